What follows belongs to an exercise in optimizing a design on an open flow for small area, a short achievable clock period and few clock cycles; a production flow would make more cautious choices.
At most, simulation tests tie the RTL to the original design; equivalence was not proved.
Order is by start time. A run may have started before the one above it ended, and the first run may already hold edits.
The series may have gaps, and a smaller design here may also do less where the tests do not look.
The RTL of runs 1 to 17, 20 to 28, 35, 37, 41, 42 and 46 was laid out without a check of its function.
Power is estimated from default activity; no workload was simulated.

==> flow/design.v <==
module geofence ( clk,reset,X,Y,valid,is_inside);
input clk;
input reset;
input [9:0] X;
input [9:0] Y;
output reg valid;
output is_inside;
reg [2:0]state, next_state;
parameter IDLE = 3'd0,
	  READ = 3'd1,
      SORTING = 3'd2,
	  CAL = 3'd3,
	  OUT = 3'd4,
      BUFFF = 3'd5;
reg [2:0] sort_cnt;
reg [2:0] cnt;
reg [9:0] tmp_x[0:5];
reg [9:0] tmp_y[0:5];
reg [9:0] target_x;
reg [9:0] target_y;
reg [2:0] sort_idx;
reg signed [10:0] buf1;
reg signed [10:0] buf2;
reg signed [21:0] tmp;
reg done;
wire signed [21:0]mul;
assign mul = buf1 * buf2;
reg [5:0] result;
assign is_inside = &result | &(~result);
always@(posedge clk or posedge reset)begin
    if(reset)
        state <= IDLE;
    else 
        state <= next_state;
end
always@(*)begin
    if(reset)
        next_state = IDLE;
    else begin
        case(state)
            IDLE:
                next_state = READ;
            READ:begin
                if(done == 1) next_state = SORTING;
                else next_state = READ;  
            end
            SORTING:begin
                if(sort_idx == 0) next_state = CAL;
                else next_state = SORTING;
            end
            CAL:begin
                if(sort_idx == 6) next_state = OUT;
                else next_state = CAL;
            end 
            OUT:
                next_state = BUFFF;
            BUFFF:
                next_state = READ; 
            default:    next_state = IDLE;
        endcase
    end 
end
always@(posedge clk or posedge reset)begin
    if(reset)begin
        cnt <= 0;
        done <= 0;
        sort_cnt <= 1;
        sort_idx <= 4;
        valid <= 0;
    end
    else begin
        if(next_state == READ) begin
            valid <= 0;
            case(cnt)
                0:begin
                    target_x <= X;
                    target_y <= Y;
                end
                1:begin
                    tmp_x[0] <= X;
                    tmp_y[0] <= Y;
                end
                2:begin
                    tmp_x[1] <= X;
                    tmp_y[1] <= Y;
                end
                3:begin
                    tmp_x[2] <= X;
                    tmp_y[2] <= Y;
                end
                4:begin
                    tmp_x[3] <= X;
                    tmp_y[3] <= Y;
                end
                5:begin
                    tmp_x[4] <= X;
                    tmp_y[4] <= Y;
                end
                6:begin
                    tmp_x[5] <= X;
                    tmp_y[5] <= Y;
                end
            endcase
            if(cnt < 6)
                cnt <= cnt + 1;
            else begin
                cnt <= 0;
                done <= 1;
            end
        end
        else if(next_state == SORTING)begin
            done <= 0;
            case(cnt)
                0:begin
                    buf1 <= tmp_x[sort_cnt] - tmp_x[0];         
                    cnt <= cnt + 1;
                end
                1:begin      
                    buf2 <= tmp_y[sort_cnt+1] - tmp_y[0];    
                    cnt <= cnt + 1;
                end
                2:begin
                    tmp <= mul;
                    buf2 <= tmp_y[sort_cnt] - tmp_y[0];    
                    cnt <= cnt + 1;
                end
                3:begin
                    buf1 <= tmp_x[sort_cnt+1] - tmp_x[0];
                    cnt <= cnt + 1;
                end
                4:begin
                    if(tmp > mul)begin
                        cnt <= 5;
                    end
                    else begin
                        if(sort_cnt == sort_idx) begin
                            sort_idx <= sort_idx - 1;
                            sort_cnt <= 1;
                        end
                        else 
                            sort_cnt <= sort_cnt + 1;
                        cnt <= 0;
                    end
                end
                5:begin
                    tmp_x[sort_cnt] <= tmp_x[sort_cnt+1];
                    tmp_x[sort_cnt+1] <= tmp_x[sort_cnt];
                    tmp_y[sort_cnt] <= tmp_y[sort_cnt+1];
                    tmp_y[sort_cnt+1] <= tmp_y[sort_cnt];
                    if(sort_cnt == sort_idx) begin
                        sort_idx <= sort_idx - 1;
                        sort_cnt <= 1;
                    end
                    else 
                        sort_cnt <= sort_cnt + 1;
                    cnt <= 0;
                end
            endcase
        end
        else if(next_state == CAL)begin
            case(cnt)
            0:begin
                buf1 <= tmp_x[sort_idx] - target_x;
            end
            1:begin
                if(sort_idx == 5)
                    buf2 <= tmp_y[0] - target_y;
                else
                    buf2 <= tmp_y[sort_idx+1] - target_y;
            end
            2:begin
                tmp <= mul;
                buf2 <= tmp_y[sort_idx] - target_y;
            end
            3:begin
                if(sort_idx == 5)
                    buf1 <= tmp_x[0] - target_x;
                else
                    buf1 <= tmp_x[sort_idx+1] - target_x;
             end
            4:begin
                result[sort_idx] <= (tmp > mul);
                sort_idx <= sort_idx + 1;
            end
            endcase
            if(cnt < 4)begin
                cnt <= cnt + 1;
            end
            else 
                cnt <= 0;
        end
        else if(next_state == OUT)begin
            sort_idx <= 4;
            sort_cnt <= 1;
            cnt <= 0;
            valid <= 1;
        end
    end
end
endmodule
==> flow/config.mk <==
export PLATFORM = sky130hd
export DESIGN_NAME = geofence
export DESIGN_NICKNAME = geofence
export VERILOG_FILES = /design/flow/design.v
export SDC_FILE = /design/flow/constraint.sdc
export NUM_CORES = 4
export LEC_CHECK = 0
export CAP_MARGIN = 20
export CORE_MARGIN = 2
export CORE_UTILIZATION = 40
export SLEW_MARGIN = 20
==> flow/run.sh <==
#!/bin/bash
# synth_recipe.tcl (not shown) runs the flow's synth.tcl, then flattens the netlist and writes it again
# the make line also repeats each setting of config.mk as NAME=value (left out here)
make -C /OpenROAD-flow-scripts/flow DESIGN_CONFIG=/design/flow/config.mk WORK_HOME=/design/flow/orfs CLKGATE_MAP_FILE= SYNTH_SCRIPT=/design/flow/synth_recipe.tcl finish
==> flow/constraint.sdc <==
create_clock -name core_clock -period 8.0 [get_ports {clk}]
set_input_delay 1.6000 -clock core_clock [delete_from_list [all_inputs] [get_ports {clk}]]
set_output_delay 1.6000 -clock core_clock [all_outputs]
set_load 0.01 [all_outputs]
==> results of run 1 <==
-- kinds of logic after synthesis --
logic type	Yosys count	share of synthesized area, %
AOI/OAI and AO/OA	705	22.4
xor gates and xnor gates	58	2.58
adders and majority gates	254	20.7
buffers and inverters	382	7.43
DFF	204	30.8
muxes	45	2.53
and+or+nand+nor	606	13.5
-- how the worst max path moves through the flow --
stage                        start     endpoint  slack [ps]  cells after the start
after floorplan            buf2[2]  sort_idx[0]        1370                     27
after global placement     buf1[7]  sort_idx[0]         850                     27
after detailed placement   buf2[2]  sort_idx[0]         710                     26
after CTS                  buf2[2]  sort_idx[0]         670                     27
after global routing      buf1[10]  sort_idx[0]         210                     26
final                     buf1[10]  sort_idx[0]         670                     27
-- synthesized netlist by cell type, drive strengths merged (10+ instances only) --
master / count / area share, %
and2: 58 / 1.8
xnor2: 38 / 1.7
a221oi: 43 / 1.9
ha: 133 / 8.4
o21ai: 221 / 5.6
a222oi: 36 / 1.8
nand2: 343 / 6.5
xor2: 20 / 0.89
a31oi: 37 / 1.2
clkbuf: 106 / 2.0
nor3: 19 / 0.51
mux2: 39 / 2.2
inv: 242 / 4.6
nor2: 117 / 2.4
a22o: 48 / 2.1
nand4: 10 / 0.32
a22oi: 29 / 1.1
dfrtp: 12 / 1.5
a21o: 16 / 0.61
a21oi: 214 / 5.4
buf: 33 / 0.77
nor2b: 16 / 0.51
edfxtp: 190 / 29
fa: 121 / 12
-- layout make-up --
cell class                      instances  area [um2]  share of cell area, %
Antenna cell                            2        5.00                 0.0232
Clock buffer                           27         654                   3.04
Clock inverter                         21         287                   1.33
Inverter                              243         912                   4.23
Multi-Input combinational cell       1668       12300                   56.9
Sequential cell                       204        6060                   28.1
Tap cell                              664         831                   3.86
Timing Repair Buffer                   65         546                   2.53
-- worst max-delay path: cells and delay by family, from the launching register on --
family          cells  cell delay (ps)
xor+xnor            1              250
compound gates      9             1920
simple gates        5              770
buf+inv             4              220
flops               1              560
fa+ha+maj           7             3150
mux                 1              320
-- state kept, by name (all words and copies together), names as in the netlist --
name,cells
buf1,11
tmp,22
sort_cnt,3
sort_idx,3
buf2,11
done,1
cnt,3
tmp_y,60
state,3
valid,1
target_x,10
target_y,10
result,6
tmp_x,60
-- routing by layer --
metal	GRT usage, %	routed length (um)	share of wire (%)	vias to the layer above
met5	0	0	0	-
met4	12.8	3550	5.5	0
met3	5.26	6440	10	246
met2	39.6	28700	44	990
met1	32.9	26000	40	8264
li1	-	-	-	7864
-- metrics by stage --
step           setup slack (ps)  instances  hold slack [ps]  instance area (um2)
6_report                    670       2894              535                21500
5_1_grt                     207       2893              562                21500
4_1_cts                     671       2892              536                21500
3_5_place_dp                709       2844              528                20600
3_3_place_gp                847       2844              525                20600
2_1_floorplan              1370       2254              480                19700
==> flow_summary.json, run 1 <==
{
  "cpPeakStageDelay_ps": 560,
  "fillers": 4672,
  "cts_hold_buf": 0,
  "place.gp.congestion": 0.912,
  "finalWirelength_um": 64600,
  "setup_viol": 0,
  "synth_ff_type": "edfxtp_1",
  "drtIter0Drc": 2356,
  "clk_path_buf_depth": 3,
  "finalSetupTns_ps": 0,
  "cts_buffers": 26,
  "antenna_found_initial": 2,
  "rsz0062_at_grt": "no",
  "start_util_pct": 40.4,
  "overflow": 0,
  "worst-path-max-fanout": 11,
  "port_buffers": 23,
  "synth_enable_flop_cells": 190,
  "insertion_delay_ps": 580,
  "min_from": "sort_idx[2]",
  "area_growth_pct": 9.38,
  "r2r_end": "sort_idx[0]",
  "grt_use_total_pct": 25.2,
  "layout_commonest_cell": "nand2_1",
  "hold_end": "sort_idx[2]",
  "cts_sinks": 204,
  "synth_area_mm2": 0.0197,
  "hold_viol": 0,
  "fmax_mhz": 136,
  "vias": 17400,
  "postRouteAntennaNets": 0,
  "htreeDepth": 1,
  "dpl.hpwl_um": 43700,
  "ys_warn_count": 3,
  "nNetsFinal": 2484,
  "cts_tree": "yes",
  "die_w_um": 226,
  "rr_startpoint": "buf1[10]",
  "ctsResizeCount": 0,
  "hold_path.class": "flip-flop to flip-flop",
  "dieArea_mm2": 0.0510,
  "ios": 24,
  "crit_path_end_kind": "flip-flop",
  "clk_pin_slew_worst_paths_ps": 60,
  "cp_common_cell": "fa_1",
  "drc_errors": 0,
  "arrival_ps": 7760,
  "avgSynthCellArea_um2": 8.74,
  "viasPerCell": 6.00,
  "grt_max_degree": 98,
  "whs_path_depth": 2,
  "async_reset_ff_share_pct": 6.86,
  "worst_pin_slew_ps": 1120,
  "finClkSkew_ps": 42.0,
  "worstSetupPathType": "flip-flop to flip-flop",
  "maxSlewHeadroom_pct": 25.6,
  "r2r_slack_ps": 670,
  "slowest_stage": "edfxtp_1",
  "outcome": "complete, no violations",
  "drtPass1Iterations": 10,
  "utilization_pct": 44.2,
  "min_period_ps": 7330,
  "seq_area_frac_synth_pct": 30.8,
  "drv_slew": 0,
  "row_count": 81,
  "fin_crit_sh_pct": 91.6,
  "ys_seq_elements": 204,
  "grt_pass1_wl_um": 98900,
  "wire_per_inst_um": 22.3,
  "start_kind": "flip-flop",
  "reg2reg_depth": 27,
  "grt_pass1_vias": 16900,
  "postSynthCellCount": 2254,
  "synth.distinct_cells": 67,
  "cts_setup_buffers": 0,
  "critical_path_required_ps": 8430,
  "layout_common_cells": "nand2_1 (338), inv_1 (241), a21oi_1 (211), o21ai_0 (197), edfxtp_1 (190)",
  "layout-drive-gt1-share_pct": 7.36,
  "syn-num-nets": 2530,
  "core_mm2": 0.0487,
  "die_y_um": 226,
  "root_buffer": "clkbuf_16",
  "maxCapViolCount": 0
}
Power of run 1 is not shown: default switching activity piles up to over one toggle a cycle in this logic, so the estimate is an artifact.
==> inputs of run 2 (changes only) <==
==> flow/design.v (replaced) <==
module geofence ( clk,reset,X,Y,valid,is_inside);
input clk;
input reset;
input [9:0] X;
input [9:0] Y;
output reg valid;
output is_inside;
reg [3:0] cnt;           
reg [9:0] px, py;        
reg vsx, vsy; reg [9:0] vmx, vmy;    
reg rsx, rsy; reg [9:0] rmx, rmy;    
reg lsx, lsy; reg [9:0] lmx, lmy;    
reg full;
assign is_inside = full;
wire [10:0] dx = {1'b0, X} - {1'b0, px};
wire [10:0] dy = {1'b0, Y} - {1'b0, py};
wire [9:0] adx = dx[10] ? (px - X) : dx[9:0];
wire [9:0] ady = dy[10] ? (py - Y) : dy[9:0];
function [1:0] xsign;
    input asx; input [9:0] amx; input asy; input [9:0] amy;
    input bsx; input [9:0] bmx; input bsy; input [9:0] bmy;
    reg sp, sq, zs, zd;
    reg [20:0] d, m1, m2;
    begin
        sp = asx ^ bsy;
        sq = asy ^ bsx;
        m1 = amx;
        m2 = amy;
        d = m1 * bmy - m2 * bmx;
        zd = (d == 21'd0);
        zs = ((amx == 10'd0) | (bmy == 10'd0)) & ((amy == 10'd0) | (bmx == 10'd0));
        if (sp == sq)
            xsign = {sp ? (~d[20] & ~zd) : d[20], zd};
        else
            xsign = {sp, zs};
    end
endfunction
wire [1:0] ca = xsign(rsx, rmx, rsy, rmy, vsx, vmx, vsy, vmy);    
wire [1:0] cb = xsign(lsx, lmx, lsy, lmy, vsx, vmx, vsy, vmy);    
wire a_neg = ca[1] & ~ca[0];
wire a_zero = ca[0];
wire a_pos = ~ca[1] & ~ca[0];
wire b_neg = cb[1] & ~cb[0];
wire b_zero = cb[0];
wire b_pos = ~cb[1] & ~cb[0];
wire opp = (rsx ^ vsx) | (rsy ^ vsy);
wire spill = (a_zero & b_pos) | (a_neg & b_zero) | (a_neg & b_pos) | (a_zero & b_zero & opp);
always @(posedge clk or posedge reset) begin
    if (reset) begin
        cnt <= 4'd0;
        valid <= 1'b0;
    end else begin
        cnt <= (cnt == 4'd8) ? 4'd0 : cnt + 4'd1;
        valid <= (cnt == 4'd7);
    end
end
always @(posedge clk) begin
    if (cnt == 4'd0) begin
        px <= X;
        py <= Y;
    end
    if (cnt >= 4'd1 && cnt <= 4'd6) begin
        vsx <= dx[10]; vmx <= adx;
        vsy <= dy[10]; vmy <= ady;
    end
    if (cnt == 4'd2) begin
        rsx <= vsx; rmx <= vmx; rsy <= vsy; rmy <= vmy;
        lsx <= vsx; lmx <= vmx; lsy <= vsy; lmy <= vmy;
        full <= 1'b0;
    end else if (cnt >= 4'd3 && cnt <= 4'd7) begin
        if (spill) full <= 1'b1;
        if (a_neg & b_neg) begin
            rsx <= vsx; rmx <= vmx; rsy <= vsy; rmy <= vmy;
        end
        if (a_pos & b_pos) begin
            lsx <= vsx; lmx <= vmx; lsy <= vsy; lmy <= vmy;
        end
    end
end
endmodule
==> run 2 against run 1 <==
Effect of this change: critical path depth decreased by 3; clock skew is 29 ps lower; cell area is 1.7% lower; register-to-register slack got worse by 400 ps; critical endpoint is now rmy[5]; highest routed layer unchanged.
==> flow_summary.json, run 2 <==
{
  "min_period_ps": 7730,
  "yosysMostFrequentCell": "inv_1",
  "synth.area.top_cells": "fa_1 (34%), ha_1 (16%), edfxtp_1 (13%)",
  "final_area_mm2": 0.0212,
  "ios": 24,
  "fmax_mhz": 129,
  "maxCapViolCount": 0,
  "hold_path.class": "flip-flop to flip-flop",
  "cts_hold_buf": 0,
  "drtPass1Iterations": 5,
  "dieArea_mm2": 0.0505,
  "drtIter0Drc": 750,
  "place.gp.congestion": 0.892,
  "r2r_end": "rmy[5]",
  "synth_commonest_cells": "inv_1 (458), fa_1 (328), ha_1 (247)",
  "drv_slew": 0,
  "arrival_ps": 7780,
  "setup_viol": 0,
  "critical_path_required_ps": 8050,
  "row_count": 80,
  "wire_per_inst_um": 16.8,
  "cts_tree": "yes",
  "insertion_delay_ps": 350,
  "die_w_um": 225,
  "cts_buffers": 9,
  "crit_chain": "and2_1 -> fa_1 -> fa_1 -> inv_1 -> fa_1 -> fa_1 -> fa_1 -> fa_1 -> inv_1 -> fa_1 -> inv_1 -> ha_1 -> nand3_1 -> a21o_1 -> and4b_1 -> o31ai_2 -> a221oi_2 -> xnor2_2 -> nor4_4 -> buf_4 -> nor3b_2 -> or4_1 -> o21ai_2 -> buf_12",
  "worst_pin_slew_ps": 1090,
  "area_growth_pct": 8.53,
  "hold_viol": 0,
  "viasPerCell": 5.13,
  "avgSynthCellArea_um2": 9.40,
  "finalWirelength_um": 45600,
  "fillers": 4571,
  "synth_ff_type": "edfxtp_1",
  "ys_warn_count": 1,
  "nNetsFinal": 2691,
  "vias": 13900,
  "hold_end": "cnt[0]",
  "cp_common_cell": "fa_1",
  "syn-num-nets": 2672,
  "min_from": "cnt[0]",
  "synth_enable_flop_cells": 86,
  "start_util_pct": 40.7,
  "regArea_mm2": 0.00273,
  "rsz0062_at_grt": "no",
  "layout-drive-gt1-share_pct": 5.76,
  "fin_crit_sh_pct": 96.6,
  "maxSlewHeadroom_pct": 27.5,
  "outcome": "complete, no violations",
  "cpPeakStageDelay_ps": 670,
  "port_buffers": 23,
  "htreeDepth": 3,
  "root_buffer": "clkbuf_16",
  "dpl.hpwl_um": 37400,
  "clk_pin_slew_worst_paths_ps": 70,
  "layout_commonest_cell": "inv_1",
  "crit_start": "rmy[2]",
  "cts_sinks": 92,
  "whs_path_depth": 1,
  "postSynthCellCount": 2075,
  "crit_path_end_kind": "flip-flop",
  "netlist.area_leader.share_pct": 33.7,
  "finClkSkew_ps": 12.7,
  "reg2reg_depth": 24,
  "worst-path-max-fanout": 22,
  "slowest_stage": "edfxtp_1",
  "core_mm2": 0.0479,
  "worstSetupPathType": "flip-flop to flip-flop",
  "seq_area_frac_synth_pct": 14.0,
  "synth_top_area_cell": "fa_1",
  "clk_path_buf_depth": 2,
  "synth_area_mm2": 0.0195,
  "grt_pass1_wl_um": 76700,
  "finalSetupTns_ps": 0,
  "cp_top_family": "adder cells",
  "utilization_pct": 44.2,
  "synth.distinct_cells": 76,
  "grt_max_degree": 24,
  "start_kind": "flip-flop",
  "drc_errors": 0,
  "async_reset_ff_share_pct": 5.43,
  "die_y_um": 225,
  "postRouteAntennaNets": 0,
  "critPathBufInv": 5,
  "postPlaceCellArea_mm2": 0.0208,
  "r2r_slack_ps": 270,
  "layout_common_cells": "inv_1 (458), fa_1 (328), ha_1 (247), nand2_1 (232), and2_1 (212)",
  "antenna_found_initial": 0,
  "grt_use_total_pct": 19.1,
  "overflow": 0,
  "multiInputGateArea_mm2": 0.0147,
  "grt_pass1_vias": 15000,
  "rr_startpoint": "rmy[2]",
  "ys_seq_elements": 92,
  "antennaDiodeCount": 0
}
==> run 2: changes by cell type after synthesis, sizes merged, moves of 104 or more <==
| cell | change |
|---|---|
| and2 | +154 |
| fa | +207 |
| o21ai | -176 |
| a21oi | -157 |
| ha | +114 |
| edfxtp | -104 |
| inv | +216 |
| nand2 | -111 |
==> run 2: layer usage <==
layer | GRT usage [%] | up-vias | share of wire [%]
li1 | - | 6498 | -
met1 | 25.0 | 6999 | 43
met2 | 34.0 | 383 | 50
met3 | 2.10 | 56 | 4.8
met4 | 4.23 | 0 | 2.0
met5 | 0 | - | 0
==> run 2: stage by stage <==
| stage | instances | hold slack, ps | setup WS [ps] |
|---|---|---|---|
| after floorplan | 2075 | 473 | 349 |
| after global placement | 2684 | 501 | 220 |
| after global routing | 2714 | 573 | 6.58 |
| final | 2714 | 539 | 272 |
| after detailed placement | 2684 | 533 | 141 |
| after CTS | 2700 | 551 | 107 |
==> run 2: how the worst max path moves through the flow <==
stage	endpoint	slack, ps	cells past startpoint
6_report	rmy[5]	270	24
5_1_grt	rmy[5]	7	24
4_1_cts	lmy[5]	110	24
3_5_place_dp	lsx	140	24
3_3_place_gp	rmx[7]	220	24
2_1_floorplan	rmx[0]	350	24
==> run 2: timing repair <==
action | 4_1_cts | 5_1_grt
endpoints found under the setup margin | 0 | 44
gates resized for setup | 0 | 2
setup buffers | 0 | 14
==> run 2: logic make-up after synthesis <==
logic type	share of synthesized area [%]
XOR/XNOR	1.97
adder cells (fa/ha/maj)	49.5
multiplexers	1.27
flip-flops	14.0
buffers and inverters	10.7
AND/OR/NAND/NOR	15.3
AO/OA/AOI/OAI	7.27
==> run 2: final cells by class <==
cell class / count / area share [%]
multi-input combinational: 1432 / 69.5
sequential: 92 / 12.9
inverter: 459 / 8.14
timing repair buffer: 100 / 4.53
tap: 615 / 3.63
clock buffer: 9 / 1.06
clock inverter: 7 / 0.272
Power of run 2 is left out for the same reason.
--- run 3: outline of the changes from run 2 ---
flow/design.v: 80 -> 640 lines; modules unchanged: 0
  geofence: edited, 80 -> 64 lines
  xsign: new, 576 lines, shown in part
==> module geofence as of run 3 <==
module geofence ( clk,reset,X,Y,valid,is_inside);
input clk;
input reset;
input [9:0] X;
input [9:0] Y;
output reg valid;
output is_inside;
reg [3:0] cnt;           
reg [9:0] px, py;        
reg vsx, vsy; reg [9:0] vmx, vmy;    
reg rsx, rsy; reg [9:0] rmx, rmy;    
reg lsx, lsy; reg [9:0] lmx, lmy;    
reg full;
assign is_inside = full;
wire [10:0] dx = {1'b0, X} - {1'b0, px};
wire [10:0] dy = {1'b0, Y} - {1'b0, py};
wire [9:0] adx = dx[10] ? (px - X) : dx[9:0];
wire [9:0] ady = dy[10] ? (py - Y) : dy[9:0];
wire ra_sp = rsx ^ vsy;
wire ra_sq = rsy ^ vsx;
wire la_sp = lsx ^ vsy;
wire la_sq = lsy ^ vsx;
wire vzx = (vmx == 10'd0);
wire vzy = (vmy == 10'd0);
wire r_zero = ((rmx == 10'd0) | vzy) & ((rmy == 10'd0) | vzx);
wire l_zero = ((lmx == 10'd0) | vzy) & ((lmy == 10'd0) | vzx);
wire r_lt, l_lt;
xsign u_r (.a(rmx), .b(vmy), .c(rmy), .d(vmx), .e(ra_sp), .neg(r_lt));
xsign u_l (.a(lmx), .b(vmy), .c(lmy), .d(vmx), .e(~la_sp), .neg(l_lt));
wire a_neg = (ra_sp == ra_sq) ? (ra_sp ^ r_lt) : (ra_sp & ~r_zero);
wire b_pos = (la_sp == la_sq) ? (~la_sp ^ l_lt) : (~la_sp & ~l_zero);
wire first = (cnt == 4'd2);      
wire second = (cnt == 4'd3);     
wire later = (cnt >= 4'd4) & (cnt <= 4'd7);
wire load_r = first | (second & a_neg) | (later & a_neg & ~b_pos);
wire load_l = first | (second & ~a_neg) | (later & ~a_neg & b_pos);
always @(posedge clk or posedge reset) begin
    if (reset) begin
        cnt <= 4'd0;
        valid <= 1'b0;
    end else begin
        cnt <= (cnt == 4'd8) ? 4'd0 : cnt + 4'd1;
        valid <= (cnt == 4'd7);
    end
end
always @(posedge clk) begin
    if (cnt == 4'd0) begin
        px <= X;
        py <= Y;
    end
    vsx <= dx[10]; vmx <= adx;
    vsy <= dy[10]; vmy <= ady;
    if (load_r) begin
        rsx <= vsx; rmx <= vmx; rsy <= vsy; rmy <= vmy;
    end
    if (load_l) begin
        lsx <= vsx; lmx <= vmx; lsy <= vsy; lmy <= vmy;
    end
    if (first)
        full <= 1'b0;
    else if (later & a_neg & b_pos)
        full <= 1'b1;
end
endmodule
==> module xsign as of run 3, first 69 of 576 lines <==
module xsign (a, b, c, d, e, neg);
input [9:0] a, b, c, d;
input e;
output neg;
wire t0 = (a[0] & b[0]);
wire t1 = ~(c[0] & d[0]);
wire t2 = ~e;
wire t3 = (a[0] & b[1]);
wire t4 = ~(c[0] & d[1]);
wire t5 = (a[1] & b[0]);
wire t6 = ~(c[1] & d[0]);
wire t7 = (a[0] & b[2]);
wire t8 = ~(c[0] & d[2]);
wire t9 = (a[1] & b[1]);
wire t10 = ~(c[1] & d[1]);
wire t11 = (a[2] & b[0]);
wire t12 = ~(c[2] & d[0]);
wire t13 = (a[0] & b[3]);
wire t14 = ~(c[0] & d[3]);
wire t15 = (a[1] & b[2]);
wire t16 = ~(c[1] & d[2]);
wire t17 = (a[2] & b[1]);
wire t18 = ~(c[2] & d[1]);
wire t19 = (a[3] & b[0]);
wire t20 = ~(c[3] & d[0]);
wire t21 = (a[0] & b[4]);
wire t22 = ~(c[0] & d[4]);
wire t23 = (a[1] & b[3]);
wire t24 = ~(c[1] & d[3]);
wire t25 = (a[2] & b[2]);
wire t26 = ~(c[2] & d[2]);
wire t27 = (a[3] & b[1]);
wire t28 = ~(c[3] & d[1]);
wire t29 = (a[4] & b[0]);
wire t30 = ~(c[4] & d[0]);
wire t31 = (a[0] & b[5]);
wire t32 = ~(c[0] & d[5]);
wire t33 = (a[1] & b[4]);
wire t34 = ~(c[1] & d[4]);
wire t35 = (a[2] & b[3]);
wire t36 = ~(c[2] & d[3]);
wire t37 = (a[3] & b[2]);
wire t38 = ~(c[3] & d[2]);
wire t39 = (a[4] & b[1]);
wire t40 = ~(c[4] & d[1]);
wire t41 = (a[5] & b[0]);
wire t42 = ~(c[5] & d[0]);
wire t43 = (a[0] & b[6]);
wire t44 = ~(c[0] & d[6]);
wire t45 = (a[1] & b[5]);
wire t46 = ~(c[1] & d[5]);
wire t47 = (a[2] & b[4]);
wire t48 = ~(c[2] & d[4]);
wire t49 = (a[3] & b[3]);
wire t50 = ~(c[3] & d[3]);
wire t51 = (a[4] & b[2]);
wire t52 = ~(c[4] & d[2]);
wire t53 = (a[5] & b[1]);
wire t54 = ~(c[5] & d[1]);
wire t55 = (a[6] & b[0]);
wire t56 = ~(c[6] & d[0]);
wire t57 = (a[0] & b[7]);
wire t58 = ~(c[0] & d[7]);
wire t59 = (a[1] & b[6]);
wire t60 = ~(c[1] & d[6]);
wire t61 = (a[2] & b[5]);
wire t62 = ~(c[2] & d[5]);
wire t63 = (a[3] & b[4]);
wire t64 = ~(c[3] & d[4]);
==> run 3 against run 2 <==
Effect of this change: worst hold slack got worse by 46 ps; cell area fell by 19%; critical path depth down 4; register-to-register slack improved by 660 ps; die area shrank 18%.
==> flow_summary.json, run 3 <==
{
  "crit_chain": "nand2_1 -> fa_1 -> inv_1 -> fa_1 -> inv_1 -> fa_1 -> fa_1 -> inv_1 -> fa_1 -> fa_1 -> inv_1 -> ha_1 -> a21oi_1 -> o21ai_0 -> a221o_1 -> a221oi_1 -> mux2i_1 -> or3b_1 -> nand3_1 -> buf_4",
  "insertion_delay_ps": 350,
  "drv_slew": 0,
  "layout_common_cells": "inv_1 (391), fa_1 (330), nand2_1 (235), and2_1 (192), ha_1 (111)",
  "cts_tree": "yes",
  "synth.distinct_cells": 59,
  "drtPass1Iterations": 5,
  "netlist.area_leader.share_pct": 41.3,
  "setup_viol": 0,
  "cpPeakStageDelay_ps": 690,
  "layout-drive-gt1-share_pct": 3.63,
  "cts_buffers": 9,
  "worstSetupPathType": "flip-flop to flip-flop",
  "rsz0062_at_grt": "no",
  "critPathBufInv": 5,
  "synth_area_mm2": 0.0160,
  "worst-path-max-fanout": 22,
  "grt_pass1_vias": 12100,
  "port_buffers": 23,
  "die_w_um": 204,
  "maxCapViolCount": 0,
  "syn-num-nets": 2135,
  "cp_common_cell": "fa_1",
  "drtIter0Drc": 668,
  "ctsResizeCount": 0,
  "synth_ff_type": "edfxtp_1",
  "clk_path_buf_depth": 2,
  "yosysMostFrequentCell": "inv_1",
  "place.gp.congestion": 0.840,
  "placed_cells": 2164,
  "hold_viol": 0,
  "wire_per_inst_um": 17.5,
  "finClkSkew_ps": 9.39,
  "area_growth_pct": 6.69,
  "synth_enable_flop_cells": 64,
  "crit_path_end_kind": "flip-flop",
  "htreeDepth": 3,
  "clk_pin_slew_worst_paths_ps": 70,
  "dpl.hpwl_um": 30200,
  "die_y_um": 204,
  "row_count": 73,
  "dieArea_mm2": 0.0416,
  "synth_commonest_cells": "inv_1 (391), fa_1 (330), nand2_1 (235)",
  "maxSlewHeadroom_pct": 50.7,
  "synth.area.top_cells": "fa_1 (41%), edfxtp_1 (12%), inv_1 (9.2%)",
  "grt_max_degree": 23,
  "async_reset_ff_share_pct": 5.43,
  "fin_cells": 2182,
  "viasPerCell": 5.02,
  "core_mm2": 0.0395,
  "postSynthCellCount": 1672,
  "grt_use_total_pct": 19.7,
  "synth_top_area_cell": "fa_1",
  "slowest_stage": "dfxtp_1",
  "fin_crit_sh_pct": 88.3,
  "cp_top_family": "adder cells",
  "min_period_ps": 7060,
  "finalSetupTns_ps": 0,
  "drc_errors": 0,
  "finalWirelength_um": 38200,
  "ios": 24,
  "antenna_found_initial": 0,
  "overflow": 0,
  "grt_pass1_wl_um": 63500,
  "start_kind": "flip-flop",
  "outcome": "complete, no violations",
  "layout_commonest_cell": "inv_1",
  "nNetsFinal": 2113,
  "seq_area_frac_synth_pct": 15.7,
  "cts_setup_buffers": 0,
  "ys_warn_count": 1,
  "arrival_ps": 7090,
  "start_util_pct": 40.4,
  "cts_hold_buf": 0,
  "cts_sinks": 92,
  "fmax_mhz": 142,
  "vias": 11000,
  "ys_seq_elements": 92,
  "postRouteAntennaNets": 0,
  "hold_path.class": "flip-flop to flip-flop",
  "root_buffer": "clkbuf_16",
  "avgSynthCellArea_um2": 9.56,
  "critical_path_required_ps": 8030,
  "worst_pin_slew_ps": 738
}
run 3: stage by stage:
step | setup slack, ps | util (%) | instance area, um2 | hold WS (ps)
finish | 936 | 43.1 | 17100 | 493
global route | 600 | 43.1 | 17000 | 539
CTS | 926 | 43.1 | 17000 | 497
detailed placement | 953 | 42.4 | 16800 | 482
global placement | 1030 | 42.4 | 16800 | 475
floorplan | 1140 | - | 16000 | 448
run 3: final cells by class:
type	instances	area, um2
antenna	2	5.00
clock buffer	9	225
clock inverter	7	63.8
fill	3849	22500
inverter	391	1470
multi-input combinational	1104	11700
sequential	92	2510
tap	525	657
timing repair buffer	52	448
run 3: logic make-up (layout without fill, tap and decap cells):
kind of cell | after synthesis | in the layout | synth area share (%)
compound gates | 103 | 103 | 4.46
other cells | 0 | 2 | 0
flops | 92 | 92 | 15.7
fa+ha+maj | 441 | 441 | 50.0
xor+xnor | 22 | 22 | 1.21
mux | 14 | 14 | 0.877
buf+inv | 476 | 459 | 11.3
simple gates | 524 | 524 | 16.5
run 3: worst paths after layout:
kind / startpoint / end / slack, ps / cells after the start
min in group asynchronous: reset / cnt[1] / 1480 / 2
max in group asynchronous: reset / cnt[2] / 6300 / 2
worst max-delay path: vmx[9] / lmx[2] / 940 / 20
worst min register to register: cnt[0] / cnt[0] / 490 / 1
worst min-delay path: cnt[0] / cnt[0] / 490 / 1
worst max register to register: vmx[9] / lmx[2] / 940 / 20
run 3: layer usage:
layer | up-vias | GRT usage (%) | share of wire (%)
met3 | 63 | 2.07 | 5.5
met4 | 0 | 5.84 | 2.8
li1 | 4926 | - | -
met5 | - | 0 | 0
met1 | 5602 | 26.7 | 43
met2 | 364 | 33.4 | 49
run 3: worst register-to-register path, stage by stage (launching register included):
cell and delay [ps]:
dfxtp_1 690, nand2_1 150, fa_1 530, inv_1 60, fa_1 540, inv_1 60
fa_1 510, fa_1 580, inv_1 60, fa_1 510, fa_1 550, inv_1 50
ha_1 280, a21oi_1 150, o21ai_0 100, a221o_1 380, a221oi_1 500, mux2i_1 280
or3b_1 400, nand3_1 90, buf_4 290
Power of run 3 is left out for the same reason.
==> inputs of run 4 (changes only) <==
--- a/flow/config.mk
+++ b/flow/config.mk
@@ -7,2 +7,3 @@
 export LEC_CHECK = 0
+export ABC_CLOCK_PERIOD_IN_PS = 4000
 export CAP_MARGIN = 20
@@ -10,2 +11,3 @@
 export CORE_UTILIZATION = 40
+export SETUP_SLACK_MARGIN = 3.0
 export SLEW_MARGIN = 20
==> run 4 against run 3 <==
Effect of this change: routed wire length up 11%; largest cell class unchanged; clock skew is 2.4 ps higher; critical endpoint is now rmx[0]; worst hold slack got worse by 7.0 ps; critical path type unchanged.
==> flow_summary.json, run 4 <==
{
  "ys_warn_count": 1,
  "regArea_mm2": 0.00257,
  "port_buffers": 23,
  "wire_per_inst_um": 18.3,
  "fillers": 3636,
  "clk_path_buf_depth": 2,
  "syn-num-nets": 2135,
  "insertion_delay_ps": 350,
  "netlist.area_leader.share_pct": 41.3,
  "maxSlewHeadroom_pct": 49.0,
  "cp_num_cells": 21,
  "postRouteAntennaNets": 0,
  "die_w_um": 204,
  "drtIter0Drc": 789,
  "grt_pass1_vias": 12800,
  "die_y_um": 204,
  "drtPass1Iterations": 7,
  "async_reset_ff_share_pct": 5.43,
  "worst-path-max-fanout": 6,
  "core_mm2": 0.0395,
  "synth.area.top_cells": "fa_1 (41%), edfxtp_1 (12%), inv_1 (9.2%)",
  "layout_common_cells": "inv_1 (380), fa_1 (316), nand2_1 (230), and2_1 (177), buf_4 (147)",
  "start_util_pct": 40.4,
  "crit_chain": "buf_4 -> and2_4 -> fa_1 -> inv_1 -> fa_1 -> inv_1 -> fa_1 -> fa_1 -> inv_1 -> fa_1 -> fa_1 -> inv_1 -> ha_4 -> a21oi_4 -> o21ai_2 -> a221o_1 -> a211o_1 -> a211o_4 -> nand2b_4 -> o221ai_4 -> buf_6",
  "reg2reg_depth": 21,
  "whs_ps": 486,
  "area_growth_pct": 18.7,
  "avgSynthCellArea_um2": 9.56,
  "critical_path_required_ps": 8060,
  "drv_slew": 0,
  "overflow": 0,
  "whs_path_depth": 1,
  "layout-drive-gt1-share_pct": 17.0,
  "dieArea_mm2": 0.0416,
  "cts_sinks": 92,
  "critPathBufInv": 6,
  "postSynthCellCount": 1672,
  "grt_pass1_wl_um": 68000,
  "yosysMostFrequentCell": "inv_1",
  "dpl.hpwl_um": 29900,
  "htreeDepth": 3,
  "min_period_ps": 6220,
  "placed_cells": 2154,
  "cp_common_cell": "fa_1",
  "cpPeakStageDelay_ps": 550,
  "multiInputGateArea_mm2": 0.0122,
  "nNetsFinal": 2263,
  "synth_ff_type": "edfxtp_1",
  "clk_pin_slew_worst_paths_ps": 70,
  "slowest_stage": "fa_1",
  "grt_use_total_pct": 21.3,
  "synth_top_area_cell": "fa_1",
  "hold_path.class": "flip-flop to flip-flop",
  "synth_enable_flop_cells": 64,
  "maxCapViolCount": 0,
  "ys_seq_elements": 92,
  "seq_area_frac_synth_pct": 15.7,
  "finalSetupTns_ps": 0,
  "synth_area_mm2": 0.0160,
  "fin_crit_sh_pct": 77.8,
  "layout_commonest_cell": "inv_1",
  "start_kind": "flip-flop",
  "cts_hold_buf": 0,
  "viasPerCell": 5.06,
  "synth_commonest_cells": "inv_1 (391), fa_1 (330), nand2_1 (235)",
  "finClkSkew_ps": 11.8,
  "outcome": "complete, no violations",
  "cts_tree": "yes",
  "fin_cells": 2331,
  "place.gp.congestion": 0.864,
  "crit_path_end_kind": "flip-flop",
  "cts_buffers": 9,
  "hold_viol": 0,
  "synth.distinct_cells": 59,
  "worstSetupPathType": "flip-flop to flip-flop",
  "setup_viol": 0,
  "rsz0062_at_grt": "yes",
  "worst_pin_slew_ps": 759,
  "utilization_pct": 48.0,
  "antenna_found_initial": 1,
  "grt_max_degree": 24,
  "drc_errors": 0,
  "arrival_ps": 6290,
  "ios": 24,
  "root_buffer": "clkbuf_16",
  "row_count": 73,
  "cp_top_family": "adder cells",
  "vias": 11800,
  "finalWirelength_um": 42600,
  "fmax_mhz": 161
}
## run 4: cell counts after synthesis
Identical to the previous run, type by type.
## run 4: path summary, 6_finish.rpt
check / start / endpoint / slack, ps
setup / recovery: rmx[5] / rmx[0] / 1780
hold / removal: cnt[0] / cnt[0] / 490
hold reg to reg: cnt[0] / cnt[0] / 490
max in group asynchronous: reset / valid / 6360
min in group asynchronous: reset / cnt[1] / 1460
setup reg to reg: rmx[5] / rmx[0] / 1780
## run 4: area by class of cell
class / instances / area share, %
sequential: 92 / 13.5
antenna: 1 / 0.0132
inverter: 391 / 7.74
multi-input combinational: 1108 / 64.5
timing repair buffer: 198 / 8.96
tap: 525 / 3.46
clock inverter: 6 / 0.581
clock buffer: 10 / 1.21
## run 4: logic make-up after synthesis
kind of cell / Yosys count / share of synthesized area [%]
muxes: 14 / 0.877
adders and majority gates: 441 / 50.0
xor gates and xnor gates: 22 / 1.21
and+or+nand+nor: 524 / 16.5
AOI/OAI and AO/OA: 103 / 4.46
buffers and inverters: 476 / 11.3
DFF: 92 / 15.7
## run 4: per-stage QoR
stage,setup WS (ps),area (um2)
finish,1780,19000
global route,1630,19000
detailed placement,883,16800
CTS,1810,18400
floorplan,1850,16100
global placement,1060,16800
## run 4: repair_timing
item,in CTS,in global routing
resized for setup,89,56
hold endpoints to repair,0,0
pin swaps,48,48
setup endpoints to repair,45,45
setup buffers,122,34
gates cloned,4,0
## run 4: per-layer routing
metal	vias to the layer above	track usage (%)	wire length, um
met5	-	0	0
met4	0	8.39	1850
met3	114	4.15	3370
met2	486	37.5	21400
met1	5972	25.8	16000
li1	5227	-	-
Power of run 4 is left out for the same reason.
==> inputs of run 5 (changes only) <==
==> flow/design.v (replaced) <==
module geofence ( clk,reset,X,Y,valid,is_inside);
input clk;
input reset;
input [9:0] X;
input [9:0] Y;
output valid;
output is_inside;
localparam USCAN = 2'd0, WSCAN = 2'd1, MUL = 2'd2, DONE = 2'd3;
reg [2:0] cnt;           
reg [9:0] px, py;        
reg [19:0] q0, q1, q2, q3, q4, q5;   
reg [15:0] m;            
reg [1:0] st;
reg pass;                
reg [2:0] ucnt, wcnt;    
reg [3:0] bcnt;          
reg signed [10:0] ux, uy, wx, wy;
reg signed [12:0] acc;
reg res;
wire load = (cnt != 3'd0) & (cnt != 3'd7);
wire [9:0] cx = load ? X : q0[19:10];
wire [9:0] cy = load ? Y : q0[9:0];
wire signed [10:0] dx = {1'b0, cx} - {1'b0, px};
wire signed [10:0] dy = {1'b0, cy} - {1'b0, py};
wire signed [12:0] ex = dx;
wire signed [12:0] ey = dy;
wire signed [12:0] s1 = 2 * ey - ex;         
wire signed [12:0] s2 = ey - ex;             
wire signed [12:0] s3 = ey - 2 * ex;         
wire signed [12:0] s5 = -ey - 2 * ex;        
wire signed [12:0] s6 = -ey - ex;            
wire signed [12:0] s7 = -2 * ey - ex;        
wire [8:0] b;
assign b[0] = ~dy[10] & (dy != 11'd0);       
assign b[1] = ~s1[12];
assign b[2] = ~s2[12];
assign b[3] = ~s3[12];
assign b[4] = dx[10] | (dx == 11'd0);        
assign b[5] = ~s5[12];
assign b[6] = ~s6[12];
assign b[7] = ~s7[12];
assign b[8] = ~b[0];
wire [15:0] h;
genvar k;
generate
    for (k = 0; k < 8; k = k + 1) begin : g_sec
        assign h[k] = b[k] & ~b[k+1];
        assign h[k+8] = ~b[k] & b[k+1];
    end
endgenerate
wire [15:0] z = ~m;
wire [31:0] zz = {z, z};
wire [15:0] r7, r8;
generate
    for (k = 0; k < 16; k = k + 1) begin : g_run
        assign r7[k] = &zz[k+6:k];
        assign r8[k] = &zz[k+7:k];
    end
endgenerate
wire out = |r8;
wire amb = ~out & (|r7);
wire lo = |r7[7:0];
wire [15:0] rs = pass ? {r7[15:8], 8'd0} : (lo ? {8'd0, r7[7:0]} : r7);
wire two = lo & (|r7[15:8]);
wire [15:0] gi = {rs[0], rs[15:1]};
wire [15:0] gj = {rs[8:0], rs[15:9]};
wire in_i = |(h & gi);
wire in_j = |(h & gj);
wire last = (bcnt == 4'd10);
wire signed [12:0] ta = wy[0] ? ux : 13'sd0;
wire signed [12:0] tb = wx[0] ? uy : 13'sd0;
wire signed [12:0] sum = last ? (acc - ta + tb) : (acc + ta - tb);
assign valid = (cnt == 3'd7) & (~amb | (st == DONE));
assign is_inside = (st == DONE) ? res : ~out;
always @(posedge clk or posedge reset) begin
    if (reset)
        cnt <= 3'd0;
    else if (cnt != 3'd7)
        cnt <= cnt + 3'd1;
    else if (~amb | (st == DONE))
        cnt <= 3'd0;
end
always @(posedge clk) begin
    if (cnt == 3'd0) begin
        px <= X;
        py <= Y;
    end
    q0 <= q1; q1 <= q2; q2 <= q3; q3 <= q4; q4 <= q5;
    q5 <= {cx, cy};
    if (cnt == 3'd1)
        m <= h;
    else if (load)
        m <= m | h;
end
always @(posedge clk) begin
    if (cnt != 3'd7) begin
        st <= USCAN;
        pass <= 1'b0;
        ucnt <= 3'd0;
    end else begin
        case (st)
        USCAN: begin
            if (ucnt == 3'd6) begin
                if (two & ~pass) begin
                    pass <= 1'b1;
                    ucnt <= 3'd0;
                end else begin
                    res <= 1'b0;
                    st <= DONE;
                end
            end else begin
                ucnt <= ucnt + 3'd1;
                if (in_i) begin
                    ux <= dx;
                    uy <= dy;
                    wcnt <= 3'd0;
                    st <= WSCAN;
                end
            end
        end
        WSCAN: begin
            wcnt <= wcnt + 3'd1;
            if (in_j) begin
                wx <= dx;
                wy <= dy;
                acc <= 13'sd0;
                bcnt <= 4'd0;
                st <= MUL;
            end else if (wcnt == 3'd5)
                st <= USCAN;
        end
        MUL: begin
            bcnt <= bcnt + 4'd1;
            if (bcnt <= 4'd10) begin
                acc <= last ? sum : (sum >>> 1);
                wx <= wx >>> 1;
                wy <= wy >>> 1;
            end else begin
                if (~acc[12]) begin
                    if (two & ~pass) begin
                        pass <= 1'b1;
                        ucnt <= 3'd0;
                        st <= USCAN;
                    end else begin
                        res <= 1'b1;
                        st <= DONE;
                    end
                end else
                    st <= (wcnt == 3'd6) ? USCAN : WSCAN;
            end
        end
        default: ;
        endcase
    end
end
endmodule
--- a/flow/config.mk
+++ b/flow/config.mk
@@ -7,3 +7,2 @@
 export LEC_CHECK = 0
-export ABC_CLOCK_PERIOD_IN_PS = 4000
 export CAP_MARGIN = 20
@@ -11,3 +10,2 @@
 export CORE_UTILIZATION = 40
-export SETUP_SLACK_MARGIN = 3.0
 export SLEW_MARGIN = 20
==> run 5 against run 4 <==
Effect of this change: still clean; clock skew up 13 ps; non-clock buffer count down 161; synthesized area down 21%; synthesized cell count is 27% lower; utilization shrank 2.1 points; critical path depth rose by 3; setup slack worse by 500 ps; die area fell by 21%; critical path type is now input pin to flip-flop.
==> flow_summary.json, run 5 <==
{
  "hold_viol": 0,
  "cts_hold_buf": 0,
  "fin_ws_ps": 1280,
  "finalSetupTns_ps": 0,
  "vias": 8460,
  "finClkSkew_ps": 24.8,
  "drv_slew": 0,
  "outcome": "complete, no violations",
  "whs_path_depth": 0,
  "seq_area_frac_synth_pct": 44.8,
  "fin_crit_sh_pct": 84.0,
  "critical_path_required_ps": 8210,
  "place.gp.congestion": 0.901,
  "grt_max_degree": 43,
  "ios": 24,
  "synth_top_area_cell": "edfxtp_1",
  "finalWirelength_um": 24900,
  "cts_tree": "yes",
  "postSynthCellCount": 1213,
  "min_period_ps": 6720,
  "maxSlewHeadroom_pct": 45.8,
  "placed_cells": 1625,
  "ctsResizeCount": 0,
  "antennaDiodeCount": 0,
  "viasPerCell": 5.08,
  "clk_path_buf_depth": 3,
  "grt_pass1_wl_um": 42000,
  "ys_warn_count": 1,
  "worstSetupPathType": "input pin to flip-flop",
  "start_util_pct": 40.9,
  "insertion_delay_ps": 530,
  "synth_area_mm2": 0.0126,
  "arrival_ps": 6930,
  "fmax_mhz": 149,
  "setup_viol": 0,
  "async_reset_ff_share_pct": 1.30,
  "min_from": "q2[15]",
  "met1_usage_pct": 21.2,
  "htreeDepth": 1,
  "r2r_end": "acc[12]",
  "overflow": 0,
  "yosysMostFrequentCell": "inv_1",
  "post-place-ws_ps": 720,
  "grt_use_total_pct": 15.4,
  "fin_cells": 1665,
  "dieArea_mm2": 0.0328,
  "grtUsageMet3_pct": 1.73,
  "avgSynthCellArea_um2": 10.4,
  "rsz0062_at_grt": "no",
  "layout_commonest_cell": "inv_1",
  "port_buffers": 23,
  "drc_errors": 0,
  "grt-busiest-layer": "met2",
  "postRouteAntennaNets": 0,
  "die_y_um": 181,
  "postPlaceCellArea_mm2": 0.0134,
  "core_mm2": 0.0307,
  "layout-drive-gt1-share_pct": 9.22,
  "cts_setup_buffers": 0,
  "syn-num-nets": 1402,
  "reg2reg_depth": 27,
  "worst_pin_slew_ps": 813,
  "dpl.hpwl_um": 19000,
  "met2_usage_pct": 25.2,
  "grt_pass1_vias": 8456,
  "drtIter0Drc": 458,
  "synth_enable_flop_cells": 101,
  "fillers": 2872,
  "worst-path-max-fanout": 33,
  "maxCapViolCount": 0,
  "r2r_slack_ps": 1290,
  "rr_startpoint": "cnt[0]",
  "area_growth_pct": 12.2,
  "synth.area.top_cells": "edfxtp_1 (24%), dfxtp_1 (20%), ha_1 (14%)",
  "drtPass1Iterations": 5,
  "hold_path.class": "flip-flop to flip-flop",
  "synth.distinct_cells": 85,
  "start_kind": "input pin",
  "final_area_mm2": 0.0141,
  "root_buffer": "clkbuf_16",
  "antenna_found_initial": 0,
  "hold_end": "q1[15]",
  "cts_buffers": 22,
  "crit_path_end_kind": "flip-flop",
  "nNetsFinal": 1442,
  "clk_pin_slew_worst_paths_ps": 70,
  "synth_commonest_cells": "inv_1 (158), ha_1 (141), dfxtp_1 (126)",
  "cts_sinks": 230,
  "layout_common_cells": "inv_1 (158), ha_1 (140), dfxtp_1 (126), nand2_1 (107), edfxtp_1 (101)",
  "wire_per_inst_um": 15.0,
  "netlist.area_leader.share_pct": 24.1,
  "die_w_um": 181,
  "synth_ff_type": "dfxtp_1",
  "row_count": 64,
  "ys_seq_elements": 230
}
==> run 5: final cells by class <==
type	count	area (um2)	share of cell area, %
clock buffers	28	646	4.58
multi-input cells	799	6270	44.4
flip-flops and latches	230	5630	39.9
inverters	163	612	4.34
well taps	396	495	3.51
clock inverters	12	104	0.736
repair buffers	37	348	2.47
==> run 5: per-layer routing <==
| layer | vias up | share of wire, % |
|---|---|---|
| li1 | 4290 | - |
| met1 | 3955 | 48 |
| met2 | 163 | 45 |
| met3 | 52 | 3.6 |
| met4 | 0 | 3.0 |
| met5 | - | 0 |
==> run 5: metrics by stage <==
step	util [%]	hold WS [ps]
5_1_grt	45.9	319
2_1_floorplan	-	310
3_5_place_dp	43.4	312
4_1_cts	45.9	311
6_report	45.9	305
3_3_place_gp	43.4	310
==> run 5: kinds of logic after synthesis <==
group / Yosys count / synth area share, %
buffers and inverters: 184 / 5.51
multiplexers: 32 / 2.86
flip-flops: 230 / 44.8
adder cells (fa/ha/maj): 167 / 18.2
XOR/XNOR: 42 / 3.32
AND/OR/NAND/NOR: 328 / 12.9
AO/OA/AOI/OAI: 230 / 12.4
==> run 5: worst max path at each step <==
stage	slack [ps]	startpoint	to	depth (start not counted)
after floorplan	560	cnt[0]	acc[0]	26
after global placement	870	Y[0]	acc[0]	24
after detailed placement	720	Y[0]	wy[1]	23
after CTS	1170	cnt[0]	wx[9]	27
after global routing	700	cnt[0]	acc[11]	26
final	1280	Y[0]	acc[12]	24
==> run 5: critical path, cell delays in order <==
cell and delay, ps:
clkdlybuf4s50_1 480, mux2i_1 100, ha_1 220, fa_1 400
nand2b_1 180, a21oi_1 280, nor3_4 80, xor2_2 310
inv_2 140, nor3_2 420, nand3_1 180, xnor2_1 170
ha_1 280, o21a_1 110, nor2_1 40, or3_1 340
o22ai_1 260, xnor2_2 150, xnor2_4 290, mux2i_1 160
nand3_1 90, nor2_1 70, nor4_4 310, buf_12 250
Power of run 5 is left out for the same reason.
==> inputs of run 6 (changes only) <==
==> flow/design.v (replaced) <==
module geofence ( clk,reset,X,Y,valid,is_inside);
input clk;
input reset;
input [9:0] X;
input [9:0] Y;
output valid;
output is_inside;
localparam FIRST = 3'd0, USCAN = 3'd1, WSCAN = 3'd2, MULW = 3'd3, DONE = 3'd4;
reg [2:0] cnt;           
reg [9:0] px, py;        
reg [25:0] q0, q1, q2, q3, q4, q5;
reg [15:0] m;            
reg [2:0] st;
reg pass;                
reg [2:0] pcnt;          
reg [2:0] wcnt;          
reg have_u, have_w, more;
reg [3:0] bcnt;          
reg signed [10:0] ux, uy, wx, wy;
reg signed [12:0] acc;
reg res;
wire load = (cnt != 3'd0) & (cnt != 3'd7);
wire signed [10:0] dx = {1'b0, X} - {1'b0, px};
wire signed [10:0] dy = {1'b0, Y} - {1'b0, py};
wire signed [12:0] ex = dx;
wire signed [12:0] ey = dy;
wire [8:0] b;
assign b[0] = dy > 11'sd0;                   
assign b[1] = 2 * ey >= ex;                  
assign b[2] = ey >= ex;                      
assign b[3] = ey >= 2 * ex;                  
assign b[4] = dx <= 11'sd0;                  
assign b[5] = ey + 2 * ex <= 13'sd0;         
assign b[6] = ey + ex <= 13'sd0;             
assign b[7] = 2 * ey + ex <= 13'sd0;         
assign b[8] = ~b[0];
wire [15:0] h;
genvar k;
generate
    for (k = 0; k < 8; k = k + 1) begin : g_sec
        assign h[k] = b[k] & ~b[k+1];
        assign h[k+8] = ~b[k] & b[k+1];
    end
endgenerate
wire [3:0] sec;
assign sec[0] = h[1] | h[3] | h[5] | h[7] | h[9] | h[11] | h[13] | h[15];
assign sec[1] = h[2] | h[3] | h[6] | h[7] | h[10] | h[11] | h[14] | h[15];
assign sec[2] = h[4] | h[5] | h[6] | h[7] | h[12] | h[13] | h[14] | h[15];
assign sec[3] = ~b[0];
wire [15:0] z = ~m;
wire [31:0] zz = {z, z};
wire [15:0] r7, r8;
generate
    for (k = 0; k < 16; k = k + 1) begin : g_run
        assign r7[k] = &zz[k+6:k];
        assign r8[k] = &zz[k+7:k];
    end
endgenerate
wire out = |r8;
wire amb = ~out & (|r7);
wire lo = |r7[7:0];
wire two = lo & (|r7[15:8]);
wire [15:0] rs = pass ? {r7[15:8], 8'd0} : (lo ? {8'd0, r7[7:0]} : r7);
wire [3:0] s;
assign s[0] = rs[1] | rs[3] | rs[5] | rs[7] | rs[9] | rs[11] | rs[13] | rs[15];
assign s[1] = rs[2] | rs[3] | rs[6] | rs[7] | rs[10] | rs[11] | rs[14] | rs[15];
assign s[2] = rs[4] | rs[5] | rs[6] | rs[7] | rs[12] | rs[13] | rs[14] | rs[15];
assign s[3] = |rs[15:8];
wire in_i = (q0[25:22] == s - 4'd1);
wire in_j = (q0[25:22] == s + 4'd7);
wire signed [10:0] qx = q0[21:11];
wire signed [10:0] qy = q0[10:0];
wire last = (bcnt == 4'd10);
wire mdone = (bcnt == 4'd11);
wire signed [12:0] ta = wy[0] ? ux : 13'sd0;
wire signed [12:0] tb = wx[0] ? uy : 13'sd0;
wire signed [12:0] sum = last ? (acc - ta + tb) : (acc + ta - tb);
wire nonneg = ~acc[12];
assign valid = (cnt == 3'd7) & (~amb | (st == DONE));
assign is_inside = (st == DONE) ? res : ~out;
always @(posedge clk or posedge reset) begin
    if (reset)
        cnt <= 3'd0;
    else if (cnt != 3'd7)
        cnt <= cnt + 3'd1;
    else if (~amb | (st == DONE))
        cnt <= 3'd0;
end
always @(posedge clk) begin
    if (cnt == 3'd0) begin
        px <= X;
        py <= Y;
    end
    q0 <= q1; q1 <= q2; q2 <= q3; q3 <= q4; q4 <= q5;
    q5 <= load ? {sec, dx, dy} : q0;
    if (cnt == 3'd1)
        m <= h;
    else if (load)
        m <= m | h;
end
task finish_run;
    input outside;
    begin
        if (outside & two & ~pass) begin
            pass <= 1'b1;
            st <= FIRST;
            pcnt <= 3'd0;
            have_u <= 1'b0;
            have_w <= 1'b0;
            more <= 1'b0;
            bcnt <= 4'd15;
        end else begin
            res <= ~outside;
            st <= DONE;
        end
    end
endtask
always @(posedge clk) begin
    if (cnt != 3'd7) begin
        st <= FIRST;
        pass <= 1'b0;
        pcnt <= 3'd0;
        have_u <= 1'b0;
        have_w <= 1'b0;
        more <= 1'b0;
        bcnt <= 4'd15;
    end else begin
        if (bcnt <= 4'd10) begin
            bcnt <= bcnt + 4'd1;
            acc <= last ? sum : (sum >>> 1);
            wx <= wx >>> 1;
            wy <= wy >>> 1;
        end
        case (st)
        FIRST: begin
            if (pcnt != 3'd6) begin
                pcnt <= pcnt + 3'd1;
                if (in_i) begin
                    if (~have_u) begin
                        ux <= qx;
                        uy <= qy;
                        have_u <= 1'b1;
                    end else
                        more <= 1'b1;
                end
                if (in_j) begin
                    if (~have_w) begin
                        wx <= qx;
                        wy <= qy;
                        have_w <= 1'b1;
                    end else
                        more <= 1'b1;
                end
            end
            if (have_u & have_w & (bcnt == 4'd15)) begin
                bcnt <= 4'd0;
                acc <= 13'sd0;
            end
            if ((pcnt == 3'd6) & mdone) begin
                if (nonneg)
                    finish_run(1'b0);
                else if (~more)
                    finish_run(1'b1);
                else begin
                    st <= USCAN;
                    pcnt <= 3'd0;
                end
            end
        end
        USCAN: begin
            if (pcnt == 3'd6)
                finish_run(1'b1);
            else begin
                pcnt <= pcnt + 3'd1;
                if (in_i) begin
                    ux <= qx;
                    uy <= qy;
                    wcnt <= 3'd0;
                    st <= WSCAN;
                end
            end
        end
        WSCAN: begin
            wcnt <= wcnt + 3'd1;
            if (in_j) begin
                wx <= qx;
                wy <= qy;
                acc <= 13'sd0;
                bcnt <= 4'd0;
                st <= MULW;
            end else if (wcnt == 3'd5)
                st <= USCAN;
        end
        MULW: begin
            if (mdone) begin
                if (nonneg)
                    finish_run(1'b0);
                else
                    st <= (wcnt == 3'd6) ? USCAN : WSCAN;
            end
        end
        default: ;
        endcase
    end
end
endmodule
==> run 6 against run 5 <==
Effect of this change: routed wire length is 19% higher; die area increased by 15%; utilization fell by 0.55 points; sequential share of layout area is 0.37 points lower; first-iteration DRC count grew 23%; synthesized cell count grew 17%; count of clock-buffer cells in the layout rose by 13; register-to-register slack better by 1800 ps; final cell count is 16% higher; critical path type unchanged; largest cell class unchanged.
==> flow_summary.json, run 6 <==
{
  "seq_area_frac_synth_pct": 44.0,
  "ctsResizeCount": 0,
  "crit_path_end_kind": "flip-flop",
  "antenna_found_initial": 0,
  "insertion_delay_ps": 540,
  "cts_setup_buffers": 0,
  "outcome": "complete, no violations",
  "layout_common_cells": "dfxtp_1 (170), inv_1 (146), nand2_1 (134), ha_1 (119), edfxtp_1 (97)",
  "hold_path.class": "flip-flop to flip-flop",
  "worst_pin_slew_ps": 893,
  "start_util_pct": 40.7,
  "critical_path_required_ps": 8250,
  "cts_hold_buf": 0,
  "vias": 10000,
  "fin_crit_sh_pct": 75.5,
  "root_buffer": "clkbuf_16",
  "grtUsageMet3_pct": 1.63,
  "dieArea_mm2": 0.0378,
  "hold_viol": 0,
  "overflow": 0,
  "postSynthCellCount": 1425,
  "dpl.hpwl_um": 21900,
  "synth_area_mm2": 0.0145,
  "finalWirelength_um": 29600,
  "postRouteAntennaNets": 0,
  "maxSlewHeadroom_pct": 39.9,
  "port_buffers": 23,
  "grt-busiest-layer": "met2",
  "worst-path-max-fanout": 7,
  "cts_buffers": 28,
  "synth_enable_flop_cells": 97,
  "synth.distinct_cells": 97,
  "die_y_um": 194,
  "met2_usage_pct": 27.0,
  "avgSynthCellArea_um2": 10.2,
  "synth_ff_type": "dfxtp_1",
  "critPathBufInv": 2,
  "grt_pass1_vias": 10100,
  "drv_slew": 0,
  "maxCapViolCount": 0,
  "antennaDiodeCount": 0,
  "wire_per_inst_um": 15.4,
  "drtIter0Drc": 563,
  "fmax_mhz": 166,
  "core_mm2": 0.0357,
  "arrival_ps": 6290,
  "worstSetupPathType": "input pin to flip-flop",
  "cpPeakStageDelay_ps": 770,
  "synth_top_area_cell": "dfxtp_1",
  "area_growth_pct": 11.3,
  "grt_use_total_pct": 15.8,
  "layout_commonest_cell": "dfxtp_1",
  "htreeDepth": 1,
  "rsz0062_at_grt": "no",
  "setup_viol": 0,
  "met1_usage_pct": 21.1,
  "nNetsFinal": 1617,
  "ios": 24,
  "place.gp.congestion": 0.849,
  "start_kind": "input pin",
  "grt_pass1_wl_um": 50000,
  "grt_max_degree": 47,
  "min_period_ps": 6040,
  "yosysMostFrequentCell": "dfxtp_1",
  "synth_commonest_cells": "dfxtp_1 (170), inv_1 (146), nand2_1 (134)",
  "row_count": 69,
  "crit_chain": "clkdlybuf4s50_1 -> ha_1 -> nor2b_1 -> o2111ai_1 -> a41oi_1 -> or2_2 -> xnor2_1 -> inv_1 -> ha_1 -> or4_1 -> a31o_2 -> a21oi_1 -> xnor2_1 -> o31ai_1 -> o21ai_0",
  "fillers": 3363,
  "ys_seq_elements": 270,
  "async_reset_ff_share_pct": 1.11,
  "viasPerCell": 5.20,
  "die_w_um": 194,
  "drtPass1Iterations": 5,
  "cts_tree": "yes",
  "finalSetupTns_ps": 0,
  "ys_warn_count": 1,
  "netlist.area_leader.share_pct": 23.5,
  "finClkSkew_ps": 22.6,
  "postPlaceCellArea_mm2": 0.0152,
  "slowest_stage": "o31ai_1",
  "syn-num-nets": 1596,
  "cts_sinks": 270,
  "layout-drive-gt1-share_pct": 9.67,
  "clk_path_buf_depth": 3,
  "synth.area.top_cells": "dfxtp_1 (23%), edfxtp_1 (20%), ha_1 (10%)",
  "drc_errors": 0,
  "final_area_mm2": 0.0162,
  "clk_pin_slew_worst_paths_ps": 60,
  "cp_top_family": "compound AO/OA/AOI/OAI gates"
}
-- run 6: path summary, 6_finish.rpt --
check,cells after the start,slack [ps],start,endpoint
worst max register to register,15,3080,px[1],m[4]
worst min register to register,0,310,q2[19],q1[19]
worst max-delay path,15,1960,X[1],m[4]
max in group asynchronous,2,6630,reset,cnt[1]
worst min-delay path,0,310,q2[19],q1[19]
min in group asynchronous,2,1230,reset,cnt[2]
-- run 6: metal layers --
layer	up-vias	part of all wire [%]
met4	0	2.1
met3	42	2.7
met2	128	47
li1	5065	-
met5	-	0
met1	4797	48
-- run 6: worst register-to-register path: cells and delay by family (launching register included) --
family,cells,cell delay (ps)
AO/OA/AOI/OAI,6,1840
XOR/XNOR,2,560
adder cells (fa/ha/maj),2,500
buffers and inverters,2,290
flip-flops,1,410
AND/OR/NAND/NOR,3,1050
-- run 6: through the flow --
stage / hold slack (ps) / instances / worst slack, ps / util (%)
floorplan: 310 / 1425 / 2380 / -
global route: 316 / 1929 / 1560 / 45.3
finish: 308 / 1929 / 1960 / 45.3
detailed placement: 312 / 1877 / 1410 / 42.6
CTS: 309 / 1929 / 1960 / 45.3
global placement: 310 / 1877 / 1540 / 42.6
-- run 6: kinds of logic (layout without fill, tap and decap cells) --
logic type	Yosys count	count (layout)	synth area share [%]
AND/OR/NAND/NOR	389	389	13.3
multiplexers	48	48	4.23
AO/OA/AOI/OAI	316	316	15.0
flip-flops	270	270	44.0
adder cells (fa/ha/maj)	149	149	14.3
buffers and inverters	190	233	5.35
XOR/XNOR	63	63	3.80
-- run 6: final cells by class --
type / count / area (um2) / share of cell area (%)
timing repair buffer: 35 / 320 / 1.98
clock buffer: 41 / 865 / 5.35
inverter: 146 / 548 / 3.39
tap: 461 / 577 / 3.57
multi-input combinational: 965 / 7360 / 45.6
sequential: 270 / 6390 / 39.6
clock inverter: 11 / 90.1 / 0.558
Power of run 6 is not shown: the default activity estimate is doubtful for this run.
==> inputs of run 7 (changes only) <==
--- a/flow/config.mk
+++ b/flow/config.mk
@@ -7,2 +7,3 @@
 export LEC_CHECK = 0
+export ABC_CLOCK_PERIOD_IN_PS = 3000
 export CAP_MARGIN = 20
@@ -10,2 +11,3 @@
 export CORE_UTILIZATION = 40
+export SETUP_SLACK_MARGIN = 2.5
 export SLEW_MARGIN = 20
==> run 7 against run 6 <==
Effect of this change: worst hold slack improved by 9.8 ps; die area is the same; synthesized area stayed put; still clean; non-clock buffer count is 27 higher; highest routed layer unchanged; global-route usage is 0.16 points lower; critical path type unchanged; critical path depth grew 2.
==> flow_summary.json, run 7 <==
{
  "layout-drive-gt1-share_pct": 16.1,
  "syn-num-nets": 1596,
  "root_buffer": "clkbuf_16",
  "viasPerCell": 5.20,
  "arrival_ps": 5800,
  "critical_path_required_ps": 8420,
  "antenna_found_initial": 0,
  "core_mm2": 0.0357,
  "rsz0062_at_grt": "yes",
  "cts_buffers": 27,
  "grt_pass1_vias": 9981,
  "avgSynthCellArea_um2": 10.2,
  "area_growth_pct": 16.2,
  "start_util_pct": 40.7,
  "vias": 10200,
  "maxSlewHeadroom_pct": 32.7,
  "dpl.hpwl_um": 21900,
  "fin_cells": 1953,
  "drtPass1Iterations": 5,
  "grt_max_degree": 48,
  "die_w_um": 194,
  "fmax_mhz": 186,
  "row_count": 69,
  "layout_common_cells": "dfxtp_1 (170), inv_1 (141), nand2_1 (134), ha_1 (103), edfxtp_1 (97)",
  "ys_warn_count": 1,
  "htreeDepth": 1,
  "synth_area_mm2": 0.0145,
  "synth_top_area_cell": "dfxtp_1",
  "drc_errors": 0,
  "drv_slew": 0,
  "grt-busiest-layer": "met2",
  "fin_crit_sh_pct": 67.2,
  "dieArea_mm2": 0.0378,
  "start_kind": "input pin",
  "hold_path.class": "flip-flop to flip-flop",
  "antennaDiodeCount": 0,
  "netlist.area_leader.share_pct": 23.5,
  "overflow": 0,
  "synth_ff_type": "dfxtp_1",
  "met2_usage_pct": 26.8,
  "min_period_ps": 5380,
  "finalSetupTns_ps": 0,
  "synth_enable_flop_cells": 97,
  "drtIter0Drc": 667,
  "seq_area_frac_synth_pct": 44.0,
  "outcome": "complete, no violations",
  "maxCapViolCount": 0,
  "setup_viol": 0,
  "crit_path_end_kind": "flip-flop",
  "worst-path-max-fanout": 4,
  "grt_pass1_wl_um": 49200,
  "worstSetupPathType": "input pin to flip-flop",
  "clk_path_buf_depth": 3,
  "ios": 24,
  "cts_tree": "yes",
  "wire_per_inst_um": 15.5,
  "finClkSkew_ps": 12.4,
  "clk_pin_slew_worst_paths_ps": 60,
  "postSynthCellCount": 1425,
  "finalWirelength_um": 30200,
  "die_y_um": 194,
  "yosysMostFrequentCell": "dfxtp_1",
  "nNetsFinal": 1643,
  "synth.area.top_cells": "dfxtp_1 (23%), edfxtp_1 (20%), ha_1 (10%)",
  "insertion_delay_ps": 540,
  "hold_viol": 0,
  "grtUsageMet3_pct": 1.68,
  "ys_seq_elements": 270,
  "synth.distinct_cells": 97,
  "async_reset_ff_share_pct": 1.11,
  "port_buffers": 23,
  "postRouteAntennaNets": 0,
  "placed_cells": 1874,
  "cts_sinks": 270,
  "layout_commonest_cell": "dfxtp_1",
  "grt_use_total_pct": 15.6,
  "worst_pin_slew_ps": 1010,
  "place.gp.congestion": 0.877,
  "cts_hold_buf": 0,
  "synth_commonest_cells": "dfxtp_1 (170), inv_1 (146), nand2_1 (134)",
  "met1_usage_pct": 20.6
}
==> run 7: final cells by class <==
cell class	instances	area [um2]
clock buffer	40	797
clock inverter	9	70.1
fill	3246	18800
inverter	146	552
multi-input combinational	965	7950
sequential	270	6390
tap	461	577
timing repair buffer	62	529
==> run 7: worst max-delay path: stages <==
cell and delay [ps]:
clkdlybuf4s50_1 430, ha_1 360, nor2b_2 170, o31a_1 310
o311ai_4 330, a21boi_4 280, buf_4 160, buf_4 120
ha_1 300, o21ai_1 200, a211oi_1 140, a2111oi_2 450
or2_2 210, a21oi_2 90, nand3b_1 220, o41ai_1 330
o21ai_1 100
==> run 7: metrics by stage <==
| step | cell area [um2] | setup slack, ps | utilization [%] | hold slack (ps) |
|---|---|---|---|---|
| after global routing | 16900 | 2410 | 47.3 | 324 |
| after floorplan | 14500 | 2520 | - | 310 |
| after global placement | 15200 | 1430 | 42.6 | 310 |
| after detailed placement | 15200 | 1240 | 42.6 | 312 |
| final | 16900 | 2620 | 47.3 | 318 |
| after CTS | 16300 | 2440 | 45.8 | 322 |
==> run 7: metal layers <==
layer  part of all wire, %  wire length (um)  vias up
met1                    47             14200     4818
met4                   2.4               713        0
met3                   3.1               932       47
met2                    47             14300      178
li1                      -                 -     5110
met5                     0                 0        -
==> run 7: logic make-up after synthesis <==
| family | Yosys count | synth area share [%] |
|---|---|---|
| buffers and inverters | 190 | 5.35 |
| adder cells (fa/ha/maj) | 149 | 14.3 |
| XOR/XNOR | 63 | 3.80 |
| flip-flops | 270 | 44.0 |
| AO/OA/AOI/OAI | 316 | 15.0 |
| AND/OR/NAND/NOR | 389 | 13.3 |
| multiplexers | 48 | 4.23 |
==> run 7: worst paths after layout <==
path / slack (ps) / cells after the start / endpoint / startpoint
worst max register to register: 3730 / 18 / q5[24] / py[0]
worst min-delay path: 320 / 0 / q1[19] / q2[19]
max in group asynchronous: 6630 / 2 / cnt[0] / reset
worst max-delay path: 2620 / 17 / q5[24] / Y[2]
worst min register to register: 320 / 0 / q1[19] / q2[19]
min in group asynchronous: 1240 / 2 / cnt[2] / reset
==> run 7: repair_timing <==
action                     4_1_cts  5_1_grt
pin swaps                        8       32
setup buffers                    9       21
gates resized for setup         38       75
setup endpoints to repair       15       12
Power of run 7 is not shown: the default activity estimate is doubtful for this run.
==> inputs of run 8 (changes only) <==
--- a/flow/config.mk
+++ b/flow/config.mk
@@ -11,3 +11,3 @@
 export CORE_UTILIZATION = 40
-export SETUP_SLACK_MARGIN = 2.5
+export SETUP_SLACK_MARGIN = 3.5
 export SLEW_MARGIN = 20
==> run 8 against run 7 <==
Effect of this change: setup slack improved by 480 ps; first-iteration DRC count fell by 7.9%; critical path type unchanged; largest cell class unchanged; synthesized area stayed put; critical endpoint is now q5[22].
==> flow_summary.json, run 8 <==
{
  "maxCapViolCount": 0,
  "fin_cells": 2023,
  "yosysMostFrequentCell": "dfxtp_1",
  "cts_tree": "yes",
  "whs_path_depth": 0,
  "insertion_delay_ps": 540,
  "wire_per_inst_um": 16.1,
  "hold_viol": 0,
  "maxSlewHeadroom_pct": 30.8,
  "postRouteAntennaNets": 0,
  "row_count": 69,
  "worstSetupPathType": "input pin to flip-flop",
  "synth_ff_type": "dfxtp_1",
  "seq_area_frac_synth_pct": 44.0,
  "r2r_end": "q5[22]",
  "hold_path.class": "flip-flop to flip-flop",
  "finalSetupTns_ps": 0,
  "antennaDiodeCount": 0,
  "viasPerCell": 5.24,
  "grt_max_degree": 48,
  "die_y_um": 194,
  "min_period_ps": 4900,
  "synth.distinct_cells": 97,
  "crit_chain": "buf_12 -> inv_12 -> ha_4 -> fa_2 -> nor2b_2 -> o31a_1 -> buf_4 -> a21oi_4 -> buf_12 -> ha_4 -> buf_4 -> nor4_2 -> a2111oi_4 -> xnor2_1 -> nand3_1 -> a2111oi_4 -> o21ai_2 -> a2111oi_2 -> a31oi_1",
  "start_util_pct": 40.7,
  "fillers": 3097,
  "worst_pin_slew_ps": 1040,
  "drc_errors": 0,
  "dpl.hpwl_um": 22300,
  "synth_enable_flop_cells": 97,
  "finalWirelength_um": 32500,
  "htreeDepth": 1,
  "area_growth_pct": 26.4,
  "overflow": 0,
  "ys_warn_count": 1,
  "cts_buffers": 27,
  "cts_sinks": 270,
  "ios": 24,
  "rsz0062_at_grt": "yes",
  "fin_crit_sh_pct": 61.3,
  "outcome": "complete, no violations",
  "arrival_ps": 5280,
  "grt_pass1_vias": 10800,
  "layout_common_cells": "dfxtp_1 (169), inv_1 (130), nand2_1 (130), edfxtp_1 (97), buf_4 (91)",
  "finClkSkew_ps": 17.2,
  "vias": 10600,
  "synth_area_mm2": 0.0145,
  "drtPass1Iterations": 5,
  "reg2reg_depth": 16,
  "layout-drive-gt1-share_pct": 25.9,
  "root_buffer": "clkbuf_16",
  "clk_path_buf_depth": 3,
  "place.gp.congestion": 0.914,
  "postSynthCellCount": 1425,
  "netlist.area_leader.share_pct": 23.5,
  "critical_path_required_ps": 8380,
  "crit_path_end_kind": "flip-flop",
  "slowest_stage": "a2111oi_4",
  "clk_pin_slew_worst_paths_ps": 70,
  "drtIter0Drc": 614,
  "synth.area.top_cells": "dfxtp_1 (23%), edfxtp_1 (20%), ha_1 (10%)",
  "ys_seq_elements": 270,
  "r2r_slack_ps": 3840,
  "antenna_found_initial": 0,
  "start_kind": "input pin",
  "nNetsFinal": 1712,
  "worst-path-max-fanout": 7,
  "dieArea_mm2": 0.0378,
  "synth_commonest_cells": "dfxtp_1 (170), inv_1 (146), nand2_1 (134)",
  "fmax_mhz": 204,
  "layout_commonest_cell": "dfxtp_1",
  "core_mm2": 0.0357,
  "drv_slew": 0,
  "grt_pass1_wl_um": 53200,
  "rr_startpoint": "px[0]",
  "hold_end": "q4[18]",
  "grt_use_total_pct": 16.9,
  "port_buffers": 23,
  "min_from": "q5[18]",
  "placed_cells": 1870,
  "syn-num-nets": 1596,
  "cpPeakStageDelay_ps": 480,
  "avgSynthCellArea_um2": 10.2,
  "die_w_um": 194,
  "synth_top_area_cell": "dfxtp_1",
  "setup_viol": 0,
  "async_reset_ff_share_pct": 1.11
}
## run 8: changes by cell type in the layout (fill, tap and decap cells not counted), sizes merged
cell / change
clkdlybuf4s50: -15
clkbuf: -7
buf: +74
inv: +4
dlygate4sd2: +8
bufinv: +1
clkinvlp: -1
clkinv: +4
clkdlybuf4s15: +2
## run 8: how the worst max path moves through the flow
stage | start | to | slack, ps | cells after the start
6_report | Y[0] | q5[22] | 3100 | 19
5_1_grt | Y[0] | q5[22] | 2950 | 20
4_1_cts | X[0] | m[5] | 3120 | 16
3_5_place_dp | Y[4] | q5[22] | 1680 | 16
3_3_place_gp | Y[0] | q5[22] | 1790 | 19
2_1_floorplan | Y[0] | q5[24] | 2790 | 18
## run 8: routing by layer
metal  vias to the layer above  GRT usage, %  share of wire, %
met2                       207          29.6                49
li1                       5245             -                 -
met4                         0          5.87               3.2
met3                        77          1.63               3.4
met5                         -             0                 0
met1                      5066          21.7                45
## run 8: timing repair
action                                  4_1_cts  5_1_grt
pin swaps                                    80       34
gates resized for setup                     169       53
hold endpoints to repair                      0        0
setup buffers                                79       24
gates cloned                                  0        0
hold buffers                                  0        0
endpoints found under the setup margin       21       22
## run 8: cell type report
| cell class | instances | area (um2) | area share (%) |
|---|---|---|---|
| clock buffer | 33 | 793 | 4.33 |
| inverter | 146 | 572 | 3.12 |
| timing repair buffer | 131 | 1140 | 6.22 |
| sequential | 270 | 6390 | 34.9 |
| clock inverter | 17 | 145 | 0.792 |
| tap | 461 | 577 | 3.15 |
| multi-input combinational | 965 | 8720 | 47.5 |
## run 8: per-stage QoR
stage	area [um2]	hold WS, ps	utilization (%)	worst slack, ps
5_1_grt	18300	323	51.4	2950
3_3_place_gp	15600	310	43.7	1790
4_1_cts	17900	318	50.2	3120
3_5_place_dp	15600	312	43.7	1680
6_report	18300	318	51.4	3100
2_1_floorplan	15000	310	-	2790
## run 8: critical path: cells and delay by family
kind | cells | cell delay, ps
adder cells (fa/ha/maj) | 3 | 540
buffers and inverters | 5 | 610
AND/OR/NAND/NOR | 3 | 560
XOR/XNOR | 1 | 150
AO/OA/AOI/OAI | 7 | 1790
## run 8: logic make-up (layout without fill, tap and decap cells)
logic type	count (synthesis)	in the layout	share of synthesized area, %
compound gates	316	316	15.0
xor+xnor	63	63	3.80
fa+ha+maj	149	149	14.3
buf+inv	190	327	5.35
flops	270	270	44.0
mux	48	48	4.23
simple gates	389	389	13.3
Power of run 8 is not shown: the default activity estimate is doubtful for this run.
==> inputs of run 9 (changes only) <==
--- a/flow/config.mk
+++ b/flow/config.mk
@@ -7,3 +7,3 @@
 export LEC_CHECK = 0
-export ABC_CLOCK_PERIOD_IN_PS = 3000
+export ABC_CLOCK_PERIOD_IN_PS = 2000
 export CAP_MARGIN = 20
@@ -11,3 +11,3 @@
 export CORE_UTILIZATION = 40
-export SETUP_SLACK_MARGIN = 3.5
+export SETUP_SLACK_MARGIN = 3.0
 export SLEW_MARGIN = 20
==> run 9 against run 8 <==
Effect of this change: still clean; worst hold slack got worse by 2.2 ps; die area unchanged; critical endpoint unchanged; cell area down 4.2%; count of clock-buffer cells in the layout up 3; sequential cell count is the same; synthesized cell count did not move.
==> flow_summary.json, run 9 <==
{
  "synth_top_family_by_area": "compound AO/OA/AOI/OAI gates",
  "drtPass1Iterations": 5,
  "row_count": 69,
  "post-place-ws_ps": 1670,
  "dieArea_mm2": 0.0378,
  "postRouteAntennaNets": 0,
  "postSynthCellCount": 1425,
  "layout_common_cells": "dfxtp_1 (170), inv_1 (135), nand2_1 (131), edfxtp_1 (97), ha_1 (88)",
  "yosysMostFrequentCell": "dfxtp_1",
  "drtIter0Drc": 588,
  "start_kind": "input pin",
  "synth_ff_type": "dfxtp_1",
  "grt_pass1_wl_um": 51400,
  "ys_seq_elements": 270,
  "fin_crit_sh_pct": 62.9,
  "grt_pass1_vias": 10300,
  "outcome": "complete, no violations",
  "netlist.area_leader.share_pct": 23.5,
  "layout-drive-gt1-share_pct": 20.5,
  "final_area_mm2": 0.0176,
  "rsz0062_at_grt": "yes",
  "cts_hold_buf": 0,
  "postPlaceCellArea_mm2": 0.0154,
  "min_from": "q2[10]",
  "worst-path-max-fanout": 8,
  "hold_viol": 0,
  "hold_path.class": "flip-flop to flip-flop",
  "whs_path_depth": 0,
  "area_growth_pct": 21.1,
  "nNetsFinal": 1666,
  "hold_end": "q1[10]",
  "min_period_ps": 5030,
  "rr_startpoint": "wy[0]",
  "arrival_ps": 5410,
  "overflow": 0,
  "core_mm2": 0.0357,
  "start_util_pct": 40.7,
  "reg2reg_depth": 13,
  "antenna_found_initial": 0,
  "port_buffers": 23,
  "antennaDiodeCount": 0,
  "ios": 24,
  "maxCapViolCount": 0,
  "root_buffer": "clkbuf_16",
  "synthAdderAreaFrac_pct": 14.3,
  "place.gp.congestion": 0.845,
  "viasPerCell": 5.19,
  "finClkSkew_ps": 15.2,
  "grt_use_total_pct": 16.3,
  "die_y_um": 194,
  "fmax_mhz": 199,
  "critical_path_required_ps": 8380,
  "synthMuxAreaShare_pct": 4.23,
  "clk_path_buf_depth": 3,
  "drc_errors": 0,
  "die_w_um": 194,
  "synth_compound_area_share_pct": 15.0,
  "finalSetupTns_ps": 0,
  "ys_warn_count": 1,
  "htreeDepth": 1,
  "synth_area_mm2": 0.0145,
  "whs_ps": 316,
  "synth_commonest_cells": "dfxtp_1 (170), inv_1 (146), nand2_1 (134)",
  "synthSimpleGateAreaFrac_pct": 13.3,
  "synth_top_area_cell": "dfxtp_1",
  "clk_pin_slew_worst_paths_ps": 60,
  "maxSlewHeadroom_pct": 38.1,
  "seq_area_frac_synth_pct": 44.0,
  "r2r_slack_ps": 3640,
  "synth_enable_flop_cells": 97,
  "cts_sinks": 270,
  "vias": 10200,
  "synth-xor-area-share_pct": 3.80,
  "insertion_delay_ps": 540,
  "layout_commonest_cell": "dfxtp_1",
  "syn-num-nets": 1596,
  "cts_tree": "yes",
  "r2r_end": "acc[12]",
  "cts_buffers": 28,
  "fillers": 3197,
  "synth.distinct_cells": 97,
  "avgSynthCellArea_um2": 10.2,
  "dpl.hpwl_um": 22000,
  "synth.area.top_cells": "dfxtp_1 (23%), edfxtp_1 (20%), ha_1 (10%)",
  "grt_max_degree": 48,
  "finalWirelength_um": 31000,
  "async_reset_ff_share_pct": 1.11,
  "fin_ws_ps": 2970,
  "crit_path_end_kind": "flip-flop",
  "drv_slew": 0,
  "wire_per_inst_um": 15.7,
  "worst_pin_slew_ps": 925,
  "setup_viol": 0,
  "worstSetupPathType": "input pin to flip-flop"
}
==> run 9: cell families after synthesis <==
| kind of cell | Yosys count |
|---|---|
| adder cells (fa/ha/maj) | 149 |
| AND/OR/NAND/NOR | 389 |
| XOR/XNOR | 63 |
| flip-flops | 270 |
| AO/OA/AOI/OAI | 316 |
| multiplexers | 48 |
| buffers and inverters | 190 |
==> run 9: worst max path at each step <==
stage | start | endpoint | cells after the start
floorplan | Y[0] | q5[24] | 18
global placement | Y[0] | q5[22] | 18
detailed placement | Y[0] | q5[22] | 19
CTS | X[4] | q5[22] | 16
global route | Y[0] | q5[22] | 21
finish | Y[0] | q5[22] | 21
==> run 9: area by class of cell <==
cell class	count	area (um2)	area share (%)
repair buffers	84	733	4.17
clock buffers	36	782	4.45
multi-input cells	965	8400	47.8
clock inverters	13	123	0.698
well taps	461	577	3.28
flip-flops and latches	270	6390	36.4
inverters	146	567	3.23
==> run 9: metal layers <==
metal	wire, um	vias to the layer above	track usage, %	share of wire (%)
met1	14400	4873	21.3	46
met5	0	-	0	0
met4	667	0	3.96	2.1
met2	14900	174	28.9	48
met3	1080	46	1.72	3.5
li1	-	5153	-	-
==> run 9: metrics by stage <==
step                      instances  utilization (%)
after floorplan                1425                -
after global placement         1872             43.3
after detailed placement       1872             43.3
after CTS                      1961             48.0
after global routing           1975             49.3
final                          1975             49.3
==> run 9: critical path: stages <==
cell and delay [ps]:
buf_8 90, inv_12 30, ha_4 160, fa_2 400, nor2b_2 130, o31a_1 240, buf_4 140, buf_4 100
a21oi_4 50, buf_6 160, ha_4 310, nand3b_1 100, o2111ai_2 270, a211oi_2 140, o31ai_4 250, xnor2_2 170
a2111oi_4 70, buf_4 150, or3_4 370, a2111oi_4 360, a31oi_1 120
==> run 9: timing repair <==
item | CTS | global route
gates resized for setup | 101 | 66
endpoints found under the setup margin | 19 | 12
buffers inserted | 40 | 14
pin swaps | 43 | 34
Power of run 9 is not shown: the default activity estimate is doubtful for this run.
==> inputs of run 10 (changes only) <==
--- a/flow/design.v
+++ b/flow/design.v
@@ -10,4 +10,6 @@
 reg [9:0] px, py;        
-reg [25:0] q0, q1, q2, q3, q4, q5;
+reg [25:0] q0, q1, q2, q3, q4;
+reg [29:0] q5;
 reg [15:0] m;            
+reg first7;              
 reg [2:0] st;
@@ -36,16 +38,35 @@
 assign b[8] = ~b[0];
-wire [15:0] h;
+function [15:0] onehot;
+    input [7:0] c;
+    integer n;
+    begin
+        for (n = 0; n < 7; n = n + 1) begin
+            onehot[n] = c[n] & ~c[n+1];
+            onehot[n+8] = ~c[n] & c[n+1];
+        end
+        onehot[7] = c[7] & c[0];
+        onehot[15] = ~c[7] & ~c[0];
+    end
+endfunction
+function [3:0] encode;
+    input [15:0] h;
+    begin
+        encode[0] = h[1] | h[3] | h[5] | h[7] | h[9] | h[11] | h[13] | h[15];
+        encode[1] = h[2] | h[3] | h[6] | h[7] | h[10] | h[11] | h[14] | h[15];
+        encode[2] = h[4] | h[5] | h[6] | h[7] | h[12] | h[13] | h[14] | h[15];
+        encode[3] = |h[15:8];
+    end
+endfunction
+function [7:0] johnson;
+    input [3:0] n;
+    integer t;
+    begin
+        for (t = 0; t < 8; t = t + 1)
+            johnson[t] = n[3] ? (t > n[2:0]) : (t <= n[2:0]);
+    end
+endfunction
+wire [15:0] h5 = onehot(q5[29:22]);
+wire [15:0] me = first7 ? (m | h5) : m;
 genvar k;
-generate
-    for (k = 0; k < 8; k = k + 1) begin : g_sec
-        assign h[k] = b[k] & ~b[k+1];
-        assign h[k+8] = ~b[k] & b[k+1];
-    end
-endgenerate
-wire [3:0] sec;
-assign sec[0] = h[1] | h[3] | h[5] | h[7] | h[9] | h[11] | h[13] | h[15];
-assign sec[1] = h[2] | h[3] | h[6] | h[7] | h[10] | h[11] | h[14] | h[15];
-assign sec[2] = h[4] | h[5] | h[6] | h[7] | h[12] | h[13] | h[14] | h[15];
-assign sec[3] = ~b[0];
-wire [15:0] z = ~m;
+wire [15:0] z = ~me;
 wire [31:0] zz = {z, z};
@@ -93,8 +114,10 @@
     end
-    q0 <= q1; q1 <= q2; q2 <= q3; q3 <= q4; q4 <= q5;
-    q5 <= load ? {sec, dx, dy} : q0;
-    if (cnt == 3'd1)
-        m <= h;
-    else if (load)
-        m <= m | h;
+    q0 <= q1; q1 <= q2; q2 <= q3; q3 <= q4;
+    q4 <= {encode(h5), q5[21:0]};
+    q5 <= load ? {b[7:0], dx, dy} : {johnson(q0[25:22]), q0[21:0]};
+    first7 <= (cnt == 3'd6);
+    if (cnt == 3'd2)
+        m <= h5;
+    else if ((cnt != 3'd0) & (cnt != 3'd1) & ((cnt != 3'd7) | first7))
+        m <= m | h5;
 end
==> run 10 against run 9 <==
Effect of this change: count of clock-buffer cells in the layout increased by 4; worst hold slack improved by 1.6 ps; final cell count decreased by 0.76%; utilization decreased by 2.4 points; sequential cell count increased by 5; critical path depth unchanged; non-clock buffer count decreased by 21; clock skew decreased by 1.9 ps; global-route usage decreased by 0.86 points; via count decreased by 4.0%; highest routed layer unchanged.
==> flow_summary.json, run 10 <==
{
  "outcome": "complete, no violations",
  "grt_pass1_vias": 9949,
  "fin_crit_sh_pct": 60.2,
  "drtPass1Iterations": 6,
  "largest-register": "q5",
  "rsz0062_at_grt": "yes",
  "crit_chain": "dlygate4sd2_1 -> ha_4 -> o21ai_1 -> nand2b_1 -> a21o_1 -> a21o_1 -> a21o_1 -> a21o_1 -> nand2_1 -> nand2_1 -> a21o_1 -> xor2_4 -> ha_4 -> nor2b_1 -> nor3_1 -> o21ai_1 -> or4_1 -> a211o_1 -> nor4_4 -> a21oi_1 -> o2bb2ai_1",
  "slowest_stage": "or4_1",
  "postSynthCellCount": 1428,
  "synth_top_area_cell": "dfxtp_1",
  "hold_viol": 0,
  "overflow": 0,
  "crit_path_end_kind": "flip-flop",
  "finalWirelength_um": 29300,
  "largest_reg_flops": 30,
  "clk_path_buf_depth": 3,
  "finalSetupTns_ps": 0,
  "antenna_found_initial": 0,
  "area_growth_pct": 15.7,
  "ys_seq_elements": 275,
  "drc_errors": 0,
  "arrival_ps": 5270,
  "grt_use_total_pct": 15.4,
  "antennaDiodeCount": 0,
  "cts_tree": "yes",
  "vias": 9836,
  "start_util_pct": 40.5,
  "wire_per_inst_um": 14.9,
  "syn-num-nets": 1602,
  "die_y_um": 194,
  "cp_top_family": "compound AO/OA/AOI/OAI gates",
  "drv_slew": 0,
  "synth_commonest_cells": "dfxtp_1 (175), inv_1 (149), nand2_1 (137)",
  "fin_cells": 1960,
  "maxCapViolCount": 0,
  "postRouteAntennaNets": 0,
  "htreeDepth": 1,
  "min_period_ps": 4810,
  "cpPeakStageDelay_ps": 410,
  "placed_cells": 1877,
  "grt_max_degree": 50,
  "worstSetupPathType": "input pin to flip-flop",
  "cts_buffers": 28,
  "synth.area.top_cells": "dfxtp_1 (24%), edfxtp_1 (20%), ha_1 (11%)",
  "layout_common_cells": "dfxtp_1 (168), inv_1 (144), nand2_1 (136), ha_1 (112), edfxtp_1 (97)",
  "grt_pass1_wl_um": 48400,
  "whs_ps": 318,
  "yosysMostFrequentCell": "dfxtp_1",
  "nNetsFinal": 1651,
  "fillers": 3285,
  "row_count": 69,
  "clk_pin_slew_worst_paths_ps": 60,
  "synth.distinct_cells": 84,
  "viasPerCell": 5.02,
  "hold_path.class": "flip-flop to flip-flop",
  "cts_sinks": 275,
  "start_kind": "input pin",
  "ios": 24,
  "core_mm2": 0.0355,
  "cp_common_cell": "a21o_1",
  "seq_area_frac_synth_pct": 45.1,
  "avgSynthCellArea_um2": 10.1,
  "finClkSkew_ps": 13.3,
  "port_buffers": 23,
  "fmax_mhz": 208,
  "drtIter0Drc": 473,
  "critPathBufInv": 1,
  "root_buffer": "clkbuf_16",
  "dieArea_mm2": 0.0375,
  "layout_commonest_cell": "dfxtp_1",
  "maxSlewHeadroom_pct": 35.4,
  "dpl.hpwl_um": 21000,
  "worst-path-max-fanout": 4,
  "insertion_delay_ps": 540,
  "synth_ff_type": "dfxtp_1",
  "worst_pin_slew_ps": 970,
  "netlist.area_leader.share_pct": 24.4,
  "place.gp.congestion": 0.848,
  "setup_viol": 0,
  "die_w_um": 194,
  "synth_enable_flop_cells": 97,
  "async_reset_ff_share_pct": 1.09,
  "ys_warn_count": 1,
  "layout-drive-gt1-share_pct": 11.9,
  "critical_path_required_ps": 8460,
  "synth_area_mm2": 0.0144
}
-- run 10: worst reg2reg max path, cell delays in order (launching register included) --
cell and delay, ps:
edfxtp_1 640, nand2_1 180, fa_1 540, inv_1 100, fa_1 440, a21oi_1 160, nor2_1 60, nor2_1 160
o21bai_1 80, a21oi_1 240, o21bai_1 110, a21oi_1 220, o21ai_0 190, o41ai_1 440, xnor2_1 190, a2bb2oi_1 170
a21oi_1 90
-- run 10: layout make-up --
cell class,instances,area [um2],area share [%]
timing repair buffer,63,520,3.13
sequential,275,6500,39.1
multi-input combinational,960,7520,45.2
clock inverter,12,120,0.722
tap,461,577,3.47
inverter,149,559,3.36
clock buffer,40,838,5.04
-- run 10: cell families (layout without fill, tap and decap cells) --
| logic type | Yosys count | after routing | share of synthesized area [%] |
|---|---|---|---|
| mux | 25 | 25 | 1.83 |
| simple gates | 351 | 351 | 11.8 |
| compound gates | 360 | 360 | 16.6 |
| xor+xnor | 72 | 72 | 4.39 |
| fa+ha+maj | 152 | 152 | 14.7 |
| buf+inv | 193 | 264 | 5.52 |
| flops | 275 | 275 | 45.1 |
-- run 10: layer usage --
layer  global-route usage (%)  vias to the layer above  routed length (um)
li1                         -                     5051                   -
met1                     20.7                     4629               14000
met2                     26.3                      116               13900
met3                     1.73                       40                 765
met4                     4.47                        0                 605
met5                        0                        -                   0
-- run 10: through the flow --
step	instance area, um2	utilization [%]	setup slack, ps
2_1_floorplan	14400	-	3050
3_3_place_gp	15100	42.5	2130
3_5_place_dp	15100	42.5	1940
4_1_cts	16400	46.3	3000
5_1_grt	16600	46.9	2950
6_report	16600	46.9	3190
-- run 10: worst paths after layout --
check | from | endpoint | slack, ps | cells past startpoint
max in group asynchronous | reset | cnt[0] | 6580 | 2
min in group asynchronous | reset | cnt[1] | 1260 | 2
worst min register to register | q1[6] | q0[6] | 320 | 0
worst max-delay path | X[2] | q5[28] | 3190 | 21
worst min-delay path | q1[6] | q0[6] | 320 | 0
worst max register to register | wx[0] | acc[12] | 3690 | 16
-- run 10: timing repair --
| item | CTS | global route |
|---|---|---|
| pin swaps | 38 | 23 |
| gates resized for setup | 59 | 29 |
| hold buffers | 0 | 0 |
| buffers inserted | 20 | 11 |
| endpoints found under the setup margin | 6 | 5 |
| cloned | 0 | 0 |
Power of run 10 is not shown: the default activity estimate is doubtful for this run.
==> inputs of run 11 (changes only) <==
--- a/flow/config.mk
+++ b/flow/config.mk
@@ -11,3 +11,3 @@
 export CORE_UTILIZATION = 40
-export SETUP_SLACK_MARGIN = 3.0
+export SETUP_SLACK_MARGIN = 3.8
 export SLEW_MARGIN = 20
==> run 11 against run 10 <==
Effect of this change: global-route usage rose by 0.11 points; still clean on timing, DRC and antenna; worst hold slack gained 3.5 ps; fmax rose by 4.0%; non-clock buffer count is 43 higher.
==> flow_summary.json, run 11 <==
{
  "worst-path-max-fanout": 3,
  "drtIter0Drc": 571,
  "postRouteAntennaNets": 0,
  "crit_path_end_kind": "flip-flop",
  "maxSlewHeadroom_pct": 50.5,
  "finClkSkew_ps": 14.7,
  "maxCapViolCount": 0,
  "overflow": 0,
  "cts_tree": "yes",
  "synth_area_mm2": 0.0144,
  "die_y_um": 194,
  "grt_max_degree": 50,
  "async_reset_ff_share_pct": 1.09,
  "syn-num-nets": 1602,
  "min_period_ps": 4630,
  "postSynthCellCount": 1428,
  "start_kind": "input pin",
  "critical_path_required_ps": 8460,
  "arrival_ps": 5080,
  "cp_common_cell": "a21o_1",
  "worstSetupPathType": "input pin to flip-flop",
  "synth.area.top_cells": "dfxtp_1 (24%), edfxtp_1 (20%), ha_1 (11%)",
  "layout_commonest_cell": "dfxtp_1",
  "viasPerCell": 5.06,
  "setup_viol": 0,
  "drtPass1Iterations": 5,
  "netlist.area_leader.share_pct": 24.4,
  "largest_reg_flops": 30,
  "layout_common_cells": "dfxtp_1 (166), inv_1 (137), nand2_1 (133), ha_1 (99), edfxtp_1 (97)",
  "dieArea_mm2": 0.0375,
  "cts_sinks": 275,
  "dpl.hpwl_um": 20900,
  "finalWirelength_um": 30000,
  "worst_pin_slew_ps": 741,
  "drv_slew": 0,
  "fmax_mhz": 216,
  "rsz0062_at_grt": "yes",
  "clk_path_buf_depth": 3,
  "cpPeakStageDelay_ps": 390,
  "outcome": "complete, no violations",
  "ys_seq_elements": 275,
  "hold_path.class": "flip-flop to flip-flop",
  "die_w_um": 194,
  "root_buffer": "clkbuf_16",
  "r2r_slack_ps": 3970,
  "fillers": 3151,
  "row_count": 69,
  "core_mm2": 0.0355,
  "clk_pin_slew_worst_paths_ps": 60,
  "largest-register": "q5",
  "synth_enable_flop_cells": 97,
  "wire_per_inst_um": 15.0,
  "ios": 24,
  "grt_pass1_wl_um": 48800,
  "ys_warn_count": 1,
  "grt_pass1_vias": 10000,
  "antennaDiodeCount": 0,
  "drc_errors": 0,
  "area_growth_pct": 21.0,
  "crit_chain": "clkdlybuf4s15_2 -> ha_4 -> o21ai_2 -> a21oi_2 -> o21ai_1 -> nand2b_1 -> a21o_1 -> a21o_1 -> a21o_1 -> a21oi_4 -> xnor2_4 -> ha_4 -> nor2b_1 -> nor3_1 -> o21ai_1 -> or4_1 -> a211o_1 -> nor4_4 -> a21oi_1 -> o2bb2ai_1",
  "cts_buffers": 27,
  "slowest_stage": "or4_1",
  "synth_commonest_cells": "dfxtp_1 (175), inv_1 (149), nand2_1 (137)",
  "vias": 10100,
  "htreeDepth": 1,
  "avgSynthCellArea_um2": 10.1,
  "antenna_found_initial": 0,
  "synth.distinct_cells": 84,
  "fin_crit_sh_pct": 57.8,
  "layout-drive-gt1-share_pct": 18.8,
  "start_util_pct": 40.5,
  "seq_area_frac_synth_pct": 45.1,
  "yosysMostFrequentCell": "dfxtp_1",
  "port_buffers": 23,
  "place.gp.congestion": 0.873,
  "nNetsFinal": 1693,
  "grt_use_total_pct": 15.5,
  "synth_ff_type": "dfxtp_1",
  "insertion_delay_ps": 540,
  "finalSetupTns_ps": 0,
  "cts_hold_buf": 0,
  "hold_viol": 0,
  "synth_top_area_cell": "dfxtp_1"
}
-- run 11: cell count changes in the layout (fill, tap and decap cells not counted), moves of 5 or more --
cell     delta
inv_1       -7
o21ai_2     +5
a21oi_2    +10
buf_4      +29
buf_8       +5
ha_1       -13
buf_6      +11
a21oi_1    -12
o21ai_0     -5
nor2b_1     -5
ha_4       +12
-- run 11: logic make-up (layout without fill, tap and decap cells) --
family | after synthesis | in the layout | share of synthesized area (%)
adders and majority gates | 152 | 152 | 14.7
AOI/OAI and AO/OA | 360 | 360 | 16.6
xor gates and xnor gates | 72 | 72 | 4.39
buffers and inverters | 193 | 305 | 5.52
and+or+nand+nor | 351 | 351 | 11.8
DFF | 275 | 275 | 45.1
muxes | 25 | 25 | 1.83
-- run 11: per-stage QoR --
stage | hold slack (ps) | instances | area [um2] | utilization (%) | worst slack (ps)
floorplan | 310 | 1428 | 14600 | - | 3140
global placement | 310 | 1877 | 15200 | 42.8 | 2370
detailed placement | 312 | 1877 | 15200 | 42.8 | 2240
CTS | 323 | 1968 | 16700 | 47.2 | 3230
global route | 326 | 2001 | 17400 | 49.1 | 3180
finish | 321 | 2001 | 17400 | 49.1 | 3370
-- run 11: worst paths after layout --
kind,startpoint,cells after the start,end
max reg2reg,py[1],21,q5[28]
max in group asynchronous,reset,2,cnt[2]
min,q4[15],0,q3[15]
max,Y[2],20,q5[28]
min reg2reg,q4[15],0,q3[15]
min in group asynchronous,reset,2,cnt[0]
-- run 11: area by class of cell --
type	instances	area, um2	share of cell area (%)
clock buffers	37	796	4.57
clock inverters	13	111	0.640
inverters	149	573	3.29
multi-input cells	960	7910	45.5
flip-flops and latches	275	6520	37.4
well taps	461	577	3.31
repair buffers	106	918	5.28
-- run 11: routing by layer --
| layer | routed length [um] | up-vias | global-route usage (%) |
|---|---|---|---|
| met5 | 0 | - | 0 |
| met4 | 492 | 0 | 4.24 |
| met3 | 1070 | 45 | 1.95 |
| met2 | 14400 | 187 | 26.7 |
| met1 | 14100 | 4749 | 20.7 |
| li1 | - | 5143 | - |
-- run 11: what timing repair did --
action / CTS / global route
pin swaps: 56 / 67
resized for setup: 105 / 93
setup endpoints to repair: 72 / 52
buffers inserted: 41 / 33
-- run 11: worst max-delay path: cells and delay by family --
kind / cells / cell delay [ps]
AND/OR/NAND/NOR: 5 / 880
AO/OA/AOI/OAI: 11 / 1680
adder cells (fa/ha/maj): 2 / 580
buffers and inverters: 1 / 210
XOR/XNOR: 1 / 120
Power of run 11 is not shown: the default activity estimate is doubtful for this run.
==> inputs of run 12 (changes only) <==
--- a/flow/design.v
+++ b/flow/design.v
@@ -5,13 +5,15 @@
 input [9:0] Y;
-output valid;
-output is_inside;
-localparam FIRST = 3'd0, USCAN = 3'd1, WSCAN = 3'd2, MULW = 3'd3, DONE = 3'd4;
-reg [2:0] cnt;           
+output reg valid;
+output reg is_inside;
+localparam FIRST = 2'd0, USCAN = 2'd1, WSCAN = 2'd2, MULW = 2'd3;
+reg [3:0] cnt;
 reg [9:0] px, py;        
-reg [25:0] q0, q1, q2, q3, q4;
-reg [29:0] q5;
+reg [21:0] q5;           
+reg [29:0] q4;           
+reg [25:0] q3, q2, q1, q0;   
 reg [15:0] m;            
-reg first7;              
-reg [2:0] st;
+reg [1:0] st;
 reg pass;                
+reg two;
+reg [3:0] si, sj;        
 reg [2:0] pcnt;          
@@ -22,10 +24,11 @@
 reg signed [12:0] acc;
-reg res;
-wire load = (cnt != 3'd0) & (cnt != 3'd7);
+reg done, res;           
 wire signed [10:0] dx = {1'b0, X} - {1'b0, px};
 wire signed [10:0] dy = {1'b0, Y} - {1'b0, py};
-wire signed [12:0] ex = dx;
-wire signed [12:0] ey = dy;
-wire [8:0] b;
-assign b[0] = dy > 11'sd0;                   
+wire signed [10:0] vx = q5[21:11];
+wire signed [10:0] vy = q5[10:0];
+wire signed [12:0] ex = vx;
+wire signed [12:0] ey = vy;
+wire [7:0] b;
+assign b[0] = vy > 11'sd0;                   
 assign b[1] = 2 * ey >= ex;                  
@@ -33,3 +36,3 @@
 assign b[3] = ey >= 2 * ex;                  
-assign b[4] = dx <= 11'sd0;                  
+assign b[4] = vx <= 11'sd0;                  
 assign b[5] = ey + 2 * ex <= 13'sd0;         
@@ -37,3 +40,2 @@
 assign b[7] = 2 * ey + ex <= 13'sd0;         
-assign b[8] = ~b[0];
 function [15:0] onehot;
@@ -59,12 +61,4 @@
 endfunction
-function [7:0] johnson;
-    input [3:0] n;
-    integer t;
-    begin
-        for (t = 0; t < 8; t = t + 1)
-            johnson[t] = n[3] ? (t > n[2:0]) : (t <= n[2:0]);
-    end
-endfunction
-wire [15:0] h5 = onehot(q5[29:22]);
-wire [15:0] me = first7 ? (m | h5) : m;
+wire [15:0] h4 = onehot(q4[29:22]);
+wire [15:0] me = m | h4;
 genvar k;
@@ -82,11 +76,5 @@
 wire lo = |r7[7:0];
-wire two = lo & (|r7[15:8]);
-wire [15:0] rs = pass ? {r7[15:8], 8'd0} : (lo ? {8'd0, r7[7:0]} : r7);
-wire [3:0] s;
-assign s[0] = rs[1] | rs[3] | rs[5] | rs[7] | rs[9] | rs[11] | rs[13] | rs[15];
-assign s[1] = rs[2] | rs[3] | rs[6] | rs[7] | rs[10] | rs[11] | rs[14] | rs[15];
-assign s[2] = rs[4] | rs[5] | rs[6] | rs[7] | rs[12] | rs[13] | rs[14] | rs[15];
-assign s[3] = |rs[15:8];
-wire in_i = (q0[25:22] == s - 4'd1);
-wire in_j = (q0[25:22] == s + 4'd7);
+wire [3:0] s = encode(lo ? {8'd0, r7[7:0]} : r7);
+wire in_i = (q0[25:22] == si);
+wire in_j = (q0[25:22] == sj);
 wire signed [10:0] qx = q0[21:11];
@@ -99,25 +87,20 @@
 wire nonneg = ~acc[12];
-assign valid = (cnt == 3'd7) & (~amb | (st == DONE));
-assign is_inside = (st == DONE) ? res : ~out;
+wire slow = (cnt == 4'd9) & ~valid;
 always @(posedge clk or posedge reset) begin
-    if (reset)
-        cnt <= 3'd0;
-    else if (cnt != 3'd7)
-        cnt <= cnt + 3'd1;
-    else if (~amb | (st == DONE))
-        cnt <= 3'd0;
-end
-always @(posedge clk) begin
-    if (cnt == 3'd0) begin
-        px <= X;
-        py <= Y;
-    end
-    q0 <= q1; q1 <= q2; q2 <= q3; q3 <= q4;
-    q4 <= {encode(h5), q5[21:0]};
-    q5 <= load ? {b[7:0], dx, dy} : {johnson(q0[25:22]), q0[21:0]};
-    first7 <= (cnt == 3'd6);
-    if (cnt == 3'd2)
-        m <= h5;
-    else if ((cnt != 3'd0) & (cnt != 3'd1) & ((cnt != 3'd7) | first7))
-        m <= m | h5;
+    if (reset) begin
+        cnt <= 4'd0;
+        valid <= 1'b0;
+    end else begin
+        if (cnt == 4'd8) begin
+            cnt <= 4'd9;
+            valid <= ~amb;
+        end else if (cnt == 4'd9) begin
+            if (valid) begin
+                cnt <= 4'd0;
+                valid <= 1'b0;
+            end else if (done)
+                valid <= 1'b1;
+        end else
+            cnt <= cnt + 4'd1;
+    end
 end
@@ -128,2 +111,4 @@
             pass <= 1'b1;
+            si <= sj;
+            sj <= si;
             st <= FIRST;
@@ -134,5 +119,2 @@
             bcnt <= 4'd15;
-        end else begin
-            res <= ~outside;
-            st <= DONE;
         end
@@ -141,3 +123,44 @@
 always @(posedge clk) begin
-    if (cnt != 3'd7) begin
+    if (cnt == 4'd0) begin
+        px <= X;
+        py <= Y;
+    end
+    q5 <= (cnt >= 4'd7) ? q0[21:0] : {dx, dy};
+    q4 <= {b, q5};
+    q3 <= {encode(h4), q4[21:0]};
+    q2 <= q3; q1 <= q2; q0 <= q1;
+    if (cnt == 4'd3)
+        m <= h4;
+    else if ((cnt >= 4'd4) & (cnt <= 4'd8))
+        m <= me;
+    if (cnt == 4'd8)
+        is_inside <= ~out;
+    else if (done)
+        is_inside <= res;
+end
+always @(*) begin
+    done = 1'b0;
+    res = 1'b0;
+    if (slow) begin
+        case (st)
+        FIRST: if ((pcnt == 3'd6) & mdone) begin
+                if (nonneg)
+                    res = 1'b1;
+                if (nonneg | ~more)
+                    done = ~(two & ~pass & ~nonneg);
+            end
+        USCAN: if (pcnt == 3'd6) done = ~(two & ~pass);
+        MULW: if (mdone & nonneg) begin
+                done = 1'b1;
+                res = 1'b1;
+            end
+        default: ;
+        endcase
+    end
+end
+always @(posedge clk) begin
+    if (~slow) begin
+        si <= s - 4'd1;
+        sj <= s + 4'd7;
+        two <= lo & (|r7[15:8]);
         st <= FIRST;
@@ -224,3 +247,2 @@
         end
-        default: ;
         endcase
--- a/flow/config.mk
+++ b/flow/config.mk
@@ -7,3 +7,3 @@
 export LEC_CHECK = 0
-export ABC_CLOCK_PERIOD_IN_PS = 2000
+export ABC_CLOCK_PERIOD_IN_PS = 2500
 export CAP_MARGIN = 20
@@ -11,3 +11,3 @@
 export CORE_UTILIZATION = 40
-export SETUP_SLACK_MARGIN = 3.8
+export SETUP_SLACK_MARGIN = 5.0
 export SLEW_MARGIN = 20
==> run 12 against run 11 <==
Effect of this change: count of clock-buffer cells in the layout increased by 2; largest cell class unchanged; clock skew is 5.0 ps higher; critical path type is now flip-flop to flip-flop; die area grew 3.6%; synthesized area grew 3.7%; via count rose by 7.4%; utilization fell by 0.96 points; first-iteration DRC count increased by 8.9%; fmax rose by 40%; cell area rose by 1.4%; setup slack improved by 1300 ps; final cell count is 2.2% higher; still clean on timing, DRC and antenna; highest routed layer is now met5; sequential cell count rose by 5.
==> flow_summary.json, run 12 <==
{
  "die_y_um": 197,
  "topRoutingLayerUsed": "met5",
  "grt_max_degree": 59,
  "hold_end": "q1[23]",
  "fin_crit_sh_pct": 41.3,
  "postSynthCellCount": 1507,
  "vias": 10900,
  "synth.distinct_cells": 80,
  "dpl.hpwl_um": 23800,
  "antenna_found_initial": 1,
  "cts_tree": "yes",
  "clk_path_buf_depth": 3,
  "min_from": "q2[23]",
  "htreeDepth": 1,
  "maxSlewHeadroom_pct": 29.4,
  "postRouteAntennaNets": 0,
  "cts_hold_buf": 0,
  "r2r_end": "acc[12]",
  "start_kind": "flip-flop",
  "r2r_slack_ps": 4690,
  "synth_top_area_cell": "dfxtp_1",
  "async_reset_ff_share_pct": 1.79,
  "outcome": "complete, no violations",
  "synth_commonest_cells": "dfxtp_1 (169), inv_1 (139), nand2_1 (125)",
  "dr_wl_met2_um": 16400,
  "root_buffer": "clkbuf_16",
  "insertion_delay_ps": 550,
  "maxCapViolCount": 0,
  "viasPerCell": 5.32,
  "ys_warn_count": 1,
  "seq_area_frac_synth_pct": 44.9,
  "fmax_mhz": 302,
  "die_w_um": 197,
  "largest-register": "q4",
  "post-place-ws_ps": 3980,
  "drv_slew": 0,
  "grt_use_total_pct": 17.1,
  "worst-path-max-fanout": 7,
  "layout_common_cells": "dfxtp_1 (157), inv_1 (130), nand2_1 (117), edfxtp_1 (106), nor2_1 (104)",
  "ys_seq_elements": 280,
  "clk_pin_slew_worst_paths_ps": 70,
  "whs_path_depth": 0,
  "worst_pin_slew_ps": 1060,
  "finalSetupTns_ps": 0,
  "postPlaceCellArea_mm2": 0.0157,
  "critical_path_required_ps": 8300,
  "port_buffers": 23,
  "ir_worst_vdd_mv": 0.204,
  "area_growth_pct": 18.4,
  "power_uw": 6650,
  "setup_viol": 0,
  "overflow": 0,
  "wl_met1_um": 15400,
  "avgSynthCellArea_um2": 9.90,
  "cts_sinks": 280,
  "wl_met3_um": 1090,
  "worstSetupPathType": "flip-flop to flip-flop",
  "drc_errors": 0,
  "syn-num-nets": 1678,
  "netlist.area_leader.share_pct": 22.7,
  "synth.area.top_cells": "dfxtp_1 (23%), edfxtp_1 (21%), ha_1 (10%)",
  "layout-drive-gt1-share_pct": 14.8,
  "finalWirelength_um": 33500,
  "final_area_mm2": 0.0177,
  "drtIter0Drc": 622,
  "arrival_ps": 3610,
  "largest_reg_flops": 30,
  "grt_pass1_wl_um": 54600,
  "core_mm2": 0.0367,
  "antennaDiodeCount": 0,
  "start_util_pct": 40.6,
  "synth_area_mm2": 0.0149,
  "p_leak_uw": 0.00715,
  "cts_buffers": 29,
  "row_count": 70,
  "nNetsFinal": 1726,
  "finClkSkew_ps": 19.7,
  "rsz0062_at_grt": "yes",
  "rr_startpoint": "wx[0]",
  "synth_ff_type": "dfxtp_1",
  "dieArea_mm2": 0.0388,
  "hold_viol": 0,
  "whs_ps": 320,
  "p_per_area_mw_per_mm2": 377,
  "hold_path.class": "flip-flop to flip-flop",
  "grt_pass1_vias": 10900,
  "reg2reg_depth": 11,
  "crit_path_end_kind": "flip-flop",
  "place.gp.congestion": 0.872,
  "synth_enable_flop_cells": 106,
  "wire_per_inst_um": 16.4,
  "yosysMostFrequentCell": "dfxtp_1",
  "ios": 24,
  "layout_commonest_cell": "dfxtp_1",
  "drtPass1Iterations": 6,
  "min_period_ps": 3310,
  "fin_ws_ps": 4690
}
[run 12: worst max-delay path by stage]
stage,cells after the start,end,from,slack [ps]
6_report,11,acc[12],wx[0],4690
5_1_grt,15,acc[11],wy[0],4530
4_1_cts,11,acc[12],wx[0],4620
3_5_place_dp,11,q5[10],Y[0],3980
3_3_place_gp,11,q5[10],Y[0],4030
2_1_floorplan,13,acc[12],wy[0],4710
[run 12: critical path, stage by stage, from the launching register on]
cell,delay [ps]
edfxtp_1,530
nand2_2,120
fa_1,550
inv_2,60
fa_2,410
a211oi_4,250
o21ai_2,130
a311oi_4,280
o21bai_2,140
a2111oi_2,330
nor3_1,80
a31o_1,180
[run 12: where the power goes]
part           internal (uW)  total [uW]  switching, uW
Clock                    843        1420            578
Sequential              2070        2540            463
Combinational           1190        2690           1500
[run 12: layout make-up]
class                   count  area, um2
clock buffers              39        912
clock inverters            15        130
fillers                  3320      19000
inverters                 142        558
multi-input cells        1037       8190
flip-flops and latches    280       6710
well taps                 468        586
repair buffers             65        569
[run 12: timing repair]
action,4_1_cts,5_1_grt
pin swaps,35,31
setup buffers,24,11
setup endpoints to repair,28,25
gates resized for setup,75,71
[run 12: cell families after synthesis]
family | count (synthesis) | share of synthesized area (%)
buffers and inverters | 190 | 4.86
XOR/XNOR | 52 | 3.05
adder cells (fa/ha/maj) | 149 | 14.0
AND/OR/NAND/NOR | 444 | 15.0
multiplexers | 28 | 1.97
AO/OA/AOI/OAI | 364 | 16.3
flip-flops | 280 | 44.9
[run 12: metal layers]
metal / track usage, % / up-vias
li1: - / 5443
met2: 30.1 / 151
met5: 0 / -
met1: 22.4 / 5239
met4: 3.84 / 2
met3: 2.08 / 42
[run 12: stage by stage]
stage	instances	util [%]
after CTS	2034	47.0
after global placement	1956	42.9
after detailed placement	1956	42.9
after floorplan	1507	-
final	2046	48.1
after global routing	2046	48.1
==> inputs of run 13 (changes only) <==
--- a/flow/config.mk
+++ b/flow/config.mk
@@ -7,3 +7,3 @@
 export LEC_CHECK = 0
-export ABC_CLOCK_PERIOD_IN_PS = 2500
+export ABC_CLOCK_PERIOD_IN_PS = 3000
 export CAP_MARGIN = 20
@@ -11,3 +11,3 @@
 export CORE_UTILIZATION = 40
-export SETUP_SLACK_MARGIN = 5.0
+export SETUP_SLACK_MARGIN = 4.5
 export SLEW_MARGIN = 20
==> run 13 against run 12 <==
Effect of this change: still clean on timing, DRC and antenna; utilization down 2.7 points; register-to-register slack worse by 80 ps; critical path depth is the same; cell area is 5.6% lower; non-clock buffer count shrank 31; global-route usage shrank 0.25 points; final cell count fell by 1.6%; synthesized area did not move; fmax decreased by 2.7%; via count down 1.6%; worst hold slack about the same; critical endpoint is now q5[21]; largest cell class unchanged.
==> flow_summary.json, run 13 <==
{
  "met2_usage_pct": 29.6,
  "grt-busiest-layer": "met2",
  "cts_hold_buf": 0,
  "synthAdderAreaFrac_pct": 14.0,
  "largest_reg_flops": 30,
  "vias": 10700,
  "crit_path_end_kind": "flip-flop",
  "cts_buffers": 29,
  "crit_chain": "clkdlybuf4s50_1 -> inv_1 -> ha_1 -> fa_1 -> nor2b_1 -> o21ai_1 -> a21boi_1 -> o21a_1 -> o21a_1 -> o31a_1 -> o41ai_1",
  "fillers": 3463,
  "row_count": 70,
  "drtPass1Iterations": 5,
  "critPathBufInv": 2,
  "maxCapViolCount": 0,
  "largest-register": "q4",
  "drtIter0Drc": 580,
  "ios": 24,
  "synth_compound_area_share_pct": 16.3,
  "nNetsFinal": 1695,
  "finalWirelength_um": 32500,
  "grtUsageMet3_pct": 1.84,
  "synth.area.top_cells": "dfxtp_1 (23%), edfxtp_1 (21%), ha_1 (10%)",
  "dieArea_mm2": 0.0388,
  "reg2reg_depth": 12,
  "area_growth_pct": 11.7,
  "postRouteAntennaNets": 0,
  "maxSlewHeadroom_pct": 26.4,
  "layout_commonest_cell": "dfxtp_1",
  "met1_usage_pct": 22.3,
  "cp_common_cell": "o21a_1",
  "synth_commonest_cells": "dfxtp_1 (169), inv_1 (139), nand2_1 (125)",
  "outcome": "complete, no violations",
  "antennaDiodeCount": 0,
  "cpPeakStageDelay_ps": 480,
  "antenna_found_initial": 0,
  "async_reset_ff_share_pct": 1.79,
  "r2r_end": "acc[12]",
  "clk_pin_slew_worst_paths_ps": 60,
  "regArea_mm2": 0.00669,
  "final_area_mm2": 0.0167,
  "p_leak_uw": 0.00683,
  "worstSetupPathType": "input pin to flip-flop",
  "synth_area_mm2": 0.0149,
  "worst-path-max-fanout": 4,
  "finClkSkew_ps": 11.0,
  "rr_startpoint": "wy[0]",
  "drc_errors": 0,
  "overflow": 0,
  "grt_max_degree": 59,
  "viasPerCell": 5.31,
  "placed_cells": 1956,
  "synth.distinct_cells": 80,
  "cts_tree": "yes",
  "port_buffers": 23,
  "wire_per_inst_um": 16.1,
  "syn-num-nets": 1678,
  "fmax_mhz": 294,
  "r2r_slack_ps": 4610,
  "hold_path.class": "flip-flop to flip-flop",
  "critical_path_required_ps": 8380,
  "ys_warn_count": 1,
  "fin_crit_sh_pct": 42.5,
  "min_from": "q2[19]",
  "synth_top_family_by_area": "compound AO/OA/AOI/OAI gates",
  "start_kind": "input pin",
  "arrival_ps": 3780,
  "synthMuxAreaShare_pct": 1.97,
  "synth_ff_type": "dfxtp_1",
  "root_buffer": "clkbuf_16",
  "whs_path_depth": 0,
  "whs_ps": 320,
  "drv_slew": 0,
  "rsz0062_at_grt": "yes",
  "grt_pass1_wl_um": 53800,
  "clk_path_buf_depth": 3,
  "place.gp.congestion": 0.879,
  "yosysMostFrequentCell": "dfxtp_1",
  "synth_enable_flop_cells": 106,
  "insertion_delay_ps": 540,
  "dpl.hpwl_um": 23900,
  "slowest_stage": "clkdlybuf4s50_1",
  "avgSynthCellArea_um2": 9.90,
  "start_util_pct": 40.6,
  "finalSetupTns_ps": 0,
  "synth_top_area_cell": "dfxtp_1",
  "cp_top_family": "compound AO/OA/AOI/OAI gates",
  "ys_seq_elements": 280,
  "setup_viol": 0,
  "p_per_area_mw_per_mm2": 381,
  "multiInputGateArea_mm2": 0.00760,
  "post-place-ws_ps": 4020,
  "core_mm2": 0.0367,
  "postSynthCellCount": 1507,
  "seq_area_frac_synth_pct": 44.9,
  "fin_ws_ps": 4600,
  "worst_pin_slew_ps": 1100,
  "min_period_ps": 3400,
  "hold_end": "q1[19]",
  "htreeDepth": 1,
  "cts_sinks": 280,
  "layout-drive-gt1-share_pct": 6.02,
  "fin_cells": 2014,
  "ir_worst_vdd_mv": 0.214,
  "postPlaceCellArea_mm2": 0.0156,
  "grt_use_total_pct": 16.8,
  "layout_common_cells": "dfxtp_1 (169), inv_1 (139), nand2_1 (125), ha_1 (118), edfxtp_1 (106)",
  "synth-xor-area-share_pct": 3.05,
  "grt_pass1_vias": 10700,
  "die_y_um": 197,
  "hold_viol": 0,
  "synthSimpleGateAreaFrac_pct": 15.0,
  "die_w_um": 197,
  "netlist.area_leader.share_pct": 22.7
}
[run 13: power breakdown]
part	switching, uW	leakage [uW]	total (uW)	internal (uW)
logic	1440	0.00392	2510	1070
registers	458	0.00245	2520	2070
clock network	551	0.000466	1310	759
[run 13: logic make-up (layout without fill, tap and decap cells)]
kind of cell,Yosys count,after routing
XOR/XNOR,52,52
buffers and inverters,190,229
adder cells (fa/ha/maj),149,149
multiplexers,28,28
AO/OA/AOI/OAI,364,364
flip-flops,280,280
AND/OR/NAND/NOR,444,444
[run 13: worst max path at each step]
stage | start | endpoint | slack [ps] | depth (start not counted)
finish | X[0] | q5[21] | 4600 | 11
global route | wy[0] | acc[12] | 4440 | 14
CTS | wy[0] | acc[12] | 4540 | 12
detailed placement | Y[0] | q5[8] | 4020 | 11
global placement | Y[0] | q5[8] | 4070 | 11
floorplan | wy[0] | acc[12] | 4550 | 13
[run 13: timing repair]
action                     in CTS  in global routing
setup endpoints to repair       4                  9
pin swaps                       2                  4
gates resized for setup         2                 14
buffers inserted                5                  0
[run 13: per-layer routing]
layer	vias up	share of wire (%)
li1	5368	-
met1	5154	47
met2	142	48
met3	36	3.0
met4	0	1.5
met5	-	0
[run 13: area by class of cell]
class                      instances  area share [%]
multi-input combinational       1037            45.6
sequential                       280            40.2
clock buffer                      44            5.25
tap                              468            3.51
inverter                         142            3.20
timing repair buffer              34            1.88
clock inverter                     9           0.391
[run 13: per-stage QoR]
stage / power, uW / util [%]
floorplan: 4340 / -
global placement: 4970 / 42.5
detailed placement: 5030 / 42.5
CTS: 6370 / 45.2
global route: 6820 / 45.4
finish: 6340 / 45.4
==> inputs of run 14 (changes only) <==
--- a/flow/design.v
+++ b/flow/design.v
@@ -17,3 +17,3 @@
 reg two;
-reg [3:0] si, sj;        
+reg [3:0] rs;            
 reg [2:0] pcnt;          
@@ -23,6 +23,29 @@
 reg signed [10:0] ux, uy, wx, wy;
-reg signed [12:0] acc;
+reg signed [12:0] acc, d;
 reg done, res;           
-wire signed [10:0] dx = {1'b0, X} - {1'b0, px};
-wire signed [10:0] dy = {1'b0, Y} - {1'b0, py};
+function [10:0] sub10;
+    input [9:0] a, b;
+    reg [10:0] g, p, gn, pn;
+    integer l, j;
+    begin
+        g = {a & ~b, 1'b1};
+        p = {~(a ^ b), 1'b0};
+        for (l = 1; l < 16; l = l * 2) begin
+            for (j = 0; j < 11; j = j + 1) begin
+                if (j >= l) begin
+                    gn[j] = g[j] | (p[j] & g[j-l]);
+                    pn[j] = p[j] & p[j-l];
+                end else begin
+                    gn[j] = g[j];
+                    pn[j] = p[j];
+                end
+            end
+            g = gn;
+            p = pn;
+        end
+        sub10 = {~g[10], ~(a ^ b) ^ g[9:0]};
+    end
+endfunction
+wire signed [10:0] dx = sub10(X, px);
+wire signed [10:0] dy = sub10(Y, py);
 wire signed [10:0] vx = q5[21:11];
@@ -77,11 +100,14 @@
 wire [3:0] s = encode(lo ? {8'd0, r7[7:0]} : r7);
-wire in_i = (q0[25:22] == si);
-wire in_j = (q0[25:22] == sj);
+wire in_i = (q0[25:22] == rs);
+wire in_j = (q0[25:22] == {~rs[3], rs[2:0]});
 wire signed [10:0] qx = q0[21:11];
 wire signed [10:0] qy = q0[10:0];
-wire last = (bcnt == 4'd10);
-wire mdone = (bcnt == 4'd11);
-wire signed [12:0] ta = wy[0] ? ux : 13'sd0;
-wire signed [12:0] tb = wx[0] ? uy : 13'sd0;
-wire signed [12:0] sum = last ? (acc - ta + tb) : (acc + ta - tb);
+wire lastbit = (bcnt == 4'd10);
+wire mdone = (bcnt == 4'd12);
+wire wtake = (st == WSCAN) & in_j;
+wire yb = wtake ? qy[0] : wy[0];
+wire xb = wtake ? qx[0] : wx[0];
+wire signed [12:0] ta = yb ? ux : 13'sd0;
+wire signed [12:0] tb = xb ? uy : 13'sd0;
+wire signed [12:0] sum = acc + d;
 wire nonneg = ~acc[12];
@@ -111,4 +137,3 @@
             pass <= 1'b1;
-            si <= sj;
-            sj <= si;
+            rs[3] <= ~rs[3];
             st <= FIRST;
@@ -129,3 +154,3 @@
     q4 <= {b, q5};
-    q3 <= {encode(h4), q4[21:0]};
+    q3 <= {encode({h4[14:0], h4[15]}), q4[21:0]};
     q2 <= q3; q1 <= q2; q0 <= q1;
@@ -162,4 +187,3 @@
     if (~slow) begin
-        si <= s - 4'd1;
-        sj <= s + 4'd7;
+        rs <= s;
         two <= lo & (|r7[15:8]);
@@ -173,7 +197,13 @@
     end else begin
-        if (bcnt <= 4'd10) begin
+        if (bcnt <= 4'd11) begin
             bcnt <= bcnt + 4'd1;
-            acc <= last ? sum : (sum >>> 1);
+            d <= lastbit ? (tb - ta) : (ta - tb);
             wx <= wx >>> 1;
             wy <= wy >>> 1;
+            if (bcnt == 4'd0)
+                acc <= 13'sd0;
+            else if (bcnt == 4'd11)
+                acc <= sum;
+            else
+                acc <= sum >>> 1;
         end
@@ -200,6 +230,4 @@
             end
-            if (have_u & have_w & (bcnt == 4'd15)) begin
+            if (have_u & have_w & (bcnt == 4'd15))
                 bcnt <= 4'd0;
-                acc <= 13'sd0;
-            end
             if ((pcnt == 3'd6) & mdone) begin
@@ -231,6 +259,7 @@
             if (in_j) begin
-                wx <= qx;
-                wy <= qy;
+                wx <= qx >>> 1;
+                wy <= qy >>> 1;
+                d <= ta - tb;
                 acc <= 13'sd0;
-                bcnt <= 4'd0;
+                bcnt <= 4'd1;
                 st <= MULW;
--- a/flow/config.mk
+++ b/flow/config.mk
@@ -7,3 +7,3 @@
 export LEC_CHECK = 0
-export ABC_CLOCK_PERIOD_IN_PS = 3000
+export ABC_CLOCK_PERIOD_IN_PS = 2500
 export CAP_MARGIN = 20
@@ -11,3 +11,3 @@
 export CORE_UTILIZATION = 40
-export SETUP_SLACK_MARGIN = 4.5
+export SETUP_SLACK_MARGIN = 5.0
 export SLEW_MARGIN = 20
==> run 14 against run 13 <==
Effect of this change: clock power increased by 13%; sequential share of layout area up 0.085 points; routed wire length up 3.4%; power is 1.5% lower; synthesized cell count is 1.3% lower; still clean on timing, DRC and antenna; cell area grew 3.9%; utilization grew 2.3 points; sequential cell count is 9 higher; global-route usage grew 0.70 points; critical endpoint is now d[10]; critical path type is now flip-flop to flip-flop; fmax down 16%; register-to-register slack worse by 670 ps; highest routed layer unchanged.
==> flow_summary.json, run 14 <==
{
  "outcome": "complete, no violations",
  "syn-num-nets": 1645,
  "die_w_um": 195,
  "hold_path.class": "flip-flop to flip-flop",
  "cp_top_family": "compound AO/OA/AOI/OAI gates",
  "maxCapViolCount": 0,
  "vias": 10900,
  "ir_worst_vdd_mv": 0.240,
  "cts_buffers": 30,
  "drtPass1Iterations": 5,
  "wire_per_inst_um": 16.5,
  "cts_setup_buffers": 31,
  "p_int_uw": 3930,
  "viasPerCell": 5.38,
  "crit_chain": "xor2_2 -> or4_4 -> nor2_8 -> mux2_4 -> nand2_4 -> ha_4 -> inv_2 -> fa_2 -> a21o_1 -> a21oi_2 -> nor2b_1 -> o21a_1 -> o41ai_4 -> o21ai_2 -> a221o_1 -> a22o_1",
  "nNetsFinal": 1699,
  "grt_max_degree": 52,
  "core_mm2": 0.0363,
  "ys_seq_elements": 289,
  "switchingPower_uw": 2310,
  "drtIter0Drc": 513,
  "switching_share_pct": 37.0,
  "synth.distinct_cells": 72,
  "crit_path_end_kind": "flip-flop",
  "worstSetupPathType": "flip-flop to flip-flop",
  "overflow": 0,
  "async_reset_ff_share_pct": 1.73,
  "cts_sinks": 289,
  "clock_power_uw": 1480,
  "ctsResizeCount": 64,
  "layout_common_cells": "dfxtp_1 (164), nand2_1 (148), edfxtp_1 (115), ha_1 (112)",
  "reg2reg_depth": 16,
  "hold_viol": 0,
  "antenna_found_initial": 0,
  "postRouteAntennaNets": 0,
  "die_y_um": 195,
  "grt_use_total_pct": 17.5,
  "layout-drive-gt1-share_pct": 13.2,
  "row_count": 70,
  "pg_comb_uw": 2220,
  "seq_area_frac_synth_pct": 47.6,
  "fillers": 3390,
  "worst_pin_slew_ps": 1040,
  "start_util_pct": 40.3,
  "pwr-share-clk_pct": 23.6,
  "fmax_mhz": 247,
  "avgSynthCellArea_um2": 9.83,
  "worst-path-max-fanout": 6,
  "synth_ff_type": "dfxtp_1",
  "netlist.area_leader.share_pct": 23.6,
  "grt_pass1_wl_um": 55000,
  "grt_pass1_vias": 10900,
  "synth_enable_flop_cells": 115,
  "drc_errors": 0,
  "synth_commonest_cells": "dfxtp_1 (169), nand2_1 (152), ha_1 (130)",
  "dieArea_mm2": 0.0381,
  "rr_startpoint": "rs[1]",
  "setup_viol": 0,
  "cts_tree": "yes",
  "whs_ps": 316,
  "r2r_end": "d[10]",
  "p_seq_share_pct": 40.8,
  "postSynthCellCount": 1487,
  "min_period_ps": 4060,
  "crit_start": "rs[1]",
  "synth.area.top_cells": "edfxtp_1 (24%), dfxtp_1 (23%), ha_1 (11%)",
  "place.gp.congestion": 0.880,
  "area_growth_pct": 18.4,
  "largest-register": "q4",
  "synth_top_area_cell": "edfxtp_1",
  "yosysMostFrequentCell": "dfxtp_1",
  "finalWirelength_um": 33600,
  "rsz0062_at_grt": "yes",
  "port_buffers": 23,
  "fin_crit_sh_pct": 50.7,
  "cts_hold_buf": 0,
  "cp_num_cells": 16,
  "drv_slew": 0,
  "layout_commonest_cell": "dfxtp_1",
  "critical_path_required_ps": 8320,
  "critPathBufInv": 1,
  "power_frac_comb_pct": 35.6,
  "critPathCapture": "d[10]",
  "maxSlewHeadroom_pct": 30.6,
  "cpPeakStageDelay_ps": 580,
  "ios": 24,
  "finalSetupTns_ps": 0,
  "arrival_ps": 4380,
  "antennaDiodeCount": 0,
  "largest_reg_flops": 30,
  "finClkSkew_ps": 26.3,
  "insertion_delay_ps": 570,
  "start_kind": "flip-flop",
  "p_seq_uw": 2550,
  "p_per_area_mw_per_mm2": 361,
  "p_leak_uw": 0.00700,
  "root_buffer": "clkbuf_16",
  "maxPowerGroup": "registers",
  "r2r_slack_ps": 3940,
  "clk_path_buf_depth": 3,
  "clk_pin_slew_worst_paths_ps": 60,
  "dpl.hpwl_um": 23500,
  "ys_warn_count": 1,
  "htreeDepth": 1,
  "slowest_stage": "or4_4",
  "synth_area_mm2": 0.0146
}
## run 14: cell count changes after synthesis, sizes merged, moves of 11 or more
cell,previous run,this run
a221o,2,25
a21oi,71,111
a21o,24,35
mux2i,26,9
inv,141,106
nand2,125,152
a211oi,26,7
fa,29,6
## run 14: kinds of logic (layout without fill, tap and decap cells)
| group | Yosys count | count (layout) | share of synthesized area [%] |
|---|---|---|---|
| buf+inv | 159 | 236 | 4.09 |
| compound gates | 405 | 405 | 18.1 |
| simple gates | 431 | 432 | 14.0 |
| xor+xnor | 55 | 55 | 3.30 |
| flops | 289 | 289 | 47.6 |
| mux | 12 | 12 | 0.873 |
| fa+ha+maj | 136 | 136 | 12.0 |
## run 14: layer usage
metal	up-vias	share of wire [%]	track usage [%]
li1	5464	-	-
met1	5191	45	22.6
met2	223	49	30.6
met3	56	3.6	1.80
met4	0	2.5	6.22
met5	-	0	0
## run 14: how the worst min path moves through the flow
| stage | startpoint | endpoint | slack [ps] | cells after the start |
|---|---|---|---|---|
| floorplan | q1[0] | q0[0] | 310 | 0 |
| global placement | q3[12] | q2[12] | 310 | 0 |
| detailed placement | q1[3] | q0[3] | 310 | 0 |
| CTS | q2[14] | q1[14] | 320 | 0 |
| global route | q2[14] | q1[14] | 320 | 0 |
| finish | q3[7] | q2[7] | 320 | 0 |
## run 14: metrics by stage
step / instance area [um2] / power [uW] / utilization (%) / cells / setup WS (ps)
2_1_floorplan: 14800 / 4000 / - / 1487 / 3900
3_3_place_gp: 15500 / 4590 / 42.8 / 1935 / 3310
3_5_place_dp: 15500 / 4630 / 42.8 / 1935 / 3230
4_1_cts: 17000 / 6210 / 47.0 / 2023 / 3960
5_1_grt: 17300 / 6700 / 47.7 / 2033 / 3810
6_report: 17300 / 6250 / 47.7 / 2033 / 3940
## run 14: worst register-to-register path, stage by stage (launching register included)
cell and delay (ps):
edfxtp_1 410, xor2_2 190, or4_4 580, nor2_8 190
mux2_4 380, nand2_4 90, ha_4 130, inv_2 40
fa_2 330, a21o_1 170, a21oi_2 160, nor2b_1 60
o21a_1 210, o41ai_4 300, o21ai_2 100, a221o_1 290
a22o_1 190
## run 14: cell type report
type	instances	area [um2]	share of cell area, %
clock buffer	43	1000	5.77
inverter	106	417	2.41
tap	468	586	3.38
multi-input combinational	1040	7610	44.0
clock inverter	13	105	0.607
timing repair buffer	74	628	3.63
sequential	289	6970	40.2
==> inputs of run 15 (changes only) <==
--- a/flow/config.mk
+++ b/flow/config.mk
@@ -7,3 +7,3 @@
 export LEC_CHECK = 0
-export ABC_CLOCK_PERIOD_IN_PS = 2500
+export ABC_CLOCK_PERIOD_IN_PS = 1800
 export CAP_MARGIN = 20
==> run 15 against run 14 <==
Effect of this change: still clean; worst hold slack did not move; register-to-register slack barely moved; clock skew did not move; critical path type unchanged; critical endpoint unchanged.
==> flow_summary.json, run 15 <==
{
  "worstSetupPathType": "flip-flop to flip-flop",
  "grt_use_total_pct": 17.5,
  "wire_per_inst_um": 16.5,
  "synth.distinct_cells": 72,
  "grt_pass1_wl_um": 55000,
  "largest_reg_flops": 30,
  "dpl.hpwl_um": 23500,
  "die_y_um": 195,
  "p_per_area_mw_per_mm2": 361,
  "crit_chain": "xor2_2 -> or4_4 -> nor2_8 -> mux2_4 -> nand2_4 -> ha_4 -> inv_2 -> fa_2 -> a21o_1 -> a21oi_2 -> nor2b_1 -> o21a_1 -> o41ai_4 -> o21ai_2 -> a221o_1 -> a22o_1",
  "seq_area_frac_synth_pct": 47.6,
  "cp_top_family": "compound AO/OA/AOI/OAI gates",
  "synth_top_area_cell": "edfxtp_1",
  "clk_pin_slew_worst_paths_ps": 60,
  "whs_path_depth": 0,
  "nNetsFinal": 1699,
  "core_mm2": 0.0363,
  "antenna_found_initial": 0,
  "worst_pin_slew_ps": 1040,
  "p_leak_uw": 0.00700,
  "viasPerCell": 5.38,
  "hold_end": "q2[7]",
  "r2r_slack_ps": 3940,
  "place.gp.congestion": 0.880,
  "cts_buffers": 30,
  "maxSlewHeadroom_pct": 30.6,
  "min_period_ps": 4060,
  "ios": 24,
  "finClkSkew_ps": 26.3,
  "synth_enable_flop_cells": 115,
  "pwr-share-clk_pct": 23.6,
  "grt_max_degree": 52,
  "layout-drive-gt1-share_pct": 13.2,
  "insertion_delay_ps": 570,
  "reg2reg_depth": 16,
  "drc_errors": 0,
  "switching_share_pct": 37.0,
  "dieArea_mm2": 0.0381,
  "maxCapViolCount": 0,
  "drtPass1Iterations": 5,
  "overflow": 0,
  "min_from": "q3[7]",
  "row_count": 70,
  "grt_pass1_vias": 10900,
  "root_buffer": "clkbuf_16",
  "port_buffers": 23,
  "synth_commonest_cells": "dfxtp_1 (169), nand2_1 (152), ha_1 (130)",
  "finalSetupTns_ps": 0,
  "critical_path_required_ps": 8320,
  "start_kind": "flip-flop",
  "slowest_stage": "or4_4",
  "htreeDepth": 1,
  "yosysMostFrequentCell": "dfxtp_1",
  "cpPeakStageDelay_ps": 580,
  "hold_viol": 0,
  "start_util_pct": 40.3,
  "layout_commonest_cell": "dfxtp_1",
  "async_reset_ff_share_pct": 1.73,
  "fmax_mhz": 247,
  "vias": 10900,
  "postSynthCellCount": 1487,
  "power_frac_comb_pct": 35.6,
  "arrival_ps": 4380,
  "synth.area.top_cells": "edfxtp_1 (24%), dfxtp_1 (23%), ha_1 (11%)",
  "syn-num-nets": 1645,
  "ir_worst_vdd_mv": 0.240,
  "die_w_um": 195,
  "drtIter0Drc": 513,
  "fin_crit_sh_pct": 50.7,
  "switchingPower_uw": 2310,
  "cts_sinks": 289,
  "rsz0062_at_grt": "yes",
  "synth_ff_type": "dfxtp_1",
  "whs_ps": 316,
  "r2r_end": "d[10]",
  "cts_hold_buf": 0,
  "postRouteAntennaNets": 0,
  "setup_viol": 0,
  "ys_warn_count": 1,
  "avgSynthCellArea_um2": 9.83,
  "clk_path_buf_depth": 3,
  "cts_tree": "yes",
  "worst-path-max-fanout": 6,
  "synth_area_mm2": 0.0146,
  "ys_seq_elements": 289,
  "outcome": "complete, no violations",
  "finalWirelength_um": 33600,
  "rr_startpoint": "rs[1]",
  "critPathBufInv": 1,
  "p_int_uw": 3930,
  "antennaDiodeCount": 0,
  "drv_slew": 0,
  "layout_common_cells": "dfxtp_1 (164), nand2_1 (148), edfxtp_1 (115), ha_1 (112)",
  "crit_path_end_kind": "flip-flop",
  "hold_path.class": "flip-flop to flip-flop",
  "area_growth_pct": 18.4,
  "netlist.area_leader.share_pct": 23.6,
  "p_seq_share_pct": 40.8,
  "largest-register": "q4"
}
==> run 15: cell counts after synthesis <==
Identical to the previous run, type by type.
==> run 15: timing repair <==
action                     4_1_cts  5_1_grt
pin swaps                       27       21
gates resized for setup         64       47
gates cloned                     1        0
setup endpoints to repair       26       33
buffers inserted                31       10
==> run 15: how the worst max path moves through the flow <==
stage / start / end / slack, ps / depth (start not counted)
after floorplan: rs[2] / d[10] / 3900 / 18
after global placement: rs[2] / d[10] / 3310 / 16
after detailed placement: rs[2] / d[10] / 3230 / 16
after CTS: rs[1] / d[10] / 3960 / 16
after global routing: rs[1] / d[10] / 3810 / 14
final: rs[1] / d[10] / 3940 / 16
==> run 15: power groups by stage <==
stage          registers [uW]  logic (uW)  clock network [uW]
6_report                 2550        2220                1480
4_1_cts                  2540        2160                1520
3_5_place_dp             2560        2070                   0
3_3_place_gp             2550        2030                   0
5_1_grt                  2610        2510                1570
2_1_floorplan            2340        1660                   0
==> run 15: logic make-up (layout without fill, tap and decap cells) <==
group / Yosys count / after routing / share of synthesized area [%]
buffers and inverters: 159 / 236 / 4.09
AO/OA/AOI/OAI: 405 / 405 / 18.1
adder cells (fa/ha/maj): 136 / 136 / 12.0
AND/OR/NAND/NOR: 431 / 432 / 14.0
multiplexers: 12 / 12 / 0.873
flip-flops: 289 / 289 / 47.6
XOR/XNOR: 55 / 55 / 3.30
==> run 15: per-stage QoR <==
| step | power [uW] | utilization (%) | cells | setup slack (ps) | area [um2] |
|---|---|---|---|---|---|
| 2_1_floorplan | 4000 | - | 1487 | 3900 | 14800 |
| 3_3_place_gp | 4590 | 42.8 | 1935 | 3310 | 15500 |
| 3_5_place_dp | 4630 | 42.8 | 1935 | 3230 | 15500 |
| 4_1_cts | 6210 | 47.0 | 2023 | 3960 | 17000 |
| 5_1_grt | 6700 | 47.7 | 2033 | 3810 | 17300 |
| 6_report | 6250 | 47.7 | 2033 | 3940 | 17300 |
==> run 15: metal layers <==
metal  up-vias  GRT usage, %  part of all wire [%]
met5         -             0                     0
met4         0          6.22                   2.5
met3        56          1.80                   3.6
met2       223          30.6                    49
met1      5191          22.6                    45
li1       5464             -                     -
==> run 15: cell type report <==
type                    count  area [um2]
fillers                  3390       18900
multi-input cells        1040        7610
flip-flops and latches    289        6970
clock buffers              43        1000
repair buffers             74         628
well taps                 468         586
inverters                 106         417
clock inverters            13         105
==> inputs of run 16 (changes only) <==
--- a/flow/design.v
+++ b/flow/design.v
@@ -106,7 +106,6 @@
 wire mdone = (bcnt == 4'd12);
-wire wtake = (st == WSCAN) & in_j;
-wire yb = wtake ? qy[0] : wy[0];
-wire xb = wtake ? qx[0] : wx[0];
-wire signed [12:0] ta = yb ? ux : 13'sd0;
-wire signed [12:0] tb = xb ? uy : 13'sd0;
+wire yb = (st == WSCAN) ? qy[0] : wy[0];
+wire xb = (st == WSCAN) ? qx[0] : wx[0];
+wire signed [12:0] ta = (lastbit ? xb : yb) ? (lastbit ? uy : ux) : 11'sd0;
+wire signed [12:0] tb = (lastbit ? yb : xb) ? (lastbit ? ux : uy) : 11'sd0;
 wire signed [12:0] sum = acc + d;
@@ -197,5 +196,6 @@
     end else begin
+        if ((bcnt <= 4'd11) | (st == WSCAN))
+            d <= ta - tb;
         if (bcnt <= 4'd11) begin
             bcnt <= bcnt + 4'd1;
-            d <= lastbit ? (tb - ta) : (ta - tb);
             wx <= wx >>> 1;
@@ -261,3 +261,2 @@
                 wy <= qy >>> 1;
-                d <= ta - tb;
                 acc <= 13'sd0;
--- a/flow/config.mk
+++ b/flow/config.mk
@@ -7,3 +7,3 @@
 export LEC_CHECK = 0
-export ABC_CLOCK_PERIOD_IN_PS = 1800
+export ABC_CLOCK_PERIOD_IN_PS = 2500
 export CAP_MARGIN = 20
==> run 16 against run 15 <==
Effect of this change: highest routed layer unchanged; critical endpoint is now d[12]; count of clock-buffer cells in the layout rose by 1; cell area fell by 0.27%; still clean on timing, DRC and antenna; critical path depth unchanged; clock skew decreased by 7.2 ps; synthesized cell count up 1.8%; clock power increased by 3%.
==> flow_summary.json, run 16 <==
{
  "worst_pin_slew_ps": 1010,
  "hold_viol": 0,
  "cts_sinks": 289,
  "wire_per_inst_um": 17.1,
  "viasPerCell": 5.53,
  "largest_reg_flops": 30,
  "syn-num-nets": 1661,
  "synth_ff_type": "dfxtp_1",
  "drtPass1Iterations": 7,
  "synth-xor-area-share_pct": 2.24,
  "switching_share_pct": 37.8,
  "dpl.hpwl_um": 24600,
  "multiInputGateArea_mm2": 0.00765,
  "finalSetupTns_ps": 0,
  "synth.area.top_cells": "edfxtp_1 (23%), dfxtp_1 (23%), ha_1 (10%)",
  "finalWirelength_um": 35000,
  "fmax_mhz": 327,
  "synth_enable_flop_cells": 115,
  "die_y_um": 197,
  "switchingPower_uw": 2430,
  "p_per_area_mw_per_mm2": 372,
  "worst-path-max-fanout": 4,
  "ir_worst_vdd_mv": 0.256,
  "fin_ws_ps": 4940,
  "grt_pass1_wl_um": 57300,
  "ys_warn_count": 1,
  "cpPeakStageDelay_ps": 390,
  "reg2reg_depth": 16,
  "fin_crit_sh_pct": 38.3,
  "crit_path_end_kind": "flip-flop",
  "maxCapViolCount": 0,
  "yosysMostFrequentCell": "dfxtp_1",
  "dieArea_mm2": 0.0387,
  "synth_commonest_cells": "dfxtp_1 (169), nand2_1 (160), ha_1 (120)",
  "layout-drive-gt1-share_pct": 12.2,
  "cp_top_family": "compound AO/OA/AOI/OAI gates",
  "finClkSkew_ps": 19.1,
  "outcome": "complete, no violations",
  "met1_usage_pct": 25.0,
  "p_int_uw": 4000,
  "postSynthCellCount": 1514,
  "cts_tree": "yes",
  "async_reset_ff_share_pct": 1.73,
  "antennaDiodeCount": 0,
  "cp_num_cells": 16,
  "regArea_mm2": 0.00699,
  "vias": 11300,
  "pwr-share-clk_pct": 23.7,
  "synth.distinct_cells": 93,
  "synth_top_area_cell": "edfxtp_1",
  "clk_path_buf_depth": 3,
  "avgSynthCellArea_um2": 9.82,
  "synthAdderAreaFrac_pct": 10.8,
  "ys_seq_elements": 289,
  "cts_hold_buf": 0,
  "start_kind": "flip-flop",
  "start_util_pct": 40.6,
  "whs_path_depth": 0,
  "ios": 24,
  "layout_commonest_cell": "nand2_1",
  "p_seq_share_pct": 40.3,
  "overflow": 0,
  "rsz0062_at_grt": "yes",
  "die_w_um": 197,
  "root_buffer": "clkbuf_16",
  "worstSetupPathType": "flip-flop to flip-flop",
  "met2_usage_pct": 30.1,
  "nNetsFinal": 1702,
  "place.gp.congestion": 0.863,
  "postRouteAntennaNets": 0,
  "seq_area_frac_synth_pct": 46.8,
  "power_frac_comb_pct": 36.0,
  "layout_common_cells": "nand2_1 (157), dfxtp_1 (156), edfxtp_1 (115), ha_1 (107)",
  "cts_buffers": 31,
  "grtUsageMet3_pct": 2.36,
  "synthSimpleGateAreaFrac_pct": 16.7,
  "grt-busiest-layer": "met2",
  "hold_path.class": "flip-flop to flip-flop",
  "synthMuxAreaShare_pct": 0.884,
  "grt_max_degree": 49,
  "row_count": 70,
  "min_period_ps": 3060,
  "netlist.area_leader.share_pct": 23.2,
  "setup_viol": 0,
  "insertion_delay_ps": 570,
  "core_mm2": 0.0366,
  "drv_slew": 0,
  "maxSlewHeadroom_pct": 32.6,
  "area_growth_pct": 16.1,
  "drc_errors": 0,
  "drtIter0Drc": 821,
  "port_buffers": 23,
  "htreeDepth": 1,
  "synth_area_mm2": 0.0149,
  "fillers": 3371,
  "slowest_stage": "fa_2",
  "antenna_found_initial": 0,
  "largest-register": "q4",
  "clk_pin_slew_worst_paths_ps": 60,
  "synth_top_family_by_area": "compound AO/OA/AOI/OAI gates",
  "arrival_ps": 3510,
  "crit_chain": "inv_2 -> ha_4 -> mux2i_2 -> nor2_4 -> a21oi_1 -> nor2_1 -> ha_2 -> inv_2 -> fa_2 -> a21o_1 -> a21oi_2 -> o21bai_1 -> a21oi_2 -> o21ai_2 -> a2111oi_2 -> or3_1",
  "synth_compound_area_share_pct": 18.7,
  "post-place-ws_ps": 3500,
  "grt_use_total_pct": 18.1,
  "critical_path_required_ps": 8440,
  "p_leak_uw": 0.00692,
  "critPathBufInv": 2,
  "grt_pass1_vias": 10900
}
==> run 16: cell count changes in the layout (fill, tap and decap cells not counted), sizes merged, moves of 11 or more <==
| cell | before | now |
|---|---|---|
| a21oi | 111 | 94 |
| inv | 112 | 95 |
| xnor2 | 39 | 22 |
| nor3 | 36 | 50 |
| buf | 55 | 42 |
| a211oi | 7 | 18 |
==> run 16: kinds of logic after synthesis <==
group                      after synthesis
and+or+nand+nor                        489
AOI/OAI and AO/OA                      410
DFF                                    289
buffers and inverters                  150
adders and majority gates              125
xor gates and xnor gates                38
muxes                                   13
==> run 16: cell type report <==
class / instances / area share, %
inverters: 94 / 2.15
clock buffers: 44 / 5.88
multi-input cells: 1076 / 44.3
flip-flops and latches: 289 / 40.5
clock inverters: 14 / 0.761
repair buffers: 63 / 3.04
well taps: 468 / 3.39
==> run 16: repair_timing <==
item,in CTS,in global routing
pin swaps,17,36
endpoints found under the hold margin,0,0
resized for setup,48,48
cloned,1,0
buffers inserted,12,17
endpoints found under the setup margin,24,37
==> run 16: power groups by stage <==
stage / clock, uW / sequential (uW) / combinational (uW)
2_1_floorplan: 0 / 2350 / 1820
3_3_place_gp: 0 / 2600 / 2190
3_5_place_dp: 0 / 2620 / 2230
4_1_cts: 1560 / 2590 / 2250
5_1_grt: 1620 / 2650 / 2620
6_report: 1520 / 2590 / 2310
==> run 16: final timing paths <==
path	from	end	slack [ps]
setup / recovery	st[0]	d[12]	4940
hold / removal	q3[22]	q2[22]	320
setup reg to reg	st[0]	d[12]	4940
hold reg to reg	q3[22]	q2[22]	320
max in group asynchronous	reset	valid	6540
min in group asynchronous	reset	cnt[2]	1260
==> run 16: per-stage QoR <==
| step | util, % | cell area (um2) | hold WS (ps) | total power (uW) | cells |
|---|---|---|---|---|---|
| finish | 47.2 | 17300 | 318 | 6420 | 2048 |
| global route | 47.2 | 17300 | 326 | 6900 | 2048 |
| CTS | 46.4 | 17000 | 320 | 6400 | 2030 |
| detailed placement | 42.8 | 15700 | 312 | 4850 | 1959 |
| global placement | 42.8 | 15700 | 310 | 4790 | 1959 |
| floorplan | - | 15000 | 310 | 4170 | 1514 |
==> run 16: metal layers <==
metal | vias to the layer above | part of all wire [%]
met5 | - | 0
met4 | 0 | 1.9
met3 | 53 | 4.5
met2 | 262 | 46
met1 | 5394 | 47
li1 | 5607 | -
==> inputs of run 17 (changes only) <==
--- a/flow/config.mk
+++ b/flow/config.mk
@@ -7,3 +7,2 @@
 export LEC_CHECK = 0
-export ABC_CLOCK_PERIOD_IN_PS = 2500
 export CAP_MARGIN = 20
==> run 17 against run 16 <==
Effect of this change: final cell count unchanged; clock skew stayed put; sequential cell count is the same.
==> flow_summary.json, run 17 <==
{
  "outcome": "complete, no violations",
  "r2r_slack_ps": 4940,
  "critical_path_required_ps": 8440,
  "synth_compound_area_share_pct": 18.7,
  "pwr-share-clk_pct": 23.7,
  "utilization_pct": 47.2,
  "whs_path_depth": 0,
  "grt_pass1_wl_um": 57300,
  "synth_ff_type": "dfxtp_1",
  "postSynthCellCount": 1514,
  "p_seq_share_pct": 40.3,
  "fillers": 3371,
  "avgSynthCellArea_um2": 9.82,
  "synth-xor-area-share_pct": 2.24,
  "cts_sinks": 289,
  "fin_crit_sh_pct": 38.3,
  "worst_pin_slew_ps": 1010,
  "min_from": "q3[22]",
  "r2r_end": "d[12]",
  "drtIter0Drc": 821,
  "synth.distinct_cells": 93,
  "die_y_um": 197,
  "synth_top_area_cell": "edfxtp_1",
  "min_period_ps": 3060,
  "port_buffers": 23,
  "switchingPower_uw": 2430,
  "synthMuxAreaShare_pct": 0.884,
  "seq_area_frac_synth_pct": 46.8,
  "p_leak_uw": 0.00692,
  "yosysMostFrequentCell": "dfxtp_1",
  "grt_max_degree": 49,
  "nNetsFinal": 1702,
  "regArea_mm2": 0.00699,
  "synthSimpleGateAreaFrac_pct": 16.7,
  "layout_commonest_cell": "nand2_1",
  "p_per_area_mw_per_mm2": 372,
  "row_count": 70,
  "arrival_ps": 3510,
  "start_util_pct": 40.6,
  "fmax_mhz": 327,
  "start_kind": "flip-flop",
  "clk_pin_slew_worst_paths_ps": 60,
  "grt_pass1_vias": 10900,
  "worst-path-max-fanout": 4,
  "postRouteAntennaNets": 0,
  "netlist.area_leader.share_pct": 23.2,
  "layout-drive-gt1-share_pct": 12.2,
  "rr_startpoint": "st[0]",
  "p_int_uw": 4000,
  "worstSetupPathType": "flip-flop to flip-flop",
  "hold_end": "q2[22]",
  "hold_viol": 0,
  "layout_common_cells": "nand2_1 (157), dfxtp_1 (156), edfxtp_1 (115), ha_1 (107)",
  "dpl.hpwl_um": 24600,
  "crit_path_end_kind": "flip-flop",
  "root_buffer": "clkbuf_16",
  "ys_warn_count": 1,
  "finalSetupTns_ps": 0,
  "synthAdderAreaFrac_pct": 10.8,
  "wire_per_inst_um": 17.1,
  "drv_slew": 0,
  "power_frac_comb_pct": 36.0,
  "synth_enable_flop_cells": 115,
  "overflow": 0,
  "area_growth_pct": 16.1,
  "cts_tree": "yes",
  "cts_hold_buf": 0,
  "antennaDiodeCount": 0,
  "die_w_um": 197,
  "ys_seq_elements": 289,
  "maxCapViolCount": 0,
  "viasPerCell": 5.53,
  "antenna_found_initial": 0,
  "maxSlewHeadroom_pct": 32.6,
  "drtPass1Iterations": 7,
  "dieArea_mm2": 0.0387,
  "finalWirelength_um": 35000,
  "place.gp.congestion": 0.863,
  "multiInputGateArea_mm2": 0.00765,
  "switching_share_pct": 37.8,
  "htreeDepth": 1,
  "ios": 24,
  "syn-num-nets": 1661,
  "reg2reg_depth": 16,
  "async_reset_ff_share_pct": 1.73,
  "largest_reg_flops": 30,
  "clk_path_buf_depth": 3,
  "drc_errors": 0,
  "rsz0062_at_grt": "yes",
  "ir_worst_vdd_mv": 0.256,
  "synth.area.top_cells": "edfxtp_1 (23%), dfxtp_1 (23%), ha_1 (10%)",
  "finClkSkew_ps": 19.1,
  "synth_area_mm2": 0.0149,
  "synth_top_family_by_area": "compound AO/OA/AOI/OAI gates",
  "hold_path.class": "flip-flop to flip-flop",
  "largest-register": "q4",
  "core_mm2": 0.0366,
  "cts_buffers": 31,
  "insertion_delay_ps": 570,
  "setup_viol": 0,
  "vias": 11300,
  "synth_commonest_cells": "dfxtp_1 (169), nand2_1 (160), ha_1 (120)",
  "grt_use_total_pct": 18.1
}
-- run 17: cell counts in the layout (fill, tap and decap cells not counted) --
Identical to the previous run, type by type.
-- run 17: cells by family after synthesis --
kind of cell,after synthesis
xor gates and xnor gates,38
and+or+nand+nor,489
adders and majority gates,125
buffers and inverters,150
muxes,13
DFF,289
AOI/OAI and AO/OA,410
-- run 17: worst max-delay path, stage by stage (launching register included) --
cell       delay [ps]
dfxtp_2           360
inv_2              60
ha_4              200
mux2i_2           170
nor2_4            140
a21oi_1            80
nor2_1            130
ha_2              200
inv_2              40
fa_2              390
a21o_1            170
a21oi_2           150
o21bai_1          100
a21oi_2           160
o21ai_2           110
a2111oi_2         290
or3_1             150
-- run 17: power groups by stage --
stage	logic, uW	clock network (uW)	registers, uW
floorplan	1820	0	2350
global placement	2190	0	2600
detailed placement	2230	0	2620
CTS	2250	1560	2590
global route	2620	1620	2650
finish	2310	1520	2590
-- run 17: cell type report --
cell class / instances / share of cell area, %
well taps: 468 / 3.39
inverters: 94 / 2.15
clock inverters: 14 / 0.761
flip-flops and latches: 289 / 40.5
clock buffers: 44 / 5.88
multi-input cells: 1076 / 44.3
repair buffers: 63 / 3.04
-- run 17: through the flow --
step	worst slack (ps)	power (uW)	hold slack [ps]	std cells	area [um2]
floorplan	4640	4170	310	1514	15000
global placement	3610	4790	310	1959	15700
detailed placement	3500	4850	312	1959	15700
CTS	4840	6400	320	2030	17000
global route	4760	6900	326	2048	17300
finish	4940	6420	318	2048	17300
-- run 17: metal layers --
layer / track usage, % / vias up / part of all wire, %
li1: - / 5607 / -
met1: 25.0 / 5394 / 47
met2: 30.1 / 262 / 46
met3: 2.36 / 53 / 4.5
met4: 4.37 / 0 / 1.9
met5: 0 / - / 0
-- run 17: timing repair --
item / CTS / global route
gates resized for setup: 48 / 48
pin swaps: 17 / 36
setup buffers: 12 / 17
cloned: 1 / 0
setup endpoints to repair: 24 / 37
-- run 17: worst max path at each step --
stage	start	endpoint	slack, ps	cells after the start
detailed placement	bcnt[3]	d[12]	3500	15
floorplan	X[0]	q5[21]	4640	9
global route	bcnt[0]	d[12]	4760	17
finish	st[0]	d[12]	4940	16
global placement	bcnt[3]	d[12]	3610	15
CTS	st[0]	d[12]	4840	16
==> inputs of run 18 (changes only) <==
--- a/flow/design.v
+++ b/flow/design.v
@@ -12,3 +12,3 @@
 reg [29:0] q4;           
-reg [25:0] q3, q2, q1, q0;   
+reg [21:0] q3, q2, q1, q0;   
 reg [15:0] m;            
@@ -17,3 +17,3 @@
 reg two;
-reg [3:0] rs;            
+reg [3:0] ri;            
 reg [2:0] pcnt;          
@@ -24,2 +24,3 @@
 reg signed [12:0] acc, d;
+reg neg;                 
 reg done, res;           
@@ -50,15 +51,40 @@
 wire signed [10:0] dy = sub10(Y, py);
+function neg13;
+    input [12:0] a, b;
+    reg [11:0] g, p, gn, pn;
+    integer l, j;
+    begin
+        g = a[11:0] & b[11:0];
+        p = a[11:0] | b[11:0];
+        for (l = 1; l < 12; l = l * 2) begin
+            for (j = 0; j < 12; j = j + 1) begin
+                if (j >= l) begin
+                    gn[j] = g[j] | (p[j] & g[j-l]);
+                    pn[j] = p[j] & p[j-l];
+                end else begin
+                    gn[j] = g[j];
+                    pn[j] = p[j];
+                end
+            end
+            g = gn;
+            p = pn;
+        end
+        neg13 = a[12] ^ b[12] ^ g[11];
+    end
+endfunction
 wire signed [10:0] vx = q5[21:11];
 wire signed [10:0] vy = q5[10:0];
-wire signed [12:0] ex = vx;
-wire signed [12:0] ey = vy;
+wire [12:0] x1 = {{2{vx[10]}}, vx};          
+wire [12:0] y1 = {{2{vy[10]}}, vy};          
+wire [12:0] x2 = {vx[10], vx, 1'b0};         
+wire [12:0] y2 = {vy[10], vy, 1'b0};         
 wire [7:0] b;
-assign b[0] = vy > 11'sd0;                   
-assign b[1] = 2 * ey >= ex;                  
-assign b[2] = ey >= ex;                      
-assign b[3] = ey >= 2 * ex;                  
-assign b[4] = vx <= 11'sd0;                  
-assign b[5] = ey + 2 * ex <= 13'sd0;         
-assign b[6] = ey + ex <= 13'sd0;             
-assign b[7] = 2 * ey + ex <= 13'sd0;         
+assign b[0] = ~vy[10];                       
+assign b[1] = ~neg13(y2, ~x1);               
+assign b[2] = ~neg13(y1, ~x1);               
+assign b[3] = ~neg13(y1, ~x2);               
+assign b[4] = vx[10];                        
+assign b[5] = neg13(y1, x2);                 
+assign b[6] = neg13(y1, x1);                 
+assign b[7] = neg13(y2, x1);                 
 function [15:0] onehot;
@@ -100,6 +126,6 @@
 wire [3:0] s = encode(lo ? {8'd0, r7[7:0]} : r7);
-wire in_i = (q0[25:22] == rs);
-wire in_j = (q0[25:22] == {~rs[3], rs[2:0]});
-wire signed [10:0] qx = q0[21:11];
-wire signed [10:0] qy = q0[10:0];
+wire in_i = h4[ri];
+wire in_j = h4[{~ri[3], ri[2:0]}];
+wire signed [10:0] qx = q4[21:11];
+wire signed [10:0] qy = q4[10:0];
 wire lastbit = (bcnt == 4'd10);
@@ -111,3 +137,3 @@
 wire signed [12:0] sum = acc + d;
-wire nonneg = ~acc[12];
+wire nonneg = ~neg;
 wire slow = (cnt == 4'd9) & ~valid;
@@ -136,3 +162,3 @@
             pass <= 1'b1;
-            rs[3] <= ~rs[3];
+            ri[3] <= ~ri[3];
             st <= FIRST;
@@ -151,5 +177,5 @@
     end
-    q5 <= (cnt >= 4'd7) ? q0[21:0] : {dx, dy};
+    q5 <= (cnt >= 4'd7) ? q0 : {dx, dy};
     q4 <= {b, q5};
-    q3 <= {encode({h4[14:0], h4[15]}), q4[21:0]};
+    q3 <= q4[21:0];
     q2 <= q3; q1 <= q2; q0 <= q1;
@@ -185,4 +211,11 @@
 always @(posedge clk) begin
+    d <= ta - tb;
+    if ((bcnt == 4'd0) | (bcnt >= 4'd11) | (st == WSCAN))
+        acc <= 13'sd0;
+    else
+        acc <= sum >>> 1;
+end
+always @(posedge clk) begin
     if (~slow) begin
-        rs <= s;
+        ri <= s - 4'd1;
         two <= lo & (|r7[15:8]);
@@ -196,4 +229,2 @@
     end else begin
-        if ((bcnt <= 4'd11) | (st == WSCAN))
-            d <= ta - tb;
         if (bcnt <= 4'd11) begin
@@ -202,9 +233,5 @@
             wy <= wy >>> 1;
-            if (bcnt == 4'd0)
-                acc <= 13'sd0;
-            else if (bcnt == 4'd11)
-                acc <= sum;
-            else
-                acc <= sum >>> 1;
-        end
+        end
+        if (bcnt == 4'd11)
+            neg <= sum[12];
         case (st)
@@ -261,3 +288,2 @@
                 wy <= qy >>> 1;
-                acc <= 13'sd0;
                 bcnt <= 4'd1;
==> run 18 against run 17 <==
Effect of this change: global-route usage down 0.72 points; sequential power down 5%; critical endpoint is now d[10]; still clean; synthesized cell count down 12%; worst hold slack better by 3.2 ps; via count down 13%; critical path depth down 1; largest cell class is now flip-flops and latches; sequential cell count down 17; first-iteration DRC count down 8.6%; cell area down 11%; synthesized area down 13%.
==> flow_summary.json, run 18 <==
{
  "r2r_end": "d[10]",
  "arrival_ps": 3530,
  "yosysMostFrequentCell": "dfxtp_1",
  "port_buffers": 23,
  "fillers": 2906,
  "die_w_um": 184,
  "outcome": "complete, no violations",
  "fmax_mhz": 329,
  "clk_pin_slew_worst_paths_ps": 60,
  "ios": 24,
  "nNetsFinal": 1459,
  "reg2reg_depth": 15,
  "dieArea_mm2": 0.0339,
  "seq_area_frac_synth_pct": 49.1,
  "worst-path-max-fanout": 4,
  "critical_path_required_ps": 8500,
  "largest_reg_flops": 29,
  "min_period_ps": 3040,
  "largest-register": "q4",
  "viasPerCell": 5.46,
  "layout_common_cells": "nand2_1 (174), dfxtp_1 (170), edfxtp_1 (90), inv_1 (89), nor2_1 (81)",
  "place.gp.congestion": 0.879,
  "p_leak_uw": 0.00618,
  "p_per_area_mw_per_mm2": 365,
  "rsz0062_at_grt": "yes",
  "synth_enable_flop_cells": 90,
  "power_uw": 5590,
  "synthAdderAreaFrac_pct": 7.20,
  "maxCapViolCount": 0,
  "synth_commonest_cells": "dfxtp_1 (177), nand2_1 (176), inv_1 (93)",
  "crit_start": "st[0]",
  "netlist.area_leader.share_pct": 27.3,
  "finalSetupTns_ps": 0,
  "layout-drive-gt1-share_pct": 14.6,
  "hold_path.class": "flip-flop to flip-flop",
  "synth_compound_area_share_pct": 18.3,
  "regArea_mm2": 0.00638,
  "die_y_um": 184,
  "rr_startpoint": "st[0]",
  "area_growth_pct": 18.0,
  "row_count": 65,
  "whs_ps": 321,
  "wire_per_inst_um": 16.1,
  "cts_hold_buf": 0,
  "p_seq_share_pct": 43.8,
  "hold_viol": 0,
  "ys_warn_count": 1,
  "drtPass1Iterations": 5,
  "synth_ff_type": "dfxtp_1",
  "synth.area.top_cells": "dfxtp_1 (27%), edfxtp_1 (21%), ha_1 (6.1%)",
  "switchingPower_uw": 2000,
  "synth-xor-area-share_pct": 1.76,
  "postSynthCellCount": 1328,
  "root_buffer": "clkbuf_16",
  "async_reset_ff_share_pct": 1.84,
  "htreeDepth": 1,
  "setup_viol": 0,
  "vias": 9818,
  "final_area_mm2": 0.0153,
  "synth_area_mm2": 0.0130,
  "synth_top_area_cell": "dfxtp_1",
  "grt_max_degree": 53,
  "synthSimpleGateAreaFrac_pct": 15.3,
  "drv_slew": 0,
  "pwr-share-clk_pct": 24.8,
  "avgSynthCellArea_um2": 9.76,
  "dpl.hpwl_um": 19000,
  "post-place-ws_ps": 3550,
  "grt_pass1_vias": 9528,
  "cts_buffers": 29,
  "overflow": 0,
  "core_mm2": 0.0317,
  "start_util_pct": 40.9,
  "cts_sinks": 272,
  "postRouteAntennaNets": 0,
  "grt_use_total_pct": 17.4,
  "maxSlewHeadroom_pct": 51.0,
  "worst_pin_slew_ps": 725,
  "multiInputGateArea_mm2": 0.00636,
  "min_from": "q1[0]",
  "whs_path_depth": 0,
  "finalWirelength_um": 29000,
  "switching_share_pct": 35.8,
  "clk_path_buf_depth": 3,
  "hold_end": "q0[0]",
  "grt_pass1_wl_um": 48300,
  "synth_top_family_by_area": "compound AO/OA/AOI/OAI gates",
  "synth.distinct_cells": 81,
  "p_int_uw": 3590,
  "ir_worst_vdd_mv": 0.243,
  "finClkSkew_ps": 12.5,
  "start_kind": "flip-flop",
  "power_frac_comb_pct": 31.4,
  "synthMuxAreaShare_pct": 3.38,
  "fin_crit_sh_pct": 37.9,
  "crit_path_end_kind": "flip-flop",
  "syn-num-nets": 1415,
  "drtIter0Drc": 750,
  "insertion_delay_ps": 560,
  "fin_ws_ps": 4960,
  "antennaDiodeCount": 0,
  "drc_errors": 0,
  "layout_commonest_cell": "nand2_1",
  "worstSetupPathType": "flip-flop to flip-flop",
  "ys_seq_elements": 272,
  "antenna_found_initial": 0,
  "postPlaceCellArea_mm2": 0.0136,
  "cts_tree": "yes",
  "r2r_slack_ps": 4960
}
[run 18: cell types whose count changed after synthesis, sizes merged, moves of 12 or more]
| cell | before | now |
|---|---|---|
| a221o | 23 | 0 |
| ha | 120 | 63 |
| nor3 | 50 | 22 |
| o221ai | 2 | 26 |
| a21oi | 94 | 59 |
| nand2 | 161 | 176 |
| edfxtp | 115 | 90 |
| o211ai | 10 | 28 |
| nor2b | 35 | 20 |
| mux2i | 12 | 28 |
| a21o | 34 | 22 |
[run 18: cells by family after synthesis]
group,Yosys count
buf+inv,157
simple gates,414
fa+ha+maj,75
flops,272
mux,37
compound gates,347
xor+xnor,26
[run 18: power groups by stage]
| stage | registers (uW) | clock network, uW | logic (uW) |
|---|---|---|---|
| after CTS | 2440 | 1420 | 1720 |
| after global routing | 2520 | 1470 | 1970 |
| after floorplan | 2220 | 0 | 1410 |
| final | 2450 | 1380 | 1760 |
| after detailed placement | 2460 | 0 | 1630 |
| after global placement | 2460 | 0 | 1610 |
[run 18: stage by stage]
step | cells | utilization, %
after floorplan | 1328 | -
after global routing | 1797 | 48.2
final | 1797 | 48.2
after global placement | 1701 | 42.9
after detailed placement | 1701 | 42.9
after CTS | 1788 | 47.6
[run 18: repair_timing]
item	in CTS	in global routing
pin swaps	38	26
gates resized for setup	65	44
cloned	4	1
setup endpoints to repair	76	62
setup buffers	29	8
[run 18: final cells by class]
type                            instances  area share (%)
Sequential cell                       272            41.7
Multi-Input combinational cell        903            41.5
Clock buffer                           42            5.74
Timing Repair Buffer                   70            4.30
Tap cell                              402            3.29
Inverter                               96            2.51
Clock inverter                         12           0.899
[run 18: worst max-delay path: stages (launching register included)]
cell and delay, ps:
dfxtp_2 320, inv_2 70, ha_4 140, buf_12 110, mux4_2 490, a21boi_2 180
ha_2 200, fa_2 370, nor2b_1 120, o21ai_1 100, a21boi_2 180, o21ai_2 100
a21boi_2 170, o21ai_2 100, a211o_1 270, nand3_1 60
[run 18: metal layers]
layer	share of wire, %	up-vias	global-route usage (%)
li1	-	4901	-
met1	48	4653	24.4
met2	45	210	27.9
met3	3.8	54	2.12
met4	3.0	0	5.50
met5	0	-	0
[run 18: how the worst max path moves through the flow]
stage	endpoint	slack, ps	cells after the start
6_report	d[10]	4960	15
5_1_grt	d[10]	4810	15
4_1_cts	d[7]	4910	16
3_5_place_dp	d[7]	3550	16
3_3_place_gp	d[7]	3760	16
2_1_floorplan	q5[7]	4870	9
Testbench counts for the RTL of run 18, summed over its fixed seeds: cycles 7,918.
==> inputs of run 19 (changes only) <==
--- a/flow/config.mk
+++ b/flow/config.mk
@@ -10,2 +10,4 @@
 export CORE_UTILIZATION = 40
+export CTS_BUF_LIST = sky130_fd_sc_hd__clkbuf_8
+export CTS_CLUSTER_SIZE = 30
 export SETUP_SLACK_MARGIN = 5.0
==> run 19 against run 18 <==
Effect of this change: still clean on timing, DRC and antenna; clock skew grew 7.7 ps; clock power shrank 9%; combinational power is essentially flat; critical path type unchanged.
==> flow_summary.json, run 19 <==
{
  "antennaDiodeCount": 0,
  "critical_path_required_ps": 8520,
  "finalSetupTns_ps": 0,
  "clk_pin_slew_worst_paths_ps": 60,
  "core_mm2": 0.0317,
  "p_per_area_mw_per_mm2": 357,
  "maxSlewHeadroom_pct": 49.2,
  "finClkSkew_ps": 20.3,
  "drtPass1Iterations": 6,
  "netlist.area_leader.share_pct": 27.3,
  "postSynthCellCount": 1328,
  "root_buffer": "clkbuf_8",
  "largest_reg_flops": 29,
  "cts_hold_buf": 0,
  "worst_pin_slew_ps": 751,
  "min_from": "q3[17]",
  "crit_path_end_kind": "flip-flop",
  "cts_tree": "yes",
  "nNetsFinal": 1480,
  "grtUsageMet3_pct": 2.89,
  "place.gp.congestion": 0.879,
  "drc_errors": 0,
  "grt_max_degree": 53,
  "grt_pass1_vias": 9696,
  "vias": 9971,
  "synth.area.top_cells": "dfxtp_1 (27%), edfxtp_1 (21%), ha_1 (6.1%)",
  "met2_usage_pct": 28.7,
  "row_count": 65,
  "worstSetupPathType": "flip-flop to flip-flop",
  "ys_seq_elements": 272,
  "cts_sinks": 272,
  "p_leak_uw": 0.00626,
  "ys_warn_count": 1,
  "ir_worst_vdd_mv": 0.187,
  "async_reset_ff_share_pct": 1.84,
  "die_w_um": 184,
  "reg2reg_depth": 14,
  "grt_use_total_pct": 17.8,
  "finalWirelength_um": 29600,
  "synth_area_mm2": 0.0130,
  "synth_commonest_cells": "dfxtp_1 (177), nand2_1 (176), inv_1 (93)",
  "hold_end": "q2[17]",
  "ios": 24,
  "worst-path-max-fanout": 4,
  "hold_viol": 0,
  "rr_startpoint": "st[1]",
  "dieArea_mm2": 0.0339,
  "grt_pass1_wl_um": 49100,
  "outcome": "complete, no violations",
  "antenna_found_initial": 0,
  "grt-busiest-layer": "met2",
  "setup_viol": 0,
  "postRouteAntennaNets": 0,
  "post-place-ws_ps": 3550,
  "dpl.hpwl_um": 19000,
  "layout-drive-gt1-share_pct": 16.5,
  "wire_per_inst_um": 16.1,
  "start_util_pct": 40.9,
  "clk_path_buf_depth": 3,
  "overflow": 0,
  "cts_buffers": 46,
  "fmax_mhz": 335,
  "start_kind": "flip-flop",
  "whs_path_depth": 0,
  "drtIter0Drc": 657,
  "insertion_delay_ps": 580,
  "maxCapViolCount": 0,
  "layout_commonest_cell": "nand2_1",
  "arrival_ps": 3510,
  "utilization_pct": 48.1,
  "synth_ff_type": "dfxtp_1",
  "viasPerCell": 5.44,
  "port_buffers": 23,
  "synth_enable_flop_cells": 90,
  "fin_crit_sh_pct": 37.4,
  "r2r_slack_ps": 5010,
  "yosysMostFrequentCell": "dfxtp_1",
  "r2r_end": "d[10]",
  "crit_start": "st[1]",
  "area_growth_pct": 17.8,
  "seq_area_frac_synth_pct": 49.1,
  "synth_top_area_cell": "dfxtp_1",
  "min_period_ps": 2990,
  "layout_common_cells": "nand2_1 (172), dfxtp_1 (170), inv_1 (101), edfxtp_1 (90), nor2_1 (81)",
  "largest-register": "q4",
  "die_y_um": 184,
  "htreeDepth": 2,
  "rsz0062_at_grt": "yes",
  "syn-num-nets": 1415,
  "synth.distinct_cells": 81,
  "avgSynthCellArea_um2": 9.76,
  "drv_slew": 0,
  "fin_ws_ps": 5010,
  "met1_usage_pct": 24.3,
  "hold_path.class": "flip-flop to flip-flop"
}
==> run 19: repair_timing <==
item,CTS,global route
setup buffers,26,15
endpoints found under the setup margin,75,64
gates cloned,4,1
resized for setup,66,43
pin swaps,31,20
==> run 19: area by class of cell <==
type	count	area (um2)
fillers	2949	16400
flip-flops and latches	272	6380
multi-input cells	903	6370
clock buffers	55	757
repair buffers	74	672
well taps	402	503
inverters	96	382
clock inverters	31	200
==> run 19: logic make-up (layout without fill, tap and decap cells) <==
group | Yosys count | count (layout) | synth area share (%)
adders and majority gates | 75 | 75 | 7.20
DFF | 272 | 272 | 49.1
muxes | 37 | 39 | 3.38
AOI/OAI and AO/OA | 347 | 347 | 18.3
xor gates and xnor gates | 26 | 26 | 1.76
and+or+nand+nor | 414 | 416 | 15.3
buffers and inverters | 157 | 256 | 4.90
==> run 19: power by group <==
part	internal (uW)	switching, uW
logic	746	996
clock network	672	581
registers	2000	449
total	3420	2030
==> run 19: worst max path at each step <==
stage	end	slack, ps	cells after the start
floorplan	q5[7]	4870	9
global placement	d[7]	3760	16
detailed placement	d[7]	3550	16
CTS	q5[10]	4980	11
global route	d[10]	4880	15
finish	d[10]	5010	14
==> run 19: metrics by stage <==
step,hold WS (ps),cell area (um2),power [uW],instances
after global routing,329,15300,5830,1833
after global placement,310,13600,4070,1701
after detailed placement,312,13600,4090,1701
after floorplan,310,13100,3630,1328
after CTS,307,15000,5440,1817
final,317,15300,5450,1833
==> run 19: worst max-delay path, cell delays in order, from the launching register on <==
cell and delay (ps):
dfxtp_2 380, ha_4 160, buf_12 110, mux4_2 510, a21boi_2 180, ha_2 180, fa_2 350, nor2b_2 130
o21ai_2 70, a21boi_2 170, o21ai_2 100, a21boi_2 170, o21ai_2 100, a211o_1 270, nand3_1 60
==> run 19: per-layer routing <==
metal / routed length (um) / vias up / share of wire [%]
met1: 14000 / 4719 / 47
met4: 746 / 0 / 2.5
met3: 1280 / 57 / 4.3
li1: - / 4949 / -
met2: 13600 / 246 / 46
met5: 0 / - / 0
==> inputs of run 20 (changes only) <==
--- a/flow/design.v
+++ b/flow/design.v
@@ -23,3 +23,3 @@
 reg signed [10:0] ux, uy, wx, wy;
-reg signed [12:0] acc, d;
+reg signed [12:0] acc;
 reg neg;                 
@@ -131,8 +131,6 @@
 wire lastbit = (bcnt == 4'd10);
-wire mdone = (bcnt == 4'd12);
-wire yb = (st == WSCAN) ? qy[0] : wy[0];
-wire xb = (st == WSCAN) ? qx[0] : wx[0];
-wire signed [12:0] ta = (lastbit ? xb : yb) ? (lastbit ? uy : ux) : 11'sd0;
-wire signed [12:0] tb = (lastbit ? yb : xb) ? (lastbit ? ux : uy) : 11'sd0;
-wire signed [12:0] sum = acc + d;
+wire mdone = (bcnt == 4'd11);
+wire signed [12:0] ta = (lastbit ? wx[0] : wy[0]) ? (lastbit ? uy : ux) : 11'sd0;
+wire signed [12:0] tb = (lastbit ? wy[0] : wx[0]) ? (lastbit ? ux : uy) : 11'sd0;
+wire signed [12:0] sum = acc + ta - tb;
 wire nonneg = ~neg;
@@ -211,4 +209,3 @@
 always @(posedge clk) begin
-    d <= ta - tb;
-    if ((bcnt == 4'd0) | (bcnt >= 4'd11) | (st == WSCAN))
+    if ((bcnt >= 4'd10) | (st == WSCAN))
         acc <= 13'sd0;
@@ -229,3 +226,3 @@
     end else begin
-        if (bcnt <= 4'd11) begin
+        if (bcnt <= 4'd10) begin
             bcnt <= bcnt + 4'd1;
@@ -234,3 +231,3 @@
         end
-        if (bcnt == 4'd11)
+        if (bcnt == 4'd10)
             neg <= sum[12];
@@ -286,5 +283,5 @@
             if (in_j) begin
-                wx <= qx >>> 1;
-                wy <= qy >>> 1;
-                bcnt <= 4'd1;
+                wx <= qx;
+                wy <= qy;
+                bcnt <= 4'd0;
                 st <= MULW;
==> run 20 against run 19 <==
Effect of this change: still clean on timing, DRC and antenna; critical path depth up 5; worst hold slack worse by 4.9 ps; register-to-register slack worse by 560 ps; clock power up 8%; sequential power down 3%; largest cell class unchanged; highest routed layer unchanged.
==> flow_summary.json, run 20 <==
{
  "avgSynthCellArea_um2": 10.2,
  "antennaDiodeCount": 0,
  "synth.area.top_cells": "dfxtp_1 (28%), edfxtp_1 (23%), ha_1 (5.5%)",
  "drc_errors": 0,
  "synth_enable_flop_cells": 90,
  "largest_reg_flops": 29,
  "utilization_pct": 48.7,
  "layout_common_cells": "dfxtp_1 (159), nand2_1 (113), inv_1 (103), edfxtp_1 (90), nor2_1 (69)",
  "finalWirelength_um": 25000,
  "min_period_ps": 3550,
  "ys_warn_count": 1,
  "critical_path_required_ps": 8420,
  "worstSetupPathType": "flip-flop to flip-flop",
  "grt_use_total_pct": 16.3,
  "drv_slew": 0,
  "grt_pass1_wl_um": 41300,
  "area_growth_pct": 19.1,
  "finClkSkew_ps": 43.4,
  "drtPass1Iterations": 5,
  "drtIter0Drc": 645,
  "place.gp.congestion": 0.918,
  "crit_path_end_kind": "flip-flop",
  "htreeDepth": 2,
  "worst_pin_slew_ps": 949,
  "p_int_uw": 3410,
  "postRouteAntennaNets": 0,
  "root_buffer": "clkbuf_8",
  "ios": 24,
  "insertion_delay_ps": 570,
  "cts_sinks": 259,
  "cp_top_family": "compound AO/OA/AOI/OAI gates",
  "switching_share_pct": 35.6,
  "fmax_mhz": 282,
  "wire_per_inst_um": 15.3,
  "layout_commonest_cell": "dfxtp_1",
  "critPathBufInv": 4,
  "outcome": "complete, no violations",
  "maxCapViolCount": 0,
  "synth.distinct_cells": 75,
  "switchingPower_uw": 1880,
  "setup_viol": 0,
  "fin_crit_sh_pct": 44.4,
  "viasPerCell": 5.18,
  "grt_pass1_vias": 8184,
  "netlist.area_leader.share_pct": 27.8,
  "power_frac_comb_pct": 29.5,
  "cts_buffers": 44,
  "seq_area_frac_synth_pct": 51.7,
  "p_leak_uw": 0.00558,
  "pwr-share-clk_pct": 25.5,
  "nNetsFinal": 1305,
  "clk_pin_slew_worst_paths_ps": 60,
  "ir_worst_vdd_mv": 0.236,
  "row_count": 62,
  "p_per_area_mw_per_mm2": 376,
  "largest-register": "q4",
  "reg2reg_depth": 19,
  "layout-drive-gt1-share_pct": 15.9,
  "cpPeakStageDelay_ps": 530,
  "async_reset_ff_share_pct": 1.93,
  "start_util_pct": 40.9,
  "crit_chain": "inv_2 -> ha_4 -> nand2b_4 -> nor2_4 -> mux2i_1 -> buf_4 -> a21o_1 -> fa_1 -> inv_1 -> ha_1 -> and3b_1 -> o21ai_2 -> a21boi_2 -> o21ai_2 -> a21oi_2 -> o41ai_2 -> buf_4 -> xor2_1 -> nor2_1",
  "hold_path.class": "flip-flop to flip-flop",
  "finalSetupTns_ps": 0,
  "ys_seq_elements": 259,
  "cts_tree": "yes",
  "postSynthCellCount": 1163,
  "worst-path-max-fanout": 4,
  "syn-num-nets": 1249,
  "die_w_um": 176,
  "hold_viol": 0,
  "synth_commonest_cells": "dfxtp_1 (164), nand2_1 (114), inv_1 (99)",
  "start_kind": "flip-flop",
  "clk_path_buf_depth": 3,
  "dpl.hpwl_um": 16500,
  "port_buffers": 23,
  "arrival_ps": 3970,
  "rsz0062_at_grt": "yes",
  "antenna_found_initial": 0,
  "synth_ff_type": "dfxtp_1",
  "cp_num_cells": 19,
  "synth_area_mm2": 0.0118,
  "whs_path_depth": 0,
  "r2r_slack_ps": 4450,
  "overflow": 0,
  "yosysMostFrequentCell": "dfxtp_1",
  "grt_max_degree": 46,
  "core_mm2": 0.0289,
  "slowest_stage": "fa_1",
  "die_y_um": 176,
  "maxSlewHeadroom_pct": 36.7,
  "dieArea_mm2": 0.0309,
  "synth_top_area_cell": "dfxtp_1",
  "p_seq_share_pct": 45.0,
  "vias": 8491
}
-- run 20: changes by cell type after synthesis, moves of 12 or more --
cell,delta
dfxtp_1,-13
nand2_1,-62
nand3_1,+16
nor2_1,-12
o211ai_1,-22
o21ai_0,+15
o21ai_1,-17
o221ai_1,-24
-- run 20: final timing paths --
| check | from | endpoint |
|---|---|---|
| max in group asynchronous | reset | valid |
| min | q1[7] | q0[7] |
| max reg2reg | bcnt[0] | acc[8] |
| max | bcnt[0] | acc[8] |
| min reg2reg | q1[7] | q0[7] |
| min in group asynchronous | reset | cnt[1] |
-- run 20: cells by family (layout without fill, tap and decap cells) --
group	after synthesis	after routing	synth area share, %
muxes	34	34	3.31
DFF	259	259	51.7
buffers and inverters	149	239	4.74
xor gates and xnor gates	31	31	2.30
and+or+nand+nor	337	339	14.1
AOI/OAI and AO/OA	275	275	15.1
adders and majority gates	78	78	8.74
-- run 20: layout make-up --
type,count,area (um2)
fillers,2664,14900
flip-flops and latches,259,6120
multi-input cells,757,5560
clock buffers,54,743
repair buffers,58,498
well taps,384,480
inverters,99,387
clock inverters,28,298
-- run 20: what timing repair did --
| action | 4_1_cts | 5_1_grt |
|---|---|---|
| gates cloned | 2 | 0 |
| setup buffers | 29 | 1 |
| hold buffers | 0 | 0 |
| gates resized for setup | 37 | 36 |
| setup endpoints to repair | 23 | 50 |
| pin swaps | 33 | 11 |
-- run 20: routing by layer --
metal	up-vias	wire (um)	part of all wire, %	track usage [%]
li1	4234	-	-	-
met1	4022	12500	50	23.3
met2	191	11000	44	25.0
met3	44	1060	4.2	2.88
met4	0	510	2.0	5.10
met5	-	0	0	0
-- run 20: power by group through the flow --
stage | Sequential, uW | Combinational, uW | Clock, uW
3_5_place_dp | 2390 | 1460 | 0
3_3_place_gp | 2380 | 1450 | 0
2_1_floorplan | 2130 | 1270 | 0
6_report | 2380 | 1560 | 1350
4_1_cts | 2370 | 1530 | 1390
5_1_grt | 2450 | 1750 | 1450
-- run 20: per-stage QoR --
| step | power (uW) | instance area, um2 | worst slack (ps) | hold slack, ps | std cells |
|---|---|---|---|---|---|
| floorplan | 3400 | 12000 | 4510 | 310 | 1163 |
| global placement | 3830 | 12500 | 4050 | 310 | 1525 |
| detailed placement | 3850 | 12500 | 3990 | 312 | 1525 |
| CTS | 5290 | 14000 | 4530 | 316 | 1638 |
| global route | 5650 | 14100 | 4260 | 322 | 1639 |
| finish | 5290 | 14100 | 4450 | 313 | 1639 |
==> inputs of run 21 (changes only) <==
--- a/flow/design.v
+++ b/flow/design.v
@@ -7,3 +7,3 @@
 output reg is_inside;
-localparam FIRST = 2'd0, USCAN = 2'd1, WSCAN = 2'd2, MULW = 2'd3;
+localparam PREP = 3'd0, FIRST = 3'd1, USCAN = 3'd2, WSCAN = 3'd3, MULW = 3'd4;
 reg [3:0] cnt;
@@ -14,3 +14,3 @@
 reg [15:0] m;            
-reg [1:0] st;
+reg [2:0] st;
 reg pass;                
@@ -111,3 +111,4 @@
 wire [15:0] h4 = onehot(q4[29:22]);
-wire [15:0] me = m | h4;
+wire [15:0] h5 = onehot(b);
+wire [15:0] me = m | (h5 & {16{cnt == 4'd7}});
 genvar k;
@@ -136,3 +137,3 @@
 wire nonneg = ~neg;
-wire slow = (cnt == 4'd9) & ~valid;
+wire slow = (cnt == 4'd8) & ~valid;
 always @(posedge clk or posedge reset) begin
@@ -142,6 +143,6 @@
     end else begin
-        if (cnt == 4'd8) begin
-            cnt <= 4'd9;
+        if (cnt == 4'd7) begin
+            cnt <= 4'd8;
             valid <= ~amb;
-        end else if (cnt == 4'd9) begin
+        end else if (cnt == 4'd8) begin
             if (valid) begin
@@ -179,7 +180,7 @@
     q2 <= q3; q1 <= q2; q0 <= q1;
-    if (cnt == 4'd3)
-        m <= h4;
-    else if ((cnt >= 4'd4) & (cnt <= 4'd8))
-        m <= me;
-    if (cnt == 4'd8)
+    if (cnt == 4'd2)
+        m <= h5;
+    else if ((cnt >= 4'd3) & (cnt <= 4'd7))
+        m <= m | h5;
+    if (cnt == 4'd7)
         is_inside <= ~out;
@@ -216,5 +217,3 @@
     if (~slow) begin
-        ri <= s - 4'd1;
-        two <= lo & (|r7[15:8]);
-        st <= FIRST;
+        st <= PREP;
         pass <= 1'b0;
@@ -234,2 +233,7 @@
         case (st)
+        PREP: begin
+            ri <= s - 4'd1;
+            two <= lo & (|r7[15:8]);
+            st <= FIRST;
+        end
         FIRST: begin
==> run 21 against run 20 <==
Effect of this change: still clean; sequential share of layout area is 4.5 points lower; clock power is 9.6% lower; power is 19% higher; count of clock-buffer cells in the layout is 7 lower; fmax is 8.9% lower; worst hold slack better by 3.3 ps; non-clock buffer count is 104 higher; synthesized area is 4.1% higher; critical endpoint is now ri[3]; largest power group is now combinational logic.
==> flow_summary.json, run 21 <==
{
  "setup_viol": 0,
  "fin_crit_sh_pct": 48.7,
  "p_per_area_mw_per_mm2": 396,
  "row_count": 64,
  "cts_tree": "yes",
  "drc_errors": 0,
  "clk_pin_slew_worst_paths_ps": 60,
  "ir_worst_vdd_mv": 0.219,
  "drv_slew": 0,
  "arrival_ps": 4200,
  "slowest_stage": "a222oi_1",
  "synth_top_area_cell": "dfxtp_1",
  "finalWirelength_um": 31100,
  "switchingPower_uw": 2470,
  "power_uw": 6310,
  "crit_path_end_kind": "flip-flop",
  "maxSlewHeadroom_pct": 33.9,
  "die_w_um": 179,
  "htreeDepth": 2,
  "cpPeakStageDelay_ps": 410,
  "critical_path_required_ps": 8300,
  "overflow": 0,
  "met1_usage_pct": 25.0,
  "place.gp.congestion": 0.898,
  "viasPerCell": 5.34,
  "hold_path.class": "flip-flop to flip-flop",
  "met2_usage_pct": 29.8,
  "synth_enable_flop_cells": 90,
  "drtPass1Iterations": 5,
  "grt_use_total_pct": 18.5,
  "grt_pass1_vias": 9545,
  "fillers": 2657,
  "vias": 9936,
  "nNetsFinal": 1516,
  "critPathBufInv": 2,
  "core_mm2": 0.0304,
  "wire_per_inst_um": 16.7,
  "maxCapViolCount": 0,
  "postSynthCellCount": 1276,
  "largest_reg_flops": 29,
  "worst_pin_slew_ps": 991,
  "largest-register": "q4",
  "grt-busiest-layer": "met2",
  "antenna_found_initial": 0,
  "worst-path-max-fanout": 6,
  "layout_commonest_cell": "nand2_1",
  "netlist.area_leader.share_pct": 26.8,
  "final_area_mm2": 0.0159,
  "port_buffers": 23,
  "finalSetupTns_ps": 0,
  "ys_warn_count": 1,
  "clk_path_buf_depth": 3,
  "area_growth_pct": 29.6,
  "whs_ps": 316,
  "synth_commonest_cells": "dfxtp_1 (165), nand2_1 (158), o21ai_0 (102)",
  "postRouteAntennaNets": 0,
  "die_y_um": 179,
  "synth_ff_type": "dfxtp_1",
  "finClkSkew_ps": 35.8,
  "async_reset_ff_share_pct": 1.92,
  "min_period_ps": 3900,
  "wl_met3_um": 1270,
  "drtIter0Drc": 951,
  "synth.distinct_cells": 86,
  "outcome": "complete, no violations",
  "cts_buffers": 44,
  "ys_seq_elements": 260,
  "pwr-share-clk_pct": 19.3,
  "fmax_mhz": 257,
  "syn-num-nets": 1361,
  "hold_viol": 0,
  "grt_max_degree": 45,
  "cts_sinks": 260,
  "worstSetupPathType": "flip-flop to flip-flop",
  "wl_met1_um": 14300,
  "layout-drive-gt1-share_pct": 27.0,
  "postPlaceCellArea_mm2": 0.0131,
  "topRoutingLayerUsed": "met4",
  "synth_area_mm2": 0.0123,
  "layout_common_cells": "nand2_1 (154), dfxtp_1 (139), inv_1 (107), buf_4 (96), edfxtp_1 (90)",
  "dieArea_mm2": 0.0322,
  "avgSynthCellArea_um2": 9.64,
  "root_buffer": "clkbuf_8",
  "dpl.hpwl_um": 19200,
  "crit_chain": "or3b_1 -> a222oi_1 -> nor3_2 -> o211ai_4 -> buf_6 -> a211oi_1 -> a311oi_2 -> buf_4 -> nand3_1 -> a21oi_1 -> o211a_1 -> o211ai_1 -> a211o_1 -> a41o_1",
  "switching_share_pct": 39.1,
  "p_leak_uw": 0.00643,
  "grtUsageMet3_pct": 2.83,
  "power_frac_comb_pct": 43.0,
  "rsz0062_at_grt": "yes",
  "synth.area.top_cells": "dfxtp_1 (27%), edfxtp_1 (22%), ha_1 (5.2%)",
  "seq_area_frac_synth_pct": 49.8,
  "dr_wl_met2_um": 14700,
  "insertion_delay_ps": 570,
  "grt_pass1_wl_um": 47500,
  "p_int_uw": 3840,
  "start_kind": "flip-flop",
  "ios": 24,
  "yosysMostFrequentCell": "dfxtp_1",
  "start_util_pct": 40.4,
  "cp_top_family": "compound AO/OA/AOI/OAI gates",
  "p_seq_share_pct": 37.7
}
-- run 21: changes by cell type after synthesis, moves of 7 or more --
cell and delta:
a21o_1 +7, a21oi_1 +9, and2b_1 -8, buf_2 +16, clkbuf_1 -9, maj3_1 -9, nand2_1 +44, nand2b_1 +10
nand3_1 -13, nor2_1 +17, o211ai_1 +8, o21ai_0 +21
-- run 21: worst paths after layout --
path | start | endpoint | slack, ps | cells past startpoint
setup / recovery | q5[12] | ri[3] | 4100 | 14
hold / removal | q3[7] | q2[7] | 320 | 0
setup reg to reg | q5[12] | ri[3] | 4100 | 14
hold reg to reg | q3[7] | q2[7] | 320 | 0
max in group asynchronous | reset | valid | 6590 | 2
min in group asynchronous | reset | cnt[2] | 1240 | 2
-- run 21: cells by family after synthesis --
| family | count (synthesis) | synth area share [%] |
|---|---|---|
| adders and majority gates | 66 | 7.38 |
| DFF | 260 | 49.8 |
| buffers and inverters | 157 | 4.97 |
| and+or+nand+nor | 396 | 15.3 |
| muxes | 27 | 2.24 |
| AOI/OAI and AO/OA | 344 | 18.4 |
| xor gates and xnor gates | 26 | 1.91 |
-- run 21: power by group through the flow --
stage	Sequential [uW]	Combinational, uW	Clock (uW)
after floorplan	2110	1600	0
final	2380	2710	1220
after detailed placement	2370	1850	0
after global placement	2370	1840	0
after global routing	2440	2920	1310
after CTS	2370	2370	1250
-- run 21: final cells by class --
cell class,instances,area (um2),share of cell area (%)
multi-input combinational,862,6470,40.6
timing repair inverter,1,5.00,0.0314
timing repair buffer,162,1450,9.11
inverter,100,414,2.60
antenna,1,2.50,0.0157
sequential,260,6210,38.9
clock buffer,47,647,4.06
clock inverter,33,258,1.62
tap,396,495,3.11
-- run 21: repair_timing --
action                                  in CTS  in global routing
cloned                                       3                  1
endpoints found under the setup margin      85                 30
gates resized for setup                    143                105
hold buffers                                 0                  0
pin swaps                                   55                 64
setup buffers                              102                 34
-- run 21: stage by stage --
stage / setup WS [ps] / std cells / utilization [%]
floorplan: 4210 / 1276 / -
global placement: 3320 / 1641 / 43.0
detailed placement: 3100 / 1641 / 43.0
CTS: 4170 / 1826 / 50.1
global route: 3890 / 1861 / 52.4
finish: 4100 / 1862 / 52.4
==> inputs of run 22 (changes only) <==
--- a/flow/design.v
+++ b/flow/design.v
@@ -23,3 +23,3 @@
 reg signed [10:0] ux, uy, wx, wy;
-reg signed [12:0] acc;
+reg signed [12:0] acc, d;
 reg neg;                 
@@ -132,6 +132,8 @@
 wire lastbit = (bcnt == 4'd10);
-wire mdone = (bcnt == 4'd11);
-wire signed [12:0] ta = (lastbit ? wx[0] : wy[0]) ? (lastbit ? uy : ux) : 11'sd0;
-wire signed [12:0] tb = (lastbit ? wy[0] : wx[0]) ? (lastbit ? ux : uy) : 11'sd0;
-wire signed [12:0] sum = acc + ta - tb;
+wire mdone = (bcnt == 4'd12);
+wire yb = (st == WSCAN) ? qy[0] : wy[0];
+wire xb = (st == WSCAN) ? qx[0] : wx[0];
+wire signed [12:0] ta = (lastbit ? xb : yb) ? (lastbit ? uy : ux) : 11'sd0;
+wire signed [12:0] tb = (lastbit ? yb : xb) ? (lastbit ? ux : uy) : 11'sd0;
+wire signed [12:0] sum = acc + d;
 wire nonneg = ~neg;
@@ -210,3 +212,4 @@
 always @(posedge clk) begin
-    if ((bcnt >= 4'd10) | (st == WSCAN))
+    d <= ta - tb;
+    if ((bcnt == 4'd0) | (bcnt >= 4'd11) | (st == WSCAN))
         acc <= 13'sd0;
@@ -225,3 +228,3 @@
     end else begin
-        if (bcnt <= 4'd10) begin
+        if (bcnt <= 4'd11) begin
             bcnt <= bcnt + 4'd1;
@@ -230,3 +233,3 @@
         end
-        if (bcnt == 4'd10)
+        if (bcnt == 4'd11)
             neg <= sum[12];
@@ -287,5 +290,5 @@
             if (in_j) begin
-                wx <= qx;
-                wy <= qy;
-                bcnt <= 4'd0;
+                wx <= qx >>> 1;
+                wy <= qy >>> 1;
+                bcnt <= 4'd1;
                 st <= MULW;
==> run 22 against run 21 <==
Effect of this change: power increased by 9.0%; utilization decreased by 0.81 points; worst hold slack worse by 3.3 ps; largest cell class unchanged; via count grew 8.3%; non-clock buffer count down 8; critical endpoint unchanged; setup slack better by 220 ps; critical path depth rose by 1; still clean; die area increased by 8.2%; combinational power grew 15%; first-iteration DRC count down 9.4%.
==> flow_summary.json, run 22 <==
{
  "antenna_found_initial": 0,
  "post-place-ws_ps": 3730,
  "cts_sinks": 273,
  "netlist.area_leader.share_pct": 26.7,
  "drc_errors": 0,
  "synthSimpleGateAreaFrac_pct": 15.2,
  "avgSynthCellArea_um2": 9.73,
  "clk_pin_slew_worst_paths_ps": 60,
  "p_leak_uw": 0.00680,
  "place.gp.congestion": 0.865,
  "largest-register": "q4",
  "insertion_delay_ps": 580,
  "reg2reg_depth": 15,
  "row_count": 66,
  "ir_worst_vdd_mv": 0.291,
  "synth_ff_type": "dfxtp_1",
  "crit_path_end_kind": "flip-flop",
  "fillers": 2924,
  "htreeDepth": 2,
  "synth_compound_area_share_pct": 19.2,
  "start_util_pct": 40.8,
  "finalSetupTns_ps": 0,
  "fin_crit_sh_pct": 46.0,
  "multiInputGateArea_mm2": 0.00721,
  "finClkSkew_ps": 34.9,
  "synth-xor-area-share_pct": 2.37,
  "synthMuxAreaShare_pct": 4.19,
  "drtPass1Iterations": 6,
  "critical_path_required_ps": 8310,
  "overflow": 0,
  "drtIter0Drc": 862,
  "worst-path-max-fanout": 11,
  "synthAdderAreaFrac_pct": 6.33,
  "dpl.hpwl_um": 21100,
  "rr_startpoint": "q5[5]",
  "vias": 10800,
  "nNetsFinal": 1585,
  "port_buffers": 23,
  "area_growth_pct": 26.6,
  "postSynthCellCount": 1370,
  "async_reset_ff_share_pct": 1.83,
  "synth_top_family_by_area": "compound AO/OA/AOI/OAI gates",
  "r2r_end": "ri[3]",
  "seq_area_frac_synth_pct": 47.9,
  "crit_start": "q5[5]",
  "min_period_ps": 3680,
  "finalWirelength_um": 33500,
  "synth_area_mm2": 0.0133,
  "clk_path_buf_depth": 3,
  "arrival_ps": 3990,
  "dieArea_mm2": 0.0348,
  "fmax_mhz": 272,
  "synth_commonest_cells": "dfxtp_1 (178), nand2_1 (153), nor2_1 (118)",
  "synth_top_area_cell": "dfxtp_1",
  "grt_use_total_pct": 19.2,
  "die_y_um": 187,
  "power_uw": 6880,
  "root_buffer": "clkbuf_8",
  "setup_viol": 0,
  "outcome": "complete, no violations",
  "ys_warn_count": 1,
  "ys_seq_elements": 273,
  "drv_slew": 0,
  "grt_pass1_wl_um": 54800,
  "hold_path.class": "flip-flop to flip-flop",
  "r2r_slack_ps": 4320,
  "maxCapViolCount": 0,
  "layout_commonest_cell": "dfxtp_1",
  "fin_ws_ps": 4320,
  "synth.area.top_cells": "dfxtp_1 (27%), edfxtp_1 (20%), ha_1 (5.7%)",
  "core_mm2": 0.0327,
  "ios": 24,
  "largest_reg_flops": 29,
  "p_per_area_mw_per_mm2": 408,
  "grt_max_degree": 45,
  "min_from": "q3[9]",
  "hold_viol": 0,
  "synth.distinct_cells": 98,
  "layout-drive-gt1-share_pct": 27.5,
  "start_kind": "flip-flop",
  "maxSlewHeadroom_pct": 38.1,
  "postRouteAntennaNets": 0,
  "syn-num-nets": 1455,
  "worstSetupPathType": "flip-flop to flip-flop",
  "synth_enable_flop_cells": 90,
  "cts_tree": "yes",
  "grt_pass1_vias": 10700,
  "antennaDiodeCount": 0,
  "regArea_mm2": 0.00647,
  "cts_buffers": 45,
  "yosysMostFrequentCell": "dfxtp_1",
  "critPathCapture": "ri[3]",
  "wire_per_inst_um": 16.9,
  "die_w_um": 187,
  "worst_pin_slew_ps": 927,
  "layout_common_cells": "dfxtp_1 (150), nand2_1 (145), nor2_1 (110), buf_4 (109), edfxtp_1 (90)",
  "rsz0062_at_grt": "yes",
  "viasPerCell": 5.44
}
run 22: metal layers:
layer	up-vias	global-route usage [%]	part of all wire (%)
met2	345	31.5	47
met4	0	8.33	3.5
li1	5210	-	-
met3	85	3.18	5.5
met5	-	0	0
met1	5121	24.9	44
run 22: layout make-up:
class | instances | share of cell area, %
inverter | 84 | 2.05
sequential | 273 | 38.4
multi-input combinational | 942 | 42.7
timing repair buffer | 154 | 8.00
tap | 442 | 3.28
clock buffer | 60 | 4.89
clock inverter | 22 | 0.667
run 22: power by group:
part,switching (uW),internal [uW],total [uW]
Combinational,1710,1420,3130
Clock,558,675,1230
Sequential,478,2040,2520
run 22: through the flow:
step                      std cells  utilization (%)  area [um2]  hold slack [ps]
after floorplan                1370                -       13500              310
after global placement         1770             42.9       14000              310
after detailed placement       1771             42.9       14000              312
after CTS                      1944             50.1       16400              312
after global routing           1977             51.6       16900              328
final                          1977             51.6       16900              313
run 22: kinds of logic (layout without fill, tap and decap cells):
kind of cell / count (synthesis) / after routing
buf+inv: 156 / 320
mux: 53 / 53
fa+ha+maj: 67 / 67
xor+xnor: 34 / 34
flops: 273 / 273
compound gates: 362 / 362
simple gates: 425 / 426
run 22: repair_timing:
item	in CTS	in global routing
pin swaps	79	54
buffers inserted	90	33
hold buffers	0	0
resized for setup	193	68
gates cloned	1	0
setup endpoints to repair	73	65
run 22: worst max-delay path: stages, from the launching register on:
cell	delay (ps)
dfxtp_4	400
inv_1	200
o22ai_1	150
nor3_1	460
o21a_1	220
o211a_4	220
inv_2	50
a31o_1	190
buf_4	140
buf_4	130
nor2_1	220
o211ai_1	210
buf_4	200
a311oi_4	340
and3_1	230
a221oi_2	60
run 22: worst min path at each step:
stage	to	slack, ps	cells past startpoint
after floorplan	q0[0]	310	0
after global placement	q1[4]	310	0
after detailed placement	q1[17]	310	0
after CTS	q2[9]	310	0
after global routing	q0[3]	330	0
final	q2[9]	310	0
==> inputs of run 23 (changes only) <==
--- a/flow/design.v
+++ b/flow/design.v
@@ -17,3 +17,3 @@
 reg two;
-reg [3:0] ri;            
+reg [15:0] gi;           
 reg [2:0] pcnt;          
@@ -101,16 +101,6 @@
 endfunction
-function [3:0] encode;
-    input [15:0] h;
-    begin
-        encode[0] = h[1] | h[3] | h[5] | h[7] | h[9] | h[11] | h[13] | h[15];
-        encode[1] = h[2] | h[3] | h[6] | h[7] | h[10] | h[11] | h[14] | h[15];
-        encode[2] = h[4] | h[5] | h[6] | h[7] | h[12] | h[13] | h[14] | h[15];
-        encode[3] = |h[15:8];
-    end
-endfunction
 wire [15:0] h4 = onehot(q4[29:22]);
 wire [15:0] h5 = onehot(b);
-wire [15:0] me = m | (h5 & {16{cnt == 4'd7}});
 genvar k;
-wire [15:0] z = ~me;
+wire [15:0] z = ~m;
 wire [31:0] zz = {z, z};
@@ -123,8 +113,17 @@
 endgenerate
-wire out = |r8;
-wire amb = ~out & (|r7);
+wire [31:0] r8r = {r8, r8};
+wire [31:0] r7r = {r7, r7};
+wire [15:0] outv, ambv;
+generate
+    for (k = 0; k < 16; k = k + 1) begin : g_dec
+        assign outv[k] = |r8r[k+8:k+1];
+        assign ambv[k] = ~outv[k] & (|r7r[k+9:k+1]);
+    end
+endgenerate
+wire out = |(h5 & outv);
+wire amb = |(h5 & ambv);
 wire lo = |r7[7:0];
-wire [3:0] s = encode(lo ? {8'd0, r7[7:0]} : r7);
-wire in_i = h4[ri];
-wire in_j = h4[{~ri[3], ri[2:0]}];
+wire [15:0] rs = lo ? {8'd0, r7[7:0]} : r7;
+wire in_i = |(h4 & gi);
+wire in_j = |(h4 & {gi[7:0], gi[15:8]});
 wire signed [10:0] qx = q4[21:11];
@@ -163,3 +162,3 @@
             pass <= 1'b1;
-            ri[3] <= ~ri[3];
+            gi <= {gi[7:0], gi[15:8]};
             st <= FIRST;
@@ -237,3 +236,3 @@
         PREP: begin
-            ri <= s - 4'd1;
+            gi <= {rs[0], rs[15:1]};
             two <= lo & (|r7[15:8]);
==> run 23 against run 22 <==
Effect of this change: still clean; critical path depth shrank 8; first-iteration DRC count shrank 5.1%; largest cell class unchanged; via count rose by 3.2%; clock power up 11%; synthesized area increased by 3.5%.
==> flow_summary.json, run 23 <==
{
  "ios": 24,
  "fillers": 3187,
  "ys_warn_count": 1,
  "synth_ff_type": "dfxtp_1",
  "cp_common_cell": "nor4_1",
  "antennaDiodeCount": 0,
  "largest-register": "q4",
  "worst-path-max-fanout": 7,
  "synth.area.top_cells": "dfxtp_1 (26%), edfxtp_1 (22%), ha_1 (5.5%)",
  "syn-num-nets": 1532,
  "netlist.area_leader.share_pct": 25.8,
  "layout_commonest_cell": "dfxtp_1",
  "hold_path.class": "flip-flop to flip-flop",
  "min_period_ps": 3130,
  "maxCapViolCount": 0,
  "overflow": 0,
  "crit_chain": "nor4_1 -> nand2b_1 -> o21ai_0 -> nor4_1 -> a2111oi_0 -> or4_4 -> o32ai_2",
  "die_y_um": 190,
  "dieArea_mm2": 0.0360,
  "p_per_area_mw_per_mm2": 416,
  "fmax_mhz": 319,
  "layout-drive-gt1-share_pct": 17.6,
  "clk_pin_slew_worst_paths_ps": 60,
  "cts_hold_buf": 0,
  "p_leak_uw": 0.00656,
  "met1_usage_pct": 26.2,
  "met2_usage_pct": 29.9,
  "arrival_ps": 3590,
  "start_kind": "flip-flop",
  "synth_enable_flop_cells": 102,
  "rsz0062_at_grt": "yes",
  "cpPeakStageDelay_ps": 670,
  "wire_per_inst_um": 17.4,
  "grt_max_degree": 45,
  "finClkSkew_ps": 28.1,
  "grt_use_total_pct": 19.0,
  "largest_reg_flops": 29,
  "cp_top_family": "simple AND/OR/NAND/NOR gates",
  "die_w_um": 190,
  "root_buffer": "clkbuf_8",
  "cts_tree": "yes",
  "drtPass1Iterations": 6,
  "yosysMostFrequentCell": "dfxtp_1",
  "worstSetupPathType": "flip-flop to flip-flop",
  "placed_cells": 1859,
  "cts_sinks": 285,
  "critPathBufInv": 0,
  "clk_path_buf_depth": 3,
  "worst_pin_slew_ps": 1130,
  "crit_path_end_kind": "flip-flop",
  "viasPerCell": 5.54,
  "insertion_delay_ps": 590,
  "port_buffers": 23,
  "avgSynthCellArea_um2": 9.54,
  "drtIter0Drc": 818,
  "ir_worst_vdd_mv": 0.228,
  "area_growth_pct": 18.3,
  "finalSetupTns_ps": 0,
  "synth_commonest_cells": "dfxtp_1 (178), nand2_1 (153), nor2_1 (115)",
  "postRouteAntennaNets": 0,
  "synth_area_mm2": 0.0138,
  "antenna_found_initial": 0,
  "grtUsageMet3_pct": 3.03,
  "fin_crit_sh_pct": 39.2,
  "dpl.hpwl_um": 23600,
  "postSynthCellCount": 1447,
  "slowest_stage": "nor4_1",
  "cts_buffers": 48,
  "postPlaceCellArea_mm2": 0.0145,
  "setup_viol": 0,
  "htreeDepth": 2,
  "grt_pass1_wl_um": 55000,
  "synth_top_area_cell": "dfxtp_1",
  "finalWirelength_um": 34900,
  "place.gp.congestion": 0.913,
  "final_area_mm2": 0.0163,
  "layout_common_cells": "dfxtp_1 (160), nand2_1 (149), nor2_1 (111), inv_1 (102), edfxtp_1 (102)",
  "async_reset_ff_share_pct": 1.75,
  "seq_area_frac_synth_pct": 48.9,
  "grt_pass1_vias": 10500,
  "hold_viol": 0,
  "maxSlewHeadroom_pct": 24.7,
  "core_mm2": 0.0343,
  "grt-busiest-layer": "met2",
  "start_util_pct": 40.2,
  "row_count": 68,
  "ys_seq_elements": 285,
  "drv_slew": 0,
  "outcome": "complete, no violations",
  "synth.distinct_cells": 89,
  "nNetsFinal": 1594,
  "critical_path_required_ps": 8450,
  "drc_errors": 0,
  "fin_cells": 2003,
  "vias": 11100
}
-- run 23: layout make-up --
cell class              count  area [um2]  area share, %
flip-flops and latches    285        6790           41.6
clock inverters            29         218           1.33
clock buffers              60         826           5.06
multi-input cells         984        6810           41.7
inverters                 105         413           2.53
repair buffers             85         698           4.28
well taps                 455         569           3.49
-- run 23: report_power, final --
part	switching, uW	internal [uW]
sequential	544	2190
combinational	1610	1080
clock	593	780
total	2740	4050
-- run 23: worst paths after layout --
| kind | from | end | slack, ps | cells past startpoint |
|---|---|---|---|---|
| hold reg to reg | q1[5] | q0[5] | 320 | 0 |
| min in group asynchronous | reset | cnt[3] | 1250 | 2 |
| hold / removal | q1[5] | q0[5] | 320 | 0 |
| setup reg to reg | m[5] | valid | 4870 | 7 |
| setup / recovery | m[5] | valid | 4870 | 7 |
| max in group asynchronous | reset | valid | 6520 | 2 |
-- run 23: routing by layer --
layer,share of wire [%],routed length [um]
met5,0,0
met4,3.3,1150
met3,5.3,1850
met2,46,16000
met1,46,15900
-- run 23: through the flow --
stage / power (uW) / hold WS (ps) / setup slack (ps) / util [%]
floorplan: 4340 / 310 / 4910 / -
global placement: 5010 / 310 / 4000 / 42.2
detailed placement: 5040 / 312 / 3890 / 42.2
CTS: 6730 / 309 / 4920 / 47.1
global route: 7250 / 326 / 4790 / 47.6
finish: 6800 / 319 / 4870 / 47.6
-- run 23: logic make-up (layout without fill, tap and decap cells) --
family	Yosys count	in the layout	synth area share [%]
buffers and inverters	179	279	5.17
muxes	30	30	2.19
adders and majority gates	67	67	6.12
DFF	285	285	48.9
and+or+nand+nor	442	442	15.3
AOI/OAI and AO/OA	418	419	20.6
xor gates and xnor gates	26	26	1.70
-- run 23: repair_timing --
item | 4_1_cts | 5_1_grt
buffers inserted | 47 | 7
pin swaps | 19 | 22
resized for setup | 81 | 31
endpoints found under the setup margin | 65 | 54
gates cloned | 0 | 1
==> inputs of run 24 (changes only) <==
--- a/flow/config.mk
+++ b/flow/config.mk
@@ -10,4 +10,5 @@
 export CORE_UTILIZATION = 40
-export CTS_BUF_LIST = sky130_fd_sc_hd__clkbuf_8
-export CTS_CLUSTER_SIZE = 30
+export CTS_BUF_LIST = sky130_fd_sc_hd__clkbuf_16
+export CTS_CLUSTER_DIAMETER = 80
+export CTS_CLUSTER_SIZE = 24
 export SETUP_SLACK_MARGIN = 5.0
==> run 24 against run 23 <==
Effect of this change: still clean on timing, DRC and antenna; worst hold slack improved by 1.4 ps; clock skew rose by 1.7 ps; sequential share of layout area rose by 0.54 points; routed wire length fell by 0.24%; utilization fell by 0.51 points; setup slack got worse by 17 ps; sequential cell count did not move; critical endpoint unchanged; largest cell class unchanged.
==> flow_summary.json, run 24 <==
{
  "finalSetupTns_ps": 0,
  "row_count": 68,
  "postRouteAntennaNets": 0,
  "grt_pass1_vias": 10200,
  "r2r_end": "valid",
  "drtPass1Iterations": 7,
  "critical_path_required_ps": 8410,
  "hold_path.class": "flip-flop to flip-flop",
  "p_leak_uw": 0.00640,
  "hold_end": "q2[20]",
  "fin_crit_sh_pct": 39.4,
  "synth_top_area_cell": "dfxtp_1",
  "start_util_pct": 40.2,
  "worst-path-max-fanout": 8,
  "clk_pin_slew_worst_paths_ps": 100,
  "insertion_delay_ps": 530,
  "rsz0062_at_grt": "yes",
  "fin_cells": 1960,
  "synth_enable_flop_cells": 102,
  "synth_commonest_cells": "dfxtp_1 (178), nand2_1 (153), nor2_1 (115)",
  "dieArea_mm2": 0.0360,
  "cts_buffers": 20,
  "largest_reg_flops": 29,
  "hold_viol": 0,
  "setup_viol": 0,
  "outcome": "complete, no violations",
  "rr_startpoint": "m[0]",
  "grt_max_degree": 45,
  "worstSetupPathType": "flip-flop to flip-flop",
  "drc_errors": 0,
  "layout_commonest_cell": "dfxtp_1",
  "crit_path_end_kind": "flip-flop",
  "nNetsFinal": 1576,
  "min_from": "q3[20]",
  "ys_warn_count": 1,
  "layout_common_cells": "dfxtp_1 (157), nand2_1 (148), nor2_1 (109), edfxtp_1 (102), inv_1 (94)",
  "antenna_found_initial": 0,
  "antennaDiodeCount": 0,
  "maxSlewHeadroom_pct": 26.1,
  "crit_chain": "or4_4 -> a2111oi_1 -> nor4_1 -> a2111oi_0 -> or4_4 -> o32ai_4",
  "finalWirelength_um": 34800,
  "viasPerCell": 5.62,
  "slowest_stage": "a2111oi_1",
  "start_kind": "flip-flop",
  "r2r_slack_ps": 4850,
  "clk_path_buf_depth": 3,
  "syn-num-nets": 1532,
  "overflow": 0,
  "avgSynthCellArea_um2": 9.54,
  "reg2reg_depth": 6,
  "core_mm2": 0.0343,
  "ir_worst_vdd_mv": 0.244,
  "ios": 24,
  "place.gp.congestion": 0.913,
  "drtIter0Drc": 833,
  "port_buffers": 23,
  "synth_area_mm2": 0.0138,
  "postSynthCellCount": 1447,
  "ys_seq_elements": 285,
  "netlist.area_leader.share_pct": 25.8,
  "drv_slew": 0,
  "fillers": 3174,
  "vias": 11000,
  "area_growth_pct": 17.0,
  "cts_sinks": 285,
  "p_per_area_mw_per_mm2": 408,
  "wire_per_inst_um": 17.8,
  "layout-drive-gt1-share_pct": 17.1,
  "largest-register": "q4",
  "cpPeakStageDelay_ps": 750,
  "fmax_mhz": 318,
  "placed_cells": 1859,
  "die_y_um": 190,
  "grt_pass1_wl_um": 54000,
  "cts_tree": "yes",
  "htreeDepth": 1,
  "power_uw": 6580,
  "maxCapViolCount": 0,
  "synth_ff_type": "dfxtp_1",
  "cp_common_cell": "or4_4",
  "async_reset_ff_share_pct": 1.75,
  "synth.area.top_cells": "dfxtp_1 (26%), edfxtp_1 (22%), ha_1 (5.5%)",
  "yosysMostFrequentCell": "dfxtp_1",
  "synth.distinct_cells": 89,
  "finClkSkew_ps": 29.9,
  "root_buffer": "clkbuf_16",
  "die_w_um": 190,
  "min_period_ps": 3150,
  "dpl.hpwl_um": 23600,
  "whs_path_depth": 0,
  "worst_pin_slew_ps": 1110,
  "arrival_ps": 3560,
  "grt_use_total_pct": 18.5,
  "crit_start": "m[0]",
  "seq_area_frac_synth_pct": 48.9
}
==> run 24: routing by layer <==
layer | track usage [%] | up-vias | part of all wire (%)
met1 | 26.3 | 5263 | 46
met3 | 1.99 | 76 | 4.7
met2 | 29.4 | 311 | 46
met5 | 0 | - | 0
met4 | 6.32 | 0 | 3.3
li1 | - | 5360 | -
==> run 24: layout make-up <==
type                       instances  area (um2)  area share [%]
clock inverter                    15         160           0.992
multi-input combinational        985        6910            42.8
clock buffer                      21         526            3.25
inverter                         105         410            2.54
sequential                       285        6810            42.2
timing repair buffer              94         767            4.75
tap                              455         569            3.53
==> run 24: how the worst max path moves through the flow <==
stage | endpoint
after global routing | valid
after CTS | d[9]
after global placement | d[10]
final | valid
after floorplan | q5[20]
after detailed placement | d[10]
==> run 24: per-stage QoR <==
stage	util [%]	cell area (um2)	hold slack (ps)	worst slack [ps]
after floorplan	-	14000	310	4910
after global placement	42.2	14500	310	4000
after detailed placement	42.2	14500	312	3890
after CTS	46.1	15800	323	4920
after global routing	47.1	16100	329	4840
final	47.1	16100	320	4850
==> run 24: logic make-up after synthesis <==
family          after synthesis  share of synthesized area [%]
simple gates                442                           15.3
compound gates              418                           20.6
flops                       285                           48.9
buf+inv                     179                           5.17
fa+ha+maj                    67                           6.12
mux                          30                           2.19
xor+xnor                     26                           1.70
==> run 24: power by group <==
| group | internal, uW | total, uW | switching [uW] |
|---|---|---|---|
| Sequential | 2190 | 2720 | 534 |
| Combinational | 1140 | 2780 | 1650 |
| Clock | 515 | 1080 | 563 |
==> run 24: worst max-delay path: cells and delay by family (launching register included) <==
| family | cells | cell delay [ps] |
|---|---|---|
| and+or+nand+nor | 3 | 980 |
| DFF | 1 | 530 |
| AOI/OAI and AO/OA | 3 | 1510 |
==> run 24: repair_timing <==
item | in CTS | in global routing
hold buffers | 0 | 0
gates resized for setup | 85 | 56
pin swaps | 28 | 34
setup endpoints to repair | 66 | 54
cloned | 1 | 1
hold endpoints to repair | 0 | 0
setup buffers | 47 | 16
==> inputs of run 25 (changes only) <==
--- a/flow/design.v
+++ b/flow/design.v
@@ -130,3 +130,2 @@
 wire signed [10:0] qy = q4[10:0];
-wire lastbit = (bcnt == 4'd10);
 wire mdone = (bcnt == 4'd12);
@@ -134,5 +133,5 @@
 wire xb = (st == WSCAN) ? qx[0] : wx[0];
-wire signed [12:0] ta = (lastbit ? xb : yb) ? (lastbit ? uy : ux) : 11'sd0;
-wire signed [12:0] tb = (lastbit ? yb : xb) ? (lastbit ? ux : uy) : 11'sd0;
-wire signed [12:0] sum = acc + d;
+wire signed [12:0] ta = yb ? ux : 11'sd0;
+wire signed [12:0] tb = xb ? uy : 11'sd0;
+wire signed [12:0] sum = (bcnt == 4'd11) ? (acc - d) : (acc + d);
 wire nonneg = ~neg;
--- a/flow/config.mk
+++ b/flow/config.mk
@@ -10,5 +10,4 @@
 export CORE_UTILIZATION = 40
-export CTS_BUF_LIST = sky130_fd_sc_hd__clkbuf_16
-export CTS_CLUSTER_DIAMETER = 80
-export CTS_CLUSTER_SIZE = 24
+export CTS_BUF_LIST = sky130_fd_sc_hd__clkbuf_8
+export CTS_CLUSTER_SIZE = 30
 export SETUP_SLACK_MARGIN = 5.0
==> run 25 against run 24 <==
Effect of this change: still clean; sequential share of layout area down 1.8 points; die area shrank 0.56%; non-clock buffer count is 31 higher; register-to-register slack improved by 120 ps; synthesized cell count decreased by 1.2%; fmax increased by 4.1%; clock power up 37%; count of clock-buffer cells in the layout increased by 33; largest cell class unchanged.
==> flow_summary.json, run 25 <==
{
  "start_kind": "flip-flop",
  "fmax_mhz": 331,
  "rsz0062_at_grt": "yes",
  "crit_chain": "buf_4 -> nor4_4 -> nand3_2 -> a21boi_2 -> nand2_1 -> a311o_1 -> mux2i_1 -> a211o_1 -> or4_4 -> o31ai_2",
  "synth_top_area_cell": "dfxtp_1",
  "crit_path_end_kind": "flip-flop",
  "dpl.hpwl_um": 23000,
  "cts_buffers": 49,
  "slowest_stage": "or4_4",
  "drc_errors": 0,
  "drtIter0Drc": 830,
  "synth.area.top_cells": "dfxtp_1 (26%), edfxtp_1 (22%), ha_1 (5.6%)",
  "htreeDepth": 2,
  "grt_pass1_vias": 10900,
  "largest_reg_flops": 29,
  "insertion_delay_ps": 620,
  "min_period_ps": 3020,
  "grt_pass1_wl_um": 56200,
  "layout_common_cells": "dfxtp_1 (148), nand2_1 (135), inv_1 (108), edfxtp_1 (102), buf_4 (100)",
  "postSynthCellCount": 1430,
  "hold_viol": 0,
  "outcome": "complete, no violations",
  "final_area_mm2": 0.0168,
  "area_growth_pct": 22.8,
  "whs_ps": 289,
  "rr_startpoint": "m[0]",
  "worst_pin_slew_ps": 981,
  "dieArea_mm2": 0.0358,
  "finalWirelength_um": 35300,
  "synth_area_mm2": 0.0137,
  "synth_enable_flop_cells": 102,
  "ys_seq_elements": 284,
  "fin_crit_sh_pct": 37.8,
  "critical_path_required_ps": 8480,
  "cts_hold_buf": 0,
  "whs_path_depth": 0,
  "yosysMostFrequentCell": "dfxtp_1",
  "finalSetupTns_ps": 0,
  "finClkSkew_ps": 43.6,
  "postRouteAntennaNets": 0,
  "drtPass1Iterations": 6,
  "async_reset_ff_share_pct": 1.76,
  "ys_warn_count": 1,
  "vias": 11200,
  "ios": 24,
  "clk_path_buf_depth": 3,
  "grt_max_degree": 45,
  "synth_commonest_cells": "dfxtp_1 (177), nand2_1 (138), edfxtp_1 (102)",
  "largest-register": "q4",
  "cts_sinks": 284,
  "place.gp.congestion": 0.931,
  "r2r_slack_ps": 4980,
  "worst-path-max-fanout": 6,
  "nNetsFinal": 1620,
  "ir_worst_vdd_mv": 0.280,
  "layout_commonest_cell": "dfxtp_1",
  "p_per_area_mw_per_mm2": 428,
  "p_leak_uw": 0.00683,
  "synth.distinct_cells": 88,
  "antenna_found_initial": 0,
  "min_from": "q3[10]",
  "synth_ff_type": "dfxtp_1",
  "start_util_pct": 40.8,
  "postPlaceCellArea_mm2": 0.0144,
  "syn-num-nets": 1515,
  "wire_per_inst_um": 17.5,
  "avgSynthCellArea_um2": 9.60,
  "overflow": 0,
  "drv_slew": 0,
  "power_uw": 7200,
  "layout-drive-gt1-share_pct": 21.3,
  "die_w_um": 189,
  "die_y_um": 189,
  "hold_end": "q2[10]",
  "viasPerCell": 5.52,
  "row_count": 67,
  "worstSetupPathType": "flip-flop to flip-flop",
  "clk_pin_slew_worst_paths_ps": 70,
  "r2r_end": "valid",
  "cpPeakStageDelay_ps": 530,
  "setup_viol": 0,
  "maxSlewHeadroom_pct": 34.5,
  "seq_area_frac_synth_pct": 49.1,
  "grt_use_total_pct": 19.3,
  "port_buffers": 23,
  "root_buffer": "clkbuf_8",
  "netlist.area_leader.share_pct": 25.8,
  "reg2reg_depth": 10,
  "maxCapViolCount": 0,
  "cts_tree": "yes",
  "core_mm2": 0.0336,
  "hold_path.class": "flip-flop to flip-flop",
  "arrival_ps": 3510,
  "antennaDiodeCount": 0
}
[run 25: changes by cell type after synthesis, moves of 10 or more]
cell	delta
o221ai_1	-23
nand3_1	+23
nand2_1	-15
a21oi_1	-24
nor2_1	-30
nor2b_1	+18
a22oi_1	+16
a221oi_1	+10
[run 25: metrics by stage]
| stage | instances | util, % | setup slack [ps] |
|---|---|---|---|
| 4_1_cts | 1970 | 47.8 | 4790 |
| 3_3_place_gp | 1837 | 42.8 | 4130 |
| 3_5_place_dp | 1837 | 42.8 | 4040 |
| 5_1_grt | 2022 | 50.1 | 4840 |
| 6_report | 2022 | 50.1 | 4980 |
| 2_1_floorplan | 1430 | - | 4920 |
[run 25: cell families (layout without fill, tap and decap cells)]
family	Yosys count	in the layout	synth area share, %
AOI/OAI and AO/OA	394	394	19.3
xor gates and xnor gates	34	34	2.22
adders and majority gates	70	70	6.37
buffers and inverters	173	317	4.91
DFF	284	284	49.1
muxes	28	28	2.07
and+or+nand+nor	447	447	16.1
[run 25: per-layer routing]
layer / global-route usage, % / up-vias / wire length [um]
li1: - / 5445 / -
met1: 26.7 / 5287 / 16300
met2: 30.4 / 355 / 15900
met3: 3.26 / 80 / 2100
met4: 7.51 / 0 / 1040
met5: 0 / - / 0
[run 25: worst max path at each step]
stage,start,to,slack [ps]
4_1_cts,st[0],d[10],4790
5_1_grt,st[0],d[10],4840
6_report,m[0],valid,4980
3_3_place_gp,Y[0],q5[8],4130
3_5_place_dp,st[0],d[10],4040
2_1_floorplan,Y[1],q5[9],4920
[run 25: area by class of cell]
type | instances | area [um2]
Sequential cell | 284 | 6800
Fill cell | 3046 | 16800
Tap cell | 448 | 561
Clock buffer | 54 | 743
Clock inverter | 36 | 358
Inverter | 102 | 405
Multi-Input combinational cell | 973 | 6980
Timing Repair Buffer | 125 | 995
[run 25: power breakdown]
part	leakage [uW]	total [uW]	internal [uW]	switching [uW]
Combinational	0.00374	3000	1270	1720
Clock	0.000623	1480	855	627
Sequential	0.00248	2720	2170	551
Total	0.00683	7200	4300	2900
[run 25: repair_timing]
item / in CTS / in global routing
pin swaps: 24 / 48
gates cloned: 0 / 0
resized for setup: 79 / 102
setup endpoints to repair: 62 / 82
setup buffers: 43 / 52
[run 25: critical path, delay by kind of cell, from the launching register on]
family / cells / cell delay, ps
buf+inv: 1 / 210
flops: 1 / 510
simple gates: 4 / 1270
compound gates: 4 / 850
mux: 1 / 80
==> inputs of run 26 (changes only) <==
--- a/flow/config.mk
+++ b/flow/config.mk
@@ -10,4 +10,5 @@
 export CORE_UTILIZATION = 40
-export CTS_BUF_LIST = sky130_fd_sc_hd__clkbuf_8
-export CTS_CLUSTER_SIZE = 30
+export CTS_BUF_LIST = sky130_fd_sc_hd__clkbuf_16
+export CTS_CLUSTER_DIAMETER = 80
+export CTS_CLUSTER_SIZE = 24
 export SETUP_SLACK_MARGIN = 5.0
==> run 26 against run 25 <==
Effect of this change: combinational power about the same; power down 7.1%; setup slack better by 17 ps; worst hold slack better by 38 ps.
==> flow_summary.json, run 26 <==
{
  "clk_path_buf_depth": 3,
  "async_reset_ff_share_pct": 1.76,
  "cts_tree": "yes",
  "crit_start": "q5[20]",
  "synth_top_area_cell": "dfxtp_1",
  "worst-path-max-fanout": 11,
  "avgSynthCellArea_um2": 9.60,
  "htreeDepth": 1,
  "start_util_pct": 40.8,
  "grt_use_total_pct": 18.5,
  "drc_errors": 0,
  "drtPass1Iterations": 6,
  "ios": 24,
  "outcome": "complete, no violations",
  "layout_commonest_cell": "dfxtp_1",
  "drtIter0Drc": 876,
  "maxCapViolCount": 0,
  "placed_cells": 1837,
  "overflow": 0,
  "worstSetupPathType": "flip-flop to flip-flop",
  "yosysMostFrequentCell": "dfxtp_1",
  "rr_startpoint": "q5[20]",
  "ys_seq_elements": 284,
  "synth_commonest_cells": "dfxtp_1 (177), nand2_1 (138), edfxtp_1 (102)",
  "clk_pin_slew_worst_paths_ps": 90,
  "critical_path_required_ps": 8380,
  "cts_sinks": 284,
  "synth.distinct_cells": 88,
  "die_y_um": 189,
  "finalSetupTns_ps": 0,
  "p_per_area_mw_per_mm2": 411,
  "area_growth_pct": 18.6,
  "postRouteAntennaNets": 0,
  "ir_worst_vdd_mv": 0.263,
  "finalWirelength_um": 34200,
  "grt_pass1_wl_um": 54400,
  "fin_crit_sh_pct": 37.6,
  "drv_slew": 0,
  "vias": 11100,
  "hold_viol": 0,
  "setup_viol": 0,
  "root_buffer": "clkbuf_16",
  "min_period_ps": 3010,
  "maxSlewHeadroom_pct": 34.3,
  "rsz0062_at_grt": "yes",
  "ys_warn_count": 1,
  "nNetsFinal": 1582,
  "finClkSkew_ps": 23.9,
  "synth_ff_type": "dfxtp_1",
  "synth.area.top_cells": "dfxtp_1 (26%), edfxtp_1 (22%), ha_1 (5.6%)",
  "dpl.hpwl_um": 23000,
  "die_w_um": 189,
  "syn-num-nets": 1515,
  "antennaDiodeCount": 0,
  "grt_pass1_vias": 10400,
  "cts_buffers": 19,
  "netlist.area_leader.share_pct": 25.8,
  "largest-register": "q4",
  "seq_area_frac_synth_pct": 49.1,
  "antenna_found_initial": 0,
  "synth_enable_flop_cells": 102,
  "wire_per_inst_um": 17.5,
  "core_mm2": 0.0336,
  "cts_hold_buf": 0,
  "layout-drive-gt1-share_pct": 18.7,
  "worst_pin_slew_ps": 985,
  "dieArea_mm2": 0.0358,
  "grt_max_degree": 45,
  "arrival_ps": 3390,
  "fin_cells": 1958,
  "start_kind": "flip-flop",
  "layout_common_cells": "dfxtp_1 (150), nand2_1 (136), edfxtp_1 (102), inv_1 (94), buf_4 (91)",
  "insertion_delay_ps": 520,
  "min_from": "q2[7]",
  "port_buffers": 23,
  "viasPerCell": 5.65,
  "fmax_mhz": 333,
  "place.gp.congestion": 0.931,
  "hold_path.class": "flip-flop to flip-flop",
  "largest_reg_flops": 29,
  "synth_area_mm2": 0.0137,
  "row_count": 67,
  "p_leak_uw": 0.00647,
  "postSynthCellCount": 1430,
  "crit_path_end_kind": "flip-flop"
}
## run 26: cell counts after synthesis
No cell type changed its count.
## run 26: routing by layer
| layer | track usage (%) | routed length, um |
|---|---|---|
| met1 | 26.6 | 16100 |
| met2 | 29.3 | 15000 |
| met3 | 2.04 | 2020 |
| met4 | 5.28 | 1090 |
| met5 | 0 | 0 |
## run 26: cell families (layout without fill, tap and decap cells)
logic type      after synthesis  after routing  synth area share [%]
compound gates              394            394                  19.3
mux                          28             28                  2.07
flops                       284            284                  49.1
simple gates                447            447                  16.1
xor+xnor                     34             34                  2.22
buf+inv                     173            253                  4.91
fa+ha+maj                    70             70                  6.37
## run 26: stage by stage
stage / setup slack (ps) / utilization, % / cell area [um2] / hold WS, ps / power (uW)
after floorplan: 4920 / - / 13800 / 310 / 4300
after global placement: 4130 / 42.8 / 14400 / 310 / 4950
after detailed placement: 4040 / 42.8 / 14400 / 312 / 4980
after CTS: 4900 / 45.9 / 15400 / 326 / 6270
after global routing: 4880 / 48.4 / 16300 / 328 / 7130
final: 4990 / 48.4 / 16300 / 328 / 6690
## run 26: worst paths after layout
kind | slack, ps | depth (start not counted) | end
min reg2reg | 330 | 0 | q1[7]
max reg2reg | 4990 | 9 | valid
max | 4990 | 9 | valid
max in group asynchronous | 6430 | 2 | valid
min | 330 | 0 | q1[7]
min in group asynchronous | 1320 | 2 | cnt[0]
## run 26: where the power goes
part | leakage [uW] | switching [uW] | internal [uW]
clock network | 0.000314 | 538 | 462
registers | 0.00248 | 559 | 2170
logic | 0.00368 | 1710 | 1250
## run 26: worst max-delay path, stage by stage (launching register included)
cell and delay [ps]:
dfxtp_2 500, inv_1 180, maj3_1 420, a21oi_4 270
a2111oi_4 80, nor3_4 340, xnor2_4 210, nand2_1 150
o311ai_0 570, o31ai_2 130
## run 26: layout make-up
| class | count | area [um2] |
|---|---|---|
| Tap cell | 448 | 561 |
| Clock buffer | 19 | 475 |
| Clock inverter | 15 | 128 |
| Fill cell | 3066 | 17300 |
| Inverter | 102 | 400 |
| Sequential cell | 284 | 6800 |
| Timing Repair Buffer | 117 | 937 |
| Multi-Input combinational cell | 973 | 6970 |
## run 26: what timing repair did
action | in CTS | in global routing
buffers inserted | 26 | 61
pin swaps | 28 | 46
resized for setup | 81 | 100
endpoints found under the setup margin | 64 | 82
==> inputs of run 27 (changes only) <==
--- a/flow/design.v
+++ b/flow/design.v
@@ -159,3 +159,3 @@
     begin
-        if (outside & two & ~pass) begin
+        if (~outside & two & ~pass) begin
             pass <= 1'b1;
@@ -195,10 +195,11 @@
         FIRST: if ((pcnt == 3'd6) & mdone) begin
-                if (nonneg)
+                if (nonneg) begin
+                    done = ~(two & ~pass);
                     res = 1'b1;
-                if (nonneg | ~more)
-                    done = ~(two & ~pass & ~nonneg);
+                end else if (~more)
+                    done = 1'b1;
             end
-        USCAN: if (pcnt == 3'd6) done = ~(two & ~pass);
+        USCAN: if (pcnt == 3'd6) done = 1'b1;
         MULW: if (mdone & nonneg) begin
-                done = 1'b1;
+                done = ~(two & ~pass);
                 res = 1'b1;
==> run 27 against run 26 <==
Effect of this change: register-to-register slack improved by 30 ps; largest cell class unchanged; non-clock buffer count up 18; count of clock-buffer cells in the layout up 1; critical endpoint is now is_inside; first-iteration DRC count grew 16%; global-route usage rose by 1.3 points.
==> flow_summary.json, run 27 <==
{
  "outcome": "complete, no violations",
  "grt_pass1_vias": 10900,
  "wire_per_inst_um": 18.3,
  "layout_common_cells": "dfxtp_1 (153), nand2_1 (136), nor2_1 (108), buf_4 (107), edfxtp_1 (102)",
  "antennaDiodeCount": 0,
  "start_kind": "flip-flop",
  "synth.area.top_cells": "dfxtp_1 (25%), edfxtp_1 (22%), ha_1 (5.2%)",
  "avgSynthCellArea_um2": 9.52,
  "cpPeakStageDelay_ps": 530,
  "cts_hold_buf": 0,
  "netlist.area_leader.share_pct": 25.2,
  "wl_met3_um": 2200,
  "clk_path_buf_depth": 3,
  "ys_warn_count": 1,
  "cts_tree": "yes",
  "wl_met1_um": 17200,
  "grt_use_total_pct": 19.8,
  "htreeDepth": 1,
  "postSynthCellCount": 1479,
  "cts_buffers": 19,
  "layout-drive-gt1-share_pct": 19.4,
  "drv_slew": 0,
  "die_w_um": 192,
  "cp_top_family": "simple AND/OR/NAND/NOR gates",
  "overflow": 0,
  "synth.distinct_cells": 84,
  "drtPass1Iterations": 6,
  "viasPerCell": 5.71,
  "synth_ff_type": "dfxtp_1",
  "dr_wl_met2_um": 16700,
  "yosysMostFrequentCell": "dfxtp_1",
  "maxSlewHeadroom_pct": 44.7,
  "syn-num-nets": 1562,
  "nNetsFinal": 1640,
  "regArea_mm2": 0.00679,
  "place.gp.congestion": 0.985,
  "synth_top_area_cell": "dfxtp_1",
  "critPathBufInv": 2,
  "grt_max_degree": 62,
  "clk_pin_slew_worst_paths_ps": 90,
  "worst_pin_slew_ps": 822,
  "root_buffer": "clkbuf_16",
  "finClkSkew_ps": 13.9,
  "slowest_stage": "or4b_1",
  "die_y_um": 192,
  "finalSetupTns_ps": 0,
  "crit_path_end_kind": "flip-flop",
  "largest_reg_flops": 29,
  "antenna_found_initial": 0,
  "largest-register": "q4",
  "rsz0062_at_grt": "yes",
  "crit_chain": "clkinvlp_4 -> ha_4 -> buf_6 -> or4_4 -> o211ai_1 -> nor2_4 -> a32oi_2 -> o2111ai_1 -> or4b_1 -> o21ai_1",
  "min_period_ps": 2970,
  "async_reset_ff_share_pct": 1.76,
  "core_mm2": 0.0346,
  "start_util_pct": 40.6,
  "critical_path_required_ps": 8380,
  "topRoutingLayerUsed": "met4",
  "dieArea_mm2": 0.0367,
  "insertion_delay_ps": 510,
  "arrival_ps": 3350,
  "finalWirelength_um": 37100,
  "row_count": 68,
  "worst-path-max-fanout": 8,
  "cts_sinks": 284,
  "port_buffers": 23,
  "postRouteAntennaNets": 0,
  "grt_pass1_wl_um": 58300,
  "fin_crit_sh_pct": 37.2,
  "synth_area_mm2": 0.0141,
  "vias": 11600,
  "area_growth_pct": 19.0,
  "synth_commonest_cells": "dfxtp_1 (177), nand2_1 (140), nor2_1 (112)",
  "ios": 24,
  "fmax_mhz": 336,
  "layout_commonest_cell": "dfxtp_1",
  "worstSetupPathType": "flip-flop to flip-flop",
  "drtIter0Drc": 1020,
  "synth_enable_flop_cells": 102,
  "ys_seq_elements": 284,
  "drc_errors": 0,
  "maxCapViolCount": 0,
  "multiInputGateArea_mm2": 0.00726,
  "seq_area_frac_synth_pct": 47.8,
  "hold_viol": 0,
  "dpl.hpwl_um": 25000,
  "hold_path.class": "flip-flop to flip-flop",
  "setup_viol": 0,
  "fillers": 3209
}
-- run 27: changes by cell type in the layout (fill, tap and decap cells not counted), moves of 8 or more --
cell      change
o211ai_1      -9
nand3_1      -20
a211o_1      +19
buf_4        +16
o311ai_0     +22
o21ai_0       -8
nor2_1       +29
or3_1         +9
and3_1        -9
a221oi_1      -8
-- run 27: cells by family (layout without fill, tap and decap cells) --
logic type	Yosys count	in the layout	synth area share (%)
simple gates	451	451	15.4
flops	284	284	47.8
compound gates	431	431	21.4
xor+xnor	35	35	2.18
fa+ha+maj	67	67	5.98
mux	29	29	2.11
buf+inv	182	272	5.06
-- run 27: final timing paths --
path / start / to / slack [ps] / cells past startpoint
worst max-delay path: q5[10] / is_inside / 5030 / 10
worst min-delay path: q3[9] / q2[9] / 320 / 0
worst max register to register: q5[10] / is_inside / 5030 / 10
worst min register to register: q3[9] / q2[9] / 320 / 0
max in group asynchronous: reset / valid / 6380 / 2
min in group asynchronous: reset / cnt[1] / 1350 / 2
-- run 27: what timing repair did --
action / 4_1_cts / 5_1_grt
gates resized for setup: 92 / 93
pin swaps: 27 / 57
endpoints found under the setup margin: 80 / 44
setup buffers: 53 / 49
endpoints found under the hold margin: 0 / 0
-- run 27: cell type report --
| cell class | instances | area share, % |
|---|---|---|
| flip-flops and latches | 284 | 40.5 |
| clock inverters | 13 | 0.792 |
| repair buffers | 135 | 6.41 |
| well taps | 455 | 3.40 |
| clock buffers | 20 | 2.99 |
| inverters | 104 | 2.52 |
| multi-input cells | 1013 | 43.4 |
-- run 27: per-layer routing --
layer	GRT usage, %	vias to the layer above
met5	0	-
met4	5.98	0
met3	2.91	91
met2	30.8	403
met1	28.4	5497
li1	-	5575
-- run 27: through the flow --
step / instances / instance area [um2] / setup slack (ps) / hold slack [ps] / util (%)
5_1_grt: 2024 / 16700 / 4890 / 332 / 48.3
2_1_floorplan: 1479 / 14200 / 4900 / 310 / -
4_1_cts: 1975 / 16100 / 4960 / 321 / 46.4
6_report: 2024 / 16700 / 5030 / 317 / 48.3
3_3_place_gp: 1889 / 14700 / 3970 / 310 / 42.5
3_5_place_dp: 1889 / 14700 / 3920 / 312 / 42.5
Power of run 27 is not shown: the default activity estimate is doubtful for this run.
==> inputs of run 28 (changes only) <==
--- a/flow/design.v
+++ b/flow/design.v
@@ -7,3 +7,3 @@
 output reg is_inside;
-localparam PREP = 3'd0, FIRST = 3'd1, USCAN = 3'd2, WSCAN = 3'd3, MULW = 3'd4;
+localparam FIRST = 2'd0, USCAN = 2'd1, WSCAN = 2'd2, MULW = 2'd3;
 reg [3:0] cnt;
@@ -14,6 +14,6 @@
 reg [15:0] m;            
-reg [2:0] st;
+reg [1:0] st;
 reg pass;                
 reg two;
-reg [15:0] gi;           
+reg [3:0] ri;            
 reg [2:0] pcnt;          
@@ -101,6 +101,15 @@
 endfunction
+function [3:0] encode;
+    input [15:0] h;
+    begin
+        encode[0] = h[1] | h[3] | h[5] | h[7] | h[9] | h[11] | h[13] | h[15];
+        encode[1] = h[2] | h[3] | h[6] | h[7] | h[10] | h[11] | h[14] | h[15];
+        encode[2] = h[4] | h[5] | h[6] | h[7] | h[12] | h[13] | h[14] | h[15];
+        encode[3] = |h[15:8];
+    end
+endfunction
 wire [15:0] h4 = onehot(q4[29:22]);
-wire [15:0] h5 = onehot(b);
+wire [15:0] me = m | h4;
 genvar k;
-wire [15:0] z = ~m;
+wire [15:0] z = ~me;
 wire [31:0] zz = {z, z};
@@ -113,19 +122,11 @@
 endgenerate
-wire [31:0] r8r = {r8, r8};
-wire [31:0] r7r = {r7, r7};
-wire [15:0] outv, ambv;
-generate
-    for (k = 0; k < 16; k = k + 1) begin : g_dec
-        assign outv[k] = |r8r[k+8:k+1];
-        assign ambv[k] = ~outv[k] & (|r7r[k+9:k+1]);
-    end
-endgenerate
-wire out = |(h5 & outv);
-wire amb = |(h5 & ambv);
+wire out = |r8;
+wire amb = ~out & (|r7);
 wire lo = |r7[7:0];
-wire [15:0] rs = lo ? {8'd0, r7[7:0]} : r7;
-wire in_i = |(h4 & gi);
-wire in_j = |(h4 & {gi[7:0], gi[15:8]});
+wire [3:0] s = encode(lo ? {8'd0, r7[7:0]} : r7);
+wire in_i = h4[ri];
+wire in_j = h4[{~ri[3], ri[2:0]}];
 wire signed [10:0] qx = q4[21:11];
 wire signed [10:0] qy = q4[10:0];
+wire lastbit = (bcnt == 4'd10);
 wire mdone = (bcnt == 4'd12);
@@ -133,7 +134,7 @@
 wire xb = (st == WSCAN) ? qx[0] : wx[0];
-wire signed [12:0] ta = yb ? ux : 11'sd0;
-wire signed [12:0] tb = xb ? uy : 11'sd0;
-wire signed [12:0] sum = (bcnt == 4'd11) ? (acc - d) : (acc + d);
+wire signed [12:0] ta = (lastbit ? xb : yb) ? (lastbit ? uy : ux) : 11'sd0;
+wire signed [12:0] tb = (lastbit ? yb : xb) ? (lastbit ? ux : uy) : 11'sd0;
+wire signed [12:0] sum = acc + d;
 wire nonneg = ~neg;
-wire slow = (cnt == 4'd8) & ~valid;
+wire slow = (cnt == 4'd9) & ~valid;
 always @(posedge clk or posedge reset) begin
@@ -143,6 +144,6 @@
     end else begin
-        if (cnt == 4'd7) begin
-            cnt <= 4'd8;
+        if (cnt == 4'd8) begin
+            cnt <= 4'd9;
             valid <= ~amb;
-        end else if (cnt == 4'd8) begin
+        end else if (cnt == 4'd9) begin
             if (valid) begin
@@ -161,3 +162,3 @@
             pass <= 1'b1;
-            gi <= {gi[7:0], gi[15:8]};
+            ri[3] <= ~ri[3];
             st <= FIRST;
@@ -180,7 +181,7 @@
     q2 <= q3; q1 <= q2; q0 <= q1;
-    if (cnt == 4'd2)
-        m <= h5;
-    else if ((cnt >= 4'd3) & (cnt <= 4'd7))
-        m <= m | h5;
-    if (cnt == 4'd7)
+    if (cnt == 4'd3)
+        m <= h4;
+    else if ((cnt >= 4'd4) & (cnt <= 4'd8))
+        m <= me;
+    if (cnt == 4'd8)
         is_inside <= ~out;
@@ -219,3 +220,5 @@
     if (~slow) begin
-        st <= PREP;
+        ri <= s - 4'd1;
+        two <= lo & (|r7[15:8]);
+        st <= FIRST;
         pass <= 1'b0;
@@ -235,7 +238,2 @@
         case (st)
-        PREP: begin
-            gi <= {rs[0], rs[15:1]};
-            two <= lo & (|r7[15:8]);
-            st <= FIRST;
-        end
         FIRST: begin
--- a/flow/config.mk
+++ b/flow/config.mk
@@ -10,5 +10,4 @@
 export CORE_UTILIZATION = 40
-export CTS_BUF_LIST = sky130_fd_sc_hd__clkbuf_16
-export CTS_CLUSTER_DIAMETER = 80
-export CTS_CLUSTER_SIZE = 24
+export CTS_BUF_LIST = sky130_fd_sc_hd__clkbuf_8
+export CTS_CLUSTER_SIZE = 30
 export SETUP_SLACK_MARGIN = 5.0
==> run 28 against run 27 <==
Effect of this change: synthesized cell count is 9.7% lower; largest cell class is now flip-flops and latches; critical path depth grew 6; critical endpoint is now d[10]; register-to-register slack worse by 230 ps.
==> flow_summary.json, run 28 <==
{
  "outcome": "complete, no violations",
  "cp_common_cell": "a21boi_2",
  "layout_commonest_cell": "nand2_1",
  "topRoutingLayerUsed": "met4",
  "die_w_um": 183,
  "rr_startpoint": "st[0]",
  "cts_buffers": 47,
  "critPathBufInv": 2,
  "htreeDepth": 2,
  "start_util_pct": 40.5,
  "drtPass1Iterations": 5,
  "synth_enable_flop_cells": 90,
  "power_uw": 5660,
  "largest-register": "q4",
  "core_mm2": 0.0315,
  "syn-num-nets": 1420,
  "rsz0062_at_grt": "yes",
  "yosysMostFrequentCell": "nand2_1",
  "switching_share_pct": 36.3,
  "p_seq_share_pct": 43.9,
  "seq_area_frac_synth_pct": 50.0,
  "die_y_um": 183,
  "cp_top_family": "compound AO/OA/AOI/OAI gates",
  "dieArea_mm2": 0.0333,
  "grt_max_degree": 45,
  "crit_start": "st[0]",
  "netlist.area_leader.share_pct": 27.8,
  "start_kind": "flip-flop",
  "insertion_delay_ps": 590,
  "finalSetupTns_ps": 0,
  "worst-path-max-fanout": 3,
  "wl_met3_um": 1350,
  "synth_commonest_cells": "nand2_1 (211), dfxtp_1 (177), o21ai_0 (95)",
  "finClkSkew_ps": 29.4,
  "async_reset_ff_share_pct": 1.84,
  "cts_hold_buf": 0,
  "nNetsFinal": 1488,
  "root_buffer": "clkbuf_8",
  "fillers": 2831,
  "min_period_ps": 3210,
  "overflow": 0,
  "antennaDiodeCount": 0,
  "avgSynthCellArea_um2": 9.55,
  "p_per_area_mw_per_mm2": 373,
  "grt_pass1_vias": 9408,
  "fin_crit_sh_pct": 40.1,
  "drc_errors": 0,
  "wire_per_inst_um": 15.6,
  "dpl.hpwl_um": 18800,
  "clk_path_buf_depth": 3,
  "layout-drive-gt1-share_pct": 16.0,
  "pwr-share-clk_pct": 24.7,
  "layout_common_cells": "nand2_1 (209), dfxtp_1 (168), edfxtp_1 (90), inv_1 (86), nor2_1 (82)",
  "switchingPower_uw": 2060,
  "wl_met1_um": 13800,
  "ys_seq_elements": 272,
  "maxCapViolCount": 0,
  "hold_viol": 0,
  "clk_pin_slew_worst_paths_ps": 60,
  "place.gp.congestion": 0.885,
  "port_buffers": 23,
  "synth_ff_type": "dfxtp_1",
  "cts_tree": "yes",
  "ys_warn_count": 1,
  "worstSetupPathType": "flip-flop to flip-flop",
  "postSynthCellCount": 1335,
  "synth_top_area_cell": "dfxtp_1",
  "crit_path_end_kind": "flip-flop",
  "finalWirelength_um": 28800,
  "ios": 24,
  "ir_worst_vdd_mv": 0.203,
  "maxSlewHeadroom_pct": 38.8,
  "setup_viol": 0,
  "area_growth_pct": 19.1,
  "cpPeakStageDelay_ps": 500,
  "grt_pass1_wl_um": 46900,
  "p_int_uw": 3600,
  "critical_path_required_ps": 8470,
  "hold_path.class": "flip-flop to flip-flop",
  "synth.distinct_cells": 75,
  "r2r_slack_ps": 4790,
  "fmax_mhz": 312,
  "viasPerCell": 5.31,
  "synth.area.top_cells": "dfxtp_1 (28%), edfxtp_1 (21%), nand2_1 (6.2%)",
  "fin_ws_ps": 4790,
  "post-place-ws_ps": 3580,
  "power_frac_comb_pct": 31.5,
  "antenna_found_initial": 0,
  "arrival_ps": 3670,
  "postRouteAntennaNets": 0,
  "row_count": 65,
  "synth_area_mm2": 0.0128,
  "worst_pin_slew_ps": 913,
  "crit_chain": "inv_4 -> ha_4 -> inv_12 -> mux4_2 -> a21boi_2 -> ha_2 -> fa_2 -> nor2b_2 -> o21ai_2 -> a21boi_2 -> o21ai_2 -> a21boi_2 -> o21ai_2 -> a21boi_2 -> nor4_1 -> a311o_1",
  "utilization_pct": 48.3,
  "grt_use_total_pct": 17.2,
  "slowest_stage": "mux4_2",
  "p_leak_uw": 0.00614,
  "min_from": "q2[6]",
  "vias": 9785,
  "dr_wl_met2_um": 13000,
  "drtIter0Drc": 564,
  "drv_slew": 0,
  "cts_sinks": 272,
  "largest_reg_flops": 29
}
-- run 28: area by class of cell --
class                   count  area (um2)  share of cell area (%)
clock buffers              55         757                    4.98
inverters                  87         359                    2.36
repair buffers             74         668                    4.40
well taps                 402         503                    3.31
repair inverters            1        8.76                  0.0577
clock inverters            33         302                    1.98
multi-input cells         920        6200                    40.8
flip-flops and latches    272        6390                    42.1
-- run 28: worst reg2reg max path, delay by kind of cell (launching register included) --
kind,cells,cell delay (ps)
buffers and inverters,2,100
muxes,1,500
and+or+nand+nor,2,190
adders and majority gates,3,730
AOI/OAI and AO/OA,8,1230
DFF,1,350
-- run 28: worst paths after layout --
kind                                to  depth (start not counted)
worst max-delay path             d[10]                         16
worst min register to register   q1[6]                          0
worst min-delay path             q1[6]                          0
min in group asynchronous       cnt[0]                          2
worst max register to register   d[10]                         16
max in group asynchronous       cnt[3]                          2
-- run 28: per-layer routing --
metal	vias up	track usage, %
met5	-	0
met4	0	5.65
met3	59	3.09
met2	236	27.7
met1	4574	23.6
li1	4916	-
-- run 28: stage by stage --
| step | cells | instance area, um2 | hold WS, ps |
|---|---|---|---|
| 2_1_floorplan | 1335 | 12900 | 310 |
| 3_3_place_gp | 1711 | 13400 | 311 |
| 3_5_place_dp | 1711 | 13400 | 312 |
| 4_1_cts | 1830 | 15000 | 311 |
| 5_1_grt | 1844 | 15200 | 313 |
| 6_report | 1844 | 15200 | 313 |
-- run 28: power by group through the flow --
stage	Clock (uW)	Combinational [uW]	Sequential (uW)
finish	1400	1780	2480
global route	1490	2010	2550
CTS	1440	1740	2470
detailed placement	0	1670	2490
global placement	0	1640	2490
floorplan	0	1420	2240
-- run 28: cell families (layout without fill, tap and decap cells) --
family / count (synthesis) / count (layout) / synth area share [%]
flip-flops: 272 / 272 / 50.0
multiplexers: 36 / 36 / 3.56
AND/OR/NAND/NOR: 441 / 443 / 15.7
AO/OA/AOI/OAI: 334 / 334 / 17.0
adder cells (fa/ha/maj): 74 / 74 / 7.19
XOR/XNOR: 33 / 33 / 2.27
buffers and inverters: 145 / 250 / 4.30
-- run 28: what timing repair did --
action | in CTS | in global routing
pin swaps | 35 | 24
gates cloned | 4 | 0
buffers inserted | 27 | 14
endpoints found under the setup margin | 68 | 35
gates resized for setup | 61 | 40
hold endpoints to repair | 0 | 0
==> inputs of run 29 (changes only) <==
==> flow/design.v (replaced) <==
module geofence ( clk,reset,X,Y,valid,is_inside);
input clk;
input reset;
input [9:0] X;
input [9:0] Y;
output reg valid;
output reg is_inside;
reg [3:0] cnt;
reg [9:0] px, py;        
reg [21:0] q5;           
reg [29:0] q4;           
reg [21:0] q3, q2, q1, q0;   
reg [15:0] m;            
reg prep;                
reg pass;                
reg two;
reg [15:0] gi;           
reg [2:0] pcnt;          
reg [2:0] rp;            
reg [2:0] cu, cw;        
reg [2:0] pu, pw;        
reg have_u, have_w;
reg [3:0] bcnt;          
reg signed [10:0] ux, uy, wx, wy;
reg signed [12:0] acc, d;
reg neg;                 
reg done, res;           
function [10:0] sub10;
    input [9:0] a, b;
    reg [10:0] g, p, gn, pn;
    integer l, j;
    begin
        g = {a & ~b, 1'b1};
        p = {~(a ^ b), 1'b0};
        for (l = 1; l < 16; l = l * 2) begin
            for (j = 0; j < 11; j = j + 1) begin
                if (j >= l) begin
                    gn[j] = g[j] | (p[j] & g[j-l]);
                    pn[j] = p[j] & p[j-l];
                end else begin
                    gn[j] = g[j];
                    pn[j] = p[j];
                end
            end
            g = gn;
            p = pn;
        end
        sub10 = {~g[10], ~(a ^ b) ^ g[9:0]};
    end
endfunction
wire signed [10:0] dx = sub10(X, px);
wire signed [10:0] dy = sub10(Y, py);
function neg13;
    input [12:0] a, b;
    reg [11:0] g, p, gn, pn;
    integer l, j;
    begin
        g = a[11:0] & b[11:0];
        p = a[11:0] | b[11:0];
        for (l = 1; l < 12; l = l * 2) begin
            for (j = 0; j < 12; j = j + 1) begin
                if (j >= l) begin
                    gn[j] = g[j] | (p[j] & g[j-l]);
                    pn[j] = p[j] & p[j-l];
                end else begin
                    gn[j] = g[j];
                    pn[j] = p[j];
                end
            end
            g = gn;
            p = pn;
        end
        neg13 = a[12] ^ b[12] ^ g[11];
    end
endfunction
wire signed [10:0] vx = q5[21:11];
wire signed [10:0] vy = q5[10:0];
wire [12:0] x1 = {{2{vx[10]}}, vx};          
wire [12:0] y1 = {{2{vy[10]}}, vy};          
wire [12:0] x2 = {vx[10], vx, 1'b0};         
wire [12:0] y2 = {vy[10], vy, 1'b0};         
wire [7:0] b;
assign b[0] = ~vy[10];                       
assign b[1] = ~neg13(y2, ~x1);               
assign b[2] = ~neg13(y1, ~x1);               
assign b[3] = ~neg13(y1, ~x2);               
assign b[4] = vx[10];                        
assign b[5] = neg13(y1, x2);                 
assign b[6] = neg13(y1, x1);                 
assign b[7] = neg13(y2, x1);                 
function [15:0] onehot;
    input [7:0] c;
    integer n;
    begin
        for (n = 0; n < 7; n = n + 1) begin
            onehot[n] = c[n] & ~c[n+1];
            onehot[n+8] = ~c[n] & c[n+1];
        end
        onehot[7] = c[7] & c[0];
        onehot[15] = ~c[7] & ~c[0];
    end
endfunction
wire [15:0] h4 = onehot(q4[29:22]);
wire [15:0] h5 = onehot(b);
genvar k;
wire [15:0] z = ~m;
wire [31:0] zz = {z, z};
wire [15:0] r7, r8;
generate
    for (k = 0; k < 16; k = k + 1) begin : g_run
        assign r7[k] = &zz[k+6:k];
        assign r8[k] = &zz[k+7:k];
    end
endgenerate
wire [31:0] r8r = {r8, r8};
wire [31:0] r7r = {r7, r7};
wire [15:0] outv, ambv;
generate
    for (k = 0; k < 16; k = k + 1) begin : g_dec
        assign outv[k] = |r8r[k+8:k+1];
        assign ambv[k] = ~outv[k] & (|r7r[k+9:k+1]);
    end
endgenerate
wire out = |(h5 & outv);
wire amb = |(h5 & ambv);
wire lo = |r7[7:0];
wire [15:0] rs = lo ? {8'd0, r7[7:0]} : r7;
wire in_i = |(h4 & gi);
wire in_j = |(h4 & {gi[7:0], gi[15:8]});
wire signed [10:0] qx = q4[21:11];
wire signed [10:0] qy = q4[10:0];
wire mdone = (bcnt == 4'd12);
wire signed [12:0] ta = wy[0] ? ux : 11'sd0;
wire signed [12:0] tb = wx[0] ? uy : 11'sd0;
wire signed [12:0] sum = (bcnt == 4'd11) ? (acc - d) : (acc + d);
wire nonneg = ~neg;
wire slow = (cnt == 4'd8) & ~valid;
always @(posedge clk or posedge reset) begin
    if (reset) begin
        cnt <= 4'd0;
        valid <= 1'b0;
    end else begin
        if (cnt == 4'd7) begin
            cnt <= 4'd8;
            valid <= ~amb;
        end else if (cnt == 4'd8) begin
            if (valid) begin
                cnt <= 4'd0;
                valid <= 1'b0;
            end else if (done)
                valid <= 1'b1;
        end else
            cnt <= cnt + 4'd1;
    end
end
always @(posedge clk) begin
    if (cnt == 4'd0) begin
        px <= X;
        py <= Y;
    end
    q5 <= (cnt >= 4'd7) ? q0 : {dx, dy};
    q4 <= {b, q5};
    q3 <= q4[21:0];
    q2 <= q3; q1 <= q2; q0 <= q1;
    if (cnt == 4'd2)
        m <= h5;
    else if ((cnt >= 4'd3) & (cnt <= 4'd7))
        m <= m | h5;
    if (cnt == 4'd7)
        is_inside <= ~out;
    else if (done)
        is_inside <= res;
end
wire pend = ~prep & (pcnt == 3'd6) & mdone;
wire lastpair = (pu == cu - 3'd1) & (pw == cw - 3'd1);
always @(*) begin
    done = 1'b0;
    res = 1'b0;
    if (slow & pend) begin
        if (nonneg) begin
            done = ~(two & ~pass);
            res = 1'b1;
        end else
            done = lastpair;
    end
end
always @(posedge clk) begin
    d <= ta - tb;
    if ((bcnt == 4'd0) | (bcnt >= 4'd11))
        acc <= 13'sd0;
    else
        acc <= sum >>> 1;
end
always @(posedge clk) begin
    if (~slow) begin
        prep <= 1'b1;
        pass <= 1'b0;
        pcnt <= 3'd0;
        cu <= 3'd0;
        cw <= 3'd0;
        pu <= 3'd0;
        pw <= 3'd0;
        have_u <= 1'b0;
        have_w <= 1'b0;
        bcnt <= 4'd15;
    end else begin
        if (bcnt <= 4'd11) begin
            bcnt <= bcnt + 4'd1;
            wx <= wx >>> 1;
            wy <= wy >>> 1;
        end
        if (bcnt == 4'd11)
            neg <= sum[12];
        rp <= (rp == 3'd5) ? 3'd0 : rp + 3'd1;
        if (prep) begin
            rp <= 3'd0;
            gi <= {rs[0], rs[15:1]};
            two <= lo & (|r7[15:8]);
            prep <= 1'b0;
        end else begin
            if ((pcnt == 3'd7) & (rp == 3'd5))
                pcnt <= 3'd0;
            if (pcnt < 3'd6) begin
                pcnt <= pcnt + 3'd1;
                if (in_i) begin
                    if (cu == pu) begin
                        ux <= qx;
                        uy <= qy;
                        have_u <= 1'b1;
                    end
                    cu <= cu + 3'd1;
                end
                if (in_j) begin
                    if (cw == pw) begin
                        wx <= qx;
                        wy <= qy;
                        have_w <= 1'b1;
                    end
                    cw <= cw + 3'd1;
                end
            end
            if (have_u & have_w & (bcnt == 4'd15))
                bcnt <= 4'd0;
            if (pend) begin
                if (nonneg) begin
                    pass <= 1'b1;
                    gi <= {gi[7:0], gi[15:8]};
                    pu <= 3'd0;
                    pw <= 3'd0;
                end else if (pw == cw - 3'd1) begin
                    pu <= pu + 3'd1;
                    pw <= 3'd0;
                end else
                    pw <= pw + 3'd1;
                pcnt <= 3'd7;
                cu <= 3'd0;
                cw <= 3'd0;
                have_u <= 1'b0;
                have_w <= 1'b0;
                bcnt <= 4'd15;
            end
        end
    end
end
endmodule
==> run 29 against run 28 <==
Effect of this change: first-iteration DRC count increased by 42%; via count increased by 5.1%; highest routed layer unchanged; sequential cell count increased by 21; non-clock buffer count increased by 3; combinational power increased by 19%; worst hold slack improved by 3.6 ps; count of clock-buffer cells in the layout increased by 4; still clean on timing, DRC and antenna; clock power decreased by 4%; die area increased by 7.3%.
==> flow_summary.json, run 29 <==
{
  "finClkSkew_ps": 27.4,
  "grt_pass1_wl_um": 50400,
  "start_kind": "flip-flop",
  "ios": 24,
  "fin_ws_ps": 5070,
  "vias": 10300,
  "largest_reg_flops": 29,
  "synthAdderAreaFrac_pct": 6.75,
  "hold_viol": 0,
  "htreeDepth": 2,
  "drtIter0Drc": 803,
  "critical_path_required_ps": 8360,
  "synth.area.top_cells": "dfxtp_1 (27%), edfxtp_1 (22%), ha_1 (5.9%)",
  "fin_cells": 1938,
  "viasPerCell": 5.31,
  "ys_seq_elements": 293,
  "drv_slew": 0,
  "layout-drive-gt1-share_pct": 15.8,
  "grt_max_degree": 43,
  "async_reset_ff_share_pct": 1.71,
  "synth_ff_type": "dfxtp_1",
  "outcome": "complete, no violations",
  "dpl.hpwl_um": 21400,
  "final_area_mm2": 0.0159,
  "synth_enable_flop_cells": 102,
  "syn-num-nets": 1474,
  "nNetsFinal": 1538,
  "avgSynthCellArea_um2": 9.90,
  "synth_top_area_cell": "dfxtp_1",
  "arrival_ps": 3300,
  "fin_crit_sh_pct": 36.7,
  "synthSimpleGateAreaFrac_pct": 14.2,
  "synth_commonest_cells": "dfxtp_1 (186), nand2_1 (133), nor2_1 (118)",
  "postPlaceCellArea_mm2": 0.0143,
  "rsz0062_at_grt": "yes",
  "worst_pin_slew_ps": 954,
  "antenna_found_initial": 0,
  "root_buffer": "clkbuf_8",
  "synthMuxAreaShare_pct": 2.67,
  "grt_use_total_pct": 17.6,
  "synth.distinct_cells": 93,
  "drc_errors": 0,
  "insertion_delay_ps": 620,
  "placed_cells": 1800,
  "fillers": 3097,
  "maxCapViolCount": 0,
  "largest-register": "q4",
  "place.gp.congestion": 0.909,
  "postSynthCellCount": 1385,
  "die_y_um": 189,
  "synth_compound_area_share_pct": 17.4,
  "wire_per_inst_um": 16.1,
  "finalWirelength_um": 31300,
  "yosysMostFrequentCell": "dfxtp_1",
  "crit_path_end_kind": "flip-flop",
  "met2_usage_pct": 27.3,
  "worst-path-max-fanout": 3,
  "postRouteAntennaNets": 0,
  "synth-xor-area-share_pct": 3.01,
  "layout_commonest_cell": "dfxtp_1",
  "grt_pass1_vias": 9772,
  "start_util_pct": 40.8,
  "clk_pin_slew_worst_paths_ps": 70,
  "synth_top_family_by_area": "compound AO/OA/AOI/OAI gates",
  "clk_path_buf_depth": 3,
  "netlist.area_leader.share_pct": 27.2,
  "die_w_um": 189,
  "met1_usage_pct": 24.2,
  "grtUsageMet3_pct": 3.30,
  "row_count": 67,
  "setup_viol": 0,
  "post-place-ws_ps": 4170,
  "worstSetupPathType": "flip-flop to flip-flop",
  "port_buffers": 23,
  "fmax_mhz": 341,
  "cts_tree": "yes",
  "layout_common_cells": "dfxtp_1 (179), nand2_1 (132), nor2_1 (115), inv_1 (104), edfxtp_1 (102)",
  "area_growth_pct": 16.0,
  "hold_path.class": "flip-flop to flip-flop",
  "antennaDiodeCount": 0,
  "dieArea_mm2": 0.0358,
  "p_leak_uw": 0.00635,
  "grt-busiest-layer": "met2",
  "overflow": 0,
  "maxSlewHeadroom_pct": 35.9,
  "finalSetupTns_ps": 0,
  "whs_ps": 316,
  "power_uw": 6140,
  "seq_area_frac_synth_pct": 50.4,
  "ys_warn_count": 1,
  "cts_buffers": 49,
  "synth_area_mm2": 0.0137,
  "utilization_pct": 47.3,
  "ir_worst_vdd_mv": 0.272,
  "drtPass1Iterations": 5,
  "min_period_ps": 2930,
  "p_per_area_mw_per_mm2": 386,
  "cts_sinks": 293,
  "core_mm2": 0.0336
}
-- run 29: changes by cell type after synthesis, moves of 10 or more --
cell      previous run  this run
nor2b_1             27        13
nand2_1            211       133
xor2_1               4        18
o221ai_1            24         3
nor2_1              84       118
edfxtp_1            90       102
clkbuf_1            52        35
inv_1               83       101
a22oi_1              6        19
o211ai_1            22         8
buf_4                0        10
-- run 29: report_power, final --
part	switching, uW	leakage [uW]	internal, uW
Sequential	538	0.00255	2140
Combinational	1230	0.00324	892
Clock	628	0.000557	716
-- run 29: final timing paths --
path / startpoint / end / slack, ps / depth (start not counted)
min: q1[18] / q0[18] / 320 / 0
min in group asynchronous: reset / cnt[1] / 1220 / 2
min reg2reg: q1[18] / q0[18] / 320 / 0
max reg2reg: bcnt[1] / neg / 5070 / 16
max in group asynchronous: reset / valid / 6540 / 2
max: bcnt[1] / neg / 5070 / 16
-- run 29: layer usage --
layer | routed length, um | part of all wire (%)
met1 | 14800 | 47
met5 | 0 | 0
met3 | 1640 | 5.2
met2 | 14100 | 45
met4 | 792 | 2.5
-- run 29: layout make-up --
| cell class | count | area (um2) | area share [%] |
|---|---|---|---|
| clock buffers | 59 | 812 | 5.11 |
| repair inverters | 1 | 5.00 | 0.0315 |
| clock inverters | 33 | 210 | 1.32 |
| multi-input cells | 919 | 6330 | 39.8 |
| well taps | 448 | 561 | 3.53 |
| inverters | 108 | 419 | 2.64 |
| flip-flops and latches | 293 | 6920 | 43.6 |
| repair buffers | 77 | 636 | 4.00 |
-- run 29: worst max-delay path, stage by stage (launching register included) --
cell,delay [ps]
dfxtp_2,360
ha_4,160
inv_4,40
nor2_4,100
and2_4,170
nor2_2,50
xnor2_2,130
ha_1,330
nor2b_4,140
o21ai_2,160
a21boi_2,80
o21ai_1,130
nand2b_1,90
a21o_1,190
a311o_1,390
nand3_2,100
nand2_1,60
-- run 29: repair_timing --
item / in CTS / in global routing
setup endpoints to repair: 51 / 65
gates cloned: 1 / 0
hold buffers: 0 / 0
buffers inserted: 16 / 29
resized for setup: 29 / 45
pin swaps: 18 / 23
-- run 29: kinds of logic after synthesis --
logic type | after synthesis
simple gates | 403
compound gates | 361
flops | 293
buf+inv | 173
fa+ha+maj | 74
xor+xnor | 45
mux | 36
Testbench counts for the RTL of run 29, summed over its fixed seeds: cycles 7,195.
==> inputs of run 30 (changes only) <==
--- a/flow/config.mk
+++ b/flow/config.mk
@@ -10,4 +10,5 @@
 export CORE_UTILIZATION = 40
-export CTS_BUF_LIST = sky130_fd_sc_hd__clkbuf_8
-export CTS_CLUSTER_SIZE = 30
+export CTS_BUF_LIST = sky130_fd_sc_hd__clkbuf_16
+export CTS_CLUSTER_DIAMETER = 80
+export CTS_CLUSTER_SIZE = 24
 export SETUP_SLACK_MARGIN = 5.0
==> run 30 against run 29 <==
Effect of this change: die area stayed put; cell area is 2.0% lower; synthesized cell count stayed put; via count is 2.2% lower; fmax is 1.6% lower; routed wire length is 2.7% lower; final cell count is 2.9% lower; setup slack worse by 48 ps; utilization is 0.94 points lower; largest cell class unchanged; highest routed layer unchanged.
==> flow_summary.json, run 30 <==
{
  "outcome": "complete, no violations",
  "p_seq_share_pct": 45.7,
  "placed_cells": 1800,
  "antennaDiodeCount": 0,
  "ir_worst_vdd_mv": 0.238,
  "layout_common_cells": "dfxtp_1 (181), nand2_1 (132), nor2_1 (115), edfxtp_1 (102), inv_1 (99)",
  "maxCapViolCount": 0,
  "row_count": 67,
  "vias": 10100,
  "hold_viol": 0,
  "cts_sinks": 293,
  "largest-register": "q4",
  "finalWirelength_um": 30400,
  "synth_ff_type": "dfxtp_1",
  "viasPerCell": 5.34,
  "crit_chain": "dlygate4sd2_1 -> ha_4 -> nor2b_1 -> o21ai_1 -> a21oi_2 -> o21ai_1 -> a21oi_2 -> o21ai_2 -> a21boi_2 -> or3_1 -> nand3_1",
  "root_buffer": "clkbuf_16",
  "switchingPower_uw": 2310,
  "fin_cells": 1882,
  "layout-drive-gt1-share_pct": 13.5,
  "fin_crit_sh_pct": 37.3,
  "yosysMostFrequentCell": "dfxtp_1",
  "netlist.area_leader.share_pct": 27.2,
  "avgSynthCellArea_um2": 9.90,
  "hold_path.class": "flip-flop to flip-flop",
  "drtIter0Drc": 733,
  "synth_top_area_cell": "dfxtp_1",
  "drv_slew": 0,
  "switching_share_pct": 39.6,
  "synth_enable_flop_cells": 102,
  "synth.area.top_cells": "dfxtp_1 (27%), edfxtp_1 (22%), ha_1 (5.9%)",
  "async_reset_ff_share_pct": 1.71,
  "fmax_mhz": 335,
  "synthAdderAreaFrac_pct": 6.75,
  "postSynthCellCount": 1385,
  "grt_pass1_wl_um": 49500,
  "largest_reg_flops": 29,
  "clk_path_buf_depth": 3,
  "power_uw": 5830,
  "utilization_pct": 46.4,
  "cpPeakStageDelay_ps": 310,
  "grt_max_degree": 43,
  "power_frac_comb_pct": 36.9,
  "synthMuxAreaShare_pct": 2.67,
  "setup_viol": 0,
  "seq_area_frac_synth_pct": 50.4,
  "rsz0062_at_grt": "yes",
  "start_kind": "input pin",
  "die_y_um": 189,
  "ios": 24,
  "die_w_um": 189,
  "maxSlewHeadroom_pct": 35.4,
  "cts_buffers": 19,
  "ys_warn_count": 1,
  "cts_hold_buf": 0,
  "synth_top_family_by_area": "compound AO/OA/AOI/OAI gates",
  "port_buffers": 23,
  "synth.distinct_cells": 93,
  "grt_use_total_pct": 17.0,
  "p_int_uw": 3520,
  "cts_tree": "yes",
  "crit_path_end_kind": "flip-flop",
  "area_growth_pct": 13.7,
  "layout_commonest_cell": "dfxtp_1",
  "final_area_mm2": 0.0156,
  "clk_pin_slew_worst_paths_ps": 100,
  "finClkSkew_ps": 22.3,
  "worstSetupPathType": "input pin to flip-flop",
  "multiInputGateArea_mm2": 0.00640,
  "dpl.hpwl_um": 21400,
  "wire_per_inst_um": 16.2,
  "finalSetupTns_ps": 0,
  "antenna_found_initial": 0,
  "insertion_delay_ps": 520,
  "synthSimpleGateAreaFrac_pct": 14.2,
  "place.gp.congestion": 0.909,
  "postRouteAntennaNets": 0,
  "postPlaceCellArea_mm2": 0.0143,
  "ys_seq_elements": 293,
  "nNetsFinal": 1510,
  "synth_area_mm2": 0.0137,
  "syn-num-nets": 1474,
  "overflow": 0,
  "worst-path-max-fanout": 3,
  "drc_errors": 0,
  "drtPass1Iterations": 5,
  "pwr-share-clk_pct": 17.4,
  "fillers": 3086,
  "dieArea_mm2": 0.0358,
  "p_per_area_mw_per_mm2": 374,
  "synth_compound_area_share_pct": 17.4,
  "htreeDepth": 1,
  "regArea_mm2": 0.00692,
  "arrival_ps": 3460,
  "grt_pass1_vias": 9500,
  "synth-xor-area-share_pct": 3.01,
  "start_util_pct": 40.8,
  "core_mm2": 0.0336,
  "critical_path_required_ps": 8480,
  "synth_commonest_cells": "dfxtp_1 (186), nand2_1 (133), nor2_1 (118)",
  "p_leak_uw": 0.00612,
  "min_period_ps": 2980,
  "worst_pin_slew_ps": 962,
  "slowest_stage": "or3_1"
}
## run 30: cell families (layout without fill, tap and decap cells)
| kind of cell | Yosys count | in the layout |
|---|---|---|
| AO/OA/AOI/OAI | 361 | 361 |
| XOR/XNOR | 45 | 45 |
| adder cells (fa/ha/maj) | 74 | 74 |
| buffers and inverters | 173 | 222 |
| flip-flops | 293 | 293 |
| multiplexers | 36 | 36 |
| AND/OR/NAND/NOR | 403 | 403 |
## run 30: power groups by stage
stage / combinational [uW] / sequential, uW / clock, uW
floorplan: 1640 / 2330 / 0
global placement: 1820 / 2700 / 0
detailed placement: 1820 / 2710 / 0
CTS: 1960 / 2660 / 1050
global route: 2370 / 2730 / 1110
finish: 2150 / 2660 / 1020
## run 30: worst max-delay path: cells and delay by family
| kind | cells | cell delay (ps) |
|---|---|---|
| fa+ha+maj | 1 | 240 |
| simple gates | 3 | 520 |
| buf+inv | 1 | 260 |
| compound gates | 6 | 840 |
## run 30: timing repair
item | 4_1_cts | 5_1_grt
endpoints found under the setup margin | 56 | 67
setup buffers | 21 | 26
cloned | 1 | 0
endpoints found under the hold margin | 0 | 0
pin swaps | 19 | 25
resized for setup | 35 | 60
## run 30: worst paths after layout
| path | startpoint | end | depth (start not counted) | slack [ps] |
|---|---|---|---|---|
| worst max-delay path | X[1] | q5[20] | 11 | 5020 |
| worst min-delay path | q2[9] | q1[9] | 0 | 300 |
| worst max register to register | m[10] | valid | 7 | 5110 |
| worst min register to register | q2[9] | q1[9] | 0 | 300 |
| max in group asynchronous | reset | valid | 2 | 6460 |
| min in group asynchronous | reset | cnt[2] | 2 | 1300 |
## run 30: area by class of cell
cell class | instances | share of cell area [%]
Clock buffer | 20 | 3.21
Timing Repair inverter | 1 | 0.0321
Timing Repair Buffer | 79 | 4.10
Clock inverter | 14 | 0.859
Multi-Input combinational cell | 919 | 41.1
Sequential cell | 293 | 44.4
Inverter | 108 | 2.69
Tap cell | 448 | 3.60
## run 30: stage by stage
stage                     hold slack [ps]  setup slack [ps]
after floorplan                       310              4900
after global placement                310              4170
after detailed placement              312              4170
after CTS                             309              4960
after global routing                  316              4940
final                                 304              5020
## run 30: metal layers
layer | routed length (um) | global-route usage (%)
met1 | 14600 | 24.2
met2 | 14000 | 27.5
met3 | 1340 | 1.91
met4 | 527 | 4.12
met5 | 0 | 0
==> inputs of run 31 (changes only) <==
--- a/flow/config.mk
+++ b/flow/config.mk
@@ -9,3 +9,3 @@
 export CORE_MARGIN = 2
-export CORE_UTILIZATION = 40
+export CORE_UTILIZATION = 60
 export CTS_BUF_LIST = sky130_fd_sc_hd__clkbuf_16
@@ -13,2 +13,3 @@
 export CTS_CLUSTER_SIZE = 24
+export PLACE_DENSITY = 0.75
 export SETUP_SLACK_MARGIN = 5.0
==> run 31 against run 30 <==
Effect of this change: critical path depth decreased by 1; cell area is 2.5% lower; sequential share of layout area increased by 1.2 points; combinational power fell by 2%; via count is 2.0% higher; power is 2.3% lower; worst hold slack better by 21 ps; final cell count is 9.4% lower; synthesized cell count stayed put; non-clock buffer count fell by 10; clock skew is 3.2 ps lower; setup slack better by 33 ps; critical path type unchanged; critical endpoint is now q5[10]; largest cell class unchanged.
==> flow_summary.json, run 31 <==
{
  "htreeDepth": 1,
  "start_util_pct": 60.9,
  "ys_warn_count": 1,
  "hold_viol": 0,
  "seq_area_frac_synth_pct": 50.4,
  "setup_viol": 0,
  "crit_path_end_kind": "flip-flop",
  "largest-register": "q4",
  "avgSynthCellArea_um2": 9.90,
  "grt_max_degree": 43,
  "power_uw": 5690,
  "wire_per_inst_um": 17.5,
  "dieArea_mm2": 0.0241,
  "layout_common_cells": "dfxtp_1 (181), nand2_1 (132), nor2_1 (115), inv_1 (102), edfxtp_1 (102)",
  "maxSlewHeadroom_pct": 33.7,
  "ios": 24,
  "grt_pass1_vias": 9562,
  "nNetsFinal": 1499,
  "fmax_mhz": 339,
  "port_buffers": 23,
  "async_reset_ff_share_pct": 1.71,
  "largest_reg_flops": 29,
  "ir_worst_vdd_mv": 0.286,
  "viasPerCell": 6.01,
  "synth_top_area_cell": "dfxtp_1",
  "die_w_um": 155,
  "drc_errors": 0,
  "root_buffer": "clkbuf_16",
  "fin_crit_sh_pct": 36.9,
  "cts_tree": "yes",
  "synth_area_mm2": 0.0137,
  "p_per_area_mw_per_mm2": 375,
  "syn-num-nets": 1474,
  "area_growth_pct": 10.8,
  "synth.area.top_cells": "dfxtp_1 (27%), edfxtp_1 (22%), ha_1 (5.9%)",
  "worstSetupPathType": "input pin to flip-flop",
  "core_mm2": 0.0225,
  "p_leak_uw": 0.00603,
  "clk_path_buf_depth": 3,
  "postRouteAntennaNets": 0,
  "grt_pass1_wl_um": 47700,
  "worst_pin_slew_ps": 995,
  "drv_slew": 0,
  "finalWirelength_um": 29900,
  "place.gp.congestion": 0.919,
  "fillers": 1713,
  "netlist.area_leader.share_pct": 27.2,
  "cts_sinks": 293,
  "maxCapViolCount": 0,
  "synth_enable_flop_cells": 102,
  "synth_ff_type": "dfxtp_1",
  "row_count": 55,
  "outcome": "complete, no violations",
  "worst-path-max-fanout": 3,
  "overflow": 0,
  "critical_path_required_ps": 8410,
  "start_kind": "input pin",
  "layout_commonest_cell": "dfxtp_1",
  "synth_commonest_cells": "dfxtp_1 (186), nand2_1 (133), nor2_1 (118)",
  "finClkSkew_ps": 19.1,
  "dpl.hpwl_um": 20500,
  "insertion_delay_ps": 520,
  "clk_pin_slew_worst_paths_ps": 100,
  "antenna_found_initial": 0,
  "drtIter0Drc": 1035,
  "cts_buffers": 17,
  "drtPass1Iterations": 6,
  "hold_path.class": "flip-flop to flip-flop",
  "arrival_ps": 3350,
  "finalSetupTns_ps": 0,
  "postSynthCellCount": 1385,
  "min_period_ps": 2950,
  "rsz0062_at_grt": "yes",
  "vias": 10300,
  "layout-drive-gt1-share_pct": 12.3,
  "die_y_um": 155,
  "yosysMostFrequentCell": "dfxtp_1",
  "antennaDiodeCount": 0,
  "grt_use_total_pct": 24.4,
  "synth.distinct_cells": 93,
  "ys_seq_elements": 293
}
## run 31: cell counts after synthesis
Identical to the previous run, type by type.
## run 31: per-stage QoR
stage	instance area, um2	std cells	util [%]	setup WS, ps	hold WS [ps]
after floorplan	13800	1385	-	4900	310
after global placement	14100	1635	62.5	4270	310
after detailed placement	14100	1635	62.5	4190	312
after CTS	14900	1687	66.0	5000	320
after global routing	15200	1706	67.5	4900	336
final	15200	1706	67.5	5050	325
## run 31: power by group
group | internal, uW | total [uW] | switching (uW)
clock | 423 | 916 | 494
combinational | 864 | 2100 | 1230
sequential | 2130 | 2680 | 546
total | 3420 | 5690 | 2270
## run 31: what timing repair did
item	4_1_cts	5_1_grt
gates resized for setup	37	53
hold buffers	0	0
pin swaps	18	19
cloned	2	0
setup endpoints to repair	56	63
setup buffers	20	19
endpoints found under the hold margin	0	0
## run 31: final cells by class
cell class	instances	area (um2)	area share, %
well taps	285	357	2.35
inverters	108	415	2.73
repair inverters	1	5.00	0.0329
multi-input cells	920	6400	42.1
clock buffers	18	450	2.96
clock inverters	12	81.3	0.535
flip-flops and latches	293	6920	45.6
repair buffers	69	562	3.70
## run 31: critical path: stages
cell	delay [ps]
dlygate4sd2_1	270
ha_4	280
a21boi_2	170
o21ai_1	110
a21boi_1	200
o21ai_1	110
nand2b_1	110
a31o_2	180
a21oi_1	80
o31a_1	240
## run 31: path summary, 6_finish.rpt
check                         from     end  slack, ps  depth (start not counted)
hold reg to reg             q3[20]  q2[20]        320                          0
setup / recovery              Y[2]  q5[10]       5050                         10
max in group asynchronous    reset   valid       6440                          2
setup reg to reg           bcnt[0]     neg       5060                         16
min in group asynchronous    reset  cnt[2]       1350                          2
hold / removal              q3[20]  q2[20]        320                          0
## run 31: logic make-up after synthesis
kind of cell	Yosys count	synth area share, %
DFF	293	50.4
xor gates and xnor gates	45	3.01
adders and majority gates	74	6.75
AOI/OAI and AO/OA	361	17.4
and+or+nand+nor	403	14.2
buffers and inverters	173	5.48
muxes	36	2.67
## run 31: layer usage
| metal | wire [um] | global-route usage [%] | up-vias |
|---|---|---|---|
| met5 | 0 | 0 | - |
| met4 | 747 | 5.91 | 0 |
| met3 | 1880 | 3.04 | 55 |
| met2 | 13800 | 40.6 | 339 |
| met1 | 13500 | 34.4 | 4869 |
| li1 | - | - | 4992 |
==> inputs of run 32 (changes only) <==
--- a/flow/config.mk
+++ b/flow/config.mk
@@ -14,3 +14,3 @@
 export PLACE_DENSITY = 0.75
-export SETUP_SLACK_MARGIN = 5.0
+export SETUP_SLACK_MARGIN = 4.5
 export SLEW_MARGIN = 20
==> run 32 against run 31 <==
Effect of this change: first-iteration DRC count fell by 13%; sequential share of layout area is 1.8 points higher; register-to-register slack worse by 330 ps; synthesized area unchanged; utilization fell by 2.7 points; combinational power decreased by about 10%.
==> flow_summary.json, run 32 <==
{
  "synth_ff_type": "dfxtp_1",
  "htreeDepth": 1,
  "rr_startpoint": "q5[21]",
  "synth_enable_flop_cells": 102,
  "vias": 9941,
  "finClkSkew_ps": 35.8,
  "async_reset_ff_share_pct": 1.71,
  "min_period_ps": 3440,
  "drtPass1Iterations": 8,
  "r2r_end": "valid",
  "maxCapViolCount": 0,
  "whs_ps": 309,
  "place.gp.congestion": 0.907,
  "largest_reg_flops": 29,
  "r2r_slack_ps": 4730,
  "min_from": "q2[10]",
  "avgSynthCellArea_um2": 9.90,
  "hold_end": "q1[10]",
  "synth_area_mm2": 0.0137,
  "clk_path_buf_depth": 3,
  "die_y_um": 155,
  "viasPerCell": 5.97,
  "p_leak_uw": 0.00580,
  "drtIter0Drc": 903,
  "netlist.area_leader.share_pct": 27.2,
  "cts_buffers": 17,
  "yosysMostFrequentCell": "dfxtp_1",
  "grt_use_total_pct": 23.7,
  "outcome": "complete, no violations",
  "p_per_area_mw_per_mm2": 375,
  "fin_crit_sh_pct": 43.0,
  "grt_pass1_wl_um": 46700,
  "fmax_mhz": 291,
  "postRouteAntennaNets": 0,
  "multiInputGateArea_mm2": 0.00610,
  "synth.distinct_cells": 93,
  "clk_pin_slew_worst_paths_ps": 100,
  "whs_path_depth": 0,
  "critical_path_required_ps": 8390,
  "crit_chain": "clkdlybuf4s50_1 -> inv_1 -> ha_1 -> o21ai_1 -> a21boi_0 -> o21ai_1 -> a21oi_1 -> o21ai_0 -> nand2b_1 -> a31oi_4 -> xnor2_1 -> o21ai_0",
  "port_buffers": 23,
  "overflow": 0,
  "row_count": 55,
  "layout_common_cells": "dfxtp_1 (185), nand2_1 (132), nor2_1 (118), inv_1 (108), edfxtp_1 (102)",
  "insertion_delay_ps": 510,
  "root_buffer": "clkbuf_16",
  "seq_area_frac_synth_pct": 50.4,
  "ir_worst_vdd_mv": 0.279,
  "arrival_ps": 3830,
  "synth_top_area_cell": "dfxtp_1",
  "core_mm2": 0.0225,
  "syn-num-nets": 1474,
  "die_w_um": 155,
  "start_util_pct": 60.9,
  "crit_path_end_kind": "flip-flop",
  "postSynthCellCount": 1385,
  "grt_max_degree": 43,
  "reg2reg_depth": 9,
  "worstSetupPathType": "input pin to flip-flop",
  "critPathBufInv": 2,
  "largest-register": "q4",
  "drv_slew": 0,
  "wire_per_inst_um": 17.0,
  "hold_viol": 0,
  "antennaDiodeCount": 0,
  "ys_seq_elements": 293,
  "grt_pass1_vias": 9395,
  "start_kind": "input pin",
  "cts_sinks": 293,
  "synth.area.top_cells": "dfxtp_1 (27%), edfxtp_1 (22%), ha_1 (5.9%)",
  "ios": 24,
  "rsz0062_at_grt": "yes",
  "layout-drive-gt1-share_pct": 5.72,
  "finalSetupTns_ps": 0,
  "setup_viol": 0,
  "slowest_stage": "clkdlybuf4s50_1",
  "maxSlewHeadroom_pct": 29.2,
  "dieArea_mm2": 0.0241,
  "synth_commonest_cells": "dfxtp_1 (186), nand2_1 (133), nor2_1 (118)",
  "dpl.hpwl_um": 20400,
  "cpPeakStageDelay_ps": 510,
  "nNetsFinal": 1460,
  "cp_top_family": "compound AO/OA/AOI/OAI gates",
  "worst-path-max-fanout": 3,
  "layout_commonest_cell": "dfxtp_1",
  "area_growth_pct": 6.39,
  "ys_warn_count": 1,
  "regArea_mm2": 0.00691,
  "fillers": 1722,
  "finalWirelength_um": 28400,
  "worst_pin_slew_ps": 1060,
  "drc_errors": 0,
  "hold_path.class": "flip-flop to flip-flop",
  "cts_tree": "yes",
  "antenna_found_initial": 0
}
-- run 32: cell counts after synthesis --
No cell type changed its count.
-- run 32: where the power goes --
| group | switching [uW] | total [uW] | internal (uW) |
|---|---|---|---|
| Sequential | 555 | 2680 | 2130 |
| Clock | 488 | 891 | 403 |
| Combinational | 1130 | 1890 | 761 |
| Total | 2170 | 5460 | 3290 |
-- run 32: per-layer routing --
metal / wire length [um] / part of all wire [%] / GRT usage (%) / vias up
li1: - / - / - / 4907
met1: 13300 / 47 / 34.1 / 4656
met2: 12900 / 45 / 38.6 / 329
met3: 1640 / 5.8 / 2.95 / 49
met4: 597 / 2.1 / 5.69 / 0
met5: 0 / 0 / 0 / -
-- run 32: how the worst max path moves through the flow --
stage / slack (ps) / startpoint / endpoint / depth (start not counted)
2_1_floorplan: 4570 / Y[1] / q5[9] / 10
3_3_place_gp: 3940 / Y[1] / q5[9] / 11
3_5_place_dp: 3710 / Y[1] / q5[9] / 11
4_1_cts: 4410 / Y[1] / q5[9] / 11
5_1_grt: 4420 / X[0] / q5[19] / 12
6_report: 4560 / X[0] / q5[19] / 12
-- run 32: through the flow --
stage	utilization [%]	instance area, um2	power [uW]	cells	worst slack, ps
finish	64.8	14600	5460	1666	4560
global route	64.8	14600	5790	1666	4420
CTS	64.6	14500	5410	1664	4410
detailed placement	62.3	14000	4490	1635	3710
global placement	62.3	14000	4450	1635	3940
floorplan	-	13700	3960	1385	4570
-- run 32: cells by family (layout without fill, tap and decap cells) --
family / count (synthesis) / in the layout / share of synthesized area [%]
AND/OR/NAND/NOR: 403 / 403 / 14.2
AO/OA/AOI/OAI: 361 / 361 / 17.4
flip-flops: 293 / 293 / 50.4
buffers and inverters: 173 / 169 / 5.48
adder cells (fa/ha/maj): 74 / 74 / 6.75
XOR/XNOR: 45 / 45 / 3.01
multiplexers: 36 / 36 / 2.67
-- run 32: final cells by class --
| type | instances | share of cell area (%) |
|---|---|---|
| Multi-Input combinational cell | 919 | 41.8 |
| Sequential cell | 293 | 47.4 |
| Timing Repair Buffer | 32 | 2.04 |
| Clock inverter | 12 | 0.600 |
| Inverter | 108 | 2.81 |
| Clock buffer | 17 | 2.92 |
| Tap cell | 285 | 2.44 |
-- run 32: timing repair --
| item | CTS | global route |
|---|---|---|
| hold buffers | 0 | 0 |
| setup buffers | 0 | 2 |
| pin swaps | 0 | 3 |
| endpoints found under the setup margin | 29 | 37 |
| resized for setup | 7 | 24 |
==> inputs of run 33 (changes only) <==
--- a/flow/config.mk
+++ b/flow/config.mk
@@ -9,3 +9,3 @@
 export CORE_MARGIN = 2
-export CORE_UTILIZATION = 60
+export CORE_UTILIZATION = 70
 export CTS_BUF_LIST = sky130_fd_sc_hd__clkbuf_16
@@ -13,4 +13,4 @@
 export CTS_CLUSTER_SIZE = 24
-export PLACE_DENSITY = 0.75
-export SETUP_SLACK_MARGIN = 4.5
+export PLACE_DENSITY = 0.85
+export SETUP_SLACK_MARGIN = 5.0
 export SLEW_MARGIN = 20
==> run 33 against run 32 <==
Effect of this change: first-iteration DRC count rose by 47%; count of clock-buffer cells in the layout rose by 1; synthesized area did not move; setup slack improved by 470 ps; die area decreased by 14%; critical path depth up 4; sequential share of layout area decreased by 1.6 points; sequential cell count unchanged; routed wire length is 12% higher; global-route usage is 6.2 points higher; largest cell class unchanged; largest power group unchanged.
==> flow_summary.json, run 33 <==
{
  "p_per_area_mw_per_mm2": 382,
  "wl_met3_um": 2620,
  "fillers": 1197,
  "finClkSkew_ps": 22.9,
  "crit_path_end_kind": "flip-flop",
  "synth_ff_type": "dfxtp_1",
  "ios": 24,
  "start_util_pct": 70.9,
  "synth_area_mm2": 0.0137,
  "yosysMostFrequentCell": "dfxtp_1",
  "layout-drive-gt1-share_pct": 11.9,
  "fmax_mhz": 337,
  "switching_share_pct": 40.1,
  "layout_commonest_cell": "dfxtp_1",
  "worst-path-max-fanout": 3,
  "grtUsageMet3_pct": 4.53,
  "rr_startpoint": "bcnt[1]",
  "min_period_ps": 2970,
  "postRouteAntennaNets": 0,
  "grt_max_degree": 43,
  "maxSlewHeadroom_pct": 26.4,
  "met2_usage_pct": 49.4,
  "die_w_um": 144,
  "largest_reg_flops": 29,
  "r2r_end": "neg",
  "cpPeakStageDelay_ps": 380,
  "multiInputGateArea_mm2": 0.00641,
  "die_y_um": 144,
  "crit_start": "bcnt[1]",
  "grt-busiest-layer": "met2",
  "setup_viol": 0,
  "p_leak_uw": 0.00600,
  "grt_pass1_vias": 9796,
  "maxCapViolCount": 0,
  "synth.area.top_cells": "dfxtp_1 (27%), edfxtp_1 (22%), ha_1 (5.9%)",
  "finalSetupTns_ps": 0,
  "insertion_delay_ps": 510,
  "cts_sinks": 293,
  "vias": 10600,
  "start_kind": "flip-flop",
  "cts_tree": "yes",
  "switchingPower_uw": 2310,
  "core_mm2": 0.0193,
  "whs_ps": 320,
  "hold_viol": 0,
  "syn-num-nets": 1474,
  "p_seq_share_pct": 46.6,
  "p_int_uw": 3460,
  "critical_path_required_ps": 8270,
  "antennaDiodeCount": 0,
  "power_frac_comb_pct": 37.6,
  "clk_pin_slew_worst_paths_ps": 90,
  "ys_warn_count": 1,
  "synth_top_area_cell": "dfxtp_1",
  "wl_met1_um": 13000,
  "critPathCapture": "neg",
  "fin_crit_sh_pct": 37.1,
  "dpl.hpwl_um": 21200,
  "met1_usage_pct": 40.5,
  "arrival_ps": 3240,
  "crit_chain": "ha_4 -> inv_2 -> nor2_4 -> and2_4 -> nor2_1 -> xnor2_1 -> ha_1 -> nor2b_4 -> o21ai_2 -> a21boi_2 -> o21ai_1 -> nand2b_1 -> a21o_1 -> a311o_1 -> nand3_1 -> nand2_1",
  "ys_seq_elements": 293,
  "synth_commonest_cells": "dfxtp_1 (186), nand2_1 (133), nor2_1 (118)",
  "topRoutingLayerUsed": "met4",
  "cts_hold_buf": 0,
  "grt_use_total_pct": 30.0,
  "viasPerCell": 6.32,
  "overflow": 0,
  "row_count": 51,
  "ir_worst_vdd_mv": 0.303,
  "area_growth_pct": 10.3,
  "synth.distinct_cells": 93,
  "htreeDepth": 1,
  "nNetsFinal": 1490,
  "slowest_stage": "a311o_1",
  "rsz0062_at_grt": "yes",
  "synth_enable_flop_cells": 102,
  "netlist.area_leader.share_pct": 27.2,
  "drv_slew": 0,
  "outcome": "complete, no violations",
  "drc_errors": 0,
  "worstSetupPathType": "flip-flop to flip-flop",
  "dr_wl_met2_um": 15100,
  "dieArea_mm2": 0.0207,
  "finalWirelength_um": 31900,
  "postSynthCellCount": 1385,
  "port_buffers": 23,
  "hold_path.class": "flip-flop to flip-flop",
  "drtIter0Drc": 1326,
  "grt_pass1_wl_um": 48700,
  "cts_buffers": 17,
  "seq_area_frac_synth_pct": 50.4,
  "worst_pin_slew_ps": 1100,
  "r2r_slack_ps": 5030,
  "clk_path_buf_depth": 3,
  "drtPass1Iterations": 5,
  "async_reset_ff_share_pct": 1.71,
  "avgSynthCellArea_um2": 9.90,
  "root_buffer": "clkbuf_16",
  "reg2reg_depth": 16,
  "antenna_found_initial": 1,
  "regArea_mm2": 0.00692,
  "pwr-share-clk_pct": 15.8,
  "largest-register": "q4",
  "wire_per_inst_um": 19.0,
  "place.gp.congestion": 0.928,
  "layout_common_cells": "dfxtp_1 (182), nand2_1 (132), nor2_1 (117), edfxtp_1 (102), inv_1 (100)"
}
-- run 33: how the worst min path moves through the flow --
stage                     startpoint  endpoint  slack (ps)  depth (start not counted)
final                         q1[16]    q0[16]         320                          0
after global placement        q1[13]    q0[13]         310                          0
after floorplan                q1[0]     q0[0]         310                          0
after detailed placement       q2[6]     q1[6]         310                          0
after CTS                     q1[16]    q0[16]         320                          0
after global routing          q3[18]    q2[18]         330                          0
-- run 33: cell type report --
type | instances | area share, %
Clock buffer | 18 | 2.98
Clock inverter | 12 | 0.513
Inverter | 108 | 2.76
Multi-Input combinational cell | 919 | 42.4
Sequential cell | 293 | 45.8
Tap cell | 265 | 2.19
Timing Repair Buffer | 61 | 3.37
Timing Repair inverter | 1 | 0.0331
-- run 33: what timing repair did --
| action | 4_1_cts | 5_1_grt |
|---|---|---|
| cloned | 1 | 0 |
| gates resized for setup | 35 | 55 |
| endpoints found under the setup margin | 54 | 57 |
| pin swaps | 17 | 27 |
| buffers inserted | 13 | 18 |
-- run 33: worst max-delay path, delay by kind of cell (launching register included) --
| kind | cells | cell delay [ps] |
|---|---|---|
| DFF | 1 | 370 |
| and+or+nand+nor | 7 | 740 |
| AOI/OAI and AO/OA | 5 | 950 |
| xor gates and xnor gates | 1 | 120 |
| buffers and inverters | 1 | 50 |
| adders and majority gates | 2 | 500 |
-- run 33: cell families (layout without fill, tap and decap cells) --
group / Yosys count / in the layout / share of synthesized area (%)
buf+inv: 173 / 200 / 5.48
fa+ha+maj: 74 / 74 / 6.75
compound gates: 361 / 361 / 17.4
flops: 293 / 293 / 50.4
mux: 36 / 36 / 2.67
xor+xnor: 45 / 45 / 3.01
simple gates: 403 / 403 / 14.2
-- run 33: power by group through the flow --
stage | clock network (uW) | registers, uW | logic [uW]
CTS | 922 | 2670 | 1920
global placement | 0 | 2680 | 1780
floorplan | 0 | 2330 | 1640
global route | 968 | 2750 | 2340
finish | 909 | 2690 | 2170
detailed placement | 0 | 2700 | 1830
-- run 33: per-stage QoR --
stage	area, um2	setup WS [ps]	std cells	utilization, %	total power, uW
after CTS	14800	5000	1659	76.4	5520
final	15100	5030	1677	78.2	5770
after detailed placement	14000	4140	1615	72.6	4530
after global placement	14000	4260	1615	72.6	4460
after floorplan	13800	4900	1385	-	3970
after global routing	15100	4930	1677	78.2	6060
==> inputs of run 34 (changes only) <==
--- a/flow/config.mk
+++ b/flow/config.mk
@@ -7,5 +7,6 @@
 export LEC_CHECK = 0
+export ABC_AREA = 1
 export CAP_MARGIN = 20
 export CORE_MARGIN = 2
-export CORE_UTILIZATION = 70
+export CORE_UTILIZATION = 60
 export CTS_BUF_LIST = sky130_fd_sc_hd__clkbuf_16
@@ -13,3 +14,3 @@
 export CTS_CLUSTER_SIZE = 24
-export PLACE_DENSITY = 0.85
+export PLACE_DENSITY = 0.75
 export SETUP_SLACK_MARGIN = 5.0
==> run 34 against run 33 <==
Effect of this change: still clean on timing, DRC and antenna; cell area up 1.2%; synthesized area up 2.6%; largest cell class unchanged; via count up 4.4%; sequential power down 4%; highest routed layer unchanged; first-iteration DRC count down 25%.
==> flow_summary.json, run 34 <==
{
  "avgSynthCellArea_um2": 8.28,
  "min_period_ps": 2900,
  "finalSetupTns_ps": 0,
  "finalWirelength_um": 30900,
  "rsz0062_at_grt": "yes",
  "yosysMostFrequentCell": "nand2_1",
  "wire_per_inst_um": 15.1,
  "arrival_ps": 3270,
  "vias": 11100,
  "core_mm2": 0.0233,
  "hold_path.class": "flip-flop to flip-flop",
  "grt_use_total_pct": 25.5,
  "start_util_pct": 60.5,
  "synth_enable_flop_cells": 102,
  "nNetsFinal": 1807,
  "drv_slew": 0,
  "ys_warn_count": 1,
  "synth_top_area_cell": "dfxtp_1",
  "placed_cells": 2008,
  "fin_crit_sh_pct": 36.2,
  "viasPerCell": 5.41,
  "dieArea_mm2": 0.0247,
  "p_leak_uw": 0.00712,
  "hold_viol": 0,
  "drtIter0Drc": 991,
  "layout_commonest_cell": "nand2_1",
  "synth.distinct_cells": 53,
  "cts_sinks": 293,
  "layout-drive-gt1-share_pct": 9.38,
  "postSynthCellCount": 1700,
  "crit_path_end_kind": "flip-flop",
  "root_buffer": "clkbuf_16",
  "finClkSkew_ps": 16.1,
  "grt_max_degree": 42,
  "setup_viol": 0,
  "drc_errors": 0,
  "fin_cells": 2047,
  "maxCapViolCount": 0,
  "async_reset_ff_share_pct": 1.71,
  "maxSlewHeadroom_pct": 38.6,
  "die_y_um": 157,
  "worstSetupPathType": "input pin to flip-flop",
  "largest-register": "q4",
  "clk_pin_slew_worst_paths_ps": 90,
  "overflow": 0,
  "grt_pass1_wl_um": 50300,
  "largest_reg_flops": 29,
  "row_count": 56,
  "cts_tree": "yes",
  "port_buffers": 23,
  "drtPass1Iterations": 5,
  "start_kind": "input pin",
  "htreeDepth": 1,
  "area_growth_pct": 8.79,
  "ios": 24,
  "insertion_delay_ps": 500,
  "r2r_slack_ps": 5180,
  "p_per_area_mw_per_mm2": 361,
  "grt_pass1_vias": 10300,
  "antennaDiodeCount": 0,
  "netlist.area_leader.share_pct": 26.5,
  "ys_seq_elements": 293,
  "outcome": "complete, no violations",
  "layout_common_cells": "nand2_1 (401), inv_1 (189), nor2_1 (188), dfxtp_1 (185), edfxtp_1 (102)",
  "critical_path_required_ps": 8370,
  "cts_buffers": 17,
  "worst-path-max-fanout": 4,
  "seq_area_frac_synth_pct": 49.1,
  "synth_commonest_cells": "nand2_1 (402), nor2_1 (194), dfxtp_1 (186)",
  "postRouteAntennaNets": 0,
  "syn-num-nets": 1789,
  "ir_worst_vdd_mv": 0.267,
  "synth_ff_type": "dfxtp_1",
  "die_w_um": 157,
  "fmax_mhz": 345,
  "dpl.hpwl_um": 22600,
  "clk_path_buf_depth": 3,
  "worst_pin_slew_ps": 918,
  "antenna_found_initial": 0,
  "place.gp.congestion": 0.943,
  "synth_area_mm2": 0.0141,
  "synth.area.top_cells": "dfxtp_1 (26%), edfxtp_1 (22%), nand2_1 (11%)"
}
==> run 34: routing by layer <==
layer / global-route usage (%) / routed length [um]
met5: 0 / 0
met4: 7.53 / 865
met3: 3.77 / 1780
met2: 40.6 / 13700
met1: 36.3 / 14500
==> run 34: layout make-up <==
| class | instances | area [um2] |
|---|---|---|
| clock buffers | 17 | 425 |
| clock inverters | 12 | 77.6 |
| fillers | 1981 | 7960 |
| inverters | 209 | 785 |
| multi-input cells | 1160 | 6380 |
| flip-flops and latches | 293 | 6910 |
| well taps | 319 | 399 |
| repair buffers | 37 | 329 |
==> run 34: timing repair <==
action / CTS / global route
setup endpoints to repair: 41 / 38
pin swaps: 6 / 8
gates cloned: 1 / 0
gates resized for setup: 21 / 24
hold buffers: 0 / 0
setup buffers: 5 / 4
==> run 34: worst max-delay path, stage by stage <==
cell and delay [ps]:
dlygate4sd2_1 270, ha_4 280, a21oi_1 210, inv_1 100, a31oi_4 180, o21ai_2 110
a21oi_1 140, nor2_1 50, nor2_1 110, xor2_1 140, o21ai_0 70
==> run 34: kinds of logic after synthesis <==
kind of cell	Yosys count	synth area share [%]
xor+xnor	51	3.17
fa+ha+maj	67	6.06
compound gates	223	9.13
buf+inv	248	7.13
simple gates	818	25.4
flops	293	49.1
==> run 34: stage by stage <==
stage	hold WS [ps]	utilization [%]	power [uW]	worst slack, ps	instance area [um2]
6_report	328	65.8	5530	5100	15300
5_1_grt	334	65.8	5910	4920	15300
4_1_cts	328	65.2	5490	4940	15200
3_5_place_dp	312	62.8	4580	4280	14600
3_3_place_gp	311	62.8	4520	4350	14600
2_1_floorplan	310	-	3970	4970	14200
==> run 34: final timing paths <==
path,from,to,cells after the start
setup / recovery,X[4],q5[20],11
hold / removal,q3[7],q2[7],0
setup reg to reg,q5[10],valid,12
hold reg to reg,q3[7],q2[7],0
max in group asynchronous,reset,valid,2
min in group asynchronous,reset,cnt[0],2
==> run 34: power breakdown <==
group          switching (uW)  internal [uW]
sequential                450           2120
combinational            1400            677
clock                     484            402
total                    2330           3200
==> inputs of run 35 (changes only) <==
--- a/flow/design.v
+++ b/flow/design.v
@@ -24,3 +24,4 @@
 reg signed [10:0] ux, uy, wx, wy;
-reg signed [12:0] acc, d;
+reg wpx, wpy;            
+reg signed [13:0] acc, d;
 reg neg;                 
@@ -131,6 +132,16 @@
 wire signed [10:0] qy = q4[10:0];
-wire mdone = (bcnt == 4'd12);
-wire signed [12:0] ta = wy[0] ? ux : 11'sd0;
-wire signed [12:0] tb = wx[0] ? uy : 11'sd0;
-wire signed [12:0] sum = (bcnt == 4'd11) ? (acc - d) : (acc + d);
+wire mdone = (bcnt == 4'd7);
+function signed [13:0] booth;
+    input signed [10:0] u;
+    input [1:0] w;
+    input wp;
+    reg signed [13:0] m;
+    begin
+        m = (w[0] ^ wp) ? u : ((w[1] ^ w[0]) & (w[0] == wp)) ? 2 * u : 14'sd0;
+        booth = (w[1] & ~(w[0] & wp)) ? -m : m;
+    end
+endfunction
+wire signed [13:0] ta = booth(ux, wy[1:0], wpy);
+wire signed [13:0] tb = booth(uy, wx[1:0], wpx);
+wire signed [13:0] sum = acc + d;
 wire nonneg = ~neg;
@@ -188,6 +199,6 @@
     d <= ta - tb;
-    if ((bcnt == 4'd0) | (bcnt >= 4'd11))
-        acc <= 13'sd0;
+    if ((bcnt == 4'd0) | (bcnt >= 4'd6))
+        acc <= 14'sd0;
     else
-        acc <= sum >>> 1;
+        acc <= sum >>> 2;
 end
@@ -206,9 +217,11 @@
     end else begin
-        if (bcnt <= 4'd11) begin
+        if (bcnt <= 4'd6) begin
             bcnt <= bcnt + 4'd1;
-            wx <= wx >>> 1;
-            wy <= wy >>> 1;
-        end
-        if (bcnt == 4'd11)
-            neg <= sum[12];
+            wx <= wx >>> 2;
+            wy <= wy >>> 2;
+            wpx <= wx[1];
+            wpy <= wy[1];
+        end
+        if (bcnt == 4'd6)
+            neg <= sum[13];
         rp <= (rp == 3'd5) ? 3'd0 : rp + 3'd1;
@@ -236,2 +249,4 @@
                         wy <= qy;
+                        wpx <= 1'b0;
+                        wpy <= 1'b0;
                         have_w <= 1'b1;
--- a/flow/config.mk
+++ b/flow/config.mk
@@ -7,3 +7,2 @@
 export LEC_CHECK = 0
-export ABC_AREA = 1
 export CAP_MARGIN = 20
==> run 35 against run 34 <==
Effect of this change: still clean on timing, DRC and antenna; utilization increased by 3.4 points; clock power increased by about 10%; sequential share of layout area decreased by 2.9 points; die area increased by 3.4%; cell area increased by 8.7%; count of clock-buffer cells in the layout increased by 3; power increased by 18%; synthesized cell count decreased by 9.8%; routed wire length increased by 10%; largest power group is now combinational logic.
==> flow_summary.json, run 35 <==
{
  "async_reset_ff_share_pct": 1.68,
  "largest-register": "q4",
  "dieArea_mm2": 0.0255,
  "drtIter0Drc": 1005,
  "worstSetupPathType": "flip-flop to flip-flop",
  "grt_max_degree": 44,
  "finalWirelength_um": 34000,
  "finalSetupTns_ps": 0,
  "fin_crit_sh_pct": 44.5,
  "port_buffers": 23,
  "largest_reg_flops": 29,
  "placed_cells": 1823,
  "setup_viol": 0,
  "ir_worst_vdd_mv": 0.289,
  "place.gp.congestion": 0.927,
  "htreeDepth": 1,
  "worst-path-max-fanout": 18,
  "cts_buffers": 18,
  "min_period_ps": 3560,
  "area_growth_pct": 14.3,
  "final_area_mm2": 0.0166,
  "nNetsFinal": 1677,
  "seq_area_frac_synth_pct": 48.2,
  "ios": 24,
  "finClkSkew_ps": 28.9,
  "arrival_ps": 4000,
  "cts_tree": "yes",
  "maxSlewHeadroom_pct": 26.5,
  "r2r_slack_ps": 4440,
  "ys_warn_count": 1,
  "post-place-ws_ps": 4070,
  "fin_ws_ps": 4440,
  "layout_common_cells": "dfxtp_1 (179), nand2_1 (156), nor2_1 (139), edfxtp_1 (104), o21ai_0 (103)",
  "die_y_um": 160,
  "cts_sinks": 297,
  "critical_path_required_ps": 8440,
  "min_from": "q3[0]",
  "whs_ps": 321,
  "wire_per_inst_um": 17.7,
  "drc_errors": 0,
  "synth_top_area_cell": "dfxtp_1",
  "vias": 11700,
  "root_buffer": "clkbuf_16",
  "die_w_um": 160,
  "maxCapViolCount": 0,
  "start_kind": "flip-flop",
  "p_leak_uw": 0.00654,
  "hold_viol": 0,
  "dpl.hpwl_um": 23500,
  "clk_pin_slew_worst_paths_ps": 90,
  "postRouteAntennaNets": 0,
  "hold_path.class": "flip-flop to flip-flop",
  "drv_slew": 0,
  "yosysMostFrequentCell": "dfxtp_1",
  "fmax_mhz": 281,
  "postPlaceCellArea_mm2": 0.0151,
  "synth_area_mm2": 0.0146,
  "viasPerCell": 6.09,
  "antenna_found_initial": 2,
  "layout-drive-gt1-share_pct": 14.4,
  "rr_startpoint": "wy[0]",
  "synth_ff_type": "dfxtp_1",
  "insertion_delay_ps": 510,
  "row_count": 57,
  "fin_cells": 1918,
  "rsz0062_at_grt": "yes",
  "core_mm2": 0.0240,
  "grt_pass1_vias": 11000,
  "antennaDiodeCount": 0,
  "worst_pin_slew_ps": 1100,
  "grt_pass1_wl_um": 54700,
  "crit_start": "wy[0]",
  "crit_path_end_kind": "flip-flop",
  "start_util_pct": 60.6,
  "synth_enable_flop_cells": 104,
  "avgSynthCellArea_um2": 9.49,
  "outcome": "complete, no violations",
  "ys_seq_elements": 297,
  "grt_use_total_pct": 26.2,
  "synth_commonest_cells": "dfxtp_1 (188), nand2_1 (157), nor2_1 (143)",
  "postSynthCellCount": 1534,
  "cts_hold_buf": 0,
  "netlist.area_leader.share_pct": 25.9,
  "synth.area.top_cells": "dfxtp_1 (26%), edfxtp_1 (21%), ha_1 (6.2%)",
  "synth.distinct_cells": 85,
  "clk_path_buf_depth": 3,
  "overflow": 0,
  "p_per_area_mw_per_mm2": 392,
  "layout_commonest_cell": "dfxtp_1",
  "syn-num-nets": 1629,
  "drtPass1Iterations": 5
}
-- run 35: changes by cell type after synthesis, sizes merged, moves of 30 or more --
cell,delta
nor2,-75
inv,-111
xnor2,+32
nand3,-68
o21ai,+41
nand2,-268
mux2i,+32
clkbuf,+30
-- run 35: path summary, 6_finish.rpt --
kind                                to  cells past startpoint
worst min register to register   q2[0]                      0
max in group asynchronous        valid                      2
worst min-delay path             q2[0]                      0
worst max register to register   d[12]                     16
worst max-delay path             d[12]                     16
min in group asynchronous       cnt[3]                      2
-- run 35: worst max-delay path, cell delays in order (launching register included) --
cell	delay, ps
edfxtp_1	460
ha_4	400
nor2_2	60
a21oi_2	130
ha_2	290
nor2_2	110
a21oi_2	70
fa_2	370
a21o_1	170
a21oi_2	170
o21bai_1	100
a21oi_2	200
nor2b_1	90
o21a_1	190
o31a_1	280
o41ai_2	260
xnor2_1	150
-- run 35: per-layer routing --
layer,up-vias,part of all wire [%],GRT usage [%]
met5,-,0.021,0
met2,366,46,42.1
li1,5607,-,-
met3,81,5.8,3.35
met1,5618,45,36.8
met4,2,3.2,8.76
-- run 35: cell families (layout without fill, tap and decap cells) --
group	Yosys count	count (layout)	share of synthesized area (%)
simple gates	485	485	15.5
compound gates	404	404	18.2
flops	297	297	48.2
buf+inv	163	223	4.54
fa+ha+maj	78	78	6.69
xor+xnor	70	70	4.26
mux	37	37	2.59
-- run 35: layout make-up --
| type | instances | area (um2) |
|---|---|---|
| Inverter | 96 | 374 |
| Clock inverter | 12 | 92.6 |
| Multi-Input combinational cell | 1074 | 7470 |
| Fill cell | 1830 | 7400 |
| Sequential cell | 297 | 7030 |
| Timing Repair Buffer | 95 | 767 |
| Tap cell | 324 | 405 |
| Clock buffer | 20 | 500 |
-- run 35: timing repair --
action | CTS | global route
hold endpoints to repair | 0 | 0
pin swaps | 31 | 35
setup endpoints to repair | 28 | 41
resized for setup | 61 | 55
setup buffers | 30 | 33
-- run 35: power by group --
part / internal [uW] / switching (uW) / leakage [uW]
clock network: 468 / 511 / 0.000308
registers: 2190 / 523 / 0.00258
logic: 1210 / 1620 / 0.00365
-- run 35: stage by stage --
stage | total power (uW) | util [%]
final | 6530 | 69.2
after detailed placement | 5000 | 62.9
after global routing | 6940 | 69.2
after floorplan | 4330 | -
after global placement | 4950 | 62.9
after CTS | 6230 | 67.4
==> inputs of run 36 (changes only) <==
--- a/flow/design.v
+++ b/flow/design.v
@@ -24,4 +24,3 @@
 reg signed [10:0] ux, uy, wx, wy;
-reg wpx, wpy;            
-reg signed [13:0] acc, d;
+reg signed [12:0] acc, d;
 reg neg;                 
@@ -132,16 +131,6 @@
 wire signed [10:0] qy = q4[10:0];
-wire mdone = (bcnt == 4'd7);
-function signed [13:0] booth;
-    input signed [10:0] u;
-    input [1:0] w;
-    input wp;
-    reg signed [13:0] m;
-    begin
-        m = (w[0] ^ wp) ? u : ((w[1] ^ w[0]) & (w[0] == wp)) ? 2 * u : 14'sd0;
-        booth = (w[1] & ~(w[0] & wp)) ? -m : m;
-    end
-endfunction
-wire signed [13:0] ta = booth(ux, wy[1:0], wpy);
-wire signed [13:0] tb = booth(uy, wx[1:0], wpx);
-wire signed [13:0] sum = acc + d;
+wire mdone = (bcnt == 4'd12);
+wire signed [12:0] ta = wy[0] ? ux : 11'sd0;
+wire signed [12:0] tb = wx[0] ? uy : 11'sd0;
+wire signed [12:0] sum = (bcnt == 4'd11) ? (acc - d) : (acc + d);
 wire nonneg = ~neg;
@@ -199,6 +188,6 @@
     d <= ta - tb;
-    if ((bcnt == 4'd0) | (bcnt >= 4'd6))
-        acc <= 14'sd0;
+    if ((bcnt == 4'd0) | (bcnt >= 4'd11))
+        acc <= 13'sd0;
     else
-        acc <= sum >>> 2;
+        acc <= sum >>> 1;
 end
@@ -217,11 +206,9 @@
     end else begin
-        if (bcnt <= 4'd6) begin
+        if (bcnt <= 4'd11) begin
             bcnt <= bcnt + 4'd1;
-            wx <= wx >>> 2;
-            wy <= wy >>> 2;
-            wpx <= wx[1];
-            wpy <= wy[1];
-        end
-        if (bcnt == 4'd6)
-            neg <= sum[13];
+            wx <= wx >>> 1;
+            wy <= wy >>> 1;
+        end
+        if (bcnt == 4'd11)
+            neg <= sum[12];
         rp <= (rp == 3'd5) ? 3'd0 : rp + 3'd1;
@@ -249,4 +236,2 @@
                         wy <= qy;
-                        wpx <= 1'b0;
-                        wpy <= 1'b0;
                         have_w <= 1'b1;
--- a/flow/config.mk
+++ b/flow/config.mk
@@ -7,3 +7,4 @@
 export LEC_CHECK = 0
-export CAP_MARGIN = 20
+export ABC_AREA = 1
+export CAP_MARGIN = 0
 export CORE_MARGIN = 2
@@ -15,2 +16,2 @@
 export SETUP_SLACK_MARGIN = 5.0
-export SLEW_MARGIN = 20
+export SLEW_MARGIN = 0
==> run 36 against run 35 <==
Effect of this change: still clean; combinational power fell by 27%; critical path depth fell by 5; synthesized area fell by 3.3%; sequential share of layout area rose by 2.9 points; first-iteration DRC count rose by 2.1%; largest cell class is now flip-flops and latches.
==> flow_summary.json, run 36 <==
{
  "slowest_stage": "ha_4",
  "grt_pass1_vias": 10300,
  "r2r_end": "valid",
  "fmax_mhz": 345,
  "ios": 24,
  "crit_chain": "dlygate4sd2_1 -> ha_4 -> a21oi_1 -> inv_1 -> a31oi_4 -> o21ai_2 -> a21oi_1 -> nor2_1 -> nor2_1 -> xor2_1 -> o21ai_0",
  "grt_pass1_wl_um": 50300,
  "htreeDepth": 1,
  "synth_ff_type": "dfxtp_1",
  "syn-num-nets": 1789,
  "place.gp.congestion": 0.943,
  "cp_num_cells": 11,
  "netlist.area_leader.share_pct": 26.5,
  "rr_startpoint": "q5[10]",
  "overflow": 0,
  "avgSynthCellArea_um2": 8.28,
  "reg2reg_depth": 12,
  "area_growth_pct": 8.78,
  "arrival_ps": 3270,
  "yosysMostFrequentCell": "nand2_1",
  "drv_slew": 0,
  "rsz0062_at_grt": "yes",
  "dieArea_mm2": 0.0247,
  "postRouteAntennaNets": 0,
  "synth-xor-area-share_pct": 3.17,
  "min_from": "q3[7]",
  "fin_crit_sh_pct": 36.3,
  "synth.area.top_cells": "dfxtp_1 (26%), edfxtp_1 (22%), nand2_1 (11%)",
  "root_buffer": "clkbuf_16",
  "min_period_ps": 2900,
  "synth_commonest_cells": "nand2_1 (402), nor2_1 (194), dfxtp_1 (186)",
  "worstSetupPathType": "input pin to flip-flop",
  "hold_path.class": "flip-flop to flip-flop",
  "synthAdderAreaFrac_pct": 6.06,
  "finalSetupTns_ps": 0,
  "antennaDiodeCount": 0,
  "final_area_mm2": 0.0153,
  "die_y_um": 157,
  "finalWirelength_um": 30900,
  "crit_path_end_kind": "flip-flop",
  "cts_sinks": 293,
  "setup_viol": 0,
  "ir_worst_vdd_mv": 0.265,
  "antenna_found_initial": 0,
  "worst_pin_slew_ps": 1150,
  "viasPerCell": 5.40,
  "drtPass1Iterations": 6,
  "synth_top_area_cell": "dfxtp_1",
  "critPathBufInv": 2,
  "ys_seq_elements": 293,
  "insertion_delay_ps": 500,
  "grt_max_degree": 42,
  "postSynthCellCount": 1700,
  "worst-path-max-fanout": 4,
  "grt_use_total_pct": 25.5,
  "vias": 11100,
  "cpPeakStageDelay_ps": 280,
  "nNetsFinal": 1807,
  "synth_enable_flop_cells": 102,
  "synth.distinct_cells": 53,
  "cts_hold_buf": 0,
  "finClkSkew_ps": 17.1,
  "whs_path_depth": 0,
  "synth_compound_area_share_pct": 9.13,
  "r2r_slack_ps": 5200,
  "layout_common_cells": "nand2_1 (401), inv_1 (189), nor2_1 (188), dfxtp_1 (183), edfxtp_1 (102)",
  "synth_area_mm2": 0.0141,
  "largest_reg_flops": 29,
  "p_leak_uw": 0.00712,
  "async_reset_ff_share_pct": 1.71,
  "outcome": "complete, no violations",
  "row_count": 56,
  "start_util_pct": 60.5,
  "cp_top_family": "compound AO/OA/AOI/OAI gates",
  "hold_viol": 0,
  "dpl.hpwl_um": 22600,
  "layout-drive-gt1-share_pct": 9.49,
  "layout_commonest_cell": "nand2_1",
  "maxSlewHeadroom_pct": 23.3,
  "postPlaceCellArea_mm2": 0.0146,
  "seq_area_frac_synth_pct": 49.1,
  "maxCapViolCount": 0,
  "start_kind": "input pin",
  "clk_path_buf_depth": 3,
  "hold_end": "q2[7]",
  "largest-register": "q4",
  "wire_per_inst_um": 15.1,
  "clk_pin_slew_worst_paths_ps": 90,
  "synthSimpleGateAreaFrac_pct": 25.4,
  "drc_errors": 0,
  "placed_cells": 2008,
  "critical_path_required_ps": 8370,
  "core_mm2": 0.0233,
  "ys_warn_count": 1,
  "port_buffers": 23,
  "p_per_area_mw_per_mm2": 361,
  "fin_cells": 2047,
  "utilization_pct": 65.8,
  "cts_buffers": 17,
  "synth_top_family_by_area": "simple AND/OR/NAND/NOR gates",
  "drtIter0Drc": 1026,
  "cts_tree": "yes",
  "synthMuxAreaShare_pct": 0,
  "die_w_um": 157
}
run 36: cell count changes after synthesis, moves of 31 or more:
cell      delta
xnor2_1     -31
inv_1       +91
o21ai_0     -52
clkbuf_1    -31
mux2i_1     -32
nor2_1      +51
nand2_1    +245
nand3_1     +63
run 36: worst max-delay path by stage:
stage | from | end | slack (ps)
final | X[4] | q5[20] | 5100
after global routing | X[2] | q5[20] | 4970
after CTS | bcnt[1] | neg | 4940
after detailed placement | X[2] | q5[20] | 4280
after global placement | X[0] | q5[21] | 4350
after floorplan | X[1] | q5[20] | 4970
run 36: cell families after synthesis:
family                     after synthesis
DFF                                    293
adders and majority gates               67
buffers and inverters                  248
AOI/OAI and AO/OA                      223
and+or+nand+nor                        818
xor gates and xnor gates                51
run 36: area by class of cell:
type / count / area [um2]
clock buffers: 17 / 425
clock inverters: 12 / 77.6
fillers: 1981 / 7960
inverters: 209 / 787
multi-input cells: 1160 / 6370
flip-flops and latches: 293 / 6920
well taps: 319 / 399
repair buffers: 37 / 329
run 36: per-stage QoR:
stage               power (uW)  setup WS, ps  hold WS (ps)
finish                    5520          5100           328
global route              5910          4970           334
CTS                       5490          4940           328
detailed placement        4580          4280           312
global placement          4520          4350           311
floorplan                 3970          4970           310
run 36: per-layer routing:
layer / track usage, % / vias to the layer above / wire length, um
li1: - / 5606 / -
met2: 40.6 / 316 / 13800
met3: 3.77 / 62 / 1870
met1: 36.3 / 5068 / 14400
met4: 7.53 / 0 / 861
met5: 0 / - / 0
run 36: power by group:
group / leakage, uW / switching (uW) / total [uW] / internal, uW
Sequential: 0.00254 / 451 / 2570 / 2120
Clock: 0.000266 / 483 / 885 / 402
Combinational: 0.00431 / 1390 / 2070 / 676
run 36: timing repair:
action | CTS | global route
cloned | 1 | 0
gates resized for setup | 21 | 27
pin swaps | 6 | 8
setup buffers | 5 | 4
endpoints found under the setup margin | 41 | 38
run 36: worst register-to-register path, cell delays in order (launching register included):
cell     delay (ps)
dfxtp_1         590
inv_2           260
ha_2            550
inv_1           230
nand4_1         150
nand2_1         220
nand3_1         160
nand2_1          60
nor2_1          180
nand2_1          90
nor2_1          110
nand2_1          80
nand3_2          60
Testbench counts for the RTL of run 36, summed over its fixed seeds: cycles 7,195.
==> inputs of run 37 (changes only) <==
--- a/flow/design.v
+++ b/flow/design.v
@@ -16,3 +16,3 @@
 reg two;
-reg [15:0] gi;           
+reg [3:0] ri;            
 reg [2:0] pcnt;          
@@ -102,2 +102,11 @@
 endfunction
+function [3:0] encode;
+    input [15:0] h;
+    begin
+        encode[0] = h[1] | h[3] | h[5] | h[7] | h[9] | h[11] | h[13] | h[15];
+        encode[1] = h[2] | h[3] | h[6] | h[7] | h[10] | h[11] | h[14] | h[15];
+        encode[2] = h[4] | h[5] | h[6] | h[7] | h[12] | h[13] | h[14] | h[15];
+        encode[3] = |h[15:8];
+    end
+endfunction
 wire [15:0] h4 = onehot(q4[29:22]);
@@ -127,4 +136,4 @@
 wire [15:0] rs = lo ? {8'd0, r7[7:0]} : r7;
-wire in_i = |(h4 & gi);
-wire in_j = |(h4 & {gi[7:0], gi[15:8]});
+wire in_i = h4[ri];
+wire in_j = h4[{~ri[3], ri[2:0]}];
 wire signed [10:0] qx = q4[21:11];
@@ -216,3 +225,3 @@
             rp <= 3'd0;
-            gi <= {rs[0], rs[15:1]};
+            ri <= encode({rs[0], rs[15:1]});
             two <= lo & (|r7[15:8]);
@@ -246,3 +255,3 @@
                     pass <= 1'b1;
-                    gi <= {gi[7:0], gi[15:8]};
+                    ri[3] <= ~ri[3];
                     pu <= 3'd0;
--- a/flow/config.mk
+++ b/flow/config.mk
@@ -8,3 +8,3 @@
 export ABC_AREA = 1
-export CAP_MARGIN = 0
+export CAP_MARGIN = 20
 export CORE_MARGIN = 2
@@ -16,2 +16,2 @@
 export SETUP_SLACK_MARGIN = 5.0
-export SLEW_MARGIN = 0
+export SLEW_MARGIN = 20
==> run 37 against run 36 <==
Effect of this change: combinational power hardly changed; utilization is 0.26 points higher; clock power is 0.7% lower.
==> flow_summary.json, run 37 <==
{
  "rsz0062_at_grt": "yes",
  "p_per_area_mw_per_mm2": 367,
  "power_uw": 5440,
  "drc_errors": 0,
  "drv_slew": 0,
  "die_w_um": 154,
  "htreeDepth": 1,
  "worst_pin_slew_ps": 832,
  "synth_ff_type": "dfxtp_1",
  "fin_crit_sh_pct": 36.7,
  "layout-drive-gt1-share_pct": 9.42,
  "min_period_ps": 2930,
  "largest-register": "q4",
  "layout_commonest_cell": "nand2_1",
  "p_leak_uw": 0.00698,
  "cts_tree": "yes",
  "core_mm2": 0.0224,
  "dpl.hpwl_um": 22600,
  "seq_area_frac_synth_pct": 48.3,
  "synth_top_area_cell": "dfxtp_1",
  "ios": 24,
  "finalWirelength_um": 30200,
  "grt_max_degree": 42,
  "root_buffer": "clkbuf_16",
  "wire_per_inst_um": 15.3,
  "hold_path.class": "flip-flop to flip-flop",
  "fmax_mhz": 341,
  "finalSetupTns_ps": 0,
  "synth_area_mm2": 0.0136,
  "largest_reg_flops": 29,
  "clk_pin_slew_worst_paths_ps": 90,
  "syn-num-nets": 1744,
  "cts_buffers": 17,
  "place.gp.congestion": 0.931,
  "overflow": 0,
  "async_reset_ff_share_pct": 1.78,
  "drtPass1Iterations": 5,
  "postRouteAntennaNets": 0,
  "fillers": 1908,
  "area_growth_pct": 9.26,
  "grt_use_total_pct": 26.0,
  "layout_common_cells": "nand2_1 (388), inv_1 (195), dfxtp_1 (184), nor2_1 (181), nand3_1 (97)",
  "ys_seq_elements": 281,
  "start_kind": "input pin",
  "yosysMostFrequentCell": "nand2_1",
  "insertion_delay_ps": 510,
  "ir_worst_vdd_mv": 0.323,
  "antennaDiodeCount": 0,
  "antenna_found_initial": 0,
  "synth.distinct_cells": 50,
  "clk_path_buf_depth": 3,
  "hold_viol": 0,
  "drtIter0Drc": 867,
  "arrival_ps": 3280,
  "avgSynthCellArea_um2": 8.20,
  "port_buffers": 23,
  "row_count": 55,
  "grt_pass1_wl_um": 50200,
  "grt_pass1_vias": 10200,
  "viasPerCell": 5.46,
  "setup_viol": 0,
  "ys_warn_count": 1,
  "finClkSkew_ps": 41.5,
  "worstSetupPathType": "input pin to flip-flop",
  "whs_ps": 307,
  "critical_path_required_ps": 8350,
  "worst-path-max-fanout": 2,
  "postSynthCellCount": 1655,
  "start_util_pct": 60.5,
  "cts_sinks": 281,
  "synth.area.top_cells": "dfxtp_1 (27%), edfxtp_1 (20%), nand2_1 (11%)",
  "dieArea_mm2": 0.0238,
  "netlist.area_leader.share_pct": 27.5,
  "maxSlewHeadroom_pct": 44.3,
  "crit_path_end_kind": "flip-flop",
  "maxCapViolCount": 0,
  "synth_commonest_cells": "nand2_1 (390), inv_1 (193), dfxtp_1 (186)",
  "outcome": "complete, no violations",
  "synth_enable_flop_cells": 90,
  "vias": 10800,
  "nNetsFinal": 1766,
  "die_y_um": 154
}
## run 37: changes by cell type in the layout (fill, tap and decap cells not counted), sizes merged, moves of 3 or more
cell	delta
nand3	-6
nand4	-7
nor2	-10
a21oi	+5
inv	+4
o211ai	+3
o21ai	+8
nand2	-17
nor3	-7
edfxtp	-12
## run 37: cell families (layout without fill, tap and decap cells)
kind of cell	Yosys count	in the layout	synth area share [%]
AND/OR/NAND/NOR	768	769	24.4
flip-flops	281	281	48.3
buffers and inverters	246	278	7.46
AO/OA/AOI/OAI	239	239	10.0
adder cells (fa/ha/maj)	67	67	6.29
XOR/XNOR	54	54	3.49
## run 37: final cells by class
class                   count  area, um2  share of cell area, %
repair buffers             35        312                   2.10
inverters                 212        807                   5.45
repair inverters            1       5.00                 0.0338
clock buffers              17        425                   2.87
flip-flops and latches    281       6560                   44.2
multi-input cells        1129       6270                   42.3
well taps                 285        357                   2.41
clock inverters            13       92.6                  0.625
## run 37: report_power, final
group | total (uW) | switching (uW) | internal [uW]
clock network | 879 | 474 | 405
registers | 2460 | 413 | 2050
logic | 2100 | 1440 | 665
## run 37: layer usage
metal	share of wire [%]	vias up	track usage [%]
li1	-	5458	-
met1	47	5005	36.7
met2	46	269	43.9
met3	5.5	42	2.63
met4	1.9	0	5.56
met5	0	-	0
## run 37: worst paths after layout
kind / start / endpoint / slack [ps] / cells after the start
min reg2reg: q2[16] / q1[16] / 310 / 0
max reg2reg: bcnt[0] / acc[10] / 5220 / 15
max: X[3] / q5[20] / 5070 / 11
min: q2[16] / q1[16] / 310 / 0
min in group asynchronous: reset / cnt[2] / 1340 / 2
max in group asynchronous: reset / valid / 6470 / 2
## run 37: repair_timing
action                     CTS  global route
gates resized for setup     29            24
hold buffers                 0             0
cloned                       2             0
buffers inserted             4             4
setup endpoints to repair   53            12
pin swaps                   11             6
## run 37: metrics by stage
step                      instance area (um2)  worst slack [ps]  utilization, %  std cells
final                                   14800              5070            66.1       1973
after global routing                    14800              4940            66.1       1973
after CTS                               14700              5010            65.4       1969
after detailed placement                14000              4260            62.6       1933
after global placement                  14000              4370            62.6       1933
after floorplan                         13600              4970               -       1655
## run 37: worst max-delay path: stages
cell	delay [ps]
clkdlybuf4s50_1	490
ha_4	200
a21oi_1	130
inv_1	80
a31oi_4	180
o21ai_2	100
a21oi_1	130
nor2_1	50
nor2_1	100
xor2_1	140
o21ai_0	80
==> inputs of run 38 (changes only) <==
--- a/flow/design.v
+++ b/flow/design.v
@@ -24,3 +24,3 @@
 reg signed [10:0] ux, uy, wx, wy;
-reg signed [12:0] acc, d;
+reg signed [11:0] acc, d;
 reg neg;                 
@@ -141,4 +141,4 @@
 wire mdone = (bcnt == 4'd12);
-wire signed [12:0] ta = wy[0] ? ux : 11'sd0;
-wire signed [12:0] tb = wx[0] ? uy : 11'sd0;
+wire signed [11:0] ta = wy[0] ? ux : 11'sd0;
+wire signed [11:0] tb = wx[0] ? uy : 11'sd0;
 wire signed [12:0] sum = (bcnt == 4'd11) ? (acc - d) : (acc + d);
@@ -198,3 +198,3 @@
     if ((bcnt == 4'd0) | (bcnt >= 4'd11))
-        acc <= 13'sd0;
+        acc <= 12'sd0;
     else
--- a/flow/config.mk
+++ b/flow/config.mk
@@ -14,2 +14,3 @@
 export CTS_CLUSTER_SIZE = 24
+export GPL_ROUTABILITY_DRIVEN = 0
 export PLACE_DENSITY = 0.75
==> run 38 against run 37 <==
Effect of this change: combinational power down 2%; global-route usage decreased by 1.8 points; sequential share of layout area increased by 0.16 points; non-clock buffer count is 1 lower; setup slack got worse by 13 ps; clock power down 2%; power down 1.2%; count of clock-buffer cells in the layout up 1; worst hold slack improved by 24 ps; fmax shrank 0.45%; sequential cell count unchanged; critical path type unchanged; largest power group unchanged.
==> flow_summary.json, run 38 <==
{
  "synthMuxAreaShare_pct": 0,
  "area_growth_pct": 8.85,
  "rsz0062_at_grt": "yes",
  "synth.area.top_cells": "dfxtp_1 (27%), edfxtp_1 (20%), nand2_1 (11%)",
  "nNetsFinal": 1764,
  "final_area_mm2": 0.0148,
  "avgSynthCellArea_um2": 8.20,
  "synth_ff_type": "dfxtp_1",
  "maxSlewHeadroom_pct": 46.6,
  "setup_viol": 0,
  "outcome": "complete, no violations",
  "largest_reg_flops": 29,
  "min_from": "q1[3]",
  "clk_pin_slew_worst_paths_ps": 90,
  "insertion_delay_ps": 490,
  "overflow": 0,
  "viasPerCell": 5.50,
  "htreeDepth": 1,
  "p_leak_uw": 0.00693,
  "r2r_slack_ps": 5120,
  "synth_compound_area_share_pct": 10.0,
  "finalWirelength_um": 28900,
  "synthSimpleGateAreaFrac_pct": 24.4,
  "grt_pass1_wl_um": 47500,
  "postSynthCellCount": 1655,
  "drtIter0Drc": 875,
  "synth.distinct_cells": 50,
  "drtPass1Iterations": 5,
  "row_count": 55,
  "syn-num-nets": 1744,
  "worst-path-max-fanout": 4,
  "maxCapViolCount": 0,
  "synth_top_area_cell": "dfxtp_1",
  "regArea_mm2": 0.00655,
  "seq_area_frac_synth_pct": 48.3,
  "r2r_end": "is_inside",
  "clk_path_buf_depth": 3,
  "postPlaceCellArea_mm2": 0.0140,
  "whs_path_depth": 0,
  "synth_area_mm2": 0.0136,
  "layout_commonest_cell": "nand2_1",
  "synthAdderAreaFrac_pct": 6.29,
  "wire_per_inst_um": 14.7,
  "fmax_mhz": 339,
  "async_reset_ff_share_pct": 1.78,
  "fin_crit_sh_pct": 36.8,
  "grt_use_total_pct": 24.2,
  "hold_end": "q0[3]",
  "antenna_found_initial": 0,
  "die_w_um": 154,
  "reg2reg_depth": 10,
  "vias": 10800,
  "critical_path_required_ps": 8370,
  "rr_startpoint": "q5[10]",
  "synth_top_family_by_area": "simple AND/OR/NAND/NOR gates",
  "largest-register": "q4",
  "core_mm2": 0.0224,
  "root_buffer": "clkbuf_16",
  "layout_common_cells": "nand2_1 (388), inv_1 (195), dfxtp_1 (185), nor2_1 (182), nand3_1 (97)",
  "drc_errors": 0,
  "crit_path_end_kind": "flip-flop",
  "cts_sinks": 281,
  "synth-xor-area-share_pct": 3.49,
  "finalSetupTns_ps": 0,
  "grt_pass1_vias": 10100,
  "ys_warn_count": 1,
  "fillers": 1866,
  "finClkSkew_ps": 12.6,
  "dieArea_mm2": 0.0238,
  "multiInputGateArea_mm2": 0.00624,
  "yosysMostFrequentCell": "nand2_1",
  "layout-drive-gt1-share_pct": 9.03,
  "hold_path.class": "flip-flop to flip-flop",
  "ir_worst_vdd_mv": 0.295,
  "die_y_um": 154,
  "grt_max_degree": 42,
  "ios": 24,
  "worst_pin_slew_ps": 798,
  "min_period_ps": 2950,
  "arrival_ps": 3320,
  "dpl.hpwl_um": 21200,
  "port_buffers": 23,
  "cts_buffers": 16,
  "worstSetupPathType": "input pin to flip-flop",
  "p_per_area_mw_per_mm2": 364,
  "postRouteAntennaNets": 0,
  "start_kind": "input pin",
  "power_uw": 5380,
  "hold_viol": 0,
  "drv_slew": 0,
  "netlist.area_leader.share_pct": 27.5,
  "ys_seq_elements": 281,
  "synth_commonest_cells": "nand2_1 (390), inv_1 (193), dfxtp_1 (186)",
  "cts_tree": "yes",
  "start_util_pct": 60.5,
  "antennaDiodeCount": 0,
  "whs_ps": 331,
  "synth_enable_flop_cells": 90
}
run 38: cell types whose count changed in the layout (fill, tap and decap cells not counted), sizes merged:
cell | previous run | this run
inv | 221 | 218
buf | 12 | 11
clkbuf | 17 | 18
clkinv | 3 | 2
run 38: repair_timing:
item	in CTS	in global routing
pin swaps	9	7
endpoints found under the setup margin	48	15
hold buffers	0	0
buffers inserted	6	1
resized for setup	27	19
gates cloned	2	0
run 38: routing by layer:
metal / share of wire, % / wire length (um) / track usage (%)
met1: 45 / 13100 / 33.0
met3: 5.9 / 1700 / 2.89
met2: 46 / 13300 / 40.6
met5: 0 / 0 / 0
met4: 2.8 / 800 / 7.58
run 38: power by group:
part / switching, uW / internal [uW] / total [uW]
clock network: 452 / 413 / 865
logic: 1400 / 659 / 2050
registers: 410 / 2050 / 2460
total: 2260 / 3120 / 5380
run 38: final cells by class:
class	count	share of cell area, %
clock buffers	18	3.05
clock inverters	9	0.356
inverters	212	5.45
multi-input cells	1129	42.2
flip-flops and latches	281	44.4
well taps	285	2.42
repair buffers	34	2.06
repair inverters	1	0.0339
run 38: critical path: stages:
cell and delay [ps]:
clkdlybuf4s50_1 490, ha_2 320, a21oi_2 150, o21ai_2 90, a31oi_2 240, buf_4 150, xor2_1 170, o21ai_0 100
run 38: kinds of logic (layout without fill, tap and decap cells):
| logic type | Yosys count | after routing |
|---|---|---|
| buffers and inverters | 246 | 274 |
| AND/OR/NAND/NOR | 768 | 769 |
| XOR/XNOR | 54 | 54 |
| adder cells (fa/ha/maj) | 67 | 67 |
| flip-flops | 281 | 281 |
| AO/OA/AOI/OAI | 239 | 239 |
run 38: worst max-delay path by stage:
stage / start / to / slack (ps) / cells past startpoint
global route: bcnt[0] / acc[10] / 4900 / 17
detailed placement: Y[2] / q5[9] / 4240 / 11
floorplan: X[1] / q5[20] / 4970 / 10
CTS: X[1] / q5[20] / 5010 / 11
finish: X[3] / q5[17] / 5050 / 8
global placement: Y[2] / q5[9] / 4340 / 11
run 38: stage by stage:
step                utilization [%]  cells  worst slack, ps
floorplan                         -   1655             4970
global placement               62.6   1933             4340
detailed placement             62.6   1933             4240
CTS                            65.5   1968             5010
global route                   65.8   1969             4900
finish                         65.8   1969             5050
Testbench counts for the RTL of run 38, summed over its fixed seeds: cycles 7,195.
==> inputs of run 39 (changes only) <==
--- a/flow/config.mk
+++ b/flow/config.mk
@@ -14,3 +14,2 @@
 export CTS_CLUSTER_SIZE = 24
-export GPL_ROUTABILITY_DRIVEN = 0
 export PLACE_DENSITY = 0.75
==> run 39 against run 38 <==
Effect of this change: combinational power increased by 2%; critical path depth increased by 3; critical path type unchanged; final cell count increased by 0.20%; die area unchanged; cell area increased by 0.38%; sequential share of layout area decreased by 0.16 points; utilization increased by 0.25 points; sequential cell count unchanged; sequential power about the same; count of clock-buffer cells in the layout decreased by 1.
==> flow_summary.json, run 39 <==
{
  "nNetsFinal": 1766,
  "die_w_um": 154,
  "worst_pin_slew_ps": 832,
  "synth-xor-area-share_pct": 3.49,
  "setup_viol": 0,
  "synth_enable_flop_cells": 90,
  "avgSynthCellArea_um2": 8.20,
  "antenna_found_initial": 0,
  "finClkSkew_ps": 41.5,
  "fin_crit_sh_pct": 36.7,
  "row_count": 55,
  "die_y_um": 154,
  "vias": 10800,
  "largest-register": "q4",
  "wire_per_inst_um": 15.3,
  "layout_common_cells": "nand2_1 (388), inv_1 (195), dfxtp_1 (184), nor2_1 (181), nand3_1 (97)",
  "synthMuxAreaShare_pct": 0,
  "antennaDiodeCount": 0,
  "fin_cells": 1973,
  "synth.area.top_cells": "dfxtp_1 (27%), edfxtp_1 (20%), nand2_1 (11%)",
  "yosysMostFrequentCell": "nand2_1",
  "overflow": 0,
  "drtIter0Drc": 867,
  "start_util_pct": 60.5,
  "grt_use_total_pct": 26.0,
  "synthAdderAreaFrac_pct": 6.29,
  "fillers": 1908,
  "viasPerCell": 5.46,
  "seq_area_frac_synth_pct": 48.3,
  "synth_compound_area_share_pct": 10.0,
  "postRouteAntennaNets": 0,
  "cp_top_family": "compound AO/OA/AOI/OAI gates",
  "syn-num-nets": 1744,
  "grt_max_degree": 42,
  "ys_warn_count": 1,
  "r2r_slack_ps": 5220,
  "clk_path_buf_depth": 3,
  "synth_area_mm2": 0.0136,
  "ios": 24,
  "ir_worst_vdd_mv": 0.323,
  "core_mm2": 0.0224,
  "p_per_area_mw_per_mm2": 367,
  "hold_path.class": "flip-flop to flip-flop",
  "p_leak_uw": 0.00698,
  "outcome": "complete, no violations",
  "clk_pin_slew_worst_paths_ps": 90,
  "critical_path_required_ps": 8350,
  "synthSimpleGateAreaFrac_pct": 24.4,
  "finalWirelength_um": 30200,
  "fmax_mhz": 341,
  "final_area_mm2": 0.0148,
  "cts_buffers": 17,
  "postPlaceCellArea_mm2": 0.0140,
  "maxSlewHeadroom_pct": 44.3,
  "start_kind": "input pin",
  "placed_cells": 1933,
  "fin_ws_ps": 5070,
  "grt_pass1_wl_um": 50200,
  "worst-path-max-fanout": 2,
  "place.gp.congestion": 0.931,
  "netlist.area_leader.share_pct": 27.5,
  "layout_commonest_cell": "nand2_1",
  "synth_commonest_cells": "nand2_1 (390), inv_1 (193), dfxtp_1 (186)",
  "synth_top_family_by_area": "simple AND/OR/NAND/NOR gates",
  "slowest_stage": "clkdlybuf4s50_1",
  "ys_seq_elements": 281,
  "layout-drive-gt1-share_pct": 9.42,
  "post-place-ws_ps": 4260,
  "crit_path_end_kind": "flip-flop",
  "htreeDepth": 1,
  "min_period_ps": 2930,
  "root_buffer": "clkbuf_16",
  "synth_top_area_cell": "dfxtp_1",
  "area_growth_pct": 9.26,
  "synth_ff_type": "dfxtp_1",
  "drtPass1Iterations": 5,
  "cts_sinks": 281,
  "drc_errors": 0,
  "cts_hold_buf": 0,
  "rsz0062_at_grt": "yes",
  "crit_chain": "clkdlybuf4s50_1 -> ha_4 -> a21oi_1 -> inv_1 -> a31oi_4 -> o21ai_2 -> a21oi_1 -> nor2_1 -> nor2_1 -> xor2_1 -> o21ai_0",
  "cts_tree": "yes",
  "port_buffers": 23,
  "drv_slew": 0,
  "grt_pass1_vias": 10200,
  "dpl.hpwl_um": 22600,
  "dieArea_mm2": 0.0238,
  "maxCapViolCount": 0,
  "worstSetupPathType": "input pin to flip-flop",
  "largest_reg_flops": 29,
  "async_reset_ff_share_pct": 1.78,
  "insertion_delay_ps": 510,
  "postSynthCellCount": 1655,
  "critPathBufInv": 2,
  "arrival_ps": 3280,
  "synth.distinct_cells": 50,
  "hold_viol": 0,
  "cpPeakStageDelay_ps": 490,
  "finalSetupTns_ps": 0
}
[run 39: changes by cell type in the layout (fill, tap and decap cells not counted), sizes merged]
| cell | delta |
|---|---|
| buf | +1 |
| clkbuf | -1 |
| clkinv | +1 |
| inv | +3 |
[run 39: cell families (layout without fill, tap and decap cells)]
group | Yosys count | count (layout)
simple gates | 768 | 769
flops | 281 | 281
buf+inv | 246 | 278
compound gates | 239 | 239
fa+ha+maj | 67 | 67
xor+xnor | 54 | 54
[run 39: final timing paths]
kind                              start  endpoint  cells after the start
worst min register to register   q2[16]    q1[16]                      0
max in group asynchronous         reset     valid                      2
worst max register to register  bcnt[0]   acc[10]                     15
worst min-delay path             q2[16]    q1[16]                      0
min in group asynchronous         reset    cnt[2]                      2
worst max-delay path               X[3]    q5[20]                     11
[run 39: worst register-to-register path, stage by stage, from the launching register on]
cell,delay (ps)
dfxtp_1,320
ha_1,200
nand2_1,120
nor2_4,90
or2_2,290
xor2_1,150
ha_1,350
nand2_1,80
o21ai_2,210
a31oi_2,150
o21ai_2,200
a21boi_2,90
o21ai_0,190
xor2_1,160
inv_1,50
nor2_1,70
[run 39: area by class of cell]
class	instances	area, um2	area share (%)
tap	285	357	2.41
sequential	281	6560	44.2
clock inverter	13	92.6	0.625
timing repair inverter	1	5.00	0.0338
timing repair buffer	35	312	2.10
multi-input combinational	1129	6270	42.3
inverter	212	807	5.45
clock buffer	17	425	2.87
[run 39: power breakdown]
group          internal (uW)  leakage, uW  total [uW]  switching [uW]
Sequential              2050      0.00243        2460             413
Combinational            665      0.00428        2100            1440
Clock                    405     0.000273         879             474
Total                   3120      0.00698        5440            2320
[run 39: stage by stage]
stage          total power, uW  utilization (%)  hold slack, ps
3_3_place_gp              4420             62.6             310
3_5_place_dp              4480             62.6             312
6_report                  5440             66.1             307
4_1_cts                   5390             65.4             307
2_1_floorplan             3860                -             310
5_1_grt                   5840             66.1             324
[run 39: timing repair]
item	in CTS	in global routing
setup buffers	4	4
gates cloned	2	0
pin swaps	11	6
setup endpoints to repair	53	12
gates resized for setup	29	24
[run 39: layer usage]
metal  vias up  global-route usage [%]  share of wire, %
li1       5458                       -                 -
met1      5005                    36.7                47
met2       269                    43.9                46
met3        42                    2.63               5.5
met4         0                    5.56               1.9
met5         -                       0                 0
==> inputs of run 40 (changes only) <==
--- a/flow/config.mk
+++ b/flow/config.mk
@@ -14,3 +14,3 @@
 export CTS_CLUSTER_SIZE = 24
-export PLACE_DENSITY = 0.75
+export PLACE_DENSITY = 0.9
 export SETUP_SLACK_MARGIN = 5.0
==> run 40 against run 39 <==
Effect of this change: sequential cell count unchanged; largest cell class unchanged; count of clock-buffer cells in the layout rose by 2; register-to-register slack lost 30 ps; still clean on timing, DRC and antenna.
==> flow_summary.json, run 40 <==
{
  "outcome": "complete, no violations",
  "cts_sinks": 281,
  "layout_commonest_cell": "nand2_1",
  "worst_pin_slew_ps": 957,
  "area_growth_pct": 9.85,
  "antennaDiodeCount": 0,
  "worst-path-max-fanout": 4,
  "hold_path.class": "flip-flop to flip-flop",
  "power_uw": 5530,
  "drtPass1Iterations": 6,
  "ios": 24,
  "place.gp.congestion": 0.912,
  "arrival_ps": 3440,
  "yosysMostFrequentCell": "nand2_1",
  "antenna_found_initial": 0,
  "cts_tree": "yes",
  "async_reset_ff_share_pct": 1.78,
  "grt_pass1_wl_um": 53700,
  "clk_path_buf_depth": 3,
  "wire_per_inst_um": 16.9,
  "synth_top_area_cell": "dfxtp_1",
  "synth_commonest_cells": "nand2_1 (390), inv_1 (193), dfxtp_1 (186)",
  "postRouteAntennaNets": 0,
  "power_frac_comb_pct": 37.9,
  "vias": 11300,
  "worstSetupPathType": "input pin to flip-flop",
  "finalWirelength_um": 33400,
  "nNetsFinal": 1771,
  "dieArea_mm2": 0.0238,
  "dpl.hpwl_um": 23500,
  "placed_cells": 1932,
  "slowest_stage": "clkdlybuf4s50_1",
  "maxSlewHeadroom_pct": 36.0,
  "utilization_pct": 66.4,
  "drc_errors": 0,
  "hold_viol": 0,
  "switchingPower_uw": 2360,
  "critPathBufInv": 3,
  "crit_chain": "clkdlybuf4s50_1 -> ha_1 -> a21oi_1 -> inv_1 -> a31oi_2 -> buf_4 -> xor2_1 -> o21ai_0",
  "largest_reg_flops": 29,
  "viasPerCell": 5.73,
  "critical_path_required_ps": 8360,
  "overflow": 0,
  "htreeDepth": 1,
  "finClkSkew_ps": 27.8,
  "fmax_mhz": 324,
  "port_buffers": 23,
  "insertion_delay_ps": 510,
  "post-place-ws_ps": 4190,
  "drtIter0Drc": 1231,
  "grt_use_total_pct": 27.9,
  "p_per_area_mw_per_mm2": 371,
  "layout-drive-gt1-share_pct": 9.75,
  "die_y_um": 154,
  "p_int_uw": 3170,
  "seq_area_frac_synth_pct": 48.3,
  "start_kind": "input pin",
  "synth_ff_type": "dfxtp_1",
  "netlist.area_leader.share_pct": 27.5,
  "drv_slew": 0,
  "fin_cells": 1978,
  "row_count": 55,
  "grt_pass1_vias": 10900,
  "finalSetupTns_ps": 0,
  "fin_crit_sh_pct": 38.5,
  "p_leak_uw": 0.00700,
  "maxCapViolCount": 0,
  "start_util_pct": 60.5,
  "cpPeakStageDelay_ps": 440,
  "ir_worst_vdd_mv": 0.291,
  "fin_ws_ps": 4920,
  "avgSynthCellArea_um2": 8.20,
  "setup_viol": 0,
  "clk_pin_slew_worst_paths_ps": 100,
  "grt_max_degree": 43,
  "crit_path_end_kind": "flip-flop",
  "synth_area_mm2": 0.0136,
  "root_buffer": "clkbuf_16",
  "min_period_ps": 3080,
  "rsz0062_at_grt": "no",
  "ys_warn_count": 1,
  "cp_top_family": "buffers and inverters",
  "pwr-share-clk_pct": 17.0,
  "largest-register": "q4",
  "switching_share_pct": 42.7,
  "synth_enable_flop_cells": 90,
  "cts_buffers": 17,
  "cts_hold_buf": 0,
  "synth.area.top_cells": "dfxtp_1 (27%), edfxtp_1 (20%), nand2_1 (11%)",
  "ys_seq_elements": 281,
  "synth.distinct_cells": 50,
  "p_seq_share_pct": 45.0,
  "die_w_um": 154,
  "layout_common_cells": "nand2_1 (388), inv_1 (198), dfxtp_1 (184), nor2_1 (182), nand3_1 (96)",
  "syn-num-nets": 1744,
  "core_mm2": 0.0224,
  "postSynthCellCount": 1655
}
[run 40: cell counts after synthesis]
Identical to the previous run, type by type.
[run 40: cell type report]
cell class / count / area, um2
fill: 1764 / 7530
sequential: 281 / 6560
multi-input combinational: 1129 / 6270
inverter: 212 / 807
clock buffer: 19 / 475
tap: 285 / 357
timing repair buffer: 40 / 345
clock inverter: 11 / 87.6
timing repair inverter: 1 / 5.00
[run 40: power groups by stage]
| stage | registers [uW] | clock network [uW] | logic [uW] |
|---|---|---|---|
| after floorplan | 2260 | 0 | 1600 |
| after global placement | 2460 | 0 | 1890 |
| after detailed placement | 2490 | 0 | 1950 |
| after CTS | 2470 | 947 | 2000 |
| after global routing | 2540 | 997 | 2330 |
| final | 2490 | 942 | 2090 |
[run 40: cell families after synthesis]
family	after synthesis	synth area share, %
AND/OR/NAND/NOR	768	24.4
flip-flops	281	48.3
buffers and inverters	246	7.46
AO/OA/AOI/OAI	239	10.0
adder cells (fa/ha/maj)	67	6.29
XOR/XNOR	54	3.49
[run 40: worst paths after layout]
path | startpoint | depth (start not counted) | end | slack, ps
worst max-delay path | X[5] | 8 | q5[17] | 4920
worst min-delay path | q3[0] | 0 | q2[0] | 310
worst max register to register | bcnt[0] | 15 | acc[10] | 5190
worst min register to register | q3[0] | 0 | q2[0] | 310
max in group asynchronous | reset | 2 | valid | 6520
min in group asynchronous | reset | 2 | cnt[0] | 1280
[run 40: metrics by stage]
stage                     instance area [um2]  hold WS, ps
after global placement                  14000          311
after CTS                               14700          316
final                                   14900          310
after global routing                    14900          314
after detailed placement                14000          312
after floorplan                         13600          310
[run 40: timing repair]
action                     4_1_cts  5_1_grt
cloned                           1        1
pin swaps                       12       12
setup endpoints to repair       49       41
gates resized for setup         28       27
buffers inserted                 6        8
[run 40: metal layers]
layer | up-vias | track usage (%) | part of all wire, %
met5 | - | 0 | 0
met4 | 0 | 9.30 | 3.5
met1 | 5298 | 35.6 | 41
met3 | 103 | 4.03 | 7.1
li1 | 5451 | - | -
met2 | 474 | 49.0 | 49
[run 40: worst reg2reg max path, cell delays in order (launching register included)]
cell and delay [ps]:
dfxtp_1 330, ha_1 230, nand2_2 130, nor2_4 80, or2_2 280, xor2_1 150, ha_1 340, nand2_1 90
o21ai_2 200, a31oi_2 140, o21ai_2 190, a21boi_2 90, o21ai_0 210, xor2_1 170, inv_1 60, nor2_1 80
==> inputs of run 41 (changes only) <==
--- a/flow/design.v
+++ b/flow/design.v
@@ -8,3 +8,2 @@
 reg [3:0] cnt;
-reg [9:0] px, py;        
 reg [21:0] q5;           
@@ -12,3 +11,2 @@
 reg [21:0] q3, q2, q1, q0;   
-reg [15:0] m;            
 reg prep;                
@@ -24,2 +22,5 @@
 reg signed [10:0] ux, uy, wx, wy;
+wire [9:0] px = ux[9:0];
+wire [9:0] py = uy[9:0];
+wire [15:0] m = {wx[4:0], wy};
 reg signed [11:0] acc, d;
@@ -165,6 +166,2 @@
 always @(posedge clk) begin
-    if (cnt == 4'd0) begin
-        px <= X;
-        py <= Y;
-    end
     q5 <= (cnt >= 4'd7) ? q0 : {dx, dy};
@@ -173,6 +170,2 @@
     q2 <= q3; q1 <= q2; q0 <= q1;
-    if (cnt == 4'd2)
-        m <= h5;
-    else if ((cnt >= 4'd3) & (cnt <= 4'd7))
-        m <= m | h5;
     if (cnt == 4'd7)
@@ -204,2 +197,10 @@
     if (~slow) begin
+        if (cnt == 4'd0) begin
+            ux <= {1'b0, X};
+            uy <= {1'b0, Y};
+        end
+        if (cnt == 4'd2)
+            {wx[4:0], wy} <= h5;
+        else if ((cnt >= 4'd3) & (cnt <= 4'd7))
+            {wx[4:0], wy} <= m | h5;
         prep <= 1'b1;
--- a/flow/config.mk
+++ b/flow/config.mk
@@ -14,3 +14,3 @@
 export CTS_CLUSTER_SIZE = 24
-export PLACE_DENSITY = 0.9
+export PLACE_DENSITY = 0.75
 export SETUP_SLACK_MARGIN = 5.0
==> run 41 against run 40 <==
Effect of this change: routed wire length up 1.9%; synthesized cell count increased by 5.9%; non-clock buffer count rose by 9; utilization increased by 1.4 points; sequential cell count fell by 36; first-iteration DRC count shrank 29%; power up 6.0%; critical path depth up 3; setup slack improved by 170 ps; largest cell class is now multi-input combinational cells.
==> flow_summary.json, run 41 <==
{
  "maxSlewHeadroom_pct": 54.7,
  "grt_max_degree": 60,
  "layout_common_cells": "nand2_1 (468), inv_1 (220), dfxtp_1 (182), nor2_1 (169)",
  "vias": 11400,
  "synth_commonest_cells": "nand2_1 (471), inv_1 (218), dfxtp_1 (186)",
  "ios": 24,
  "clk_path_buf_depth": 3,
  "p_leak_uw": 0.00702,
  "critical_path_required_ps": 8370,
  "seq_area_frac_synth_pct": 41.9,
  "netlist.area_leader.share_pct": 28.5,
  "hold_path.class": "flip-flop to flip-flop",
  "largest_reg_flops": 29,
  "worst-path-max-fanout": 4,
  "outcome": "complete, no violations",
  "critPathCapture": "q5[20]",
  "setup_viol": 0,
  "r2r_end": "neg",
  "start_util_pct": 61.6,
  "finalWirelength_um": 34100,
  "p_per_area_mw_per_mm2": 407,
  "yosysMostFrequentCell": "nand2_1",
  "dpl.hpwl_um": 25000,
  "cts_buffers": 15,
  "synthMuxAreaShare_pct": 0,
  "synth_compound_area_share_pct": 11.0,
  "maxCapViolCount": 0,
  "synth-xor-area-share_pct": 3.35,
  "finalSetupTns_ps": 0,
  "port_buffers": 23,
  "fin_ws_ps": 5080,
  "synth_ff_type": "dfxtp_1",
  "fin_crit_sh_pct": 36.4,
  "antenna_found_initial": 0,
  "start_kind": "input pin",
  "postSynthCellCount": 1752,
  "core_mm2": 0.0212,
  "insertion_delay_ps": 510,
  "worstSetupPathType": "input pin to flip-flop",
  "postPlaceCellArea_mm2": 0.0135,
  "antennaDiodeCount": 0,
  "drv_slew": 0,
  "htreeDepth": 1,
  "grt_pass1_vias": 10400,
  "cts_tree": "yes",
  "synth_top_family_by_area": "simple AND/OR/NAND/NOR gates",
  "ir_worst_vdd_mv": 0.469,
  "crit_path_end_kind": "flip-flop",
  "fillers": 1807,
  "crit_start": "X[2]",
  "layout_commonest_cell": "nand2_1",
  "min_period_ps": 2920,
  "avgSynthCellArea_um2": 7.46,
  "cts_sinks": 245,
  "largest-register": "q4",
  "synth_top_area_cell": "dfxtp_1",
  "wire_per_inst_um": 16.5,
  "hold_viol": 0,
  "place.gp.congestion": 0.984,
  "root_buffer": "clkbuf_16",
  "grt_use_total_pct": 29.1,
  "viasPerCell": 5.55,
  "row_count": 53,
  "synthAdderAreaFrac_pct": 6.53,
  "postRouteAntennaNets": 0,
  "die_y_um": 152,
  "worst_pin_slew_ps": 679,
  "grt_pass1_wl_um": 52500,
  "post-place-ws_ps": 4280,
  "finClkSkew_ps": 25.6,
  "arrival_ps": 3290,
  "synthSimpleGateAreaFrac_pct": 29.0,
  "async_reset_ff_share_pct": 2.04,
  "ys_warn_count": 1,
  "die_w_um": 152,
  "synth.area.top_cells": "dfxtp_1 (28%), nand2_1 (14%), edfxtp_1 (12%)",
  "rsz0062_at_grt": "no",
  "synth_enable_flop_cells": 54,
  "syn-num-nets": 1841,
  "synth.distinct_cells": 52,
  "reg2reg_depth": 14,
  "drtPass1Iterations": 6,
  "regArea_mm2": 0.00548,
  "r2r_slack_ps": 5150,
  "ys_seq_elements": 245,
  "final_area_mm2": 0.0144,
  "area_growth_pct": 10.1,
  "nNetsFinal": 1866,
  "rr_startpoint": "bcnt[0]",
  "drc_errors": 0,
  "overflow": 0,
  "drtIter0Drc": 878,
  "dieArea_mm2": 0.0230,
  "clk_pin_slew_worst_paths_ps": 100,
  "fmax_mhz": 343,
  "multiInputGateArea_mm2": 0.00680,
  "layout-drive-gt1-share_pct": 10.2,
  "synth_area_mm2": 0.0131
}
run 41: cell families (layout without fill, tap and decap cells):
kind of cell | count (synthesis) | after routing
AND/OR/NAND/NOR | 861 | 862
buffers and inverters | 275 | 308
AO/OA/AOI/OAI | 254 | 254
flip-flops | 245 | 245
adder cells (fa/ha/maj) | 67 | 67
XOR/XNOR | 50 | 50
run 41: area by class of cell:
class / count / area share (%)
flip-flops and latches: 245 / 38.0
clock buffers: 15 / 2.61
clock inverters: 11 / 0.582
well taps: 275 / 2.39
multi-input cells: 1233 / 47.3
inverters: 233 / 6.08
repair buffers: 49 / 3.03
run 41: report_power, final:
group          internal [uW]  switching (uW)  total, uW  leakage, uW
Sequential              1840             455       2300      0.00211
Clock                    360             438        798     0.000248
Combinational            920            1840       2760      0.00466
Total                   3120            2740       5860      0.00702
run 41: worst min-delay path by stage:
stage	startpoint	endpoint	slack [ps]	depth (start not counted)
2_1_floorplan	q1[0]	q0[0]	310	0
3_3_place_gp	q3[8]	q2[8]	310	0
3_5_place_dp	q2[3]	q1[3]	310	0
4_1_cts	q2[5]	q1[5]	330	0
5_1_grt	q2[5]	q1[5]	330	0
6_report	q2[5]	q1[5]	320	0
run 41: timing repair:
action	in CTS	in global routing
pin swaps	12	16
setup endpoints to repair	43	62
gates resized for setup	23	36
hold buffers	0	0
buffers inserted	8	14
gates cloned	0	1
run 41: per-layer routing:
metal,share of wire (%),routed length (um),vias to the layer above,GRT usage (%)
met5,0,0,-,0
met4,2.6,895,0,7.82
met3,6.4,2190,66,3.41
met2,47,15900,387,49.5
met1,44,15100,5275,39.4
li1,-,-,5706,-
run 41: stage by stage:
stage          power (uW)  hold WS (ps)  util (%)  std cells
6_report             5860           319      67.8       2061
2_1_floorplan        4110           310         -       1752
5_1_grt              6280           328      67.8       2061
4_1_cts              5710           327      66.6       2046
3_5_place_dp         4880           312      63.7       2012
3_3_place_gp         4830           310      63.7       2012
run 41: worst max-delay path, stage by stage:
cell	delay (ps)
dlygate4sd2_1	270
ha_4	270
a21oi_1	180
nand2_1	160
a21boi_4	200
o21ai_2	80
a21oi_1	130
nor2_1	60
nor2_1	110
xor2_1	150
o21ai_0	80
==> inputs of run 42 (changes only) <==
--- a/flow/design.v
+++ b/flow/design.v
@@ -9,3 +9,3 @@
 reg [21:0] q5;           
-reg [29:0] q4;           
+reg [25:0] q4;           
 reg [21:0] q3, q2, q1, q0;   
@@ -112,3 +112,2 @@
 endfunction
-wire [15:0] h4 = onehot(q4[29:22]);
 wire [15:0] h5 = onehot(b);
@@ -137,4 +136,4 @@
 wire [15:0] rs = lo ? {8'd0, r7[7:0]} : r7;
-wire in_i = h4[ri];
-wire in_j = h4[{~ri[3], ri[2:0]}];
+wire in_i = (q4[25:22] == ri);
+wire in_j = (q4[25:22] == {~ri[3], ri[2:0]});
 wire signed [10:0] qx = q4[21:11];
@@ -167,3 +166,3 @@
     q5 <= (cnt >= 4'd7) ? q0 : {dx, dy};
-    q4 <= {b, q5};
+    q4 <= {encode(h5), q5};
     q3 <= q4[21:0];
==> run 42 against run 41 <==
Effect of this change: critical path type unchanged; cell area fell by 3.4%; register-to-register slack worse by 130 ps; largest power group unchanged; utilization shrank 1.3 points.
==> flow_summary.json, run 42 <==
{
  "yosysMostFrequentCell": "nand2_1",
  "cts_tree": "yes",
  "avgSynthCellArea_um2": 7.42,
  "p_per_area_mw_per_mm2": 404,
  "synth_ff_type": "dfxtp_1",
  "start_util_pct": 60.7,
  "setup_viol": 0,
  "insertion_delay_ps": 500,
  "whs_ps": 328,
  "largest-register": "q4",
  "grt_max_degree": 50,
  "place.gp.congestion": 0.949,
  "dpl.hpwl_um": 24300,
  "overflow": 0,
  "arrival_ps": 3350,
  "clk_pin_slew_worst_paths_ps": 90,
  "wire_per_inst_um": 16.0,
  "netlist.area_leader.share_pct": 28.9,
  "finalWirelength_um": 32200,
  "worstSetupPathType": "input pin to flip-flop",
  "fmax_mhz": 333,
  "layout_commonest_cell": "nand2_1",
  "die_y_um": 149,
  "drtPass1Iterations": 7,
  "fin_cells": 2016,
  "syn-num-nets": 1799,
  "dieArea_mm2": 0.0223,
  "ios": 24,
  "worst-path-max-fanout": 2,
  "drc_errors": 0,
  "clk_path_buf_depth": 3,
  "postRouteAntennaNets": 0,
  "hold_viol": 0,
  "viasPerCell": 5.51,
  "row_count": 53,
  "crit_path_end_kind": "flip-flop",
  "synth.distinct_cells": 54,
  "maxCapViolCount": 0,
  "rsz0062_at_grt": "yes",
  "htreeDepth": 1,
  "ys_warn_count": 1,
  "fin_crit_sh_pct": 37.5,
  "layout-drive-gt1-share_pct": 8.50,
  "drv_slew": 0,
  "synth_top_area_cell": "dfxtp_1",
  "synth_enable_flop_cells": 54,
  "worst_pin_slew_ps": 1030,
  "ir_worst_vdd_mv": 0.445,
  "largest_reg_flops": 26,
  "area_growth_pct": 9.53,
  "post-place-ws_ps": 4210,
  "placed_cells": 1975,
  "port_buffers": 23,
  "min_period_ps": 3000,
  "antenna_found_initial": 1,
  "async_reset_ff_share_pct": 2.07,
  "vias": 11100,
  "root_buffer": "clkbuf_16",
  "start_kind": "input pin",
  "finalSetupTns_ps": 0,
  "synth_commonest_cells": "nand2_1 (480), inv_1 (213), nor2_1 (204)",
  "seq_area_frac_synth_pct": 42.6,
  "fillers": 1813,
  "grt_pass1_wl_um": 51400,
  "hold_path.class": "flip-flop to flip-flop",
  "outcome": "complete, no violations",
  "p_leak_uw": 0.00688,
  "antennaDiodeCount": 0,
  "synth_area_mm2": 0.0127,
  "cts_buffers": 14,
  "cts_sinks": 242,
  "synth.area.top_cells": "dfxtp_1 (29%), nand2_1 (14%), edfxtp_1 (13%)",
  "nNetsFinal": 1822,
  "grt_pass1_vias": 10400,
  "core_mm2": 0.0209,
  "power_uw": 5620,
  "maxSlewHeadroom_pct": 30.9,
  "ys_seq_elements": 242,
  "layout_common_cells": "nand2_1 (477), inv_1 (217), nor2_1 (202), dfxtp_1 (181), o21ai_0 (87)",
  "postSynthCellCount": 1710,
  "grt_use_total_pct": 28.9,
  "critical_path_required_ps": 8350,
  "drtIter0Drc": 823,
  "die_w_um": 149,
  "fin_ws_ps": 5000,
  "finClkSkew_ps": 39.5
}
[run 42: cell count changes after synthesis, moves of 5 or more]
cell and delta:
inv_1 -5, nand3_1 -19, o211ai_1 -10, nand2_1 +9, o21ai_0 -12, a31oi_1 -8
a21oi_1 -8, nor2_1 +30, nand2_2 +7, xnor2_1 +6, buf_2 -6, xor2_1 -7
o2111ai_1 +8
[run 42: power by group]
part | switching, uW | total (uW) | internal, uW
Clock | 400 | 750 | 350
Sequential | 453 | 2260 | 1810
Combinational | 1740 | 2610 | 869
Total | 2590 | 5620 | 3020
[run 42: metal layers]
metal  global-route usage [%]  vias up  part of all wire [%]  wire (um)
li1                         -     5527                     -          -
met1                     39.6     5142                    44      14300
met2                     49.1      374                    47      15300
met3                     2.77       63                   5.7       1840
met4                     7.62        0                   2.5        811
met5                        0        -                     0          0
[run 42: final timing paths]
path | slack, ps | start | end | cells after the start
min in group asynchronous | 1330 | reset | cnt[1] | 2
max in group asynchronous | 6490 | reset | cnt[3] | 2
worst min-delay path | 330 | q1[6] | q0[6] | 0
worst min register to register | 330 | q1[6] | q0[6] | 0
worst max-delay path | 5000 | X[3] | q5[20] | 11
worst max register to register | 5020 | q5[21] | is_inside | 15
[run 42: logic make-up (layout without fill, tap and decap cells)]
group	Yosys count	count (layout)	synth area share, %
simple gates	869	869	29.2
buf+inv	263	294	8.01
flops	242	242	42.6
compound gates	219	219	9.91
fa+ha+maj	67	67	6.72
xor+xnor	50	50	3.56
[run 42: final cells by class]
class / count / area, um2 / share of cell area (%)
multi-input cells: 1205 / 6470 / 46.5
flip-flops and latches: 242 / 5410 / 38.9
inverters: 228 / 856 / 6.16
repair buffers: 42 / 383 / 2.75
clock buffers: 15 / 375 / 2.70
well taps: 275 / 344 / 2.48
clock inverters: 9 / 58.8 / 0.423
[run 42: critical path: stages]
cell	delay [ps]
clkdlybuf4s50_1	450
ha_2	210
a21oi_1	140
inv_1	80
a31oi_4	170
o21ai_1	120
a21oi_1	150
nor2_1	50
nor2_1	100
xor2_1	160
o21ai_0	110
[run 42: repair_timing]
item | in CTS | in global routing
setup endpoints to repair | 17 | 27
hold endpoints to repair | 0 | 0
setup buffers | 10 | 7
pin swaps | 8 | 7
gates resized for setup | 16 | 29
hold buffers | 0 | 0
[run 42: stage by stage]
stage          utilization [%]  area [um2]
6_report                  66.5       13900
2_1_floorplan                -       12800
3_5_place_dp              63.2       13200
3_3_place_gp              63.2       13200
5_1_grt                   66.5       13900
4_1_cts                   65.8       13800
==> inputs of run 43 (changes only) <==
--- a/flow/design.v
+++ b/flow/design.v
@@ -26,3 +26,2 @@
 reg signed [11:0] acc, d;
-reg neg;                 
 reg done, res;           
@@ -140,3 +139,3 @@
 wire signed [10:0] qy = q4[10:0];
-wire mdone = (bcnt == 4'd12);
+wire mdone = (bcnt == 4'd11);
 wire signed [11:0] ta = wy[0] ? ux : 11'sd0;
@@ -144,3 +143,3 @@
 wire signed [12:0] sum = (bcnt == 4'd11) ? (acc - d) : (acc + d);
-wire nonneg = ~neg;
+wire nonneg = ~sum[12];
 wire slow = (cnt == 4'd8) & ~valid;
@@ -220,4 +219,2 @@
         end
-        if (bcnt == 4'd11)
-            neg <= sum[12];
         rp <= (rp == 3'd5) ? 3'd0 : rp + 3'd1;
--- a/flow/config.mk
+++ b/flow/config.mk
@@ -14,2 +14,3 @@
 export CTS_CLUSTER_SIZE = 24
+export GPL_TIMING_DRIVEN = 0
 export PLACE_DENSITY = 0.75
==> run 43 against run 42 <==
Effect of this change: still clean on timing, DRC and antenna; first-iteration DRC count increased by 8.9%; count of clock-buffer cells in the layout decreased by 1; clock skew decreased by 6.8 ps; via count about the same; non-clock buffer count increased by 28; combinational power increased by 9.6%; worst hold slack got worse by 8.2 ps; critical endpoint is now q5[9]; largest cell class unchanged.
==> flow_summary.json, run 43 <==
{
  "avgSynthCellArea_um2": 7.51,
  "layout-drive-gt1-share_pct": 12.6,
  "crit_chain": "clkdlybuf4s50_1 -> ha_2 -> a21oi_2 -> inv_1 -> a31oi_4 -> o21ai_2 -> a21oi_1 -> nor2_1 -> nor2_1 -> xor2_1 -> o21ai_0",
  "cts_tree": "yes",
  "area_growth_pct": 11.6,
  "critical_path_required_ps": 8340,
  "row_count": 53,
  "synth.area.top_cells": "dfxtp_1 (29%), nand2_1 (13%), edfxtp_1 (13%)",
  "viasPerCell": 5.48,
  "setup_viol": 0,
  "antenna_found_initial": 0,
  "die_y_um": 150,
  "drc_errors": 0,
  "root_buffer": "clkbuf_16",
  "finalSetupTns_ps": 0,
  "ios": 24,
  "nNetsFinal": 1831,
  "worst_pin_slew_ps": 958,
  "r2r_slack_ps": 5090,
  "postRouteAntennaNets": 0,
  "cp_common_cell": "nor2_1",
  "drtIter0Drc": 896,
  "cpPeakStageDelay_ps": 450,
  "slowest_stage": "clkdlybuf4s50_1",
  "layout_common_cells": "nand2_1 (448), nor2_1 (195), inv_1 (186), dfxtp_1 (176), o21ai_0 (83)",
  "finClkSkew_ps": 32.6,
  "place.gp.congestion": 0.933,
  "multiInputGateArea_mm2": 0.00678,
  "p_leak_uw": 0.00682,
  "core_mm2": 0.0209,
  "antennaDiodeCount": 0,
  "drtPass1Iterations": 6,
  "dieArea_mm2": 0.0224,
  "fin_crit_sh_pct": 38.2,
  "crit_start": "Y[3]",
  "grtUsageMet3_pct": 2.53,
  "cts_hold_buf": 0,
  "grt-busiest-layer": "met2",
  "ys_warn_count": 1,
  "cts_buffers": 14,
  "netlist.area_leader.share_pct": 28.8,
  "final_area_mm2": 0.0142,
  "clk_pin_slew_worst_paths_ps": 90,
  "seq_area_frac_synth_pct": 42.3,
  "min_from": "q2[19]",
  "async_reset_ff_share_pct": 2.07,
  "vias": 11100,
  "layout_commonest_cell": "nand2_1",
  "met2_usage_pct": 49.6,
  "ys_seq_elements": 241,
  "fillers": 1814,
  "fin_ws_ps": 4950,
  "outcome": "complete, no violations",
  "regArea_mm2": 0.00539,
  "worstSetupPathType": "input pin to flip-flop",
  "synth_commonest_cells": "nand2_1 (456), nor2_1 (199), inv_1 (184)",
  "grt_use_total_pct": 29.7,
  "synth_top_area_cell": "dfxtp_1",
  "drv_slew": 0,
  "maxCapViolCount": 0,
  "rsz0062_at_grt": "yes",
  "start_util_pct": 60.9,
  "maxSlewHeadroom_pct": 36.1,
  "post-place-ws_ps": 4200,
  "grt_pass1_vias": 10600,
  "arrival_ps": 3390,
  "start_kind": "input pin",
  "whs_path_depth": 0,
  "grt_pass1_wl_um": 52600,
  "postPlaceCellArea_mm2": 0.0134,
  "synth_enable_flop_cells": 53,
  "syn-num-nets": 1782,
  "crit_path_end_kind": "flip-flop",
  "clk_path_buf_depth": 3,
  "grt_max_degree": 26,
  "fmax_mhz": 328,
  "yosysMostFrequentCell": "nand2_1",
  "dpl.hpwl_um": 25400,
  "synth.distinct_cells": 53,
  "wire_per_inst_um": 16.5,
  "postSynthCellCount": 1693,
  "r2r_end": "is_inside",
  "htreeDepth": 1,
  "finalWirelength_um": 33300,
  "die_w_um": 150,
  "largest-register": "q4",
  "critPathBufInv": 2,
  "ir_worst_vdd_mv": 0.494,
  "reg2reg_depth": 21,
  "hold_viol": 0,
  "largest_reg_flops": 26,
  "worst-path-max-fanout": 2,
  "rr_startpoint": "bcnt[1]",
  "synth_ff_type": "dfxtp_1",
  "min_period_ps": 3050,
  "overflow": 0,
  "insertion_delay_ps": 500,
  "hold_end": "q1[19]",
  "p_per_area_mw_per_mm2": 404,
  "cp_top_family": "compound AO/OA/AOI/OAI gates",
  "port_buffers": 23,
  "synth_area_mm2": 0.0127,
  "hold_path.class": "flip-flop to flip-flop",
  "cts_sinks": 241,
  "met1_usage_pct": 40.3
}
[run 43: changes by cell type after synthesis, moves of 6 or more]
cell,change
inv_1,-29
nand2_1,-24
nand3_1,+6
o2111ai_1,-9
o21ai_1,+10
o221ai_1,+12
[run 43: worst register-to-register path: cells and delay by family (launching register included)]
family | cells | cell delay (ps)
adders and majority gates | 2 | 430
AOI/OAI and AO/OA | 1 | 160
DFF | 1 | 370
and+or+nand+nor | 14 | 1370
xor gates and xnor gates | 1 | 100
buffers and inverters | 3 | 180
[run 43: what timing repair did]
item	CTS	global route
resized for setup	40	55
pin swaps	20	18
setup endpoints to repair	18	23
setup buffers	7	3
[run 43: logic make-up (layout without fill, tap and decap cells)]
group                      Yosys count  count (layout)  share of synthesized area [%]
buffers and inverters              244             301                           7.52
DFF                                241             241                           42.3
and+or+nand+nor                    865             865                           29.9
adders and majority gates           67              67                           6.71
AOI/OAI and AO/OA                  222             222                           9.80
xor gates and xnor gates            54              54                           3.78
[run 43: how the worst max path moves through the flow]
stage                     endpoint  slack [ps]  cells after the start
after floorplan             q5[20]        5000                     10
final                        q5[9]        4950                     11
after global placement      q5[20]        4230                     11
after detailed placement    q5[20]        4200                     11
after CTS                   q5[21]        4980                     11
after global routing       acc[10]        4860                     16
[run 43: routing by layer]
layer  wire length [um]  share of wire, %
met1              14700                44
met2              15700                47
met3               1680               5.0
met4               1180               3.5
met5                  0                 0
[run 43: where the power goes]
part / internal [uW] / total [uW] / switching [uW]
registers: 1800 / 2140 / 340
logic: 946 / 2860 / 1920
clock network: 331 / 739 / 408
total: 3070 / 5740 / 2660
[run 43: layout make-up]
type	instances	area share, %
Clock inverter	10	0.494
Inverter	207	5.49
Clock buffer	14	2.47
Timing Repair Buffer	33	2.12
Buffer	37	1.28
Tap cell	275	2.42
Multi-Input combinational cell	1208	47.8
Sequential cell	241	38.0
[run 43: per-stage QoR]
stage / hold slack (ps) / power [uW] / instances / utilization, %
2_1_floorplan: 310 / 4030 / 1693 / -
3_3_place_gp: 310 / 4770 / 1991 / 64.1
5_1_grt: 319 / 6200 / 2025 / 68.0
4_1_cts: 313 / 5630 / 2022 / 66.8
6_report: 320 / 5740 / 2025 / 68.0
3_5_place_dp: 312 / 4850 / 1991 / 64.1
Testbench counts for the RTL of run 43, summed over its fixed seeds: cycles 7,162.
==> inputs of run 44 (changes only) <==
--- a/flow/config.mk
+++ b/flow/config.mk
@@ -14,3 +14,2 @@
 export CTS_CLUSTER_SIZE = 24
-export GPL_TIMING_DRIVEN = 0
 export PLACE_DENSITY = 0.75
==> run 44 against run 43 <==
Effect of this change: still clean; critical path depth is 10 lower; synthesized area unchanged; non-clock buffer count fell by 32; critical path type is now flip-flop to output pin; largest power group unchanged.
==> flow_summary.json, run 44 <==
{
  "r2r_slack_ps": 5100,
  "place.gp.congestion": 0.969,
  "slowest_stage": "clkdlybuf4s50_1",
  "start_kind": "flip-flop",
  "start_util_pct": 60.9,
  "clk_path_buf_depth": 3,
  "die_w_um": 150,
  "seq_area_frac_synth_pct": 42.3,
  "cp_top_family": "buffers and inverters",
  "ios": 24,
  "fin_crit_sh_pct": 36.8,
  "min_period_ps": 2940,
  "worst-path-max-fanout": 1,
  "crit_path_end_kind": "output pin",
  "synth_top_area_cell": "dfxtp_1",
  "die_y_um": 150,
  "grt_max_degree": 43,
  "area_growth_pct": 10.4,
  "p_leak_uw": 0.00672,
  "synth_area_mm2": 0.0127,
  "postSynthCellCount": 1693,
  "critical_path_required_ps": 6400,
  "cts_tree": "yes",
  "wire_per_inst_um": 16.0,
  "ys_seq_elements": 241,
  "port_buffers": 23,
  "syn-num-nets": 1782,
  "async_reset_ff_share_pct": 2.07,
  "finalWirelength_um": 31900,
  "drv_slew": 0,
  "hold_path.class": "flip-flop to flip-flop",
  "p_per_area_mw_per_mm2": 402,
  "ys_warn_count": 1,
  "r2r_end": "ri[3]",
  "maxCapViolCount": 0,
  "dieArea_mm2": 0.0224,
  "rr_startpoint": "bcnt[0]",
  "synth_ff_type": "dfxtp_1",
  "row_count": 53,
  "fmax_mhz": 340,
  "vias": 11000,
  "layout_common_cells": "nand2_1 (449), nor2_1 (195), inv_1 (182), dfxtp_1 (176), o21ai_0 (85)",
  "drc_errors": 0,
  "critPathBufInv": 1,
  "whs_path_depth": 0,
  "finClkSkew_ps": 32.8,
  "fin_cells": 1994,
  "synth_commonest_cells": "nand2_1 (456), nor2_1 (199), inv_1 (184)",
  "netlist.area_leader.share_pct": 28.8,
  "antenna_found_initial": 0,
  "reg2reg_depth": 17,
  "maxSlewHeadroom_pct": 34.5,
  "setup_viol": 0,
  "min_from": "q1[9]",
  "synth.distinct_cells": 53,
  "grt_pass1_vias": 10200,
  "worst_pin_slew_ps": 979,
  "crit_chain": "clkdlybuf4s50_1",
  "hold_viol": 0,
  "largest_reg_flops": 26,
  "power_uw": 5650,
  "placed_cells": 1957,
  "worstSetupPathType": "flip-flop to output pin",
  "overflow": 0,
  "layout_commonest_cell": "nand2_1",
  "nNetsFinal": 1799,
  "cts_sinks": 241,
  "yosysMostFrequentCell": "nand2_1",
  "htreeDepth": 1,
  "arrival_ps": 1340,
  "postRouteAntennaNets": 0,
  "rsz0062_at_grt": "yes",
  "root_buffer": "clkbuf_16",
  "cpPeakStageDelay_ps": 520,
  "viasPerCell": 5.50,
  "core_mm2": 0.0209,
  "insertion_delay_ps": 500,
  "synth.area.top_cells": "dfxtp_1 (29%), nand2_1 (13%), edfxtp_1 (13%)",
  "clk_pin_slew_worst_paths_ps": 100,
  "grt_pass1_wl_um": 50600,
  "drtIter0Drc": 829,
  "layout-drive-gt1-share_pct": 12.0,
  "grt_use_total_pct": 28.3,
  "largest-register": "q4",
  "avgSynthCellArea_um2": 7.51,
  "hold_end": "q0[9]",
  "outcome": "complete, no violations",
  "cts_buffers": 14,
  "finalSetupTns_ps": 0,
  "synth_enable_flop_cells": 53,
  "drtPass1Iterations": 5,
  "dpl.hpwl_um": 23900,
  "ir_worst_vdd_mv": 0.397
}
==> run 44: cell families after synthesis <==
family,count (synthesis),synth area share [%]
AO/OA/AOI/OAI,222,9.80
XOR/XNOR,54,3.78
adder cells (fa/ha/maj),67,6.71
buffers and inverters,244,7.52
flip-flops,241,42.3
AND/OR/NAND/NOR,865,29.9
==> run 44: repair_timing <==
action                     in CTS  in global routing
hold buffers                    0                  0
pin swaps                      10                 14
resized for setup              31                 61
setup endpoints to repair      28                 39
setup buffers                   4                  8
==> run 44: final cells by class <==
cell class | instances | area (um2)
inverter | 207 | 779
sequential | 241 | 5390
multi-input combinational | 1208 | 6770
timing repair buffer | 38 | 342
fill | 1744 | 6840
tap | 275 | 344
clock buffer | 14 | 350
clock inverter | 10 | 68.8
antenna | 1 | 2.50
==> run 44: how the worst max path moves through the flow <==
| stage | start | to | cells after the start |
|---|---|---|---|
| final | is_inside | is_inside | 1 |
| after global routing | bcnt[0] | ri[3] | 17 |
| after CTS | d[0] | ri[3] | 13 |
| after detailed placement | X[2] | q5[20] | 11 |
| after global placement | X[2] | q5[20] | 11 |
| after floorplan | X[2] | q5[20] | 10 |
==> run 44: through the flow <==
stage	hold WS, ps	area, um2	setup WS (ps)	utilization (%)
6_report	312	14000	5060	67.2
5_1_grt	311	14000	4900	67.2
4_1_cts	299	13800	4980	65.9
3_5_place_dp	312	13200	4260	63.3
3_3_place_gp	310	13200	4290	63.3
2_1_floorplan	310	12800	5000	-
==> run 44: report_power, final <==
part / internal (uW) / switching, uW
Sequential: 1800 / 417
Clock: 332 / 405
Combinational: 910 / 1790
==> run 44: layer usage <==
layer | vias to the layer above | track usage [%] | wire length [um]
li1 | 5476 | - | -
met5 | - | 0 | 0
met3 | 48 | 2.29 | 1720
met4 | 0 | 8.19 | 731
met2 | 315 | 47.8 | 15000
met1 | 5131 | 38.9 | 14400
==> inputs of run 45 (changes only) <==
--- a/flow/config.mk
+++ b/flow/config.mk
@@ -12,4 +12,4 @@
 export CTS_BUF_LIST = sky130_fd_sc_hd__clkbuf_16
-export CTS_CLUSTER_DIAMETER = 80
-export CTS_CLUSTER_SIZE = 24
+export CTS_CLUSTER_DIAMETER = 60
+export CTS_CLUSTER_SIZE = 32
 export PLACE_DENSITY = 0.75
==> run 45 against run 44 <==
Effect of this change: critical endpoint is now ri[3]; critical path type is now flip-flop to flip-flop; final cell count about the same; clock skew up 7.4 ps; synthesized cell count stayed put; clock power grew 3.9%; die area did not move; global-route usage grew 0.075 points; combinational power barely moved; utilization about the same; sequential cell count stayed put.
==> flow_summary.json, run 45 <==
{
  "outcome": "complete, no violations",
  "worst-path-max-fanout": 4,
  "vias": 10900,
  "drv_slew": 0,
  "avgSynthCellArea_um2": 7.51,
  "worst_pin_slew_ps": 996,
  "ios": 24,
  "grt_max_degree": 43,
  "cp_top_family": "simple AND/OR/NAND/NOR gates",
  "reg2reg_depth": 16,
  "start_util_pct": 60.9,
  "power_uw": 5680,
  "finalWirelength_um": 31800,
  "switching_share_pct": 46.2,
  "synth_ff_type": "dfxtp_1",
  "maxSlewHeadroom_pct": 33.3,
  "grt-busiest-layer": "met2",
  "whs_path_depth": 0,
  "power_frac_comb_pct": 47.5,
  "antenna_found_initial": 0,
  "critical_path_required_ps": 8180,
  "clk_pin_slew_worst_paths_ps": 100,
  "worstSetupPathType": "flip-flop to flip-flop",
  "pwr-share-clk_pct": 13.5,
  "core_mm2": 0.0209,
  "postRouteAntennaNets": 0,
  "switchingPower_uw": 2620,
  "drtPass1Iterations": 5,
  "synth_commonest_cells": "nand2_1 (456), nor2_1 (199), inv_1 (184)",
  "fmax_mhz": 342,
  "cts_hold_buf": 0,
  "cts_sinks": 241,
  "synth_top_area_cell": "dfxtp_1",
  "ys_seq_elements": 241,
  "finClkSkew_ps": 40.1,
  "grtUsageMet3_pct": 3.32,
  "viasPerCell": 5.48,
  "rr_startpoint": "d[1]",
  "r2r_slack_ps": 5080,
  "async_reset_ff_share_pct": 2.07,
  "row_count": 53,
  "netlist.area_leader.share_pct": 28.8,
  "cpPeakStageDelay_ps": 360,
  "slowest_stage": "dfxtp_2",
  "syn-num-nets": 1782,
  "cts_setup_buffers": 3,
  "synth.distinct_cells": 53,
  "min_from": "q2[10]",
  "cts_tree": "yes",
  "largest_reg_flops": 26,
  "grt_pass1_wl_um": 50600,
  "r2r_end": "ri[3]",
  "layout_common_cells": "nand2_1 (451), nor2_1 (195), inv_1 (182), dfxtp_1 (176), o21ai_0 (84)",
  "grt_use_total_pct": 28.3,
  "min_period_ps": 2920,
  "hold_end": "q1[10]",
  "fin_crit_sh_pct": 36.5,
  "yosysMostFrequentCell": "nand2_1",
  "overflow": 0,
  "met2_usage_pct": 47.1,
  "htreeDepth": 1,
  "place.gp.congestion": 0.969,
  "finalSetupTns_ps": 0,
  "crit_chain": "inv_1 -> ha_2 -> or2_2 -> xor2_1 -> ha_1 -> nand3_1 -> nand3_2 -> inv_2 -> nor2_2 -> nor2_2 -> o21ai_2 -> nand2_2 -> nand2_4 -> xor2_4 -> nand3_2 -> o21ai_2",
  "dieArea_mm2": 0.0224,
  "layout-drive-gt1-share_pct": 11.9,
  "drtIter0Drc": 831,
  "root_buffer": "clkbuf_16",
  "start_kind": "flip-flop",
  "ctsResizeCount": 29,
  "drc_errors": 0,
  "port_buffers": 23,
  "maxCapViolCount": 0,
  "met1_usage_pct": 38.5,
  "hold_viol": 0,
  "grt_pass1_vias": 10300,
  "postSynthCellCount": 1693,
  "largest-register": "q4",
  "crit_start": "d[1]",
  "dpl.hpwl_um": 23900,
  "seq_area_frac_synth_pct": 42.3,
  "arrival_ps": 3100,
  "setup_viol": 0,
  "p_int_uw": 3060,
  "synth_area_mm2": 0.0127,
  "die_w_um": 150,
  "hold_path.class": "flip-flop to flip-flop",
  "area_growth_pct": 10.4,
  "die_y_um": 150,
  "critPathBufInv": 2,
  "wire_per_inst_um": 16.0,
  "clk_path_buf_depth": 3,
  "rsz0062_at_grt": "yes",
  "cts_buffers": 15,
  "p_leak_uw": 0.00673,
  "p_seq_share_pct": 39.0,
  "synth_enable_flop_cells": 53,
  "insertion_delay_ps": 500,
  "layout_commonest_cell": "nand2_1",
  "ir_worst_vdd_mv": 0.396,
  "crit_path_end_kind": "flip-flop",
  "ys_warn_count": 1,
  "p_per_area_mw_per_mm2": 404,
  "synth.area.top_cells": "dfxtp_1 (29%), nand2_1 (13%), edfxtp_1 (13%)",
  "nNetsFinal": 1798
}
==> run 45: cell counts after synthesis <==
Identical to the previous run, type by type.
==> run 45: worst max path at each step <==
| stage | depth (start not counted) | to | slack, ps |
|---|---|---|---|
| after floorplan | 10 | q5[20] | 5000 |
| after global placement | 11 | q5[20] | 4290 |
| after detailed placement | 11 | q5[20] | 4260 |
| after CTS | 13 | ri[3] | 4960 |
| after global routing | 16 | ri[3] | 4910 |
| final | 16 | ri[3] | 5080 |
==> run 45: power groups by stage <==
stage | combinational (uW) | sequential [uW] | clock, uW
6_report | 2700 | 2210 | 766
5_1_grt | 3030 | 2270 | 824
4_1_cts | 2560 | 2210 | 778
3_5_place_dp | 2530 | 2220 | 0
3_3_place_gp | 2490 | 2210 | 0
2_1_floorplan | 2020 | 2010 | 0
==> run 45: cell type report <==
class                      count  area, um2
inverter                     207        779
multi-input combinational   1208       6760
sequential                   241       5390
fill                        1732       6840
tap                          275        344
clock inverter                10       75.1
timing repair buffer          36        328
clock buffer                  15        375
antenna                        1       2.50
==> run 45: worst register-to-register path, stage by stage (launching register included) <==
cell and delay, ps:
dfxtp_2 360, inv_1 70, ha_2 170, or2_2 300, xor2_1 150, ha_1 320, nand3_1 110, nand3_2 80
inv_2 50, nor2_2 80, nor2_2 50, o21ai_2 180, nand2_2 90, nand2_4 120, xor2_4 230, nand3_2 150
o21ai_2 90
==> run 45: routing by layer <==
metal / part of all wire (%) / vias up
met4: 3.0 / 0
met1: 46 / 5068
met5: 0 / -
met2: 46 / 325
met3: 5.2 / 60
li1: - / 5478
==> run 45: logic make-up (layout without fill, tap and decap cells) <==
logic type / after synthesis / count (layout) / share of synthesized area, %
AND/OR/NAND/NOR: 865 / 865 / 29.9
XOR/XNOR: 54 / 54 / 3.78
adder cells (fa/ha/maj): 67 / 67 / 6.71
flip-flops: 241 / 241 / 42.3
other: 0 / 1 / 0
AO/OA/AOI/OAI: 222 / 222 / 9.80
buffers and inverters: 244 / 268 / 7.52
==> run 45: stage by stage <==
stage	instances	utilization (%)	hold slack [ps]	setup slack (ps)	cell area (um2)
5_1_grt	1992	67.2	304	4910	14000
6_report	1993	67.3	299	5080	14000
3_3_place_gp	1957	63.3	310	4290	13200
3_5_place_dp	1957	63.3	312	4260	13200
4_1_cts	1985	66.0	294	4960	13800
2_1_floorplan	1693	-	310	5000	12800
==> inputs of run 46 (changes only) <==
--- a/flow/design.v
+++ b/flow/design.v
@@ -25,3 +25,4 @@
 wire [15:0] m = {wx[4:0], wy};
-reg signed [11:0] acc, d;
+reg signed [11:0] acc;
+reg signed [13:0] d;
 reg done, res;           
@@ -139,7 +140,12 @@
 wire signed [10:0] qy = q4[10:0];
-wire mdone = (bcnt == 4'd11);
-wire signed [11:0] ta = wy[0] ? ux : 11'sd0;
-wire signed [11:0] tb = wx[0] ? uy : 11'sd0;
-wire signed [12:0] sum = (bcnt == 4'd11) ? (acc - d) : (acc + d);
-wire nonneg = ~sum[12];
+wire mdone = (bcnt == 4'd6);
+wire lastbit = (bcnt == 4'd5);
+wire signed [13:0] ta1 = (lastbit ? wx[0] : wy[0]) ? (lastbit ? uy : ux) : 11'sd0;
+wire signed [13:0] tb1 = (lastbit ? wy[0] : wx[0]) ? (lastbit ? ux : uy) : 11'sd0;
+wire signed [13:0] ux2 = ux;
+wire signed [13:0] uy2 = uy;
+wire signed [13:0] ta2 = (~lastbit & wy[1]) ? (ux2 <<< 1) : 14'sd0;
+wire signed [13:0] tb2 = (~lastbit & wx[1]) ? (uy2 <<< 1) : 14'sd0;
+wire signed [13:0] sum = acc + d;
+wire nonneg = ~sum[13];
 wire slow = (cnt == 4'd8) & ~valid;
@@ -187,7 +193,7 @@
 always @(posedge clk) begin
-    d <= ta - tb;
-    if ((bcnt == 4'd0) | (bcnt >= 4'd11))
+    d <= ta1 + ta2 - tb1 - tb2;
+    if ((bcnt == 4'd0) | (bcnt >= 4'd6))
         acc <= 12'sd0;
     else
-        acc <= sum >>> 1;
+        acc <= sum >>> 2;
 end
@@ -214,6 +220,6 @@
     end else begin
-        if (bcnt <= 4'd11) begin
+        if (bcnt <= 4'd6) begin
             bcnt <= bcnt + 4'd1;
-            wx <= wx >>> 1;
-            wy <= wy >>> 1;
+            wx <= wx >>> 2;
+            wy <= wy >>> 2;
         end
--- a/flow/config.mk
+++ b/flow/config.mk
@@ -12,4 +12,4 @@
 export CTS_BUF_LIST = sky130_fd_sc_hd__clkbuf_16
-export CTS_CLUSTER_DIAMETER = 60
-export CTS_CLUSTER_SIZE = 32
+export CTS_CLUSTER_DIAMETER = 80
+export CTS_CLUSTER_SIZE = 24
 export PLACE_DENSITY = 0.75
==> run 46 against run 45 <==
Effect of this change: setup slack lost 930 ps; routed wire length grew 14%; critical endpoint is now d[12]; utilization grew 2.2 points; non-clock buffer count grew 29.
==> flow_summary.json, run 46 <==
{
  "largest_reg_flops": 26,
  "drtPass1Iterations": 7,
  "grt_pass1_vias": 11100,
  "slowest_stage": "fa_1",
  "start_util_pct": 61.1,
  "synth_top_area_cell": "dfxtp_1",
  "start_kind": "flip-flop",
  "area_growth_pct": 13.6,
  "fin_cells": 2117,
  "nNetsFinal": 1943,
  "syn-num-nets": 1897,
  "clk_pin_slew_worst_paths_ps": 90,
  "min_period_ps": 3850,
  "cts_buffers": 15,
  "vias": 11800,
  "synth_ff_type": "dfxtp_1",
  "critical_path_required_ps": 8380,
  "maxSlewHeadroom_pct": 27.6,
  "drtIter0Drc": 1103,
  "core_mm2": 0.0218,
  "insertion_delay_ps": 500,
  "r2r_slack_ps": 4150,
  "largest-register": "q4",
  "postSynthCellCount": 1782,
  "seq_area_frac_synth_pct": 40.8,
  "ys_seq_elements": 243,
  "htreeDepth": 1,
  "postRouteAntennaNets": 0,
  "worstSetupPathType": "flip-flop to flip-flop",
  "grt_max_degree": 52,
  "post-place-ws_ps": 3670,
  "worst_pin_slew_ps": 1080,
  "synth_enable_flop_cells": 53,
  "worst-path-max-fanout": 6,
  "synth.distinct_cells": 52,
  "viasPerCell": 5.57,
  "ios": 24,
  "rsz0062_at_grt": "yes",
  "fmax_mhz": 260,
  "synth.area.top_cells": "dfxtp_1 (28%), nand2_1 (14%), edfxtp_1 (12%)",
  "crit_start": "bcnt[1]",
  "dpl.hpwl_um": 26200,
  "outcome": "complete, no violations",
  "crit_chain": "inv_4 -> ha_4 -> nand3_4 -> o21ai_4 -> o211ai_1 -> fa_1 -> inv_2 -> fa_1 -> inv_2 -> ha_4 -> a21oi_2 -> o21ai_2 -> a21oi_2 -> nor2_1 -> o21ai_1 -> nand2_1 -> nand2_1 -> inv_1 -> o21ai_1 -> nand2_1 -> xor2_1",
  "die_y_um": 153,
  "reg2reg_depth": 21,
  "cp_common_cell": "nand2_1",
  "critPathBufInv": 4,
  "finClkSkew_ps": 54.5,
  "finalWirelength_um": 36200,
  "synth_commonest_cells": "nand2_1 (502), nor2_1 (223), inv_1 (193)",
  "place.gp.congestion": 0.952,
  "rr_startpoint": "bcnt[1]",
  "hold_end": "q0[6]",
  "maxCapViolCount": 0,
  "clk_path_buf_depth": 3,
  "die_w_um": 153,
  "yosysMostFrequentCell": "nand2_1",
  "async_reset_ff_share_pct": 2.06,
  "avgSynthCellArea_um2": 7.46,
  "crit_path_end_kind": "flip-flop",
  "layout_common_cells": "nand2_1 (492), nor2_1 (213), inv_1 (188), dfxtp_1 (180), o21ai_0 (87)",
  "r2r_end": "d[12]",
  "synth_area_mm2": 0.0133,
  "placed_cells": 2050,
  "cp_top_family": "adder cells",
  "hold_path.class": "flip-flop to flip-flop",
  "finalSetupTns_ps": 0,
  "fin_crit_sh_pct": 48.1,
  "hold_viol": 0,
  "row_count": 54,
  "netlist.area_leader.share_pct": 27.9,
  "root_buffer": "clkbuf_16",
  "cts_tree": "yes",
  "layout_commonest_cell": "nand2_1",
  "drc_errors": 0,
  "overflow": 0,
  "setup_viol": 0,
  "port_buffers": 23,
  "wire_per_inst_um": 17.1,
  "grt_pass1_wl_um": 56500,
  "fin_ws_ps": 4150,
  "layout-drive-gt1-share_pct": 12.3,
  "min_from": "q1[6]",
  "ys_warn_count": 1,
  "drv_slew": 0,
  "antenna_found_initial": 0,
  "dieArea_mm2": 0.0234,
  "cpPeakStageDelay_ps": 550,
  "whs_path_depth": 0,
  "grt_use_total_pct": 29.8,
  "cts_sinks": 243,
  "arrival_ps": 4230
}
[run 46: area by class of cell]
class	instances	area, um2
Antenna cell	1	2.50
Clock buffer	15	375
Clock inverter	10	70.1
Fill cell	1769	6650
Inverter	224	851
Multi-Input combinational cell	1279	7450
Sequential cell	243	5430
Tap cell	280	350
Timing Repair Buffer	65	578
[run 46: metal layers]
metal	GRT usage (%)	share of wire [%]	vias to the layer above	wire length [um]
met5	0	0	-	0
met2	50.0	47	380	16900
met3	2.58	5.1	94	1830
met4	9.74	3.7	0	1350
li1	-	-	5840	-
met1	41.1	44	5485	16100
[run 46: metrics by stage]
stage | area, um2 | hold WS [ps] | utilization [%]
floorplan | 13600 | 310 | -
global placement | 14000 | 310 | 64.3
detailed placement | 14000 | 312 | 64.3
CTS | 14900 | 309 | 68.3
global route | 15100 | 310 | 69.4
finish | 15100 | 307 | 69.5
[run 46: repair_timing]
action	4_1_cts	5_1_grt
resized for setup	56	39
endpoints found under the setup margin	23	66
setup buffers	26	12
hold buffers	0	0
pin swaps	46	19
endpoints found under the hold margin	0	0
gates cloned	3	0
[run 46: kinds of logic (layout without fill, tap and decap cells)]
group	after synthesis	count (layout)	share of synthesized area, %
and+or+nand+nor	886	889	27.7
buffers and inverters	263	314	7.59
AOI/OAI and AO/OA	251	251	10.9
DFF	243	243	40.8
adders and majority gates	93	93	10.0
xor gates and xnor gates	46	46	3.03
other	0	1	0
[run 46: how the worst max path moves through the flow]
| stage | to | depth (start not counted) |
|---|---|---|
| floorplan | d[12] | 20 |
| detailed placement | d[12] | 20 |
| finish | d[12] | 21 |
| CTS | d[12] | 20 |
| global route | d[12] | 21 |
| global placement | d[12] | 20 |
[run 46: worst reg2reg max path, cell delays in order (launching register included)]
cell and delay [ps]:
dfxtp_4 360, inv_4 60, ha_4 160, nand3_4 160
o21ai_4 260, o211ai_1 160, fa_1 550, inv_2 40
fa_1 550, inv_2 50, ha_4 250, a21oi_2 140
o21ai_2 80, a21oi_2 140, nor2_1 60, o21ai_1 140
nand2_1 100, nand2_1 80, inv_1 60, o21ai_1 130
nand2_1 80, xor2_1 140
Power of run 46 is not shown: the default activity estimate is doubtful for this run.
==> inputs of run 47 (changes only) <==
--- a/flow/design.v
+++ b/flow/design.v
@@ -24,5 +24,4 @@
 wire [9:0] py = uy[9:0];
-wire [15:0] m = {wx[4:0], wy};
-reg signed [11:0] acc;
-reg signed [13:0] d;
+wire [11:0] m = {wx[0], wy};
+reg signed [11:0] acc, d;
 reg done, res;           
@@ -82,21 +81,19 @@
 wire [12:0] y2 = {vy[10], vy, 1'b0};         
-wire [7:0] b;
+wire [5:0] b;
 assign b[0] = ~vy[10];                       
 assign b[1] = ~neg13(y2, ~x1);               
-assign b[2] = ~neg13(y1, ~x1);               
-assign b[3] = ~neg13(y1, ~x2);               
-assign b[4] = vx[10];                        
-assign b[5] = neg13(y1, x2);                 
-assign b[6] = neg13(y1, x1);                 
-assign b[7] = neg13(y2, x1);                 
-function [15:0] onehot;
-    input [7:0] c;
+assign b[2] = ~neg13(y1, ~x2);               
+assign b[3] = vx[10];                        
+assign b[4] = neg13(y1, x2);                 
+assign b[5] = neg13(y2, x1);                 
+function [11:0] onehot;
+    input [5:0] c;
     integer n;
     begin
-        for (n = 0; n < 7; n = n + 1) begin
+        for (n = 0; n < 5; n = n + 1) begin
             onehot[n] = c[n] & ~c[n+1];
-            onehot[n+8] = ~c[n] & c[n+1];
-        end
-        onehot[7] = c[7] & c[0];
-        onehot[15] = ~c[7] & ~c[0];
+            onehot[n+6] = ~c[n] & c[n+1];
+        end
+        onehot[5] = c[5] & c[0];
+        onehot[11] = ~c[5] & ~c[0];
     end
@@ -104,28 +101,28 @@
 function [3:0] encode;
-    input [15:0] h;
-    begin
-        encode[0] = h[1] | h[3] | h[5] | h[7] | h[9] | h[11] | h[13] | h[15];
-        encode[1] = h[2] | h[3] | h[6] | h[7] | h[10] | h[11] | h[14] | h[15];
-        encode[2] = h[4] | h[5] | h[6] | h[7] | h[12] | h[13] | h[14] | h[15];
-        encode[3] = |h[15:8];
-    end
-endfunction
-wire [15:0] h5 = onehot(b);
+    input [11:0] h;
+    begin
+        encode[0] = h[1] | h[3] | h[5] | h[7] | h[9] | h[11];
+        encode[1] = h[2] | h[3] | h[6] | h[7] | h[10] | h[11];
+        encode[2] = h[4] | h[5] | h[6] | h[7];
+        encode[3] = |h[11:8];
+    end
+endfunction
+wire [11:0] h5 = onehot(b);
 genvar k;
-wire [15:0] z = ~m;
-wire [31:0] zz = {z, z};
-wire [15:0] r7, r8;
+wire [11:0] z = ~m;
+wire [23:0] zz = {z, z};
+wire [11:0] r5, r6;
 generate
-    for (k = 0; k < 16; k = k + 1) begin : g_run
-        assign r7[k] = &zz[k+6:k];
-        assign r8[k] = &zz[k+7:k];
+    for (k = 0; k < 12; k = k + 1) begin : g_run
+        assign r5[k] = &zz[k+4:k];
+        assign r6[k] = &zz[k+5:k];
     end
 endgenerate
-wire [31:0] r8r = {r8, r8};
-wire [31:0] r7r = {r7, r7};
-wire [15:0] outv, ambv;
+wire [23:0] r6r = {r6, r6};
+wire [23:0] r5r = {r5, r5};
+wire [11:0] outv, ambv;
 generate
-    for (k = 0; k < 16; k = k + 1) begin : g_dec
-        assign outv[k] = |r8r[k+8:k+1];
-        assign ambv[k] = ~outv[k] & (|r7r[k+9:k+1]);
+    for (k = 0; k < 12; k = k + 1) begin : g_dec
+        assign outv[k] = |r6r[k+6:k+1];
+        assign ambv[k] = ~outv[k] & (|r5r[k+7:k+1]);
     end
@@ -134,18 +131,14 @@
 wire amb = |(h5 & ambv);
-wire lo = |r7[7:0];
-wire [15:0] rs = lo ? {8'd0, r7[7:0]} : r7;
+wire lo = |r5[5:0];
+wire [11:0] rs = lo ? {6'd0, r5[5:0]} : r5;
+wire [3:0] rj = (ri >= 4'd6) ? ri - 4'd6 : ri + 4'd6;
 wire in_i = (q4[25:22] == ri);
-wire in_j = (q4[25:22] == {~ri[3], ri[2:0]});
+wire in_j = (q4[25:22] == rj);
 wire signed [10:0] qx = q4[21:11];
 wire signed [10:0] qy = q4[10:0];
-wire mdone = (bcnt == 4'd6);
-wire lastbit = (bcnt == 4'd5);
-wire signed [13:0] ta1 = (lastbit ? wx[0] : wy[0]) ? (lastbit ? uy : ux) : 11'sd0;
-wire signed [13:0] tb1 = (lastbit ? wy[0] : wx[0]) ? (lastbit ? ux : uy) : 11'sd0;
-wire signed [13:0] ux2 = ux;
-wire signed [13:0] uy2 = uy;
-wire signed [13:0] ta2 = (~lastbit & wy[1]) ? (ux2 <<< 1) : 14'sd0;
-wire signed [13:0] tb2 = (~lastbit & wx[1]) ? (uy2 <<< 1) : 14'sd0;
-wire signed [13:0] sum = acc + d;
-wire nonneg = ~sum[13];
+wire mdone = (bcnt == 4'd11);
+wire signed [11:0] ta = wy[0] ? ux : 11'sd0;
+wire signed [11:0] tb = wx[0] ? uy : 11'sd0;
+wire signed [12:0] sum = (bcnt == 4'd11) ? (acc - d) : (acc + d);
+wire nonneg = ~sum[12];
 wire slow = (cnt == 4'd8) & ~valid;
@@ -193,7 +186,7 @@
 always @(posedge clk) begin
-    d <= ta1 + ta2 - tb1 - tb2;
-    if ((bcnt == 4'd0) | (bcnt >= 4'd6))
+    d <= ta - tb;
+    if ((bcnt == 4'd0) | (bcnt >= 4'd11))
         acc <= 12'sd0;
     else
-        acc <= sum >>> 2;
+        acc <= sum >>> 1;
 end
@@ -206,5 +199,5 @@
         if (cnt == 4'd2)
-            {wx[4:0], wy} <= h5;
+            {wx[0], wy} <= h5;
         else if ((cnt >= 4'd3) & (cnt <= 4'd7))
-            {wx[4:0], wy} <= m | h5;
+            {wx[0], wy} <= m | h5;
         prep <= 1'b1;
@@ -220,6 +213,6 @@
     end else begin
-        if (bcnt <= 4'd6) begin
+        if (bcnt <= 4'd11) begin
             bcnt <= bcnt + 4'd1;
-            wx <= wx >>> 2;
-            wy <= wy >>> 2;
+            wx <= wx >>> 1;
+            wy <= wy >>> 1;
         end
@@ -228,4 +221,4 @@
             rp <= 3'd0;
-            ri <= encode({rs[0], rs[15:1]});
-            two <= lo & (|r7[15:8]);
+            ri <= encode({rs[0], rs[11:1]});
+            two <= lo & (|r5[11:6]);
             prep <= 1'b0;
@@ -258,3 +251,3 @@
                     pass <= 1'b1;
-                    ri[3] <= ~ri[3];
+                    ri <= rj;
                     pu <= 3'd0;
==> run 47 against run 46 <==
Effect of this change: critical path depth decreased by 12; highest routed layer unchanged; utilization decreased by 1.6 points; final cell count decreased by 14%.
==> flow_summary.json, run 47 <==
{
  "seq_area_frac_synth_pct": 45.9,
  "drc_errors": 0,
  "finalSetupTns_ps": 0,
  "antenna_found_initial": 0,
  "nNetsFinal": 1642,
  "fin_crit_sh_pct": 36.7,
  "rr_startpoint": "bcnt[0]",
  "async_reset_ff_share_pct": 2.07,
  "slowest_stage": "clkdlybuf4s50_1",
  "netlist.area_leader.share_pct": 31.3,
  "ys_seq_elements": 241,
  "hold_viol": 0,
  "grtUsageMet3_pct": 3.10,
  "ios": 24,
  "hold_path.class": "flip-flop to flip-flop",
  "grt_pass1_wl_um": 45100,
  "regArea_mm2": 0.00539,
  "layout_commonest_cell": "nand2_1",
  "rsz0062_at_grt": "yes",
  "synth_area_mm2": 0.0117,
  "worstSetupPathType": "input pin to flip-flop",
  "fillers": 1623,
  "p_per_area_mw_per_mm2": 395,
  "setup_viol": 0,
  "start_kind": "input pin",
  "postSynthCellCount": 1514,
  "start_util_pct": 60.6,
  "maxCapViolCount": 0,
  "synth_ff_type": "dfxtp_1",
  "min_period_ps": 2940,
  "p_leak_uw": 0.00632,
  "layout_common_cells": "nand2_1 (428), inv_1 (193), dfxtp_1 (178), nor2_1 (142), o21ai_0 (80)",
  "grt-busiest-layer": "met2",
  "crit_path_end_kind": "flip-flop",
  "root_buffer": "clkbuf_16",
  "finalWirelength_um": 28800,
  "arrival_ps": 3350,
  "area_growth_pct": 12.0,
  "htreeDepth": 1,
  "drtPass1Iterations": 6,
  "dieArea_mm2": 0.0206,
  "crit_chain": "clkdlybuf4s50_1 -> ha_2 -> a21o_1 -> a21oi_2 -> o21ai_2 -> a21oi_1 -> o21ai_1 -> xor2_1 -> o21ai_0",
  "finClkSkew_ps": 19.1,
  "drtIter0Drc": 913,
  "met1_usage_pct": 39.6,
  "outcome": "complete, no violations",
  "avgSynthCellArea_um2": 7.73,
  "synth.area.top_cells": "dfxtp_1 (31%), nand2_1 (14%), edfxtp_1 (14%)",
  "postRouteAntennaNets": 0,
  "met2_usage_pct": 43.6,
  "die_w_um": 144,
  "vias": 9948,
  "grt_pass1_vias": 8989,
  "fmax_mhz": 340,
  "maxSlewHeadroom_pct": 48.8,
  "crit_start": "X[4]",
  "clk_path_buf_depth": 3,
  "min_from": "q1[20]",
  "insertion_delay_ps": 490,
  "cts_tree": "yes",
  "row_count": 51,
  "ir_worst_vdd_mv": 0.155,
  "layout-drive-gt1-share_pct": 8.47,
  "syn-num-nets": 1605,
  "synth_enable_flop_cells": 53,
  "worst_pin_slew_ps": 760,
  "place.gp.congestion": 0.921,
  "viasPerCell": 5.45,
  "die_y_um": 144,
  "wire_per_inst_um": 15.8,
  "fin_cells": 1825,
  "synth.distinct_cells": 45,
  "multiInputGateArea_mm2": 0.00581,
  "cts_sinks": 241,
  "yosysMostFrequentCell": "nand2_1",
  "cts_buffers": 14,
  "dpl.hpwl_um": 20600,
  "grt_use_total_pct": 27.5,
  "grt_max_degree": 49,
  "port_buffers": 23,
  "placed_cells": 1785,
  "drv_slew": 0,
  "clk_pin_slew_worst_paths_ps": 100,
  "synth_commonest_cells": "nand2_1 (432), inv_1 (192), dfxtp_1 (183)",
  "largest_reg_flops": 26,
  "ys_warn_count": 1,
  "overflow": 0,
  "largest-register": "q4",
  "synth_top_area_cell": "dfxtp_1",
  "worst-path-max-fanout": 4,
  "core_mm2": 0.0193,
  "cpPeakStageDelay_ps": 480,
  "critical_path_required_ps": 8410
}
[run 47: area by class of cell]
class                      instances  area share [%]
clock buffer                      16            3.05
sequential                       241            41.1
timing repair buffer              44            2.99
inverter                         198            5.67
clock inverter                     8           0.353
tap                              265            2.53
antenna                            1          0.0191
multi-input combinational       1052            44.3
[run 47: worst max-delay path, delay by kind of cell]
family | cells | cell delay [ps]
XOR/XNOR | 1 | 140
adder cells (fa/ha/maj) | 1 | 320
AO/OA/AOI/OAI | 6 | 800
buffers and inverters | 1 | 480
[run 47: cell families (layout without fill, tap and decap cells)]
kind of cell               Yosys count  after routing  share of synthesized area (%)
AOI/OAI and AO/OA                  214            214                           10.2
xor gates and xnor gates            56             56                           4.25
adders and majority gates           69             69                           7.50
buffers and inverters              221            266                           7.17
DFF                                241            241                           45.9
other                                0              1                              0
and+or+nand+nor                    713            713                           25.0
[run 47: stage by stage]
step	power (uW)	instance area, um2	util [%]	setup slack (ps)	hold slack [ps]
6_report	5190	13100	67.8	5060	319
5_1_grt	5560	13100	67.8	4940	326
4_1_cts	5060	12800	66.3	5000	322
3_5_place_dp	4250	12200	63.2	4250	312
3_3_place_gp	4200	12200	63.2	4320	310
2_1_floorplan	3610	11700	-	5000	310
[run 47: worst paths after layout]
path | end | slack (ps) | cells past startpoint
max in group asynchronous | valid | 6450 | 2
worst max-delay path | q5[20] | 5060 | 9
worst min-delay path | q0[20] | 320 | 0
min in group asynchronous | cnt[1] | 1330 | 2
worst max register to register | is_inside | 5110 | 17
worst min register to register | q0[20] | 320 | 0
[run 47: where the power goes]
part	internal, uW	switching, uW
Clock	367	401
Sequential	1780	381
Combinational	786	1470
Total	2930	2250
[run 47: timing repair]
| action | CTS | global route |
|---|---|---|
| hold buffers | 0 | 0 |
| setup buffers | 8 | 7 |
| pin swaps | 10 | 21 |
| resized for setup | 31 | 56 |
| setup endpoints to repair | 23 | 22 |
[run 47: routing by layer]
layer  vias to the layer above  routed length (um)
met5                         -                   0
met3                        76                1720
met4                         0                 873
met2                       343               13100
met1                      4588               13100
li1                       4941                   -
Testbench counts for the RTL of run 47, summed over its fixed seeds: cycles 7,216.
==> inputs of run 48 (changes only) <==
--- a/flow/config.mk
+++ b/flow/config.mk
@@ -10,3 +10,3 @@
 export CORE_MARGIN = 2
-export CORE_UTILIZATION = 60
+export CORE_UTILIZATION = 70
 export CTS_BUF_LIST = sky130_fd_sc_hd__clkbuf_16
@@ -14,3 +14,3 @@
 export CTS_CLUSTER_SIZE = 24
-export PLACE_DENSITY = 0.75
+export PLACE_DENSITY = 0.8
 export SETUP_SLACK_MARGIN = 5.0
==> run 48 against run 47 <==
Effect of this change: synthesized area is the same; clock skew is essentially flat; synthesized cell count is the same; register-to-register slack lost 80 ps; global-route usage grew 5.1 points; first-iteration DRC count grew 17%; power grew 1.9%; non-clock buffer count grew 7; highest routed layer unchanged; cell area grew 0.44%; largest cell class unchanged; clock power shrank 1%; critical endpoint is now is_inside; combinational power grew 4%; still clean; final cell count shrank 2.1%.
==> flow_summary.json, run 48 <==
{
  "drc_errors": 0,
  "finalSetupTns_ps": 0,
  "fin_ws_ps": 5000,
  "met2_usage_pct": 52.0,
  "worstSetupPathType": "flip-flop to output pin",
  "start_util_pct": 71.1,
  "finClkSkew_ps": 19.4,
  "postSynthCellCount": 1514,
  "antenna_found_initial": 0,
  "grtUsageMet3_pct": 3.92,
  "synth_commonest_cells": "nand2_1 (432), inv_1 (192), dfxtp_1 (183)",
  "ir_worst_vdd_mv": 0.203,
  "finalWirelength_um": 30700,
  "largest_reg_flops": 26,
  "port_buffers": 23,
  "worst-path-max-fanout": 1,
  "viasPerCell": 5.75,
  "cpPeakStageDelay_ps": 550,
  "cts_sinks": 241,
  "wire_per_inst_um": 17.2,
  "layout-drive-gt1-share_pct": 9.32,
  "multiInputGateArea_mm2": 0.00587,
  "maxSlewHeadroom_pct": 47.8,
  "area_growth_pct": 12.5,
  "yosysMostFrequentCell": "nand2_1",
  "cp_top_family": "buffers and inverters",
  "worst_pin_slew_ps": 774,
  "switching_share_pct": 44.1,
  "p_int_uw": 2950,
  "maxCapViolCount": 0,
  "drtIter0Drc": 1072,
  "met1_usage_pct": 44.8,
  "fillers": 1061,
  "setup_viol": 0,
  "hold_path.class": "flip-flop to flip-flop",
  "cts_tree": "yes",
  "dieArea_mm2": 0.0178,
  "r2r_slack_ps": 5030,
  "layout_commonest_cell": "nand2_1",
  "largest-register": "q4",
  "grt_use_total_pct": 32.6,
  "syn-num-nets": 1605,
  "crit_path_end_kind": "output pin",
  "overflow": 0,
  "outcome": "complete, no violations",
  "die_y_um": 133,
  "rsz0062_at_grt": "no",
  "nNetsFinal": 1649,
  "root_buffer": "clkbuf_16",
  "drv_slew": 0,
  "synth.distinct_cells": 45,
  "seq_area_frac_synth_pct": 45.9,
  "critical_path_required_ps": 6400,
  "min_period_ps": 3000,
  "avgSynthCellArea_um2": 7.73,
  "p_seq_share_pct": 41.2,
  "grt-busiest-layer": "met2",
  "drtPass1Iterations": 8,
  "row_count": 47,
  "postRouteAntennaNets": 0,
  "ios": 24,
  "grt_pass1_wl_um": 46400,
  "cts_buffers": 14,
  "htreeDepth": 1,
  "insertion_delay_ps": 500,
  "power_uw": 5280,
  "clk_pin_slew_worst_paths_ps": 100,
  "fin_crit_sh_pct": 37.5,
  "dpl.hpwl_um": 21000,
  "critPathBufInv": 1,
  "netlist.area_leader.share_pct": 31.3,
  "post-place-ws_ps": 4220,
  "clk_path_buf_depth": 3,
  "synth.area.top_cells": "dfxtp_1 (31%), nand2_1 (14%), edfxtp_1 (14%)",
  "synth_enable_flop_cells": 53,
  "arrival_ps": 1400,
  "layout_common_cells": "nand2_1 (426), inv_1 (195), dfxtp_1 (176), nor2_1 (141), o21ai_0 (79)",
  "synth_top_area_cell": "dfxtp_1",
  "ys_warn_count": 1,
  "die_w_um": 133,
  "slowest_stage": "clkdlybuf4s50_1",
  "synth_area_mm2": 0.0117,
  "switchingPower_uw": 2330,
  "antennaDiodeCount": 0,
  "fmax_mhz": 333,
  "ys_seq_elements": 241,
  "power_frac_comb_pct": 44.5,
  "async_reset_ff_share_pct": 2.07,
  "start_kind": "flip-flop",
  "grt_pass1_vias": 9415,
  "core_mm2": 0.0165,
  "hold_viol": 0,
  "p_per_area_mw_per_mm2": 401,
  "regArea_mm2": 0.00539,
  "place.gp.congestion": 0.989,
  "vias": 10300,
  "synth_ff_type": "dfxtp_1",
  "grt_max_degree": 49,
  "crit_chain": "clkdlybuf4s50_1",
  "pwr-share-clk_pct": 14.4,
  "p_leak_uw": 0.00636
}
==> run 48: what timing repair did <==
action / CTS / global route
resized for setup: 34 / 69
hold buffers: 0 / 0
gates cloned: 0 / 0
buffers inserted: 9 / 13
endpoints found under the setup margin: 25 / 44
pin swaps: 13 / 20
==> run 48: kinds of logic (layout without fill, tap and decap cells) <==
| family | Yosys count | count (layout) | share of synthesized area (%) |
|---|---|---|---|
| compound gates | 214 | 214 | 10.2 |
| xor+xnor | 56 | 56 | 4.25 |
| fa+ha+maj | 69 | 69 | 7.50 |
| buf+inv | 221 | 273 | 7.17 |
| flops | 241 | 241 | 45.9 |
| simple gates | 713 | 713 | 25.0 |
==> run 48: layout make-up <==
| class | instances | area share (%) |
|---|---|---|
| clock buffers | 15 | 2.85 |
| clock inverters | 9 | 0.409 |
| inverters | 198 | 5.66 |
| multi-input cells | 1052 | 44.6 |
| flip-flops and latches | 241 | 40.9 |
| well taps | 220 | 2.09 |
| repair buffers | 51 | 3.47 |
==> run 48: final timing paths <==
path	from	end	cells past startpoint
min in group asynchronous	reset	cnt[1]	2
max reg2reg	d[1]	ri[2]	18
min	q3[15]	q2[15]	0
min reg2reg	q3[15]	q2[15]	0
max	is_inside	is_inside	1
max in group asynchronous	reset	cnt[2]	2
==> run 48: per-layer routing <==
layer / up-vias / wire length (um) / share of wire [%]
met5: - / 0 / 0
met4: 0 / 1390 / 4.5
met3: 96 / 2250 / 7.4
met2: 478 / 13900 / 45
met1: 4750 / 13100 / 43
li1: 4950 / - / -
==> run 48: power groups by stage <==
stage               Sequential [uW]  Combinational (uW)  Clock, uW
CTS                            2140                2160        762
global placement               2140                2040          0
global route                   2210                2610        800
finish                         2180                2350        758
floorplan                      2000                1610          0
detailed placement             2160                2100          0
==> run 48: stage by stage <==
step | hold WS, ps | std cells | instance area (um2) | utilization, %
floorplan | 310 | 1514 | 11700 | -
global placement | 310 | 1740 | 12200 | 73.9
detailed placement | 312 | 1740 | 12200 | 73.9
CTS | 319 | 1773 | 12800 | 77.7
global route | 333 | 1786 | 13200 | 80.0
finish | 324 | 1786 | 13200 | 80.0
==> inputs of run 49 (changes only) <==
--- a/flow/config.mk
+++ b/flow/config.mk
@@ -7,6 +7,5 @@
 export LEC_CHECK = 0
-export ABC_AREA = 1
 export CAP_MARGIN = 20
 export CORE_MARGIN = 2
-export CORE_UTILIZATION = 70
+export CORE_UTILIZATION = 60
 export CTS_BUF_LIST = sky130_fd_sc_hd__clkbuf_16
@@ -14,3 +13,3 @@
 export CTS_CLUSTER_SIZE = 24
-export PLACE_DENSITY = 0.8
+export PLACE_DENSITY = 0.75
 export SETUP_SLACK_MARGIN = 5.0
==> run 49 against run 48 <==
Effect of this change: fmax decreased by 16%; die area increased by 14%; synthesized area decreased by 1.5%; first-iteration DRC count decreased by 7.2%; largest cell class unchanged; highest routed layer unchanged.
==> flow_summary.json, run 49 <==
{
  "outcome": "complete, no violations",
  "drtPass1Iterations": 5,
  "wire_per_inst_um": 18.6,
  "netlist.area_leader.share_pct": 31.8,
  "seq_area_frac_synth_pct": 46.7,
  "overflow": 0,
  "start_util_pct": 61.4,
  "grt_pass1_vias": 8709,
  "worst-path-max-fanout": 6,
  "ys_seq_elements": 241,
  "yosysMostFrequentCell": "dfxtp_1",
  "maxCapViolCount": 0,
  "synth_top_area_cell": "dfxtp_1",
  "r2r_slack_ps": 4430,
  "antennaDiodeCount": 0,
  "insertion_delay_ps": 490,
  "grt_pass1_wl_um": 45200,
  "crit_path_end_kind": "flip-flop",
  "place.gp.congestion": 0.964,
  "die_y_um": 143,
  "r2r_end": "valid",
  "clk_path_buf_depth": 3,
  "die_w_um": 143,
  "largest-register": "q4",
  "grt_use_total_pct": 28.0,
  "synth.distinct_cells": 76,
  "synth_enable_flop_cells": 53,
  "finalSetupTns_ps": 0,
  "arrival_ps": 3940,
  "worst_pin_slew_ps": 976,
  "hold_viol": 0,
  "nNetsFinal": 1382,
  "synth_ff_type": "dfxtp_1",
  "min_period_ps": 3570,
  "layout_commonest_cell": "dfxtp_1",
  "port_buffers": 23,
  "worstSetupPathType": "flip-flop to flip-flop",
  "maxSlewHeadroom_pct": 34.4,
  "whs_path_depth": 0,
  "min_from": "q1[10]",
  "layout-drive-gt1-share_pct": 11.8,
  "drv_slew": 0,
  "clk_pin_slew_worst_paths_ps": 100,
  "row_count": 50,
  "ios": 24,
  "setup_viol": 0,
  "syn-num-nets": 1350,
  "synth_commonest_cells": "dfxtp_1 (183), nand2_1 (162), nor2_1 (92)",
  "dieArea_mm2": 0.0203,
  "postRouteAntennaNets": 0,
  "reg2reg_depth": 15,
  "layout_common_cells": "dfxtp_1 (176), nand2_1 (161), nor2_1 (91), inv_1 (80), a21oi_1 (63)",
  "largest_reg_flops": 26,
  "root_buffer": "clkbuf_16",
  "start_kind": "flip-flop",
  "avgSynthCellArea_um2": 9.16,
  "drtIter0Drc": 995,
  "fmax_mhz": 280,
  "hold_path.class": "flip-flop to flip-flop",
  "dpl.hpwl_um": 19500,
  "cts_buffers": 14,
  "hold_end": "q0[10]",
  "synth.area.top_cells": "dfxtp_1 (32%), edfxtp_1 (14%), ha_1 (7.3%)",
  "fin_crit_sh_pct": 44.7,
  "core_mm2": 0.0188,
  "cts_hold_buf": 0,
  "viasPerCell": 6.05,
  "htreeDepth": 1,
  "rsz0062_at_grt": "yes",
  "cts_sinks": 241,
  "critical_path_required_ps": 8370,
  "rr_startpoint": "d[1]",
  "postSynthCellCount": 1259,
  "ys_warn_count": 1,
  "async_reset_ff_share_pct": 2.07,
  "area_growth_pct": 13.6,
  "cts_tree": "yes",
  "drc_errors": 0,
  "synth_area_mm2": 0.0115,
  "finalWirelength_um": 28500,
  "antenna_found_initial": 0,
  "grt_max_degree": 60,
  "vias": 9256,
  "finClkSkew_ps": 22.9
}
-- run 49: per-stage QoR --
stage | instance area (um2) | util, % | hold WS, ps | setup slack (ps) | instances
2_1_floorplan | 11700 | - | 310 | 4610 | 1259
3_3_place_gp | 12000 | 64.2 | 310 | 4000 | 1469
3_5_place_dp | 12000 | 64.2 | 312 | 3940 | 1469
4_1_cts | 12900 | 68.6 | 333 | 4370 | 1523
5_1_grt | 13100 | 69.8 | 338 | 4240 | 1531
6_report | 13100 | 69.8 | 330 | 4430 | 1531
-- run 49: kinds of logic after synthesis --
logic type	after synthesis	synth area share [%]
buffers and inverters	138	4.62
xor gates and xnor gates	60	4.56
adders and majority gates	75	8.17
DFF	241	46.7
AOI/OAI and AO/OA	300	16.9
muxes	22	1.92
and+or+nand+nor	423	17.1
-- run 49: worst max-delay path by stage --
| stage | startpoint | end | slack, ps | depth (start not counted) |
|---|---|---|---|---|
| after floorplan | d[1] | valid | 4610 | 15 |
| after global placement | X[0] | q5[21] | 4000 | 12 |
| after detailed placement | X[0] | q5[21] | 3940 | 12 |
| after CTS | d[1] | valid | 4370 | 15 |
| after global routing | bcnt[1] | valid | 4240 | 14 |
| final | d[1] | valid | 4430 | 15 |
-- run 49: final cells by class --
class | instances | area (um2)
inverters | 82 | 337
multi-input cells | 880 | 6030
fillers | 1427 | 5680
clock buffers | 15 | 375
clock inverters | 7 | 43.8
repair buffers | 72 | 613
flip-flops and latches | 241 | 5400
well taps | 234 | 293
-- run 49: repair_timing --
action                                  in CTS  in global routing
pin swaps                                   27                 29
hold endpoints to repair                     0                  0
resized for setup                           61                 39
endpoints found under the setup margin      57                 39
gates cloned                                 0                  0
buffers inserted                            32                  8
-- run 49: layer usage --
metal / track usage [%] / vias to the layer above / wire (um)
met5: 0 / - / 0
met4: 8.44 / 0 / 822
met2: 45.3 / 321 / 12900
met1: 39.2 / 4393 / 12900
met3: 3.92 / 61 / 1850
li1: - / 4481 / -
-- run 49: worst max-delay path, stage by stage, from the launching register on --
cell	delay (ps)
dfxtp_2	340
inv_2	70
ha_4	120
or3b_4	390
o31ai_4	200
xor2_1	230
ha_1	280
o21a_1	120
o21a_1	180
a2111o_1	380
a31o_1	210
a21oi_4	190
xnor2_4	190
mux2i_2	280
a21boi_1	90
a41o_1	200
Power of run 49 is not shown: the default activity estimate is doubtful for this run.
==> inputs of run 50 (changes only) <==
--- a/flow/config.mk
+++ b/flow/config.mk
@@ -7,5 +7,6 @@
 export LEC_CHECK = 0
+export ABC_AREA = 1
 export CAP_MARGIN = 20
 export CORE_MARGIN = 2
-export CORE_UTILIZATION = 60
+export CORE_UTILIZATION = 50
 export CTS_BUF_LIST = sky130_fd_sc_hd__clkbuf_16
@@ -13,3 +14,3 @@
 export CTS_CLUSTER_SIZE = 24
-export PLACE_DENSITY = 0.75
+export PLACE_DENSITY = 0.65
 export SETUP_SLACK_MARGIN = 5.0
==> run 50 against run 49 <==
Effect of this change: still clean on timing, DRC and antenna; sequential share of layout area down 0.85 points; synthesized area up 1.6%; cell area up 1.9%; critical endpoint is now is_inside.
==> flow_summary.json, run 50 <==
{
  "min_period_ps": 2900,
  "synth_area_mm2": 0.0117,
  "pwr-share-clk_pct": 15.1,
  "drtPass1Iterations": 5,
  "fin_crit_sh_pct": 36.3,
  "postSynthCellCount": 1514,
  "maxSlewHeadroom_pct": 52.3,
  "placed_cells": 1833,
  "hold_path.class": "flip-flop to flip-flop",
  "setup_viol": 0,
  "die_w_um": 157,
  "antennaDiodeCount": 0,
  "finalWirelength_um": 29400,
  "start_util_pct": 51.2,
  "finalSetupTns_ps": 0,
  "overflow": 0,
  "antenna_found_initial": 0,
  "power_frac_comb_pct": 43.5,
  "netlist.area_leader.share_pct": 31.3,
  "synth_top_area_cell": "dfxtp_1",
  "synth.area.top_cells": "dfxtp_1 (31%), nand2_1 (14%), edfxtp_1 (14%)",
  "outcome": "complete, no violations",
  "start_kind": "flip-flop",
  "drv_slew": 0,
  "htreeDepth": 1,
  "synth_ff_type": "dfxtp_1",
  "critical_path_required_ps": 8210,
  "crit_path_end_kind": "flip-flop",
  "fmax_mhz": 344,
  "ys_warn_count": 1,
  "cts_tree": "yes",
  "layout_commonest_cell": "nand2_1",
  "viasPerCell": 5.17,
  "wire_per_inst_um": 15.6,
  "hold_viol": 0,
  "yosysMostFrequentCell": "nand2_1",
  "p_per_area_mw_per_mm2": 392,
  "p_seq_share_pct": 41.3,
  "area_growth_pct": 13.9,
  "ys_seq_elements": 241,
  "layout_common_cells": "nand2_1 (423), inv_1 (192), dfxtp_1 (179), nor2_1 (141), o21ai_0 (79)",
  "ios": 24,
  "largest-register": "q4",
  "cts_buffers": 15,
  "row_count": 55,
  "clk_path_buf_depth": 3,
  "port_buffers": 23,
  "place.gp.congestion": 0.898,
  "dieArea_mm2": 0.0247,
  "clk_pin_slew_worst_paths_ps": 90,
  "grt_pass1_vias": 9177,
  "p_leak_uw": 0.00639,
  "worst_pin_slew_ps": 708,
  "die_y_um": 157,
  "nNetsFinal": 1650,
  "worstSetupPathType": "flip-flop to flip-flop",
  "postRouteAntennaNets": 0,
  "avgSynthCellArea_um2": 7.73,
  "switchingPower_uw": 2280,
  "rsz0062_at_grt": "yes",
  "synth.distinct_cells": 45,
  "grt_pass1_wl_um": 46900,
  "ir_worst_vdd_mv": 0.185,
  "syn-num-nets": 1605,
  "seq_area_frac_synth_pct": 45.9,
  "worst-path-max-fanout": 6,
  "vias": 9731,
  "layout-drive-gt1-share_pct": 9.69,
  "root_buffer": "clkbuf_16",
  "p_int_uw": 2950,
  "core_mm2": 0.0228,
  "switching_share_pct": 43.6,
  "fin_cells": 1881,
  "arrival_ps": 3120,
  "cts_hold_buf": 0,
  "synth_commonest_cells": "nand2_1 (432), inv_1 (192), dfxtp_1 (183)",
  "drc_errors": 0,
  "grt_use_total_pct": 23.9,
  "drtIter0Drc": 820,
  "async_reset_ff_share_pct": 2.07,
  "insertion_delay_ps": 500,
  "finClkSkew_ps": 22.6,
  "largest_reg_flops": 26,
  "grt_max_degree": 46,
  "maxCapViolCount": 0,
  "dpl.hpwl_um": 21300,
  "synth_enable_flop_cells": 53,
  "cts_sinks": 241
}
==> run 50: cell families (layout without fill, tap and decap cells) <==
group | count (synthesis) | count (layout) | synth area share (%)
buf+inv | 221 | 275 | 7.17
compound gates | 214 | 214 | 10.2
flops | 241 | 241 | 45.9
simple gates | 713 | 713 | 25.0
xor+xnor | 56 | 56 | 4.25
fa+ha+maj | 69 | 69 | 7.50
==> run 50: worst max-delay path: stages (launching register included) <==
cell	delay, ps
dfxtp_2	360
ha_4	150
nand2_4	60
nor2_4	250
inv_4	90
nand2_2	80
xor2_1	150
inv_1	90
ha_4	300
nand2_2	80
nor3_4	220
nand3_2	110
nand3_2	90
nand3b_1	140
nand2_2	110
o21ai_1	90
nand3_1	130
nand2_1	110
==> run 50: repair_timing <==
action	4_1_cts	5_1_grt
setup endpoints to repair	24	24
gates resized for setup	29	74
pin swaps	5	36
cloned	0	1
buffers inserted	8	13
==> run 50: power by group through the flow <==
stage	Sequential, uW	Clock [uW]	Combinational [uW]
final	2160	790	2280
after global routing	2210	853	2600
after CTS	2150	803	2150
after global placement	2170	0	2080
after floorplan	2000	0	1610
after detailed placement	2170	0	2110
==> run 50: per-stage QoR <==
step                      setup slack (ps)  hold slack (ps)  total power, uW  util, %  instance area, um2
after global routing                  4920              325             5660     58.4               13300
final                                 5100              319             5230     58.4               13300
after detailed placement              4260              312             4280     53.8               12300
after global placement                4310              310             4250     53.8               12300
after CTS                             4990              322             5100     56.6               12900
after floorplan                       5000              310             3610        -               11700
==> run 50: path summary, 6_finish.rpt <==
| path | slack, ps | cells after the start | endpoint | startpoint |
|---|---|---|---|---|
| min in group asynchronous | 1320 | 2 | cnt[0] | reset |
| max reg2reg | 5100 | 17 | is_inside | bcnt[1] |
| max | 5100 | 17 | is_inside | bcnt[1] |
| max in group asynchronous | 6460 | 2 | cnt[1] | reset |
| min reg2reg | 320 | 0 | q2[20] | q3[20] |
| min | 320 | 0 | q2[20] | q3[20] |
==> run 50: routing by layer <==
metal | wire, um | up-vias | GRT usage (%)
li1 | - | 4954 | -
met1 | 14100 | 4496 | 33.8
met2 | 13300 | 235 | 40.0
met3 | 1400 | 46 | 1.93
met4 | 548 | 0 | 5.50
met5 | 0 | - | 0
==> run 50: area by class of cell <==
class	instances	area, um2
well taps	313	392
flip-flops and latches	241	5390
inverters	198	748
fillers	2166	9510
multi-input cells	1052	5890
repair inverters	1	7.51
repair buffers	50	452
clock buffers	15	375
clock inverters	11	86.3
==> inputs of run 51 (changes only) <==
--- a/flow/config.mk
+++ b/flow/config.mk
@@ -10,7 +10,7 @@
 export CORE_MARGIN = 2
-export CORE_UTILIZATION = 50
+export CORE_UTILIZATION = 60
 export CTS_BUF_LIST = sky130_fd_sc_hd__clkbuf_16
-export CTS_CLUSTER_DIAMETER = 80
-export CTS_CLUSTER_SIZE = 24
-export PLACE_DENSITY = 0.65
+export CTS_CLUSTER_DIAMETER = 60
+export CTS_CLUSTER_SIZE = 30
+export PLACE_DENSITY = 0.75
 export SETUP_SLACK_MARGIN = 5.0
==> run 51 against run 50 <==
Effect of this change: routed wire length hardly changed; sequential share of layout area grew 0.17 points; clock power rose by 12%; highest routed layer unchanged; sequential cell count is the same.
==> flow_summary.json, run 51 <==
{
  "whs_path_depth": 0,
  "cp_top_family": "compound AO/OA/AOI/OAI gates",
  "cpPeakStageDelay_ps": 430,
  "area_growth_pct": 13.5,
  "largest-register": "q4",
  "postPlaceCellArea_mm2": 0.0122,
  "cts_buffers": 17,
  "finalWirelength_um": 29400,
  "cts_tree": "yes",
  "insertion_delay_ps": 510,
  "p_per_area_mw_per_mm2": 401,
  "ios": 24,
  "vias": 10000,
  "die_w_um": 144,
  "worst_pin_slew_ps": 741,
  "cts_hold_buf": 0,
  "core_mm2": 0.0193,
  "synth_area_mm2": 0.0117,
  "whs_ps": 298,
  "hold_viol": 0,
  "layout-drive-gt1-share_pct": 9.44,
  "postRouteAntennaNets": 0,
  "multiInputGateArea_mm2": 0.00583,
  "synth.distinct_cells": 45,
  "crit_chain": "clkdlybuf4s50_1 -> ha_1 -> nand2_1 -> o21ai_4 -> a31oi_4 -> o21ai_2 -> xor2_1 -> o21ai_0",
  "clk_pin_slew_worst_paths_ps": 100,
  "clk_path_buf_depth": 3,
  "die_y_um": 144,
  "critical_path_required_ps": 8380,
  "rsz0062_at_grt": "yes",
  "grt_max_degree": 49,
  "crit_path_end_kind": "flip-flop",
  "outcome": "complete, no violations",
  "drc_errors": 0,
  "seq_area_frac_synth_pct": 45.9,
  "nNetsFinal": 1649,
  "slowest_stage": "clkdlybuf4s50_1",
  "dpl.hpwl_um": 20600,
  "start_util_pct": 60.6,
  "fin_crit_sh_pct": 37.1,
  "htreeDepth": 1,
  "antenna_found_initial": 0,
  "ir_worst_vdd_mv": 0.184,
  "fillers": 1619,
  "cp_num_cells": 8,
  "async_reset_ff_share_pct": 2.07,
  "grt_pass1_vias": 9065,
  "grt_pass1_wl_um": 45300,
  "syn-num-nets": 1605,
  "port_buffers": 23,
  "drv_slew": 0,
  "largest_reg_flops": 26,
  "synth_ff_type": "dfxtp_1",
  "final_area_mm2": 0.0133,
  "synth_enable_flop_cells": 53,
  "reg2reg_depth": 20,
  "netlist.area_leader.share_pct": 31.3,
  "avgSynthCellArea_um2": 7.73,
  "yosysMostFrequentCell": "nand2_1",
  "setup_viol": 0,
  "ys_seq_elements": 241,
  "drtIter0Drc": 877,
  "overflow": 0,
  "viasPerCell": 5.46,
  "drtPass1Iterations": 5,
  "arrival_ps": 3340,
  "layout_common_cells": "nand2_1 (426), inv_1 (189), dfxtp_1 (178), nor2_1 (143), o21ai_0 (80)",
  "p_leak_uw": 0.00639,
  "dieArea_mm2": 0.0206,
  "cts_sinks": 241,
  "maxCapViolCount": 0,
  "layout_commonest_cell": "nand2_1",
  "wire_per_inst_um": 16.0,
  "synth.area.top_cells": "dfxtp_1 (31%), nand2_1 (14%), edfxtp_1 (14%)",
  "postSynthCellCount": 1514,
  "worstSetupPathType": "input pin to flip-flop",
  "place.gp.congestion": 0.921,
  "row_count": 51,
  "ys_warn_count": 1,
  "fmax_mhz": 337,
  "min_period_ps": 2970,
  "regArea_mm2": 0.00539,
  "maxSlewHeadroom_pct": 50.1,
  "grt_use_total_pct": 27.7,
  "root_buffer": "clkbuf_16",
  "hold_path.class": "flip-flop to flip-flop",
  "synth_top_area_cell": "dfxtp_1",
  "finClkSkew_ps": 33.2,
  "start_kind": "input pin",
  "antennaDiodeCount": 0,
  "worst-path-max-fanout": 4,
  "finalSetupTns_ps": 0,
  "synth_commonest_cells": "nand2_1 (432), inv_1 (192), dfxtp_1 (183)",
  "critPathBufInv": 1
}
==> run 51: cell types whose count changed in the layout (fill, tap and decap cells not counted), moves of 2 or more <==
cell | previous run | this run
ha_4 | 15 | 11
inv_1 | 192 | 189
inv_2 | 8 | 11
nand2_1 | 423 | 426
nand2_4 | 4 | 1
buf_6 | 2 | 0
clkbuf_16 | 15 | 17
clkdlybuf4s50_1 | 14 | 16
clkinv_16 | 0 | 2
ha_1 | 51 | 53
ha_2 | 1 | 3
nor2_1 | 141 | 143
nor2_2 | 9 | 7
==> run 51: metal layers <==
layer / vias to the layer above / GRT usage, % / routed length, um
met3: 75 / 3.43 / 2090
li1: 4959 / - / -
met5: - / 0 / 0
met1: 4592 / 39.0 / 13000
met4: 0 / 9.49 / 959
met2: 380 / 44.4 / 13300
==> run 51: area by class of cell <==
cell class | instances | share of cell area (%)
multi-input combinational | 1052 | 43.9
sequential | 241 | 40.5
inverter | 198 | 5.59
timing repair buffer | 48 | 3.22
clock buffer | 17 | 3.20
tap | 265 | 2.50
clock inverter | 12 | 1.05
==> run 51: final timing paths <==
check | startpoint | end | slack (ps)
min in group asynchronous | reset | cnt[0] | 1340
max in group asynchronous | reset | valid | 6430
setup / recovery | X[3] | q5[19] | 5030
hold / removal | q3[5] | q2[5] | 300
setup reg to reg | bcnt[1] | pu[1] | 5120
hold reg to reg | q3[5] | q2[5] | 300
==> run 51: repair_timing <==
action / 4_1_cts / 5_1_grt
pin swaps: 7 / 25
buffers inserted: 11 / 8
endpoints found under the setup margin: 22 / 25
gates resized for setup: 26 / 64
==> run 51: per-stage QoR <==
stage          power [uW]  setup slack, ps  std cells  utilization, %
3_5_place_dp         4250             4250       1785            63.2
4_1_cts              5180             5010       1825            67.1
5_1_grt              5700             4910       1833            68.7
2_1_floorplan        3610             5000       1514               -
3_3_place_gp         4200             4320       1785            63.2
6_report             5320             5030       1833            68.7
==> run 51: kinds of logic after synthesis <==
group / share of synthesized area, %
AND/OR/NAND/NOR: 25.0
buffers and inverters: 7.17
XOR/XNOR: 4.25
adder cells (fa/ha/maj): 7.50
flip-flops: 45.9
AO/OA/AOI/OAI: 10.2
==> run 51: report_power, final <==
group	total [uW]	leakage, uW	internal, uW	switching, uW
Combinational	2270	0.00405	792	1480
Sequential	2160	0.00207	1780	380
Clock	887	0.000270	418	469
Total	5320	0.00639	2990	2330
==> inputs of run 52 (changes only) <==
--- a/flow/config.mk
+++ b/flow/config.mk
@@ -11,5 +11,5 @@
 export CORE_UTILIZATION = 60
-export CTS_BUF_LIST = sky130_fd_sc_hd__clkbuf_16
-export CTS_CLUSTER_DIAMETER = 60
-export CTS_CLUSTER_SIZE = 30
+export CTS_BUF_LIST = sky130_fd_sc_hd__clkbuf_8
+export CTS_CLUSTER_DIAMETER = 50
+export CTS_CLUSTER_SIZE = 16
 export PLACE_DENSITY = 0.75
==> run 52 against run 51 <==
Effect of this change: sequential cell count stayed put; power is 2.4% lower; clock skew is 3.6 ps higher; combinational power hardly changed; fmax is 1.5% higher; synthesized area stayed put.
==> flow_summary.json, run 52 <==
{
  "outcome": "complete, no violations",
  "worstSetupPathType": "flip-flop to flip-flop",
  "crit_chain": "ha_2 -> nand2_2 -> nor2_4 -> buf_12 -> or2_2 -> xor2_1 -> ha_1 -> nand3_2 -> nand3_4 -> nand3_2 -> nand3_1 -> nand3b_1 -> buf_4 -> nand4_1 -> nand3_2 -> nand2_1",
  "postRouteAntennaNets": 0,
  "postSynthCellCount": 1514,
  "viasPerCell": 5.41,
  "wire_per_inst_um": 15.6,
  "layout-drive-gt1-share_pct": 8.91,
  "cp_common_cell": "nand3_2",
  "nNetsFinal": 1647,
  "synth_area_mm2": 0.0117,
  "worst_pin_slew_ps": 747,
  "synth_commonest_cells": "nand2_1 (432), inv_1 (192), dfxtp_1 (183)",
  "slowest_stage": "ha_1",
  "post-place-ws_ps": 4250,
  "htreeDepth": 1,
  "synth_ff_type": "dfxtp_1",
  "synth_top_area_cell": "dfxtp_1",
  "critPathBufInv": 2,
  "finalSetupTns_ps": 0,
  "grt_pass1_wl_um": 44700,
  "drv_slew": 0,
  "drtPass1Iterations": 5,
  "largest-register": "q4",
  "cts_tree": "yes",
  "p_per_area_mw_per_mm2": 396,
  "antenna_found_initial": 0,
  "critical_path_required_ps": 8270,
  "ir_worst_vdd_mv": 0.157,
  "crit_path_end_kind": "flip-flop",
  "fin_ws_ps": 5080,
  "clk_path_buf_depth": 3,
  "hold_viol": 0,
  "finalWirelength_um": 28700,
  "place.gp.congestion": 0.921,
  "root_buffer": "clkbuf_8",
  "fmax_mhz": 342,
  "seq_area_frac_synth_pct": 45.9,
  "area_growth_pct": 12.1,
  "ios": 24,
  "async_reset_ff_share_pct": 2.07,
  "hold_path.class": "flip-flop to flip-flop",
  "p_leak_uw": 0.00633,
  "antennaDiodeCount": 0,
  "ys_seq_elements": 241,
  "maxCapViolCount": 0,
  "min_period_ps": 2920,
  "start_util_pct": 60.6,
  "cts_sinks": 241,
  "r2r_slack_ps": 5080,
  "rsz0062_at_grt": "yes",
  "layout_common_cells": "nand2_1 (427), inv_1 (193), dfxtp_1 (179), nor2_1 (143), o21ai_0 (79)",
  "finClkSkew_ps": 36.7,
  "setup_viol": 0,
  "core_mm2": 0.0193,
  "cpPeakStageDelay_ps": 360,
  "fin_crit_sh_pct": 36.5,
  "cts_buffers": 23,
  "drc_errors": 0,
  "insertion_delay_ps": 570,
  "arrival_ps": 3200,
  "ys_warn_count": 1,
  "clk_pin_slew_worst_paths_ps": 100,
  "layout_commonest_cell": "nand2_1",
  "synth.distinct_cells": 45,
  "netlist.area_leader.share_pct": 31.3,
  "grt_max_degree": 49,
  "synth_enable_flop_cells": 53,
  "avgSynthCellArea_um2": 7.73,
  "maxSlewHeadroom_pct": 49.7,
  "overflow": 0,
  "dpl.hpwl_um": 20600,
  "worst-path-max-fanout": 7,
  "start_kind": "flip-flop",
  "ctsResizeCount": 18,
  "synth.area.top_cells": "dfxtp_1 (31%), nand2_1 (14%), edfxtp_1 (14%)",
  "drtIter0Drc": 865,
  "cts_setup_buffers": 4,
  "cts_hold_buf": 0,
  "yosysMostFrequentCell": "nand2_1",
  "cp_top_family": "simple AND/OR/NAND/NOR gates",
  "port_buffers": 23,
  "vias": 9936,
  "die_y_um": 144,
  "die_w_um": 144,
  "grt_use_total_pct": 27.3,
  "grt_pass1_vias": 9042,
  "largest_reg_flops": 26,
  "dieArea_mm2": 0.0206,
  "row_count": 51,
  "syn-num-nets": 1605
}
==> run 52: cell counts after synthesis <==
No cell type changed its count.
==> run 52: path summary, 6_finish.rpt <==
check,from,to,depth (start not counted)
worst max-delay path,bcnt[0],is_inside,16
worst min register to register,q1[9],q0[9],0
worst min-delay path,q1[9],q0[9],0
max in group asynchronous,reset,valid,2
worst max register to register,bcnt[0],is_inside,16
min in group asynchronous,reset,cnt[0],2
==> run 52: cells by family after synthesis <==
kind of cell | after synthesis | synth area share, %
and+or+nand+nor | 713 | 25.0
DFF | 241 | 45.9
buffers and inverters | 221 | 7.17
AOI/OAI and AO/OA | 214 | 10.2
adders and majority gates | 69 | 7.50
xor gates and xnor gates | 56 | 4.25
==> run 52: worst reg2reg max path, stage by stage (launching register included) <==
cell and delay, ps:
dfxtp_2 330, ha_2 180, nand2_2 90, nor2_4 50, buf_12 130, or2_2 280
xor2_1 150, ha_1 360, nand3_2 120, nand3_4 100, nand3_2 80, nand3_1 90
nand3b_1 230, buf_4 170, nand4_1 90, nand3_2 100, nand2_1 90
==> run 52: cell type report <==
| type | instances | area (um2) |
|---|---|---|
| timing repair buffer | 40 | 378 |
| tap | 265 | 332 |
| sequential | 241 | 5390 |
| multi-input combinational | 1052 | 5810 |
| clock buffer | 24 | 330 |
| inverter | 198 | 743 |
| fill | 1645 | 6210 |
| clock inverter | 16 | 148 |
==> run 52: routing by layer <==
layer / vias up / GRT usage [%] / share of wire [%]
met2: 338 / 42.9 / 45
met3: 77 / 3.03 / 5.8
met1: 4570 / 39.0 / 46
met4: 0 / 10.3 / 3.2
met5: - / 0 / 0
li1: 4951 / - / -
==> run 52: power breakdown <==
| group | internal (uW) | switching, uW | leakage (uW) |
|---|---|---|---|
| Combinational | 789 | 1480 | 0.00400 |
| Clock | 331 | 446 | 0.000253 |
| Sequential | 1780 | 373 | 0.00207 |
| Total | 2900 | 2300 | 0.00633 |
==> run 52: per-stage QoR <==
stage | power, uW | hold slack [ps] | cell area [um2] | util (%) | std cells
final | 5200 | 310 | 13100 | 67.9 | 1836
after global routing | 5580 | 312 | 13100 | 67.9 | 1836
after CTS | 5060 | 314 | 12800 | 66.2 | 1829
after detailed placement | 4250 | 312 | 12200 | 63.2 | 1785
after global placement | 4200 | 310 | 12200 | 63.2 | 1785
after floorplan | 3610 | 310 | 11700 | - | 1514
==> inputs of run 53 (changes only) <==
--- a/flow/config.mk
+++ b/flow/config.mk
@@ -11,5 +11,5 @@
 export CORE_UTILIZATION = 60
-export CTS_BUF_LIST = sky130_fd_sc_hd__clkbuf_8
-export CTS_CLUSTER_DIAMETER = 50
-export CTS_CLUSTER_SIZE = 16
+export CTS_BUF_LIST = sky130_fd_sc_hd__clkbuf_8 sky130_fd_sc_hd__clkbuf_16
+export CTS_CLUSTER_DIAMETER = 60
+export CTS_CLUSTER_SIZE = 20
 export PLACE_DENSITY = 0.75
==> run 53 against run 52 <==
Effect of this change: still clean; first-iteration DRC count increased by 9.1%; global-route usage increased by 0.45 points; count of clock-buffer cells in the layout decreased by 4; via count increased by 0.82%; critical endpoint is now q5[21].
==> flow_summary.json, run 53 <==
{
  "ys_warn_count": 1,
  "cts_hold_buf": 0,
  "synth.distinct_cells": 45,
  "r2r_end": "is_inside",
  "layout-drive-gt1-share_pct": 9.43,
  "min_period_ps": 2950,
  "netlist.area_leader.share_pct": 31.3,
  "drtIter0Drc": 944,
  "hold_viol": 0,
  "power_frac_comb_pct": 42.7,
  "wire_per_inst_um": 16.0,
  "pwr-share-clk_pct": 16.8,
  "die_w_um": 144,
  "postPlaceCellArea_mm2": 0.0122,
  "start_kind": "input pin",
  "grtUsageMet3_pct": 3.40,
  "drc_errors": 0,
  "grt_pass1_wl_um": 45300,
  "clk_pin_slew_worst_paths_ps": 80,
  "worst_pin_slew_ps": 746,
  "arrival_ps": 3350,
  "rsz0062_at_grt": "yes",
  "synth_top_area_cell": "dfxtp_1",
  "clk_path_buf_depth": 3,
  "port_buffers": 23,
  "htreeDepth": 1,
  "met2_usage_pct": 42.8,
  "antennaDiodeCount": 0,
  "worst-path-max-fanout": 4,
  "overflow": 0,
  "fin_crit_sh_pct": 36.9,
  "syn-num-nets": 1605,
  "finalWirelength_um": 29300,
  "finClkSkew_ps": 20.6,
  "dpl.hpwl_um": 20600,
  "reg2reg_depth": 16,
  "crit_chain": "clkdlybuf4s50_1 -> ha_1 -> nand2_1 -> o21ai_2 -> a31oi_4 -> o21ai_2 -> nand2_1 -> a21oi_1 -> o21ai_0",
  "cts_tree": "yes",
  "p_seq_share_pct": 40.5,
  "p_int_uw": 3040,
  "cpPeakStageDelay_ps": 450,
  "slowest_stage": "clkdlybuf4s50_1",
  "async_reset_ff_share_pct": 2.07,
  "area_growth_pct": 14.0,
  "synth_ff_type": "dfxtp_1",
  "ir_worst_vdd_mv": 0.150,
  "finalSetupTns_ps": 0,
  "nNetsFinal": 1649,
  "crit_start": "X[3]",
  "viasPerCell": 5.46,
  "switching_share_pct": 43.3,
  "critPathBufInv": 1,
  "final_area_mm2": 0.0134,
  "synth_commonest_cells": "nand2_1 (432), inv_1 (192), dfxtp_1 (183)",
  "ys_seq_elements": 241,
  "root_buffer": "clkbuf_16",
  "drv_slew": 0,
  "synth_enable_flop_cells": 53,
  "largest-register": "q4",
  "seq_area_frac_synth_pct": 45.9,
  "p_per_area_mw_per_mm2": 401,
  "fin_ws_ps": 5050,
  "ios": 24,
  "hold_path.class": "flip-flop to flip-flop",
  "yosysMostFrequentCell": "nand2_1",
  "placed_cells": 1785,
  "drtPass1Iterations": 6,
  "fin_cells": 1835,
  "avgSynthCellArea_um2": 7.73,
  "cts_buffers": 18,
  "setup_viol": 0,
  "switchingPower_uw": 2320,
  "vias": 10000,
  "insertion_delay_ps": 510,
  "fmax_mhz": 339,
  "min_from": "q3[5]",
  "grt-busiest-layer": "met2",
  "largest_reg_flops": 26,
  "row_count": 51,
  "cp_num_cells": 9,
  "critPathCapture": "q5[21]",
  "critical_path_required_ps": 8400,
  "grt_max_degree": 49,
  "postSynthCellCount": 1514,
  "utilization_pct": 69.1,
  "grt_use_total_pct": 27.8,
  "antenna_found_initial": 0,
  "r2r_slack_ps": 5080,
  "cp_top_family": "compound AO/OA/AOI/OAI gates",
  "place.gp.congestion": 0.921,
  "layout_common_cells": "nand2_1 (426), inv_1 (193), dfxtp_1 (177), nor2_1 (142), o21ai_0 (80)",
  "met1_usage_pct": 39.5,
  "dieArea_mm2": 0.0206,
  "grt_pass1_vias": 9005,
  "worstSetupPathType": "input pin to flip-flop",
  "rr_startpoint": "bcnt[0]",
  "layout_commonest_cell": "nand2_1",
  "outcome": "complete, no violations",
  "die_y_um": 144,
  "cts_sinks": 241,
  "start_util_pct": 60.6,
  "p_leak_uw": 0.00643,
  "post-place-ws_ps": 4250,
  "maxCapViolCount": 0,
  "core_mm2": 0.0193,
  "postRouteAntennaNets": 0,
  "crit_path_end_kind": "flip-flop",
  "synth.area.top_cells": "dfxtp_1 (31%), nand2_1 (14%), edfxtp_1 (14%)",
  "maxSlewHeadroom_pct": 49.7,
  "fillers": 1603,
  "synth_area_mm2": 0.0117
}
-- run 53: cell count changes in the layout (fill, tap and decap cells not counted), sizes merged --
cell and change:
buf +7, bufinv -1, clkbuf -4, clkdlybuf4s50 -2, clkinv -3, dlymetal6s2s +2
-- run 53: power groups by stage --
stage / sequential (uW) / clock, uW / combinational, uW
2_1_floorplan: 2000 / 0 / 1610
3_3_place_gp: 2150 / 0 / 2050
3_5_place_dp: 2160 / 0 / 2090
4_1_cts: 2150 / 916 / 2130
5_1_grt: 2210 / 957 / 2570
6_report: 2170 / 902 / 2290
-- run 53: per-stage QoR --
stage	total power (uW)	hold slack (ps)
3_5_place_dp	4250	312
4_1_cts	5190	323
5_1_grt	5740	327
6_report	5360	313
2_1_floorplan	3610	310
3_3_place_gp	4200	310
-- run 53: worst min-delay path by stage --
stage               slack, ps     end  cells after the start
finish                    310   q2[5]                      0
global route              330   q2[5]                      0
CTS                       320   q2[5]                      0
detailed placement        310  q0[10]                      0
global placement          310   q2[8]                      0
floorplan                 310   q0[0]                      0
-- run 53: timing repair --
action	CTS	global route
gates resized for setup	26	74
buffers inserted	9	9
pin swaps	6	26
setup endpoints to repair	23	25
hold endpoints to repair	0	0
-- run 53: cell type report --
| cell class | instances | area, um2 | area share (%) |
|---|---|---|---|
| Clock buffer | 20 | 489 | 3.66 |
| Tap cell | 265 | 332 | 2.48 |
| Inverter | 198 | 746 | 5.59 |
| Sequential cell | 241 | 5390 | 40.4 |
| Timing Repair Buffer | 47 | 427 | 3.20 |
| Clock inverter | 12 | 81.3 | 0.609 |
| Multi-Input combinational cell | 1052 | 5890 | 44.1 |
-- run 53: kinds of logic after synthesis --
family / count (synthesis) / share of synthesized area, %
flip-flops: 241 / 45.9
AO/OA/AOI/OAI: 214 / 10.2
XOR/XNOR: 56 / 4.25
adder cells (fa/ha/maj): 69 / 7.50
buffers and inverters: 221 / 7.17
AND/OR/NAND/NOR: 713 / 25.0
-- run 53: worst register-to-register path: cells and delay by family (launching register included) --
kind,cells,cell delay [ps]
xor gates and xnor gates,1,150
adders and majority gates,2,530
buffers and inverters,2,320
DFF,1,340
and+or+nand+nor,11,1300
-- run 53: routing by layer --
metal | up-vias | routed length [um]
met5 | - | 0
li1 | 4954 | -
met3 | 88 | 2010
met2 | 369 | 13000
met4 | 0 | 1200
met1 | 4606 | 13100

separate check: timing with driven ports:
No port has a modelled driver above. Below, the same layouts with a new extraction and two added sets of constraints. Step 1, drivers: a clkbuf_16 drives clk and a buf_2 each remaining input, both assumed. Step 2 moves the port delays by t, midway between the first and last clock arrival at a register: inputs arrive t later, outputs are due t later. That takes back most of the time a late clock gives input paths. Three values: ideal ports, drivers, drivers and shift; two values: the first two.
run	t (ns)	setup slack, ns	clock arrival spread, ns
run 1	0.622	0.670 / 0.670 / 0.670	0.043 / 0.042
run 2	0.383	0.272 / 0.272 / 0.272	0.013 / 0.013
run 3	0.386	0.936 / 0.936 / 0.936	0.010 / 0.010
run 4	0.384	1.775 / 1.775 / 1.775	0.012 / 0.012
run 5	0.564	1.279 / 1.290 / 0.739	0.024 / 0.024
run 6	0.582	1.958 / 1.988 / 1.406	0.022 / 0.022
run 7	0.581	2.620 / 2.645 / 2.064	0.013 / 0.013
run 8	0.583	3.099 / 3.103 / 2.520	0.018 / 0.018
run 9	0.583	2.969 / 2.968 / 2.385	0.019 / 0.019
run 10	0.583	3.187 / 3.221 / 2.637	0.014 / 0.015
run 11	0.587	3.372 / 3.388 / 2.802	0.015 / 0.015
run 12	0.590	4.692 / 4.692 / 4.491	0.020 / 0.020
run 13	0.587	4.601 / 4.610 / 4.046	0.013 / 0.013
run 14	0.611	3.944 / 3.944 / 3.944	0.027 / 0.027
run 15	0.611	3.944 / 3.944 / 3.944	0.027 / 0.027
run 16	0.610	4.938 / 4.938 / 4.386	0.024 / 0.024
run 17	0.610	4.938 / 4.938 / 4.386	0.024 / 0.024
run 18	0.605	4.965 / 4.965 / 4.506	0.014 / 0.013
run 19	0.615	5.011 / 5.011 / 4.492	0.020 / 0.020
run 20	0.597	4.449 / 4.449 / 4.449	0.047 / 0.047
run 21	0.600	4.103 / 4.103 / 4.103	0.036 / 0.036
run 22	0.611	4.322 / 4.322 / 4.238	0.038 / 0.038
run 23	0.619	4.867 / 4.867 / 4.462	0.029 / 0.029
run 24	0.572	4.851 / 4.851 / 4.498	0.033 / 0.032
run 25	0.641	4.975 / 4.975 / 4.479	0.044 / 0.044
run 26	0.561	4.993 / 4.993 / 4.559	0.025 / 0.026
run 27	0.554	5.027 / 5.027 / 4.540	0.016 / 0.016
run 28	0.623	4.793 / 4.793 / 4.469	0.030 / 0.029
run 29	0.657	5.066 / 5.030 / 4.475	0.027 / 0.028
run 30	0.565	5.019 / 5.053 / 4.488	0.028 / 0.028
run 31	0.551	5.052 / 5.064 / 4.532	0.022 / 0.023
run 32	0.542	4.558 / 4.585 / 4.043	0.041 / 0.040
run 33	0.550	5.029 / 5.029 / 4.537	0.024 / 0.024
run 34	0.542	5.104 / 5.135 / 4.594	0.017 / 0.017
run 35	0.549	4.438 / 4.438 / 4.438	0.029 / 0.030
run 36	0.540	5.100 / 5.132 / 4.592	0.018 / 0.018
run 37	0.542	5.065 / 5.092 / 4.550	0.043 / 0.043
run 38	0.528	5.052 / 5.075 / 4.546	0.019 / 0.019
run 39	0.542	5.065 / 5.092 / 4.550	0.043 / 0.043
run 40	0.546	4.917 / 4.935 / 4.390	0.029 / 0.029
run 41	0.536	5.084 / 5.109 / 4.573	0.027 / 0.027
run 42	0.524	4.998 / 5.005 / 4.498	0.041 / 0.040
run 43	0.534	4.948 / 4.973 / 4.439	0.036 / 0.036
run 44	0.532	5.060 / 5.013 / 4.586	0.033 / 0.033
run 45	0.519	5.079 / 5.043 / 4.590	0.042 / 0.042
run 46	0.518	4.149 / 4.149 / 4.149	0.055 / 0.055
run 47	0.527	5.062 / 5.083 / 4.556	0.020 / 0.020
run 48	0.532	4.997 / 4.953 / 4.557	0.020 / 0.020
run 49	0.524	4.427 / 4.427 / 4.427	0.023 / 0.023
run 50	0.530	5.097 / 5.097 / 4.593	0.023 / 0.022
run 51	0.536	5.034 / 5.001 / 4.524	0.034 / 0.033
run 52	0.591	5.077 / 5.077 / 4.516	0.037 / 0.037
run 53	0.546	5.050 / 5.076 / 4.530	0.020 / 0.020
After both steps setup and hold are still met in every run listed. The setup slack of run 29, which loses most, moves by -0.036 ns with the drivers and by -0.591 ns with both steps.
